Context: an optimization exercise on an open-source flow, tuned for small area, a short achievable clock period and few clock cycles. The choices shown serve that exercise and are no tape-out recipe.
At most, simulation tests tie the RTL to the original design; equivalence was not proved.
Order is by start time. A run may have started before the one above it ended, and the first run may already hold edits.
The series may have gaps, and a smaller design here may also do less where the tests do not look.
Only the layout flow was run in runs 2, 3 and 6 to 9; the RTL was not checked for function there.

`design/flow/constraint.sdc`:
```
create_clock -name core_clock -period 17.0 [get_ports {clk}]
set_input_delay 3.4000 -clock core_clock [delete_from_list [all_inputs] [get_ports {clk}]]
set_output_delay 3.4000 -clock core_clock [all_outputs]
set_load 0.01 [all_outputs]
```
`design/flow/design.v`:
```
localparam [4:0]
    NOP_ALU  = 5'd0,
    ADD_ALU  = 5'd1,
    SUB_ALU  = 5'd2,
    DAA_ALU  = 5'd3,
    BAND_ALU = 5'd4,
    BOR_ALU  = 5'd5,
    BXOR_ALU = 5'd6,
    BSET_ALU = 5'd7,
    AND_ALU  = 5'd8,
    OR_ALU   = 5'd9,
    XOR_ALU  = 5'd10,
    CPL_ALU  = 5'd11,
    MUL_ALU  = 5'd12,
    MULS_ALU = 5'd13,
    SH4_ALU  = 5'd14,
    DIV_ALU  = 5'd15,
    SHL_ALU  = 5'd16,
    SHR_ALU  = 5'd17,
    RRD_ALU  = 5'd18,
    RLD_ALU  = 5'd19,
    MIRR_ALU = 5'd20,
    BS1B_ALU = 5'd21,
    MOD_ALU  = 5'd22;
localparam [2:0]
    NONE_CX  = 3'd0,
    CIN_CX   = 3'd1,
    COM_CX   = 3'd2,
    B0_CX    = 3'd3,
    HI_CX    = 3'd4,
    ZF_CX    = 3'd5,
    SA_CX    = 3'd6,
    SH_CX    = 3'd7;
module jt900h_div(
    input             rst,
    input             clk,
    input             cen,
    input      [31:0] op0,  
    input      [15:0] op1,  
    input             len,
    input             start,
    input             sign,
    output     [15:0] quot,
    output reg [15:0] rem,
    output reg        busy,
    output reg        v
);
reg  [31:0] divend, sub, fullq, op0_unsig;
reg  [15:0] divor, op1_unsig, nx_rem;
wire [31:0] rslt, nx_quot;
reg  [ 4:0] st;
wire        larger;
reg         start_l;
reg         sign0, sign1, rsi;
assign larger = sub>=divor;
assign rslt   = sub - { 16'd0, divor };
assign nx_quot= { fullq[30:0], larger };
assign quot   = fullq[15:0];
always @* begin
    op0_unsig = op0;
    op1_unsig = op1;
    sign0     = len ? op0[31] : op0[15];
    sign1     = len ? op1[15] : op1[7];
    if( sign ) begin
        if( sign0 ) op0_unsig = ~op0 + 32'd1;
        if( sign1 ) op1_unsig = ~op1 + 16'd1;
    end
    nx_rem = larger ? rslt[15:0] : sub[15:0];
    if( sign && sign0 ) nx_rem = -nx_rem;
end
always @(posedge clk or posedge rst) begin
    if(rst) begin
        fullq  <= 0;
        rem    <= 0;
        busy   <= 0;
        divend <= 0;
        divor  <= 0;
        sub    <= 0;
        st     <= 0;
        start_l<= 0;
        v      <= 0;
        rsi    <= 0;
    end else begin
        start_l <= start;
        if( start && !start_l) begin
            busy   <= 1;
            fullq  <= 0;
            rem    <= 0;
            { sub, divend } <= { 31'd0, len ? op0_unsig : { op0_unsig[15:0], 16'd0 }, 1'b0 };
            divor  <= len ? op1_unsig : { 8'd0, op1_unsig[7:0] };
            st     <= len ? 5'd0 : 5'd16;
            v      <= op1 == 0;
            rsi    <= sign & (sign0 ^ sign1);
        end else if( busy ) begin
            fullq <= nx_quot;
            { sub, divend } <= { larger ? rslt[30:0] : sub[30:0], divend, 1'b0 };
            st <= st+1'd1;
            if( &st ) begin
                busy <= 0;
                rem  <= nx_rem;
                if( rsi ) fullq <= -nx_quot;
                if( sign ) begin
                    if( len ? nx_quot[31:16]!={16{nx_quot[15]}} : nx_quot[15:8]!={8{nx_quot[7]}} ) v <= 1;
                end else begin
                    if( len ? nx_quot[31:16]!=0 : nx_quot[15:8]!=0 ) v <= 1;
                end
            end
        end
    end
end
endmodule
module jt900h_alu(
    input             rst,
    input             clk,
    input             cen,
    input      [31:0] op0,       
    input      [31:0] op1,       
    input      [31:0] op2,       
    input             bs,ws,qs,
    input             div_sign,       
    input             div,
    output            div_busy,
    input       [4:0] alu_sel,
    input       [2:0] cx_sel,
    input             nin, hin, cin, zin,
    output            s,z,p,c,v,
    output reg        h,
    output reg [31:0] rslt
);
localparam [4:0]
    NOP_ALU  = 5'd0,
    ADD_ALU  = 5'd1,
    SUB_ALU  = 5'd2,
    DAA_ALU  = 5'd3,
    BAND_ALU = 5'd4,
    BOR_ALU  = 5'd5,
    BXOR_ALU = 5'd6,
    BSET_ALU = 5'd7,
    AND_ALU  = 5'd8,
    OR_ALU   = 5'd9,
    XOR_ALU  = 5'd10,
    CPL_ALU  = 5'd11,
    MUL_ALU  = 5'd12,
    MULS_ALU = 5'd13,
    SH4_ALU  = 5'd14,
    DIV_ALU  = 5'd15,
    SHL_ALU  = 5'd16,
    SHR_ALU  = 5'd17,
    RRD_ALU  = 5'd18,
    RLD_ALU  = 5'd19,
    MIRR_ALU = 5'd20,
    BS1B_ALU = 5'd21,
    MOD_ALU  = 5'd22;
localparam [2:0]
    NONE_CX  = 3'd0,
    CIN_CX   = 3'd1,
    COM_CX   = 3'd2,
    B0_CX    = 3'd3,
    HI_CX    = 3'd4,
    ZF_CX    = 3'd5,
    SA_CX    = 3'd6,
    SH_CX    = 3'd7;
reg  cx,
     c8, c16, c32,
     z8, z16, z32,
     v8, v16, v32,
     s8, s16, s32;
reg  [ 7:0] daa;
wire [15:0] div_quot, div_rem;
wire [ 4:0] bidx;
wire [11:0] rdig;
wire        daa_carry, bsel,
            div_v;
reg         upper02, upper03, upper08, upper09, upperaf, upper9f,
            upper7f, upper6f, lower09, loweraf, lower03, lower6f, cdaa;
assign z = bs ? z8 : ws ? z16 : z32;
assign s = bs ? s8 : ws ? s16 : s32;
assign v = bs ? v8 : ws ? v16 : v32;
assign c = bs ? c8 : ws ? c16 : c32;
assign p = bs ? ~^rslt[7:0] : ~^rslt[15:0];
assign bidx = {1'b0,op1[3:0]};
assign bsel = op0[bidx];
assign rdig = {op1[3:0],op0[7:0]};  
jt900h_div u_div (
    .rst  ( rst         ),
    .clk  ( clk         ),
    .cen  ( cen         ),
    .op0  ( op0         ),  
    .op1  ( op1[15:0]   ),
    .len  ( qs          ),
    .sign ( div_sign    ),
    .start( div         ),
    .quot ( div_quot    ),
    .rem  ( div_rem     ),
    .busy ( div_busy    ),
    .v    ( div_v       )
);
function signed [31:0] smul( input signed [15:0] a,b );
    smul = a*b;
endfunction
always @* begin
    {cdaa,daa} = 0;
    upper02 = op0[7:4]<=2;
    upper03 = op0[7:4]<=3;
    upper08 = op0[7:4]<=8;
    upper09 = op0[7:4]<=9;
    upperaf = ~upper09;
    upper9f = ~upper08;
    upper7f = op0[7:4]>=7;
    upper6f = op0[7:4]>=6;
    lower09 = op0[3:0]<=9;
    loweraf = ~lower09;
    lower03 = op0[3:0]<=3;
    lower6f = op0[3:0]>=6;
    if( !nin && !cin && upper09 && !hin && lower09 ) { cdaa, daa } = 9'h000;
    if( !nin && !cin && upper08 && !hin && loweraf ) { cdaa, daa } = 9'h006;
    if( !nin && !cin && upper09 &&  hin && lower03 ) { cdaa, daa } = 9'h006;
    if( !nin && !cin && upperaf && !hin && lower09 ) { cdaa, daa } = 9'h160;
    if( !nin && !cin && upper9f && !hin && loweraf ) { cdaa, daa } = 9'h166;
    if( !nin && !cin && upperaf &&  hin && lower03 ) { cdaa, daa } = 9'h166;
    if( !nin &&  cin && upper02 && !hin && lower09 ) { cdaa, daa } = 9'h160;
    if( !nin &&  cin && upper02 && !hin && loweraf ) { cdaa, daa } = 9'h166;
    if( !nin &&  cin && upper03 &&  hin && lower03 ) { cdaa, daa } = 9'h166;
    if(  nin && !cin && upper09 && !hin && lower09 ) { cdaa, daa } = 9'h000;
    if(  nin && !cin && upper08 &&  hin && lower6f ) { cdaa, daa } = 9'h0fa;
    if(  nin &&  cin && upper7f && !hin && lower09 ) { cdaa, daa } = 9'h1a0;
    if(  nin &&  cin && upper6f &&  hin && lower6f ) { cdaa, daa } = 9'h19a;
end
always @* begin
    case( cx_sel )
        CIN_CX:  cx =  cin;
        COM_CX:  cx = ~cin;
        B0_CX:   cx = op0[0];  
        HI_CX:   cx = 1;
        ZF_CX:   cx = ~zin;
        SA_CX:   cx = bs ? op2[7] : ws ? op2[15] : op2[31];    
        SH_CX:   cx = op2[0];
        default: cx = 0;
    endcase
    {c32,c16,c8}={3{cx}};
    {v32,v16,v8}= 3'd0;
    rslt = op0;
    h    = 0;
    case(alu_sel)
        ADD_ALU: begin
            { h,   rslt[ 3: 0] } = {1'b0,op0[ 3: 0]}+{1'b0,op1[ 3: 0]}+{ 4'd0,cx };
            { c8,  rslt[ 7: 4] } = {1'b0,op0[ 7: 4]}+{1'b0,op1[ 7: 4]}+{ 4'b0,h  };
            { c16, rslt[15: 8] } = {1'b0,op0[15: 8]}+{1'b0,op1[15: 8]}+{ 8'b0,c8 };
            { c32, rslt[31:16] } = {1'b0,op0[31:16]}+{1'b0,op1[31:16]}+{16'b0,c16};
            v8  = &{op0[ 7],op1[ 7],~rslt[ 7]}|&{~op0[ 7],~op1[ 7],rslt[ 7]};
            v16 = &{op0[15],op1[15],~rslt[15]}|&{~op0[15],~op1[15],rslt[15]};
            v32 = &{op0[31],op1[31],~rslt[31]}|&{~op0[31],~op1[31],rslt[31]};
        end
        SUB_ALU: begin
            { h,   rslt[ 3: 0] } = {1'b0,op0[ 3: 0]}-{1'b0,op1[ 3: 0]}-{ 4'd0,cx };
            { c8,  rslt[ 7: 4] } = {1'b0,op0[ 7: 4]}-{1'b0,op1[ 7: 4]}-{ 4'b0,h  };
            { c16, rslt[15: 8] } = {1'b0,op0[15: 8]}-{1'b0,op1[15: 8]}-{ 8'b0,c8 };
            { c32, rslt[31:16] } = {1'b0,op0[31:16]}-{1'b0,op1[31:16]}-{16'b0,c16};
            v8  = &{op0[ 7],~op1[ 7],~rslt[ 7]}|&{~op0[ 7],op1[ 7],rslt[ 7]};
            v16 = &{op0[15],~op1[15],~rslt[15]}|&{~op0[15],op1[15],rslt[15]};
            v32 = &{op0[31],~op1[31],~rslt[31]}|&{~op0[31],op1[31],rslt[31]};
        end
        DAA_ALU:  {c8, rslt[7:0]}= {cdaa,daa};
        BAND_ALU: begin {c32,c16,c8} =  {3{bsel & cx}}; rslt[bidx]=c8; end
        BOR_ALU:  begin {c32,c16,c8} =  {3{bsel | cx}}; rslt[bidx]=c8; end
        BXOR_ALU: begin {c32,c16,c8} =  {3{bsel ^ cx}}; rslt[bidx]=c8; end
        BSET_ALU: begin {c32,c16,c8} =  {3{bsel ^ cx}}; rslt[bidx]=cx; end
        AND_ALU:  rslt = op0&op1;
        OR_ALU:   rslt = op0|op1;
        XOR_ALU:  rslt = op0^op1;
        CPL_ALU:  rslt[15:0] = ~op0[15:0];
        MUL_ALU:  rslt = op0[15:0]*op1[15:0];
        MULS_ALU: rslt = smul( op0[15:0], op1[15:0] );
        SH4_ALU:  rslt = { 27'd0, op1[3:0]==0, op1[3:0] };  
        DIV_ALU: begin
            if( ws )
                rslt[15:0] = { div_rem[ 7:0], div_quot[ 7:0] };
            else
                rslt[31:0] = { div_rem[15:0], div_quot[15:0] };
            {v32,v16,v8} = {3{div_v}};
        end
        SHL_ALU: begin  
            {c32,rslt} = {op2,cx};
            c8  = op2[ 7];
            c16 = op2[15];
        end
        SHR_ALU: begin  
            {rslt,c8} = {cx,op2};
            if( bs ) rslt[ 7] = cx;
            if( ws ) rslt[15] = cx;
            {c32,c16} = {2{op2[0]}};
        end
        RRD_ALU: {rslt[7:0],rslt[15:8]}={op1[7:4], rdig[3:0],rdig[11:4]};  
        RLD_ALU: {rslt[7:0],rslt[15:8]}={op1[7:4], rdig[7:0],rdig[11:8]};  
        MIRR_ALU: rslt[15:0] = {
                op0[0], op0[1], op0[2], op0[3], op0[4], op0[5], op0[6], op0[7],
                op0[8], op0[9], op0[10], op0[11], op0[12], op0[13], op0[14], op0[15] };
        BS1B_ALU: casez(op0[15:0])  
            16'b1???_????_????_????: rslt[7:0] = 15;
            16'b01??_????_????_????: rslt[7:0] = 14;
            16'b001?_????_????_????: rslt[7:0] = 13;
            16'b0001_????_????_????: rslt[7:0] = 12;
            16'b0000_1???_????_????: rslt[7:0] = 11;
            16'b0000_01??_????_????: rslt[7:0] = 10;
            16'b0000_001?_????_????: rslt[7:0] = 9;
            16'b0000_0001_????_????: rslt[7:0] = 8;
            16'b0000_0000_1???_????: rslt[7:0] = 7;
            16'b0000_0000_01??_????: rslt[7:0] = 6;
            16'b0000_0000_001?_????: rslt[7:0] = 5;
            16'b0000_0000_0001_????: rslt[7:0] = 4;
            16'b0000_0000_0000_1???: rslt[7:0] = 3;
            16'b0000_0000_0000_01??: rslt[7:0] = 2;
            16'b0000_0000_0000_001?: rslt[7:0] = 1;
            16'b0000_0000_0000_0001: rslt[7:0] = 0;
            default: begin rslt[7:0]=0; {v32,v16,v8}=3'b111; end
        endcase
        MOD_ALU: rslt[15:0] = (op0[15:0]&~op1[15:0])|(op2[15:0]&op1[15:0]);
        default:;
    endcase
    z8  = rslt[ 7: 0]==0;
    z16 = rslt[15: 8]==0 && z8;      
    z32 = rslt[31:16]==0 && z16;
    s8  = rslt[ 7];
    s16 = rslt[15];
    s32 = rslt[31];
end
endmodule
```
`design/flow/run.sh`:
```
#!/bin/bash
# synth_recipe.tcl (not shown) runs the flow's synth.tcl, then flattens the netlist and writes it again
# the make line also repeats each setting of config.mk as NAME=value (left out here)
make -C /OpenROAD-flow-scripts/flow DESIGN_CONFIG=/design/flow/config.mk WORK_HOME=/design/flow/orfs CLKGATE_MAP_FILE= SYNTH_SCRIPT=/design/flow/synth_recipe.tcl finish
```
`design/flow/config.mk`:
```
export PLATFORM = sky130hd
export DESIGN_NAME = jt900h_alu
export DESIGN_NICKNAME = jt900h_alu
export VERILOG_FILES = /design/flow/design.v
export SDC_FILE = /design/flow/constraint.sdc
export NUM_CORES = 4
export LEC_CHECK = 0
export CAP_MARGIN = 20
export CORE_MARGIN = 2
export CORE_UTILIZATION = 40
export PLACE_DENSITY = 0.6
export SLEW_MARGIN = 20
```
==> results of run 1 <==
## placed cells by master, fill, tap and decap left out, types with 24 or more instances in the layout
| cell | n |
|---|---|
| o22ai_1 | 51 |
| a21oi_1 | 203 |
| nand2_1 | 400 |
| mux2i_1 | 101 |
| inv_1 | 598 |
| nor3_1 | 62 |
| ha_1 | 316 |
| a22oi_1 | 29 |
| a221oi_1 | 41 |
| a21o_1 | 41 |
| a211oi_1 | 68 |
| a31oi_1 | 37 |
| xnor2_1 | 138 |
| o21ai_0 | 163 |
| o211ai_1 | 30 |
| fa_1 | 383 |
| xor2_1 | 59 |
| clkdlybuf4s50_1 | 148 |
| nor2_1 | 352 |
| nand3_1 | 76 |
| dfrtp_1 | 134 |
| or3_1 | 33 |
| nand2b_1 | 30 |
| buf_4 | 166 |
| o21a_1 | 28 |
| nand4_1 | 43 |
| nor4_1 | 24 |
## worst max-delay path by stage
| stage | start | end | slack, ns | cells after the start |
|---|---|---|---|---|
| after global placement | op2[15] | z | -0.1 | 44 |
| after floorplan | op1[0] | z | 2.05 | 40 |
| after detailed placement | op2[15] | z | -0.12 | 44 |
| after CTS | bs | z | 0.08 | 45 |
| final | bs | c | 0.40 | 48 |
| after global routing | bs | c | -0.06 | 48 |
## metal layers
metal  track usage  wire length (µm)  up-vias
met2        0.5100             61740     1871
met1        0.4343             56520    15920
met5             0                61        -
met3       0.08451             15570      520
met4        0.1993             10570        8
li1              -                 -    14160
## critical path, delay by kind of cell
family | cells | cell delay, ns
AOI/OAI and AO/OA | 16 | 2.80
adders and majority gates | 9 | 3.09
and+or+nand+nor | 7 | 0.84
buffers and inverters | 12 | 2.23
xor gates and xnor gates | 4 | 0.82
## kinds of logic (layout without fill, tap and decap cells)
family	count (synthesis)	after routing	share of synthesized area
and+or+nand+nor	1159	1159	0.1620
AOI/OAI and AO/OA	934	934	0.1918
buffers and inverters	845	968	0.09744
adders and majority gates	699	699	0.3538
xor gates and xnor gates	198	198	0.05280
DFF	135	135	0.1028
muxes	121	121	0.03931
other	0	3	0
## final cells by class
class,instances,area [µm²]
Clock inverter,12,143.9
Antenna cell,3,7.507
Fill cell,8299,44930
Inverter,617,2321
Timing Repair Buffer,320,2788
Multi-Input combinational cell,3111,26360
Clock buffer,19,442.9
Sequential cell,135,3382
Tap cell,1070,1339
## metrics by stage
| stage | TNS, ns | util | std cells | hold WS, ns | cell area, µm² |
|---|---|---|---|---|---|
| 2_1_floorplan | 0 | - | 4091 | 0.4498 | 32850 |
| 3_3_place_gp | -0.09673 | 0.4421 | 5253 | 0.4657 | 36130 |
| 3_5_place_dp | -0.1189 | 0.4421 | 5253 | 0.4766 | 36130 |
| 4_1_cts | 0 | 0.4493 | 5284 | 0.4911 | 36720 |
| 5_1_grt | -0.05875 | 0.4501 | 5284 | 0.5199 | 36780 |
| 6_report | 0 | 0.4502 | 5287 | 0.4924 | 36790 |
## registers in the layout (all words and copies together) (netlist names)
register       count
u_div.busy         1
u_div.divend      31
u_div.divor       16
u_div.fullq       31
u_div.rem         16
u_div.rsi          1
u_div.st           5
u_div.start_l      1
u_div.sub         32
u_div.v            1
## timing repair
item,in CTS,in global routing
endpoints found under the setup margin,1,4
resized for setup,3,13
hold buffers,0,0
==> impl_metrics.yaml, run 1 <==
clock_tree:
  cts_tree: "yes"
  clock_latency_ns: 0.43
  clockBufferDepth: 2
  cts_root_buffer: "clkbuf_16"
  htreeDepth: 4
  clkSinkCount: 135
  clk_pin_slew_worst_paths_ns: 0.06
  numCtsBuffers: 17
  cts_setup_buffers: 0
logic_synthesis:
  netlist_instances: 4091
  ys_types: 88
  synth_top_area_frac: 0.2334
  syn_avg_cell_area_um2: 8.029
  async_reset_ff_frac: 1.000
  syn-cell-area_um2: 32850
  seq_area_frac_synth: 0.1028
  synth_top_area_cell: "fa_1"
  yosysMostFrequentCell: "inv_1"
  synth_flop_cell: "dfrtp_1"
  ys_ff_latch: 135
  syn_nets: 4906
  yosys_warnings: 2
  synth_commonest_cells: "inv_1 (599), nand2_1 (401), fa_1 (383), nor2_1 (358), ha_1 (316)"
  synth_edf_count: 0
  ys_top_cells_by_area: "fa_1 (23%), ha_1 (12%), dfrtp_1 (10%)"
placement:
  io_buffers: 153
  hpwl_um: 114200
  gp_congestion: 1.023
  dp_slack_ns: -0.1189
timing:
  setup_viol: 0
  finClkSkew_ns: 0.01247
  period_share: 0.9765
  setup_ws_ns: 0.3992
  max-slew-margin-rel: 0.2130
  hold_viol: 0
  rsz0062_at_grt: "yes"
  tightest_slew_ns: 1.179
  drv_slew: 0
  period_minus_slack_ns: 16.60
  fmax_mhz: 60.24
worst_hold_path:
  min_from: "u_div.divor[2]$_DFFE_PP0P_"
  hold_depth: 2
  min_to: "u_div.divor[2]$_DFFE_PP0P_"
  min_path_type: "reg -> reg"
setup_path:
  cp_common_cell: "fa_1"
  r2r_cells: 19
  path_max_fanout: 3
  cp_data_required_time_ns: 13.60
  max_stage_delay_ns: 0.49
  timing.rr.start: "u_div.sub[0]$_DFFE_PP0P_"
  slowest_stage: "fa_1"
  critPathLaunchType: "input port"
  arrival_ns: 13.20
  r2r_end: "u_div.fullq[30]$_DFFE_PP0P_"
  reg2reg_slack_ns: 11.55
  worstSetupEndpointType: "output port"
  critPathKind: "in -> out"
detailed_routing:
  drc: 0
  wire_per_inst_um: 27.32
  ant_nets: 0
  vias: 32490
  drtPass1Iterations: 6
  wl_um: 144500
  vias_per_cell: 6.145
  first_iter_violations: 3743
run:
  drv_cap: 0
global_route:
  grt_first_pass_wirelength_um: 212100
  grt_pass1_vias: 31930
  grt-ovfl-total: 0
  grtUsageTotal: 0.3367
  grt_max_degree: 94
  grt_antenna_before_repair: 8
layout:
  drive_gt1_frac: 0.06455
  area_growth_pct: 12.00
  final_net_count: 5017
die:
  core-area_um2: 81720
  ioPinCount: 155
  dieArea_um2: 84430
  die_w_um: 290.6
  initial_utilization: 0.4020
  die_height_um: 290.6
  rows: 105
outcome:
  outcome: "finished clean"
Testbench counts, summed over its fixed seeds: cycles 70,556.
Power of run 1 is not shown: the default activity estimate is doubtful for this run.
==> inputs of run 2 (changes only) <==
==> design/flow/design.v (replaced) <==
localparam [4:0]
    NOP_ALU  = 5'd0,
    ADD_ALU  = 5'd1,
    SUB_ALU  = 5'd2,
    DAA_ALU  = 5'd3,
    BAND_ALU = 5'd4,
    BOR_ALU  = 5'd5,
    BXOR_ALU = 5'd6,
    BSET_ALU = 5'd7,
    AND_ALU  = 5'd8,
    OR_ALU   = 5'd9,
    XOR_ALU  = 5'd10,
    CPL_ALU  = 5'd11,
    MUL_ALU  = 5'd12,
    MULS_ALU = 5'd13,
    SH4_ALU  = 5'd14,
    DIV_ALU  = 5'd15,
    SHL_ALU  = 5'd16,
    SHR_ALU  = 5'd17,
    RRD_ALU  = 5'd18,
    RLD_ALU  = 5'd19,
    MIRR_ALU = 5'd20,
    BS1B_ALU = 5'd21,
    MOD_ALU  = 5'd22;
localparam [2:0]
    NONE_CX  = 3'd0,
    CIN_CX   = 3'd1,
    COM_CX   = 3'd2,
    B0_CX    = 3'd3,
    HI_CX    = 3'd4,
    ZF_CX    = 3'd5,
    SA_CX    = 3'd6,
    SH_CX    = 3'd7;
module jt900h_div(
    input             rst,
    input             clk,
    input             cen,
    input      [31:0] op0,  
    input      [15:0] op1,  
    input             len,
    input             start,
    input             sign,
    output     [15:0] quot,
    output     [15:0] rem,
    output reg        busy,
    output            v
);
localparam STEPS = 4;
localparam NQL = 32/STEPS;  
reg  [15:0] r, s, d;
reg  [ 2:0] cnt;
reg         lng;
wire        sign0 = len ? op0[31] : op0[15];
wire        sign1 = len ? op1[15] : op1[7];
wire        neg0  = sign & sign0;
wire        neg1  = sign & sign1;
wire [31:0] a     = neg0 ? -op0 : op0;           
wire [15:0] b16   = neg1 ? -op1 : op1;
wire [15:0] dm    = len ? b16 : { 8'd0, b16[7:0] };  
wire        long0 = len ? a[31:16] >= dm : a[15:8] >= dm[7:0];
reg  [15:0] rr, ss;
reg  [16:0] t, dif;
integer k;
always @* begin
    rr = r;
    ss = s;
    for( k=0; k<STEPS; k=k+1 ) begin
        t   = { rr, ss[15] };
        dif = t - { 1'b0, d };
        ss  = { ss[14:0], ~dif[16] };
        rr  = dif[16] ? t[15:0] : dif[15:0];
    end
end
always @(posedge clk) begin
    if( start ) begin
        d   <= dm;
        lng <= long0;
        r   <= long0 ? 16'd0 : len ? a[31:16] : { 8'd0, a[15:8] };
        s   <= len ? ( long0 ? a[31:16] : a[15:0] ) : ( long0 ? a[15:0] : { a[7:0], 8'd0 } );
        cnt <= len ? ( long0 ? NQL-1 : NQL/2-1 ) : ( long0 ? NQL/2-1 : NQL/4-1 );
    end else begin
        r   <= rr;
        s   <= ( len && lng && cnt==NQL/2 ) ? a[15:0] : ss;
        cnt <= cnt - 1'd1;
    end
end
always @(posedge clk or posedge rst) begin
    if( rst )
        busy <= 0;
    else
        busy <= start | ( busy && cnt!=0 );
end
wire rsi = sign & (sign0 ^ sign1);
assign quot = rsi  ? -s : s;
assign rem  = neg0 ? -r : r;
assign v    = lng | ( sign & ( len ? s[15] : s[7] ) );
endmodule
module jt900h_alu(
    input             rst,
    input             clk,
    input             cen,
    input      [31:0] op0,       
    input      [31:0] op1,       
    input      [31:0] op2,       
    input             bs,ws,qs,
    input             div_sign,       
    input             div,
    output            div_busy,
    input       [4:0] alu_sel,
    input       [2:0] cx_sel,
    input             nin, hin, cin, zin,
    output            s,z,p,c,v,
    output reg        h,
    output reg [31:0] rslt
);
localparam [4:0]
    NOP_ALU  = 5'd0,
    ADD_ALU  = 5'd1,
    SUB_ALU  = 5'd2,
    DAA_ALU  = 5'd3,
    BAND_ALU = 5'd4,
    BOR_ALU  = 5'd5,
    BXOR_ALU = 5'd6,
    BSET_ALU = 5'd7,
    AND_ALU  = 5'd8,
    OR_ALU   = 5'd9,
    XOR_ALU  = 5'd10,
    CPL_ALU  = 5'd11,
    MUL_ALU  = 5'd12,
    MULS_ALU = 5'd13,
    SH4_ALU  = 5'd14,
    DIV_ALU  = 5'd15,
    SHL_ALU  = 5'd16,
    SHR_ALU  = 5'd17,
    RRD_ALU  = 5'd18,
    RLD_ALU  = 5'd19,
    MIRR_ALU = 5'd20,
    BS1B_ALU = 5'd21,
    MOD_ALU  = 5'd22;
localparam [2:0]
    NONE_CX  = 3'd0,
    CIN_CX   = 3'd1,
    COM_CX   = 3'd2,
    B0_CX    = 3'd3,
    HI_CX    = 3'd4,
    ZF_CX    = 3'd5,
    SA_CX    = 3'd6,
    SH_CX    = 3'd7;
reg  cx, c8, c16, c32, vv;
reg  [ 7:0] daa;
wire [15:0] div_quot, div_rem;
wire        bsel, div_v;
reg         upper02, upper03, upper08, upper09, upperaf, upper9f,
            upper7f, upper6f, lower09, loweraf, lower03, lower6f, cdaa;
jt900h_div u_div (
    .rst  ( rst         ),
    .clk  ( clk         ),
    .cen  ( cen         ),
    .op0  ( op0         ),  
    .op1  ( op1[15:0]   ),
    .len  ( qs          ),
    .sign ( div_sign    ),
    .start( div         ),
    .quot ( div_quot    ),
    .rem  ( div_rem     ),
    .busy ( div_busy    ),
    .v    ( div_v       )
);
always @* begin
    {cdaa,daa} = 0;
    upper02 = op0[7:4]<=2;
    upper03 = op0[7:4]<=3;
    upper08 = op0[7:4]<=8;
    upper09 = op0[7:4]<=9;
    upperaf = ~upper09;
    upper9f = ~upper08;
    upper7f = op0[7:4]>=7;
    upper6f = op0[7:4]>=6;
    lower09 = op0[3:0]<=9;
    loweraf = ~lower09;
    lower03 = op0[3:0]<=3;
    lower6f = op0[3:0]>=6;
    if( !nin && !cin && upper09 && !hin && lower09 ) { cdaa, daa } = 9'h000;
    if( !nin && !cin && upper08 && !hin && loweraf ) { cdaa, daa } = 9'h006;
    if( !nin && !cin && upper09 &&  hin && lower03 ) { cdaa, daa } = 9'h006;
    if( !nin && !cin && upperaf && !hin && lower09 ) { cdaa, daa } = 9'h160;
    if( !nin && !cin && upper9f && !hin && loweraf ) { cdaa, daa } = 9'h166;
    if( !nin && !cin && upperaf &&  hin && lower03 ) { cdaa, daa } = 9'h166;
    if( !nin &&  cin && upper02 && !hin && lower09 ) { cdaa, daa } = 9'h160;
    if( !nin &&  cin && upper02 && !hin && loweraf ) { cdaa, daa } = 9'h166;
    if( !nin &&  cin && upper03 &&  hin && lower03 ) { cdaa, daa } = 9'h166;
    if(  nin && !cin && upper09 && !hin && lower09 ) { cdaa, daa } = 9'h000;
    if(  nin && !cin && upper08 &&  hin && lower6f ) { cdaa, daa } = 9'h0fa;
    if(  nin &&  cin && upper7f && !hin && lower09 ) { cdaa, daa } = 9'h1a0;
    if(  nin &&  cin && upper6f &&  hin && lower6f ) { cdaa, daa } = 9'h19a;
end
wire        sub  = alu_sel==SUB_ALU;
wire [31:0] addb = sub ? ~op1 : op1;
wire [32:0] sumx = {1'b0,op0} + {1'b0,addb} + {32'd0,cx^sub};
wire [31:0] sum  = sumx[31:0];
wire [31:0] cry  = sum ^ op0 ^ addb;     
wire [31:0] mp;
jt900h_mul u_mul(
    .a ( { alu_sel[0] & op0[15], op0[15:0] } ),
    .b ( { alu_sel[0] & op1[15], op1[15:0] } ),
    .p ( mp )
);
assign bsel = op0[op1[3:0]];
always @* begin
    case( cx_sel )
        CIN_CX:  cx =  cin;
        COM_CX:  cx = ~cin;
        B0_CX:   cx = op0[0];  
        HI_CX:   cx = 1;
        ZF_CX:   cx = ~zin;
        SA_CX:   cx = bs ? op2[7] : ws ? op2[15] : op2[31];    
        SH_CX:   cx = op2[0];
        default: cx = 0;
    endcase
    {c32,c16,c8}={3{cx}};
    vv   = 0;
    rslt = op0;
    h    = 0;
    case(alu_sel)
        ADD_ALU, SUB_ALU: begin
            rslt = sum;
            h    = cry[ 4] ^ sub;
            c8   = cry[ 8] ^ sub;
            c16  = cry[16] ^ sub;
            c32  = sumx[32] ^ sub;
            vv   = bs ? &{op0[ 7],addb[ 7],~sum[ 7]}|&{~op0[ 7],~addb[ 7],sum[ 7]} :
                   ws ? &{op0[15],addb[15],~sum[15]}|&{~op0[15],~addb[15],sum[15]} :
                        &{op0[31],addb[31],~sum[31]}|&{~op0[31],~addb[31],sum[31]};
        end
        DAA_ALU:  {c8, rslt[7:0]}= {cdaa,daa};
        BAND_ALU: begin {c32,c16,c8} =  {3{bsel & cx}}; rslt[op1[3:0]]=c8; end
        BOR_ALU:  begin {c32,c16,c8} =  {3{bsel | cx}}; rslt[op1[3:0]]=c8; end
        BXOR_ALU: begin {c32,c16,c8} =  {3{bsel ^ cx}}; rslt[op1[3:0]]=c8; end
        BSET_ALU: begin {c32,c16,c8} =  {3{bsel ^ cx}}; rslt[op1[3:0]]=cx; end
        AND_ALU:  rslt = op0&op1;
        OR_ALU:   rslt = op0|op1;
        XOR_ALU:  rslt = op0^op1;
        CPL_ALU:  rslt[15:0] = ~op0[15:0];
        MUL_ALU, MULS_ALU: rslt = mp[31:0];
        SH4_ALU:  rslt = { 27'd0, op1[3:0]==0, op1[3:0] };  
        DIV_ALU: begin
            if( ws )
                rslt[15:0] = { div_rem[ 7:0], div_quot[ 7:0] };
            else
                rslt[31:0] = { div_rem[15:0], div_quot[15:0] };
            vv = div_v;
        end
        SHL_ALU: begin  
            {c32,rslt} = {op2,cx};
            c8  = op2[ 7];
            c16 = op2[15];
        end
        SHR_ALU: begin  
            {rslt,c8} = {cx,op2};
            if( bs ) rslt[ 7] = cx;
            if( ws ) rslt[15] = cx;
            {c32,c16} = {2{op2[0]}};
        end
        RRD_ALU: rslt[15:0] = { op1[3:0], op0[7:4], op1[7:4], op0[3:0] };  
        RLD_ALU: rslt[15:0] = { op0[3:0], op1[3:0], op1[7:4], op0[7:4] };  
        MIRR_ALU: rslt[15:0] = {
                op0[0], op0[1], op0[2], op0[3], op0[4], op0[5], op0[6], op0[7],
                op0[8], op0[9], op0[10], op0[11], op0[12], op0[13], op0[14], op0[15] };
        BS1B_ALU: casez(op0[15:0])  
            16'b1???_????_????_????: rslt[7:0] = 15;
            16'b01??_????_????_????: rslt[7:0] = 14;
            16'b001?_????_????_????: rslt[7:0] = 13;
            16'b0001_????_????_????: rslt[7:0] = 12;
            16'b0000_1???_????_????: rslt[7:0] = 11;
            16'b0000_01??_????_????: rslt[7:0] = 10;
            16'b0000_001?_????_????: rslt[7:0] = 9;
            16'b0000_0001_????_????: rslt[7:0] = 8;
            16'b0000_0000_1???_????: rslt[7:0] = 7;
            16'b0000_0000_01??_????: rslt[7:0] = 6;
            16'b0000_0000_001?_????: rslt[7:0] = 5;
            16'b0000_0000_0001_????: rslt[7:0] = 4;
            16'b0000_0000_0000_1???: rslt[7:0] = 3;
            16'b0000_0000_0000_01??: rslt[7:0] = 2;
            16'b0000_0000_0000_001?: rslt[7:0] = 1;
            16'b0000_0000_0000_0001: rslt[7:0] = 0;
            default: begin rslt[7:0]=0; vv=1; end
        endcase
        MOD_ALU: rslt[15:0] = (op0[15:0]&~op1[15:0])|(op2[15:0]&op1[15:0]);
        default:;
    endcase
end
assign z = bs ? rslt[7:0]==0 : ws ? rslt[15:0]==0 : rslt==0;
assign s = bs ? rslt[7] : ws ? rslt[15] : rslt[31];
assign v = vv;
assign c = bs ? c8 : ws ? c16 : c32;
assign p = bs ? ~^rslt[7:0] : ~^rslt[15:0];
endmodule
module jt900h_mul(
    input  [16:0] a,
    input  [16:0] b,
    output [31:0] p
);
wire [17:0] bx = { b[16], b };
wire [18:0] ax = { a[16], a, 1'b0 };  
wire one0 = bx[0] ^ 1'b0;
wire two0 = ( bx[1] & ~bx[0] & ~1'b0 ) | ( ~bx[1] & bx[0] & 1'b0 );
wire neg0 = bx[1];
wire pp0_0 = ( ( one0 & ax[1] ) | ( two0 & ax[0] ) ) ^ neg0;
wire pp0_1 = ( ( one0 & ax[2] ) | ( two0 & ax[1] ) ) ^ neg0;
wire pp0_2 = ( ( one0 & ax[3] ) | ( two0 & ax[2] ) ) ^ neg0;
wire pp0_3 = ( ( one0 & ax[4] ) | ( two0 & ax[3] ) ) ^ neg0;
wire pp0_4 = ( ( one0 & ax[5] ) | ( two0 & ax[4] ) ) ^ neg0;
wire pp0_5 = ( ( one0 & ax[6] ) | ( two0 & ax[5] ) ) ^ neg0;
wire pp0_6 = ( ( one0 & ax[7] ) | ( two0 & ax[6] ) ) ^ neg0;
wire pp0_7 = ( ( one0 & ax[8] ) | ( two0 & ax[7] ) ) ^ neg0;
wire pp0_8 = ( ( one0 & ax[9] ) | ( two0 & ax[8] ) ) ^ neg0;
wire pp0_9 = ( ( one0 & ax[10] ) | ( two0 & ax[9] ) ) ^ neg0;
wire pp0_10 = ( ( one0 & ax[11] ) | ( two0 & ax[10] ) ) ^ neg0;
wire pp0_11 = ( ( one0 & ax[12] ) | ( two0 & ax[11] ) ) ^ neg0;
wire pp0_12 = ( ( one0 & ax[13] ) | ( two0 & ax[12] ) ) ^ neg0;
wire pp0_13 = ( ( one0 & ax[14] ) | ( two0 & ax[13] ) ) ^ neg0;
wire pp0_14 = ( ( one0 & ax[15] ) | ( two0 & ax[14] ) ) ^ neg0;
wire pp0_15 = ( ( one0 & ax[16] ) | ( two0 & ax[15] ) ) ^ neg0;
wire pp0_16 = ( ( one0 & ax[17] ) | ( two0 & ax[16] ) ) ^ neg0;
wire pp0_17 = ~( ( ( one0 & ax[18] ) | ( two0 & ax[17] ) ) ^ neg0 );
wire one1 = bx[2] ^ bx[1];
wire two1 = ( bx[3] & ~bx[2] & ~bx[1] ) | ( ~bx[3] & bx[2] & bx[1] );
wire neg1 = bx[3];
wire pp1_0 = ( ( one1 & ax[1] ) | ( two1 & ax[0] ) ) ^ neg1;
wire pp1_1 = ( ( one1 & ax[2] ) | ( two1 & ax[1] ) ) ^ neg1;
wire pp1_2 = ( ( one1 & ax[3] ) | ( two1 & ax[2] ) ) ^ neg1;
wire pp1_3 = ( ( one1 & ax[4] ) | ( two1 & ax[3] ) ) ^ neg1;
wire pp1_4 = ( ( one1 & ax[5] ) | ( two1 & ax[4] ) ) ^ neg1;
wire pp1_5 = ( ( one1 & ax[6] ) | ( two1 & ax[5] ) ) ^ neg1;
wire pp1_6 = ( ( one1 & ax[7] ) | ( two1 & ax[6] ) ) ^ neg1;
wire pp1_7 = ( ( one1 & ax[8] ) | ( two1 & ax[7] ) ) ^ neg1;
wire pp1_8 = ( ( one1 & ax[9] ) | ( two1 & ax[8] ) ) ^ neg1;
wire pp1_9 = ( ( one1 & ax[10] ) | ( two1 & ax[9] ) ) ^ neg1;
wire pp1_10 = ( ( one1 & ax[11] ) | ( two1 & ax[10] ) ) ^ neg1;
wire pp1_11 = ( ( one1 & ax[12] ) | ( two1 & ax[11] ) ) ^ neg1;
wire pp1_12 = ( ( one1 & ax[13] ) | ( two1 & ax[12] ) ) ^ neg1;
wire pp1_13 = ( ( one1 & ax[14] ) | ( two1 & ax[13] ) ) ^ neg1;
wire pp1_14 = ( ( one1 & ax[15] ) | ( two1 & ax[14] ) ) ^ neg1;
wire pp1_15 = ( ( one1 & ax[16] ) | ( two1 & ax[15] ) ) ^ neg1;
wire pp1_16 = ( ( one1 & ax[17] ) | ( two1 & ax[16] ) ) ^ neg1;
wire pp1_17 = ~( ( ( one1 & ax[18] ) | ( two1 & ax[17] ) ) ^ neg1 );
wire one2 = bx[4] ^ bx[3];
wire two2 = ( bx[5] & ~bx[4] & ~bx[3] ) | ( ~bx[5] & bx[4] & bx[3] );
wire neg2 = bx[5];
wire pp2_0 = ( ( one2 & ax[1] ) | ( two2 & ax[0] ) ) ^ neg2;
wire pp2_1 = ( ( one2 & ax[2] ) | ( two2 & ax[1] ) ) ^ neg2;
wire pp2_2 = ( ( one2 & ax[3] ) | ( two2 & ax[2] ) ) ^ neg2;
wire pp2_3 = ( ( one2 & ax[4] ) | ( two2 & ax[3] ) ) ^ neg2;
wire pp2_4 = ( ( one2 & ax[5] ) | ( two2 & ax[4] ) ) ^ neg2;
wire pp2_5 = ( ( one2 & ax[6] ) | ( two2 & ax[5] ) ) ^ neg2;
wire pp2_6 = ( ( one2 & ax[7] ) | ( two2 & ax[6] ) ) ^ neg2;
wire pp2_7 = ( ( one2 & ax[8] ) | ( two2 & ax[7] ) ) ^ neg2;
wire pp2_8 = ( ( one2 & ax[9] ) | ( two2 & ax[8] ) ) ^ neg2;
wire pp2_9 = ( ( one2 & ax[10] ) | ( two2 & ax[9] ) ) ^ neg2;
wire pp2_10 = ( ( one2 & ax[11] ) | ( two2 & ax[10] ) ) ^ neg2;
wire pp2_11 = ( ( one2 & ax[12] ) | ( two2 & ax[11] ) ) ^ neg2;
wire pp2_12 = ( ( one2 & ax[13] ) | ( two2 & ax[12] ) ) ^ neg2;
wire pp2_13 = ( ( one2 & ax[14] ) | ( two2 & ax[13] ) ) ^ neg2;
wire pp2_14 = ( ( one2 & ax[15] ) | ( two2 & ax[14] ) ) ^ neg2;
wire pp2_15 = ( ( one2 & ax[16] ) | ( two2 & ax[15] ) ) ^ neg2;
wire pp2_16 = ( ( one2 & ax[17] ) | ( two2 & ax[16] ) ) ^ neg2;
wire pp2_17 = ~( ( ( one2 & ax[18] ) | ( two2 & ax[17] ) ) ^ neg2 );
wire one3 = bx[6] ^ bx[5];
wire two3 = ( bx[7] & ~bx[6] & ~bx[5] ) | ( ~bx[7] & bx[6] & bx[5] );
wire neg3 = bx[7];
wire pp3_0 = ( ( one3 & ax[1] ) | ( two3 & ax[0] ) ) ^ neg3;
wire pp3_1 = ( ( one3 & ax[2] ) | ( two3 & ax[1] ) ) ^ neg3;
wire pp3_2 = ( ( one3 & ax[3] ) | ( two3 & ax[2] ) ) ^ neg3;
wire pp3_3 = ( ( one3 & ax[4] ) | ( two3 & ax[3] ) ) ^ neg3;
wire pp3_4 = ( ( one3 & ax[5] ) | ( two3 & ax[4] ) ) ^ neg3;
wire pp3_5 = ( ( one3 & ax[6] ) | ( two3 & ax[5] ) ) ^ neg3;
wire pp3_6 = ( ( one3 & ax[7] ) | ( two3 & ax[6] ) ) ^ neg3;
wire pp3_7 = ( ( one3 & ax[8] ) | ( two3 & ax[7] ) ) ^ neg3;
wire pp3_8 = ( ( one3 & ax[9] ) | ( two3 & ax[8] ) ) ^ neg3;
wire pp3_9 = ( ( one3 & ax[10] ) | ( two3 & ax[9] ) ) ^ neg3;
wire pp3_10 = ( ( one3 & ax[11] ) | ( two3 & ax[10] ) ) ^ neg3;
wire pp3_11 = ( ( one3 & ax[12] ) | ( two3 & ax[11] ) ) ^ neg3;
wire pp3_12 = ( ( one3 & ax[13] ) | ( two3 & ax[12] ) ) ^ neg3;
wire pp3_13 = ( ( one3 & ax[14] ) | ( two3 & ax[13] ) ) ^ neg3;
wire pp3_14 = ( ( one3 & ax[15] ) | ( two3 & ax[14] ) ) ^ neg3;
wire pp3_15 = ( ( one3 & ax[16] ) | ( two3 & ax[15] ) ) ^ neg3;
wire pp3_16 = ( ( one3 & ax[17] ) | ( two3 & ax[16] ) ) ^ neg3;
wire pp3_17 = ~( ( ( one3 & ax[18] ) | ( two3 & ax[17] ) ) ^ neg3 );
wire one4 = bx[8] ^ bx[7];
wire two4 = ( bx[9] & ~bx[8] & ~bx[7] ) | ( ~bx[9] & bx[8] & bx[7] );
wire neg4 = bx[9];
wire pp4_0 = ( ( one4 & ax[1] ) | ( two4 & ax[0] ) ) ^ neg4;
wire pp4_1 = ( ( one4 & ax[2] ) | ( two4 & ax[1] ) ) ^ neg4;
wire pp4_2 = ( ( one4 & ax[3] ) | ( two4 & ax[2] ) ) ^ neg4;
wire pp4_3 = ( ( one4 & ax[4] ) | ( two4 & ax[3] ) ) ^ neg4;
wire pp4_4 = ( ( one4 & ax[5] ) | ( two4 & ax[4] ) ) ^ neg4;
wire pp4_5 = ( ( one4 & ax[6] ) | ( two4 & ax[5] ) ) ^ neg4;
wire pp4_6 = ( ( one4 & ax[7] ) | ( two4 & ax[6] ) ) ^ neg4;
wire pp4_7 = ( ( one4 & ax[8] ) | ( two4 & ax[7] ) ) ^ neg4;
wire pp4_8 = ( ( one4 & ax[9] ) | ( two4 & ax[8] ) ) ^ neg4;
wire pp4_9 = ( ( one4 & ax[10] ) | ( two4 & ax[9] ) ) ^ neg4;
wire pp4_10 = ( ( one4 & ax[11] ) | ( two4 & ax[10] ) ) ^ neg4;
wire pp4_11 = ( ( one4 & ax[12] ) | ( two4 & ax[11] ) ) ^ neg4;
wire pp4_12 = ( ( one4 & ax[13] ) | ( two4 & ax[12] ) ) ^ neg4;
wire pp4_13 = ( ( one4 & ax[14] ) | ( two4 & ax[13] ) ) ^ neg4;
wire pp4_14 = ( ( one4 & ax[15] ) | ( two4 & ax[14] ) ) ^ neg4;
wire pp4_15 = ( ( one4 & ax[16] ) | ( two4 & ax[15] ) ) ^ neg4;
wire pp4_16 = ( ( one4 & ax[17] ) | ( two4 & ax[16] ) ) ^ neg4;
wire pp4_17 = ~( ( ( one4 & ax[18] ) | ( two4 & ax[17] ) ) ^ neg4 );
wire one5 = bx[10] ^ bx[9];
wire two5 = ( bx[11] & ~bx[10] & ~bx[9] ) | ( ~bx[11] & bx[10] & bx[9] );
wire neg5 = bx[11];
wire pp5_0 = ( ( one5 & ax[1] ) | ( two5 & ax[0] ) ) ^ neg5;
wire pp5_1 = ( ( one5 & ax[2] ) | ( two5 & ax[1] ) ) ^ neg5;
wire pp5_2 = ( ( one5 & ax[3] ) | ( two5 & ax[2] ) ) ^ neg5;
wire pp5_3 = ( ( one5 & ax[4] ) | ( two5 & ax[3] ) ) ^ neg5;
wire pp5_4 = ( ( one5 & ax[5] ) | ( two5 & ax[4] ) ) ^ neg5;
wire pp5_5 = ( ( one5 & ax[6] ) | ( two5 & ax[5] ) ) ^ neg5;
wire pp5_6 = ( ( one5 & ax[7] ) | ( two5 & ax[6] ) ) ^ neg5;
wire pp5_7 = ( ( one5 & ax[8] ) | ( two5 & ax[7] ) ) ^ neg5;
wire pp5_8 = ( ( one5 & ax[9] ) | ( two5 & ax[8] ) ) ^ neg5;
wire pp5_9 = ( ( one5 & ax[10] ) | ( two5 & ax[9] ) ) ^ neg5;
wire pp5_10 = ( ( one5 & ax[11] ) | ( two5 & ax[10] ) ) ^ neg5;
wire pp5_11 = ( ( one5 & ax[12] ) | ( two5 & ax[11] ) ) ^ neg5;
wire pp5_12 = ( ( one5 & ax[13] ) | ( two5 & ax[12] ) ) ^ neg5;
wire pp5_13 = ( ( one5 & ax[14] ) | ( two5 & ax[13] ) ) ^ neg5;
wire pp5_14 = ( ( one5 & ax[15] ) | ( two5 & ax[14] ) ) ^ neg5;
wire pp5_15 = ( ( one5 & ax[16] ) | ( two5 & ax[15] ) ) ^ neg5;
wire pp5_16 = ( ( one5 & ax[17] ) | ( two5 & ax[16] ) ) ^ neg5;
wire pp5_17 = ~( ( ( one5 & ax[18] ) | ( two5 & ax[17] ) ) ^ neg5 );
wire one6 = bx[12] ^ bx[11];
wire two6 = ( bx[13] & ~bx[12] & ~bx[11] ) | ( ~bx[13] & bx[12] & bx[11] );
wire neg6 = bx[13];
wire pp6_0 = ( ( one6 & ax[1] ) | ( two6 & ax[0] ) ) ^ neg6;
wire pp6_1 = ( ( one6 & ax[2] ) | ( two6 & ax[1] ) ) ^ neg6;
wire pp6_2 = ( ( one6 & ax[3] ) | ( two6 & ax[2] ) ) ^ neg6;
wire pp6_3 = ( ( one6 & ax[4] ) | ( two6 & ax[3] ) ) ^ neg6;
wire pp6_4 = ( ( one6 & ax[5] ) | ( two6 & ax[4] ) ) ^ neg6;
wire pp6_5 = ( ( one6 & ax[6] ) | ( two6 & ax[5] ) ) ^ neg6;
wire pp6_6 = ( ( one6 & ax[7] ) | ( two6 & ax[6] ) ) ^ neg6;
wire pp6_7 = ( ( one6 & ax[8] ) | ( two6 & ax[7] ) ) ^ neg6;
wire pp6_8 = ( ( one6 & ax[9] ) | ( two6 & ax[8] ) ) ^ neg6;
wire pp6_9 = ( ( one6 & ax[10] ) | ( two6 & ax[9] ) ) ^ neg6;
wire pp6_10 = ( ( one6 & ax[11] ) | ( two6 & ax[10] ) ) ^ neg6;
wire pp6_11 = ( ( one6 & ax[12] ) | ( two6 & ax[11] ) ) ^ neg6;
wire pp6_12 = ( ( one6 & ax[13] ) | ( two6 & ax[12] ) ) ^ neg6;
wire pp6_13 = ( ( one6 & ax[14] ) | ( two6 & ax[13] ) ) ^ neg6;
wire pp6_14 = ( ( one6 & ax[15] ) | ( two6 & ax[14] ) ) ^ neg6;
wire pp6_15 = ( ( one6 & ax[16] ) | ( two6 & ax[15] ) ) ^ neg6;
wire pp6_16 = ( ( one6 & ax[17] ) | ( two6 & ax[16] ) ) ^ neg6;
wire pp6_17 = ~( ( ( one6 & ax[18] ) | ( two6 & ax[17] ) ) ^ neg6 );
wire one7 = bx[14] ^ bx[13];
wire two7 = ( bx[15] & ~bx[14] & ~bx[13] ) | ( ~bx[15] & bx[14] & bx[13] );
wire neg7 = bx[15];
wire pp7_0 = ( ( one7 & ax[1] ) | ( two7 & ax[0] ) ) ^ neg7;
wire pp7_1 = ( ( one7 & ax[2] ) | ( two7 & ax[1] ) ) ^ neg7;
wire pp7_2 = ( ( one7 & ax[3] ) | ( two7 & ax[2] ) ) ^ neg7;
wire pp7_3 = ( ( one7 & ax[4] ) | ( two7 & ax[3] ) ) ^ neg7;
wire pp7_4 = ( ( one7 & ax[5] ) | ( two7 & ax[4] ) ) ^ neg7;
wire pp7_5 = ( ( one7 & ax[6] ) | ( two7 & ax[5] ) ) ^ neg7;
wire pp7_6 = ( ( one7 & ax[7] ) | ( two7 & ax[6] ) ) ^ neg7;
wire pp7_7 = ( ( one7 & ax[8] ) | ( two7 & ax[7] ) ) ^ neg7;
wire pp7_8 = ( ( one7 & ax[9] ) | ( two7 & ax[8] ) ) ^ neg7;
wire pp7_9 = ( ( one7 & ax[10] ) | ( two7 & ax[9] ) ) ^ neg7;
wire pp7_10 = ( ( one7 & ax[11] ) | ( two7 & ax[10] ) ) ^ neg7;
wire pp7_11 = ( ( one7 & ax[12] ) | ( two7 & ax[11] ) ) ^ neg7;
wire pp7_12 = ( ( one7 & ax[13] ) | ( two7 & ax[12] ) ) ^ neg7;
wire pp7_13 = ( ( one7 & ax[14] ) | ( two7 & ax[13] ) ) ^ neg7;
wire pp7_14 = ( ( one7 & ax[15] ) | ( two7 & ax[14] ) ) ^ neg7;
wire pp7_15 = ( ( one7 & ax[16] ) | ( two7 & ax[15] ) ) ^ neg7;
wire pp7_16 = ( ( one7 & ax[17] ) | ( two7 & ax[16] ) ) ^ neg7;
wire pp7_17 = ~( ( ( one7 & ax[18] ) | ( two7 & ax[17] ) ) ^ neg7 );
wire one8 = bx[16] ^ bx[15];
wire two8 = ( bx[17] & ~bx[16] & ~bx[15] ) | ( ~bx[17] & bx[16] & bx[15] );
wire neg8 = bx[17];
wire pp8_0 = ( ( one8 & ax[1] ) | ( two8 & ax[0] ) ) ^ neg8;
wire pp8_1 = ( ( one8 & ax[2] ) | ( two8 & ax[1] ) ) ^ neg8;
wire pp8_2 = ( ( one8 & ax[3] ) | ( two8 & ax[2] ) ) ^ neg8;
wire pp8_3 = ( ( one8 & ax[4] ) | ( two8 & ax[3] ) ) ^ neg8;
wire pp8_4 = ( ( one8 & ax[5] ) | ( two8 & ax[4] ) ) ^ neg8;
wire pp8_5 = ( ( one8 & ax[6] ) | ( two8 & ax[5] ) ) ^ neg8;
wire pp8_6 = ( ( one8 & ax[7] ) | ( two8 & ax[6] ) ) ^ neg8;
wire pp8_7 = ( ( one8 & ax[8] ) | ( two8 & ax[7] ) ) ^ neg8;
wire pp8_8 = ( ( one8 & ax[9] ) | ( two8 & ax[8] ) ) ^ neg8;
wire pp8_9 = ( ( one8 & ax[10] ) | ( two8 & ax[9] ) ) ^ neg8;
wire pp8_10 = ( ( one8 & ax[11] ) | ( two8 & ax[10] ) ) ^ neg8;
wire pp8_11 = ( ( one8 & ax[12] ) | ( two8 & ax[11] ) ) ^ neg8;
wire pp8_12 = ( ( one8 & ax[13] ) | ( two8 & ax[12] ) ) ^ neg8;
wire pp8_13 = ( ( one8 & ax[14] ) | ( two8 & ax[13] ) ) ^ neg8;
wire pp8_14 = ( ( one8 & ax[15] ) | ( two8 & ax[14] ) ) ^ neg8;
wire pp8_15 = ( ( one8 & ax[16] ) | ( two8 & ax[15] ) ) ^ neg8;
wire s1 = pp0_16 ^ pp1_14;
wire c2 = pp0_16 & pp1_14;
wire s3 = pp0_17 ^ pp1_15 ^ pp2_13;
wire c4 = ( pp0_17 & pp1_15 ) | ( pp0_17 & pp2_13 ) | ( pp1_15 & pp2_13 );
wire s5 = pp1_16 ^ pp2_14;
wire c6 = pp1_16 & pp2_14;
wire s7 = pp0_10 ^ pp1_8;
wire c8 = pp0_10 & pp1_8;
wire s9 = pp0_11 ^ pp1_9;
wire c10 = pp0_11 & pp1_9;
wire s11 = pp0_12 ^ pp1_10 ^ pp2_8;
wire c12 = ( pp0_12 & pp1_10 ) | ( pp0_12 & pp2_8 ) | ( pp1_10 & pp2_8 );
wire s13 = pp3_6 ^ pp4_4;
wire c14 = pp3_6 & pp4_4;
wire s15 = pp0_13 ^ pp1_11 ^ pp2_9;
wire c16 = ( pp0_13 & pp1_11 ) | ( pp0_13 & pp2_9 ) | ( pp1_11 & pp2_9 );
wire s17 = pp3_7 ^ pp4_5;
wire c18 = pp3_7 & pp4_5;
wire s19 = pp0_14 ^ pp1_12 ^ pp2_10;
wire c20 = ( pp0_14 & pp1_12 ) | ( pp0_14 & pp2_10 ) | ( pp1_12 & pp2_10 );
wire s21 = pp3_8 ^ pp4_6 ^ pp5_4;
wire c22 = ( pp3_8 & pp4_6 ) | ( pp3_8 & pp5_4 ) | ( pp4_6 & pp5_4 );
wire s23 = pp6_2 ^ pp7_0;
wire c24 = pp6_2 & pp7_0;
wire s25 = pp0_15 ^ pp1_13 ^ pp2_11;
wire c26 = ( pp0_15 & pp1_13 ) | ( pp0_15 & pp2_11 ) | ( pp1_13 & pp2_11 );
wire s27 = pp3_9 ^ pp4_7 ^ pp5_5;
wire c28 = ( pp3_9 & pp4_7 ) | ( pp3_9 & pp5_5 ) | ( pp4_7 & pp5_5 );
wire s29 = pp6_3 ^ pp7_1;
wire c30 = pp6_3 & pp7_1;
wire s31 = s1 ^ pp2_12 ^ pp3_10;
wire c32 = ( s1 & pp2_12 ) | ( s1 & pp3_10 ) | ( pp2_12 & pp3_10 );
wire s33 = pp4_8 ^ pp5_6 ^ pp6_4;
wire c34 = ( pp4_8 & pp5_6 ) | ( pp4_8 & pp6_4 ) | ( pp5_6 & pp6_4 );
wire s35 = pp7_2 ^ pp8_0 ^ neg8;
wire c36 = ( pp7_2 & pp8_0 ) | ( pp7_2 & neg8 ) | ( pp8_0 & neg8 );
wire s37 = c2 ^ s3 ^ pp3_11;
wire c38 = ( c2 & s3 ) | ( c2 & pp3_11 ) | ( s3 & pp3_11 );
wire s39 = pp4_9 ^ pp5_7 ^ pp6_5;
wire c40 = ( pp4_9 & pp5_7 ) | ( pp4_9 & pp6_5 ) | ( pp5_7 & pp6_5 );
wire s41 = pp7_3 ^ pp8_1 ^ 1'b1;
wire c42 = ( pp7_3 & pp8_1 ) | ( pp7_3 & 1'b1 ) | ( pp8_1 & 1'b1 );
wire s43 = c4 ^ s5 ^ pp3_12;
wire c44 = ( c4 & s5 ) | ( c4 & pp3_12 ) | ( s5 & pp3_12 );
wire s45 = pp4_10 ^ pp5_8 ^ pp6_6;
wire c46 = ( pp4_10 & pp5_8 ) | ( pp4_10 & pp6_6 ) | ( pp5_8 & pp6_6 );
wire s47 = pp7_4 ^ pp8_2 ^ 1'b1;
wire c48 = ( pp7_4 & pp8_2 ) | ( pp7_4 & 1'b1 ) | ( pp8_2 & 1'b1 );
wire s49 = c6 ^ pp1_17 ^ pp2_15;
wire c50 = ( c6 & pp1_17 ) | ( c6 & pp2_15 ) | ( pp1_17 & pp2_15 );
wire s51 = pp3_13 ^ pp4_11 ^ pp5_9;
wire c52 = ( pp3_13 & pp4_11 ) | ( pp3_13 & pp5_9 ) | ( pp4_11 & pp5_9 );
wire s53 = pp6_7 ^ pp7_5 ^ pp8_3;
wire c54 = ( pp6_7 & pp7_5 ) | ( pp6_7 & pp8_3 ) | ( pp7_5 & pp8_3 );
wire s55 = pp2_16 ^ pp3_14 ^ pp4_12;
wire c56 = ( pp2_16 & pp3_14 ) | ( pp2_16 & pp4_12 ) | ( pp3_14 & pp4_12 );
wire s57 = pp5_10 ^ pp6_8 ^ pp7_6;
wire c58 = ( pp5_10 & pp6_8 ) | ( pp5_10 & pp7_6 ) | ( pp6_8 & pp7_6 );
wire s59 = pp8_4 ^ 1'b1;
wire c60 = pp8_4 & 1'b1;
wire s61 = pp2_17 ^ pp3_15 ^ pp4_13;
wire c62 = ( pp2_17 & pp3_15 ) | ( pp2_17 & pp4_13 ) | ( pp3_15 & pp4_13 );
wire s63 = pp5_11 ^ pp6_9 ^ pp7_7;
wire c64 = ( pp5_11 & pp6_9 ) | ( pp5_11 & pp7_7 ) | ( pp6_9 & pp7_7 );
wire s65 = pp3_16 ^ pp4_14 ^ pp5_12;
wire c66 = ( pp3_16 & pp4_14 ) | ( pp3_16 & pp5_12 ) | ( pp4_14 & pp5_12 );
wire s67 = pp6_10 ^ pp7_8;
wire c68 = pp6_10 & pp7_8;
wire s69 = pp3_17 ^ pp4_15 ^ pp5_13;
wire c70 = ( pp3_17 & pp4_15 ) | ( pp3_17 & pp5_13 ) | ( pp4_15 & pp5_13 );
wire s71 = pp4_16 ^ pp5_14;
wire c72 = pp4_16 & pp5_14;
wire s73 = pp0_6 ^ pp1_4;
wire c74 = pp0_6 & pp1_4;
wire s75 = pp0_7 ^ pp1_5;
wire c76 = pp0_7 & pp1_5;
wire s77 = pp0_8 ^ pp1_6 ^ pp2_4;
wire c78 = ( pp0_8 & pp1_6 ) | ( pp0_8 & pp2_4 ) | ( pp1_6 & pp2_4 );
wire s79 = pp3_2 ^ pp4_0;
wire c80 = pp3_2 & pp4_0;
wire s81 = pp0_9 ^ pp1_7 ^ pp2_5;
wire c82 = ( pp0_9 & pp1_7 ) | ( pp0_9 & pp2_5 ) | ( pp1_7 & pp2_5 );
wire s83 = pp3_3 ^ pp4_1;
wire c84 = pp3_3 & pp4_1;
wire s85 = s7 ^ pp2_6 ^ pp3_4;
wire c86 = ( s7 & pp2_6 ) | ( s7 & pp3_4 ) | ( pp2_6 & pp3_4 );
wire s87 = pp4_2 ^ pp5_0 ^ neg5;
wire c88 = ( pp4_2 & pp5_0 ) | ( pp4_2 & neg5 ) | ( pp5_0 & neg5 );
wire s89 = c8 ^ s9 ^ pp2_7;
wire c90 = ( c8 & s9 ) | ( c8 & pp2_7 ) | ( s9 & pp2_7 );
wire s91 = pp3_5 ^ pp4_3 ^ pp5_1;
wire c92 = ( pp3_5 & pp4_3 ) | ( pp3_5 & pp5_1 ) | ( pp4_3 & pp5_1 );
wire s93 = c10 ^ s11 ^ s13;
wire c94 = ( c10 & s11 ) | ( c10 & s13 ) | ( s11 & s13 );
wire s95 = pp5_2 ^ pp6_0 ^ neg6;
wire c96 = ( pp5_2 & pp6_0 ) | ( pp5_2 & neg6 ) | ( pp6_0 & neg6 );
wire s97 = c12 ^ c14 ^ s15;
wire c98 = ( c12 & c14 ) | ( c12 & s15 ) | ( c14 & s15 );
wire s99 = s17 ^ pp5_3 ^ pp6_1;
wire c100 = ( s17 & pp5_3 ) | ( s17 & pp6_1 ) | ( pp5_3 & pp6_1 );
wire s101 = c16 ^ c18 ^ s19;
wire c102 = ( c16 & c18 ) | ( c16 & s19 ) | ( c18 & s19 );
wire s103 = s21 ^ s23 ^ neg7;
wire c104 = ( s21 & s23 ) | ( s21 & neg7 ) | ( s23 & neg7 );
wire s105 = c20 ^ c22 ^ c24;
wire c106 = ( c20 & c22 ) | ( c20 & c24 ) | ( c22 & c24 );
wire s107 = s25 ^ s27 ^ s29;
wire c108 = ( s25 & s27 ) | ( s25 & s29 ) | ( s27 & s29 );
wire s109 = c26 ^ c28 ^ c30;
wire c110 = ( c26 & c28 ) | ( c26 & c30 ) | ( c28 & c30 );
wire s111 = s31 ^ s33 ^ s35;
wire c112 = ( s31 & s33 ) | ( s31 & s35 ) | ( s33 & s35 );
wire s113 = c32 ^ c34 ^ c36;
wire c114 = ( c32 & c34 ) | ( c32 & c36 ) | ( c34 & c36 );
wire s115 = s37 ^ s39 ^ s41;
wire c116 = ( s37 & s39 ) | ( s37 & s41 ) | ( s39 & s41 );
wire s117 = c38 ^ c40 ^ c42;
wire c118 = ( c38 & c40 ) | ( c38 & c42 ) | ( c40 & c42 );
wire s119 = s43 ^ s45 ^ s47;
wire c120 = ( s43 & s45 ) | ( s43 & s47 ) | ( s45 & s47 );
wire s121 = c44 ^ c46 ^ c48;
wire c122 = ( c44 & c46 ) | ( c44 & c48 ) | ( c46 & c48 );
wire s123 = s49 ^ s51 ^ s53;
wire c124 = ( s49 & s51 ) | ( s49 & s53 ) | ( s51 & s53 );
wire s125 = c50 ^ c52 ^ c54;
wire c126 = ( c50 & c52 ) | ( c50 & c54 ) | ( c52 & c54 );
wire s127 = s55 ^ s57 ^ s59;
wire c128 = ( s55 & s57 ) | ( s55 & s59 ) | ( s57 & s59 );
wire s129 = c56 ^ c58 ^ c60;
wire c130 = ( c56 & c58 ) | ( c56 & c60 ) | ( c58 & c60 );
wire s131 = s61 ^ s63 ^ pp8_5;
wire c132 = ( s61 & s63 ) | ( s61 & pp8_5 ) | ( s63 & pp8_5 );
wire s133 = c62 ^ c64 ^ s65;
wire c134 = ( c62 & c64 ) | ( c62 & s65 ) | ( c64 & s65 );
wire s135 = s67 ^ pp8_6 ^ 1'b1;
wire c136 = ( s67 & pp8_6 ) | ( s67 & 1'b1 ) | ( pp8_6 & 1'b1 );
wire s137 = c66 ^ c68 ^ s69;
wire c138 = ( c66 & c68 ) | ( c66 & s69 ) | ( c68 & s69 );
wire s139 = pp6_11 ^ pp7_9 ^ pp8_7;
wire c140 = ( pp6_11 & pp7_9 ) | ( pp6_11 & pp8_7 ) | ( pp7_9 & pp8_7 );
wire s141 = c70 ^ s71 ^ pp6_12;
wire c142 = ( c70 & s71 ) | ( c70 & pp6_12 ) | ( s71 & pp6_12 );
wire s143 = pp7_10 ^ pp8_8 ^ 1'b1;
wire c144 = ( pp7_10 & pp8_8 ) | ( pp7_10 & 1'b1 ) | ( pp8_8 & 1'b1 );
wire s145 = c72 ^ pp4_17 ^ pp5_15;
wire c146 = ( c72 & pp4_17 ) | ( c72 & pp5_15 ) | ( pp4_17 & pp5_15 );
wire s147 = pp6_13 ^ pp7_11 ^ pp8_9;
wire c148 = ( pp6_13 & pp7_11 ) | ( pp6_13 & pp8_9 ) | ( pp7_11 & pp8_9 );
wire s149 = pp5_16 ^ pp6_14 ^ pp7_12;
wire c150 = ( pp5_16 & pp6_14 ) | ( pp5_16 & pp7_12 ) | ( pp6_14 & pp7_12 );
wire s151 = pp8_10 ^ 1'b1;
wire c152 = pp8_10 & 1'b1;
wire s153 = pp5_17 ^ pp6_15 ^ pp7_13;
wire c154 = ( pp5_17 & pp6_15 ) | ( pp5_17 & pp7_13 ) | ( pp6_15 & pp7_13 );
wire s155 = pp6_16 ^ pp7_14;
wire c156 = pp6_16 & pp7_14;
wire s157 = pp0_4 ^ pp1_2;
wire c158 = pp0_4 & pp1_2;
wire s159 = pp0_5 ^ pp1_3;
wire c160 = pp0_5 & pp1_3;
wire s161 = s73 ^ pp2_2 ^ pp3_0;
wire c162 = ( s73 & pp2_2 ) | ( s73 & pp3_0 ) | ( pp2_2 & pp3_0 );
wire s163 = c74 ^ s75 ^ pp2_3;
wire c164 = ( c74 & s75 ) | ( c74 & pp2_3 ) | ( s75 & pp2_3 );
wire s165 = c76 ^ s77 ^ s79;
wire c166 = ( c76 & s77 ) | ( c76 & s79 ) | ( s77 & s79 );
wire s167 = c78 ^ c80 ^ s81;
wire c168 = ( c78 & c80 ) | ( c78 & s81 ) | ( c80 & s81 );
wire s169 = c82 ^ c84 ^ s85;
wire c170 = ( c82 & c84 ) | ( c82 & s85 ) | ( c84 & s85 );
wire s171 = c86 ^ c88 ^ s89;
wire c172 = ( c86 & c88 ) | ( c86 & s89 ) | ( c88 & s89 );
wire s173 = c90 ^ c92 ^ s93;
wire c174 = ( c90 & c92 ) | ( c90 & s93 ) | ( c92 & s93 );
wire s175 = c94 ^ c96 ^ s97;
wire c176 = ( c94 & c96 ) | ( c94 & s97 ) | ( c96 & s97 );
wire s177 = c98 ^ c100 ^ s101;
wire c178 = ( c98 & c100 ) | ( c98 & s101 ) | ( c100 & s101 );
wire s179 = c102 ^ c104 ^ s105;
wire c180 = ( c102 & c104 ) | ( c102 & s105 ) | ( c104 & s105 );
wire s181 = c106 ^ c108 ^ s109;
wire c182 = ( c106 & c108 ) | ( c106 & s109 ) | ( c108 & s109 );
wire s183 = c110 ^ c112 ^ s113;
wire c184 = ( c110 & c112 ) | ( c110 & s113 ) | ( c112 & s113 );
wire s185 = c114 ^ c116 ^ s117;
wire c186 = ( c114 & c116 ) | ( c114 & s117 ) | ( c116 & s117 );
wire s187 = c118 ^ c120 ^ s121;
wire c188 = ( c118 & c120 ) | ( c118 & s121 ) | ( c120 & s121 );
wire s189 = c122 ^ c124 ^ s125;
wire c190 = ( c122 & c124 ) | ( c122 & s125 ) | ( c124 & s125 );
wire s191 = c126 ^ c128 ^ s129;
wire c192 = ( c126 & c128 ) | ( c126 & s129 ) | ( c128 & s129 );
wire s193 = c130 ^ c132 ^ s133;
wire c194 = ( c130 & c132 ) | ( c130 & s133 ) | ( c132 & s133 );
wire s195 = c134 ^ c136 ^ s137;
wire c196 = ( c134 & c136 ) | ( c134 & s137 ) | ( c136 & s137 );
wire s197 = c138 ^ c140 ^ s141;
wire c198 = ( c138 & c140 ) | ( c138 & s141 ) | ( c140 & s141 );
wire s199 = c142 ^ c144 ^ s145;
wire c200 = ( c142 & c144 ) | ( c142 & s145 ) | ( c144 & s145 );
wire s201 = c146 ^ c148 ^ s149;
wire c202 = ( c146 & c148 ) | ( c146 & s149 ) | ( c148 & s149 );
wire s203 = c150 ^ c152 ^ s153;
wire c204 = ( c150 & c152 ) | ( c150 & s153 ) | ( c152 & s153 );
wire s205 = c154 ^ s155 ^ pp8_12;
wire c206 = ( c154 & s155 ) | ( c154 & pp8_12 ) | ( s155 & pp8_12 );
wire s207 = c156 ^ pp6_17 ^ pp7_15;
wire c208 = ( c156 & pp6_17 ) | ( c156 & pp7_15 ) | ( pp6_17 & pp7_15 );
wire s209 = pp7_16 ^ pp8_14;
wire c210 = pp7_16 & pp8_14;
wire s211 = pp0_2 ^ pp1_0;
wire c212 = pp0_2 & pp1_0;
wire s213 = pp0_3 ^ pp1_1;
wire c214 = pp0_3 & pp1_1;
wire s215 = s157 ^ pp2_0 ^ neg2;
wire c216 = ( s157 & pp2_0 ) | ( s157 & neg2 ) | ( pp2_0 & neg2 );
wire s217 = c158 ^ s159 ^ pp2_1;
wire c218 = ( c158 & s159 ) | ( c158 & pp2_1 ) | ( s159 & pp2_1 );
wire s219 = c160 ^ s161 ^ neg3;
wire c220 = ( c160 & s161 ) | ( c160 & neg3 ) | ( s161 & neg3 );
wire s221 = c162 ^ s163 ^ pp3_1;
wire c222 = ( c162 & s163 ) | ( c162 & pp3_1 ) | ( s163 & pp3_1 );
wire s223 = c164 ^ s165 ^ neg4;
wire c224 = ( c164 & s165 ) | ( c164 & neg4 ) | ( s165 & neg4 );
wire s225 = c166 ^ s167 ^ s83;
wire c226 = ( c166 & s167 ) | ( c166 & s83 ) | ( s167 & s83 );
wire s227 = c168 ^ s169 ^ s87;
wire c228 = ( c168 & s169 ) | ( c168 & s87 ) | ( s169 & s87 );
wire s229 = c170 ^ s171 ^ s91;
wire c230 = ( c170 & s171 ) | ( c170 & s91 ) | ( s171 & s91 );
wire s231 = c172 ^ s173 ^ s95;
wire c232 = ( c172 & s173 ) | ( c172 & s95 ) | ( s173 & s95 );
wire s233 = c174 ^ s175 ^ s99;
wire c234 = ( c174 & s175 ) | ( c174 & s99 ) | ( s175 & s99 );
wire s235 = c176 ^ s177 ^ s103;
wire c236 = ( c176 & s177 ) | ( c176 & s103 ) | ( s177 & s103 );
wire s237 = c178 ^ s179 ^ s107;
wire c238 = ( c178 & s179 ) | ( c178 & s107 ) | ( s179 & s107 );
wire s239 = c180 ^ s181 ^ s111;
wire c240 = ( c180 & s181 ) | ( c180 & s111 ) | ( s181 & s111 );
wire s241 = c182 ^ s183 ^ s115;
wire c242 = ( c182 & s183 ) | ( c182 & s115 ) | ( s183 & s115 );
wire s243 = c184 ^ s185 ^ s119;
wire c244 = ( c184 & s185 ) | ( c184 & s119 ) | ( s185 & s119 );
wire s245 = c186 ^ s187 ^ s123;
wire c246 = ( c186 & s187 ) | ( c186 & s123 ) | ( s187 & s123 );
wire s247 = c188 ^ s189 ^ s127;
wire c248 = ( c188 & s189 ) | ( c188 & s127 ) | ( s189 & s127 );
wire s249 = c190 ^ s191 ^ s131;
wire c250 = ( c190 & s191 ) | ( c190 & s131 ) | ( s191 & s131 );
wire s251 = c192 ^ s193 ^ s135;
wire c252 = ( c192 & s193 ) | ( c192 & s135 ) | ( s193 & s135 );
wire s253 = c194 ^ s195 ^ s139;
wire c254 = ( c194 & s195 ) | ( c194 & s139 ) | ( s195 & s139 );
wire s255 = c196 ^ s197 ^ s143;
wire c256 = ( c196 & s197 ) | ( c196 & s143 ) | ( s197 & s143 );
wire s257 = c198 ^ s199 ^ s147;
wire c258 = ( c198 & s199 ) | ( c198 & s147 ) | ( s199 & s147 );
wire s259 = c200 ^ s201 ^ s151;
wire c260 = ( c200 & s201 ) | ( c200 & s151 ) | ( s201 & s151 );
wire s261 = c202 ^ s203 ^ pp8_11;
wire c262 = ( c202 & s203 ) | ( c202 & pp8_11 ) | ( s203 & pp8_11 );
wire s263 = c204 ^ s205 ^ 1'b1;
wire c264 = ( c204 & s205 ) | ( c204 & 1'b1 ) | ( s205 & 1'b1 );
wire s265 = c206 ^ s207 ^ pp8_13;
wire c266 = ( c206 & s207 ) | ( c206 & pp8_13 ) | ( s207 & pp8_13 );
wire s267 = c208 ^ s209 ^ 1'b1;
wire c268 = ( c208 & s209 ) | ( c208 & 1'b1 ) | ( s209 & 1'b1 );
wire s269 = c210 ^ pp7_17 ^ pp8_15;
wire c270 = ( c210 & pp7_17 ) | ( c210 & pp8_15 ) | ( pp7_17 & pp8_15 );
wire [31:0] r0 = { c268, c266, c264, c262, c260, c258, c256, c254, c252, c250, c248, c246, c244, c242, c240, c238, c236, c234, c232, c230, c228, c226, c224, c222, c220, c218, c216, c214, c212, s211, pp0_1, pp0_0 };
wire [31:0] r1 = { s269, s267, s265, s263, s261, s259, s257, s255, s253, s251, s249, s247, s245, s243, s241, s239, s237, s235, s233, s231, s229, s227, s225, s223, s221, s219, s217, s215, s213, neg1, 1'b0, neg0 };
assign p = r0 + r1;
endmodule
==> run 2 against run 1 <==
  * Still clean
  * Global-route usage fell by 0.51 points
  * Hold slack got worse by 0.096 ns
  * Sequential cell count fell by 82
  * Via count fell by 20%
  * Count of clock-buffer cells in the layout fell by 12
  * Setup slack improved by 0.50 ns
  * Non-clock buffer count fell by 84
  * Critical path type unchanged
==> impl_metrics.yaml, run 2 <==
outcome:
  outcome: "finished clean"
detailed_routing:
  drc: 0
  vias_per_cell: 6.347
  drtPass1Iterations: 9
  wire_per_inst_um: 25.63
  first_iter_violations: 2935
  wl_um: 104600
  vias: 25900
  ant_nets: 0
layout:
  final_net_count: 3796
  mostFrequentLayoutCells: "inv_1 (318), xnor2_1 (306), ha_1 (269), nand2_1 (258), o21ai_0 (222)"
  top_regs: "u_div.d: 16 flops, u_div.r: 16 flops, u_div.s: 16 flops"
  area_growth_pct: 10.35
  fill_cells: 6088
  final_common_cell: "inv_1"
  drive_gt1_frac: 0.04933
setup_path:
  worstSetupEndpointType: "output port"
  max_stage_delay_ns: 0.66
  r2r_end: "u_div.r[12]$_DFF_P_"
  cp_data_required_time_ns: 13.60
  reg2reg_slack_ns: 3.61
  startpoint: "op1[3]"
  crit_cells: 28
  crit_family: "adder cells"
  timing.rr.start: "u_div.d[1]$_DFFE_PP_"
  slowest_stage: "or4_1"
  path_max_fanout: 18
  r2r_cells: 43
  arrival_ns: 12.70
  critPathKind: "in -> out"
  crit_buf_inv: 8
  critPathLaunchType: "input port"
logic_synthesis:
  syn_avg_cell_area_um2: 7.266
  syn_nets: 3766
  synth_top_area_cell: "ha_1"
  ys_ff_latch: 53
  seq_area_frac_synth: 0.05198
  async_reset_ff_frac: 0.01887
  synth_top_area_frac: 0.1415
  ys_types: 105
  synth_flop_cell: "dfxtp_1"
  synth_commonest_cells: "inv_1 (318), xnor2_1 (306), ha_1 (269), nand2_1 (259)"
  ys_top_cells_by_area: "ha_1 (14%), xnor2_1 (11%), fa_1 (9.1%)"
  yosysMostFrequentCell: "inv_1"
  netlist_instances: 3273
  syn-cell-area_um2: 23780
  synth_edf_count: 17
  yosys_warnings: 2
timing:
  rsz0062_at_grt: "no"
  fmax_mhz: 62.12
  tightest_slew_ns: 1.102
  hold_viol: 0
  finClkSkew_ns: 0.01148
  setup_viol: 0
  period_minus_slack_ns: 16.10
  tns_ns: 0
  drv_slew: 0
  period_share: 0.9470
  max-slew-margin-rel: 0.2588
global_route:
  grt-busiest-layer: "met2"
  grt_antenna_before_repair: 7
  use_met1: 0.4347
  gr-usage-met2: 0.5169
  grt-ovfl-total: 0
  grtUsageTotal: 0.3316
  grt_first_pass_wirelength_um: 154900
  met3_usage: 0.06423
  grt_max_degree: 83
  grt_pass1_vias: 24340
die:
  die_w_um: 247.8
  core-area_um2: 58910
  ioPinCount: 155
  initial_utilization: 0.4037
  die_height_um: 247.8
  rows: 89
  dieArea_um2: 61420
clock_tree:
  clk_pin_slew_worst_paths_ns: 0.07
  clock_latency_ns: 0.30
  cts_root_buffer: "clkbuf_16"
  htreeDepth: 2
  cts-resized-gates: 0
  clockBufferDepth: 2
  numCtsBuffers: 5
  cts_setup_buffers: 0
  hold_buffers: 0
  cts_tree: "yes"
  clkSinkCount: 53
worst_hold_path:
  min_path_type: "reg -> reg"
  hold_depth: 1
  min_to: "u_div.cnt[0]$_SDFF_PP1_"
  min_from: "u_div.cnt[0]$_SDFF_PP1_"
run:
  drv_cap: 0
placement:
  hpwl_um: 81460
  io_buffers: 153
  gp_congestion: 1.097
## run 2: cells by family after synthesis
family | share of synthesized area
muxes | 0.03793
AOI/OAI and AO/OA | 0.2864
xor gates and xnor gates | 0.1344
buffers and inverters | 0.08586
DFF | 0.05198
and+or+nand+nor | 0.1710
adders and majority gates | 0.2324
## run 2: worst register-to-register path, delay by kind of cell, from the launching register on
kind / cells / cell delay [ns]
AO/OA/AOI/OAI: 25 / 7.73
AND/OR/NAND/NOR: 10 / 2.75
adder cells (fa/ha/maj): 4 / 1.37
buffers and inverters: 2 / 0.53
flip-flops: 1 / 0.52
XOR/XNOR: 1 / 0.19
multiplexers: 1 / 0.16
## run 2: routing by layer
metal	vias up	wire [µm]
met3	360	10790
li1	11750	-
met2	1470	45290
met4	8	6291
met5	-	55
met1	12320	42180
## run 2: stage by stage
step                      hold slack (ns)  setup slack (ns)  instances    util  instance area, µm²
after detailed placement           0.3848             1.043       4069  0.4428               26080
final                              0.3961            0.9014       4081  0.4455               26240
after global routing               0.4231            0.6400       4077  0.4453               26230
after floorplan                    0.3703             2.764       3273       -               23780
after CTS                          0.4023             1.051       4077  0.4453               26230
after global placement             0.3784             1.134       4069  0.4428               26080
## run 2: worst max-delay path by stage
stage,endpoint,slack [ns]
final,z,0.90
after global routing,z,0.64
after CTS,z,1.05
after detailed placement,z,1.04
after global placement,z,1.13
after floorplan,z,2.76
## run 2: layout make-up
cell class                      instances  area (µm²)  share of cell area
Timing Repair Buffer                  236        2130             0.08115
Tap cell                              773       967.2             0.03686
Multi-Input combinational cell       2681       20530              0.7822
Antenna cell                            4       10.01           0.0003814
Sequential cell                        53        1236             0.04711
Inverter                              326        1224             0.04663
Clock buffer                            7       142.6            0.005435
Clock inverter                          1       7.507           0.0002861
Power of run 2 is not shown: the default activity estimate is doubtful for this run.
==> inputs of run 3 (changes only) <==
--- a/design/flow/design.v
+++ b/design/flow/design.v
@@ -47,7 +47,8 @@
 );
 localparam STEPS = 4;
 localparam NQL = 32/STEPS;  
-reg  [15:0] r, s, d;
+reg  [15:0] r, s, d;     
+reg         dc;          
 reg  [ 2:0] cnt;
 reg         lng;
 wire        sign0 = len ? op0[31] : op0[15];
@@ -55,9 +56,10 @@
 wire        neg0  = sign & sign0;
 wire        neg1  = sign & sign1;
 wire [31:0] a     = neg0 ? -op0 : op0;           
-wire [15:0] b16   = neg1 ? -op1 : op1;
-wire [15:0] dm    = len ? b16 : { 8'd0, b16[7:0] };  
-wire        long0 = len ? a[31:16] >= dm : a[15:8] >= dm[7:0];
+wire [15:0] dn    = len ? op1 ^ {16{~neg1}} : { 8'hff, op1[7:0] ^ {8{~neg1}} };
+wire [15:0] ahi   = len ? a[31:16] : { 8'd0, a[15:8] };
+wire [16:0] cmp0  = { 1'b0, ahi } + { 1'b1, dn } + { 16'd0, ~neg1 };
+wire        long0 = ~cmp0[16];
 reg  [15:0] rr, ss;
 reg  [16:0] t, dif;
 integer k;
@@ -66,16 +68,17 @@
     ss = s;
     for( k=0; k<STEPS; k=k+1 ) begin
         t   = { rr, ss[15] };
-        dif = t - { 1'b0, d };
+        dif = t + { 1'b1, d } + { 16'd0, dc };
         ss  = { ss[14:0], ~dif[16] };
         rr  = dif[16] ? t[15:0] : dif[15:0];
     end
 end
 always @(posedge clk) begin
     if( start ) begin
-        d   <= dm;
+        d   <= dn;
+        dc  <= ~neg1;
         lng <= long0;
-        r   <= long0 ? 16'd0 : len ? a[31:16] : { 8'd0, a[15:8] };
+        r   <= long0 ? 16'd0 : ahi;
         s   <= len ? ( long0 ? a[31:16] : a[15:0] ) : ( long0 ? a[15:0] : { a[7:0], 8'd0 } );
         cnt <= len ? ( long0 ? NQL-1 : NQL/2-1 ) : ( long0 ? NQL/2-1 : NQL/4-1 );
     end else begin
@@ -110,8 +113,8 @@
     input       [2:0] cx_sel,
     input             nin, hin, cin, zin,
     output            s,z,p,c,v,
-    output reg        h,
-    output reg [31:0] rslt
+    output            h,
+    output     [31:0] rslt
 );
 localparam [4:0]
     NOP_ALU  = 5'd0,
@@ -146,10 +149,10 @@
     ZF_CX    = 3'd5,
     SA_CX    = 3'd6,
     SH_CX    = 3'd7;
-reg  cx, c8, c16, c32, vv;
+reg         cx;
 reg  [ 7:0] daa;
 wire [15:0] div_quot, div_rem;
-wire        bsel, div_v;
+wire        div_v;
 reg         upper02, upper03, upper08, upper09, upperaf, upper9f,
             upper7f, upper6f, lower09, loweraf, lower03, lower6f, cdaa;
 jt900h_div u_div (
@@ -194,18 +197,6 @@
     if(  nin &&  cin && upper7f && !hin && lower09 ) { cdaa, daa } = 9'h1a0;
     if(  nin &&  cin && upper6f &&  hin && lower6f ) { cdaa, daa } = 9'h19a;
 end
-wire        sub  = alu_sel==SUB_ALU;
-wire [31:0] addb = sub ? ~op1 : op1;
-wire [32:0] sumx = {1'b0,op0} + {1'b0,addb} + {32'd0,cx^sub};
-wire [31:0] sum  = sumx[31:0];
-wire [31:0] cry  = sum ^ op0 ^ addb;     
-wire [31:0] mp;
-jt900h_mul u_mul(
-    .a ( { alu_sel[0] & op0[15], op0[15:0] } ),
-    .b ( { alu_sel[0] & op1[15], op1[15:0] } ),
-    .p ( mp )
-);
-assign bsel = op0[op1[3:0]];
 always @* begin
     case( cx_sel )
         CIN_CX:  cx =  cin;
@@ -217,82 +208,126 @@
         SH_CX:   cx = op2[0];
         default: cx = 0;
     endcase
-    {c32,c16,c8}={3{cx}};
-    vv   = 0;
-    rslt = op0;
-    h    = 0;
-    case(alu_sel)
-        ADD_ALU, SUB_ALU: begin
-            rslt = sum;
-            h    = cry[ 4] ^ sub;
-            c8   = cry[ 8] ^ sub;
-            c16  = cry[16] ^ sub;
-            c32  = sumx[32] ^ sub;
-            vv   = bs ? &{op0[ 7],addb[ 7],~sum[ 7]}|&{~op0[ 7],~addb[ 7],sum[ 7]} :
-                   ws ? &{op0[15],addb[15],~sum[15]}|&{~op0[15],~addb[15],sum[15]} :
-                        &{op0[31],addb[31],~sum[31]}|&{~op0[31],~addb[31],sum[31]};
-        end
-        DAA_ALU:  {c8, rslt[7:0]}= {cdaa,daa};
-        BAND_ALU: begin {c32,c16,c8} =  {3{bsel & cx}}; rslt[op1[3:0]]=c8; end
-        BOR_ALU:  begin {c32,c16,c8} =  {3{bsel | cx}}; rslt[op1[3:0]]=c8; end
-        BXOR_ALU: begin {c32,c16,c8} =  {3{bsel ^ cx}}; rslt[op1[3:0]]=c8; end
-        BSET_ALU: begin {c32,c16,c8} =  {3{bsel ^ cx}}; rslt[op1[3:0]]=cx; end
-        AND_ALU:  rslt = op0&op1;
-        OR_ALU:   rslt = op0|op1;
-        XOR_ALU:  rslt = op0^op1;
-        CPL_ALU:  rslt[15:0] = ~op0[15:0];
-        MUL_ALU, MULS_ALU: rslt = mp[31:0];
-        SH4_ALU:  rslt = { 27'd0, op1[3:0]==0, op1[3:0] };  
-        DIV_ALU: begin
-            if( ws )
-                rslt[15:0] = { div_rem[ 7:0], div_quot[ 7:0] };
-            else
-                rslt[31:0] = { div_rem[15:0], div_quot[15:0] };
-            vv = div_v;
-        end
-        SHL_ALU: begin  
-            {c32,rslt} = {op2,cx};
-            c8  = op2[ 7];
-            c16 = op2[15];
-        end
-        SHR_ALU: begin  
-            {rslt,c8} = {cx,op2};
-            if( bs ) rslt[ 7] = cx;
-            if( ws ) rslt[15] = cx;
-            {c32,c16} = {2{op2[0]}};
+end
+wire m_add  = alu_sel==ADD_ALU;
+wire m_sub  = alu_sel==SUB_ALU;
+wire m_as   = m_add | m_sub;
+wire m_daa  = alu_sel==DAA_ALU;
+wire m_band = alu_sel==BAND_ALU;
+wire m_bor  = alu_sel==BOR_ALU;
+wire m_bxor = alu_sel==BXOR_ALU;
+wire m_bset = alu_sel==BSET_ALU;
+wire m_bit  = m_band | m_bor | m_bxor | m_bset;
+wire m_and  = alu_sel==AND_ALU;
+wire m_or   = alu_sel==OR_ALU;
+wire m_xor  = alu_sel==XOR_ALU;
+wire m_cpl  = alu_sel==CPL_ALU;
+wire m_mul  = alu_sel==MUL_ALU || alu_sel==MULS_ALU;
+wire m_sh4  = alu_sel==SH4_ALU;
+wire m_div  = alu_sel==DIV_ALU;
+wire m_shl  = alu_sel==SHL_ALU;
+wire m_shr  = alu_sel==SHR_ALU;
+wire m_rrd  = alu_sel==RRD_ALU;
+wire m_rld  = alu_sel==RLD_ALU;
+wire m_mirr = alu_sel==MIRR_ALU;
+wire m_bs1b = alu_sel==BS1B_ALU;
+wire m_mod  = alu_sel==MOD_ALU;
+wire [31:0] addb = m_sub ? ~op1 : op1;
+wire [31:0] sum;
+wire        sum_co;
+jt900h_add32 u_add( .a(op0), .b(addb), .ci(cx^m_sub), .s(sum), .co(sum_co) );
+wire [31:0] cry  = sum ^ op0 ^ addb;     
+wire [31:0] mp;
+jt900h_mul u_mul(
+    .a ( { alu_sel[0] & op0[15], op0[15:0] } ),
+    .b ( { alu_sel[0] & op1[15], op1[15:0] } ),
+    .p ( mp )
+);
+localparam [3:0] TT_OP0 = 4'b1100, TT_OP1 = 4'b1010, TT_NOT0 = 4'b0011,
+                 TT_AND = 4'b1000, TT_OR  = 4'b1110, TT_XOR  = 4'b0110;
+reg  [3:0] tt_hi, tt_15, tt_11, tt_7, tt_3;
+always @* begin
+    tt_hi = TT_OP0; tt_15 = TT_OP0; tt_11 = TT_OP0; tt_7 = TT_OP0; tt_3 = TT_OP0;
+    if( m_and ) begin tt_hi = TT_AND; tt_15 = TT_AND; tt_11 = TT_AND; tt_7 = TT_AND; tt_3 = TT_AND; end
+    if( m_or  ) begin tt_hi = TT_OR;  tt_15 = TT_OR;  tt_11 = TT_OR;  tt_7 = TT_OR;  tt_3 = TT_OR;  end
+    if( m_xor ) begin tt_hi = TT_XOR; tt_15 = TT_XOR; tt_11 = TT_XOR; tt_7 = TT_XOR; tt_3 = TT_XOR; end
+    if( m_as | m_shl | m_shr | m_sh4 | (m_div & ~ws) ) tt_hi = 0;
+    if( m_as | m_shl | m_shr | m_sh4 | m_div | m_mirr | m_mod ) begin
+        tt_15 = 0; tt_11 = 0; tt_7 = 0; tt_3 = 0;
+    end
+    if( m_cpl ) begin tt_15 = TT_NOT0; tt_11 = TT_NOT0; tt_7 = TT_NOT0; tt_3 = TT_NOT0; end
+    if( m_daa | m_bs1b ) begin tt_7 = 0; tt_3 = 0; end
+    if( m_rrd ) begin tt_15 = 0; tt_11 = 0; tt_7 = TT_OP1; tt_3 = TT_OP0; end
+    if( m_rld ) begin tt_15 = 0; tt_11 = 0; tt_7 = TT_OP1; tt_3 = 0;      end
+    if( m_sh4 ) tt_3 = TT_OP1;
+end
+reg nb1, nb0;
+always @* begin
+    nb1 = cx; nb0 = cx;              
+    if( m_band ) begin nb1 = cx;  nb0 = 0;  end
+    if( m_bor  ) begin nb1 = 1;   nb0 = cx; end
+    if( m_bxor ) begin nb1 = ~cx; nb0 = cx; end
+end
+wire [ 3:0] bidx = op1[3:0];
+wire        bsel = op0[bidx];
+wire [31:0] shl  = { op2[30:0], cx };
+wire [31:0] shr  = { cx, op2[31:17], ws ? cx : op2[16], op2[15:9], bs ? cx : op2[8], op2[7:1] };
+wire [15:0] mirr = { op0[0], op0[1], op0[2], op0[3], op0[4], op0[5], op0[6], op0[7],
+                     op0[8], op0[9], op0[10], op0[11], op0[12], op0[13], op0[14], op0[15] };
+wire [15:0] divr = ws ? { div_rem[7:0], div_quot[7:0] } : div_quot;
+reg  [ 3:0] bs1;
+integer k;
+always @* begin
+    bs1 = 0;
+    for( k=0; k<16; k=k+1 ) if( op0[k] ) bs1 = k[3:0];
+end
+reg [31:0] ro;   
+reg [ 3:0] tt;
+always @* begin
+    for( k=0; k<32; k=k+1 ) begin
+        tt = k>=16 ? tt_hi : k>=12 ? tt_15 : k>=8 ? tt_11 : k>=4 ? tt_7 : tt_3;
+        ro[k] = tt[{op0[k],op1[k]}] | (m_as & sum[k]) | (m_shl & shl[k]) | (m_shr & shr[k]);
+        if( k>=16 ) ro[k] = ro[k] | (m_div & ~ws & div_rem[k-16]);
+        if( k<16 ) begin
+            ro[k] = ro[k] | (m_div & divr[k]) | (m_mirr & mirr[k]) |
+                    (m_mod & (op1[k] ? op2[k] : op0[k]));
+            if( m_bit && bidx==k ) ro[k] = op0[k] ? nb1 : nb0;
         end
-        RRD_ALU: rslt[15:0] = { op1[3:0], op0[7:4], op1[7:4], op0[3:0] };  
-        RLD_ALU: rslt[15:0] = { op0[3:0], op1[3:0], op1[7:4], op0[7:4] };  
-        MIRR_ALU: rslt[15:0] = {
-                op0[0], op0[1], op0[2], op0[3], op0[4], op0[5], op0[6], op0[7],
-                op0[8], op0[9], op0[10], op0[11], op0[12], op0[13], op0[14], op0[15] };
-        BS1B_ALU: casez(op0[15:0])  
-            16'b1???_????_????_????: rslt[7:0] = 15;
-            16'b01??_????_????_????: rslt[7:0] = 14;
-            16'b001?_????_????_????: rslt[7:0] = 13;
-            16'b0001_????_????_????: rslt[7:0] = 12;
-            16'b0000_1???_????_????: rslt[7:0] = 11;
-            16'b0000_01??_????_????: rslt[7:0] = 10;
-            16'b0000_001?_????_????: rslt[7:0] = 9;
-            16'b0000_0001_????_????: rslt[7:0] = 8;
-            16'b0000_0000_1???_????: rslt[7:0] = 7;
-            16'b0000_0000_01??_????: rslt[7:0] = 6;
-            16'b0000_0000_001?_????: rslt[7:0] = 5;
-            16'b0000_0000_0001_????: rslt[7:0] = 4;
-            16'b0000_0000_0000_1???: rslt[7:0] = 3;
-            16'b0000_0000_0000_01??: rslt[7:0] = 2;
-            16'b0000_0000_0000_001?: rslt[7:0] = 1;
-            16'b0000_0000_0000_0001: rslt[7:0] = 0;
-            default: begin rslt[7:0]=0; vv=1; end
-        endcase
-        MOD_ALU: rslt[15:0] = (op0[15:0]&~op1[15:0])|(op2[15:0]&op1[15:0]);
-        default:;
-    endcase
+        if( k<8 ) ro[k] = ro[k] | (m_daa & daa[k]);
+    end
+    ro[3:0] = ro[3:0] | ( {4{m_rld}} & op0[7:4] ) | ( {4{m_bs1b}} & bs1 );
+    ro[15:12] = ro[15:12] | ( {4{m_rld}} & op0[3:0] ) | ( {4{m_rrd}} & op1[3:0] );
+    ro[11: 8] = ro[11: 8] | ( {4{m_rrd}} & op0[7:4] ) | ( {4{m_rld}} & op1[3:0] );
+    ro[4] = ro[4] | ( m_sh4 & op1[3:0]==0 );
 end
-assign z = bs ? rslt[7:0]==0 : ws ? rslt[15:0]==0 : rslt==0;
+wire bnew = bsel ? nb1 : nb0;
+wire [2:0] sz = { qs, ws, bs };
+wire cflag = m_as  ? ( bs ? cry[8] : ws ? cry[16] : sum_co ) ^ m_sub :
+             m_daa ? ( bs ? cdaa : cx ) :
+             m_bit ? ( m_bset ? bsel ^ cx : bnew ) :
+             m_shl ? ( bs ? op2[7] : ws ? op2[15] : op2[31] ) :
+             m_shr ? op2[0] : cx;
+wire vadd = bs ? cry[7] ^ cry[8] : ws ? cry[15] ^ cry[16] : cry[31] ^ sum_co;
+assign v = ( m_as & vadd ) | ( m_div & div_v ) | ( m_bs1b & op0[15:0]==0 );
+assign c = cflag;
+assign h = m_as & ( cry[4] ^ m_sub );
+reg  [16:0] za, zb;
+reg         zm8, zm16;
+always @* begin
+    za[0] = 1; zb[0] = 1;
+    for( k=1; k<17; k=k+1 ) begin
+        za[k] = za[k-1] & ~op0[k-1];
+        zb[k] = zb[k-1] & ~op1[k-1];
+    end
+    zm8 = 0; zm16 = 0;
+    for( k=0; k<9;  k=k+1 ) zm8  = zm8  | ( za[k] & zb[8-k] );
+    for( k=0; k<17; k=k+1 ) zm16 = zm16 | ( za[k] & zb[16-k] );
+end
+wire        zm = bs ? zm8 : ws ? zm16 : za[16] | zb[16];
+wire        zo = bs ? ro[7:0]==0 : ws ? ro[15:0]==0 : ro==0;
+assign rslt = m_mul ? mp : ro;
+assign z = m_mul ? zm : zo;
 assign s = bs ? rslt[7] : ws ? rslt[15] : rslt[31];
-assign v = vv;
-assign c = bs ? c8 : ws ? c16 : c32;
 assign p = bs ? ~^rslt[7:0] : ~^rslt[15:0];
 endmodule
 module jt900h_mul(
@@ -763,3 +798,127 @@
 wire [31:0] r1 = { s269, s267, s265, s263, s261, s259, s257, s255, s253, s251, s249, s247, s245, s243, s241, s239, s237, s235, s233, s231, s229, s227, s225, s223, s221, s219, s217, s215, s213, neg1, 1'b0, neg0 };
 assign p = r0 + r1;
 endmodule
+module jt900h_add32(input [31:0] a, input [31:0] b, input ci, output [31:0] s, output co);
+wire [31:0] p0 = a ^ b;
+wire [31:0] g0 = a & b;
+wire gg0 = g0[0] | ( p0[0] & ci );
+wire g_1_0 = g0[1] | ( p0[1] & gg0 );
+wire g_3_2 = g0[3] | ( p0[3] & g0[2] );
+wire p_3_2 = p0[3] & p0[2];
+wire g_5_4 = g0[5] | ( p0[5] & g0[4] );
+wire p_5_4 = p0[5] & p0[4];
+wire g_7_6 = g0[7] | ( p0[7] & g0[6] );
+wire p_7_6 = p0[7] & p0[6];
+wire g_9_8 = g0[9] | ( p0[9] & g0[8] );
+wire p_9_8 = p0[9] & p0[8];
+wire g_11_10 = g0[11] | ( p0[11] & g0[10] );
+wire p_11_10 = p0[11] & p0[10];
+wire g_13_12 = g0[13] | ( p0[13] & g0[12] );
+wire p_13_12 = p0[13] & p0[12];
+wire g_15_14 = g0[15] | ( p0[15] & g0[14] );
+wire p_15_14 = p0[15] & p0[14];
+wire g_17_16 = g0[17] | ( p0[17] & g0[16] );
+wire p_17_16 = p0[17] & p0[16];
+wire g_19_18 = g0[19] | ( p0[19] & g0[18] );
+wire p_19_18 = p0[19] & p0[18];
+wire g_21_20 = g0[21] | ( p0[21] & g0[20] );
+wire p_21_20 = p0[21] & p0[20];
+wire g_23_22 = g0[23] | ( p0[23] & g0[22] );
+wire p_23_22 = p0[23] & p0[22];
+wire g_25_24 = g0[25] | ( p0[25] & g0[24] );
+wire p_25_24 = p0[25] & p0[24];
+wire g_27_26 = g0[27] | ( p0[27] & g0[26] );
+wire p_27_26 = p0[27] & p0[26];
+wire g_29_28 = g0[29] | ( p0[29] & g0[28] );
+wire p_29_28 = p0[29] & p0[28];
+wire g_31_30 = g0[31] | ( p0[31] & g0[30] );
+wire p_31_30 = p0[31] & p0[30];
+wire g_3_0 = g_3_2 | ( p_3_2 & g_1_0 );
+wire g_7_4 = g_7_6 | ( p_7_6 & g_5_4 );
+wire p_7_4 = p_7_6 & p_5_4;
+wire g_11_8 = g_11_10 | ( p_11_10 & g_9_8 );
+wire p_11_8 = p_11_10 & p_9_8;
+wire g_15_12 = g_15_14 | ( p_15_14 & g_13_12 );
+wire p_15_12 = p_15_14 & p_13_12;
+wire g_19_16 = g_19_18 | ( p_19_18 & g_17_16 );
+wire p_19_16 = p_19_18 & p_17_16;
+wire g_23_20 = g_23_22 | ( p_23_22 & g_21_20 );
+wire p_23_20 = p_23_22 & p_21_20;
+wire g_27_24 = g_27_26 | ( p_27_26 & g_25_24 );
+wire p_27_24 = p_27_26 & p_25_24;
+wire g_31_28 = g_31_30 | ( p_31_30 & g_29_28 );
+wire p_31_28 = p_31_30 & p_29_28;
+wire g_7_0 = g_7_4 | ( p_7_4 & g_3_0 );
+wire g_15_8 = g_15_12 | ( p_15_12 & g_11_8 );
+wire p_15_8 = p_15_12 & p_11_8;
+wire g_23_16 = g_23_20 | ( p_23_20 & g_19_16 );
+wire p_23_16 = p_23_20 & p_19_16;
+wire g_31_24 = g_31_28 | ( p_31_28 & g_27_24 );
+wire p_31_24 = p_31_28 & p_27_24;
+wire g_15_0 = g_15_8 | ( p_15_8 & g_7_0 );
+wire g_31_16 = g_31_24 | ( p_31_24 & g_23_16 );
+wire p_31_16 = p_31_24 & p_23_16;
+wire g_31_0 = g_31_16 | ( p_31_16 & g_15_0 );
+wire g_23_0 = g_23_16 | ( p_23_16 & g_15_0 );
+wire g_11_0 = g_11_8 | ( p_11_8 & g_7_0 );
+wire g_19_0 = g_19_16 | ( p_19_16 & g_15_0 );
+wire g_27_0 = g_27_24 | ( p_27_24 & g_23_0 );
+wire g_5_0 = g_5_4 | ( p_5_4 & g_3_0 );
+wire g_9_0 = g_9_8 | ( p_9_8 & g_7_0 );
+wire g_13_0 = g_13_12 | ( p_13_12 & g_11_0 );
+wire g_17_0 = g_17_16 | ( p_17_16 & g_15_0 );
+wire g_21_0 = g_21_20 | ( p_21_20 & g_19_0 );
+wire g_25_0 = g_25_24 | ( p_25_24 & g_23_0 );
+wire g_29_0 = g_29_28 | ( p_29_28 & g_27_0 );
+wire g_2_0 = g0[2] | ( p0[2] & g_1_0 );
+wire g_4_0 = g0[4] | ( p0[4] & g_3_0 );
+wire g_6_0 = g0[6] | ( p0[6] & g_5_0 );
+wire g_8_0 = g0[8] | ( p0[8] & g_7_0 );
+wire g_10_0 = g0[10] | ( p0[10] & g_9_0 );
+wire g_12_0 = g0[12] | ( p0[12] & g_11_0 );
+wire g_14_0 = g0[14] | ( p0[14] & g_13_0 );
+wire g_16_0 = g0[16] | ( p0[16] & g_15_0 );
+wire g_18_0 = g0[18] | ( p0[18] & g_17_0 );
+wire g_20_0 = g0[20] | ( p0[20] & g_19_0 );
+wire g_22_0 = g0[22] | ( p0[22] & g_21_0 );
+wire g_24_0 = g0[24] | ( p0[24] & g_23_0 );
+wire g_26_0 = g0[26] | ( p0[26] & g_25_0 );
+wire g_28_0 = g0[28] | ( p0[28] & g_27_0 );
+wire g_30_0 = g0[30] | ( p0[30] & g_29_0 );
+wire [32:0] c;
+assign c[0] = ci;
+assign c[1] = gg0;
+assign c[2] = g_1_0;
+assign c[3] = g_2_0;
+assign c[4] = g_3_0;
+assign c[5] = g_4_0;
+assign c[6] = g_5_0;
+assign c[7] = g_6_0;
+assign c[8] = g_7_0;
+assign c[9] = g_8_0;
+assign c[10] = g_9_0;
+assign c[11] = g_10_0;
+assign c[12] = g_11_0;
+assign c[13] = g_12_0;
+assign c[14] = g_13_0;
+assign c[15] = g_14_0;
+assign c[16] = g_15_0;
+assign c[17] = g_16_0;
+assign c[18] = g_17_0;
+assign c[19] = g_18_0;
+assign c[20] = g_19_0;
+assign c[21] = g_20_0;
+assign c[22] = g_21_0;
+assign c[23] = g_22_0;
+assign c[24] = g_23_0;
+assign c[25] = g_24_0;
+assign c[26] = g_25_0;
+assign c[27] = g_26_0;
+assign c[28] = g_27_0;
+assign c[29] = g_28_0;
+assign c[30] = g_29_0;
+assign c[31] = g_30_0;
+assign c[32] = g_31_0;
+assign s = p0 ^ c[31:0];
+assign co = c[32];
+endmodule
--- a/design/flow/config.mk
+++ b/design/flow/config.mk
@@ -7,6 +7,7 @@
 export LEC_CHECK = 0
 export CAP_MARGIN = 20
 export CORE_MARGIN = 2
-export CORE_UTILIZATION = 40
-export PLACE_DENSITY = 0.6
+export CORE_UTILIZATION = 55
+export PLACE_DENSITY = 0.7
+export SETUP_SLACK_MARGIN = 4
 export SLEW_MARGIN = 20
==> run 3 against run 2 <==
  * Still clean on timing, DRC and antenna
  * Core utilization grew 21 points
  * Non-clock buffer count grew 101
  * Sequential cell count grew 1
  * Synthesized area shrank 0.87%
  * Register-to-register slack gained 0.97 ns
  * Sequential share of layout area shrank 0.13 points
  * Synthesized cell count grew 1.7%
  * Cell area grew 5.4%
  * Final cell count shrank 3.5%
  * First-iteration DRC count grew 41%
  * Critical path type unchanged
  * Critical endpoint is now rslt[30]
==> impl_metrics.yaml, run 3 <==
layout:
  area_growth_pct: 17.35
  final_common_cell: "nor2_1"
  drive_gt1_frac: 0.1303
  mostFrequentLayoutCells: "nor2_1 (362), a21oi_1 (242), o21ai_0 (241), nand2_1 (216), inv_1 (195)"
  top_regs: "u_div.d: 16 flops, u_div.r: 16 flops, u_div.s: 16 flops"
  final_net_count: 3811
logic_synthesis:
  synth.area.mux_share: 0.04310
  synth_compound_area_frac: 0.3410
  synth_top_family_by_area: "compound AO/OA/AOI/OAI gates"
  yosysMostFrequentCell: "nor2_1"
  synth_commonest_cells: "nor2_1 (374), o21ai_0 (259), a21oi_1 (252), nand2_1 (228), clkbuf_1 (221)"
  synth_edf_count: 18
  syn_nets: 3742
  ys_ff_latch: 54
  async_reset_ff_frac: 0.01852
  synth_top_area_frac: 0.1078
  ys_top_cells_by_area: "fa_1 (11%), ha_1 (9.0%), xnor2_1 (6.5%)"
  synth-simple-area-share: 0.1896
  ys_types: 100
  syn-cell-area_um2: 23570
  netlist_instances: 3329
  synthAdderAreaFrac: 0.2002
  syn_avg_cell_area_um2: 7.081
  seq_area_frac_synth: 0.05371
  synth_top_area_cell: "fa_1"
  synth_xor_area_frac: 0.09315
  yosys_warnings: 2
  synth_flop_cell: "dfxtp_1"
clock_tree:
  clock_latency_ns: 0.31
  htreeDepth: 2
  cts_tree: "yes"
  clockBufferDepth: 2
  numCtsBuffers: 5
  cts_root_buffer: "clkbuf_16"
  clk_pin_slew_worst_paths_ns: 0.08
  clkSinkCount: 54
die:
  die_height_um: 211.0
  dieArea_um2: 44530
  die_w_um: 211.0
  core-area_um2: 42130
  initial_utilization: 0.5595
  rows: 75
  ioPinCount: 155
placement:
  io_buffers: 153
  gp_congestion: 1.026
  hpwl_um: 78240
run:
  drv_cap: 0
detailed_routing:
  ant_nets: 0
  vias: 28460
  drtPass1Iterations: 7
  wire_per_inst_um: 27.40
  drc: 0
  wl_um: 107900
  first_iter_violations: 4127
  vias_per_cell: 7.226
global_route:
  grtUsageTotal: 0.4661
  grt-ovfl-total: 0
  grt_first_pass_wirelength_um: 159800
  grt_max_degree: 71
  grt_antenna_before_repair: 4
  grt_pass1_vias: 26700
timing:
  rsz0062_at_grt: "yes"
  max-slew-margin-rel: 0.2520
  period_share: 0.7640
  tightest_slew_ns: 1.114
  period_minus_slack_ns: 12.99
  fmax_mhz: 77.00
  setup_viol: 0
  hold_viol: 0
  tns_ns: 0
  finClkSkew_ns: 0.005193
  drv_slew: 0
worst_hold_path:
  hold_depth: 1
  min_path_type: "reg -> reg"
  min_to: "u_div.cnt[0]$_SDFF_PP1_"
  min_from: "u_div.cnt[0]$_SDFF_PP1_"
setup_path:
  r2r_end: "u_div.r[15]$_DFF_P_"
  max_stage_delay_ns: 0.75
  arrival_ns: 9.59
  critPathKind: "in -> out"
  path_cells: "buf_2 > buf_12 > buf_12 > nor2_1 > a21oi_1 > o21ai_0 > fa_1 > fa_1 > inv_1 > fa_1 > fa_1 > ha_1 > a21o_1 > a21oi_1 > o21ai_0 > a41o_1 > or4_1 > a31oi_1 > xor2_1 > mux2i_1 > dlygate4sd2_1"
  path_max_fanout: 36
  worstSetupEndpointType: "output port"
  reg2reg_slack_ns: 4.58
  crit_buf_inv: 5
  r2r_cells: 45
  crit_family: "adder cells"
  timing.rr.start: "u_div.dc$_DFFE_PP_"
  slowest_stage: "nor2_1"
  cp_common_cell: "fa_1"
  cp_data_required_time_ns: 13.60
  critPathLaunchType: "input port"
outcome:
  outcome: "finished clean"
-- run 3: cell count changes in the layout (fill, tap and decap cells not counted), moves of 39 or more --
cell / change
nor2_1: +141
xnor2_1: -133
inv_1: -123
ha_1: -107
a211oi_1: +102
a22oi_1: -60
buf_4: +56
clkdlybuf4s50_1: -48
nand2_1: -42
a21oi_1: +39
-- run 3: final cells by class --
type | count | area, µm²
clock buffer | 6 | 128.9
multi-input combinational | 2788 | 21310
sequential | 54 | 1266
antenna | 1 | 2.502
tap | 539 | 674.4
clock inverter | 2 | 37.54
inverter | 212 | 845.8
fill | 3671 | 14470
timing repair buffer | 337 | 3395
-- run 3: what timing repair did --
action,CTS,global route
hold buffers,0,0
endpoints found under the setup margin,45,32
pin swaps,29,43
cloned,9,4
buffers inserted,50,40
resized for setup,284,143
-- run 3: cells by family (layout without fill, tap and decap cells) --
logic type               count (synthesis)  after routing
AO/OA/AOI/OAI                         1192           1192
XOR/XNOR                               246            246
adder cells (fa/ha/maj)                302            302
buffers and inverters                  489            557
flip-flops                              54             54
multiplexers                            94             94
other                                    0              1
AND/OR/NAND/NOR                        952            954
-- run 3: metrics by stage --
stage                     area [µm²]  std cells  hold slack (ns)  setup WS [ns]  utilization
final                          27660       3939           0.4128          4.013       0.6566
after floorplan                23590       3329           0.3703          3.989            -
after global routing           27660       3939           0.4296          3.790       0.6566
after detailed placement       25330       3827           0.4017          1.683       0.6011
after CTS                      26880       3894           0.4180          3.942       0.6380
after global placement         25320       3826           0.3813          1.699       0.6009
-- run 3: per-layer routing --
layer	global-route usage	part of all wire	vias up
met5	0	0.00012	-
met4	0.2810	0.078	2
met3	0.1158	0.13	601
met2	0.7266	0.43	2191
met1	0.5812	0.36	13350
li1	-	-	12320
-- run 3: how the worst max path moves through the flow --
stage / startpoint / end / slack [ns] / depth (start not counted)
after floorplan: op0[7] / rslt[29] / 3.99 / 27
after global placement: op2[15] / p / 1.70 / 31
after detailed placement: op2[15] / p / 1.68 / 31
after CTS: op2[0] / p / 3.94 / 31
after global routing: op1[2] / rslt[30] / 3.79 / 28
final: alu_sel[0] / rslt[30] / 4.01 / 21
Power of run 3 is not shown: default switching activity piles up to over one toggle a cycle in this logic, so the estimate is an artifact.
==> inputs of run 4 (changes only) <==
--- a/design/flow/design.v
+++ b/design/flow/design.v
@@ -60,19 +60,23 @@
 wire [15:0] ahi   = len ? a[31:16] : { 8'd0, a[15:8] };
 wire [16:0] cmp0  = { 1'b0, ahi } + { 1'b1, dn } + { 16'd0, ~neg1 };
 wire        long0 = ~cmp0[16];
-reg  [15:0] rr, ss;
-reg  [16:0] t, dif;
-integer k;
-always @* begin
-    rr = r;
-    ss = s;
-    for( k=0; k<STEPS; k=k+1 ) begin
-        t   = { rr, ss[15] };
-        dif = t + { 1'b1, d } + { 16'd0, dc };
-        ss  = { ss[14:0], ~dif[16] };
-        rr  = dif[16] ? t[15:0] : dif[15:0];
+wire [15:0] rs [0:STEPS];
+wire [15:0] ss [0:STEPS];
+assign rs[0] = r;
+assign ss[0] = s;
+genvar g;
+generate
+    for( g=0; g<STEPS; g=g+1 ) begin : steps
+        wire [16:0] t = { rs[g], ss[g][15] };
+        wire [16:0] dif;
+        wire        co;
+        jt900h_add17 u_sub( .a(t), .b({ 1'b1, d }), .ci(dc), .s(dif), .co(co) );
+        assign ss[g+1] = { ss[g][14:0], ~dif[16] };
+        assign rs[g+1] = dif[16] ? t[15:0] : dif[15:0];
     end
-end
+endgenerate
+wire [15:0] rr = rs[STEPS];
+wire [15:0] sx = ss[STEPS];
 always @(posedge clk) begin
     if( start ) begin
         d   <= dn;
@@ -83,7 +87,7 @@
         cnt <= len ? ( long0 ? NQL-1 : NQL/2-1 ) : ( long0 ? NQL/2-1 : NQL/4-1 );
     end else begin
         r   <= rr;
-        s   <= ( len && lng && cnt==NQL/2 ) ? a[15:0] : ss;
+        s   <= ( len && lng && cnt==NQL/2 ) ? a[15:0] : sx;
         cnt <= cnt - 1'd1;
     end
 end
@@ -98,6 +102,70 @@
 assign rem  = neg0 ? -r : r;
 assign v    = lng | ( sign & ( len ? s[15] : s[7] ) );
 endmodule
+module jt900h_add17(input [16:0] a, input [16:0] b, input ci, output [16:0] s, output co);
+wire [16:0] p0 = a ^ b;
+wire [16:0] g0 = a & b;
+wire gg0 = g0[0] | ( p0[0] & ci );
+wire g_1_0 = g0[1] | ( p0[1] & gg0 );
+wire g_3_2 = g0[3] | ( p0[3] & g0[2] );
+wire p_3_2 = p0[3] & p0[2];
+wire g_5_4 = g0[5] | ( p0[5] & g0[4] );
+wire p_5_4 = p0[5] & p0[4];
+wire g_7_6 = g0[7] | ( p0[7] & g0[6] );
+wire p_7_6 = p0[7] & p0[6];
+wire g_9_8 = g0[9] | ( p0[9] & g0[8] );
+wire p_9_8 = p0[9] & p0[8];
+wire g_11_10 = g0[11] | ( p0[11] & g0[10] );
+wire p_11_10 = p0[11] & p0[10];
+wire g_13_12 = g0[13] | ( p0[13] & g0[12] );
+wire p_13_12 = p0[13] & p0[12];
+wire g_15_14 = g0[15] | ( p0[15] & g0[14] );
+wire p_15_14 = p0[15] & p0[14];
+wire g_3_0 = g_3_2 | ( p_3_2 & g_1_0 );
+wire g_7_4 = g_7_6 | ( p_7_6 & g_5_4 );
+wire p_7_4 = p_7_6 & p_5_4;
+wire g_11_8 = g_11_10 | ( p_11_10 & g_9_8 );
+wire p_11_8 = p_11_10 & p_9_8;
+wire g_15_12 = g_15_14 | ( p_15_14 & g_13_12 );
+wire p_15_12 = p_15_14 & p_13_12;
+wire g_7_0 = g_7_4 | ( p_7_4 & g_3_0 );
+wire g_15_8 = g_15_12 | ( p_15_12 & g_11_8 );
+wire p_15_8 = p_15_12 & p_11_8;
+wire g_15_0 = g_15_8 | ( p_15_8 & g_7_0 );
+wire g_11_0 = g_11_8 | ( p_11_8 & g_7_0 );
+wire g_5_0 = g_5_4 | ( p_5_4 & g_3_0 );
+wire g_9_0 = g_9_8 | ( p_9_8 & g_7_0 );
+wire g_13_0 = g_13_12 | ( p_13_12 & g_11_0 );
+wire g_2_0 = g0[2] | ( p0[2] & g_1_0 );
+wire g_4_0 = g0[4] | ( p0[4] & g_3_0 );
+wire g_6_0 = g0[6] | ( p0[6] & g_5_0 );
+wire g_8_0 = g0[8] | ( p0[8] & g_7_0 );
+wire g_10_0 = g0[10] | ( p0[10] & g_9_0 );
+wire g_12_0 = g0[12] | ( p0[12] & g_11_0 );
+wire g_14_0 = g0[14] | ( p0[14] & g_13_0 );
+wire g_16_0 = g0[16] | ( p0[16] & g_15_0 );
+wire [17:0] c;
+assign c[0] = ci;
+assign c[1] = gg0;
+assign c[2] = g_1_0;
+assign c[3] = g_2_0;
+assign c[4] = g_3_0;
+assign c[5] = g_4_0;
+assign c[6] = g_5_0;
+assign c[7] = g_6_0;
+assign c[8] = g_7_0;
+assign c[9] = g_8_0;
+assign c[10] = g_9_0;
+assign c[11] = g_10_0;
+assign c[12] = g_11_0;
+assign c[13] = g_12_0;
+assign c[14] = g_13_0;
+assign c[15] = g_14_0;
+assign c[16] = g_15_0;
+assign c[17] = g_16_0;
+assign s = p0 ^ c[16:0];
+assign co = c[17];
+endmodule
 module jt900h_alu(
     input             rst,
     input             clk,
==> run 4 against run 3 <==
  * Sequential share of layout area grew 0.16 points
  * Wire length shrank 2.0%
  * Global-route usage shrank 0.24 points
  * Non-clock buffer count shrank 18
  * Critical path depth grew 3
  * Synthesized area shrank 3.0%
  * Clock skew grew 0.0087 ns
  * Die area shrank 3.0%
  * Via count shrank 4.4%
  * Hold slack lost 0.0042 ns
  * Critical path type unchanged
  * Highest routed layer unchanged
==> impl_metrics.yaml, run 4 <==
outcome:
  outcome: "finished clean"
layout:
  area_growth_pct: 17.05
  regArea_um2: 1266
  top_regs: "u_div.d: 16 flops, u_div.r: 16 flops, u_div.s: 16 flops"
  final_common_cell: "nor2_1"
  final_net_count: 3696
  drive_gt1_frac: 0.1242
  fill_cells: 3531
  mostFrequentLayoutCells: "nor2_1 (325), nand2_1 (257), o21ai_0 (240), inv_1 (215), a21oi_1 (201)"
  multi_input_area_um2: 20510
placement:
  hpwl_um: 76960
  io_buffers: 153
  gp_congestion: 1.055
clock_tree:
  clockBufferDepth: 2
  numCtsBuffers: 5
  htreeDepth: 2
  clock_latency_ns: 0.31
  cts_tree: "yes"
  clk_pin_slew_worst_paths_ns: 0.07
  cts_root_buffer: "clkbuf_16"
  clkSinkCount: 54
die:
  rows: 74
  ioPinCount: 155
  die_w_um: 207.9
  core-area_um2: 40920
  initial_utilization: 0.5585
  dieArea_um2: 43200
  die_height_um: 207.9
timing:
  rsz0062_at_grt: "yes"
  tns_ns: 0
  finClkSkew_ns: 0.01384
  period_minus_slack_ns: 12.97
  hold_viol: 0
  setup_viol: 0
  fmax_mhz: 77.10
  drv_slew: 0
  period_share: 0.7629
  max-slew-margin-rel: 0.1757
  tightest_slew_ns: 1.223
setup_path:
  path_max_fanout: 32
  worstSetupEndpointType: "output port"
  startpoint: "alu_sel[1]"
  critPathKind: "in -> out"
  critPathLaunchType: "input port"
  arrival_ns: 9.57
  slowest_stage: "or4_1"
  timing.rr.start: "u_div.dc$_DFFE_PP_"
  path_cells: "clkdlybuf4s50_1 > nor2b_4 > nand2_4 > buf_12 > xnor2_1 > ha_1 > o21a_1 > o21a_1 > nand4_1 > a21oi_4 > buf_4 > nor2_1 > fa_1 > o22ai_1 > or4_1 > a211o_1 > a221oi_2 > a21oi_2 > mux2_4 > xnor3_1 > xnor3_1 > nor2_2 > xor2_1 > clkdlybuf4s15_2"
  cp_data_required_time_ns: 13.60
  r2r_end: "u_div.r[15]$_DFF_P_"
  reg2reg_slack_ns: 4.71
  r2r_cells: 42
  max_stage_delay_ns: 0.55
detailed_routing:
  wl_um: 105700
  ant_nets: 0
  vias_per_cell: 7.175
  drc: 0
  wire_per_inst_um: 27.87
  drtPass1Iterations: 7
  first_iter_violations: 4108
  vias: 27220
run:
  drv_cap: 0
logic_synthesis:
  synth_top_area_frac: 0.1358
  seq_area_frac_synth: 0.05540
  async_reset_ff_frac: 0.01852
  syn_avg_cell_area_um2: 7.132
  ys_types: 96
  syn-cell-area_um2: 22860
  yosys_warnings: 2
  ys_ff_latch: 54
  yosysMostFrequentCell: "nor2_1"
  syn_nets: 3641
  synth_flop_cell: "dfxtp_1"
  ys_top_cells_by_area: "fa_1 (14%), ha_1 (9.0%), xnor2_1 (6.4%)"
  netlist_instances: 3205
  synth_edf_count: 18
  synth_commonest_cells: "nor2_1 (337), nand2_1 (265), o21ai_0 (256), inv_1 (220), a21oi_1 (215)"
  synth_top_area_cell: "fa_1"
global_route:
  grt_max_degree: 62
  grt_pass1_vias: 25660
  grt_first_pass_wirelength_um: 155900
  grt_antenna_before_repair: 3
  grtUsageTotal: 0.4637
  grt-ovfl-total: 0
worst_hold_path:
  hold_depth: 1
  min_from: "u_div.cnt[0]$_SDFF_PP1_"
  min_path_type: "reg -> reg"
  min_to: "u_div.cnt[0]$_SDFF_PP1_"
## run 4: changes by cell type in the layout (fill, tap and decap cells not counted), moves of 14 or more
| cell | previous run | this run |
|---|---|---|
| a211oi_1 | 120 | 102 |
| a21oi_1 | 242 | 201 |
| buf_4 | 139 | 117 |
| fa_1 | 119 | 150 |
| inv_1 | 195 | 215 |
| nand2_1 | 216 | 257 |
| nand3_1 | 62 | 48 |
| nor2_1 | 362 | 325 |
| nor3_1 | 39 | 55 |
| o31ai_1 | 30 | 10 |
## run 4: kinds of logic after synthesis
group / synth area share
flops: 0.05540
simple gates: 0.1858
buf+inv: 0.08375
compound gates: 0.3130
fa+ha+maj: 0.2265
xor+xnor: 0.09262
mux: 0.04297
## run 4: critical path, delay by kind of cell
family                   cells  cell delay, ns
adder cells (fa/ha/maj)      2            0.74
multiplexers                 1            0.31
XOR/XNOR                     4            1.32
AND/OR/NAND/NOR              6            1.38
buffers and inverters        4            1.07
AO/OA/AOI/OAI                7            1.27
## run 4: metrics by stage
step | utilization | cells | hold slack [ns] | setup slack [ns] | instance area (µm²)
6_report | 0.6538 | 3794 | 0.4087 | 4.030 | 26750
5_1_grt | 0.6538 | 3794 | 0.4254 | 3.768 | 26750
4_1_cts | 0.6349 | 3762 | 0.4144 | 3.832 | 25980
3_5_place_dp | 0.6034 | 3713 | 0.3940 | 1.509 | 24690
3_3_place_gp | 0.6034 | 3713 | 0.3756 | 1.683 | 24690
2_1_floorplan | - | 3205 | 0.3663 | 4.034 | 22860
## run 4: cell type report
type | count | share of cell area
multi-input cells | 2652 | 0.7668
repair buffers | 319 | 0.1227
flip-flops and latches | 54 | 0.04733
inverters | 228 | 0.03269
well taps | 532 | 0.02488
clock buffers | 5 | 0.004677
clock inverters | 3 | 0.0008418
diodes | 1 | 0.00009353
## run 4: worst max path at each step
| stage | endpoint | slack [ns] | depth (start not counted) |
|---|---|---|---|
| 2_1_floorplan | s | 4.03 | 27 |
| 3_3_place_gp | z | 1.68 | 31 |
| 3_5_place_dp | z | 1.51 | 31 |
| 4_1_cts | z | 3.83 | 31 |
| 5_1_grt | z | 3.77 | 30 |
| 6_report | p | 4.03 | 24 |
## run 4: what timing repair did
item,4_1_cts,5_1_grt
hold buffers,0,0
gates cloned,8,5
pin swaps,25,40
endpoints found under the setup margin,29,19
buffers inserted,33,26
gates resized for setup,214,143
## run 4: routing by layer
layer	part of all wire	wire length (µm)	GRT usage	vias to the layer above
met1	0.36	37710	0.5773	12790
met4	0.081	8567	0.2773	2
met2	0.43	45400	0.7241	2171
met5	0.00012	13	0	-
li1	-	-	-	11650
met3	0.13	14050	0.1165	612
Testbench counts for the RTL of run 4, summed over its fixed seeds: cycles 34,238.
Power of run 4 is left out for the same reason.
==> inputs of run 5 (changes only) <==
==> design/flow/flow/run.sh (new file) <==
#!/bin/bash
# The standard layout, with plain buf_1 cells as the port buffers instead
# of the delay buffers buffer_ports picks by default. Every other step is the
# standard one. make's output goes to std_flow.log; ORFS keeps each step's log
# under orfs/logs.
set -euo pipefail
export BUFFER_PORTS_ARGS="-buffer_cell sky130_fd_sc_hd__buf_1"
bash standard.sh finish > std_flow.log 2>&1
==> design/flow/standard.sh (new file) <==
#!/bin/bash
# synth_recipe.tcl (not shown) runs the flow's synth.tcl, then flattens the netlist and writes it again
# the make line also repeats each setting of config.mk as NAME=value (left out here)
make -C /OpenROAD-flow-scripts/flow DESIGN_CONFIG=/design/flow/config.mk WORK_HOME=/design/flow/orfs CLKGATE_MAP_FILE= SYNTH_SCRIPT=/design/flow/synth_recipe.tcl "${@:-finish}"
removed: design/flow/run.sh
==> run 5 against run 4 <==
  * Critical path depth down 2
  * Critical endpoint is now s
  * Count of clock-buffer cells in the layout rose by 1
  * Cell area shrank 5.7%
  * Critical path type unchanged
  * Still clean on timing, DRC and antenna
  * Core utilization fell by 3.7 points
==> impl_metrics.yaml, run 5 <==
layout:
  finalInstanceArea_um2: 25230
  final_common_cell: "nor2_1"
  final_net_count: 3656
  drive_gt1_frac: 0.1043
  mostFrequentLayoutCells: "nor2_1 (328), nand2_1 (256), o21ai_0 (246), inv_1 (215), a21oi_1 (206)"
  top_regs: "u_div.d: 16 flops, u_div.r: 16 flops, u_div.s: 16 flops"
  area_growth_pct: 10.40
setup_path:
  slowest_stage: "fa_2"
  worstSetupEndpointType: "output port"
  cp_common_cell: "fa_1"
  crit_family: "adder cells"
  startpoint: "op1[2]"
  max_stage_delay_ns: 0.58
  timing.rr.start: "u_div.dc$_DFFE_PP_"
  path_max_fanout: 12
  arrival_ns: 9.51
  critPathKind: "in -> out"
  cp_data_required_time_ns: 13.60
  path_cells: "clkbuf_2 > buf_12 > xor2_2 > and2_4 > a22oi_1 > o21ai_1 > fa_1 > fa_2 > inv_1 > fa_1 > fa_1 > fa_1 > ha_2 > nand3_2 > o31ai_2 > a21oi_2 > o21bai_1 > o31ai_4 > o21ai_0 > a211o_1 > a2bb2oi_2 > buf_1"
  crit_buf_inv: 4
  critPathLaunchType: "input port"
die:
  initial_utilization: 0.5585
  rows: 74
  core-area_um2: 40920
  die_w_um: 207.9
  dieArea_um2: 43200
  die_height_um: 207.9
  ioPinCount: 155
logic_synthesis:
  seq_area_frac_synth: 0.05540
  yosysMostFrequentCell: "nor2_1"
  ys_ff_latch: 54
  synth_flop_cell: "dfxtp_1"
  syn_avg_cell_area_um2: 7.132
  synth_top_area_cell: "fa_1"
  synth_commonest_cells: "nor2_1 (337), nand2_1 (265), o21ai_0 (256), inv_1 (220), a21oi_1 (215)"
  synth-simple-area-share: 0.1858
  synth_top_area_frac: 0.1358
  syn_nets: 3641
  synth_compound_area_frac: 0.3130
  yosys_warnings: 2
  ys_types: 96
  ys_top_cells_by_area: "fa_1 (14%), ha_1 (9.0%), xnor2_1 (6.4%)"
  async_reset_ff_frac: 0.01852
  synthAdderAreaFrac: 0.2265
  netlist_instances: 3205
  syn-cell-area_um2: 22860
  synth.area.mux_share: 0.04297
  synth_top_family_by_area: "compound AO/OA/AOI/OAI gates"
  synth_edf_count: 18
  synth_xor_area_frac: 0.09262
global_route:
  grt_first_pass_wirelength_um: 150700
  grt_max_degree: 62
  grtUsageTotal: 0.4476
  grt_antenna_before_repair: 4
  grt-ovfl-total: 0
  grt_pass1_vias: 24620
clock_tree:
  htreeDepth: 2
  hold_buffers: 0
  clock_latency_ns: 0.30
  cts_root_buffer: "clkbuf_16"
  clkSinkCount: 54
  clockBufferDepth: 2
  clk_pin_slew_worst_paths_ns: 0.07
  cts_tree: "yes"
  numCtsBuffers: 5
timing:
  hold_viol: 0
  hold-worst-slack_ns: 0.4004
  max-slew-margin-rel: 0.2385
  tightest_slew_ns: 1.134
  finClkSkew_ns: 0.01134
  period_share: 0.7596
  drv_slew: 0
  setup_viol: 0
  fmax_mhz: 77.44
  rsz0062_at_grt: "yes"
  tns_ns: 0
  period_minus_slack_ns: 12.91
placement:
  io_buffers: 153
  hpwl_um: 75520
  place_area_um2: 23730
  gp_congestion: 1.038
detailed_routing:
  vias: 26670
  vias_per_cell: 7.098
  ant_nets: 0
  drtPass1Iterations: 8
  first_iter_violations: 3963
  wl_um: 103200
  wire_per_inst_um: 27.45
  drc: 0
run:
  drv_cap: 0
outcome:
  outcome: "finished clean"
worst_hold_path:
  min_from: "u_div.cnt[0]$_SDFF_PP1_"
  min_path_type: "reg -> reg"
[run 5: final cells by class]
type,instances,area (µm²)
Tap cell,532,665.6
Clock inverter,2,17.52
Timing Repair Buffer,277,1987
Antenna cell,5,12.51
Clock buffer,6,128.9
Multi-Input combinational cell,2654,20270
Sequential cell,54,1266
Fill cell,3766,15690
Inverter,228,883.3
[run 5: cells by family after synthesis]
| kind of cell | Yosys count |
|---|---|
| XOR/XNOR | 234 |
| buffers and inverters | 500 |
| multiplexers | 94 |
| flip-flops | 54 |
| adder cells (fa/ha/maj) | 321 |
| AO/OA/AOI/OAI | 1075 |
| AND/OR/NAND/NOR | 927 |
[run 5: repair_timing]
item / in CTS / in global routing
cloned: 1 / 10
buffers inserted: 10 / 25
gates resized for setup: 121 / 114
endpoints found under the setup margin: 23 / 14
hold endpoints to repair: 0 / 0
pin swaps: 11 / 23
[run 5: worst paths after layout]
path | end | slack (ns) | cells after the start
hold reg to reg | u_div.cnt[0]$_SDFF_PP1_ | 0.40 | 1
hold / removal | u_div.cnt[0]$_SDFF_PP1_ | 0.40 | 1
setup reg to reg | u_div.r[1]$_DFF_P_ | 4.81 | 41
max in group asynchronous | u_div.busy$_DFF_PP0_ | 14.02 | 2
setup / recovery | s | 4.09 | 22
min in group asynchronous | u_div.busy$_DFF_PP0_ | 2.90 | 2
[run 5: layer usage]
layer	wire, µm	vias to the layer above	GRT usage
li1	-	11570	-
met1	38250	12540	0.5887
met2	43820	2025	0.6917
met3	13200	539	0.08971
met4	7803	2	0.2355
met5	82	-	0.01446
[run 5: stage by stage]
| stage | utilization | instances | setup slack, ns |
|---|---|---|---|
| floorplan | - | 3205 | 4.034 |
| global placement | 0.5797 | 3698 | 2.278 |
| detailed placement | 0.5797 | 3698 | 2.193 |
| CTS | 0.5968 | 3717 | 4.001 |
| global route | 0.6165 | 3756 | 3.914 |
| finish | 0.6166 | 3758 | 4.086 |
Power of run 5 is left out for the same reason.
==> inputs of run 6 (changes only) <==
--- a/design/flow/design.v
+++ b/design/flow/design.v
@@ -573,297 +573,290 @@
 wire pp7_15 = ( ( one7 & ax[16] ) | ( two7 & ax[15] ) ) ^ neg7;
 wire pp7_16 = ( ( one7 & ax[17] ) | ( two7 & ax[16] ) ) ^ neg7;
 wire pp7_17 = ~( ( ( one7 & ax[18] ) | ( two7 & ax[17] ) ) ^ neg7 );
-wire one8 = bx[16] ^ bx[15];
-wire two8 = ( bx[17] & ~bx[16] & ~bx[15] ) | ( ~bx[17] & bx[16] & bx[15] );
-wire neg8 = bx[17];
-wire pp8_0 = ( ( one8 & ax[1] ) | ( two8 & ax[0] ) ) ^ neg8;
-wire pp8_1 = ( ( one8 & ax[2] ) | ( two8 & ax[1] ) ) ^ neg8;
-wire pp8_2 = ( ( one8 & ax[3] ) | ( two8 & ax[2] ) ) ^ neg8;
-wire pp8_3 = ( ( one8 & ax[4] ) | ( two8 & ax[3] ) ) ^ neg8;
-wire pp8_4 = ( ( one8 & ax[5] ) | ( two8 & ax[4] ) ) ^ neg8;
-wire pp8_5 = ( ( one8 & ax[6] ) | ( two8 & ax[5] ) ) ^ neg8;
-wire pp8_6 = ( ( one8 & ax[7] ) | ( two8 & ax[6] ) ) ^ neg8;
-wire pp8_7 = ( ( one8 & ax[8] ) | ( two8 & ax[7] ) ) ^ neg8;
-wire pp8_8 = ( ( one8 & ax[9] ) | ( two8 & ax[8] ) ) ^ neg8;
-wire pp8_9 = ( ( one8 & ax[10] ) | ( two8 & ax[9] ) ) ^ neg8;
-wire pp8_10 = ( ( one8 & ax[11] ) | ( two8 & ax[10] ) ) ^ neg8;
-wire pp8_11 = ( ( one8 & ax[12] ) | ( two8 & ax[11] ) ) ^ neg8;
-wire pp8_12 = ( ( one8 & ax[13] ) | ( two8 & ax[12] ) ) ^ neg8;
-wire pp8_13 = ( ( one8 & ax[14] ) | ( two8 & ax[13] ) ) ^ neg8;
-wire pp8_14 = ( ( one8 & ax[15] ) | ( two8 & ax[14] ) ) ^ neg8;
-wire pp8_15 = ( ( one8 & ax[16] ) | ( two8 & ax[15] ) ) ^ neg8;
-wire s1 = pp0_16 ^ pp1_14;
-wire c2 = pp0_16 & pp1_14;
-wire s3 = pp0_17 ^ pp1_15 ^ pp2_13;
-wire c4 = ( pp0_17 & pp1_15 ) | ( pp0_17 & pp2_13 ) | ( pp1_15 & pp2_13 );
-wire s5 = pp1_16 ^ pp2_14;
-wire c6 = pp1_16 & pp2_14;
-wire s7 = pp0_10 ^ pp1_8;
-wire c8 = pp0_10 & pp1_8;
-wire s9 = pp0_11 ^ pp1_9;
-wire c10 = pp0_11 & pp1_9;
-wire s11 = pp0_12 ^ pp1_10 ^ pp2_8;
-wire c12 = ( pp0_12 & pp1_10 ) | ( pp0_12 & pp2_8 ) | ( pp1_10 & pp2_8 );
-wire s13 = pp3_6 ^ pp4_4;
-wire c14 = pp3_6 & pp4_4;
-wire s15 = pp0_13 ^ pp1_11 ^ pp2_9;
-wire c16 = ( pp0_13 & pp1_11 ) | ( pp0_13 & pp2_9 ) | ( pp1_11 & pp2_9 );
-wire s17 = pp3_7 ^ pp4_5;
-wire c18 = pp3_7 & pp4_5;
-wire s19 = pp0_14 ^ pp1_12 ^ pp2_10;
-wire c20 = ( pp0_14 & pp1_12 ) | ( pp0_14 & pp2_10 ) | ( pp1_12 & pp2_10 );
-wire s21 = pp3_8 ^ pp4_6 ^ pp5_4;
-wire c22 = ( pp3_8 & pp4_6 ) | ( pp3_8 & pp5_4 ) | ( pp4_6 & pp5_4 );
-wire s23 = pp6_2 ^ pp7_0;
-wire c24 = pp6_2 & pp7_0;
-wire s25 = pp0_15 ^ pp1_13 ^ pp2_11;
-wire c26 = ( pp0_15 & pp1_13 ) | ( pp0_15 & pp2_11 ) | ( pp1_13 & pp2_11 );
-wire s27 = pp3_9 ^ pp4_7 ^ pp5_5;
-wire c28 = ( pp3_9 & pp4_7 ) | ( pp3_9 & pp5_5 ) | ( pp4_7 & pp5_5 );
-wire s29 = pp6_3 ^ pp7_1;
-wire c30 = pp6_3 & pp7_1;
-wire s31 = s1 ^ pp2_12 ^ pp3_10;
-wire c32 = ( s1 & pp2_12 ) | ( s1 & pp3_10 ) | ( pp2_12 & pp3_10 );
-wire s33 = pp4_8 ^ pp5_6 ^ pp6_4;
-wire c34 = ( pp4_8 & pp5_6 ) | ( pp4_8 & pp6_4 ) | ( pp5_6 & pp6_4 );
-wire s35 = pp7_2 ^ pp8_0 ^ neg8;
-wire c36 = ( pp7_2 & pp8_0 ) | ( pp7_2 & neg8 ) | ( pp8_0 & neg8 );
-wire s37 = c2 ^ s3 ^ pp3_11;
-wire c38 = ( c2 & s3 ) | ( c2 & pp3_11 ) | ( s3 & pp3_11 );
-wire s39 = pp4_9 ^ pp5_7 ^ pp6_5;
-wire c40 = ( pp4_9 & pp5_7 ) | ( pp4_9 & pp6_5 ) | ( pp5_7 & pp6_5 );
-wire s41 = pp7_3 ^ pp8_1 ^ 1'b1;
-wire c42 = ( pp7_3 & pp8_1 ) | ( pp7_3 & 1'b1 ) | ( pp8_1 & 1'b1 );
-wire s43 = c4 ^ s5 ^ pp3_12;
-wire c44 = ( c4 & s5 ) | ( c4 & pp3_12 ) | ( s5 & pp3_12 );
-wire s45 = pp4_10 ^ pp5_8 ^ pp6_6;
-wire c46 = ( pp4_10 & pp5_8 ) | ( pp4_10 & pp6_6 ) | ( pp5_8 & pp6_6 );
-wire s47 = pp7_4 ^ pp8_2 ^ 1'b1;
-wire c48 = ( pp7_4 & pp8_2 ) | ( pp7_4 & 1'b1 ) | ( pp8_2 & 1'b1 );
-wire s49 = c6 ^ pp1_17 ^ pp2_15;
-wire c50 = ( c6 & pp1_17 ) | ( c6 & pp2_15 ) | ( pp1_17 & pp2_15 );
-wire s51 = pp3_13 ^ pp4_11 ^ pp5_9;
-wire c52 = ( pp3_13 & pp4_11 ) | ( pp3_13 & pp5_9 ) | ( pp4_11 & pp5_9 );
-wire s53 = pp6_7 ^ pp7_5 ^ pp8_3;
-wire c54 = ( pp6_7 & pp7_5 ) | ( pp6_7 & pp8_3 ) | ( pp7_5 & pp8_3 );
-wire s55 = pp2_16 ^ pp3_14 ^ pp4_12;
-wire c56 = ( pp2_16 & pp3_14 ) | ( pp2_16 & pp4_12 ) | ( pp3_14 & pp4_12 );
-wire s57 = pp5_10 ^ pp6_8 ^ pp7_6;
-wire c58 = ( pp5_10 & pp6_8 ) | ( pp5_10 & pp7_6 ) | ( pp6_8 & pp7_6 );
-wire s59 = pp8_4 ^ 1'b1;
-wire c60 = pp8_4 & 1'b1;
-wire s61 = pp2_17 ^ pp3_15 ^ pp4_13;
-wire c62 = ( pp2_17 & pp3_15 ) | ( pp2_17 & pp4_13 ) | ( pp3_15 & pp4_13 );
-wire s63 = pp5_11 ^ pp6_9 ^ pp7_7;
-wire c64 = ( pp5_11 & pp6_9 ) | ( pp5_11 & pp7_7 ) | ( pp6_9 & pp7_7 );
-wire s65 = pp3_16 ^ pp4_14 ^ pp5_12;
-wire c66 = ( pp3_16 & pp4_14 ) | ( pp3_16 & pp5_12 ) | ( pp4_14 & pp5_12 );
-wire s67 = pp6_10 ^ pp7_8;
-wire c68 = pp6_10 & pp7_8;
-wire s69 = pp3_17 ^ pp4_15 ^ pp5_13;
-wire c70 = ( pp3_17 & pp4_15 ) | ( pp3_17 & pp5_13 ) | ( pp4_15 & pp5_13 );
-wire s71 = pp4_16 ^ pp5_14;
-wire c72 = pp4_16 & pp5_14;
-wire s73 = pp0_6 ^ pp1_4;
-wire c74 = pp0_6 & pp1_4;
-wire s75 = pp0_7 ^ pp1_5;
-wire c76 = pp0_7 & pp1_5;
-wire s77 = pp0_8 ^ pp1_6 ^ pp2_4;
-wire c78 = ( pp0_8 & pp1_6 ) | ( pp0_8 & pp2_4 ) | ( pp1_6 & pp2_4 );
-wire s79 = pp3_2 ^ pp4_0;
-wire c80 = pp3_2 & pp4_0;
-wire s81 = pp0_9 ^ pp1_7 ^ pp2_5;
-wire c82 = ( pp0_9 & pp1_7 ) | ( pp0_9 & pp2_5 ) | ( pp1_7 & pp2_5 );
-wire s83 = pp3_3 ^ pp4_1;
-wire c84 = pp3_3 & pp4_1;
-wire s85 = s7 ^ pp2_6 ^ pp3_4;
-wire c86 = ( s7 & pp2_6 ) | ( s7 & pp3_4 ) | ( pp2_6 & pp3_4 );
-wire s87 = pp4_2 ^ pp5_0 ^ neg5;
-wire c88 = ( pp4_2 & pp5_0 ) | ( pp4_2 & neg5 ) | ( pp5_0 & neg5 );
-wire s89 = c8 ^ s9 ^ pp2_7;
-wire c90 = ( c8 & s9 ) | ( c8 & pp2_7 ) | ( s9 & pp2_7 );
-wire s91 = pp3_5 ^ pp4_3 ^ pp5_1;
-wire c92 = ( pp3_5 & pp4_3 ) | ( pp3_5 & pp5_1 ) | ( pp4_3 & pp5_1 );
-wire s93 = c10 ^ s11 ^ s13;
-wire c94 = ( c10 & s11 ) | ( c10 & s13 ) | ( s11 & s13 );
-wire s95 = pp5_2 ^ pp6_0 ^ neg6;
-wire c96 = ( pp5_2 & pp6_0 ) | ( pp5_2 & neg6 ) | ( pp6_0 & neg6 );
-wire s97 = c12 ^ c14 ^ s15;
-wire c98 = ( c12 & c14 ) | ( c12 & s15 ) | ( c14 & s15 );
-wire s99 = s17 ^ pp5_3 ^ pp6_1;
-wire c100 = ( s17 & pp5_3 ) | ( s17 & pp6_1 ) | ( pp5_3 & pp6_1 );
-wire s101 = c16 ^ c18 ^ s19;
-wire c102 = ( c16 & c18 ) | ( c16 & s19 ) | ( c18 & s19 );
-wire s103 = s21 ^ s23 ^ neg7;
-wire c104 = ( s21 & s23 ) | ( s21 & neg7 ) | ( s23 & neg7 );
-wire s105 = c20 ^ c22 ^ c24;
-wire c106 = ( c20 & c22 ) | ( c20 & c24 ) | ( c22 & c24 );
-wire s107 = s25 ^ s27 ^ s29;
-wire c108 = ( s25 & s27 ) | ( s25 & s29 ) | ( s27 & s29 );
-wire s109 = c26 ^ c28 ^ c30;
-wire c110 = ( c26 & c28 ) | ( c26 & c30 ) | ( c28 & c30 );
-wire s111 = s31 ^ s33 ^ s35;
-wire c112 = ( s31 & s33 ) | ( s31 & s35 ) | ( s33 & s35 );
-wire s113 = c32 ^ c34 ^ c36;
-wire c114 = ( c32 & c34 ) | ( c32 & c36 ) | ( c34 & c36 );
-wire s115 = s37 ^ s39 ^ s41;
-wire c116 = ( s37 & s39 ) | ( s37 & s41 ) | ( s39 & s41 );
-wire s117 = c38 ^ c40 ^ c42;
-wire c118 = ( c38 & c40 ) | ( c38 & c42 ) | ( c40 & c42 );
-wire s119 = s43 ^ s45 ^ s47;
-wire c120 = ( s43 & s45 ) | ( s43 & s47 ) | ( s45 & s47 );
-wire s121 = c44 ^ c46 ^ c48;
-wire c122 = ( c44 & c46 ) | ( c44 & c48 ) | ( c46 & c48 );
-wire s123 = s49 ^ s51 ^ s53;
-wire c124 = ( s49 & s51 ) | ( s49 & s53 ) | ( s51 & s53 );
-wire s125 = c50 ^ c52 ^ c54;
-wire c126 = ( c50 & c52 ) | ( c50 & c54 ) | ( c52 & c54 );
-wire s127 = s55 ^ s57 ^ s59;
-wire c128 = ( s55 & s57 ) | ( s55 & s59 ) | ( s57 & s59 );
-wire s129 = c56 ^ c58 ^ c60;
-wire c130 = ( c56 & c58 ) | ( c56 & c60 ) | ( c58 & c60 );
-wire s131 = s61 ^ s63 ^ pp8_5;
-wire c132 = ( s61 & s63 ) | ( s61 & pp8_5 ) | ( s63 & pp8_5 );
-wire s133 = c62 ^ c64 ^ s65;
-wire c134 = ( c62 & c64 ) | ( c62 & s65 ) | ( c64 & s65 );
-wire s135 = s67 ^ pp8_6 ^ 1'b1;
-wire c136 = ( s67 & pp8_6 ) | ( s67 & 1'b1 ) | ( pp8_6 & 1'b1 );
-wire s137 = c66 ^ c68 ^ s69;
-wire c138 = ( c66 & c68 ) | ( c66 & s69 ) | ( c68 & s69 );
-wire s139 = pp6_11 ^ pp7_9 ^ pp8_7;
-wire c140 = ( pp6_11 & pp7_9 ) | ( pp6_11 & pp8_7 ) | ( pp7_9 & pp8_7 );
-wire s141 = c70 ^ s71 ^ pp6_12;
-wire c142 = ( c70 & s71 ) | ( c70 & pp6_12 ) | ( s71 & pp6_12 );
-wire s143 = pp7_10 ^ pp8_8 ^ 1'b1;
-wire c144 = ( pp7_10 & pp8_8 ) | ( pp7_10 & 1'b1 ) | ( pp8_8 & 1'b1 );
-wire s145 = c72 ^ pp4_17 ^ pp5_15;
-wire c146 = ( c72 & pp4_17 ) | ( c72 & pp5_15 ) | ( pp4_17 & pp5_15 );
-wire s147 = pp6_13 ^ pp7_11 ^ pp8_9;
-wire c148 = ( pp6_13 & pp7_11 ) | ( pp6_13 & pp8_9 ) | ( pp7_11 & pp8_9 );
-wire s149 = pp5_16 ^ pp6_14 ^ pp7_12;
-wire c150 = ( pp5_16 & pp6_14 ) | ( pp5_16 & pp7_12 ) | ( pp6_14 & pp7_12 );
-wire s151 = pp8_10 ^ 1'b1;
-wire c152 = pp8_10 & 1'b1;
-wire s153 = pp5_17 ^ pp6_15 ^ pp7_13;
-wire c154 = ( pp5_17 & pp6_15 ) | ( pp5_17 & pp7_13 ) | ( pp6_15 & pp7_13 );
-wire s155 = pp6_16 ^ pp7_14;
-wire c156 = pp6_16 & pp7_14;
-wire s157 = pp0_4 ^ pp1_2;
-wire c158 = pp0_4 & pp1_2;
-wire s159 = pp0_5 ^ pp1_3;
-wire c160 = pp0_5 & pp1_3;
-wire s161 = s73 ^ pp2_2 ^ pp3_0;
-wire c162 = ( s73 & pp2_2 ) | ( s73 & pp3_0 ) | ( pp2_2 & pp3_0 );
-wire s163 = c74 ^ s75 ^ pp2_3;
-wire c164 = ( c74 & s75 ) | ( c74 & pp2_3 ) | ( s75 & pp2_3 );
-wire s165 = c76 ^ s77 ^ s79;
-wire c166 = ( c76 & s77 ) | ( c76 & s79 ) | ( s77 & s79 );
-wire s167 = c78 ^ c80 ^ s81;
-wire c168 = ( c78 & c80 ) | ( c78 & s81 ) | ( c80 & s81 );
-wire s169 = c82 ^ c84 ^ s85;
-wire c170 = ( c82 & c84 ) | ( c82 & s85 ) | ( c84 & s85 );
-wire s171 = c86 ^ c88 ^ s89;
-wire c172 = ( c86 & c88 ) | ( c86 & s89 ) | ( c88 & s89 );
-wire s173 = c90 ^ c92 ^ s93;
-wire c174 = ( c90 & c92 ) | ( c90 & s93 ) | ( c92 & s93 );
-wire s175 = c94 ^ c96 ^ s97;
-wire c176 = ( c94 & c96 ) | ( c94 & s97 ) | ( c96 & s97 );
-wire s177 = c98 ^ c100 ^ s101;
-wire c178 = ( c98 & c100 ) | ( c98 & s101 ) | ( c100 & s101 );
-wire s179 = c102 ^ c104 ^ s105;
-wire c180 = ( c102 & c104 ) | ( c102 & s105 ) | ( c104 & s105 );
-wire s181 = c106 ^ c108 ^ s109;
-wire c182 = ( c106 & c108 ) | ( c106 & s109 ) | ( c108 & s109 );
-wire s183 = c110 ^ c112 ^ s113;
-wire c184 = ( c110 & c112 ) | ( c110 & s113 ) | ( c112 & s113 );
-wire s185 = c114 ^ c116 ^ s117;
-wire c186 = ( c114 & c116 ) | ( c114 & s117 ) | ( c116 & s117 );
-wire s187 = c118 ^ c120 ^ s121;
-wire c188 = ( c118 & c120 ) | ( c118 & s121 ) | ( c120 & s121 );
-wire s189 = c122 ^ c124 ^ s125;
-wire c190 = ( c122 & c124 ) | ( c122 & s125 ) | ( c124 & s125 );
-wire s191 = c126 ^ c128 ^ s129;
-wire c192 = ( c126 & c128 ) | ( c126 & s129 ) | ( c128 & s129 );
-wire s193 = c130 ^ c132 ^ s133;
-wire c194 = ( c130 & c132 ) | ( c130 & s133 ) | ( c132 & s133 );
-wire s195 = c134 ^ c136 ^ s137;
-wire c196 = ( c134 & c136 ) | ( c134 & s137 ) | ( c136 & s137 );
-wire s197 = c138 ^ c140 ^ s141;
-wire c198 = ( c138 & c140 ) | ( c138 & s141 ) | ( c140 & s141 );
-wire s199 = c142 ^ c144 ^ s145;
-wire c200 = ( c142 & c144 ) | ( c142 & s145 ) | ( c144 & s145 );
-wire s201 = c146 ^ c148 ^ s149;
-wire c202 = ( c146 & c148 ) | ( c146 & s149 ) | ( c148 & s149 );
-wire s203 = c150 ^ c152 ^ s153;
-wire c204 = ( c150 & c152 ) | ( c150 & s153 ) | ( c152 & s153 );
-wire s205 = c154 ^ s155 ^ pp8_12;
-wire c206 = ( c154 & s155 ) | ( c154 & pp8_12 ) | ( s155 & pp8_12 );
-wire s207 = c156 ^ pp6_17 ^ pp7_15;
-wire c208 = ( c156 & pp6_17 ) | ( c156 & pp7_15 ) | ( pp6_17 & pp7_15 );
-wire s209 = pp7_16 ^ pp8_14;
-wire c210 = pp7_16 & pp8_14;
-wire s211 = pp0_2 ^ pp1_0;
-wire c212 = pp0_2 & pp1_0;
-wire s213 = pp0_3 ^ pp1_1;
-wire c214 = pp0_3 & pp1_1;
-wire s215 = s157 ^ pp2_0 ^ neg2;
-wire c216 = ( s157 & pp2_0 ) | ( s157 & neg2 ) | ( pp2_0 & neg2 );
-wire s217 = c158 ^ s159 ^ pp2_1;
-wire c218 = ( c158 & s159 ) | ( c158 & pp2_1 ) | ( s159 & pp2_1 );
-wire s219 = c160 ^ s161 ^ neg3;
-wire c220 = ( c160 & s161 ) | ( c160 & neg3 ) | ( s161 & neg3 );
-wire s221 = c162 ^ s163 ^ pp3_1;
-wire c222 = ( c162 & s163 ) | ( c162 & pp3_1 ) | ( s163 & pp3_1 );
-wire s223 = c164 ^ s165 ^ neg4;
-wire c224 = ( c164 & s165 ) | ( c164 & neg4 ) | ( s165 & neg4 );
-wire s225 = c166 ^ s167 ^ s83;
-wire c226 = ( c166 & s167 ) | ( c166 & s83 ) | ( s167 & s83 );
-wire s227 = c168 ^ s169 ^ s87;
-wire c228 = ( c168 & s169 ) | ( c168 & s87 ) | ( s169 & s87 );
-wire s229 = c170 ^ s171 ^ s91;
-wire c230 = ( c170 & s171 ) | ( c170 & s91 ) | ( s171 & s91 );
-wire s231 = c172 ^ s173 ^ s95;
-wire c232 = ( c172 & s173 ) | ( c172 & s95 ) | ( s173 & s95 );
-wire s233 = c174 ^ s175 ^ s99;
-wire c234 = ( c174 & s175 ) | ( c174 & s99 ) | ( s175 & s99 );
-wire s235 = c176 ^ s177 ^ s103;
-wire c236 = ( c176 & s177 ) | ( c176 & s103 ) | ( s177 & s103 );
-wire s237 = c178 ^ s179 ^ s107;
-wire c238 = ( c178 & s179 ) | ( c178 & s107 ) | ( s179 & s107 );
-wire s239 = c180 ^ s181 ^ s111;
-wire c240 = ( c180 & s181 ) | ( c180 & s111 ) | ( s181 & s111 );
-wire s241 = c182 ^ s183 ^ s115;
-wire c242 = ( c182 & s183 ) | ( c182 & s115 ) | ( s183 & s115 );
-wire s243 = c184 ^ s185 ^ s119;
-wire c244 = ( c184 & s185 ) | ( c184 & s119 ) | ( s185 & s119 );
-wire s245 = c186 ^ s187 ^ s123;
-wire c246 = ( c186 & s187 ) | ( c186 & s123 ) | ( s187 & s123 );
-wire s247 = c188 ^ s189 ^ s127;
-wire c248 = ( c188 & s189 ) | ( c188 & s127 ) | ( s189 & s127 );
-wire s249 = c190 ^ s191 ^ s131;
-wire c250 = ( c190 & s191 ) | ( c190 & s131 ) | ( s191 & s131 );
-wire s251 = c192 ^ s193 ^ s135;
-wire c252 = ( c192 & s193 ) | ( c192 & s135 ) | ( s193 & s135 );
-wire s253 = c194 ^ s195 ^ s139;
-wire c254 = ( c194 & s195 ) | ( c194 & s139 ) | ( s195 & s139 );
-wire s255 = c196 ^ s197 ^ s143;
-wire c256 = ( c196 & s197 ) | ( c196 & s143 ) | ( s197 & s143 );
-wire s257 = c198 ^ s199 ^ s147;
-wire c258 = ( c198 & s199 ) | ( c198 & s147 ) | ( s199 & s147 );
-wire s259 = c200 ^ s201 ^ s151;
-wire c260 = ( c200 & s201 ) | ( c200 & s151 ) | ( s201 & s151 );
-wire s261 = c202 ^ s203 ^ pp8_11;
-wire c262 = ( c202 & s203 ) | ( c202 & pp8_11 ) | ( s203 & pp8_11 );
-wire s263 = c204 ^ s205 ^ 1'b1;
-wire c264 = ( c204 & s205 ) | ( c204 & 1'b1 ) | ( s205 & 1'b1 );
-wire s265 = c206 ^ s207 ^ pp8_13;
-wire c266 = ( c206 & s207 ) | ( c206 & pp8_13 ) | ( s207 & pp8_13 );
-wire s267 = c208 ^ s209 ^ 1'b1;
-wire c268 = ( c208 & s209 ) | ( c208 & 1'b1 ) | ( s209 & 1'b1 );
-wire s269 = c210 ^ pp7_17 ^ pp8_15;
-wire c270 = ( c210 & pp7_17 ) | ( c210 & pp8_15 ) | ( pp7_17 & pp8_15 );
-wire [31:0] r0 = { c268, c266, c264, c262, c260, c258, c256, c254, c252, c250, c248, c246, c244, c242, c240, c238, c236, c234, c232, c230, c228, c226, c224, c222, c220, c218, c216, c214, c212, s211, pp0_1, pp0_0 };
-wire [31:0] r1 = { s269, s267, s265, s263, s261, s259, s257, s255, s253, s251, s249, s247, s245, s243, s241, s239, s237, s235, s233, s231, s229, s227, s225, s223, s221, s219, s217, s215, s213, neg1, 1'b0, neg0 };
+wire one8 = b[15] & ~b[16];
+wire pp8_0 = one8 & ax[1];
+wire pp8_1 = one8 & ax[2];
+wire pp8_2 = one8 & ax[3];
+wire pp8_3 = one8 & ax[4];
+wire pp8_4 = one8 & ax[5];
+wire pp8_5 = one8 & ax[6];
+wire pp8_6 = one8 & ax[7];
+wire pp8_7 = one8 & ax[8];
+wire pp8_8 = one8 & ax[9];
+wire pp8_9 = one8 & ax[10];
+wire pp8_10 = one8 & ax[11];
+wire pp8_11 = one8 & ax[12];
+wire pp8_12 = one8 & ax[13];
+wire pp8_13 = one8 & ax[14];
+wire pp8_14 = one8 & ax[15];
+wire pp8_15 = one8 & ax[16];
+wire s0 = ~pp0_17;
+wire s1 = pp0_10 ^ pp1_8;
+wire c2 = pp0_10 & pp1_8;
+wire s3 = pp0_11 ^ pp1_9;
+wire c4 = pp0_11 & pp1_9;
+wire s5 = pp0_12 ^ pp1_10 ^ pp2_8;
+wire c6 = ( pp0_12 & pp1_10 ) | ( pp0_12 & pp2_8 ) | ( pp1_10 & pp2_8 );
+wire s7 = pp3_6 ^ pp4_4;
+wire c8 = pp3_6 & pp4_4;
+wire s9 = pp0_13 ^ pp1_11 ^ pp2_9;
+wire c10 = ( pp0_13 & pp1_11 ) | ( pp0_13 & pp2_9 ) | ( pp1_11 & pp2_9 );
+wire s11 = pp3_7 ^ pp4_5;
+wire c12 = pp3_7 & pp4_5;
+wire s13 = pp0_14 ^ pp1_12 ^ pp2_10;
+wire c14 = ( pp0_14 & pp1_12 ) | ( pp0_14 & pp2_10 ) | ( pp1_12 & pp2_10 );
+wire s15 = pp3_8 ^ pp4_6 ^ pp5_4;
+wire c16 = ( pp3_8 & pp4_6 ) | ( pp3_8 & pp5_4 ) | ( pp4_6 & pp5_4 );
+wire s17 = pp6_2 ^ pp7_0;
+wire c18 = pp6_2 & pp7_0;
+wire s19 = pp0_15 ^ pp1_13 ^ pp2_11;
+wire c20 = ( pp0_15 & pp1_13 ) | ( pp0_15 & pp2_11 ) | ( pp1_13 & pp2_11 );
+wire s21 = pp3_9 ^ pp4_7 ^ pp5_5;
+wire c22 = ( pp3_9 & pp4_7 ) | ( pp3_9 & pp5_5 ) | ( pp4_7 & pp5_5 );
+wire s23 = pp6_3 ^ pp7_1;
+wire c24 = pp6_3 & pp7_1;
+wire s25 = pp0_16 ^ pp1_14 ^ pp2_12;
+wire c26 = ( pp0_16 & pp1_14 ) | ( pp0_16 & pp2_12 ) | ( pp1_14 & pp2_12 );
+wire s27 = pp3_10 ^ pp4_8 ^ pp5_6;
+wire c28 = ( pp3_10 & pp4_8 ) | ( pp3_10 & pp5_6 ) | ( pp4_8 & pp5_6 );
+wire s29 = pp6_4 ^ pp7_2 ^ pp8_0;
+wire c30 = ( pp6_4 & pp7_2 ) | ( pp6_4 & pp8_0 ) | ( pp7_2 & pp8_0 );
+wire s31 = pp1_15 ^ pp2_13 ^ pp3_11;
+wire c32 = ( pp1_15 & pp2_13 ) | ( pp1_15 & pp3_11 ) | ( pp2_13 & pp3_11 );
+wire s33 = pp4_9 ^ pp5_7 ^ pp6_5;
+wire c34 = ( pp4_9 & pp5_7 ) | ( pp4_9 & pp6_5 ) | ( pp5_7 & pp6_5 );
+wire s35 = pp7_3 ^ pp8_1 ^ s0;
+wire c36 = ( pp7_3 & pp8_1 ) | ( pp7_3 & s0 ) | ( pp8_1 & s0 );
+wire s37 = pp1_16 ^ pp2_14 ^ pp3_12;
+wire c38 = ( pp1_16 & pp2_14 ) | ( pp1_16 & pp3_12 ) | ( pp2_14 & pp3_12 );
+wire s39 = pp4_10 ^ pp5_8 ^ pp6_6;
+wire c40 = ( pp4_10 & pp5_8 ) | ( pp4_10 & pp6_6 ) | ( pp5_8 & pp6_6 );
+wire s41 = pp7_4 ^ pp8_2 ^ s0;
+wire c42 = ( pp7_4 & pp8_2 ) | ( pp7_4 & s0 ) | ( pp8_2 & s0 );
+wire s43 = pp1_17 ^ pp2_15 ^ pp3_13;
+wire c44 = ( pp1_17 & pp2_15 ) | ( pp1_17 & pp3_13 ) | ( pp2_15 & pp3_13 );
+wire s45 = pp4_11 ^ pp5_9 ^ pp6_7;
+wire c46 = ( pp4_11 & pp5_9 ) | ( pp4_11 & pp6_7 ) | ( pp5_9 & pp6_7 );
+wire s47 = pp7_5 ^ pp8_3 ^ pp0_17;
+wire c48 = ( pp7_5 & pp8_3 ) | ( pp7_5 & pp0_17 ) | ( pp8_3 & pp0_17 );
+wire s49 = pp2_16 ^ pp3_14 ^ pp4_12;
+wire c50 = ( pp2_16 & pp3_14 ) | ( pp2_16 & pp4_12 ) | ( pp3_14 & pp4_12 );
+wire s51 = pp5_10 ^ pp6_8 ^ pp7_6;
+wire c52 = ( pp5_10 & pp6_8 ) | ( pp5_10 & pp7_6 ) | ( pp6_8 & pp7_6 );
+wire s53 = pp8_4 ^ 1'b1;
+wire c54 = pp8_4 & 1'b1;
+wire s55 = pp2_17 ^ pp3_15 ^ pp4_13;
+wire c56 = ( pp2_17 & pp3_15 ) | ( pp2_17 & pp4_13 ) | ( pp3_15 & pp4_13 );
+wire s57 = pp5_11 ^ pp6_9 ^ pp7_7;
+wire c58 = ( pp5_11 & pp6_9 ) | ( pp5_11 & pp7_7 ) | ( pp6_9 & pp7_7 );
+wire s59 = pp3_16 ^ pp4_14 ^ pp5_12;
+wire c60 = ( pp3_16 & pp4_14 ) | ( pp3_16 & pp5_12 ) | ( pp4_14 & pp5_12 );
+wire s61 = pp6_10 ^ pp7_8;
+wire c62 = pp6_10 & pp7_8;
+wire s63 = pp3_17 ^ pp4_15 ^ pp5_13;
+wire c64 = ( pp3_17 & pp4_15 ) | ( pp3_17 & pp5_13 ) | ( pp4_15 & pp5_13 );
+wire s65 = pp4_16 ^ pp5_14;
+wire c66 = pp4_16 & pp5_14;
+wire s67 = pp0_6 ^ pp1_4;
+wire c68 = pp0_6 & pp1_4;
+wire s69 = pp0_7 ^ pp1_5;
+wire c70 = pp0_7 & pp1_5;
+wire s71 = pp0_8 ^ pp1_6 ^ pp2_4;
+wire c72 = ( pp0_8 & pp1_6 ) | ( pp0_8 & pp2_4 ) | ( pp1_6 & pp2_4 );
+wire s73 = pp3_2 ^ pp4_0;
+wire c74 = pp3_2 & pp4_0;
+wire s75 = pp0_9 ^ pp1_7 ^ pp2_5;
+wire c76 = ( pp0_9 & pp1_7 ) | ( pp0_9 & pp2_5 ) | ( pp1_7 & pp2_5 );
+wire s77 = pp3_3 ^ pp4_1;
+wire c78 = pp3_3 & pp4_1;
+wire s79 = s1 ^ pp2_6 ^ pp3_4;
+wire c80 = ( s1 & pp2_6 ) | ( s1 & pp3_4 ) | ( pp2_6 & pp3_4 );
+wire s81 = pp4_2 ^ pp5_0 ^ neg5;
+wire c82 = ( pp4_2 & pp5_0 ) | ( pp4_2 & neg5 ) | ( pp5_0 & neg5 );
+wire s83 = c2 ^ s3 ^ pp2_7;
+wire c84 = ( c2 & s3 ) | ( c2 & pp2_7 ) | ( s3 & pp2_7 );
+wire s85 = pp3_5 ^ pp4_3 ^ pp5_1;
+wire c86 = ( pp3_5 & pp4_3 ) | ( pp3_5 & pp5_1 ) | ( pp4_3 & pp5_1 );
+wire s87 = c4 ^ s5 ^ s7;
+wire c88 = ( c4 & s5 ) | ( c4 & s7 ) | ( s5 & s7 );
+wire s89 = pp5_2 ^ pp6_0 ^ neg6;
+wire c90 = ( pp5_2 & pp6_0 ) | ( pp5_2 & neg6 ) | ( pp6_0 & neg6 );
+wire s91 = c6 ^ c8 ^ s9;
+wire c92 = ( c6 & c8 ) | ( c6 & s9 ) | ( c8 & s9 );
+wire s93 = s11 ^ pp5_3 ^ pp6_1;
+wire c94 = ( s11 & pp5_3 ) | ( s11 & pp6_1 ) | ( pp5_3 & pp6_1 );
+wire s95 = c10 ^ c12 ^ s13;
+wire c96 = ( c10 & c12 ) | ( c10 & s13 ) | ( c12 & s13 );
+wire s97 = s15 ^ s17 ^ neg7;
+wire c98 = ( s15 & s17 ) | ( s15 & neg7 ) | ( s17 & neg7 );
+wire s99 = c14 ^ c16 ^ c18;
+wire c100 = ( c14 & c16 ) | ( c14 & c18 ) | ( c16 & c18 );
+wire s101 = s19 ^ s21 ^ s23;
+wire c102 = ( s19 & s21 ) | ( s19 & s23 ) | ( s21 & s23 );
+wire s103 = c20 ^ c22 ^ c24;
+wire c104 = ( c20 & c22 ) | ( c20 & c24 ) | ( c22 & c24 );
+wire s105 = s25 ^ s27 ^ s29;
+wire c106 = ( s25 & s27 ) | ( s25 & s29 ) | ( s27 & s29 );
+wire s107 = c26 ^ c28 ^ c30;
+wire c108 = ( c26 & c28 ) | ( c26 & c30 ) | ( c28 & c30 );
+wire s109 = s31 ^ s33 ^ s35;
+wire c110 = ( s31 & s33 ) | ( s31 & s35 ) | ( s33 & s35 );
+wire s111 = c32 ^ c34 ^ c36;
+wire c112 = ( c32 & c34 ) | ( c32 & c36 ) | ( c34 & c36 );
+wire s113 = s37 ^ s39 ^ s41;
+wire c114 = ( s37 & s39 ) | ( s37 & s41 ) | ( s39 & s41 );
+wire s115 = c38 ^ c40 ^ c42;
+wire c116 = ( c38 & c40 ) | ( c38 & c42 ) | ( c40 & c42 );
+wire s117 = s43 ^ s45 ^ s47;
+wire c118 = ( s43 & s45 ) | ( s43 & s47 ) | ( s45 & s47 );
+wire s119 = c44 ^ c46 ^ c48;
+wire c120 = ( c44 & c46 ) | ( c44 & c48 ) | ( c46 & c48 );
+wire s121 = s49 ^ s51 ^ s53;
+wire c122 = ( s49 & s51 ) | ( s49 & s53 ) | ( s51 & s53 );
+wire s123 = c50 ^ c52 ^ c54;
+wire c124 = ( c50 & c52 ) | ( c50 & c54 ) | ( c52 & c54 );
+wire s125 = s55 ^ s57 ^ pp8_5;
+wire c126 = ( s55 & s57 ) | ( s55 & pp8_5 ) | ( s57 & pp8_5 );
+wire s127 = c56 ^ c58 ^ s59;
+wire c128 = ( c56 & c58 ) | ( c56 & s59 ) | ( c58 & s59 );
+wire s129 = s61 ^ pp8_6 ^ 1'b1;
+wire c130 = ( s61 & pp8_6 ) | ( s61 & 1'b1 ) | ( pp8_6 & 1'b1 );
+wire s131 = c60 ^ c62 ^ s63;
+wire c132 = ( c60 & c62 ) | ( c60 & s63 ) | ( c62 & s63 );
+wire s133 = pp6_11 ^ pp7_9 ^ pp8_7;
+wire c134 = ( pp6_11 & pp7_9 ) | ( pp6_11 & pp8_7 ) | ( pp7_9 & pp8_7 );
+wire s135 = c64 ^ s65 ^ pp6_12;
+wire c136 = ( c64 & s65 ) | ( c64 & pp6_12 ) | ( s65 & pp6_12 );
+wire s137 = pp7_10 ^ pp8_8 ^ 1'b1;
+wire c138 = ( pp7_10 & pp8_8 ) | ( pp7_10 & 1'b1 ) | ( pp8_8 & 1'b1 );
+wire s139 = c66 ^ pp4_17 ^ pp5_15;
+wire c140 = ( c66 & pp4_17 ) | ( c66 & pp5_15 ) | ( pp4_17 & pp5_15 );
+wire s141 = pp6_13 ^ pp7_11 ^ pp8_9;
+wire c142 = ( pp6_13 & pp7_11 ) | ( pp6_13 & pp8_9 ) | ( pp7_11 & pp8_9 );
+wire s143 = pp5_16 ^ pp6_14 ^ pp7_12;
+wire c144 = ( pp5_16 & pp6_14 ) | ( pp5_16 & pp7_12 ) | ( pp6_14 & pp7_12 );
+wire s145 = pp8_10 ^ 1'b1;
+wire c146 = pp8_10 & 1'b1;
+wire s147 = pp5_17 ^ pp6_15 ^ pp7_13;
+wire c148 = ( pp5_17 & pp6_15 ) | ( pp5_17 & pp7_13 ) | ( pp6_15 & pp7_13 );
+wire s149 = pp6_16 ^ pp7_14;
+wire c150 = pp6_16 & pp7_14;
+wire s151 = pp0_4 ^ pp1_2;
+wire c152 = pp0_4 & pp1_2;
+wire s153 = pp0_5 ^ pp1_3;
+wire c154 = pp0_5 & pp1_3;
+wire s155 = s67 ^ pp2_2 ^ pp3_0;
+wire c156 = ( s67 & pp2_2 ) | ( s67 & pp3_0 ) | ( pp2_2 & pp3_0 );
+wire s157 = c68 ^ s69 ^ pp2_3;
+wire c158 = ( c68 & s69 ) | ( c68 & pp2_3 ) | ( s69 & pp2_3 );
+wire s159 = c70 ^ s71 ^ s73;
+wire c160 = ( c70 & s71 ) | ( c70 & s73 ) | ( s71 & s73 );
+wire s161 = c72 ^ c74 ^ s75;
+wire c162 = ( c72 & c74 ) | ( c72 & s75 ) | ( c74 & s75 );
+wire s163 = c76 ^ c78 ^ s79;
+wire c164 = ( c76 & c78 ) | ( c76 & s79 ) | ( c78 & s79 );
+wire s165 = c80 ^ c82 ^ s83;
+wire c166 = ( c80 & c82 ) | ( c80 & s83 ) | ( c82 & s83 );
+wire s167 = c84 ^ c86 ^ s87;
+wire c168 = ( c84 & c86 ) | ( c84 & s87 ) | ( c86 & s87 );
+wire s169 = c88 ^ c90 ^ s91;
+wire c170 = ( c88 & c90 ) | ( c88 & s91 ) | ( c90 & s91 );
+wire s171 = c92 ^ c94 ^ s95;
+wire c172 = ( c92 & c94 ) | ( c92 & s95 ) | ( c94 & s95 );
+wire s173 = c96 ^ c98 ^ s99;
+wire c174 = ( c96 & c98 ) | ( c96 & s99 ) | ( c98 & s99 );
+wire s175 = c100 ^ c102 ^ s103;
+wire c176 = ( c100 & c102 ) | ( c100 & s103 ) | ( c102 & s103 );
+wire s177 = c104 ^ c106 ^ s107;
+wire c178 = ( c104 & c106 ) | ( c104 & s107 ) | ( c106 & s107 );
+wire s179 = c108 ^ c110 ^ s111;
+wire c180 = ( c108 & c110 ) | ( c108 & s111 ) | ( c110 & s111 );
+wire s181 = c112 ^ c114 ^ s115;
+wire c182 = ( c112 & c114 ) | ( c112 & s115 ) | ( c114 & s115 );
+wire s183 = c116 ^ c118 ^ s119;
+wire c184 = ( c116 & c118 ) | ( c116 & s119 ) | ( c118 & s119 );
+wire s185 = c120 ^ c122 ^ s123;
+wire c186 = ( c120 & c122 ) | ( c120 & s123 ) | ( c122 & s123 );
+wire s187 = c124 ^ c126 ^ s127;
+wire c188 = ( c124 & c126 ) | ( c124 & s127 ) | ( c126 & s127 );
+wire s189 = c128 ^ c130 ^ s131;
+wire c190 = ( c128 & c130 ) | ( c128 & s131 ) | ( c130 & s131 );
+wire s191 = c132 ^ c134 ^ s135;
+wire c192 = ( c132 & c134 ) | ( c132 & s135 ) | ( c134 & s135 );
+wire s193 = c136 ^ c138 ^ s139;
+wire c194 = ( c136 & c138 ) | ( c136 & s139 ) | ( c138 & s139 );
+wire s195 = c140 ^ c142 ^ s143;
+wire c196 = ( c140 & c142 ) | ( c140 & s143 ) | ( c142 & s143 );
+wire s197 = c144 ^ c146 ^ s147;
+wire c198 = ( c144 & c146 ) | ( c144 & s147 ) | ( c146 & s147 );
+wire s199 = c148 ^ s149 ^ pp8_12;
+wire c200 = ( c148 & s149 ) | ( c148 & pp8_12 ) | ( s149 & pp8_12 );
+wire s201 = c150 ^ pp6_17 ^ pp7_15;
+wire c202 = ( c150 & pp6_17 ) | ( c150 & pp7_15 ) | ( pp6_17 & pp7_15 );
+wire s203 = pp7_16 ^ pp8_14;
+wire c204 = pp7_16 & pp8_14;
+wire s205 = pp0_2 ^ pp1_0;
+wire c206 = pp0_2 & pp1_0;
+wire s207 = pp0_3 ^ pp1_1;
+wire c208 = pp0_3 & pp1_1;
+wire s209 = s151 ^ pp2_0 ^ neg2;
+wire c210 = ( s151 & pp2_0 ) | ( s151 & neg2 ) | ( pp2_0 & neg2 );
+wire s211 = c152 ^ s153 ^ pp2_1;
+wire c212 = ( c152 & s153 ) | ( c152 & pp2_1 ) | ( s153 & pp2_1 );
+wire s213 = c154 ^ s155 ^ neg3;
+wire c214 = ( c154 & s155 ) | ( c154 & neg3 ) | ( s155 & neg3 );
+wire s215 = c156 ^ s157 ^ pp3_1;
+wire c216 = ( c156 & s157 ) | ( c156 & pp3_1 ) | ( s157 & pp3_1 );
+wire s217 = c158 ^ s159 ^ neg4;
+wire c218 = ( c158 & s159 ) | ( c158 & neg4 ) | ( s159 & neg4 );
+wire s219 = c160 ^ s161 ^ s77;
+wire c220 = ( c160 & s161 ) | ( c160 & s77 ) | ( s161 & s77 );
+wire s221 = c162 ^ s163 ^ s81;
+wire c222 = ( c162 & s163 ) | ( c162 & s81 ) | ( s163 & s81 );
+wire s223 = c164 ^ s165 ^ s85;
+wire c224 = ( c164 & s165 ) | ( c164 & s85 ) | ( s165 & s85 );
+wire s225 = c166 ^ s167 ^ s89;
+wire c226 = ( c166 & s167 ) | ( c166 & s89 ) | ( s167 & s89 );
+wire s227 = c168 ^ s169 ^ s93;
+wire c228 = ( c168 & s169 ) | ( c168 & s93 ) | ( s169 & s93 );
+wire s229 = c170 ^ s171 ^ s97;
+wire c230 = ( c170 & s171 ) | ( c170 & s97 ) | ( s171 & s97 );
+wire s231 = c172 ^ s173 ^ s101;
+wire c232 = ( c172 & s173 ) | ( c172 & s101 ) | ( s173 & s101 );
+wire s233 = c174 ^ s175 ^ s105;
+wire c234 = ( c174 & s175 ) | ( c174 & s105 ) | ( s175 & s105 );
+wire s235 = c176 ^ s177 ^ s109;
+wire c236 = ( c176 & s177 ) | ( c176 & s109 ) | ( s177 & s109 );
+wire s237 = c178 ^ s179 ^ s113;
+wire c238 = ( c178 & s179 ) | ( c178 & s113 ) | ( s179 & s113 );
+wire s239 = c180 ^ s181 ^ s117;
+wire c240 = ( c180 & s181 ) | ( c180 & s117 ) | ( s181 & s117 );
+wire s241 = c182 ^ s183 ^ s121;
+wire c242 = ( c182 & s183 ) | ( c182 & s121 ) | ( s183 & s121 );
+wire s243 = c184 ^ s185 ^ s125;
+wire c244 = ( c184 & s185 ) | ( c184 & s125 ) | ( s185 & s125 );
+wire s245 = c186 ^ s187 ^ s129;
+wire c246 = ( c186 & s187 ) | ( c186 & s129 ) | ( s187 & s129 );
+wire s247 = c188 ^ s189 ^ s133;
+wire c248 = ( c188 & s189 ) | ( c188 & s133 ) | ( s189 & s133 );
+wire s249 = c190 ^ s191 ^ s137;
+wire c250 = ( c190 & s191 ) | ( c190 & s137 ) | ( s191 & s137 );
+wire s251 = c192 ^ s193 ^ s141;
+wire c252 = ( c192 & s193 ) | ( c192 & s141 ) | ( s193 & s141 );
+wire s253 = c194 ^ s195 ^ s145;
+wire c254 = ( c194 & s195 ) | ( c194 & s145 ) | ( s195 & s145 );
+wire s255 = c196 ^ s197 ^ pp8_11;
+wire c256 = ( c196 & s197 ) | ( c196 & pp8_11 ) | ( s197 & pp8_11 );
+wire s257 = c198 ^ s199 ^ 1'b1;
+wire c258 = ( c198 & s199 ) | ( c198 & 1'b1 ) | ( s199 & 1'b1 );
+wire s259 = c200 ^ s201 ^ pp8_13;
+wire c260 = ( c200 & s201 ) | ( c200 & pp8_13 ) | ( s201 & pp8_13 );
+wire s261 = c202 ^ s203 ^ 1'b1;
+wire c262 = ( c202 & s203 ) | ( c202 & 1'b1 ) | ( s203 & 1'b1 );
+wire s263 = c204 ^ pp7_17 ^ pp8_15;
+wire c264 = ( c204 & pp7_17 ) | ( c204 & pp8_15 ) | ( pp7_17 & pp8_15 );
+wire [31:0] r0 = { c262, c260, c258, c256, c254, c252, c250, c248, c246, c244, c242, c240, c238, c236, c234, c232, c230, c228, c226, c224, c222, c220, c218, c216, c214, c212, c210, c208, c206, s205, pp0_1, pp0_0 };
+wire [31:0] r1 = { s263, s261, s259, s257, s255, s253, s251, s249, s247, s245, s243, s241, s239, s237, s235, s233, s231, s229, s227, s225, s223, s221, s219, s217, s215, s213, s211, s209, s207, neg1, 1'b0, neg0 };
 assign p = r0 + r1;
 endmodule
 module jt900h_add32(input [31:0] a, input [31:0] b, input ci, output [31:0] s, output co);
==> run 6 against run 5 <==
  * Still clean on timing, DRC and antenna
  * Cell area is 0.95% higher
  * Sequential share of layout area hardly changed
  * Global-route usage hardly changed
  * Synthesized area is 0.60% lower
  * Setup slack worse by 0.33 ns
  * Hold slack worse by 0.00099 ns
  * Final cell count is 0.13% lower
  * Maximum frequency is 2.5% lower
  * Critical path depth is 6 higher
  * Wire length is 1.3% lower
  * First-iteration DRC count is 5.2% lower
  * Highest routed layer is now met4
==> impl_metrics.yaml, run 6 <==
timing:
  rsz0062_at_grt: "yes"
  hold_viol: 0
  finClkSkew_ns: 0.005434
  period_minus_slack_ns: 13.24
  tns_ns: 0
  drv_slew: 0
  tightest_slew_ns: 1.250
  period_share: 0.7789
  fmax_mhz: 75.52
  setup_viol: 0
  max-slew-margin-rel: 0.1669
detailed_routing:
  met1Wirelength_um: 36750
  vias: 26380
  drtPass1Iterations: 9
  drc: 0
  wire_per_inst_um: 27.13
  vias_per_cell: 7.029
  wl_met3_um: 13650
  ant_nets: 0
  highest_layer: "met4"
  wl_um: 101800
  route.met2.wl_um: 42450
  first_iter_violations: 3757
layout:
  top_regs: "u_div.d: 16 flops, u_div.r: 16 flops, u_div.s: 16 flops"
  regArea_um2: 1266
  mostFrequentLayoutCells: "nor2_1 (299), o21ai_0 (260), a21oi_1 (256), nand2_1 (243), inv_1 (216)"
  multi_input_area_um2: 20210
  drive_gt1_frac: 0.1200
  final_net_count: 3651
  final_common_cell: "nor2_1"
  fill_cells: 3778
  area_growth_pct: 12.12
clock_tree:
  clkSinkCount: 54
  cts_root_buffer: "clkbuf_16"
  cts_tree: "yes"
  htreeDepth: 2
  hold_buffers: 0
  clk_pin_slew_worst_paths_ns: 0.07
  clockBufferDepth: 2
  clock_latency_ns: 0.32
  numCtsBuffers: 5
die:
  core-area_um2: 40830
  rows: 74
  die_w_um: 207.3
  dieArea_um2: 42950
  die_height_um: 207.3
  initial_utilization: 0.5564
  ioPinCount: 155
setup_path:
  timing.rr.start: "u_div.r[0]$_DFF_P_"
  reg2reg_slack_ns: 4.54
  worstSetupEndpointType: "output port"
  arrival_ns: 9.84
  cp_data_required_time_ns: 13.60
  path_max_fanout: 3
  critPathLaunchType: "input port"
  r2r_cells: 45
  r2r_end: "u_div.r[9]$_DFF_P_"
  critPathKind: "in -> out"
logic_synthesis:
  ys_top_cells_by_area: "fa_1 (14%), ha_1 (8.9%), xnor2_1 (6.2%)"
  ys_types: 90
  yosysMostFrequentCell: "nor2_1"
  netlist_instances: 3169
  synth_top_area_frac: 0.1383
  synth_edf_count: 18
  synth_top_area_cell: "fa_1"
  syn_nets: 3603
  syn-cell-area_um2: 22720
  async_reset_ff_frac: 0.01852
  seq_area_frac_synth: 0.05573
  synth_commonest_cells: "nor2_1 (310), o21ai_0 (269), a21oi_1 (264), nand2_1 (253), inv_1 (223)"
  syn_avg_cell_area_um2: 7.170
  ys_ff_latch: 54
  synth_flop_cell: "dfxtp_1"
  yosys_warnings: 2
outcome:
  outcome: "finished clean"
worst_hold_path:
  min_to: "u_div.cnt[0]$_SDFF_PP1_"
  min_from: "u_div.cnt[0]$_SDFF_PP1_"
  min_path_type: "reg -> reg"
  hold_depth: 1
global_route:
  grt_first_pass_wirelength_um: 149400
  grt_max_degree: 50
  grt_antenna_before_repair: 3
  grtUsageTotal: 0.4471
  grt_pass1_vias: 24590
  grt-ovfl-total: 0
placement:
  io_buffers: 153
  hpwl_um: 75240
  gp_congestion: 1.062
run:
  drv_cap: 0
==> run 6: timing repair <==
item	4_1_cts	5_1_grt
cloned	0	8
setup buffers	13	43
resized for setup	120	159
pin swaps	12	34
endpoints found under the setup margin	38	26
==> run 6: how the worst max path moves through the flow <==
stage | end | from | depth (start not counted) | slack [ns]
detailed placement | z | bs | 26 | 2.05
CTS | z | op2[31] | 28 | 3.79
global route | z | op0[0] | 28 | 3.50
global placement | z | alu_sel[1] | 27 | 2.08
finish | z | op2[31] | 28 | 3.76
floorplan | p | op1[2] | 27 | 4.04
==> run 6: layout make-up <==
type / instances / area share
Clock buffer: 5 / 0.004912
Clock inverter: 3 / 0.0008841
Multi-Input combinational cell: 2618 / 0.7934
Antenna cell: 3 / 0.0002947
Timing Repair Buffer: 307 / 0.08935
Inverter: 231 / 0.03532
Sequential cell: 54 / 0.04971
Tap cell: 532 / 0.02613
==> run 6: kinds of logic (layout without fill, tap and decap cells) <==
family	count (synthesis)	after routing	synth area share
muxes	108	108	0.05265
adders and majority gates	334	334	0.2340
AOI/OAI and AO/OA	1099	1099	0.3149
and+or+nand+nor	843	843	0.1667
other	0	3	0
buffers and inverters	497	546	0.08359
xor gates and xnor gates	234	234	0.09235
DFF	54	54	0.05573
==> run 6: metrics by stage <==
step                utilization  std cells  worst slack [ns]  hold slack, ns  instance area [µm²]
floorplan                     -       3169             4.035          0.3663                22720
global placement         0.5800       3678             2.083          0.3759                23680
detailed placement       0.5803       3678             2.050          0.3829                23690
CTS                      0.5973       3699             3.795          0.4008                24390
global route             0.6237       3751             3.503          0.4348                25470
finish                   0.6239       3753             3.759          0.3994                25470
==> run 6: per-layer routing <==
metal	up-vias	GRT usage
li1	11510	-
met5	-	0
met1	12390	0.5578
met2	1931	0.6662
met3	544	0.1224
met4	0	0.3192
==> run 6: worst max-delay path, stage by stage <==
cell       delay, ns
buf_4           0.15
mux2i_4         0.19
o2111ai_2       0.16
a31o_4          0.31
xnor2_4         0.15
fa_2            0.39
fa_2            0.35
a21o_1          0.20
a21o_4          0.25
a2111oi_4       0.32
o21a_1          0.24
or3_4           0.16
nand4_1         0.10
buf_6           0.16
a311oi_4        0.37
o2bb2ai_2       0.19
fa_2            0.25
xnor2_2         0.09
a221oi_2        0.20
o21ai_1         0.12
a211oi_2        0.32
nand3_1         0.14
nor4_2          0.35
nand4_1         0.36
a21oi_1         0.29
a31oi_1         0.13
o31ai_1         0.30
buf_2           0.19
Power of run 6 is not shown: the default activity estimate is doubtful for this run.
==> inputs of run 7 (changes only) <==
--- a/design/flow/config.mk
+++ b/design/flow/config.mk
@@ -9,5 +9,5 @@
 export CORE_MARGIN = 2
 export CORE_UTILIZATION = 55
 export PLACE_DENSITY = 0.7
-export SETUP_SLACK_MARGIN = 4
+export SETUP_SLACK_MARGIN = 3
 export SLEW_MARGIN = 20
==> run 7 against run 6 <==
  * Sequential share of layout area is 0.30 points higher
  * Cell area down 5.6%
  * Synthesized cell count stayed put
  * Sequential cell count is the same
  * Via count fell by 2.3%
  * Wire length is 2.4% lower
  * Non-clock buffer count down 67
  * Core utilization shrank 3.5 points
  * Clock skew is 0.0014 ns higher
  * First-iteration DRC count decreased by 2.7%
  * Critical path type unchanged
  * Highest routed layer is now met5
==> impl_metrics.yaml, run 7 <==
timing:
  max-slew-margin-rel: 0.2167
  drv_slew: 0
  fmax_mhz: 71.42
  setup_viol: 0
  rsz0062_at_grt: "yes"
  hold_viol: 0
  tns_ns: 0
  period_share: 0.8236
  tightest_slew_ns: 1.167
  period_minus_slack_ns: 14.00
  finClkSkew_ns: 0.006854
worst_hold_path:
  min_path_type: "reg -> reg"
logic_synthesis:
  yosysMostFrequentCell: "nor2_1"
  synth_commonest_cells: "nor2_1 (310), o21ai_0 (269), a21oi_1 (264), nand2_1 (253), inv_1 (223)"
  ys_ff_latch: 54
  synthAdderAreaFrac: 0.2340
  synth_top_family_by_area: "compound AO/OA/AOI/OAI gates"
  ys_types: 90
  seq_area_frac_synth: 0.05573
  synth-simple-area-share: 0.1667
  synth_flop_cell: "dfxtp_1"
  synth.area.mux_share: 0.05265
  synth_top_area_frac: 0.1383
  syn-cell-area_um2: 22720
  synth_edf_count: 18
  netlist_instances: 3169
  ys_top_cells_by_area: "fa_1 (14%), ha_1 (8.9%), xnor2_1 (6.2%)"
  syn_nets: 3603
  async_reset_ff_frac: 0.01852
  syn_avg_cell_area_um2: 7.170
  synth_xor_area_frac: 0.09235
  synth_top_area_cell: "fa_1"
  synth_compound_area_frac: 0.3149
  yosys_warnings: 2
clock_tree:
  numCtsBuffers: 5
  clock_latency_ns: 0.32
  clkSinkCount: 54
  cts_tree: "yes"
  clk_pin_slew_worst_paths_ns: 0.07
  clockBufferDepth: 2
  cts_root_buffer: "clkbuf_16"
  hold_buffers: 0
  htreeDepth: 2
detailed_routing:
  wire_per_inst_um: 26.96
  ant_nets: 0
  drtPass1Iterations: 9
  drc: 0
  first_iter_violations: 3656
  vias_per_cell: 6.997
  vias: 25780
  wl_um: 99350
placement:
  gp_congestion: 1.032
  io_buffers: 153
  place_inst: 3669
  hpwl_um: 75460
global_route:
  grt-ovfl-total: 0
  met3_usage: 0.1150
  grt_max_degree: 53
  gr-usage-met2: 0.6707
  grt_antenna_before_repair: 3
  grt_pass1_vias: 24390
  grtUsageTotal: 0.4455
  grt-busiest-layer: "met2"
  grt_first_pass_wirelength_um: 148700
  use_met1: 0.5620
die:
  die_w_um: 207.3
  rows: 74
  dieArea_um2: 42950
  die_height_um: 207.3
  ioPinCount: 155
  core-area_um2: 40830
  initial_utilization: 0.5564
layout:
  area_growth_pct: 5.788
  stdcell_count: 3685
  mostFrequentLayoutCells: "nor2_1 (303), o21ai_0 (267), a21oi_1 (264), nand2_1 (248), inv_1 (223)"
  final_net_count: 3584
  top_regs: "u_div.d: 16 flops, u_div.r: 16 flops, u_div.s: 16 flops"
  final_common_cell: "nor2_1"
  drive_gt1_frac: 0.07648
run:
  drv_cap: 0
setup_path:
  cp_common_cell: "fa_1"
  crit_buf_inv: 2
  crit_family: "compound AO/OA/AOI/OAI gates"
  worstSetupEndpointType: "output port"
  slowest_stage: "fa_1"
  cp_data_required_time_ns: 13.60
  critPathLaunchType: "input port"
  arrival_ns: 10.60
  max_stage_delay_ns: 0.45
  path_max_fanout: 11
  critPathKind: "in -> out"
outcome:
  outcome: "finished clean"
run 7: path summary, 6_finish.rpt:
kind / cells after the start / end / start / slack, ns
worst min-delay path: 1 / u_div.cnt[0]$_SDFF_PP1_ / u_div.cnt[0]$_SDFF_PP1_ / 0.43
min in group asynchronous: 2 / u_div.busy$_DFF_PP0_ / rst / 2.88
max in group asynchronous: 2 / u_div.busy$_DFF_PP0_ / rst / 14.04
worst max-delay path: 27 / z / ws / 3.00
worst max register to register: 45 / u_div.r[14]$_DFF_P_ / u_div.dc$_DFFE_PP_ / 3.65
worst min register to register: 1 / u_div.cnt[0]$_SDFF_PP1_ / u_div.cnt[0]$_SDFF_PP1_ / 0.43
run 7: kinds of logic (layout without fill, tap and decap cells):
family | Yosys count | in the layout
compound gates | 1099 | 1099
buf+inv | 497 | 479
fa+ha+maj | 334 | 334
xor+xnor | 234 | 234
mux | 108 | 108
flops | 54 | 54
simple gates | 843 | 843
other cells | 0 | 2
run 7: what timing repair did:
action	in CTS	in global routing
setup buffers	0	5
pin swaps	1	8
hold endpoints to repair	0	0
setup endpoints to repair	7	25
resized for setup	22	34
run 7: layout make-up:
cell class | instances | area, µm²
Multi-Input combinational cell | 2618 | 19760
Fill cell | 3868 | 16800
Timing Repair Buffer | 240 | 1303
Sequential cell | 54 | 1266
Inverter | 231 | 868.3
Tap cell | 532 | 665.6
Clock buffer | 5 | 125.1
Clock inverter | 3 | 47.55
Antenna cell | 2 | 5.005
run 7: per-stage QoR:
stage	setup slack, ns	util	hold slack [ns]	cell area, µm²
4_1_cts	2.984	0.5846	0.4414	23870
6_report	2.999	0.5887	0.4295	24040
3_5_place_dp	1.864	0.5787	0.4236	23630
5_1_grt	2.692	0.5887	0.4452	24040
2_1_floorplan	3.983	-	0.3663	22720
3_3_place_gp	1.855	0.5786	0.3739	23630
run 7: per-layer routing:
layer / wire length, µm / share of wire / up-vias
li1: - / - / 11340
met1: 36730 / 0.37 / 12060
met2: 41590 / 0.42 / 1929
met3: 12930 / 0.13 / 455
met4: 8093 / 0.081 / 2
met5: 10 / 0.00010 / -
Power of run 7 is not shown: the default activity estimate is doubtful for this run.
==> inputs of run 8 (changes only) <==
--- a/design/flow/design.v
+++ b/design/flow/design.v
@@ -60,6 +60,9 @@
 wire [15:0] ahi   = len ? a[31:16] : { 8'd0, a[15:8] };
 wire [16:0] cmp0  = { 1'b0, ahi } + { 1'b1, dn } + { 16'd0, ~neg1 };
 wire        long0 = ~cmp0[16];
+wire [15:0] alo   = len ? a[15:0] : { 8'd0, a[7:0] };
+wire [16:0] cmpz  = { 1'b0, alo } + { 1'b1, dn } + { 16'd0, ~neg1 };
+wire        zq0   = ahi==0 && cmpz[16];
 wire [15:0] rs [0:STEPS];
 wire [15:0] ss [0:STEPS];
 assign rs[0] = r;
@@ -82,8 +85,8 @@
         d   <= dn;
         dc  <= ~neg1;
         lng <= long0;
-        r   <= long0 ? 16'd0 : ahi;
-        s   <= len ? ( long0 ? a[31:16] : a[15:0] ) : ( long0 ? a[15:0] : { a[7:0], 8'd0 } );
+        r   <= zq0 ? alo : long0 ? 16'd0 : ahi;
+        s   <= zq0 ? 16'd0 : len ? ( long0 ? a[31:16] : a[15:0] ) : ( long0 ? a[15:0] : { a[7:0], 8'd0 } );
         cnt <= len ? ( long0 ? NQL-1 : NQL/2-1 ) : ( long0 ? NQL/2-1 : NQL/4-1 );
     end else begin
         r   <= rr;
@@ -95,7 +98,7 @@
     if( rst )
         busy <= 0;
     else
-        busy <= start | ( busy && cnt!=0 );
+        busy <= ( start & ~zq0 ) | ( busy && cnt!=0 );
 end
 wire rsi = sign & (sign0 ^ sign1);
 assign quot = rsi  ? -s : s;
@@ -573,290 +576,297 @@
 wire pp7_15 = ( ( one7 & ax[16] ) | ( two7 & ax[15] ) ) ^ neg7;
 wire pp7_16 = ( ( one7 & ax[17] ) | ( two7 & ax[16] ) ) ^ neg7;
 wire pp7_17 = ~( ( ( one7 & ax[18] ) | ( two7 & ax[17] ) ) ^ neg7 );
-wire one8 = b[15] & ~b[16];
-wire pp8_0 = one8 & ax[1];
-wire pp8_1 = one8 & ax[2];
-wire pp8_2 = one8 & ax[3];
-wire pp8_3 = one8 & ax[4];
-wire pp8_4 = one8 & ax[5];
-wire pp8_5 = one8 & ax[6];
-wire pp8_6 = one8 & ax[7];
-wire pp8_7 = one8 & ax[8];
-wire pp8_8 = one8 & ax[9];
-wire pp8_9 = one8 & ax[10];
-wire pp8_10 = one8 & ax[11];
-wire pp8_11 = one8 & ax[12];
-wire pp8_12 = one8 & ax[13];
-wire pp8_13 = one8 & ax[14];
-wire pp8_14 = one8 & ax[15];
-wire pp8_15 = one8 & ax[16];
-wire s0 = ~pp0_17;
-wire s1 = pp0_10 ^ pp1_8;
-wire c2 = pp0_10 & pp1_8;
-wire s3 = pp0_11 ^ pp1_9;
-wire c4 = pp0_11 & pp1_9;
-wire s5 = pp0_12 ^ pp1_10 ^ pp2_8;
-wire c6 = ( pp0_12 & pp1_10 ) | ( pp0_12 & pp2_8 ) | ( pp1_10 & pp2_8 );
-wire s7 = pp3_6 ^ pp4_4;
-wire c8 = pp3_6 & pp4_4;
-wire s9 = pp0_13 ^ pp1_11 ^ pp2_9;
-wire c10 = ( pp0_13 & pp1_11 ) | ( pp0_13 & pp2_9 ) | ( pp1_11 & pp2_9 );
-wire s11 = pp3_7 ^ pp4_5;
-wire c12 = pp3_7 & pp4_5;
-wire s13 = pp0_14 ^ pp1_12 ^ pp2_10;
-wire c14 = ( pp0_14 & pp1_12 ) | ( pp0_14 & pp2_10 ) | ( pp1_12 & pp2_10 );
-wire s15 = pp3_8 ^ pp4_6 ^ pp5_4;
-wire c16 = ( pp3_8 & pp4_6 ) | ( pp3_8 & pp5_4 ) | ( pp4_6 & pp5_4 );
-wire s17 = pp6_2 ^ pp7_0;
-wire c18 = pp6_2 & pp7_0;
-wire s19 = pp0_15 ^ pp1_13 ^ pp2_11;
-wire c20 = ( pp0_15 & pp1_13 ) | ( pp0_15 & pp2_11 ) | ( pp1_13 & pp2_11 );
-wire s21 = pp3_9 ^ pp4_7 ^ pp5_5;
-wire c22 = ( pp3_9 & pp4_7 ) | ( pp3_9 & pp5_5 ) | ( pp4_7 & pp5_5 );
-wire s23 = pp6_3 ^ pp7_1;
-wire c24 = pp6_3 & pp7_1;
-wire s25 = pp0_16 ^ pp1_14 ^ pp2_12;
-wire c26 = ( pp0_16 & pp1_14 ) | ( pp0_16 & pp2_12 ) | ( pp1_14 & pp2_12 );
-wire s27 = pp3_10 ^ pp4_8 ^ pp5_6;
-wire c28 = ( pp3_10 & pp4_8 ) | ( pp3_10 & pp5_6 ) | ( pp4_8 & pp5_6 );
-wire s29 = pp6_4 ^ pp7_2 ^ pp8_0;
-wire c30 = ( pp6_4 & pp7_2 ) | ( pp6_4 & pp8_0 ) | ( pp7_2 & pp8_0 );
-wire s31 = pp1_15 ^ pp2_13 ^ pp3_11;
-wire c32 = ( pp1_15 & pp2_13 ) | ( pp1_15 & pp3_11 ) | ( pp2_13 & pp3_11 );
-wire s33 = pp4_9 ^ pp5_7 ^ pp6_5;
-wire c34 = ( pp4_9 & pp5_7 ) | ( pp4_9 & pp6_5 ) | ( pp5_7 & pp6_5 );
-wire s35 = pp7_3 ^ pp8_1 ^ s0;
-wire c36 = ( pp7_3 & pp8_1 ) | ( pp7_3 & s0 ) | ( pp8_1 & s0 );
-wire s37 = pp1_16 ^ pp2_14 ^ pp3_12;
-wire c38 = ( pp1_16 & pp2_14 ) | ( pp1_16 & pp3_12 ) | ( pp2_14 & pp3_12 );
-wire s39 = pp4_10 ^ pp5_8 ^ pp6_6;
-wire c40 = ( pp4_10 & pp5_8 ) | ( pp4_10 & pp6_6 ) | ( pp5_8 & pp6_6 );
-wire s41 = pp7_4 ^ pp8_2 ^ s0;
-wire c42 = ( pp7_4 & pp8_2 ) | ( pp7_4 & s0 ) | ( pp8_2 & s0 );
-wire s43 = pp1_17 ^ pp2_15 ^ pp3_13;
-wire c44 = ( pp1_17 & pp2_15 ) | ( pp1_17 & pp3_13 ) | ( pp2_15 & pp3_13 );
-wire s45 = pp4_11 ^ pp5_9 ^ pp6_7;
-wire c46 = ( pp4_11 & pp5_9 ) | ( pp4_11 & pp6_7 ) | ( pp5_9 & pp6_7 );
-wire s47 = pp7_5 ^ pp8_3 ^ pp0_17;
-wire c48 = ( pp7_5 & pp8_3 ) | ( pp7_5 & pp0_17 ) | ( pp8_3 & pp0_17 );
-wire s49 = pp2_16 ^ pp3_14 ^ pp4_12;
-wire c50 = ( pp2_16 & pp3_14 ) | ( pp2_16 & pp4_12 ) | ( pp3_14 & pp4_12 );
-wire s51 = pp5_10 ^ pp6_8 ^ pp7_6;
-wire c52 = ( pp5_10 & pp6_8 ) | ( pp5_10 & pp7_6 ) | ( pp6_8 & pp7_6 );
-wire s53 = pp8_4 ^ 1'b1;
-wire c54 = pp8_4 & 1'b1;
-wire s55 = pp2_17 ^ pp3_15 ^ pp4_13;
-wire c56 = ( pp2_17 & pp3_15 ) | ( pp2_17 & pp4_13 ) | ( pp3_15 & pp4_13 );
-wire s57 = pp5_11 ^ pp6_9 ^ pp7_7;
-wire c58 = ( pp5_11 & pp6_9 ) | ( pp5_11 & pp7_7 ) | ( pp6_9 & pp7_7 );
-wire s59 = pp3_16 ^ pp4_14 ^ pp5_12;
-wire c60 = ( pp3_16 & pp4_14 ) | ( pp3_16 & pp5_12 ) | ( pp4_14 & pp5_12 );
-wire s61 = pp6_10 ^ pp7_8;
-wire c62 = pp6_10 & pp7_8;
-wire s63 = pp3_17 ^ pp4_15 ^ pp5_13;
-wire c64 = ( pp3_17 & pp4_15 ) | ( pp3_17 & pp5_13 ) | ( pp4_15 & pp5_13 );
-wire s65 = pp4_16 ^ pp5_14;
-wire c66 = pp4_16 & pp5_14;
-wire s67 = pp0_6 ^ pp1_4;
-wire c68 = pp0_6 & pp1_4;
-wire s69 = pp0_7 ^ pp1_5;
-wire c70 = pp0_7 & pp1_5;
-wire s71 = pp0_8 ^ pp1_6 ^ pp2_4;
-wire c72 = ( pp0_8 & pp1_6 ) | ( pp0_8 & pp2_4 ) | ( pp1_6 & pp2_4 );
-wire s73 = pp3_2 ^ pp4_0;
-wire c74 = pp3_2 & pp4_0;
-wire s75 = pp0_9 ^ pp1_7 ^ pp2_5;
-wire c76 = ( pp0_9 & pp1_7 ) | ( pp0_9 & pp2_5 ) | ( pp1_7 & pp2_5 );
-wire s77 = pp3_3 ^ pp4_1;
-wire c78 = pp3_3 & pp4_1;
-wire s79 = s1 ^ pp2_6 ^ pp3_4;
-wire c80 = ( s1 & pp2_6 ) | ( s1 & pp3_4 ) | ( pp2_6 & pp3_4 );
-wire s81 = pp4_2 ^ pp5_0 ^ neg5;
-wire c82 = ( pp4_2 & pp5_0 ) | ( pp4_2 & neg5 ) | ( pp5_0 & neg5 );
-wire s83 = c2 ^ s3 ^ pp2_7;
-wire c84 = ( c2 & s3 ) | ( c2 & pp2_7 ) | ( s3 & pp2_7 );
-wire s85 = pp3_5 ^ pp4_3 ^ pp5_1;
-wire c86 = ( pp3_5 & pp4_3 ) | ( pp3_5 & pp5_1 ) | ( pp4_3 & pp5_1 );
-wire s87 = c4 ^ s5 ^ s7;
-wire c88 = ( c4 & s5 ) | ( c4 & s7 ) | ( s5 & s7 );
-wire s89 = pp5_2 ^ pp6_0 ^ neg6;
-wire c90 = ( pp5_2 & pp6_0 ) | ( pp5_2 & neg6 ) | ( pp6_0 & neg6 );
-wire s91 = c6 ^ c8 ^ s9;
-wire c92 = ( c6 & c8 ) | ( c6 & s9 ) | ( c8 & s9 );
-wire s93 = s11 ^ pp5_3 ^ pp6_1;
-wire c94 = ( s11 & pp5_3 ) | ( s11 & pp6_1 ) | ( pp5_3 & pp6_1 );
-wire s95 = c10 ^ c12 ^ s13;
-wire c96 = ( c10 & c12 ) | ( c10 & s13 ) | ( c12 & s13 );
-wire s97 = s15 ^ s17 ^ neg7;
-wire c98 = ( s15 & s17 ) | ( s15 & neg7 ) | ( s17 & neg7 );
-wire s99 = c14 ^ c16 ^ c18;
-wire c100 = ( c14 & c16 ) | ( c14 & c18 ) | ( c16 & c18 );
-wire s101 = s19 ^ s21 ^ s23;
-wire c102 = ( s19 & s21 ) | ( s19 & s23 ) | ( s21 & s23 );
-wire s103 = c20 ^ c22 ^ c24;
-wire c104 = ( c20 & c22 ) | ( c20 & c24 ) | ( c22 & c24 );
-wire s105 = s25 ^ s27 ^ s29;
-wire c106 = ( s25 & s27 ) | ( s25 & s29 ) | ( s27 & s29 );
-wire s107 = c26 ^ c28 ^ c30;
-wire c108 = ( c26 & c28 ) | ( c26 & c30 ) | ( c28 & c30 );
-wire s109 = s31 ^ s33 ^ s35;
-wire c110 = ( s31 & s33 ) | ( s31 & s35 ) | ( s33 & s35 );
-wire s111 = c32 ^ c34 ^ c36;
-wire c112 = ( c32 & c34 ) | ( c32 & c36 ) | ( c34 & c36 );
-wire s113 = s37 ^ s39 ^ s41;
-wire c114 = ( s37 & s39 ) | ( s37 & s41 ) | ( s39 & s41 );
-wire s115 = c38 ^ c40 ^ c42;
-wire c116 = ( c38 & c40 ) | ( c38 & c42 ) | ( c40 & c42 );
-wire s117 = s43 ^ s45 ^ s47;
-wire c118 = ( s43 & s45 ) | ( s43 & s47 ) | ( s45 & s47 );
-wire s119 = c44 ^ c46 ^ c48;
-wire c120 = ( c44 & c46 ) | ( c44 & c48 ) | ( c46 & c48 );
-wire s121 = s49 ^ s51 ^ s53;
-wire c122 = ( s49 & s51 ) | ( s49 & s53 ) | ( s51 & s53 );
-wire s123 = c50 ^ c52 ^ c54;
-wire c124 = ( c50 & c52 ) | ( c50 & c54 ) | ( c52 & c54 );
-wire s125 = s55 ^ s57 ^ pp8_5;
-wire c126 = ( s55 & s57 ) | ( s55 & pp8_5 ) | ( s57 & pp8_5 );
-wire s127 = c56 ^ c58 ^ s59;
-wire c128 = ( c56 & c58 ) | ( c56 & s59 ) | ( c58 & s59 );
-wire s129 = s61 ^ pp8_6 ^ 1'b1;
-wire c130 = ( s61 & pp8_6 ) | ( s61 & 1'b1 ) | ( pp8_6 & 1'b1 );
-wire s131 = c60 ^ c62 ^ s63;
-wire c132 = ( c60 & c62 ) | ( c60 & s63 ) | ( c62 & s63 );
-wire s133 = pp6_11 ^ pp7_9 ^ pp8_7;
-wire c134 = ( pp6_11 & pp7_9 ) | ( pp6_11 & pp8_7 ) | ( pp7_9 & pp8_7 );
-wire s135 = c64 ^ s65 ^ pp6_12;
-wire c136 = ( c64 & s65 ) | ( c64 & pp6_12 ) | ( s65 & pp6_12 );
-wire s137 = pp7_10 ^ pp8_8 ^ 1'b1;
-wire c138 = ( pp7_10 & pp8_8 ) | ( pp7_10 & 1'b1 ) | ( pp8_8 & 1'b1 );
-wire s139 = c66 ^ pp4_17 ^ pp5_15;
-wire c140 = ( c66 & pp4_17 ) | ( c66 & pp5_15 ) | ( pp4_17 & pp5_15 );
-wire s141 = pp6_13 ^ pp7_11 ^ pp8_9;
-wire c142 = ( pp6_13 & pp7_11 ) | ( pp6_13 & pp8_9 ) | ( pp7_11 & pp8_9 );
-wire s143 = pp5_16 ^ pp6_14 ^ pp7_12;
-wire c144 = ( pp5_16 & pp6_14 ) | ( pp5_16 & pp7_12 ) | ( pp6_14 & pp7_12 );
-wire s145 = pp8_10 ^ 1'b1;
-wire c146 = pp8_10 & 1'b1;
-wire s147 = pp5_17 ^ pp6_15 ^ pp7_13;
-wire c148 = ( pp5_17 & pp6_15 ) | ( pp5_17 & pp7_13 ) | ( pp6_15 & pp7_13 );
-wire s149 = pp6_16 ^ pp7_14;
-wire c150 = pp6_16 & pp7_14;
-wire s151 = pp0_4 ^ pp1_2;
-wire c152 = pp0_4 & pp1_2;
-wire s153 = pp0_5 ^ pp1_3;
-wire c154 = pp0_5 & pp1_3;
-wire s155 = s67 ^ pp2_2 ^ pp3_0;
-wire c156 = ( s67 & pp2_2 ) | ( s67 & pp3_0 ) | ( pp2_2 & pp3_0 );
-wire s157 = c68 ^ s69 ^ pp2_3;
-wire c158 = ( c68 & s69 ) | ( c68 & pp2_3 ) | ( s69 & pp2_3 );
-wire s159 = c70 ^ s71 ^ s73;
-wire c160 = ( c70 & s71 ) | ( c70 & s73 ) | ( s71 & s73 );
-wire s161 = c72 ^ c74 ^ s75;
-wire c162 = ( c72 & c74 ) | ( c72 & s75 ) | ( c74 & s75 );
-wire s163 = c76 ^ c78 ^ s79;
-wire c164 = ( c76 & c78 ) | ( c76 & s79 ) | ( c78 & s79 );
-wire s165 = c80 ^ c82 ^ s83;
-wire c166 = ( c80 & c82 ) | ( c80 & s83 ) | ( c82 & s83 );
-wire s167 = c84 ^ c86 ^ s87;
-wire c168 = ( c84 & c86 ) | ( c84 & s87 ) | ( c86 & s87 );
-wire s169 = c88 ^ c90 ^ s91;
-wire c170 = ( c88 & c90 ) | ( c88 & s91 ) | ( c90 & s91 );
-wire s171 = c92 ^ c94 ^ s95;
-wire c172 = ( c92 & c94 ) | ( c92 & s95 ) | ( c94 & s95 );
-wire s173 = c96 ^ c98 ^ s99;
-wire c174 = ( c96 & c98 ) | ( c96 & s99 ) | ( c98 & s99 );
-wire s175 = c100 ^ c102 ^ s103;
-wire c176 = ( c100 & c102 ) | ( c100 & s103 ) | ( c102 & s103 );
-wire s177 = c104 ^ c106 ^ s107;
-wire c178 = ( c104 & c106 ) | ( c104 & s107 ) | ( c106 & s107 );
-wire s179 = c108 ^ c110 ^ s111;
-wire c180 = ( c108 & c110 ) | ( c108 & s111 ) | ( c110 & s111 );
-wire s181 = c112 ^ c114 ^ s115;
-wire c182 = ( c112 & c114 ) | ( c112 & s115 ) | ( c114 & s115 );
-wire s183 = c116 ^ c118 ^ s119;
-wire c184 = ( c116 & c118 ) | ( c116 & s119 ) | ( c118 & s119 );
-wire s185 = c120 ^ c122 ^ s123;
-wire c186 = ( c120 & c122 ) | ( c120 & s123 ) | ( c122 & s123 );
-wire s187 = c124 ^ c126 ^ s127;
-wire c188 = ( c124 & c126 ) | ( c124 & s127 ) | ( c126 & s127 );
-wire s189 = c128 ^ c130 ^ s131;
-wire c190 = ( c128 & c130 ) | ( c128 & s131 ) | ( c130 & s131 );
-wire s191 = c132 ^ c134 ^ s135;
-wire c192 = ( c132 & c134 ) | ( c132 & s135 ) | ( c134 & s135 );
-wire s193 = c136 ^ c138 ^ s139;
-wire c194 = ( c136 & c138 ) | ( c136 & s139 ) | ( c138 & s139 );
-wire s195 = c140 ^ c142 ^ s143;
-wire c196 = ( c140 & c142 ) | ( c140 & s143 ) | ( c142 & s143 );
-wire s197 = c144 ^ c146 ^ s147;
-wire c198 = ( c144 & c146 ) | ( c144 & s147 ) | ( c146 & s147 );
-wire s199 = c148 ^ s149 ^ pp8_12;
-wire c200 = ( c148 & s149 ) | ( c148 & pp8_12 ) | ( s149 & pp8_12 );
-wire s201 = c150 ^ pp6_17 ^ pp7_15;
-wire c202 = ( c150 & pp6_17 ) | ( c150 & pp7_15 ) | ( pp6_17 & pp7_15 );
-wire s203 = pp7_16 ^ pp8_14;
-wire c204 = pp7_16 & pp8_14;
-wire s205 = pp0_2 ^ pp1_0;
-wire c206 = pp0_2 & pp1_0;
-wire s207 = pp0_3 ^ pp1_1;
-wire c208 = pp0_3 & pp1_1;
-wire s209 = s151 ^ pp2_0 ^ neg2;
-wire c210 = ( s151 & pp2_0 ) | ( s151 & neg2 ) | ( pp2_0 & neg2 );
-wire s211 = c152 ^ s153 ^ pp2_1;
-wire c212 = ( c152 & s153 ) | ( c152 & pp2_1 ) | ( s153 & pp2_1 );
-wire s213 = c154 ^ s155 ^ neg3;
-wire c214 = ( c154 & s155 ) | ( c154 & neg3 ) | ( s155 & neg3 );
-wire s215 = c156 ^ s157 ^ pp3_1;
-wire c216 = ( c156 & s157 ) | ( c156 & pp3_1 ) | ( s157 & pp3_1 );
-wire s217 = c158 ^ s159 ^ neg4;
-wire c218 = ( c158 & s159 ) | ( c158 & neg4 ) | ( s159 & neg4 );
-wire s219 = c160 ^ s161 ^ s77;
-wire c220 = ( c160 & s161 ) | ( c160 & s77 ) | ( s161 & s77 );
-wire s221 = c162 ^ s163 ^ s81;
-wire c222 = ( c162 & s163 ) | ( c162 & s81 ) | ( s163 & s81 );
-wire s223 = c164 ^ s165 ^ s85;
-wire c224 = ( c164 & s165 ) | ( c164 & s85 ) | ( s165 & s85 );
-wire s225 = c166 ^ s167 ^ s89;
-wire c226 = ( c166 & s167 ) | ( c166 & s89 ) | ( s167 & s89 );
-wire s227 = c168 ^ s169 ^ s93;
-wire c228 = ( c168 & s169 ) | ( c168 & s93 ) | ( s169 & s93 );
-wire s229 = c170 ^ s171 ^ s97;
-wire c230 = ( c170 & s171 ) | ( c170 & s97 ) | ( s171 & s97 );
-wire s231 = c172 ^ s173 ^ s101;
-wire c232 = ( c172 & s173 ) | ( c172 & s101 ) | ( s173 & s101 );
-wire s233 = c174 ^ s175 ^ s105;
-wire c234 = ( c174 & s175 ) | ( c174 & s105 ) | ( s175 & s105 );
-wire s235 = c176 ^ s177 ^ s109;
-wire c236 = ( c176 & s177 ) | ( c176 & s109 ) | ( s177 & s109 );
-wire s237 = c178 ^ s179 ^ s113;
-wire c238 = ( c178 & s179 ) | ( c178 & s113 ) | ( s179 & s113 );
-wire s239 = c180 ^ s181 ^ s117;
-wire c240 = ( c180 & s181 ) | ( c180 & s117 ) | ( s181 & s117 );
-wire s241 = c182 ^ s183 ^ s121;
-wire c242 = ( c182 & s183 ) | ( c182 & s121 ) | ( s183 & s121 );
-wire s243 = c184 ^ s185 ^ s125;
-wire c244 = ( c184 & s185 ) | ( c184 & s125 ) | ( s185 & s125 );
-wire s245 = c186 ^ s187 ^ s129;
-wire c246 = ( c186 & s187 ) | ( c186 & s129 ) | ( s187 & s129 );
-wire s247 = c188 ^ s189 ^ s133;
-wire c248 = ( c188 & s189 ) | ( c188 & s133 ) | ( s189 & s133 );
-wire s249 = c190 ^ s191 ^ s137;
-wire c250 = ( c190 & s191 ) | ( c190 & s137 ) | ( s191 & s137 );
-wire s251 = c192 ^ s193 ^ s141;
-wire c252 = ( c192 & s193 ) | ( c192 & s141 ) | ( s193 & s141 );
-wire s253 = c194 ^ s195 ^ s145;
-wire c254 = ( c194 & s195 ) | ( c194 & s145 ) | ( s195 & s145 );
-wire s255 = c196 ^ s197 ^ pp8_11;
-wire c256 = ( c196 & s197 ) | ( c196 & pp8_11 ) | ( s197 & pp8_11 );
-wire s257 = c198 ^ s199 ^ 1'b1;
-wire c258 = ( c198 & s199 ) | ( c198 & 1'b1 ) | ( s199 & 1'b1 );
-wire s259 = c200 ^ s201 ^ pp8_13;
-wire c260 = ( c200 & s201 ) | ( c200 & pp8_13 ) | ( s201 & pp8_13 );
-wire s261 = c202 ^ s203 ^ 1'b1;
-wire c262 = ( c202 & s203 ) | ( c202 & 1'b1 ) | ( s203 & 1'b1 );
-wire s263 = c204 ^ pp7_17 ^ pp8_15;
-wire c264 = ( c204 & pp7_17 ) | ( c204 & pp8_15 ) | ( pp7_17 & pp8_15 );
-wire [31:0] r0 = { c262, c260, c258, c256, c254, c252, c250, c248, c246, c244, c242, c240, c238, c236, c234, c232, c230, c228, c226, c224, c222, c220, c218, c216, c214, c212, c210, c208, c206, s205, pp0_1, pp0_0 };
-wire [31:0] r1 = { s263, s261, s259, s257, s255, s253, s251, s249, s247, s245, s243, s241, s239, s237, s235, s233, s231, s229, s227, s225, s223, s221, s219, s217, s215, s213, s211, s209, s207, neg1, 1'b0, neg0 };
+wire one8 = bx[16] ^ bx[15];
+wire two8 = ( bx[17] & ~bx[16] & ~bx[15] ) | ( ~bx[17] & bx[16] & bx[15] );
+wire neg8 = bx[17];
+wire pp8_0 = ( ( one8 & ax[1] ) | ( two8 & ax[0] ) ) ^ neg8;
+wire pp8_1 = ( ( one8 & ax[2] ) | ( two8 & ax[1] ) ) ^ neg8;
+wire pp8_2 = ( ( one8 & ax[3] ) | ( two8 & ax[2] ) ) ^ neg8;
+wire pp8_3 = ( ( one8 & ax[4] ) | ( two8 & ax[3] ) ) ^ neg8;
+wire pp8_4 = ( ( one8 & ax[5] ) | ( two8 & ax[4] ) ) ^ neg8;
+wire pp8_5 = ( ( one8 & ax[6] ) | ( two8 & ax[5] ) ) ^ neg8;
+wire pp8_6 = ( ( one8 & ax[7] ) | ( two8 & ax[6] ) ) ^ neg8;
+wire pp8_7 = ( ( one8 & ax[8] ) | ( two8 & ax[7] ) ) ^ neg8;
+wire pp8_8 = ( ( one8 & ax[9] ) | ( two8 & ax[8] ) ) ^ neg8;
+wire pp8_9 = ( ( one8 & ax[10] ) | ( two8 & ax[9] ) ) ^ neg8;
+wire pp8_10 = ( ( one8 & ax[11] ) | ( two8 & ax[10] ) ) ^ neg8;
+wire pp8_11 = ( ( one8 & ax[12] ) | ( two8 & ax[11] ) ) ^ neg8;
+wire pp8_12 = ( ( one8 & ax[13] ) | ( two8 & ax[12] ) ) ^ neg8;
+wire pp8_13 = ( ( one8 & ax[14] ) | ( two8 & ax[13] ) ) ^ neg8;
+wire pp8_14 = ( ( one8 & ax[15] ) | ( two8 & ax[14] ) ) ^ neg8;
+wire pp8_15 = ( ( one8 & ax[16] ) | ( two8 & ax[15] ) ) ^ neg8;
+wire s1 = pp0_16 ^ pp1_14;
+wire c2 = pp0_16 & pp1_14;
+wire s3 = pp0_17 ^ pp1_15 ^ pp2_13;
+wire c4 = ( pp0_17 & pp1_15 ) | ( pp0_17 & pp2_13 ) | ( pp1_15 & pp2_13 );
+wire s5 = pp1_16 ^ pp2_14;
+wire c6 = pp1_16 & pp2_14;
+wire s7 = pp0_10 ^ pp1_8;
+wire c8 = pp0_10 & pp1_8;
+wire s9 = pp0_11 ^ pp1_9;
+wire c10 = pp0_11 & pp1_9;
+wire s11 = pp0_12 ^ pp1_10 ^ pp2_8;
+wire c12 = ( pp0_12 & pp1_10 ) | ( pp0_12 & pp2_8 ) | ( pp1_10 & pp2_8 );
+wire s13 = pp3_6 ^ pp4_4;
+wire c14 = pp3_6 & pp4_4;
+wire s15 = pp0_13 ^ pp1_11 ^ pp2_9;
+wire c16 = ( pp0_13 & pp1_11 ) | ( pp0_13 & pp2_9 ) | ( pp1_11 & pp2_9 );
+wire s17 = pp3_7 ^ pp4_5;
+wire c18 = pp3_7 & pp4_5;
+wire s19 = pp0_14 ^ pp1_12 ^ pp2_10;
+wire c20 = ( pp0_14 & pp1_12 ) | ( pp0_14 & pp2_10 ) | ( pp1_12 & pp2_10 );
+wire s21 = pp3_8 ^ pp4_6 ^ pp5_4;
+wire c22 = ( pp3_8 & pp4_6 ) | ( pp3_8 & pp5_4 ) | ( pp4_6 & pp5_4 );
+wire s23 = pp6_2 ^ pp7_0;
+wire c24 = pp6_2 & pp7_0;
+wire s25 = pp0_15 ^ pp1_13 ^ pp2_11;
+wire c26 = ( pp0_15 & pp1_13 ) | ( pp0_15 & pp2_11 ) | ( pp1_13 & pp2_11 );
+wire s27 = pp3_9 ^ pp4_7 ^ pp5_5;
+wire c28 = ( pp3_9 & pp4_7 ) | ( pp3_9 & pp5_5 ) | ( pp4_7 & pp5_5 );
+wire s29 = pp6_3 ^ pp7_1;
+wire c30 = pp6_3 & pp7_1;
+wire s31 = s1 ^ pp2_12 ^ pp3_10;
+wire c32 = ( s1 & pp2_12 ) | ( s1 & pp3_10 ) | ( pp2_12 & pp3_10 );
+wire s33 = pp4_8 ^ pp5_6 ^ pp6_4;
+wire c34 = ( pp4_8 & pp5_6 ) | ( pp4_8 & pp6_4 ) | ( pp5_6 & pp6_4 );
+wire s35 = pp7_2 ^ pp8_0 ^ neg8;
+wire c36 = ( pp7_2 & pp8_0 ) | ( pp7_2 & neg8 ) | ( pp8_0 & neg8 );
+wire s37 = c2 ^ s3 ^ pp3_11;
+wire c38 = ( c2 & s3 ) | ( c2 & pp3_11 ) | ( s3 & pp3_11 );
+wire s39 = pp4_9 ^ pp5_7 ^ pp6_5;
+wire c40 = ( pp4_9 & pp5_7 ) | ( pp4_9 & pp6_5 ) | ( pp5_7 & pp6_5 );
+wire s41 = pp7_3 ^ pp8_1 ^ 1'b1;
+wire c42 = ( pp7_3 & pp8_1 ) | ( pp7_3 & 1'b1 ) | ( pp8_1 & 1'b1 );
+wire s43 = c4 ^ s5 ^ pp3_12;
+wire c44 = ( c4 & s5 ) | ( c4 & pp3_12 ) | ( s5 & pp3_12 );
+wire s45 = pp4_10 ^ pp5_8 ^ pp6_6;
+wire c46 = ( pp4_10 & pp5_8 ) | ( pp4_10 & pp6_6 ) | ( pp5_8 & pp6_6 );
+wire s47 = pp7_4 ^ pp8_2 ^ 1'b1;
+wire c48 = ( pp7_4 & pp8_2 ) | ( pp7_4 & 1'b1 ) | ( pp8_2 & 1'b1 );
+wire s49 = c6 ^ pp1_17 ^ pp2_15;
+wire c50 = ( c6 & pp1_17 ) | ( c6 & pp2_15 ) | ( pp1_17 & pp2_15 );
+wire s51 = pp3_13 ^ pp4_11 ^ pp5_9;
+wire c52 = ( pp3_13 & pp4_11 ) | ( pp3_13 & pp5_9 ) | ( pp4_11 & pp5_9 );
+wire s53 = pp6_7 ^ pp7_5 ^ pp8_3;
+wire c54 = ( pp6_7 & pp7_5 ) | ( pp6_7 & pp8_3 ) | ( pp7_5 & pp8_3 );
+wire s55 = pp2_16 ^ pp3_14 ^ pp4_12;
+wire c56 = ( pp2_16 & pp3_14 ) | ( pp2_16 & pp4_12 ) | ( pp3_14 & pp4_12 );
+wire s57 = pp5_10 ^ pp6_8 ^ pp7_6;
+wire c58 = ( pp5_10 & pp6_8 ) | ( pp5_10 & pp7_6 ) | ( pp6_8 & pp7_6 );
+wire s59 = pp8_4 ^ 1'b1;
+wire c60 = pp8_4 & 1'b1;
+wire s61 = pp2_17 ^ pp3_15 ^ pp4_13;
+wire c62 = ( pp2_17 & pp3_15 ) | ( pp2_17 & pp4_13 ) | ( pp3_15 & pp4_13 );
+wire s63 = pp5_11 ^ pp6_9 ^ pp7_7;
+wire c64 = ( pp5_11 & pp6_9 ) | ( pp5_11 & pp7_7 ) | ( pp6_9 & pp7_7 );
+wire s65 = pp3_16 ^ pp4_14 ^ pp5_12;
+wire c66 = ( pp3_16 & pp4_14 ) | ( pp3_16 & pp5_12 ) | ( pp4_14 & pp5_12 );
+wire s67 = pp6_10 ^ pp7_8;
+wire c68 = pp6_10 & pp7_8;
+wire s69 = pp3_17 ^ pp4_15 ^ pp5_13;
+wire c70 = ( pp3_17 & pp4_15 ) | ( pp3_17 & pp5_13 ) | ( pp4_15 & pp5_13 );
+wire s71 = pp4_16 ^ pp5_14;
+wire c72 = pp4_16 & pp5_14;
+wire s73 = pp0_6 ^ pp1_4;
+wire c74 = pp0_6 & pp1_4;
+wire s75 = pp0_7 ^ pp1_5;
+wire c76 = pp0_7 & pp1_5;
+wire s77 = pp0_8 ^ pp1_6 ^ pp2_4;
+wire c78 = ( pp0_8 & pp1_6 ) | ( pp0_8 & pp2_4 ) | ( pp1_6 & pp2_4 );
+wire s79 = pp3_2 ^ pp4_0;
+wire c80 = pp3_2 & pp4_0;
+wire s81 = pp0_9 ^ pp1_7 ^ pp2_5;
+wire c82 = ( pp0_9 & pp1_7 ) | ( pp0_9 & pp2_5 ) | ( pp1_7 & pp2_5 );
+wire s83 = pp3_3 ^ pp4_1;
+wire c84 = pp3_3 & pp4_1;
+wire s85 = s7 ^ pp2_6 ^ pp3_4;
+wire c86 = ( s7 & pp2_6 ) | ( s7 & pp3_4 ) | ( pp2_6 & pp3_4 );
+wire s87 = pp4_2 ^ pp5_0 ^ neg5;
+wire c88 = ( pp4_2 & pp5_0 ) | ( pp4_2 & neg5 ) | ( pp5_0 & neg5 );
+wire s89 = c8 ^ s9 ^ pp2_7;
+wire c90 = ( c8 & s9 ) | ( c8 & pp2_7 ) | ( s9 & pp2_7 );
+wire s91 = pp3_5 ^ pp4_3 ^ pp5_1;
+wire c92 = ( pp3_5 & pp4_3 ) | ( pp3_5 & pp5_1 ) | ( pp4_3 & pp5_1 );
+wire s93 = c10 ^ s11 ^ s13;
+wire c94 = ( c10 & s11 ) | ( c10 & s13 ) | ( s11 & s13 );
+wire s95 = pp5_2 ^ pp6_0 ^ neg6;
+wire c96 = ( pp5_2 & pp6_0 ) | ( pp5_2 & neg6 ) | ( pp6_0 & neg6 );
+wire s97 = c12 ^ c14 ^ s15;
+wire c98 = ( c12 & c14 ) | ( c12 & s15 ) | ( c14 & s15 );
+wire s99 = s17 ^ pp5_3 ^ pp6_1;
+wire c100 = ( s17 & pp5_3 ) | ( s17 & pp6_1 ) | ( pp5_3 & pp6_1 );
+wire s101 = c16 ^ c18 ^ s19;
+wire c102 = ( c16 & c18 ) | ( c16 & s19 ) | ( c18 & s19 );
+wire s103 = s21 ^ s23 ^ neg7;
+wire c104 = ( s21 & s23 ) | ( s21 & neg7 ) | ( s23 & neg7 );
+wire s105 = c20 ^ c22 ^ c24;
+wire c106 = ( c20 & c22 ) | ( c20 & c24 ) | ( c22 & c24 );
+wire s107 = s25 ^ s27 ^ s29;
+wire c108 = ( s25 & s27 ) | ( s25 & s29 ) | ( s27 & s29 );
+wire s109 = c26 ^ c28 ^ c30;
+wire c110 = ( c26 & c28 ) | ( c26 & c30 ) | ( c28 & c30 );
+wire s111 = s31 ^ s33 ^ s35;
+wire c112 = ( s31 & s33 ) | ( s31 & s35 ) | ( s33 & s35 );
+wire s113 = c32 ^ c34 ^ c36;
+wire c114 = ( c32 & c34 ) | ( c32 & c36 ) | ( c34 & c36 );
+wire s115 = s37 ^ s39 ^ s41;
+wire c116 = ( s37 & s39 ) | ( s37 & s41 ) | ( s39 & s41 );
+wire s117 = c38 ^ c40 ^ c42;
+wire c118 = ( c38 & c40 ) | ( c38 & c42 ) | ( c40 & c42 );
+wire s119 = s43 ^ s45 ^ s47;
+wire c120 = ( s43 & s45 ) | ( s43 & s47 ) | ( s45 & s47 );
+wire s121 = c44 ^ c46 ^ c48;
+wire c122 = ( c44 & c46 ) | ( c44 & c48 ) | ( c46 & c48 );
+wire s123 = s49 ^ s51 ^ s53;
+wire c124 = ( s49 & s51 ) | ( s49 & s53 ) | ( s51 & s53 );
+wire s125 = c50 ^ c52 ^ c54;
+wire c126 = ( c50 & c52 ) | ( c50 & c54 ) | ( c52 & c54 );
+wire s127 = s55 ^ s57 ^ s59;
+wire c128 = ( s55 & s57 ) | ( s55 & s59 ) | ( s57 & s59 );
+wire s129 = c56 ^ c58 ^ c60;
+wire c130 = ( c56 & c58 ) | ( c56 & c60 ) | ( c58 & c60 );
+wire s131 = s61 ^ s63 ^ pp8_5;
+wire c132 = ( s61 & s63 ) | ( s61 & pp8_5 ) | ( s63 & pp8_5 );
+wire s133 = c62 ^ c64 ^ s65;
+wire c134 = ( c62 & c64 ) | ( c62 & s65 ) | ( c64 & s65 );
+wire s135 = s67 ^ pp8_6 ^ 1'b1;
+wire c136 = ( s67 & pp8_6 ) | ( s67 & 1'b1 ) | ( pp8_6 & 1'b1 );
+wire s137 = c66 ^ c68 ^ s69;
+wire c138 = ( c66 & c68 ) | ( c66 & s69 ) | ( c68 & s69 );
+wire s139 = pp6_11 ^ pp7_9 ^ pp8_7;
+wire c140 = ( pp6_11 & pp7_9 ) | ( pp6_11 & pp8_7 ) | ( pp7_9 & pp8_7 );
+wire s141 = c70 ^ s71 ^ pp6_12;
+wire c142 = ( c70 & s71 ) | ( c70 & pp6_12 ) | ( s71 & pp6_12 );
+wire s143 = pp7_10 ^ pp8_8 ^ 1'b1;
+wire c144 = ( pp7_10 & pp8_8 ) | ( pp7_10 & 1'b1 ) | ( pp8_8 & 1'b1 );
+wire s145 = c72 ^ pp4_17 ^ pp5_15;
+wire c146 = ( c72 & pp4_17 ) | ( c72 & pp5_15 ) | ( pp4_17 & pp5_15 );
+wire s147 = pp6_13 ^ pp7_11 ^ pp8_9;
+wire c148 = ( pp6_13 & pp7_11 ) | ( pp6_13 & pp8_9 ) | ( pp7_11 & pp8_9 );
+wire s149 = pp5_16 ^ pp6_14 ^ pp7_12;
+wire c150 = ( pp5_16 & pp6_14 ) | ( pp5_16 & pp7_12 ) | ( pp6_14 & pp7_12 );
+wire s151 = pp8_10 ^ 1'b1;
+wire c152 = pp8_10 & 1'b1;
+wire s153 = pp5_17 ^ pp6_15 ^ pp7_13;
+wire c154 = ( pp5_17 & pp6_15 ) | ( pp5_17 & pp7_13 ) | ( pp6_15 & pp7_13 );
+wire s155 = pp6_16 ^ pp7_14;
+wire c156 = pp6_16 & pp7_14;
+wire s157 = pp0_4 ^ pp1_2;
+wire c158 = pp0_4 & pp1_2;
+wire s159 = pp0_5 ^ pp1_3;
+wire c160 = pp0_5 & pp1_3;
+wire s161 = s73 ^ pp2_2 ^ pp3_0;
+wire c162 = ( s73 & pp2_2 ) | ( s73 & pp3_0 ) | ( pp2_2 & pp3_0 );
+wire s163 = c74 ^ s75 ^ pp2_3;
+wire c164 = ( c74 & s75 ) | ( c74 & pp2_3 ) | ( s75 & pp2_3 );
+wire s165 = c76 ^ s77 ^ s79;
+wire c166 = ( c76 & s77 ) | ( c76 & s79 ) | ( s77 & s79 );
+wire s167 = c78 ^ c80 ^ s81;
+wire c168 = ( c78 & c80 ) | ( c78 & s81 ) | ( c80 & s81 );
+wire s169 = c82 ^ c84 ^ s85;
+wire c170 = ( c82 & c84 ) | ( c82 & s85 ) | ( c84 & s85 );
+wire s171 = c86 ^ c88 ^ s89;
+wire c172 = ( c86 & c88 ) | ( c86 & s89 ) | ( c88 & s89 );
+wire s173 = c90 ^ c92 ^ s93;
+wire c174 = ( c90 & c92 ) | ( c90 & s93 ) | ( c92 & s93 );
+wire s175 = c94 ^ c96 ^ s97;
+wire c176 = ( c94 & c96 ) | ( c94 & s97 ) | ( c96 & s97 );
+wire s177 = c98 ^ c100 ^ s101;
+wire c178 = ( c98 & c100 ) | ( c98 & s101 ) | ( c100 & s101 );
+wire s179 = c102 ^ c104 ^ s105;
+wire c180 = ( c102 & c104 ) | ( c102 & s105 ) | ( c104 & s105 );
+wire s181 = c106 ^ c108 ^ s109;
+wire c182 = ( c106 & c108 ) | ( c106 & s109 ) | ( c108 & s109 );
+wire s183 = c110 ^ c112 ^ s113;
+wire c184 = ( c110 & c112 ) | ( c110 & s113 ) | ( c112 & s113 );
+wire s185 = c114 ^ c116 ^ s117;
+wire c186 = ( c114 & c116 ) | ( c114 & s117 ) | ( c116 & s117 );
+wire s187 = c118 ^ c120 ^ s121;
+wire c188 = ( c118 & c120 ) | ( c118 & s121 ) | ( c120 & s121 );
+wire s189 = c122 ^ c124 ^ s125;
+wire c190 = ( c122 & c124 ) | ( c122 & s125 ) | ( c124 & s125 );
+wire s191 = c126 ^ c128 ^ s129;
+wire c192 = ( c126 & c128 ) | ( c126 & s129 ) | ( c128 & s129 );
+wire s193 = c130 ^ c132 ^ s133;
+wire c194 = ( c130 & c132 ) | ( c130 & s133 ) | ( c132 & s133 );
+wire s195 = c134 ^ c136 ^ s137;
+wire c196 = ( c134 & c136 ) | ( c134 & s137 ) | ( c136 & s137 );
+wire s197 = c138 ^ c140 ^ s141;
+wire c198 = ( c138 & c140 ) | ( c138 & s141 ) | ( c140 & s141 );
+wire s199 = c142 ^ c144 ^ s145;
+wire c200 = ( c142 & c144 ) | ( c142 & s145 ) | ( c144 & s145 );
+wire s201 = c146 ^ c148 ^ s149;
+wire c202 = ( c146 & c148 ) | ( c146 & s149 ) | ( c148 & s149 );
+wire s203 = c150 ^ c152 ^ s153;
+wire c204 = ( c150 & c152 ) | ( c150 & s153 ) | ( c152 & s153 );
+wire s205 = c154 ^ s155 ^ pp8_12;
+wire c206 = ( c154 & s155 ) | ( c154 & pp8_12 ) | ( s155 & pp8_12 );
+wire s207 = c156 ^ pp6_17 ^ pp7_15;
+wire c208 = ( c156 & pp6_17 ) | ( c156 & pp7_15 ) | ( pp6_17 & pp7_15 );
+wire s209 = pp7_16 ^ pp8_14;
+wire c210 = pp7_16 & pp8_14;
+wire s211 = pp0_2 ^ pp1_0;
+wire c212 = pp0_2 & pp1_0;
+wire s213 = pp0_3 ^ pp1_1;
+wire c214 = pp0_3 & pp1_1;
+wire s215 = s157 ^ pp2_0 ^ neg2;
+wire c216 = ( s157 & pp2_0 ) | ( s157 & neg2 ) | ( pp2_0 & neg2 );
+wire s217 = c158 ^ s159 ^ pp2_1;
+wire c218 = ( c158 & s159 ) | ( c158 & pp2_1 ) | ( s159 & pp2_1 );
+wire s219 = c160 ^ s161 ^ neg3;
+wire c220 = ( c160 & s161 ) | ( c160 & neg3 ) | ( s161 & neg3 );
+wire s221 = c162 ^ s163 ^ pp3_1;
+wire c222 = ( c162 & s163 ) | ( c162 & pp3_1 ) | ( s163 & pp3_1 );
+wire s223 = c164 ^ s165 ^ neg4;
+wire c224 = ( c164 & s165 ) | ( c164 & neg4 ) | ( s165 & neg4 );
+wire s225 = c166 ^ s167 ^ s83;
+wire c226 = ( c166 & s167 ) | ( c166 & s83 ) | ( s167 & s83 );
+wire s227 = c168 ^ s169 ^ s87;
+wire c228 = ( c168 & s169 ) | ( c168 & s87 ) | ( s169 & s87 );
+wire s229 = c170 ^ s171 ^ s91;
+wire c230 = ( c170 & s171 ) | ( c170 & s91 ) | ( s171 & s91 );
+wire s231 = c172 ^ s173 ^ s95;
+wire c232 = ( c172 & s173 ) | ( c172 & s95 ) | ( s173 & s95 );
+wire s233 = c174 ^ s175 ^ s99;
+wire c234 = ( c174 & s175 ) | ( c174 & s99 ) | ( s175 & s99 );
+wire s235 = c176 ^ s177 ^ s103;
+wire c236 = ( c176 & s177 ) | ( c176 & s103 ) | ( s177 & s103 );
+wire s237 = c178 ^ s179 ^ s107;
+wire c238 = ( c178 & s179 ) | ( c178 & s107 ) | ( s179 & s107 );
+wire s239 = c180 ^ s181 ^ s111;
+wire c240 = ( c180 & s181 ) | ( c180 & s111 ) | ( s181 & s111 );
+wire s241 = c182 ^ s183 ^ s115;
+wire c242 = ( c182 & s183 ) | ( c182 & s115 ) | ( s183 & s115 );
+wire s243 = c184 ^ s185 ^ s119;
+wire c244 = ( c184 & s185 ) | ( c184 & s119 ) | ( s185 & s119 );
+wire s245 = c186 ^ s187 ^ s123;
+wire c246 = ( c186 & s187 ) | ( c186 & s123 ) | ( s187 & s123 );
+wire s247 = c188 ^ s189 ^ s127;
+wire c248 = ( c188 & s189 ) | ( c188 & s127 ) | ( s189 & s127 );
+wire s249 = c190 ^ s191 ^ s131;
+wire c250 = ( c190 & s191 ) | ( c190 & s131 ) | ( s191 & s131 );
+wire s251 = c192 ^ s193 ^ s135;
+wire c252 = ( c192 & s193 ) | ( c192 & s135 ) | ( s193 & s135 );
+wire s253 = c194 ^ s195 ^ s139;
+wire c254 = ( c194 & s195 ) | ( c194 & s139 ) | ( s195 & s139 );
+wire s255 = c196 ^ s197 ^ s143;
+wire c256 = ( c196 & s197 ) | ( c196 & s143 ) | ( s197 & s143 );
+wire s257 = c198 ^ s199 ^ s147;
+wire c258 = ( c198 & s199 ) | ( c198 & s147 ) | ( s199 & s147 );
+wire s259 = c200 ^ s201 ^ s151;
+wire c260 = ( c200 & s201 ) | ( c200 & s151 ) | ( s201 & s151 );
+wire s261 = c202 ^ s203 ^ pp8_11;
+wire c262 = ( c202 & s203 ) | ( c202 & pp8_11 ) | ( s203 & pp8_11 );
+wire s263 = c204 ^ s205 ^ 1'b1;
+wire c264 = ( c204 & s205 ) | ( c204 & 1'b1 ) | ( s205 & 1'b1 );
+wire s265 = c206 ^ s207 ^ pp8_13;
+wire c266 = ( c206 & s207 ) | ( c206 & pp8_13 ) | ( s207 & pp8_13 );
+wire s267 = c208 ^ s209 ^ 1'b1;
+wire c268 = ( c208 & s209 ) | ( c208 & 1'b1 ) | ( s209 & 1'b1 );
+wire s269 = c210 ^ pp7_17 ^ pp8_15;
+wire c270 = ( c210 & pp7_17 ) | ( c210 & pp8_15 ) | ( pp7_17 & pp8_15 );
+wire [31:0] r0 = { c268, c266, c264, c262, c260, c258, c256, c254, c252, c250, c248, c246, c244, c242, c240, c238, c236, c234, c232, c230, c228, c226, c224, c222, c220, c218, c216, c214, c212, s211, pp0_1, pp0_0 };
+wire [31:0] r1 = { s269, s267, s265, s263, s261, s259, s257, s255, s253, s251, s249, s247, s245, s243, s241, s239, s237, s235, s233, s231, s229, s227, s225, s223, s221, s219, s217, s215, s213, neg1, 1'b0, neg0 };
 assign p = r0 + r1;
 endmodule
 module jt900h_add32(input [31:0] a, input [31:0] b, input ci, output [31:0] s, output co);
--- a/design/flow/config.mk
+++ b/design/flow/config.mk
@@ -9,5 +9,5 @@
 export CORE_MARGIN = 2
 export CORE_UTILIZATION = 55
 export PLACE_DENSITY = 0.7
-export SETUP_SLACK_MARGIN = 3
+export SETUP_SLACK_MARGIN = 4
 export SLEW_MARGIN = 20
==> run 8 against run 7 <==
  * Hold slack got worse by 0.032 ns
  * Still clean on timing, DRC and antenna
  * Via count rose by 6.7%
  * Sequential share of layout area fell by 0.36 points
==> impl_metrics.yaml, run 8 <==
global_route:
  grtUsageTotal: 0.4572
  grt_pass1_vias: 26220
  grt_first_pass_wirelength_um: 158100
  grt_antenna_before_repair: 5
  grt_max_degree: 68
  grt-ovfl-total: 0
setup_path:
  slowest_stage: "fa_1"
  r2r_end: "u_div.r[11]$_DFF_P_"
  max_stage_delay_ns: 0.48
  r2r_cells: 48
  critPathKind: "in -> out"
  timing.rr.start: "u_div.s[15]$_DFF_P_"
  cp_common_cell: "a21oi_2"
  worstSetupEndpointType: "output port"
  cp_data_required_time_ns: 13.60
  path_max_fanout: 3
  reg2reg_slack_ns: 4.56
  critPathLaunchType: "input port"
  arrival_ns: 9.90
logic_synthesis:
  yosysMostFrequentCell: "nor2_1"
  ys_top_cells_by_area: "fa_1 (13%), ha_1 (9.5%), xnor2_1 (5.7%)"
  syn-cell-area_um2: 24090
  synth_compound_area_frac: 0.3187
  syn_avg_cell_area_um2: 7.217
  netlist_instances: 3338
  syn_nets: 3791
  synthAdderAreaFrac: 0.2308
  synth_flop_cell: "dfxtp_1"
  ys_types: 121
  synth_commonest_cells: "nor2_1 (352), nand2_1 (271), o21ai_0 (247), a21oi_1 (234), inv_1 (206)"
  synth_top_area_frac: 0.1288
  synth_top_family_by_area: "compound AO/OA/AOI/OAI gates"
  synth_xor_area_frac: 0.08669
  synth.area.mux_share: 0.04202
  synth-simple-area-share: 0.1851
  async_reset_ff_frac: 0.01852
  synth_edf_count: 18
  seq_area_frac_synth: 0.05256
  ys_ff_latch: 54
  yosys_warnings: 2
  synth_top_area_cell: "fa_1"
die:
  core-area_um2: 43170
  dieArea_um2: 45490
  die_w_um: 213.3
  initial_utilization: 0.5580
  rows: 76
  ioPinCount: 155
  die_height_um: 213.3
clock_tree:
  clock_latency_ns: 0.32
  cts_tree: "yes"
  clkSinkCount: 54
  numCtsBuffers: 5
  clk_pin_slew_worst_paths_ns: 0.09
  htreeDepth: 2
  cts_root_buffer: "clkbuf_16"
  clockBufferDepth: 2
detailed_routing:
  vias_per_cell: 7.032
  wl_met3_um: 13230
  vias: 27520
  ant_nets: 0
  highest_layer: "met5"
  drc: 0
  wire_per_inst_um: 27.18
  wl_um: 106300
  route.met2.wl_um: 46180
  met1Wirelength_um: 39770
  drtPass1Iterations: 7
  first_iter_violations: 3714
timing:
  setup_ws_ns: 3.699
  tightest_slew_ns: 1.119
  hold_viol: 0
  hold-worst-slack_ns: 0.3977
  rsz0062_at_grt: "yes"
  finClkSkew_ns: 0.01756
  tns_ns: 0
  setup_viol: 0
  period_minus_slack_ns: 13.30
  fmax_mhz: 75.18
  period_share: 0.7824
  max-slew-margin-rel: 0.2532
  drv_slew: 0
layout:
  fin_util: 0.5981
  final_net_count: 3776
  drive_gt1_frac: 0.09777
  area_growth_pct: 7.194
  final_common_cell: "nor2_1"
  mostFrequentLayoutCells: "nor2_1 (342), nand2_1 (263), o21ai_0 (236), a21oi_1 (226), inv_1 (203)"
  top_regs: "u_div.d: 16 flops, u_div.r: 16 flops, u_div.s: 16 flops"
placement:
  dp_slack_ns: 1.689
  io_buffers: 153
  gp_congestion: 1.014
  hpwl_um: 79940
outcome:
  outcome: "finished clean"
run:
  drv_cap: 0
worst_hold_path:
  min_from: "u_div.cnt[0]$_SDFF_PP1_"
  min_to: "u_div.cnt[0]$_SDFF_PP1_"
  hold_depth: 1
  min_path_type: "reg -> reg"
[run 8: timing repair]
item	in CTS	in global routing
pin swaps	21	25
hold buffers	0	0
gates resized for setup	66	86
endpoints found under the setup margin	30	30
setup buffers	14	16
[run 8: cells by family after synthesis]
kind of cell             Yosys count
flip-flops                        54
multiplexers                      95
buffers and inverters            501
AND/OR/NAND/NOR                  954
adder cells (fa/ha/maj)          355
XOR/XNOR                         229
AO/OA/AOI/OAI                   1150
[run 8: critical path, delay by kind of cell]
kind / cells / cell delay [ns]
and+or+nand+nor: 3 / 0.84
adders and majority gates: 3 / 0.92
buffers and inverters: 4 / 0.44
xor gates and xnor gates: 1 / 0.18
muxes: 1 / 0.32
AOI/OAI and AO/OA: 19 / 3.78
[run 8: layer usage]
layer | track usage | vias up
met5 | 0.01780 | -
li1 | - | 12090
met2 | 0.7026 | 1994
met3 | 0.1031 | 454
met1 | 0.5847 | 12980
met4 | 0.2701 | 4
[run 8: how the worst max path moves through the flow]
stage | start | end | cells after the start
floorplan | op1[1] | p | 23
global placement | alu_sel[1] | z | 30
detailed placement | alu_sel[1] | z | 30
CTS | ws | z | 31
global route | ws | z | 31
finish | ws | z | 31
[run 8: per-stage QoR]
step,area [µm²],cells
2_1_floorplan,24090,3338
3_3_place_gp,24860,3871
3_5_place_dp,24860,3871
4_1_cts,25370,3893
5_1_grt,25820,3912
6_report,25820,3913
[run 8: final cells by class]
type                            instances  area [µm²]
Tap cell                              585       732.0
Clock buffer                            5       125.1
Multi-Input combinational cell       2783       21240
Inverter                              213       807.0
Clock inverter                          3       47.55
Fill cell                            4077       17350
Timing Repair Buffer                  266        1595
Antenna cell                            4       10.01
Sequential cell                        54        1267
Power of run 8 is left out: the tool's default activity adds up to more than one toggle a clock period on the data nets, which glitch-free logic cannot reach.
==> inputs of run 9 (changes only) <==
--- a/design/flow/design.v
+++ b/design/flow/design.v
@@ -60,9 +60,6 @@
 wire [15:0] ahi   = len ? a[31:16] : { 8'd0, a[15:8] };
 wire [16:0] cmp0  = { 1'b0, ahi } + { 1'b1, dn } + { 16'd0, ~neg1 };
 wire        long0 = ~cmp0[16];
-wire [15:0] alo   = len ? a[15:0] : { 8'd0, a[7:0] };
-wire [16:0] cmpz  = { 1'b0, alo } + { 1'b1, dn } + { 16'd0, ~neg1 };
-wire        zq0   = ahi==0 && cmpz[16];
 wire [15:0] rs [0:STEPS];
 wire [15:0] ss [0:STEPS];
 assign rs[0] = r;
@@ -85,8 +82,8 @@
         d   <= dn;
         dc  <= ~neg1;
         lng <= long0;
-        r   <= zq0 ? alo : long0 ? 16'd0 : ahi;
-        s   <= zq0 ? 16'd0 : len ? ( long0 ? a[31:16] : a[15:0] ) : ( long0 ? a[15:0] : { a[7:0], 8'd0 } );
+        r   <= long0 ? 16'd0 : ahi;
+        s   <= len ? ( long0 ? a[31:16] : a[15:0] ) : ( long0 ? a[15:0] : { a[7:0], 8'd0 } );
         cnt <= len ? ( long0 ? NQL-1 : NQL/2-1 ) : ( long0 ? NQL/2-1 : NQL/4-1 );
     end else begin
         r   <= rr;
@@ -98,7 +95,7 @@
     if( rst )
         busy <= 0;
     else
-        busy <= ( start & ~zq0 ) | ( busy && cnt!=0 );
+        busy <= start | ( busy && cnt!=0 );
 end
 wire rsi = sign & (sign0 ^ sign1);
 assign quot = rsi  ? -s : s;
@@ -867,7 +864,8 @@
 wire c270 = ( c210 & pp7_17 ) | ( c210 & pp8_15 ) | ( pp7_17 & pp8_15 );
 wire [31:0] r0 = { c268, c266, c264, c262, c260, c258, c256, c254, c252, c250, c248, c246, c244, c242, c240, c238, c236, c234, c232, c230, c228, c226, c224, c222, c220, c218, c216, c214, c212, s211, pp0_1, pp0_0 };
 wire [31:0] r1 = { s269, s267, s265, s263, s261, s259, s257, s255, s253, s251, s249, s247, s245, s243, s241, s239, s237, s235, s233, s231, s229, s227, s225, s223, s221, s219, s217, s215, s213, neg1, 1'b0, neg0 };
-assign p = r0 + r1;
+wire co_unused;
+jt900h_add32sk u_add( .a(r0), .b(r1), .ci(1'b0), .s(p), .co(co_unused) );
 endmodule
 module jt900h_add32(input [31:0] a, input [31:0] b, input ci, output [31:0] s, output co);
 wire [31:0] p0 = a ^ b;
@@ -959,6 +957,176 @@
 wire [32:0] c;
 assign c[0] = ci;
 assign c[1] = gg0;
+assign c[2] = g_1_0;
+assign c[3] = g_2_0;
+assign c[4] = g_3_0;
+assign c[5] = g_4_0;
+assign c[6] = g_5_0;
+assign c[7] = g_6_0;
+assign c[8] = g_7_0;
+assign c[9] = g_8_0;
+assign c[10] = g_9_0;
+assign c[11] = g_10_0;
+assign c[12] = g_11_0;
+assign c[13] = g_12_0;
+assign c[14] = g_13_0;
+assign c[15] = g_14_0;
+assign c[16] = g_15_0;
+assign c[17] = g_16_0;
+assign c[18] = g_17_0;
+assign c[19] = g_18_0;
+assign c[20] = g_19_0;
+assign c[21] = g_20_0;
+assign c[22] = g_21_0;
+assign c[23] = g_22_0;
+assign c[24] = g_23_0;
+assign c[25] = g_24_0;
+assign c[26] = g_25_0;
+assign c[27] = g_26_0;
+assign c[28] = g_27_0;
+assign c[29] = g_28_0;
+assign c[30] = g_29_0;
+assign c[31] = g_30_0;
+assign c[32] = g_31_0;
+assign s = p0 ^ c[31:0];
+assign co = c[32];
+endmodule
+module jt900h_add32sk(input [31:0] a, input [31:0] b, input ci, output [31:0] s, output co);
+wire [31:0] p0 = a ^ b;
+wire [31:0] g0 = a & b;
+wire gg0 = g0[0] | ( p0[0] & ci );
+wire g_1_0 = g0[1] | ( p0[1] & gg0 );
+wire g_3_2 = g0[3] | ( p0[3] & g0[2] );
+wire p_3_2 = p0[3] & p0[2];
+wire g_5_4 = g0[5] | ( p0[5] & g0[4] );
+wire p_5_4 = p0[5] & p0[4];
+wire g_7_6 = g0[7] | ( p0[7] & g0[6] );
+wire p_7_6 = p0[7] & p0[6];
+wire g_9_8 = g0[9] | ( p0[9] & g0[8] );
+wire p_9_8 = p0[9] & p0[8];
+wire g_11_10 = g0[11] | ( p0[11] & g0[10] );
+wire p_11_10 = p0[11] & p0[10];
+wire g_13_12 = g0[13] | ( p0[13] & g0[12] );
+wire p_13_12 = p0[13] & p0[12];
+wire g_15_14 = g0[15] | ( p0[15] & g0[14] );
+wire p_15_14 = p0[15] & p0[14];
+wire g_17_16 = g0[17] | ( p0[17] & g0[16] );
+wire p_17_16 = p0[17] & p0[16];
+wire g_19_18 = g0[19] | ( p0[19] & g0[18] );
+wire p_19_18 = p0[19] & p0[18];
+wire g_21_20 = g0[21] | ( p0[21] & g0[20] );
+wire p_21_20 = p0[21] & p0[20];
+wire g_23_22 = g0[23] | ( p0[23] & g0[22] );
+wire p_23_22 = p0[23] & p0[22];
+wire g_25_24 = g0[25] | ( p0[25] & g0[24] );
+wire p_25_24 = p0[25] & p0[24];
+wire g_27_26 = g0[27] | ( p0[27] & g0[26] );
+wire p_27_26 = p0[27] & p0[26];
+wire g_29_28 = g0[29] | ( p0[29] & g0[28] );
+wire p_29_28 = p0[29] & p0[28];
+wire g_31_30 = g0[31] | ( p0[31] & g0[30] );
+wire p_31_30 = p0[31] & p0[30];
+wire g_2_0 = g0[2] | ( p0[2] & g_1_0 );
+wire g_3_0 = g_3_2 | ( p_3_2 & g_1_0 );
+wire g_6_4 = g0[6] | ( p0[6] & g_5_4 );
+wire p_6_4 = p0[6] & p_5_4;
+wire g_7_4 = g_7_6 | ( p_7_6 & g_5_4 );
+wire p_7_4 = p_7_6 & p_5_4;
+wire g_10_8 = g0[10] | ( p0[10] & g_9_8 );
+wire p_10_8 = p0[10] & p_9_8;
+wire g_11_8 = g_11_10 | ( p_11_10 & g_9_8 );
+wire p_11_8 = p_11_10 & p_9_8;
+wire g_14_12 = g0[14] | ( p0[14] & g_13_12 );
+wire p_14_12 = p0[14] & p_13_12;
+wire g_15_12 = g_15_14 | ( p_15_14 & g_13_12 );
+wire p_15_12 = p_15_14 & p_13_12;
+wire g_18_16 = g0[18] | ( p0[18] & g_17_16 );
+wire p_18_16 = p0[18] & p_17_16;
+wire g_19_16 = g_19_18 | ( p_19_18 & g_17_16 );
+wire p_19_16 = p_19_18 & p_17_16;
+wire g_22_20 = g0[22] | ( p0[22] & g_21_20 );
+wire p_22_20 = p0[22] & p_21_20;
+wire g_23_20 = g_23_22 | ( p_23_22 & g_21_20 );
+wire p_23_20 = p_23_22 & p_21_20;
+wire g_26_24 = g0[26] | ( p0[26] & g_25_24 );
+wire p_26_24 = p0[26] & p_25_24;
+wire g_27_24 = g_27_26 | ( p_27_26 & g_25_24 );
+wire p_27_24 = p_27_26 & p_25_24;
+wire g_30_28 = g0[30] | ( p0[30] & g_29_28 );
+wire p_30_28 = p0[30] & p_29_28;
+wire g_31_28 = g_31_30 | ( p_31_30 & g_29_28 );
+wire p_31_28 = p_31_30 & p_29_28;
+wire g_4_0 = g0[4] | ( p0[4] & g_3_0 );
+wire g_5_0 = g_5_4 | ( p_5_4 & g_3_0 );
+wire g_6_0 = g_6_4 | ( p_6_4 & g_3_0 );
+wire g_7_0 = g_7_4 | ( p_7_4 & g_3_0 );
+wire g_12_8 = g0[12] | ( p0[12] & g_11_8 );
+wire p_12_8 = p0[12] & p_11_8;
+wire g_13_8 = g_13_12 | ( p_13_12 & g_11_8 );
+wire p_13_8 = p_13_12 & p_11_8;
+wire g_14_8 = g_14_12 | ( p_14_12 & g_11_8 );
+wire p_14_8 = p_14_12 & p_11_8;
+wire g_15_8 = g_15_12 | ( p_15_12 & g_11_8 );
+wire p_15_8 = p_15_12 & p_11_8;
+wire g_20_16 = g0[20] | ( p0[20] & g_19_16 );
+wire p_20_16 = p0[20] & p_19_16;
+wire g_21_16 = g_21_20 | ( p_21_20 & g_19_16 );
+wire p_21_16 = p_21_20 & p_19_16;
+wire g_22_16 = g_22_20 | ( p_22_20 & g_19_16 );
+wire p_22_16 = p_22_20 & p_19_16;
+wire g_23_16 = g_23_20 | ( p_23_20 & g_19_16 );
+wire p_23_16 = p_23_20 & p_19_16;
+wire g_28_24 = g0[28] | ( p0[28] & g_27_24 );
+wire p_28_24 = p0[28] & p_27_24;
+wire g_29_24 = g_29_28 | ( p_29_28 & g_27_24 );
+wire p_29_24 = p_29_28 & p_27_24;
+wire g_30_24 = g_30_28 | ( p_30_28 & g_27_24 );
+wire p_30_24 = p_30_28 & p_27_24;
+wire g_31_24 = g_31_28 | ( p_31_28 & g_27_24 );
+wire p_31_24 = p_31_28 & p_27_24;
+wire g_8_0 = g0[8] | ( p0[8] & g_7_0 );
+wire g_9_0 = g_9_8 | ( p_9_8 & g_7_0 );
+wire g_10_0 = g_10_8 | ( p_10_8 & g_7_0 );
+wire g_11_0 = g_11_8 | ( p_11_8 & g_7_0 );
+wire g_12_0 = g_12_8 | ( p_12_8 & g_7_0 );
+wire g_13_0 = g_13_8 | ( p_13_8 & g_7_0 );
+wire g_14_0 = g_14_8 | ( p_14_8 & g_7_0 );
+wire g_15_0 = g_15_8 | ( p_15_8 & g_7_0 );
+wire g_24_16 = g0[24] | ( p0[24] & g_23_16 );
+wire p_24_16 = p0[24] & p_23_16;
+wire g_25_16 = g_25_24 | ( p_25_24 & g_23_16 );
+wire p_25_16 = p_25_24 & p_23_16;
+wire g_26_16 = g_26_24 | ( p_26_24 & g_23_16 );
+wire p_26_16 = p_26_24 & p_23_16;
+wire g_27_16 = g_27_24 | ( p_27_24 & g_23_16 );
+wire p_27_16 = p_27_24 & p_23_16;
+wire g_28_16 = g_28_24 | ( p_28_24 & g_23_16 );
+wire p_28_16 = p_28_24 & p_23_16;
+wire g_29_16 = g_29_24 | ( p_29_24 & g_23_16 );
+wire p_29_16 = p_29_24 & p_23_16;
+wire g_30_16 = g_30_24 | ( p_30_24 & g_23_16 );
+wire p_30_16 = p_30_24 & p_23_16;
+wire g_31_16 = g_31_24 | ( p_31_24 & g_23_16 );
+wire p_31_16 = p_31_24 & p_23_16;
+wire g_16_0 = g0[16] | ( p0[16] & g_15_0 );
+wire g_17_0 = g_17_16 | ( p_17_16 & g_15_0 );
+wire g_18_0 = g_18_16 | ( p_18_16 & g_15_0 );
+wire g_19_0 = g_19_16 | ( p_19_16 & g_15_0 );
+wire g_20_0 = g_20_16 | ( p_20_16 & g_15_0 );
+wire g_21_0 = g_21_16 | ( p_21_16 & g_15_0 );
+wire g_22_0 = g_22_16 | ( p_22_16 & g_15_0 );
+wire g_23_0 = g_23_16 | ( p_23_16 & g_15_0 );
+wire g_24_0 = g_24_16 | ( p_24_16 & g_15_0 );
+wire g_25_0 = g_25_16 | ( p_25_16 & g_15_0 );
+wire g_26_0 = g_26_16 | ( p_26_16 & g_15_0 );
+wire g_27_0 = g_27_16 | ( p_27_16 & g_15_0 );
+wire g_28_0 = g_28_16 | ( p_28_16 & g_15_0 );
+wire g_29_0 = g_29_16 | ( p_29_16 & g_15_0 );
+wire g_30_0 = g_30_16 | ( p_30_16 & g_15_0 );
+wire g_31_0 = g_31_16 | ( p_31_16 & g_15_0 );
+wire [32:0] c;
+assign c[0] = ci;
+assign c[1] = gg0;
 assign c[2] = g_1_0;
 assign c[3] = g_2_0;
 assign c[4] = g_3_0;
==> run 9 against run 8 <==
  * Still clean on timing, DRC and antenna
  * Core utilization grew 2.6 points
  * Cell area is 1.6% lower
  * Hold slack barely moved
  * Synthesized area fell by 6.1%
  * Via count shrank 2.4%
  * Critical endpoint unchanged
==> impl_metrics.yaml, run 9 <==
die:
  dieArea_um2: 42750
  core-area_um2: 40740
  initial_utilization: 0.5550
  rows: 74
  die_height_um: 206.8
  ioPinCount: 155
  die_w_um: 206.8
layout:
  mostFrequentLayoutCells: "nor2_1 (307), nand2_1 (254), o21ai_0 (217), inv_1 (204), a21oi_1 (192)"
  fill_cells: 3624
  finalInstanceArea_um2: 25420
  final_net_count: 3609
  top_regs: "u_div.d: 16 flops, u_div.r: 16 flops, u_div.s: 16 flops"
  final_common_cell: "nor2_1"
  drive_gt1_frac: 0.1152
  area_growth_pct: 12.44
clock_tree:
  clock_latency_ns: 0.32
  clockBufferDepth: 2
  hold_buffers: 0
  cts_tree: "yes"
  htreeDepth: 2
  clkSinkCount: 54
  numCtsBuffers: 5
  cts_root_buffer: "clkbuf_16"
  clk_pin_slew_worst_paths_ns: 0.08
placement:
  io_buffers: 153
  place_area_um2: 23510
  hpwl_um: 77760
  dp_slack_ns: 2.675
  gp_congestion: 1.070
logic_synthesis:
  syn_avg_cell_area_um2: 7.256
  syn-cell-area_um2: 22610
  seq_area_frac_synth: 0.05600
  netlist_instances: 3116
  yosysMostFrequentCell: "nor2_1"
  synth_edf_count: 18
  synth_top_area_cell: "fa_1"
  synth_top_area_frac: 0.1408
  synth_commonest_cells: "nor2_1 (320), nand2_1 (264), o21ai_0 (223), inv_1 (209), a21oi_1 (201)"
  async_reset_ff_frac: 0.01852
  ys_top_cells_by_area: "fa_1 (14%), ha_1 (9.2%), xnor2_1 (6.1%)"
  ys_types: 103
  syn_nets: 3557
  yosys_warnings: 2
  synth_flop_cell: "dfxtp_1"
  ys_ff_latch: 54
timing:
  setup_ws_ns: 4.020
  rsz0062_at_grt: "yes"
  finClkSkew_ns: 0.007903
  period_share: 0.7636
  drv_slew: 0
  period_minus_slack_ns: 12.98
  fmax_mhz: 77.04
  hold_viol: 0
  setup_viol: 0
  max-slew-margin-rel: 0.1841
  tightest_slew_ns: 1.207
  tns_ns: 0
detailed_routing:
  vias_per_cell: 7.248
  drtPass1Iterations: 7
  drc: 0
  wl_um: 108500
  vias: 26870
  first_iter_violations: 4575
  wire_per_inst_um: 29.27
  ant_nets: 0
global_route:
  grtUsageTotal: 0.4858
  grt_max_degree: 62
  grt_first_pass_wirelength_um: 155600
  grt_antenna_before_repair: 5
  grt-ovfl-total: 0
  grt_pass1_vias: 24850
setup_path:
  worstSetupEndpointType: "output port"
  timing.rr.start: "u_div.s[15]$_DFF_P_"
  arrival_ns: 9.58
  cp_data_required_time_ns: 13.60
  r2r_cells: 44
  critPathKind: "in -> out"
  r2r_end: "u_div.r[15]$_DFF_P_"
  reg2reg_slack_ns: 4.82
  critPathLaunchType: "input port"
  path_max_fanout: 34
worst_hold_path:
  min_to: "u_div.cnt[0]$_SDFF_PP1_"
  min_from: "u_div.cnt[0]$_SDFF_PP1_"
  hold_depth: 1
  min_path_type: "reg -> reg"
outcome:
  outcome: "finished clean"
run:
  drv_cap: 0
-- run 9: changes by cell type after synthesis, moves of 16 or more --
| cell | before | now |
|---|---|---|
| o22ai_1 | 53 | 19 |
| a21oi_1 | 234 | 201 |
| nor2_1 | 352 | 320 |
| o21ai_0 | 247 | 223 |
| o211ai_1 | 34 | 15 |
| a211oi_1 | 103 | 120 |
| buf_1 | 63 | 47 |
| ha_1 | 182 | 166 |
-- run 9: cell type report --
| type | count | area (µm²) | area share |
|---|---|---|---|
| Clock buffer | 5 | 125.1 | 0.004922 |
| Clock inverter | 3 | 28.78 | 0.001132 |
| Timing Repair inverter | 1 | 5.005 | 0.0001969 |
| Multi-Input combinational cell | 2580 | 20080 | 0.7899 |
| Antenna cell | 6 | 15.01 | 0.0005906 |
| Inverter | 220 | 874.6 | 0.03440 |
| Timing Repair Buffer | 306 | 2361 | 0.09287 |
| Tap cell | 532 | 665.6 | 0.02618 |
| Sequential cell | 54 | 1266 | 0.04981 |
-- run 9: routing by layer --
layer  global-route usage  routed length (µm)
met1               0.6151               38520
met2               0.7093               44160
met3               0.1305               15340
met4               0.3554               10400
met5             0.009217                  88
-- run 9: kinds of logic after synthesis --
family | after synthesis | share of synthesized area
DFF | 54 | 0.05600
muxes | 90 | 0.04283
and+or+nand+nor | 862 | 0.1727
buffers and inverters | 484 | 0.08163
adders and majority gates | 331 | 0.2353
AOI/OAI and AO/OA | 1063 | 0.3198
xor gates and xnor gates | 232 | 0.09175
-- run 9: per-stage QoR --
step	util	instances	hold slack, ns
2_1_floorplan	-	3116	0.3663
3_3_place_gp	0.5771	3619	0.3760
3_5_place_dp	0.5771	3619	0.3861
4_1_cts	0.5996	3652	0.4062
5_1_grt	0.6238	3704	0.4233
6_report	0.6240	3707	0.3978
-- run 9: how the worst max path moves through the flow --
| stage | to | cells past startpoint | from |
|---|---|---|---|
| 6_report | z | 28 | alu_sel[1] |
| 5_1_grt | rslt[29] | 28 | op1[3] |
| 4_1_cts | s | 26 | op1[11] |
| 3_5_place_dp | z | 28 | alu_sel[0] |
| 3_3_place_gp | z | 28 | alu_sel[0] |
| 2_1_floorplan | s | 28 | op1[3] |
-- run 9: worst max-delay path: stages --
cell,delay [ns]
buf_2,0.14
buf_12,0.16
nor2b_1,0.13
buf_6,0.14
nand2_2,0.07
buf_12,0.27
xnor2_1,0.13
fa_1,0.42
fa_2,0.36
a21o_1,0.19
a21oi_4,0.17
o21bai_4,0.11
a2111oi_4,0.46
o211ai_1,0.13
buf_4,0.19
nand2_2,0.10
o21a_1,0.20
fa_1,0.20
xor2_1,0.19
o32ai_1,0.11
a31oi_1,0.18
o21ai_0,0.10
a21oi_1,0.69
nand3_1,0.28
o41ai_4,0.45
nand3_1,0.12
nand2_1,0.24
buf_1,0.18
-- run 9: timing repair --
item / CTS / global route
buffers inserted: 20 / 37
cloned: 5 / 10
endpoints found under the setup margin: 20 / 25
pin swaps: 13 / 29
resized for setup: 124 / 110
Power of run 9 is left out for the same reason.
==> inputs of run 10 (changes only) <==
==> design/flow/design.v: back to that of run 4 <==
--- a/design/flow/config.mk
+++ b/design/flow/config.mk
@@ -9,5 +9,5 @@
 export CORE_MARGIN = 2
 export CORE_UTILIZATION = 55
 export PLACE_DENSITY = 0.7
-export SETUP_SLACK_MARGIN = 4
+export SETUP_SLACK_MARGIN = 3.5
 export SLEW_MARGIN = 20
==> run 10 against run 9 <==
  * Still clean on timing, DRC and antenna
  * Critical path depth fell by 5
  * Global-route usage fell by 3.4 points
  * First-iteration DRC count fell by 9.7%
  * Synthesized area rose by 1.1%
  * Via count fell by 1.2%
  * Wire length fell by 6.6%
  * Maximum frequency fell by 2.3%
  * Clock skew barely moved
  * Register-to-register slack improved by 0.12 ns
  * Sequential cell count did not move
==> impl_metrics.yaml, run 10 <==
global_route:
  grtUsageTotal: 0.4521
  met3_usage: 0.1011
  grt_first_pass_wirelength_um: 152500
  gr-usage-met2: 0.7062
  grt_pass1_vias: 25330
  grt_max_degree: 62
  grt_antenna_before_repair: 5
  grt-busiest-layer: "met2"
  grt-ovfl-total: 0
  use_met1: 0.5671
clock_tree:
  numCtsBuffers: 5
  cts_tree: "yes"
  hold_buffers: 0
  clkSinkCount: 54
  clk_pin_slew_worst_paths_ns: 0.07
  htreeDepth: 2
  cts_root_buffer: "clkbuf_16"
  clock_latency_ns: 0.31
  clockBufferDepth: 2
setup_path:
  crit_family: "compound AO/OA/AOI/OAI gates"
  critPathKind: "in -> out"
  slowest_stage: "and2_0"
  crit_buf_inv: 5
  startpoint: "op1[13]"
  path_max_fanout: 33
  cp_data_required_time_ns: 13.60
  critPathLaunchType: "input port"
  arrival_ns: 9.89
  path_cells: "clkbuf_2 > buf_4 > xor2_1 > and2_0 > a221oi_1 > fa_1 > inv_1 > fa_1 > inv_1 > fa_1 > fa_1 > ha_1 > a21o_1 > a21o_1 > a21oi_1 > o21ai_0 > a21oi_4 > o21bai_1 > o31ai_4 > o21ai_0 > a211o_1 > a2bb2oi_1 > buf_1"
  max_stage_delay_ns: 0.87
  r2r_cells: 41
  crit_cells: 23
  worstSetupEndpointType: "output port"
  timing.rr.start: "u_div.dc$_DFFE_PP_"
  reg2reg_slack_ns: 4.94
  cp_common_cell: "fa_1"
detailed_routing:
  wire_per_inst_um: 27.16
  vias: 26530
  ant_nets: 0
  drtPass1Iterations: 9
  vias_per_cell: 7.110
  wl_um: 101300
  first_iter_violations: 4129
  drc: 0
die:
  core-area_um2: 40920
  ioPinCount: 155
  rows: 74
  dieArea_um2: 43200
  die_w_um: 207.9
  initial_utilization: 0.5585
  die_height_um: 207.9
logic_synthesis:
  netlist_instances: 3205
  yosys_warnings: 2
  synth_top_area_cell: "fa_1"
  syn_nets: 3641
  syn-cell-area_um2: 22860
  ys_types: 96
  ys_ff_latch: 54
  syn_avg_cell_area_um2: 7.132
  synth_edf_count: 18
  yosysMostFrequentCell: "nor2_1"
  synth_commonest_cells: "nor2_1 (337), nand2_1 (265), o21ai_0 (256), inv_1 (220), a21oi_1 (215)"
  async_reset_ff_frac: 0.01852
  seq_area_frac_synth: 0.05540
  synth_flop_cell: "dfxtp_1"
  synth_top_area_frac: 0.1358
  ys_top_cells_by_area: "fa_1 (14%), ha_1 (9.0%), xnor2_1 (6.4%)"
worst_hold_path:
  hold_depth: 1
  min_from: "u_div.cnt[0]$_SDFF_PP1_"
  min_path_type: "reg -> reg"
timing:
  max-slew-margin-rel: 0.2146
  drv_slew: 0
  rsz0062_at_grt: "no"
  setup_viol: 0
  period_minus_slack_ns: 13.29
  fmax_mhz: 75.25
  tns_ns: 0
  hold_viol: 0
  period_share: 0.7818
  tightest_slew_ns: 1.169
  finClkSkew_ns: 0.008241
layout:
  drive_gt1_frac: 0.07890
  fill_cells: 3881
  final_net_count: 3629
  final_common_cell: "nor2_1"
  mostFrequentLayoutCells: "nor2_1 (329), nand2_1 (260), o21ai_0 (252), inv_1 (218), a21oi_1 (209)"
  area_growth_pct: 6.624
  top_regs: "u_div.d: 16 flops, u_div.r: 16 flops, u_div.s: 16 flops"
outcome:
  outcome: "finished clean"
placement:
  io_buffers: 153
  hpwl_um: 76470
  gp_congestion: 1.044
run:
  drv_cap: 0
run 10: changes by cell type after synthesis, sizes merged, moves of 13 or more:
cell,before,now
a21oi,203,216
o21a,30,17
nor2,323,339
clkbuf,196,209
o21ai,232,262
a21o,65,49
o221ai,22,6
nor3,41,61
run 10: per-stage QoR:
| step | setup WS (ns) | util | hold WS (ns) | cells | instance area [µm²] |
|---|---|---|---|---|---|
| 6_report | 3.710 | 0.5955 | 0.3951 | 3732 | 24370 |
| 5_1_grt | 3.503 | 0.5954 | 0.4284 | 3730 | 24370 |
| 4_1_cts | 3.394 | 0.5902 | 0.3944 | 3721 | 24150 |
| 3_5_place_dp | 2.101 | 0.5815 | 0.3769 | 3709 | 23800 |
| 3_3_place_gp | 2.167 | 0.5815 | 0.3756 | 3709 | 23800 |
| 2_1_floorplan | 3.840 | - | 0.3663 | 3205 | 22860 |
run 10: worst paths after layout:
path                                      endpoint
hold reg to reg            u_div.cnt[0]$_SDFF_PP1_
setup / recovery                                 s
setup reg to reg                u_div.r[5]$_DFF_P_
min in group asynchronous     u_div.busy$_DFF_PP0_
max in group asynchronous     u_div.busy$_DFF_PP0_
hold / removal             u_div.cnt[0]$_SDFF_PP1_
run 10: cells by family after synthesis:
kind of cell / after synthesis / share of synthesized area
DFF: 54 / 0.05540
AOI/OAI and AO/OA: 1075 / 0.3130
adders and majority gates: 321 / 0.2265
buffers and inverters: 500 / 0.08375
xor gates and xnor gates: 234 / 0.09262
and+or+nand+nor: 927 / 0.1858
muxes: 94 / 0.04297
run 10: layout make-up:
type | instances | area (µm²) | area share
Antenna cell | 6 | 15.01 | 0.0006161
Clock buffer | 7 | 152.6 | 0.006263
Clock inverter | 1 | 8.758 | 0.0003594
Inverter | 228 | 867.1 | 0.03558
Multi-Input combinational cell | 2652 | 19970 | 0.8193
Sequential cell | 54 | 1266 | 0.05196
Tap cell | 532 | 665.6 | 0.02731
Timing Repair Buffer | 252 | 1428 | 0.05858
run 10: layer usage:
metal  wire length, µm  part of all wire  vias to the layer above
met5                10          0.000099                        -
met4              7523             0.074                        2
met3             12050              0.12                      507
met2             44460              0.44                     1929
met1             37300              0.37                    12600
li1                  -                 -                    11500
run 10: what timing repair did:
| action | 4_1_cts | 5_1_grt |
|---|---|---|
| cloned | 1 | 0 |
| setup buffers | 3 | 5 |
| gates resized for setup | 42 | 53 |
| endpoints found under the setup margin | 13 | 11 |
| pin swaps | 2 | 4 |
Testbench counts for the RTL of run 10, summed over its fixed seeds: cycles 34,238.
Power of run 10 is left out for the same reason.
==> inputs of run 11 (changes only) <==
--- a/design/flow/config.mk
+++ b/design/flow/config.mk
@@ -7,7 +7,7 @@
 export LEC_CHECK = 0
 export CAP_MARGIN = 20
 export CORE_MARGIN = 2
-export CORE_UTILIZATION = 55
-export PLACE_DENSITY = 0.7
-export SETUP_SLACK_MARGIN = 3.5
+export CORE_UTILIZATION = 45
+export PLACE_DENSITY = 0.6
+export SETUP_SLACK_MARGIN = 4
 export SLEW_MARGIN = 20
==> run 11 against run 10 <==
  * Sequential cell count is the same
  * First-iteration DRC count shrank 25%
  * Count of clock-buffer cells in the layout shrank 1
  * Still clean on timing, DRC and antenna
  * Largest cell class unchanged
  * Clock skew grew 0.0012 ns
  * Hold slack gained 0.00087 ns
  * Via count shrank 1.6%
  * Register-to-register slack is essentially flat
  * Cell area grew 3.1%
  * Global-route usage shrank 5.8 points
  * Synthesized area is the same
  * Core utilization shrank 9.5 points
  * Final cell count grew 4.2%
==> impl_metrics.yaml, run 11 <==
clock_tree:
  htreeDepth: 2
  clock_latency_ns: 0.31
  cts_tree: "yes"
  clkSinkCount: 54
  cts_root_buffer: "clkbuf_16"
  clk_pin_slew_worst_paths_ns: 0.07
  clockBufferDepth: 2
  numCtsBuffers: 5
run:
  drv_cap: 0
logic_synthesis:
  synth_edf_count: 18
  yosysMostFrequentCell: "nor2_1"
  ys_top_cells_by_area: "fa_1 (14%), ha_1 (9.0%), xnor2_1 (6.4%)"
  ys_ff_latch: 54
  syn_nets: 3641
  netlist_instances: 3205
  synth_top_area_cell: "fa_1"
  syn_avg_cell_area_um2: 7.132
  ys_types: 96
  yosys_warnings: 2
  seq_area_frac_synth: 0.05540
  synth_commonest_cells: "nor2_1 (337), nand2_1 (265), o21ai_0 (256), inv_1 (220), a21oi_1 (215)"
  synth_flop_cell: "dfxtp_1"
  syn-cell-area_um2: 22860
  synth_top_area_frac: 0.1358
  async_reset_ff_frac: 0.01852
timing:
  max-slew-margin-rel: 0.2394
  period_share: 0.7632
  tns_ns: 0
  drv_slew: 0
  finClkSkew_ns: 0.009434
  tightest_slew_ns: 1.137
  fmax_mhz: 77.08
  hold_viol: 0
  period_minus_slack_ns: 12.97
  rsz0062_at_grt: "yes"
  setup_viol: 0
worst_hold_path:
  min_from: "u_div.cnt[0]$_SDFF_PP1_"
  min_path_type: "reg -> reg"
  hold_depth: 1
  min_to: "u_div.cnt[0]$_SDFF_PP1_"
layout:
  fill_cells: 5035
  final_common_cell: "nor2_1"
  final_net_count: 3646
  stdcell_count: 3890
  fin_util: 0.5009
  top_regs: "u_div.d: 16 flops, u_div.r: 16 flops, u_div.s: 16 flops"
  regArea_um2: 1266
  multi_input_area_um2: 20210
  drive_gt1_frac: 0.09903
  area_growth_pct: 9.957
  mostFrequentLayoutCells: "nor2_1 (328), nand2_1 (257), o21ai_0 (247), inv_1 (216), a21oi_1 (204)"
placement:
  hpwl_um: 81260
  io_buffers: 153
  place_inst: 3848
  gp_congestion: 1.029
setup_path:
  reg2reg_slack_ns: 4.94
  worstSetupEndpointType: "output port"
  path_max_fanout: 12
  slowest_stage: "nor4_4"
  startpoint: "bs"
  critPathKind: "in -> out"
  arrival_ns: 9.57
  max_stage_delay_ns: 0.46
  r2r_cells: 41
  r2r_end: "u_div.r[12]$_DFF_P_"
  timing.rr.start: "u_div.dc$_DFFE_PP_"
  critPathLaunchType: "input port"
  cp_data_required_time_ns: 13.60
global_route:
  grt-ovfl-total: 0
  grt_pass1_vias: 24530
  grt_antenna_before_repair: 6
  grtUsageTotal: 0.3937
  grt_max_degree: 62
  grt_first_pass_wirelength_um: 157900
detailed_routing:
  drc: 0
  first_iter_violations: 3093
  wire_per_inst_um: 27.80
  ant_nets: 0
  vias_per_cell: 6.709
  wl_um: 108100
  drtPass1Iterations: 8
  vias: 26100
die:
  core-area_um2: 50170
  rows: 82
  ioPinCount: 155
  die_w_um: 229.4
  initial_utilization: 0.4556
  die_height_um: 229.4
  dieArea_um2: 52610
outcome:
  outcome: "finished clean"
## run 11: logic make-up after synthesis
| kind of cell | share of synthesized area |
|---|---|
| simple gates | 0.1858 |
| compound gates | 0.3130 |
| xor+xnor | 0.09262 |
| flops | 0.05540 |
| buf+inv | 0.08375 |
| fa+ha+maj | 0.2265 |
| mux | 0.04297 |
## run 11: worst max path at each step
stage | end | slack [ns] | depth (start not counted)
after floorplan | s | 4.03 | 27
after global placement | z | 2.23 | 30
after detailed placement | z | 2.10 | 30
after CTS | z | 3.92 | 29
after global routing | z | 3.81 | 30
final | z | 4.03 | 30
## run 11: layout make-up
class / instances / area share
sequential: 54 / 0.05038
inverter: 228 / 0.03480
tap: 672 / 0.03345
multi-input combinational: 2654 / 0.8040
timing repair buffer: 267 / 0.07005
antenna: 7 / 0.0006970
clock inverter: 2 / 0.001494
clock buffer: 6 / 0.005128
## run 11: worst max-delay path: cells and delay by family
| kind | cells | cell delay, ns |
|---|---|---|
| AO/OA/AOI/OAI | 16 | 2.90 |
| adder cells (fa/ha/maj) | 3 | 0.94 |
| buffers and inverters | 3 | 0.58 |
| AND/OR/NAND/NOR | 6 | 1.50 |
| XOR/XNOR | 2 | 0.24 |
## run 11: timing repair
item,CTS,global route
hold buffers,0,0
cloned,0,5
pin swaps,6,17
buffers inserted,3,19
endpoints found under the hold margin,0,0
gates resized for setup,93,104
endpoints found under the setup margin,20,8
## run 11: metrics by stage
stage	hold WS, ns	setup WS [ns]	instance area (µm²)
final	0.3960	4.026	25130
after global routing	0.4273	3.809	25130
after CTS	0.3997	3.919	24470
after global placement	0.3761	2.234	23990
after floorplan	0.3663	4.034	22860
after detailed placement	0.3820	2.099	23990
## run 11: routing by layer
metal / GRT usage / wire, µm
met5: 0 / 13
met4: 0.2084 / 6511
met3: 0.07570 / 11230
met2: 0.6149 / 47670
met1: 0.5142 / 42710
Power of run 11 is left out for the same reason.
==> inputs of run 12 (changes only) <==
==> design/flow/config.mk (replaced) <==
export PLATFORM = sky130hd
export DESIGN_NAME = jt900h_alu
export DESIGN_NICKNAME = jt900h_alu
export VERILOG_FILES = /design/flow/design.v
export SDC_FILE = /design/flow/constraint.sdc
export NUM_CORES = 4
export LEC_CHECK = 0
export CAP_MARGIN = 5
export CORE_MARGIN = 2
export CORE_UTILIZATION = 55
export PLACE_DENSITY = 0.7
export SETUP_SLACK_MARGIN = 4
export SLEW_MARGIN = 5
==> run 12 against run 11 <==
  * Die area fell by 18%
  * Register-to-register slack got worse by 0.10 ns
  * Clock skew increased by 0.0046 ns
  * Largest cell class unchanged
  * Final cell count fell by 3.4%
  * Setup slack better by 0.13 ns
  * Critical path depth unchanged
  * Count of clock-buffer cells in the layout did not move
  * Synthesized cell count unchanged
  * Still clean on timing, DRC and antenna
  * Maximum frequency rose by 0.98%
==> impl_metrics.yaml, run 12 <==
outcome:
  outcome: "finished clean"
setup_path:
  startpoint: "ws"
  critPathKind: "in -> out"
  cp_data_required_time_ns: 13.60
  timing.rr.start: "u_div.dc$_DFFE_PP_"
  r2r_cells: 41
  r2r_end: "u_div.r[1]$_DFF_P_"
  critPathLaunchType: "input port"
  max_stage_delay_ns: 0.48
  reg2reg_slack_ns: 4.84
  worstSetupEndpointType: "output port"
  slowest_stage: "nor4_4"
  crit_end: "z"
  path_max_fanout: 4
  arrival_ns: 9.45
layout:
  area_growth_pct: 10.47
  fill_cells: 3764
  final_common_cell: "nor2_1"
  mostFrequentLayoutCells: "nor2_1 (328), nand2_1 (256), o21ai_0 (246), inv_1 (215), a21oi_1 (206)"
  top_regs: "u_div.d: 16 flops, u_div.r: 16 flops, u_div.s: 16 flops"
  drive_gt1_frac: 0.1052
  final_net_count: 3656
timing:
  setup_viol: 0
  tightest_slew_ns: 1.188
  period_share: 0.7557
  rsz0062_at_grt: "no"
  fmax_mhz: 77.84
  hold_viol: 0
  max-slew-margin-rel: 0.2062
  finClkSkew_ns: 0.01408
  tns_ns: 0
  hold-worst-slack_ns: 0.4005
  period_minus_slack_ns: 12.85
  drv_slew: 0
global_route:
  grt-ovfl-total: 0
  grt_max_degree: 62
  grt_pass1_vias: 24620
  grtUsageTotal: 0.4476
  grt_antenna_before_repair: 5
  grt_first_pass_wirelength_um: 150700
detailed_routing:
  vias: 26720
  first_iter_violations: 4273
  wire_per_inst_um: 27.44
  ant_nets: 0
  drtPass1Iterations: 9
  vias_per_cell: 7.113
  wl_um: 103100
  drc: 0
die:
  die_height_um: 207.9
  initial_utilization: 0.5585
  die_w_um: 207.9
  ioPinCount: 155
  dieArea_um2: 43200
  core-area_um2: 40920
  rows: 74
logic_synthesis:
  syn-cell-area_um2: 22860
  ys_top_cells_by_area: "fa_1 (14%), ha_1 (9.0%), xnor2_1 (6.4%)"
  synth_top_family_by_area: "compound AO/OA/AOI/OAI gates"
  synth-simple-area-share: 0.1858
  ys_ff_latch: 54
  seq_area_frac_synth: 0.05540
  synth_edf_count: 18
  syn_avg_cell_area_um2: 7.132
  synth_flop_cell: "dfxtp_1"
  synth_top_area_frac: 0.1358
  synthAdderAreaFrac: 0.2265
  synth_xor_area_frac: 0.09262
  ys_types: 96
  yosysMostFrequentCell: "nor2_1"
  netlist_instances: 3205
  synth_compound_area_frac: 0.3130
  synth_commonest_cells: "nor2_1 (337), nand2_1 (265), o21ai_0 (256), inv_1 (220), a21oi_1 (215)"
  syn_nets: 3641
  synth_top_area_cell: "fa_1"
  async_reset_ff_frac: 0.01852
  synth.area.mux_share: 0.04297
  yosys_warnings: 2
clock_tree:
  hold_buffers: 0
  htreeDepth: 2
  clockBufferDepth: 2
  cts_root_buffer: "clkbuf_16"
  clk_pin_slew_worst_paths_ns: 0.07
  cts_tree: "yes"
  clkSinkCount: 54
  numCtsBuffers: 5
  clock_latency_ns: 0.31
placement:
  gp_congestion: 1.038
  io_buffers: 153
  hpwl_um: 75520
worst_hold_path:
  min_path_type: "reg -> reg"
run:
  drv_cap: 0
## run 12: worst min-delay path by stage
stage | startpoint | to | slack [ns] | depth (start not counted)
floorplan | u_div.cnt[0]$_SDFF_PP1_ | u_div.cnt[0]$_SDFF_PP1_ | 0.37 | 1
finish | u_div.cnt[0]$_SDFF_PP1_ | u_div.cnt[0]$_SDFF_PP1_ | 0.40 | 1
global placement | u_div.cnt[0]$_SDFF_PP1_ | u_div.cnt[0]$_SDFF_PP1_ | 0.38 | 1
detailed placement | u_div.cnt[0]$_SDFF_PP1_ | u_div.cnt[0]$_SDFF_PP1_ | 0.38 | 1
CTS | u_div.cnt[0]$_SDFF_PP1_ | u_div.cnt[0]$_SDFF_PP1_ | 0.40 | 1
global route | u_div.cnt[0]$_SDFF_PP1_ | u_div.cnt[0]$_SDFF_PP1_ | 0.42 | 1
## run 12: per-layer routing
metal	global-route usage	vias up	wire length [µm]
met2	0.6917	2106	43830
met1	0.5887	12520	38160
met5	0.01446	-	103
li1	-	11560	-
met3	0.08971	530	13270
met4	0.2355	4	7739
## run 12: cell families (layout without fill, tap and decap cells)
kind of cell	count (synthesis)	in the layout
DFF	54	54
xor gates and xnor gates	234	234
AOI/OAI and AO/OA	1075	1075
other	0	4
adders and majority gates	321	321
muxes	94	94
and+or+nand+nor	927	930
buffers and inverters	500	513
## run 12: per-stage QoR
stage | util | setup WS, ns | cells | cell area, µm²
3_3_place_gp | 0.5797 | 2.278 | 3698 | 23730
2_1_floorplan | - | 4.034 | 3205 | 22860
4_1_cts | 0.5968 | 4.001 | 3717 | 24420
3_5_place_dp | 0.5797 | 2.193 | 3698 | 23730
5_1_grt | 0.6169 | 3.956 | 3756 | 25250
6_report | 0.6170 | 4.153 | 3757 | 25250
## run 12: layout make-up
| class | count | area [µm²] | share of cell area |
|---|---|---|---|
| clock inverter | 2 | 17.52 | 0.0006938 |
| clock buffer | 6 | 128.9 | 0.005104 |
| timing repair buffer | 277 | 1997 | 0.07909 |
| sequential | 54 | 1266 | 0.05015 |
| multi-input combinational | 2654 | 20280 | 0.8032 |
| inverter | 228 | 883.3 | 0.03499 |
| tap | 532 | 665.6 | 0.02636 |
| antenna | 4 | 10.01 | 0.0003964 |
## run 12: what timing repair did
action | CTS | global route
gates cloned | 1 | 10
pin swaps | 11 | 24
gates resized for setup | 121 | 122
setup endpoints to repair | 23 | 14
setup buffers | 10 | 26
## run 12: critical path, delay by kind of cell
family / cells / cell delay (ns)
simple gates: 5 / 1.33
buf+inv: 4 / 0.55
mux: 1 / 0.26
fa+ha+maj: 3 / 0.91
compound gates: 15 / 2.71
xor+xnor: 2 / 0.28
Power of run 12 is left out for the same reason.
==> inputs of run 13 (changes only) <==
==> design/flow/config.mk (replaced) <==
export PLATFORM = sky130hd
export DESIGN_NAME = jt900h_alu
export DESIGN_NICKNAME = jt900h_alu
export VERILOG_FILES = /design/flow/design.v
export SDC_FILE = /design/flow/constraint.sdc
export NUM_CORES = 4
export LEC_CHECK = 0
export CAP_MARGIN = 20
export CORE_MARGIN = 2
export CORE_UTILIZATION = 40
export PLACE_DENSITY = 0.55
export SETUP_SLACK_MARGIN = 4
export SLEW_MARGIN = 20
==> run 13 against run 12 <==
  * Highest routed layer is now met4
  * Sequential cell count unchanged
  * Core utilization is 17 points lower
  * Maximum frequency grew 0.32%
==> impl_metrics.yaml, run 13 <==
outcome:
  outcome: "finished clean"
logic_synthesis:
  syn_nets: 3641
  synth_flop_cell: "dfxtp_1"
  synth_edf_count: 18
  ys_types: 96
  syn-cell-area_um2: 22860
  synth_commonest_cells: "nor2_1 (337), nand2_1 (265), o21ai_0 (256), inv_1 (220), a21oi_1 (215)"
  synth_top_area_cell: "fa_1"
  ys_ff_latch: 54
  netlist_instances: 3205
  synth_top_area_frac: 0.1358
  syn_avg_cell_area_um2: 7.132
  yosys_warnings: 2
  async_reset_ff_frac: 0.01852
  seq_area_frac_synth: 0.05540
  ys_top_cells_by_area: "fa_1 (14%), ha_1 (9.0%), xnor2_1 (6.4%)"
  yosysMostFrequentCell: "nor2_1"
clock_tree:
  cts_root_buffer: "clkbuf_16"
  htreeDepth: 2
  clk_pin_slew_worst_paths_ns: 0.07
  cts_tree: "yes"
  clockBufferDepth: 2
  clock_latency_ns: 0.30
  numCtsBuffers: 5
  clkSinkCount: 54
  hold_buffers: 0
detailed_routing:
  vias_per_cell: 6.512
  first_iter_violations: 3143
  drc: 0
  drtPass1Iterations: 8
  vias: 25910
  ant_nets: 0
  wire_per_inst_um: 26.72
  wl_um: 106300
timing:
  period_minus_slack_ns: 12.81
  period_share: 0.7534
  max-slew-margin-rel: 0.2053
  setup_viol: 0
  finClkSkew_ns: 0.006235
  drv_slew: 0
  hold_viol: 0
  fmax_mhz: 78.08
  rsz0062_at_grt: "yes"
  tns_ns: 0
  tightest_slew_ns: 1.182
layout:
  stdcell_count: 3978
  mostFrequentLayoutCells: "nor2_1 (327), nand2_1 (256), o21ai_0 (246), inv_1 (216), a21oi_1 (206)"
  drive_gt1_frac: 0.1011
  final_common_cell: "nor2_1"
  final_net_count: 3649
  top_regs: "u_div.d: 16 flops, u_div.r: 16 flops, u_div.s: 16 flops"
  fill_cells: 5812
  multi_input_area_um2: 20250
  regArea_um2: 1266
  area_growth_pct: 10.91
setup_path:
  worstSetupEndpointType: "output port"
  cp_data_required_time_ns: 13.60
  path_cells: "clkbuf_2 > clkbuf_8 > nor2_1 > a21oi_1 > o21ai_1 > fa_1 > fa_1 > inv_1 > fa_1 > fa_1 > ha_1 > a21o_1 > a21o_1 > a21oi_1 > o21ai_0 > a21oi_2 > o21bai_1 > o31ai_2 > o21ai_1 > a211o_2 > a2bb2oi_2 > buf_1"
  startpoint: "alu_sel[0]"
  crit_buf_inv: 4
  timing.rr.start: "u_div.dc$_DFFE_PP_"
  cp_common_cell: "fa_1"
  critPathLaunchType: "input port"
  slowest_stage: "nor2_1"
  path_max_fanout: 45
  crit_family: "compound AO/OA/AOI/OAI gates"
  arrival_ns: 9.41
  max_stage_delay_ns: 0.70
  critPathKind: "in -> out"
global_route:
  grt_max_degree: 62
  grt_first_pass_wirelength_um: 156800
  grt_pass1_vias: 24610
  grt_antenna_before_repair: 7
  grt-ovfl-total: 0
  grtUsageTotal: 0.3440
die:
  initial_utilization: 0.4046
  die_height_um: 243.0
  die_w_um: 243.0
  rows: 87
  core-area_um2: 56500
  ioPinCount: 155
  dieArea_um2: 59070
placement:
  place_inst: 3929
  gp_congestion: 0.9893
  hpwl_um: 79640
  io_buffers: 153
run:
  drv_cap: 0
worst_hold_path:
  min_from: "u_div.cnt[0]$_SDFF_PP1_"
  min_path_type: "reg -> reg"
-- run 13: cell types whose count changed in the layout (fill, tap and decap cells not counted), sizes merged --
cell,previous run,this run
buf,243,239
diode,4,8
bufinv,0,1
clkbuf,38,37
clkdlybuf4s15,1,0
clkinv,8,7
nor2,340,339
-- run 13: final timing paths --
| kind | endpoint | slack, ns | cells after the start |
|---|---|---|---|
| min in group asynchronous | u_div.busy$_DFF_PP0_ | 2.89 | 2 |
| hold reg to reg | u_div.cnt[0]$_SDFF_PP1_ | 0.40 | 1 |
| hold / removal | u_div.cnt[0]$_SDFF_PP1_ | 0.40 | 1 |
| max in group asynchronous | u_div.busy$_DFF_PP0_ | 14.02 | 2 |
| setup / recovery | s | 4.19 | 22 |
| setup reg to reg | u_div.r[1]$_DFF_P_ | 4.95 | 41 |
-- run 13: worst reg2reg max path: cells and delay by family, from the launching register on --
| family | cells | cell delay (ns) |
|---|---|---|
| adder cells (fa/ha/maj) | 5 | 1.97 |
| flip-flops | 1 | 0.50 |
| XOR/XNOR | 3 | 1.54 |
| multiplexers | 3 | 1.06 |
| AND/OR/NAND/NOR | 7 | 1.30 |
| AO/OA/AOI/OAI | 20 | 5.02 |
| buffers and inverters | 3 | 0.59 |
-- run 13: layout make-up --
| cell class | instances | share of cell area |
|---|---|---|
| multi-input cells | 2653 | 0.7986 |
| repair buffers | 271 | 0.07102 |
| flip-flops and latches | 54 | 0.04995 |
| well taps | 756 | 0.03731 |
| inverters | 228 | 0.03504 |
| clock buffers | 6 | 0.005923 |
| clock inverters | 2 | 0.001333 |
| diodes | 8 | 0.0007897 |
-- run 13: cells by family (layout without fill, tap and decap cells) --
| logic type | after synthesis | after routing | share of synthesized area |
|---|---|---|---|
| XOR/XNOR | 234 | 234 | 0.09262 |
| flip-flops | 54 | 54 | 0.05540 |
| AO/OA/AOI/OAI | 1075 | 1075 | 0.3130 |
| adder cells (fa/ha/maj) | 321 | 321 | 0.2265 |
| other | 0 | 8 | 0 |
| multiplexers | 94 | 94 | 0.04297 |
| buffers and inverters | 500 | 507 | 0.08375 |
| AND/OR/NAND/NOR | 927 | 929 | 0.1858 |
-- run 13: per-stage QoR --
stage	hold slack (ns)	utilization	area, µm²	setup slack, ns
finish	0.3976	0.4487	25350	4.193
global route	0.4381	0.4486	25340	3.976
CTS	0.4018	0.4375	24720	4.003
detailed placement	0.3835	0.4260	24070	2.233
global placement	0.3750	0.4260	24070	2.308
floorplan	0.3663	-	22860	4.034
-- run 13: timing repair --
item                       in CTS  in global routing
setup endpoints to repair      21                 11
buffers inserted                9                 19
cloned                          1                  4
pin swaps                      11                 26
gates resized for setup       110                 95
-- run 13: metal layers --
layer,up-vias,GRT usage,wire length (µm)
li1,11540,-,-
met1,12560,0.4400,41390
met2,1469,0.5649,48560
met3,339,0.04788,9625
met4,0,0.1745,6710
met5,-,0,0
Power of run 13 is left out for the same reason.
==> inputs of run 14 (changes only) <==
--- a/design/flow/config.mk
+++ b/design/flow/config.mk
@@ -7,7 +7,7 @@
 export LEC_CHECK = 0
 export CAP_MARGIN = 20
 export CORE_MARGIN = 2
-export CORE_UTILIZATION = 40
-export PLACE_DENSITY = 0.55
+export CORE_UTILIZATION = 35
+export PLACE_DENSITY = 0.5
 export SETUP_SLACK_MARGIN = 4
 export SLEW_MARGIN = 20
==> run 14 against run 13 <==
  * Non-clock buffer count is 14 higher
  * Sequential cell count stayed put
  * Synthesized cell count stayed put
  * Die area is 14% higher
  * Synthesized area stayed put
  * Final cell count is 2.7% higher
  * Sequential share of layout area hardly changed
  * Count of clock-buffer cells in the layout stayed put
  * Via count is 0.39% lower
  * Critical endpoint is now z
==> impl_metrics.yaml, run 14 <==
outcome:
  outcome: "finished clean"
timing:
  fmax_mhz: 78.03
  max-slew-margin-rel: 0.2373
  tightest_slew_ns: 1.130
  setup_viol: 0
  period_share: 0.7538
  hold_viol: 0
  drv_slew: 0
  rsz0062_at_grt: "yes"
  period_minus_slack_ns: 12.82
  tns_ns: 0
  finClkSkew_ns: 0.007026
global_route:
  grt_max_degree: 62
  grt-ovfl-total: 0
  grt_pass1_vias: 24740
  grt_antenna_before_repair: 4
  grtUsageTotal: 0.3107
  grt_first_pass_wirelength_um: 159200
die:
  die_height_um: 259.6
  initial_utilization: 0.3546
  core-area_um2: 64460
  ioPinCount: 155
  die_w_um: 259.6
  rows: 93
  dieArea_um2: 67370
clock_tree:
  cts_tree: "yes"
  clock_latency_ns: 0.30
  cts_root_buffer: "clkbuf_16"
  htreeDepth: 2
  numCtsBuffers: 5
  clkSinkCount: 54
  clockBufferDepth: 2
  hold_buffers: 0
  clk_pin_slew_worst_paths_ns: 0.08
logic_synthesis:
  synth.area.mux_share: 0.04297
  syn_nets: 3641
  ys_top_cells_by_area: "fa_1 (14%), ha_1 (9.0%), xnor2_1 (6.4%)"
  netlist_instances: 3205
  syn-cell-area_um2: 22860
  yosysMostFrequentCell: "nor2_1"
  synth_xor_area_frac: 0.09262
  seq_area_frac_synth: 0.05540
  synthAdderAreaFrac: 0.2265
  synth_compound_area_frac: 0.3130
  synth_edf_count: 18
  synth_top_family_by_area: "compound AO/OA/AOI/OAI gates"
  synth_top_area_cell: "fa_1"
  synth_top_area_frac: 0.1358
  synth_flop_cell: "dfxtp_1"
  ys_types: 96
  ys_ff_latch: 54
  async_reset_ff_frac: 0.01852
  synth_commonest_cells: "nor2_1 (337), nand2_1 (265), o21ai_0 (256), inv_1 (220), a21oi_1 (215)"
  syn_avg_cell_area_um2: 7.132
  synth-simple-area-share: 0.1858
  yosys_warnings: 2
layout:
  area_growth_pct: 11.56
  drive_gt1_frac: 0.1025
  fill_cells: 6854
  multi_input_area_um2: 20200
  mostFrequentLayoutCells: "nor2_1 (327), nand2_1 (259), o21ai_0 (245), inv_1 (218), a21oi_1 (207)"
  final_common_cell: "nor2_1"
  top_regs: "u_div.d: 16 flops, u_div.r: 16 flops, u_div.s: 16 flops"
  final_net_count: 3663
  regArea_um2: 1266
setup_path:
  r2r_end: "u_div.r[1]$_DFF_P_"
  slowest_stage: "nor4_4"
  max_stage_delay_ns: 0.50
  reg2reg_slack_ns: 4.87
  timing.rr.start: "u_div.dc$_DFFE_PP_"
  arrival_ns: 9.42
  critPathKind: "in -> out"
  cp_data_required_time_ns: 13.60
  critPathLaunchType: "input port"
  r2r_cells: 41
  path_max_fanout: 4
  worstSetupEndpointType: "output port"
detailed_routing:
  wl_met3_um: 8650
  wire_per_inst_um: 26.79
  drc: 0
  vias_per_cell: 6.314
  first_iter_violations: 2914
  met1Wirelength_um: 44110
  highest_layer: "met4"
  wl_um: 109500
  ant_nets: 0
  vias: 25810
  drtPass1Iterations: 8
  route.met2.wl_um: 50730
worst_hold_path:
  min_to: "u_div.cnt[0]$_SDFF_PP1_"
  min_path_type: "reg -> reg"
  hold_depth: 1
  min_from: "u_div.cnt[0]$_SDFF_PP1_"
placement:
  gp_congestion: 0.9777
  io_buffers: 153
  hpwl_um: 82210
run:
  drv_cap: 0
==> run 14: timing repair <==
item / in CTS / in global routing
setup buffers: 5 / 29
cloned: 1 / 4
resized for setup: 103 / 97
setup endpoints to repair: 24 / 13
pin swaps: 8 / 33
==> run 14: critical path, delay by kind of cell <==
| kind | cells | cell delay (ns) |
|---|---|---|
| buffers and inverters | 3 | 0.50 |
| multiplexers | 1 | 0.31 |
| XOR/XNOR | 2 | 0.29 |
| AO/OA/AOI/OAI | 15 | 2.69 |
| AND/OR/NAND/NOR | 5 | 1.31 |
| adder cells (fa/ha/maj) | 3 | 0.87 |
==> run 14: metrics by stage <==
stage / cell area (µm²) / std cells / setup slack (ns) / hold WS, ns / util
3_3_place_gp: 24250 / 4036 / 1.936 / 0.3749 / 0.3762
5_1_grt: 25500 / 4087 / 3.969 / 0.4334 / 0.3956
4_1_cts: 24810 / 4050 / 4.002 / 0.4080 / 0.3849
6_report: 25500 / 4087 / 4.185 / 0.4054 / 0.3956
3_5_place_dp: 24260 / 4036 / 1.966 / 0.3861 / 0.3763
2_1_floorplan: 22860 / 3205 / 4.034 / 0.3663 / -
==> run 14: layout make-up <==
| class | count | share of cell area |
|---|---|---|
| Tap cell | 855 | 0.04195 |
| Inverter | 228 | 0.03440 |
| Clock inverter | 2 | 0.0007360 |
| Sequential cell | 54 | 0.04966 |
| Timing Repair Buffer | 285 | 0.07483 |
| Clock buffer | 6 | 0.005888 |
| Multi-Input combinational cell | 2653 | 0.7921 |
| Antenna cell | 4 | 0.0003925 |
==> run 14: how the worst max path moves through the flow <==
stage,cells past startpoint,slack (ns),endpoint,startpoint
floorplan,27,4.03,s,op1[1]
global placement,29,1.94,z,ws
detailed placement,29,1.97,z,ws
CTS,29,4.00,z,ws
global route,30,3.97,z,cx_sel[1]
finish,29,4.18,z,ws
==> run 14: routing by layer <==
layer | vias up | global-route usage
li1 | 11570 | -
met1 | 12580 | 0.3982
met2 | 1355 | 0.5121
met3 | 300 | 0.04257
met4 | 0 | 0.1521
met5 | - | 0
==> run 14: kinds of logic (layout without fill, tap and decap cells) <==
| logic type | count (synthesis) | in the layout |
|---|---|---|
| AO/OA/AOI/OAI | 1075 | 1075 |
| XOR/XNOR | 234 | 234 |
| adder cells (fa/ha/maj) | 321 | 321 |
| buffers and inverters | 500 | 521 |
| flip-flops | 54 | 54 |
| multiplexers | 94 | 94 |
| other | 0 | 4 |
| AND/OR/NAND/NOR | 927 | 929 |
Power of run 14 is left out for the same reason.
==> inputs of run 15 (changes only) <==
==> design/flow/config.mk (replaced) <==
export PLATFORM = sky130hd
export DESIGN_NAME = jt900h_alu
export DESIGN_NICKNAME = jt900h_alu
export VERILOG_FILES = /design/flow/design.v
export SDC_FILE = /design/flow/constraint.sdc
export NUM_CORES = 4
export LEC_CHECK = 0
export CAP_MARGIN = 5
export CORE_MARGIN = 2
export CORE_UTILIZATION = 40
export PLACE_DENSITY = 0.55
export SETUP_SLACK_MARGIN = 4
export SLEW_MARGIN = 5
==> run 15 against run 14 <==
  * Wire length down 2.9%
  * First-iteration DRC count up 7.9%
  * Sequential cell count unchanged
  * Highest routed layer unchanged
  * Register-to-register slack better by 0.08 ns
  * Setup slack better by 0.0080 ns
  * Critical path type unchanged
==> impl_metrics.yaml, run 15 <==
detailed_routing:
  wire_per_inst_um: 26.72
  met1Wirelength_um: 41390
  route.met2.wl_um: 48560
  highest_layer: "met4"
  drc: 0
  drtPass1Iterations: 8
  ant_nets: 0
  wl_um: 106300
  first_iter_violations: 3143
  vias_per_cell: 6.512
  vias: 25910
  wl_met3_um: 9625
setup_path:
  cp_common_cell: "fa_1"
  r2r_end: "u_div.r[1]$_DFF_P_"
  critPathKind: "in -> out"
  path_max_fanout: 45
  max_stage_delay_ns: 0.70
  cp_data_required_time_ns: 13.60
  r2r_cells: 41
  critPathLaunchType: "input port"
  arrival_ns: 9.41
  slowest_stage: "nor2_1"
  path_cells: "clkbuf_2 > clkbuf_8 > nor2_1 > a21oi_1 > o21ai_1 > fa_1 > fa_1 > inv_1 > fa_1 > fa_1 > ha_1 > a21o_1 > a21o_1 > a21oi_1 > o21ai_0 > a21oi_2 > o21bai_1 > o31ai_2 > o21ai_1 > a211o_2 > a2bb2oi_2 > buf_1"
  timing.rr.start: "u_div.dc$_DFFE_PP_"
  crit_family: "compound AO/OA/AOI/OAI gates"
  crit_buf_inv: 4
  crit_cells: 22
  reg2reg_slack_ns: 4.95
  worstSetupEndpointType: "output port"
logic_synthesis:
  syn_avg_cell_area_um2: 7.132
  ys_types: 96
  ys_top_cells_by_area: "fa_1 (14%), ha_1 (9.0%), xnor2_1 (6.4%)"
  synth_top_area_cell: "fa_1"
  async_reset_ff_frac: 0.01852
  yosys_warnings: 2
  synth_top_area_frac: 0.1358
  seq_area_frac_synth: 0.05540
  synth_commonest_cells: "nor2_1 (337), nand2_1 (265), o21ai_0 (256), inv_1 (220), a21oi_1 (215)"
  netlist_instances: 3205
  yosysMostFrequentCell: "nor2_1"
  ys_ff_latch: 54
  synth_edf_count: 18
  synth_flop_cell: "dfxtp_1"
  syn-cell-area_um2: 22860
  syn_nets: 3641
global_route:
  grtUsageTotal: 0.3440
  grt_pass1_vias: 24610
  grt-ovfl-total: 0
  grt_max_degree: 62
  grt_first_pass_wirelength_um: 156800
  grt_antenna_before_repair: 7
worst_hold_path:
  min_to: "u_div.cnt[0]$_SDFF_PP1_"
  min_path_type: "reg -> reg"
  min_from: "u_div.cnt[0]$_SDFF_PP1_"
  hold_depth: 1
placement:
  gp_congestion: 0.9893
  io_buffers: 153
  hpwl_um: 79640
run:
  drv_cap: 0
layout:
  final_common_cell: "nor2_1"
  mostFrequentLayoutCells: "nor2_1 (327), nand2_1 (256), o21ai_0 (246), inv_1 (216), a21oi_1 (206)"
  top_regs: "u_div.d: 16 flops, u_div.r: 16 flops, u_div.s: 16 flops"
  drive_gt1_frac: 0.1011
  area_growth_pct: 10.91
  final_net_count: 3649
clock_tree:
  clk_pin_slew_worst_paths_ns: 0.07
  clock_latency_ns: 0.30
  htreeDepth: 2
  hold_buffers: 0
  cts_root_buffer: "clkbuf_16"
  clkSinkCount: 54
  cts_tree: "yes"
  numCtsBuffers: 5
  clockBufferDepth: 2
timing:
  tns_ns: 0
  period_minus_slack_ns: 12.81
  max-slew-margin-rel: 0.2053
  setup_viol: 0
  drv_slew: 0
  rsz0062_at_grt: "yes"
  hold_viol: 0
  fmax_mhz: 78.08
  finClkSkew_ns: 0.006235
  period_share: 0.7534
  tightest_slew_ns: 1.182
die:
  rows: 87
  die_height_um: 243.0
  ioPinCount: 155
  initial_utilization: 0.4046
  core-area_um2: 56500
  dieArea_um2: 59070
  die_w_um: 243.0
outcome:
  outcome: "finished clean"
[run 15: cell counts after synthesis]
No cell type changed its count.
[run 15: timing repair]
item / CTS / global route
pin swaps: 11 / 26
setup endpoints to repair: 21 / 11
cloned: 1 / 4
gates resized for setup: 110 / 95
setup buffers: 9 / 19
[run 15: worst max path at each step]
stage,slack [ns],startpoint,endpoint
2_1_floorplan,4.03,op1[1],s
6_report,4.19,alu_sel[0],s
5_1_grt,3.98,op0[12],s
3_3_place_gp,2.31,cin,z
3_5_place_dp,2.23,cin,z
4_1_cts,4.00,op1[13],s
[run 15: layout make-up]
cell class                 count  area, µm²
fill                        5812      31140
multi-input combinational   2653      20250
timing repair buffer         271       1800
sequential                    54       1266
tap                          756      945.9
inverter                     228      888.4
clock buffer                   6      150.1
clock inverter                 2      33.78
antenna                        8      20.02
[run 15: worst reg2reg max path: cells and delay by family, from the launching register on]
kind | cells | cell delay [ns]
buffers and inverters | 3 | 0.59
AO/OA/AOI/OAI | 20 | 5.02
adder cells (fa/ha/maj) | 5 | 1.97
flip-flops | 1 | 0.50
multiplexers | 3 | 1.06
XOR/XNOR | 3 | 1.54
AND/OR/NAND/NOR | 7 | 1.30
[run 15: per-layer routing]
layer	up-vias	track usage
li1	11540	-
met1	12560	0.4400
met2	1469	0.5649
met3	339	0.04788
met4	0	0.1745
met5	-	0
[run 15: stage by stage]
step / area, µm² / hold slack [ns] / std cells / setup WS, ns / util
3_5_place_dp: 24070 / 0.3835 / 3929 / 2.233 / 0.4260
6_report: 25350 / 0.3976 / 3978 / 4.193 / 0.4487
3_3_place_gp: 24070 / 0.3750 / 3929 / 2.308 / 0.4260
4_1_cts: 24720 / 0.4018 / 3947 / 4.003 / 0.4375
5_1_grt: 25340 / 0.4381 / 3975 / 3.976 / 0.4486
2_1_floorplan: 22860 / 0.3663 / 3205 / 4.034 / -
[run 15: logic make-up after synthesis]
logic type	after synthesis	share of synthesized area
compound gates	1075	0.3130
flops	54	0.05540
fa+ha+maj	321	0.2265
simple gates	927	0.1858
mux	94	0.04297
buf+inv	500	0.08375
xor+xnor	234	0.09262
Power of run 15 is left out for the same reason.
==> inputs of run 16 (changes only) <==
==> design/flow/config.mk (replaced) <==
export PLATFORM = sky130hd
export DESIGN_NAME = jt900h_alu
export DESIGN_NICKNAME = jt900h_alu
export VERILOG_FILES = /design/flow/design.v
export SDC_FILE = /design/flow/constraint.sdc
export NUM_CORES = 4
export LEC_CHECK = 0
export CAP_MARGIN = 20
export CORE_MARGIN = 2
export CORE_UTILIZATION = 40
export PLACE_DENSITY = 0.55
export SETUP_SLACK_MARGIN = 3.5
export SLEW_MARGIN = 20
==> run 16 against run 15 <==
  * Wire length decreased by 0.79%
  * Setup slack got worse by 0.54 ns
  * Synthesized area unchanged
  * Synthesized cell count unchanged
  * Clock skew increased by 0.00075 ns
  * Largest cell class unchanged
==> impl_metrics.yaml, run 16 <==
layout:
  mostFrequentLayoutCells: "nor2_1 (328), nand2_1 (261), o21ai_0 (254), inv_1 (219), a21oi_1 (209)"
  final_common_cell: "nor2_1"
  top_regs: "u_div.d: 16 flops, u_div.r: 16 flops, u_div.s: 16 flops"
  area_growth_pct: 7.532
  finalInstanceArea_um2: 24580
  drive_gt1_frac: 0.07839
  fin_util: 0.4351
  final_net_count: 3624
detailed_routing:
  drtPass1Iterations: 7
  vias_per_cell: 6.483
  ant_nets: 0
  drc: 0
  vias: 25630
  wire_per_inst_um: 26.67
  wl_um: 105400
  first_iter_violations: 2716
placement:
  io_buffers: 153
  gp_congestion: 1.018
  place_area_um2: 24100
  hpwl_um: 80490
run:
  drv_cap: 0
clock_tree:
  numCtsBuffers: 5
  clkSinkCount: 54
  clock_latency_ns: 0.31
  hold_buffers: 0
  clockBufferDepth: 2
  cts_tree: "yes"
  cts_root_buffer: "clkbuf_16"
  htreeDepth: 2
  clk_pin_slew_worst_paths_ns: 0.08
logic_synthesis:
  syn_avg_cell_area_um2: 7.132
  synth_top_area_cell: "fa_1"
  ys_types: 96
  syn_nets: 3641
  synth_commonest_cells: "nor2_1 (337), nand2_1 (265), o21ai_0 (256), inv_1 (220), a21oi_1 (215)"
  netlist_instances: 3205
  synth_top_area_frac: 0.1358
  ys_top_cells_by_area: "fa_1 (14%), ha_1 (9.0%), xnor2_1 (6.4%)"
  synth_flop_cell: "dfxtp_1"
  yosysMostFrequentCell: "nor2_1"
  async_reset_ff_frac: 0.01852
  seq_area_frac_synth: 0.05540
  yosys_warnings: 2
  syn-cell-area_um2: 22860
  ys_ff_latch: 54
  synth_edf_count: 18
die:
  dieArea_um2: 59070
  rows: 87
  ioPinCount: 155
  die_height_um: 243.0
  initial_utilization: 0.4046
  core-area_um2: 56500
  die_w_um: 243.0
timing:
  drv_slew: 0
  hold_viol: 0
  period_minus_slack_ns: 13.34
  rsz0062_at_grt: "yes"
  tns_ns: 0
  hold-worst-slack_ns: 0.3989
  finClkSkew_ns: 0.006987
  setup_viol: 0
  period_share: 0.7849
  max-slew-margin-rel: 0.2247
  tightest_slew_ns: 1.158
  fmax_mhz: 74.94
global_route:
  grt-busiest-layer: "met2"
  gr-usage-met2: 0.5697
  grt_pass1_vias: 24540
  met3_usage: 0.04036
  use_met1: 0.4410
  grt_first_pass_wirelength_um: 156000
  grt_max_degree: 62
  grt-ovfl-total: 0
  grt_antenna_before_repair: 12
  grtUsageTotal: 0.3433
worst_hold_path:
  min_path_type: "reg -> reg"
setup_path:
  arrival_ns: 9.94
  critPathLaunchType: "input port"
  path_max_fanout: 20
  worstSetupEndpointType: "output port"
  critPathKind: "in -> out"
  cp_data_required_time_ns: 13.60
outcome:
  outcome: "finished clean"
==> run 16: area by class of cell <==
cell class / instances / area, µm²
clock buffers: 6 / 150.1
diodes: 9 / 22.52
multi-input cells: 2652 / 19940
clock inverters: 2 / 17.52
inverters: 228 / 865.8
fillers: 5874 / 31920
well taps: 756 / 945.9
repair buffers: 247 / 1368
flip-flops and latches: 54 / 1266
==> run 16: cell families (layout without fill, tap and decap cells) <==
family / Yosys count / count (layout) / share of synthesized area
xor+xnor: 234 / 234 / 0.09262
simple gates: 927 / 928 / 0.1858
compound gates: 1075 / 1075 / 0.3130
flops: 54 / 54 / 0.05540
mux: 94 / 94 / 0.04297
fa+ha+maj: 321 / 321 / 0.2265
buf+inv: 500 / 483 / 0.08375
other cells: 0 / 9 / 0
==> run 16: final timing paths <==
check / to / depth (start not counted) / startpoint / slack [ns]
worst min-delay path: u_div.cnt[0]$_SDFF_PP1_ / 1 / u_div.cnt[0]$_SDFF_PP1_ / 0.40
worst min register to register: u_div.cnt[0]$_SDFF_PP1_ / 1 / u_div.cnt[0]$_SDFF_PP1_ / 0.40
max in group asynchronous: u_div.busy$_DFF_PP0_ / 2 / rst / 14.03
min in group asynchronous: u_div.busy$_DFF_PP0_ / 2 / rst / 2.89
worst max register to register: u_div.r[1]$_DFF_P_ / 41 / u_div.dc$_DFFE_PP_ / 4.82
worst max-delay path: s / 23 / op1[9] / 3.66
==> run 16: worst max-delay path: stages <==
cell and delay (ns):
clkbuf_2 0.40, buf_6 0.32, xor2_1 0.40, and2_4 0.38, a22oi_1 0.09, o21ai_0 0.15
fa_1 0.48, fa_1 0.40, inv_1 0.09, fa_1 0.45, fa_1 0.53, ha_1 0.39
a21o_1 0.18, a21o_1 0.18, a21oi_1 0.18, o31ai_2 0.14, a21oi_2 0.24, o21bai_1 0.15
o31ai_4 0.31, o21ai_0 0.17, a211o_1 0.41, a2bb2oi_1 0.29, buf_1 0.19
==> run 16: per-layer routing <==
metal  vias to the layer above  routed length [µm]
met5                         -                  23
met4                         4                5874
met3                       296                8734
met1                     12400               41860
li1                      11490                   -
met2                      1436               48950
==> run 16: metrics by stage <==
step                      setup slack [ns]  std cells
after floorplan                      3.840       3205
after global placement               2.071       3934
after detailed placement             2.006       3934
after CTS                            3.485       3944
after global routing                 3.426       3954
final                                3.656       3954
==> run 16: timing repair <==
item,CTS,global route
buffers inserted,2,0
resized for setup,37,40
endpoints found under the setup margin,13,11
gates cloned,0,1
pin swaps,1,7
Power of run 16 is left out for the same reason.

static timing again, ports no longer ideal:
Ports are ideal in the flow. The routed layouts listed here were re-timed in OpenROAD. Step 1: set_driving_cell puts a clkbuf_16 on clk and a buf_2 on each other input, an assumption about the parent block. Step 2 adds t to the input delays and takes it off the output delays; t is the mean of the earliest and latest rising clock arrival at the registers after step 1. Input paths then give back, and output paths get back, about the clock's delay inside the block. Slacks: ideal ports / drivers / drivers and shift; pairs: ideal ports / drivers.
run | t, ns | setup slack, ns | slew at the worst register clock pin (ns) | cell pins on the clock port's net
run 1 | 0.471 | 0.399 / 0.379 / 0.379 | 0.07 / 0.07 | 1
run 2 | 0.336 | 0.901 / 0.874 / 0.874 | 0.07 / 0.07 | 1
run 3 | 0.357 | 4.013 / 3.986 / 3.986 | 0.08 / 0.08 | 1
run 4 | 0.342 | 4.030 / 4.002 / 4.002 | 0.08 / 0.08 | 1
run 5 | 0.342 | 4.086 / 4.039 / 4.039 | 0.08 / 0.08 | 1
run 6 | 0.362 | 3.759 / 3.704 / 3.704 | 0.08 / 0.08 | 1
run 7 | 0.359 | 2.999 / 2.974 / 2.974 | 0.08 / 0.08 | 1
run 8 | 0.355 | 3.699 / 3.666 / 3.666 | 0.09 / 0.09 | 1
run 9 | 0.367 | 4.020 / 3.996 / 3.996 | 0.09 / 0.09 | 1
run 10 | 0.340 | 3.710 / 3.682 / 3.682 | 0.08 / 0.08 | 1
run 11 | 0.349 | 4.026 / 4.002 / 4.002 | 0.08 / 0.08 | 1
run 12 | 0.343 | 4.153 / 4.126 / 4.126 | 0.08 / 0.08 | 1
run 13 | 0.347 | 4.193 / 4.171 / 4.171 | 0.08 / 0.08 | 1
run 14 | 0.346 | 4.185 / 4.159 / 4.159 | 0.08 / 0.08 | 1
run 15 | 0.347 | 4.193 / 4.171 / 4.171 | 0.08 / 0.08 | 1
run 16 | 0.351 | 3.656 / 3.627 / 3.627 | 0.08 / 0.08 | 1
After both steps every run listed still meets setup and hold. For run 6, which loses most, drivers alone change the setup slack by -0.055 ns; drivers and shift together by -0.055 ns.
